This is an optimization exercise on Yosys and OpenROAD, whose aim is small area, not a production implementation. Where RTL was checked, it was by simulation tests only, not by an equivalence proof against the original. Runs are listed by start time; runs that overlapped did not see each other's results, and the first one shown may already differ from the original design. Not every run is shown, and edits may drop behaviour that the tests do not exercise. For runs 1, 3 to 8, 11, 15 to 17, 21, 29 and 33, only the layout was checked, not whether the RTL still works. Power is estimated from default activity; no workload was simulated.

**flow/road6.hex**
```
0000000000000031
000000000000005F
0000000000000000
0000000000000000
0000000000000000
0000000000000000
0000000000000000
0000000000000000
0000000000000000
0000000000000000
0000000000000000
0000000000000000
0000000000000000
0000000000000000
0000000000000000
0000000000000000
0000000000000000
0000000000000000
0000000000000000
0000000000000000
007C008600B400B4
008E0086005A0000
008E007400B400B4
008E0062005A0000
007C006200B400B4
006A0062005A0000
006A0074005A00B4
007C007401680000
006A0074010E00B4
006A0062005A0000
0058006200B400B4
0046006200B40000
0034006200B400B4
0022006280870000
00150055802D00B4
0027005500B40000
0039005500B400B4
004B005500B40000
005D005500B400B4
006F0055810E0000
006F0043805A00B4
0081004380B40000
00930043805A00B4
00930055805A0000
00810055016800B4
0093005500B40000
00A5005500B400B4
00B70055005A0000
00B7004300B400B4
00B70031005A0000
00A5003100B400B4
00930031005A0000
00930043005A00B4
00A5004300870000
00B20037002D00B4
00A0003700B40000
008E003700B400B4
007C003700B40000
006A003700B400B4
00580037805A0000
00580025805A00B4
006A002580870000
00770031802D00B4
0065003180B40000
0053003180B400B4
0041003180B40000
002F003180B400B4
001D003180B40000
000B0031805A00B4
0003006E80B40000
00030060805A00B4
00120060810E0000
00120051805A00B4
0020005181680000
00120051816800B4
0020005180B40000
002F0051808700B4
0039005B802D0000
002A005B805A00B4
002A004D80B40000
002A003E805A00B4
0039003E80B40000
0047003E80B400B4
0056003E810E0000
00560030805A00B4
0064003080870000
006F003A802D00B4
0060003A80B40000
0052003A816800B4
0060003A80870000
006A0044802D00B4
005C004480B40000
004D0044810E00B4
004D0053005A00B4
005C005300870000
00660049002D00B4
00580049005A0000
00580057005A00B4
0066005700B40000
0075005700B400B4
0083005700870000
008D004D002D00B4
007F004D005A0000
007F005B005A00B4
008D005B010E0000
008D006A005A00B4
009C006A00870000
00A6005F002D00B4
0098005F005A0000
0098006E005A00B4
00A6006E00B40000
00B5006E005A00B4
00B5005F005A0000
00A6005F016800B4
00B5005F00B40000
000B003F00B400B4
001B003F00870000
00270033002D00B4
00170033005A0000
00170044005A00B4
0027004400B40000
0037004400B400B4
0048004400870000
00530038002D00B4
00430038005A0000
00430049005A00B4
0053004900B40000
0064004900B400B4
0074004900B40000
0085004900B400B4
0095004900B40000
00A5004900B400B4
00B6004900870000
00C1003D002D00B4
00B1003D00B40000
00A1003D00B400B4
0090003D00B40000
0080003D005A00B4
0080004D00B40000
0080005E805A0000
006F005E80B400B4
005F005E80B40000
004F005E816800B4
005F005E80B40000
006F005E805A00B4
006F006E805A0000
005F006E80B400B4
004F006E80B40000
003E006E80B400B4
002E006E80B40000
001D006E810E00B4
001D007F805A0000
000C007F000000B4
0000000000000000
0000000000000000
0000000000000000
0000000000000000
0000000000000000
0000000000000000
0000000000000000
0000000000000000
0000000000000000
0000000000000000
0000000000000000
0000000000000000
0000000000000000
0000000000000000
0000000000000000
0000000000000000
0000000000000000
0000000000000000
0000000000000000
0000000000000000
0000000000000000
0000000000000000
0000000000000000
0000000000000000
0000000000000000
0000000000000000
0000000000000000
0000000000000000
0000000000000000
0000000000000000
0000000000000000
0000000000000000
0000000000000000
0000000000000000
0000000000000000
0000000000000000
0000000000000000
0000000000000000
0000000000000000
0000000000000000
0000000000000000
0000000000000000
0000000000000000
0000000000000000
0000000000000000
0000000000000000
0000000000000000
0000000000000000
0000000000000000
0000000000000000
0000000000000000
0000000000000000
0000000000000000
0000000000000000
0000000000000000
0000000000000000
0000000000000000
0000000000000000
0000000000000000
0000000000000000
0000000000000000
0000000000000000
0000000000000000
0000000000000000
0000000000000000
0000000000000000
0000000000000000
0000000000000000
0000000000000000
0000000000000000
0000000000000000
0000000000000000
0000000000000000
0000000000000000
0000000000000000
0000000000000000
0000000000000000
0000000000000000
0000000000000000
0000000000000000
0000000000000000
0000000000000000
0000000000000000
0000000000000000
0000000000000000
0000000000000000
0000000000000000
0000000000000000
0000000000000000
0000000000000000
0000000000000000
0000000000000000
0000000000000000
0000000000000000
0000000000000000
0000000000000000
0000000000000000
0000000000000000
0000000000000000
0000000000000000
0000000000000000
0000000000000000
0000000000000000
0000000000000000
0000000000000000
0000000000000000
0000000000000000
0000000000000000
0000000000000000
0000000000000000
0000000000000000
0000000000000000
0000000000000000
0000000000000000
0000000000000000
0000000000000000
0000000000000000
0000000000000000
0000000000000000
0000000000000000
0000000000000000
0000000000000000
0000000000000000
0000000000000000
0000000000000000
0000000000000000
0000000000000000
0000000000000000
0000000000000000
0000000000000000
0000000000000000
0000000000000000
0000000000000000
0000000000000000
0000000000000000
0000000000000000
0000000000000000
0000000000000000
0000000000000000
0000000000000000
0000000000000000
0000000000000000
0000000000000000
0000000000000000
0000000000000000
0000000000000000
0000000000000000
0000000000000000
0000000000000000
0000000000000000
0000000000000000
0000000000000000
0000000000000000
0000000000000000
0000000000000000
0000000000000000
0000000000000000
0000000000000000
0000000000000000
0000000000000000
0000000000000000
0000000000000000
0000000000000000
0000000000000000
0000000000000000
0000000000000000
0000000000000000
0000000000000000
0000000000000000
0000000000000000
0000000000000000
0000000000000000
0000000000000000
0000000000000000
0000000000000000
0000000000000000
0000000000000000
0000000000000000
0000000000000000
0000000000000000
0000000000000000
0000000000000000
0000000000000000
0000000000000000
0000000000000000
0000000000000000
0000000000000000
0000000000000000
0000000000000000
0000000000000000
0000000000000000
0000000000000000
0000000000000000
0000000000000000
0000000000000000
0000000000000000
0000000000000000
0000000000000000
0000000000000000
0000000000000000
0000000000000000
0000000000000000
0000000000000000
0000000000000000
0000000000000000
0000000000000000
0000000000000000
0000000000000000
0000000000000000
0000000000000000
0000000000000000
0000000000000000
0000000000000000
0000000000000000
0000000000000000
0000000000000000
0000000000000000
0000000000000000
0000000000000000
0000000000000000
0000000000000000
0000000000000000
0000000000000000
0000000000000000
0000000000000000
0000000000000000
0000000000000000
0000000000000000
0000000000000000
0000000000000000
0000000000000000
0000000000000000
0000000000000000
0000000000000000
0000000000000000
0000000000000000
0000000000000000
0000000000000000
0000000000000000
0000000000000000
0000000000000000
0000000000000000
0000000000000000
0000000000000000
0000000000000000
0000000000000000
0000000000000000
0000000000000000
0000000000000000
0000000000000000
0000000000000000
0000000000000000
0000000000000000
0000000000000000
0000000000000000
0000000000000000
0000000000000000
0000000000000000
0000000000000000
0000000000000000
0000000000000000
0000000000000000
0000000000000000
0000000000000000
0000000000000000
0000000000000000
0000000000000000
0000000000000000
0000000000000000
0000000000000000
0000000000000000
0000000000000000
0000000000000000
0000000000000000
0000000000000000
0000000000000000
0000000000000000
0000000000000000
0000000000000000
0000000000000000
0000000000000000
0000000000000000
0000000000000000
0000000000000000
0000000000000000
0000000000000000
0000000000000000
0000000000000000
0000000000000000
0000000000000000
0000000000000000
0000000000000000
0000000000000000
0000000000000000
0000000000000000
0000000000000000
0000000000000000
0000000000000000
0000000000000000
0000000000000000
0000000000000000
0000000000000000
0000000000000000
0000000000000000
0000000000000000
0000000000000000
0000000000000000
0000000000000000
0000000000000000
0000000000000000
0000000000000000
0000000000000000
0000000000000000
0000000000000000
0000000000000000
0000000000000000
0000000000000000
0000000000000000
0000000000000000
0000000000000000
0000000000000000
0000000000000000
0000000000000000
0000000000000000
0000000000000000
0000000000000000
0000000000000000
0000000000000000
0000000000000000
0000000000000000
0000000000000000
0000000000000000
0000000000000000
0000000000000000
0000000000000000
0000000000000000
0000000000000000
0000000000000000
0000000000000000
0000000000000000
0000000000000000
0000000000000000
0000000000000000
0000000000000000
0000000000000000
0000000000000000
0000000000000000
0000000000000000
0000000000000000
0000000000000000
0000000000000000
0000000000000000
0000000000000000
0000000000000000
0000000000000000
0000000000000000
0000000000000000
0000000000000000
0000000000000000
0000000000000000
0000000000000000
0000000000000000
0000000000000000
0000000000000000
0000000000000000
0000000000000000
0000000000000000
0000000000000000
0000000000000000
0000000000000000
0000000000000000
0000000000000000
0000000000000000
0000000000000000
0000000000000000
0000000000000000
0000000000000000
0000000000000000
0000000000000000
0000000000000000
0000000000000000
0000000000000000
0000000000000000
0000000000000000
0000000000000000
0000000000000000
0000000000000000
0000000000000000
0000000000000000
0000000000000000
0000000000000000
0000000000000000
0000000000000000
0000000000000000
0000000000000000
0000000000000000
0000000000000000
0000000000000000
0000000000000000
0000000000000000
0000000000000000
0000000000000000
0000000000000000
0000000000000000
0000000000000000
0000000000000000
0000000000000000
0000000000000000
0000000000000000
0000000000000000
0000000000000000
0000000000000000
0000000000000000
0000000000000000
0000000000000000
0000000000000000
0000000000000000
0000000000000000
0000000000000000
0000000000000000
0000000000000000
0000000000000000
0000000000000000
0000000000000000
0000000000000000
0000000000000000
0000000000000000
0000000000000000
0000000000000000
0000000000000000
0000000000000000
0000000000000000
0000000000000000
0000000000000000
0000000000000000
0000000000000000
0000000000000000
0000000000000000
0000000000000000
0000000000000000
0000000000000000
0000000000000000
0000000000000000
0000000000000000
0000000000000000
0000000000000000
0000000000000000
0000000000000000
0000000000000000
0000000000000000
0000000000000000
0000000000000000
0000000000000000
0000000000000000
0000000000000000
0000000000000000
0000000000000000
0000000000000000
0000000000000000
0000000000000000
0000000000000000
0000000000000000
0000000000000000
0000000000000000
0000000000000000
0000000000000000
0000000000000000
0000000000000000
0000000000000000
0000000000000000
0000000000000000
0000000000000000
0000000000000000
0000000000000000
0000000000000000
0000000000000000
0000000000000000
0000000000000000
0000000000000000
0000000000000000
0000000000000000
0000000000000000
0000000000000000
0000000000000000
0000000000000000
0000000000000000
0000000000000000
0000000000000000
0000000000000000
0000000000000000
0000000000000000
0000000000000000
0000000000000000
0000000000000000
0000000000000000
0000000000000000
0000000000000000
0000000000000000
0000000000000000
0000000000000000
0000000000000000
0000000000000000
0000000000000000
0000000000000000
0000000000000000
0000000000000000
0000000000000000
0000000000000000
0000000000000000
0000000000000000
0000000000000000
0000000000000000
0000000000000000
0000000000000000
0000000000000000
0000000000000000
0000000000000000
0000000000000000
0000000000000000
0000000000000000
0000000000000000
0000000000000000
0000000000000000
0000000000000000
0000000000000000
0000000000000000
0000000000000000
0000000000000000
0000000000000000
0000000000000000
0000000000000000
0000000000000000
0000000000000000
0000000000000000
0000000000000000
0000000000000000
0000000000000000
0000000000000000
0000000000000000
0000000000000000
0000000000000000
0000000000000000
0000000000000000
0000000000000000
0000000000000000
0000000000000000
0000000000000000
0000000000000000
0000000000000000
0000000000000000
0000000000000000
0000000000000000
0000000000000000
0000000000000000
0000000000000000
0000000000000000
0000000000000000
0000000000000000
0000000000000000
0000000000000000
0000000000000000
0000000000000000
0000000000000000
0000000000000000
0000000000000000
0000000000000000
0000000000000000
0000000000000000
0000000000000000
0000000000000000
0000000000000000
0000000000000000
0000000000000000
0000000000000000
0000000000000000
0000000000000000
0000000000000000
0000000000000000
0000000000000000
0000000000000000
0000000000000000
0000000000000000
0000000000000000
0000000000000000
0000000000000000
0000000000000000
0000000000000000
0000000000000000
0000000000000000
0000000000000000
0000000000000000
0000000000000000
0000000000000000
0000000000000000
0000000000000000
0000000000000000
0000000000000000
0000000000000000
0000000000000000
0000000000000000
0000000000000000
0000000000000000
0000000000000000
0000000000000000
0000000000000000
0000000000000000
0000000000000000
0000000000000000
0000000000000000
0000000000000000
0000000000000000
0000000000000000
0000000000000000
0000000000000000
0000000000000000
0000000000000000
0000000000000000
0000000000000000
0000000000000000
0000000000000000
0000000000000000
0000000000000000
0000000000000000
0000000000000000
0000000000000000
0000000000000000
0000000000000000
0000000000000000
0000000000000000
0000000000000000
0000000000000000
0000000000000000
0000000000000000
0000000000000000
0000000000000000
0000000000000000
0000000000000000
0000000000000000
0000000000000000
0000000000000000
0000000000000000
0000000000000000
0000000000000000
0000000000000000
0000000000000000
0000000000000000
0000000000000000
0000000000000000
0000000000000000
0000000000000000
0000000000000000
0000000000000000
0000000000000000
0000000000000000
0000000000000000
0000000000000000
0000000000000000
0000000000000000
0000000000000000
0000000000000000
0000000000000000
0000000000000000
0000000000000000
0000000000000000
0000000000000000
0000000000000000
0000000000000000
0000000000000000
0000000000000000
0000000000000000
0000000000000000
0000000000000000
0000000000000000
0000000000000000
0000000000000000
0000000000000000
0000000000000000
0000000000000000
0000000000000000
0000000000000000
0000000000000000
0000000000000000
0000000000000000
0000000000000000
0000000000000000
0000000000000000
0000000000000000
0000000000000000
0000000000000000
0000000000000000
0000000000000000
0000000000000000
0000000000000000
0000000000000000
0000000000000000
0000000000000000
0000000000000000
0000000000000000
0000000000000000
0000000000000000
0000000000000000
0000000000000000
0000000000000000
0000000000000000
0000000000000000
0000000000000000
0000000000000000
0000000000000000
0000000000000000
0000000000000000
0000000000000000
0000000000000000
0000000000000000
0000000000000000
0000000000000000
0000000000000000
0000000000000000
0000000000000000
0000000000000000
0000000000000000
0000000000000000
0000000000000000
0000000000000000
0000000000000000
0000000000000000
0000000000000000
0000000000000000
0000000000000000
0000000000000000
0000000000000000
0000000000000000
0000000000000000
0000000000000000
0000000000000000
0000000000000000
0000000000000000
0000000000000000
0000000000000000
0000000000000000
0000000000000000
0000000000000000
0000000000000000
0000000000000000
0000000000000000
0000000000000000
0000000000000000
0000000000000000
0000000000000000
0000000000000000
0000000000000000
0000000000000000
0000000000000000
0000000000000000
0000000000000000
0000000000000000
0000000000000000
0000000000000000
0000000000000000
0000000000000000
0000000000000000
0000000000000000
0000000000000000
0000000000000000
0000000000000000
0000000000000000
0000000000000000
0000000000000000
0000000000000000
0000000000000000
0000000000000000
0000000000000000
0000000000000000
0000000000000000
0000000000000000
0000000000000000
0000000000000000
0000000000000000
0000000000000000
0000000000000000
0000000000000000
0000000000000000
0000000000000000
0000000000000000
0000000000000000
0000000000000000
0000000000000000
0000000000000000
0000000000000000
0000000000000000
0000000000000000
0000000000000000
0000000000000000
0000000000000000
0000000000000000
0000000000000000
0000000000000000
0000000000000000
0000000000000000
0000000000000000
0000000000000000
0000000000000000
0000000000000000
0000000000000000
0000000000000000
0000000000000000
0000000000000000
0000000000000000
0000000000000000
0000000000000000
0000000000000000
0000000000000000
0000000000000000
0000000000000000
0000000000000000
0000000000000000
0000000000000000
0000000000000000
0000000000000000
0000000000000000
0000000000000000
0000000000000000
0000000000000000
0000000000000000
0000000000000000
0000000000000000
0000000000000000
0000000000000000
0000000000000000
0000000000000000
0000000000000000
0000000000000000
0000000000000000
0000000000000000
0000000000000000
0000000000000000
0000000000000000
0000000000000000
0000000000000000
0000000000000000
0000000000000000
0000000000000000
0000000000000000
0000000000000000
0000000000000000
0000000000000000
0000000000000000
0000000000000000
0000000000000000
0000000000000000
0000000000000000
0000000000000000
0000000000000000
0000000000000000
0000000000000000
0000000000000000
0000000000000000
0000000000000000
0000000000000000
0000000000000000
0000000000000000
0000000000000000
0000000000000000
0000000000000000
0000000000000000
0000000000000000
0000000000000000
0000000000000000
0000000000000000
0000000000000000
0000000000000000
0000000000000000
```
**flow/constraint.sdc**
```tcl
create_clock -name core_clock -period 10.0 [get_ports {clk}]
set_input_delay 2.0000 -clock core_clock [delete_from_list [all_inputs] [get_ports {clk}]]
set_output_delay 2.0000 -clock core_clock [all_outputs]
set_load 0.01 [all_outputs]
```
**flow/run.sh**
```bash
#!/bin/bash
# synth_recipe.tcl (not shown) runs the flow's synth.tcl, then flattens the netlist and writes it again
# the make line also repeats each setting of config.mk as NAME=value (left out here)
make -C /OpenROAD-flow-scripts/flow DESIGN_CONFIG=/design/flow/config.mk WORK_HOME=/design/flow/orfs CLKGATE_MAP_FILE= SYNTH_SCRIPT=/design/flow/synth_recipe.tcl finish
```
**flow/config.mk**
```make
export PLATFORM = sky130hd
export DESIGN_NAME = Solve
export DESIGN_NICKNAME = Solve
export VERILOG_FILES = /design/flow/design.v
export SDC_FILE = /design/flow/constraint.sdc
export NUM_CORES = 4
export LEC_CHECK = 0
export CAP_MARGIN = 20
export CORE_MARGIN = 2
export CORE_UTILIZATION = 40
export SLEW_MARGIN = 20
export SYNTH_MEMORY_MAX_BITS = 65536
```
**flow/design.v**
```verilog
module Adder8421(
    input clk,start,rst,
    input reset,
    input [31:0] a,b,
    output [31:0] c,
    output ready
);
reg [3:0] state;
reg [31:0] deal;
reg [31:0] modi;
assign c=deal;
localparam IDLE=9;
localparam OK=8;
assign ready=(state==OK);
wire [4:0] pos=(state&3'd7)<<2;
always @(posedge clk)begin
    if(reset)begin
        state<=IDLE;
        modi<=0;
        deal<=0;
    end else if(rst)begin
        state<=IDLE;
    end else if(state==IDLE)begin
        if(start)begin
            state<=0;
            modi<=6;
            deal<=a;
        end
    end else if(state==OK)begin
        state<=IDLE;
    end else begin
        if(b[pos+:4]+deal[pos+:4]>=4'd10)begin
            deal<=deal+(b[pos+:4]<<pos)+modi;
        end else begin
            deal<=deal+(b[pos+:4]<<pos);
        end
        modi<=modi<<4;
        state<=state+1;
    end
end
endmodule
module JK(
    input J,K,clk,
    input reset,
    output out
);
reg e;
assign out=e;
always @(posedge clk)begin
    if(reset)e<=0;
    else if(J)e<=1;
    else if(K)e<=0;
end
endmodule
module STreg(
    input clk,
    input rst,
    input reset,
    input we,
    input [15:0]data,
    output [15:0]out
);
reg [15:0] re;
reg modi;
always @(posedge clk)begin
    if(reset)begin
        re<=0;
        modi<=0;
    end else if(we)begin
        if(rst)re<=0;
        if(modi)begin
            re<=data;
            modi<=0;
        end
    end else begin
        if(rst)re<=0;
        modi<=1;
    end
end
assign out=re;
endmodule
module Judge(
    input clk,
    input start,
    input reset,
    input [15:0] now,
    input [15:0] fac,
    output [2:0] out,
    output signed [15:0] modi,
    output ready
);
reg [1:0] state;
reg [2:0] res;
reg signed [15:0] dec;
reg signed [15:0] rmodi;
assign modi=rmodi;
reg resd;
assign out=res;
assign ready=resd;
always @ (posedge clk) begin
    if(reset)begin
        state<=0;
        resd<=0;
        res<=0;
        dec<=0;
        rmodi<=0;
    end else
    case(state)
        2'd0:begin
            resd<=0;
            if(start)begin
                state<=1;
                dec<=$signed(fac)-$signed(now);
            end
        end
        2'd1:begin
            rmodi<=dec;
            dec<=(dec>16'd360)?dec+16'd360:dec;
            state<=2;
        end
        2'd2:begin
            state<=3;
            if(rmodi<16'd360&&rmodi>=16'd180)begin
                rmodi<=rmodi-16'd360;
            end else if(rmodi>=16'd360&&rmodi<=16'hff4B)begin
                rmodi<=rmodi+16'd360;
            end
            if(dec<16'd180)begin
                if(dec>16'd45)begin
                    if(dec>16'd60)res<=3'b111;
                    else res<=3'b110;
                end else begin
                    if(dec>16'd30)res<=3'b101;
                    else res<=3'b100;
                end 
            end else begin
                if(dec<16'd315)begin
                    if(dec<16'd300)res<=3'b011;
                    else res<=3'b010;
                end else begin
                    if(dec<16'd330)res<=3'b001;
                    else res<=3'b000;
                end 
            end
        end
        2'd3:begin
            state<=0;
            resd<=1;
        end
    endcase
end
endmodule
module Score#(
    parameter AC=32'h100
)(
    input clk,
    input rst,
    input reset,
    input cal,
    input [2:0] result,
    input signed [15:0] dev,
    output [31:0] out
);
wire [31:0] value;
wire ok;
reg [31:0] mid;
reg [31:0] score;
wire signed [15:0] nmodi=-dev;
reg start;
Adder8421 adder(
    .clk(clk),
    .rst(rst),
    .reset(reset),
    .c(value),
    .start(start),
    .ready(ok),
    .a(score),
    .b(mid)
);
reg state;
always @(posedge clk)begin
    if(reset)begin
        state<=0;
        start<=0;
        score<=0;
        mid<=0;
    end else if(rst)score<=0;
    else begin 
        if(state)begin
            start<=0;
            if(ok)begin
                state<=0;
                score<=value;
            end
        end else begin   
            if(cal)begin
                state<=1;
                start<=1;
                if(result[1:0]==0)begin
                    mid<=AC;
                end else if(result[1:0]==3)begin
                    mid<=0;
                end else if(dev>=16'sh0)begin
                    if(result[1])begin
                        mid<=32'h89-{nmodi[5:3],1'd0,nmodi[2:0]};
                    end else begin
                        mid<=32'h99-{nmodi[5:3],1'd0,nmodi[2:0]};
                    end
                end else begin
                    if(result[1])begin
                        mid<=32'h89-{dev[5:3],1'd0,dev[2:0]};
                    end else begin
                        mid<=32'h99-{dev[5:3],1'd0,dev[2:0]};
                    end
                end
            end
        end
    end
end
assign out=score;
endmodule
module memroad(
    input [9:0] a,
    output [63:0] spo
);
reg [63:0] mem [0:1023];
initial $readmemh("road6.hex", mem);
assign spo = mem[a];
endmodule
module Solve#(
    parameter Y=150,
    parameter X=200
)(
    input clk,
    input rst,
    input halt,
    input prepare,
    input start,
    input next,
    input switcher,
    input sw2,
    input auto,
    input keep,
    input [15:0] length,
    input [15:0] now,
    input [4:0] debug,
    output [15:0] dataput, 
    output [31:0] dataput2, 
    output wrong,
    output solved,
    output fakeclick,
    output [31:0] score,
    output signed [15:0] wwmodi, 
    output ready,
    output wfresh,
    output [11:0] wcolorp,
    output [17:0] wBLOn,
    output nnote0,
    output [15:0] wnotex,wnotey,
    output [15:0] wperc,
    output endpass
);
localparam RED12 = 12'hf00;      
localparam BLUE12 = 12'h00f;      
reg [15:0] alldev;
reg [15:0] nnote;
reg [15:0] snote;
reg [15:0] notex,notey,noted,notel;
reg anti;
wire [15:0] per=noted+(anti?now:16'd360-now);
wire [15:0] perc=(per>=16'd360)?(per-16'd360):per;
assign wperc=perc;
reg dealtadd;
reg invalidadd;
reg fclick;
reg [31:0] BLOR0;
localparam BLOR=20;
reg [17:0] BLOn;
reg fresh;
reg [3:0] state;
localparam IDLE=10;
localparam WAITSTART=1;
localparam READNOTE=2;
localparam READINGNOTE=3;
localparam README=4;
localparam READINGSWI=5;
localparam WAIT=6;
localparam WAITJUDGE=7;
localparam CACHEDEV=8;
localparam PASS=14;
localparam WRONG=15;
localparam XY=X*Y;
reg [15:0] cnttt;
reg [31:0] getted;
reg signed [15:0] modi;
reg startcnt;
reg beginscore;
reg preparing;
reg judgestart;
wire addsign;
wire [15:0] outnow,outlength;
JK regjk(
    .clk(clk),
    .reset(rst),
    .J(next),
    .K(dealtadd||(state==IDLE)),
    .out(addsign)
);
STreg regtime(
    .clk(clk),
    .reset(rst),
    .rst(prepare),
    .we(next),
    .data(now),
    .out(outnow)
);
STreg reglength(
    .clk(clk),
    .reset(rst),
    .rst(prepare),
    .we(next),
    .data(length),
    .out(outlength)
);
wire [2:0] jures;
wire AC=~(jures[1]&jures[0]);
wire judgeready;
wire signed [15:0] wmodi;
assign wwmodi=modi;
Judge judger(
    .clk(clk),
    .reset(rst),
    .start(judgestart),
    .ready(judgeready),
    .now(outnow),
    .fac(alldev),
    .modi(wmodi),
    .out(jures)
);
Score #(.AC(16'h100)) scorer(
    .clk(clk),
    .rst(preparing),
    .reset(rst),
    .cal(beginscore),
    .dev(wmodi),
    .result(jures),
    .out(score)
);
reg [9:0] aroad;
reg [15:0] till;
wire [63:0] droad;
memroad memroad(
  .a(aroad),       
  .spo(droad)   
);
reg [63:0] ssav;
reg [11:0] colorp;
wire [15:0] taskp=notel+16'd80+modi;
wire [15:0] taskri=notel+modi;
reg [3:0] waitr;
wire [15:0] tasklow=((notel+modi+16'd90)>16'd180)?(notel+modi-16'd90):0;
assign ready=(state==WAITSTART);
assign wrong=(state==WRONG);
assign wnotex=notex;
assign wnotey=notey;
assign solved=dealtadd&&(!invalidadd);
assign fakeclick=fclick;
assign wBLOn=BLOn;
assign wfresh=fresh;
assign wcolorp=colorp;
assign nnote0=nnote[0];
assign endpass=(state==PASS);
always @(posedge clk) begin
    if(rst)begin
        state<=IDLE;
        fclick<=0;
        BLOR0<=0;
        BLOn<=0;
        fresh<=0;
        nnote<=0;
        snote<=0;
        modi<=0;
        cnttt<=0;
        waitr<=0;
        preparing<=0;
        alldev<=0;
        colorp<=0;
        anti<=0;
        till<=0;
        notel<=0;
        noted<=0;
        notex<=0;
        notey<=0;
        aroad<=0;
        ssav<=0;
        dealtadd<=0;
        invalidadd<=0;
        beginscore<=0;
        judgestart<=0;
    end else
    case(state)
        IDLE:begin
            if(prepare)begin
                fresh<=0;
                nnote<=0;
                modi<=0;
                cnttt<=0;
                waitr<=15;
                preparing<=1;
                snote<=0;
                alldev<=0;
                BLOn<=0;
                BLOR0<=0;
                state<=READNOTE;
            end
        end
        WAITSTART:begin
            preparing<=0;
            if(start)begin
                fresh<=1;
                state<=WAIT;
            end
        end
        READNOTE:begin
            fresh<=0;
            dealtadd<=0;
            beginscore<=0;
            cnttt<=0;
            if(snote==nnote)begin
                aroad<=BLOR0;
                BLOR0<=BLOR0+16'd1;
            end else begin
                aroad<=nnote+BLOR;
            end 
            state<=README;
        end
        READINGSWI:begin 
            fresh<=1;
            snote<=ssav[15:0];
            aroad<=nnote+BLOR;
            state<=README;
            if(nnote!=0)BLOn<=BLOn+XY;
        end
        READINGNOTE:begin
            if(ssav==0)begin
                state<=PASS;
            end else begin
                anti<=ssav[31]; 
                till<={1'b0,ssav[30:16]};
                notel<={1'b0,ssav[30:16]};
                noted<=ssav[15:0];
                notex<=ssav[63:48];
                notey<=ssav[47:32];
                if(ssav[30:16]==0)state<=PASS;
                else state<=CACHEDEV;
            end
        end
        README:begin
            fresh<=0;
            state<=(aroad<BLOR)?READINGSWI:READINGNOTE;
            ssav<=droad;
        end
        CACHEDEV: begin
            fresh<=0;
            dealtadd<=0;
            invalidadd<=0;
            fclick<=0;
            if(till!=0)begin
                till<=0;
                alldev<=alldev+till;
            end else if(alldev>=16'd360)begin
                alldev<=alldev-16'd360;
            end else if(preparing)begin
                state<=WAITSTART;
            end else if(waitr!=4'd15)begin
                waitr<=waitr+4'd1;
            end else state<=WAIT;
        end
        WAIT: begin
            fresh<=0;
            if(debug[4]&&nnote<(debug[3:0]<<3))begin
                nnote<=nnote+1;
                state<=READNOTE;
                fresh<=1;
            end else if(halt)begin
                state<=IDLE;
            end else if(addsign)begin
                if(outlength+16'd150<=notel)begin
                    dealtadd<=1;
                    if(keep||length<=tasklow)begin
                        state<=CACHEDEV;
                        invalidadd<=1;
                    end
                    else begin
                        state<=WAITJUDGE;
                        judgestart<=1;
                        dealtadd<=1;
                    end 
                end else if(length<=tasklow)begin
                    state<=CACHEDEV;
                    dealtadd<=1;
                    invalidadd<=1;
                end else begin
                    state<=WAITJUDGE;
                    judgestart<=1;
                    dealtadd<=1;
                end 
            end else if(length>=taskp)begin
                if(keep)begin
                    state<=CACHEDEV;
                    waitr<=4'd1;
                    fclick<=1;
                end
                else begin
                    modi<=0-16'sd80;
                    colorp<=12'h22f;
                    state<=WRONG;
                end
            end else if(auto)begin
                if(length==taskri)begin
                    state<=CACHEDEV;
                    waitr<=4'd1;
                    fclick<=1;
                end
            end
        end
        WAITJUDGE:begin
            judgestart<=0;
            if(judgeready)begin
                case(jures)
                    3'd4:colorp<=12'h2f0;
                    3'd5:colorp<=12'hff0;
                    3'd6:colorp<=12'hf80;
                    3'd7:colorp<=12'hf00;
                    3'd0:colorp<=12'h0f2;
                    3'd1:colorp<=12'h0ff;
                    3'd2:colorp<=12'h08f;
                    3'd3:colorp<=12'h22f;
                endcase
                if((!AC)&&(!keep))begin
                    modi<=wmodi;
                    state<=WRONG;
                end else begin
                    modi<=wmodi;
                    beginscore<=1;
                    nnote<=nnote+1;
                    state<=READNOTE;
                end
            end
        end
        WRONG:begin
            if(halt)begin
                state<=IDLE;
            end
        end
        PASS:begin 
            if(halt)begin
                state<=IDLE;
            end
        end
        default:;
    endcase
end
assign dataput=switcher?(sw2?perc[15:0]:now[15:0]):{snote[3:0],waitr[3:0],state[3:0],cnttt[3:0]};
wire [31:0] putdata1={colorp,1'd0,jures,score[31:16]};
wire [31:0] putdata2={modi[15:0],wmodi[15:0]};
wire [31:0] dataput22=switcher?putdata1:putdata2;
wire [31:0] putdata3=switcher?{modi,-modi}:{-modi,modi};
assign dataput2=sw2?putdata3:dataput22;
endmodule
```
==> summary.txt, run 1 <==
CTS Buf Count = 44
first-pass GRT wire length = 165700 µm
Area Overhead vs Synth = 13.40%
Avg Cell Area, Syn = 7.249 µm²
sequential element share of the synthesized area = 0.2318
H-Tree Depth = 2
initial core utilization = 0.4042
Sum Neg Setup Slack = 0 ps
Worst Hold Class = flip-flop to flip-flop
Die Y = 278.5 µm
Final Hold Viols = 0
fmax = 0.1134 GHz
Lkg Pwr = 13.20 nW
Setup Fix Bufs, Post-CTS = 0
Rel. slew slack = 0.2804
clk buf depth = 3
CP top delay family = compound AO/OA/AOI/OAI gates
placeable core area = 74570 µm²
Slew @ Worst Pin = 1075 ps
clock sink total = 349
layout net count = 4479
design area = 34180 µm²
Max Clock Skew = 37.89 ps
final worst-path cycle share = 0.8818
drt first-iter violations = 3111
minimum clock period = 8818 ps
Sw Share = 0.4629
YS warnings = 7
# DRC = 0
antenna-violating nets left = 0
DR vias/cell = 5.873
Worst Slack Setup Final = 1182 ps
DIE AREA = 77570 µm²
DRT Pass-1 Iters = 7
Gate power share = 0.542
RSZ-0062 raised after global routing = no
final max-slew violation count = 0
port bufs = 207
Post-synth EDFFs = 0
vias in the first global route = 28.46k
PostCTS Resize Cnt = 0
Critical Path Start = now[0]
clock power share = 0.217
Worst R2R Start = modi[1]$_SDFFE_PP0P_
share of cells above drive strength 1 = 0.05094
status = timing/DRC/antenna clean
R2R setup slack = 3260 ps
critical path endpoint category = primary output
Int Pwr = 0.004039 W
hold buffers post-CTS = 0
CP max stage delay = 610 ps
Critical Path AT = 6820 ps
WP data required = 8000 ps
Worst Path Max Fanout = 13
Cell Rows = 100
Routed Wire Length = 106500 µm
Setup CP Type = primary input to primary output
crit path to = dataput[6]
drt wl/cell = 20.51 µm
Total GRT Usage = 0.2660
initial antenna violation count = 5
Unique masters post-synth = 113
Overflow after GRT = 0
Primary FF master, synth = dfxtp_1
CP cell instances = clkdlybuf4s50_1, inv_1, ha_1, mux2_2, ha_1, a21o_1, a21oi_1, o21ai_0, a21boi_0, or2_2, nor3_1, xnor2_1, and2_4, nand4_4, nor2b_1, xnor2_1, a221o_1, clkdlybuf4s50_1
Top Ports = 228
endpoints failing setup = 0
Chip Width = 278.5 µm
#FFs+latches synth = 349
cell area after synthesis = 30140 µm²
worst-case reg-to-reg path depth = 25
vias = 30.49k
Reg power frac = 0.241
Peak VDD IR = 0.1261 mV
Synth Instances = 4158
DP HPWL = 77770 µm
cell area power density = 220.0 nW/µm²
CTS tree = yes
CTS root buffer = clkbuf_16
worst path bufs/invs = 3
placed cell area = 32680 µm²
sw power = 0.003481 W
Filler cells = 7631
fraction of synthesis flops using an asynchronous set or reset pin = 0
reg-to-reg critical path endpoint = state[2]$_SDFFE_PP0P_
Max-Cap Viols = 0
slowest cell on the critical path = clkdlybuf4s50_1
Setup WS pre-CTS = 1185 ps
Placer Congestion = 0.9762
Clk pin slew, worst setup/hold paths = 50 ps
Skew-Pair Late Insertion Delay = 580 ps
Crit path depth = 18
Startpoint Class = primary input
largest net degree at the start of global routing = 184
==> power by group through the flow <==
stage / Sequential (W) / Combinational (W) / Clock [W]
3_3_place_gp: 0.00184 / 0.00397 / 0
3_5_place_dp: 0.00184 / 0.00397 / 0
4_1_cts: 0.00181 / 0.00399 / 0.00167
6_report: 0.00181 / 0.00407 / 0.00163
2_1_floorplan: 0.00167 / 0.00291 / 0
5_1_grt: 0.00183 / 0.00446 / 0.00173
==> Yosys cell counts (36+ instances only) <==
cell type  number  area [µm²]
nand3_1        98       490.5
nand2_1       555        2083
xnor2_1       145        1270
xor2_1         92       805.8
a21oi_1       440        2202
nor2b_1        44       275.3
nor2_1        452        1697
ha_1          224        2803
inv_1         154       578.1
o21ai_0       230        1151
dfxtp_1       349        6987
mux2i_1        65       650.6
nand2b_1       39       244.0
a211oi_1       76       570.6
and3_1         36       225.2
nor3_1        119       595.6
or3_1          50       312.8
clkbuf_1      243       912.1
a21o_1         64       480.5
a31oi_1        66       412.9
==> metrics by stage <==
stage | util | instances | hold slack, ps | power, W
2_1_floorplan | - | 4199 | 433.5 | 0.004578
3_3_place_gp | 0.4382 | 5114 | 442.0 | 0.005809
3_5_place_dp | 0.4382 | 5114 | 444.1 | 0.005808
4_1_cts | 0.4582 | 5189 | 454.6 | 0.007475
5_1_grt | 0.4583 | 5190 | 469.4 | 0.008019
6_report | 0.4584 | 5192 | 450.2 | 0.007520
==> state kept, by name, indices dropped and copies added, names as in the netlist, 9 cells and up, named ones only <==
| register | cells |
|---|---|
| regtime.re | 16 |
| nnote | 16 |
| ssav | 32 |
| notel | 9 |
| BLOn | 14 |
| reglength.re | 16 |
| alldev | 16 |
| judger.dec | 16 |
| BLOR0 | 10 |
| till | 9 |
| aroad | 10 |
| modi | 16 |
| judger.rmodi | 16 |
| scorer.adder.deal | 32 |
| scorer.score | 32 |
| scorer.mid | 9 |
==> cells in the final DEF (no fill, tap or decap), types with 32 or more instances in the layout <==
cell type        synthesis  final
mux2i_1                 65     65
nor2b_1                 44     44
conb_1                   1     42
inv_1                  154    153
ha_1                   224    224
a211oi_1                76     76
buf_4                   25     42
a21o_1                  64     64
dfxtp_1                349    345
nor2_1                 452    450
and3_1                  36     36
or3_1                   50     50
clkbuf_16                0     44
o211ai_1                32     32
a31oi_1                 66     66
xnor2_1                145    145
clkdlybuf4s50_1          0    204
nand3_1                 98     98
a21oi_1                440    440
a22oi_1                 35     35
xor2_1                  92     92
nand2b_1                39     39
nor3_1                 119    118
nand2_1                555    554
o21ai_0                230    230
==> final cells by class <==
type                    instances  area [µm²]  share of cell area
flip-flops and latches        349        6994              0.2046
clock inverters                 9       145.1            0.004246
well taps                     969        1212             0.03547
repair buffers                249        2396             0.07010
clock buffers                  66        1344             0.03931
inverters                     159       596.8             0.01746
multi-input cells            3389       21490              0.6286
diodes                          2       5.005           0.0001464
==> worst reg2reg max path: stages (launching register included) <==
cell and delay, ps:
dfxtp_1 530, inv_1 150, ha_1 350, inv_1 50
ha_1 210, fa_1 440, maj3_1 380, a21oi_1 230
o21bai_1 90, a21oi_1 220, o21bai_1 110, a21o_1 210
a21oi_1 210, o21bai_1 120, a221o_1 350, a2111oi_0 340
o21ai_0 150, ha_1 340, nand4_1 130, o21ai_0 390
o21ai_0 160, nor3_1 660, nand2_1 220, o31ai_1 150
a31oi_1 180, a311oi_1 310
==> worst min-delay path by stage <==
stage,cells past startpoint,end,from,slack (ps)
after floorplan,2,colorp[10]$_SDFFE_PP0P_,flip-flop,430
after global placement,2,notex[2]$_SDFFE_PP0P_,notex[2]$_SDFFE_PP0P_,440
after detailed placement,2,colorp[10]$_SDFFE_PP0P_,flip-flop,440
after CTS,2,colorp[10]$_SDFFE_PP0P_,flip-flop,450
after global routing,2,colorp[10]$_SDFFE_PP0P_,flip-flop,470
final,2,notey[5]$_SDFFE_PP0P_,notey[5]$_SDFFE_PP0P_,450
==> routing by layer <==
| metal | part of all wire | global-route usage | routed length [µm] | up-vias |
|---|---|---|---|---|
| met5 | 0.00039 | 0 | 41 | - |
| met4 | 0.036 | 0.09691 | 3846 | 6 |
| met3 | 0.075 | 0.04651 | 8034 | 230 |
| met2 | 0.45 | 0.4242 | 47530 | 1169 |
| met1 | 0.44 | 0.3590 | 47020 | 14263 |
| li1 | - | - | - | 14826 |
==> cells by family (layout without fill, tap and decap cells) <==
| logic type | after synthesis | in the layout | synth area share |
|---|---|---|---|
| xor+xnor | 245 | 245 | 0.07380 |
| flops | 349 | 349 | 0.2318 |
| other cells | 1 | 44 | 0.0001244 |
| fa+ha+maj | 241 | 241 | 0.1039 |
| simple gates | 1564 | 1564 | 0.2390 |
| buf+inv | 461 | 483 | 0.06110 |
| compound gates | 1213 | 1213 | 0.2575 |
| mux | 84 | 84 | 0.03279 |
==> run 2: changes to the inputs <==
==> flow/design.v (replaced) <==
module Adder8421(
    input [16:0] a,
    input [8:0] b,
    output [16:0] c
);
wire [3:0] b0=b[3:0], b1=b[7:4], b2={3'd0,b[8]};
wire [4:0] t0={1'b0,a[3:0]};
wire [3:0] n0=t0[3:0];
wire f0=((n0+b0)&4'hf)>=4'd10;
wire [4:0] u0=n0+b0+(f0?4'd6:4'd0);
wire [1:0] c0=t0[4]+u0[4];
wire [4:0] t1=a[7:4]+c0;
wire [3:0] n1=t1[3:0];
wire f1=((n1+b1)&4'hf)>=4'd10;
wire [4:0] u1=n1+b1+(f1?4'd6:4'd0);
wire [1:0] c1=t1[4]+u1[4];
wire [4:0] t2=a[11:8]+c1;
wire [3:0] n2=t2[3:0];
wire f2=((n2+b2)&4'hf)>=4'd10;
wire [4:0] u2=n2+b2+(f2?4'd6:4'd0);
wire [1:0] c2=t2[4]+u2[4];
wire [4:0] t3=a[15:12]+c2;
wire [3:0] n3=t3[3:0];
wire f3=n3>=4'd10;
wire [4:0] u3=n3+(f3?4'd6:4'd0);
wire [1:0] c3=t3[4]+u3[4];
assign c={a[16]^c3[0],u3[3:0],u2[3:0],u1[3:0],u0[3:0]};
endmodule
module JK(
    input J,K,clk,
    input reset,
    output out
);
reg e;
assign out=e;
always @(posedge clk)begin
    if(reset)e<=0;
    else if(J)e<=1;
    else if(K)e<=0;
end
endmodule
module STreg(
    input clk,
    input rst,
    input reset,
    input we,
    input [15:0] data,
    input [15:0] ldata,
    output [15:0] out,
    output [2:0] lcode
);
reg [15:0] re;
reg [2:0] lc;
reg modi;
wire [15:0] w=ldata+16'd150;
wire [2:0] wc=(w==16'd0)?3'd0:(w<=16'd45)?3'd1:(w<=16'd90)?3'd2:(w<=16'd135)?3'd3:
              (w<=16'd180)?3'd4:(w<=16'd270)?3'd5:(w<=16'd360)?3'd6:3'd7;
always @(posedge clk)begin
    if(reset)begin
        re<=0;
        lc<=3'd4;
        modi<=0;
    end else begin
        if(we&&modi)begin
            re<=data;
            lc<=wc;
        end else if(rst)begin
            re<=0;
            lc<=3'd4;
        end
        modi<=!we;
    end
end
assign out=re;
assign lcode=lc;
endmodule
module Judge(
    input clk,
    input start,
    input reset,
    input [15:0] now,
    input [15:0] fac,
    output [2:0] out,
    output signed [15:0] modi,
    output ready
);
reg [1:0] state;
reg [2:0] res;
reg [15:0] dec;
reg [15:0] rmodi;
assign modi=rmodi;
reg resd;
assign out=res;
assign ready=resd;
wire [15:0] d2=(dec>16'd360)?dec+16'd360:dec;
always @ (posedge clk) begin
    if(reset)begin
        state<=0;
        resd<=0;
        res<=0;
        dec<=0;
        rmodi<=0;
    end else
    case(state)
        2'd0:begin
            resd<=0;
            if(start)begin
                state<=1;
                dec<=fac-now;
            end
        end
        2'd1:begin
            rmodi<=dec;
            state<=2;
        end
        2'd2:begin
            state<=3;
            if(rmodi<16'd360&&rmodi>=16'd180)begin
                rmodi<=rmodi-16'd360;
            end else if(rmodi>=16'd360&&rmodi<=16'hff4B)begin
                rmodi<=rmodi+16'd360;
            end
            if(d2<16'd180)begin
                if(d2>16'd45)begin
                    if(d2>16'd60)res<=3'b111;
                    else res<=3'b110;
                end else begin
                    if(d2>16'd30)res<=3'b101;
                    else res<=3'b100;
                end
            end else begin
                if(d2<16'd315)begin
                    if(d2<16'd300)res<=3'b011;
                    else res<=3'b010;
                end else begin
                    if(d2<16'd330)res<=3'b001;
                    else res<=3'b000;
                end
            end
        end
        2'd3:begin
            state<=0;
            resd<=1;
        end
    endcase
end
endmodule
module Score#(
    parameter AC=16'h100
)(
    input clk,
    input rst,
    input reset,
    input cal,
    input [2:0] result,
    input signed [15:0] dev,
    output [31:0] out
);
reg [8:0] mid;
reg [16:0] score;
wire [16:0] value;
wire [15:0] nmodi=-dev;
wire [15:0] m=dev[15]?dev:nmodi;
reg start;
reg state;
reg [3:0] astate;
wire ok=(astate==4'd8);
Adder8421 adder(
    .a(score),
    .b(mid),
    .c(value)
);
always @(posedge clk)begin
    if(reset)astate<=4'd9;
    else if(rst)astate<=4'd9;
    else if(astate==4'd9)begin
        if(start)astate<=4'd0;
    end else if(astate==4'd8)astate<=4'd9;
    else astate<=astate+4'd1;
end
always @(posedge clk)begin
    if(reset)begin
        state<=0;
        start<=0;
        score<=0;
        mid<=0;
    end else if(rst)score<=0;
    else begin
        if(state)begin
            start<=0;
            if(ok)begin
                state<=0;
                score<=value;
            end
        end else begin
            if(cal)begin
                state<=1;
                start<=1;
                if(result[1:0]==0)begin
                    mid<=AC;
                end else if(result[1:0]==3)begin
                    mid<=0;
                end else if(result[1])begin
                    mid<=9'h89-{m[5:3],1'd0,m[2:0]};
                end else begin
                    mid<=9'h99-{m[5:3],1'd0,m[2:0]};
                end
            end
        end
    end
end
assign out={15'd0,score};
endmodule
module memroad(
    input [7:0] a,
    output reg [7:0] x,
    output reg [7:0] y,
    output reg anti,
    output reg [2:0] lc,
    output reg d
);
always @(*) begin
    case(a)
        8'd0: {x,y,anti,lc,d}={8'd124,8'd134,1'b0,3'd4,1'b1};
        8'd1: {x,y,anti,lc,d}={8'd142,8'd134,1'b0,3'd2,1'b0};
        8'd2: {x,y,anti,lc,d}={8'd142,8'd116,1'b0,3'd4,1'b1};
        8'd3: {x,y,anti,lc,d}={8'd142,8'd98,1'b0,3'd2,1'b0};
        8'd4: {x,y,anti,lc,d}={8'd124,8'd98,1'b0,3'd4,1'b1};
        8'd5: {x,y,anti,lc,d}={8'd106,8'd98,1'b0,3'd2,1'b0};
        8'd6: {x,y,anti,lc,d}={8'd106,8'd116,1'b0,3'd2,1'b1};
        8'd7: {x,y,anti,lc,d}={8'd124,8'd116,1'b0,3'd6,1'b0};
        8'd8: {x,y,anti,lc,d}={8'd106,8'd116,1'b0,3'd5,1'b1};
        8'd9: {x,y,anti,lc,d}={8'd106,8'd98,1'b0,3'd2,1'b0};
        8'd10: {x,y,anti,lc,d}={8'd88,8'd98,1'b0,3'd4,1'b1};
        8'd11: {x,y,anti,lc,d}={8'd70,8'd98,1'b0,3'd4,1'b0};
        8'd12: {x,y,anti,lc,d}={8'd52,8'd98,1'b0,3'd4,1'b1};
        8'd13: {x,y,anti,lc,d}={8'd34,8'd98,1'b1,3'd3,1'b0};
        8'd14: {x,y,anti,lc,d}={8'd21,8'd85,1'b1,3'd1,1'b1};
        8'd15: {x,y,anti,lc,d}={8'd39,8'd85,1'b0,3'd4,1'b0};
        8'd16: {x,y,anti,lc,d}={8'd57,8'd85,1'b0,3'd4,1'b1};
        8'd17: {x,y,anti,lc,d}={8'd75,8'd85,1'b0,3'd4,1'b0};
        8'd18: {x,y,anti,lc,d}={8'd93,8'd85,1'b0,3'd4,1'b1};
        8'd19: {x,y,anti,lc,d}={8'd111,8'd85,1'b1,3'd5,1'b0};
        8'd20: {x,y,anti,lc,d}={8'd111,8'd67,1'b1,3'd2,1'b1};
        8'd21: {x,y,anti,lc,d}={8'd129,8'd67,1'b1,3'd4,1'b0};
        8'd22: {x,y,anti,lc,d}={8'd147,8'd67,1'b1,3'd2,1'b1};
        8'd23: {x,y,anti,lc,d}={8'd147,8'd85,1'b1,3'd2,1'b0};
        8'd24: {x,y,anti,lc,d}={8'd129,8'd85,1'b0,3'd6,1'b1};
        8'd25: {x,y,anti,lc,d}={8'd147,8'd85,1'b0,3'd4,1'b0};
        8'd26: {x,y,anti,lc,d}={8'd165,8'd85,1'b0,3'd4,1'b1};
        8'd27: {x,y,anti,lc,d}={8'd183,8'd85,1'b0,3'd2,1'b0};
        8'd28: {x,y,anti,lc,d}={8'd183,8'd67,1'b0,3'd4,1'b1};
        8'd29: {x,y,anti,lc,d}={8'd183,8'd49,1'b0,3'd2,1'b0};
        8'd30: {x,y,anti,lc,d}={8'd165,8'd49,1'b0,3'd4,1'b1};
        8'd31: {x,y,anti,lc,d}={8'd147,8'd49,1'b0,3'd2,1'b0};
        8'd32: {x,y,anti,lc,d}={8'd147,8'd67,1'b0,3'd2,1'b1};
        8'd33: {x,y,anti,lc,d}={8'd165,8'd67,1'b0,3'd3,1'b0};
        8'd34: {x,y,anti,lc,d}={8'd178,8'd55,1'b0,3'd1,1'b1};
        8'd35: {x,y,anti,lc,d}={8'd160,8'd55,1'b0,3'd4,1'b0};
        8'd36: {x,y,anti,lc,d}={8'd142,8'd55,1'b0,3'd4,1'b1};
        8'd37: {x,y,anti,lc,d}={8'd124,8'd55,1'b0,3'd4,1'b0};
        8'd38: {x,y,anti,lc,d}={8'd106,8'd55,1'b0,3'd4,1'b1};
        8'd39: {x,y,anti,lc,d}={8'd88,8'd55,1'b1,3'd2,1'b0};
        8'd40: {x,y,anti,lc,d}={8'd88,8'd37,1'b1,3'd2,1'b1};
        8'd41: {x,y,anti,lc,d}={8'd106,8'd37,1'b1,3'd3,1'b0};
        8'd42: {x,y,anti,lc,d}={8'd119,8'd49,1'b1,3'd1,1'b1};
        8'd43: {x,y,anti,lc,d}={8'd101,8'd49,1'b1,3'd4,1'b0};
        8'd44: {x,y,anti,lc,d}={8'd83,8'd49,1'b1,3'd4,1'b1};
        8'd45: {x,y,anti,lc,d}={8'd65,8'd49,1'b1,3'd4,1'b0};
        8'd46: {x,y,anti,lc,d}={8'd47,8'd49,1'b1,3'd4,1'b1};
        8'd47: {x,y,anti,lc,d}={8'd29,8'd49,1'b1,3'd4,1'b0};
        8'd48: {x,y,anti,lc,d}={8'd11,8'd49,1'b1,3'd2,1'b1};
        8'd49: {x,y,anti,lc,d}={8'd3,8'd110,1'b1,3'd4,1'b0};
        8'd50: {x,y,anti,lc,d}={8'd3,8'd96,1'b1,3'd2,1'b1};
        8'd51: {x,y,anti,lc,d}={8'd18,8'd96,1'b1,3'd5,1'b0};
        8'd52: {x,y,anti,lc,d}={8'd18,8'd81,1'b1,3'd2,1'b1};
        8'd53: {x,y,anti,lc,d}={8'd32,8'd81,1'b1,3'd6,1'b0};
        8'd54: {x,y,anti,lc,d}={8'd18,8'd81,1'b1,3'd6,1'b1};
        8'd55: {x,y,anti,lc,d}={8'd32,8'd81,1'b1,3'd4,1'b0};
        8'd56: {x,y,anti,lc,d}={8'd47,8'd81,1'b1,3'd3,1'b1};
        8'd57: {x,y,anti,lc,d}={8'd57,8'd91,1'b1,3'd1,1'b0};
        8'd58: {x,y,anti,lc,d}={8'd42,8'd91,1'b1,3'd2,1'b1};
        8'd59: {x,y,anti,lc,d}={8'd42,8'd77,1'b1,3'd4,1'b0};
        8'd60: {x,y,anti,lc,d}={8'd42,8'd62,1'b1,3'd2,1'b1};
        8'd61: {x,y,anti,lc,d}={8'd57,8'd62,1'b1,3'd4,1'b0};
        8'd62: {x,y,anti,lc,d}={8'd71,8'd62,1'b1,3'd4,1'b1};
        8'd63: {x,y,anti,lc,d}={8'd86,8'd62,1'b1,3'd5,1'b0};
        8'd64: {x,y,anti,lc,d}={8'd86,8'd48,1'b1,3'd2,1'b1};
        8'd65: {x,y,anti,lc,d}={8'd100,8'd48,1'b1,3'd3,1'b0};
        8'd66: {x,y,anti,lc,d}={8'd111,8'd58,1'b1,3'd1,1'b1};
        8'd67: {x,y,anti,lc,d}={8'd96,8'd58,1'b1,3'd4,1'b0};
        8'd68: {x,y,anti,lc,d}={8'd82,8'd58,1'b1,3'd6,1'b1};
        8'd69: {x,y,anti,lc,d}={8'd96,8'd58,1'b1,3'd3,1'b0};
        8'd70: {x,y,anti,lc,d}={8'd106,8'd68,1'b1,3'd1,1'b1};
        8'd71: {x,y,anti,lc,d}={8'd92,8'd68,1'b1,3'd4,1'b0};
        8'd72: {x,y,anti,lc,d}={8'd77,8'd68,1'b1,3'd5,1'b1};
        8'd73: {x,y,anti,lc,d}={8'd77,8'd83,1'b0,3'd2,1'b1};
        8'd74: {x,y,anti,lc,d}={8'd92,8'd83,1'b0,3'd3,1'b0};
        8'd75: {x,y,anti,lc,d}={8'd102,8'd73,1'b0,3'd1,1'b1};
        8'd76: {x,y,anti,lc,d}={8'd88,8'd73,1'b0,3'd2,1'b0};
        8'd77: {x,y,anti,lc,d}={8'd88,8'd87,1'b0,3'd2,1'b1};
        8'd78: {x,y,anti,lc,d}={8'd102,8'd87,1'b0,3'd4,1'b0};
        8'd79: {x,y,anti,lc,d}={8'd117,8'd87,1'b0,3'd4,1'b1};
        8'd80: {x,y,anti,lc,d}={8'd131,8'd87,1'b0,3'd3,1'b0};
        8'd81: {x,y,anti,lc,d}={8'd141,8'd77,1'b0,3'd1,1'b1};
        8'd82: {x,y,anti,lc,d}={8'd127,8'd77,1'b0,3'd2,1'b0};
        8'd83: {x,y,anti,lc,d}={8'd127,8'd91,1'b0,3'd2,1'b1};
        8'd84: {x,y,anti,lc,d}={8'd141,8'd91,1'b0,3'd5,1'b0};
        8'd85: {x,y,anti,lc,d}={8'd141,8'd106,1'b0,3'd2,1'b1};
        8'd86: {x,y,anti,lc,d}={8'd156,8'd106,1'b0,3'd3,1'b0};
        8'd87: {x,y,anti,lc,d}={8'd166,8'd95,1'b0,3'd1,1'b1};
        8'd88: {x,y,anti,lc,d}={8'd152,8'd95,1'b0,3'd2,1'b0};
        8'd89: {x,y,anti,lc,d}={8'd152,8'd110,1'b0,3'd2,1'b1};
        8'd90: {x,y,anti,lc,d}={8'd166,8'd110,1'b0,3'd4,1'b0};
        8'd91: {x,y,anti,lc,d}={8'd181,8'd110,1'b0,3'd2,1'b1};
        8'd92: {x,y,anti,lc,d}={8'd181,8'd95,1'b0,3'd2,1'b0};
        8'd93: {x,y,anti,lc,d}={8'd166,8'd95,1'b0,3'd6,1'b1};
        8'd94: {x,y,anti,lc,d}={8'd181,8'd95,1'b0,3'd4,1'b0};
        8'd95: {x,y,anti,lc,d}={8'd11,8'd63,1'b0,3'd4,1'b1};
        8'd96: {x,y,anti,lc,d}={8'd27,8'd63,1'b0,3'd3,1'b0};
        8'd97: {x,y,anti,lc,d}={8'd39,8'd51,1'b0,3'd1,1'b1};
        8'd98: {x,y,anti,lc,d}={8'd23,8'd51,1'b0,3'd2,1'b0};
        8'd99: {x,y,anti,lc,d}={8'd23,8'd68,1'b0,3'd2,1'b1};
        8'd100: {x,y,anti,lc,d}={8'd39,8'd68,1'b0,3'd4,1'b0};
        8'd101: {x,y,anti,lc,d}={8'd55,8'd68,1'b0,3'd4,1'b1};
        8'd102: {x,y,anti,lc,d}={8'd72,8'd68,1'b0,3'd3,1'b0};
        8'd103: {x,y,anti,lc,d}={8'd83,8'd56,1'b0,3'd1,1'b1};
        8'd104: {x,y,anti,lc,d}={8'd67,8'd56,1'b0,3'd2,1'b0};
        8'd105: {x,y,anti,lc,d}={8'd67,8'd73,1'b0,3'd2,1'b1};
        8'd106: {x,y,anti,lc,d}={8'd83,8'd73,1'b0,3'd4,1'b0};
        8'd107: {x,y,anti,lc,d}={8'd100,8'd73,1'b0,3'd4,1'b1};
        8'd108: {x,y,anti,lc,d}={8'd116,8'd73,1'b0,3'd4,1'b0};
        8'd109: {x,y,anti,lc,d}={8'd133,8'd73,1'b0,3'd4,1'b1};
        8'd110: {x,y,anti,lc,d}={8'd149,8'd73,1'b0,3'd4,1'b0};
        8'd111: {x,y,anti,lc,d}={8'd165,8'd73,1'b0,3'd4,1'b1};
        8'd112: {x,y,anti,lc,d}={8'd182,8'd73,1'b0,3'd3,1'b0};
        8'd113: {x,y,anti,lc,d}={8'd193,8'd61,1'b0,3'd1,1'b1};
        8'd114: {x,y,anti,lc,d}={8'd177,8'd61,1'b0,3'd4,1'b0};
        8'd115: {x,y,anti,lc,d}={8'd161,8'd61,1'b0,3'd4,1'b1};
        8'd116: {x,y,anti,lc,d}={8'd144,8'd61,1'b0,3'd4,1'b0};
        8'd117: {x,y,anti,lc,d}={8'd128,8'd61,1'b0,3'd2,1'b1};
        8'd118: {x,y,anti,lc,d}={8'd128,8'd77,1'b0,3'd4,1'b0};
        8'd119: {x,y,anti,lc,d}={8'd128,8'd94,1'b1,3'd2,1'b0};
        8'd120: {x,y,anti,lc,d}={8'd111,8'd94,1'b1,3'd4,1'b1};
        8'd121: {x,y,anti,lc,d}={8'd95,8'd94,1'b1,3'd4,1'b0};
        8'd122: {x,y,anti,lc,d}={8'd79,8'd94,1'b1,3'd6,1'b1};
        8'd123: {x,y,anti,lc,d}={8'd95,8'd94,1'b1,3'd4,1'b0};
        8'd124: {x,y,anti,lc,d}={8'd111,8'd94,1'b1,3'd2,1'b1};
        8'd125: {x,y,anti,lc,d}={8'd111,8'd110,1'b1,3'd2,1'b0};
        8'd126: {x,y,anti,lc,d}={8'd95,8'd110,1'b1,3'd4,1'b1};
        8'd127: {x,y,anti,lc,d}={8'd79,8'd110,1'b1,3'd4,1'b0};
        8'd128: {x,y,anti,lc,d}={8'd62,8'd110,1'b1,3'd4,1'b1};
        8'd129: {x,y,anti,lc,d}={8'd46,8'd110,1'b1,3'd4,1'b0};
        8'd130: {x,y,anti,lc,d}={8'd29,8'd110,1'b1,3'd5,1'b1};
        8'd131: {x,y,anti,lc,d}={8'd29,8'd127,1'b1,3'd2,1'b0};
        8'd132: {x,y,anti,lc,d}={8'd12,8'd127,1'b0,3'd0,1'b1};
        default: {x,y,anti,lc,d}=21'd0;
    endcase
end
endmodule
module Solve#(
    parameter Y=150,
    parameter X=200
)(
    input clk,
    input rst,
    input halt,
    input prepare,
    input start,
    input next,
    input switcher,
    input sw2,
    input auto,
    input keep,
    input [15:0] length,
    input [15:0] now,
    input [4:0] debug,
    output [15:0] dataput,
    output [31:0] dataput2,
    output wrong,
    output solved,
    output fakeclick,
    output [31:0] score,
    output signed [15:0] wwmodi,
    output ready,
    output wfresh,
    output [11:0] wcolorp,
    output [17:0] wBLOn,
    output nnote0,
    output [15:0] wnotex,wnotey,
    output [15:0] wperc,
    output endpass
);
localparam IDLE=10;
localparam WAITSTART=1;
localparam READNOTE=2;
localparam READINGNOTE=3;
localparam README=4;
localparam READINGSWI=5;
localparam WAIT=6;
localparam WAITJUDGE=7;
localparam CACHEDEV=8;
localparam PASS=14;
localparam WRONG=15;
localparam XY=X*Y;
localparam LAST=132;         
reg [3:0] state;
reg [7:0] nnote;             
reg [7:0] cur;               
reg [1:0] sn;                
reg tillf;                   
reg [9:0] alldev;
reg signed [15:0] modi;
reg [3:0] waitr;
reg [3:0] cc;                
reg fclick;
reg fresh;
reg dealtadd;
reg invalidadd;
reg preparing;
reg beginscore;
reg judgestart;
wire [7:0] nx,ny;
wire anti,nd;
wire [2:0] lc;
memroad memroad(
    .a(cur),
    .x(nx),
    .y(ny),
    .anti(anti),
    .lc(lc),
    .d(nd)
);
reg [8:0] notel;
always @(*) begin
    case(lc)
        3'd1: notel=9'd45;
        3'd2: notel=9'd90;
        3'd3: notel=9'd135;
        3'd4: notel=9'd180;
        3'd5: notel=9'd270;
        3'd6: notel=9'd360;
        default: notel=9'd0;
    endcase
end
wire [15:0] per=(nd?16'd180:16'd0)+(anti?now:16'd360-now);
wire [15:0] perc=(per>=16'd360)?(per-16'd360):per;
assign wperc=perc;
wire addsign;
wire [15:0] outnow;
wire [2:0] lcode;
JK regjk(
    .clk(clk),
    .reset(rst),
    .J(next),
    .K(dealtadd||(state==IDLE)),
    .out(addsign)
);
STreg regtime(
    .clk(clk),
    .reset(rst),
    .rst(prepare),
    .we(next),
    .data(now),
    .ldata(length),
    .out(outnow),
    .lcode(lcode)
);
wire [2:0] jures;
wire AC=~(jures[1]&jures[0]);
wire judgeready;
wire signed [15:0] wmodi;
assign wwmodi=modi;
Judge judger(
    .clk(clk),
    .reset(rst),
    .start(judgestart),
    .ready(judgeready),
    .now(outnow),
    .fac({6'd0,alldev}),
    .modi(wmodi),
    .out(jures)
);
Score #(.AC(16'h100)) scorer(
    .clk(clk),
    .rst(preparing),
    .reset(rst),
    .cal(beginscore),
    .dev(wmodi),
    .result(jures),
    .out(score)
);
wire [15:0] taskri=notel+modi;
wire [15:0] taskp=taskri+16'd80;
wire [15:0] tasklow=((taskri+16'd90)>16'd180)?(taskri-16'd90):0;
wire early=(lcode<=lc);      
wire seq=(sn==2'd0||sn==2'd3)?(nnote==8'd0):(sn==2'd1)?(nnote==8'd49):(nnote==8'd95);
wire s2=(sn==2'd2);
wire [3:0] snote4={s2,s2,s2,sn[0]^sn[1]};
assign ready=(state==WAITSTART);
assign wrong=(state==WRONG);
assign wnotex={8'd0,nx};
assign wnotey={8'd0,ny};
assign solved=dealtadd&&(!invalidadd);
assign fakeclick=fclick;
assign wBLOn=(sn==2'd2)?XY:(sn==2'd3)?2*XY:18'd0;
assign wfresh=fresh;
reg [11:0] colorp;
always @(*) begin
    case(cc)
        4'd12:colorp=12'h2f0;
        4'd13:colorp=12'hff0;
        4'd14:colorp=12'hf80;
        4'd15:colorp=12'hf00;
        4'd8:colorp=12'h0f2;
        4'd9:colorp=12'h0ff;
        4'd10:colorp=12'h08f;
        4'd11:colorp=12'h22f;
        default:colorp=12'h000;
    endcase
end
assign wcolorp=colorp;
assign nnote0=nnote[0];
assign endpass=(state==PASS);
always @(posedge clk) begin
    if(rst)begin
        state<=IDLE;
        fclick<=0;
        fresh<=0;
        nnote<=0;
        cur<=8'd255;
        sn<=0;
        tillf<=0;
        modi<=0;
        waitr<=0;
        preparing<=0;
        alldev<=0;
        cc<=0;
        dealtadd<=0;
        invalidadd<=0;
        beginscore<=0;
        judgestart<=0;
    end else
    case(state)
        IDLE:begin
            if(prepare)begin
                fresh<=0;
                nnote<=0;
                modi<=0;
                waitr<=15;
                preparing<=1;
                sn<=0;
                alldev<=0;
                state<=READNOTE;
            end
        end
        WAITSTART:begin
            preparing<=0;
            if(start)begin
                fresh<=1;
                state<=WAIT;
            end
        end
        READNOTE:begin
            fresh<=0;
            dealtadd<=0;
            beginscore<=0;
            state<=README;
        end
        READINGSWI:begin
            fresh<=1;
            sn<=sn+2'd1;
            state<=README;
        end
        READINGNOTE:begin
            cur<=nnote;
            tillf<=1;
            if(nnote==LAST)state<=PASS;
            else state<=CACHEDEV;
        end
        README:begin
            fresh<=0;
            state<=seq?READINGSWI:READINGNOTE;
        end
        CACHEDEV: begin
            fresh<=0;
            dealtadd<=0;
            invalidadd<=0;
            fclick<=0;
            if(tillf)begin
                tillf<=0;
                alldev<=alldev+notel;
            end else if(alldev>=10'd360)begin
                alldev<=alldev-10'd360;
            end else if(preparing)begin
                state<=WAITSTART;
            end else if(waitr!=4'd15)begin
                waitr<=waitr+4'd1;
            end else state<=WAIT;
        end
        WAIT: begin
            fresh<=0;
            if(debug[4]&&nnote<{debug[3:0],3'd0})begin
                nnote<=nnote+8'd1;
                state<=READNOTE;
                fresh<=1;
            end else if(halt)begin
                state<=IDLE;
            end else if(addsign)begin
                dealtadd<=1;
                if((early&&keep)||length<=tasklow)begin
                    state<=CACHEDEV;
                    invalidadd<=1;
                end else begin
                    state<=WAITJUDGE;
                    judgestart<=1;
                end
            end else if(length>=taskp)begin
                if(keep)begin
                    state<=CACHEDEV;
                    waitr<=4'd1;
                    fclick<=1;
                end
                else begin
                    modi<=-16'sd80;
                    cc<=4'd11;
                    state<=WRONG;
                end
            end else if(auto)begin
                if(length==taskri)begin
                    state<=CACHEDEV;
                    waitr<=4'd1;
                    fclick<=1;
                end
            end
        end
        WAITJUDGE:begin
            judgestart<=0;
            if(judgeready)begin
                cc<={1'b1,jures};
                modi<=wmodi;
                if((!AC)&&(!keep))begin
                    state<=WRONG;
                end else begin
                    beginscore<=1;
                    nnote<=nnote+8'd1;
                    state<=READNOTE;
                end
            end
        end
        WRONG:begin
            if(halt)begin
                state<=IDLE;
            end
        end
        PASS:begin
            if(halt)begin
                state<=IDLE;
            end
        end
        default:;
    endcase
end
wire [15:0] nmodi=-modi;
assign dataput=switcher?(sw2?perc[15:0]:now[15:0]):{snote4,waitr[3:0],state[3:0],4'd0};
wire [31:0] putdata1={colorp,1'd0,jures,score[31:16]};
wire [31:0] putdata2={modi[15:0],wmodi[15:0]};
wire [31:0] dataput22=switcher?putdata1:putdata2;
wire [31:0] putdata3=switcher?{modi,nmodi}:{nmodi,modi};
assign dataput2=sw2?putdata3:dataput22;
endmodule
removed: flow/road6.hex
==> summary.txt, run 2 <==
Primary FF master, synth = dfxtp_1 (unchanged)
largest net degree at the start of global routing = 69 (was 184)
Biggest register = scorer.score
Worst R2R Start = scorer.score[1]$_SDFFE_PP0P_ (was modi[1]$_SDFFE_PP0P_)
WP data required = 10410 ps (was 8000 ps)
Worst Hold Class = flip-flop to flip-flop (unchanged)
count leader, synth = nand2_1 (unchanged)
Worst Path Max Fanout = 5 (was 13)
R2R setup slack = 430 ps (was 3260 ps)
Rel. slew slack = 0.2417 (was 0.2804)
placed cell area = 21480 µm² (was 32680 µm²)
Unique masters post-synth = 88 (was 113)
most common cell after layout, fill and taps aside = nand2_1 (unchanged)
H-Tree Depth = 4 (was 2)
initial core utilization = 0.4020 (was 0.4042)
Critical Path AT = 9980 ps (was 6820 ps)
Reg power frac = 0.265 (was 0.241)
Cell Rows = 81 (was 100)
# DRC = 0 (unchanged)
Overflow after GRT = 0 (unchanged)
Commonest cells post-synth = 292 x nand2_1, 281 x nor2_1, 229 x a21oi_1 (was 555 x nand2_1, 452 x nor2_1, 440 x a21oi_1)
Worst Slack Setup Final = 429.3 ps (was 1182 ps)
hold wc startpoint = cur[0]$_SDFFE_PP1P_ (was notey[5]$_SDFFE_PP0P_)
DIE AREA = 50680 µm² (was 77570 µm²)
Gate power share = 0.525 (was 0.542)
Lkg Pwr = 8.496 nW (was 13.20 nW)
drt first-iter violations = 1928 (was 3111)
Startpoint Class = flip-flop (was primary input)
hold path depth = 2 (unchanged)
Avg Cell Area, Syn = 7.104 µm² (was 7.249 µm²)
worst-case reg-to-reg path depth = 45 (was 25)
Skew-Pair Late Insertion Delay = 490 ps (was 580 ps)
Post-Layout Cell Count = 3423 (was 5192)
DP HPWL = 50650 µm (was 77770 µm)
cell area power density = 149.1 nW/µm² (was 220.0 nW/µm²)
reg-to-reg critical path endpoint = scorer.score[16]$_SDFFE_PP0P_ (was state[2]$_SDFFE_PP0P_)
final max-slew violation count = 0 (unchanged)
Die Y = 225.1 µm (was 278.5 µm)
Peak VDD IR = 0.1329 mV (was 0.1261 mV)
CP max stage delay = 540 ps (was 610 ps)
Placer Congestion = 0.9575 (was 0.9762)
clock power share = 0.210 (was 0.217)
sw power = 0.001506 W (was 0.003481 W)
Sw Share = 0.4550 (was 0.4629)
CTS tree = yes (unchanged)
Routed Wire Length = 68010 µm (was 106500 µm)
final total power = 0.003309 W (was 0.007520 W)
max reg flops = 17
Synth area leader = dfxtp_1 (unchanged)
Chip Width = 225.1 µm (was 278.5 µm)
post-synth top area share = 0.1873 (was 0.2318)
placeable core area = 48650 µm² (was 74570 µm²)
Max-Cap Viols = 0 (unchanged)
drt wl/cell = 19.87 µm (was 20.51 µm)
commonest cells after routing, fill and taps aside = 292 x nand2_1, 277 x nor2_1, 226 x a21oi_1 (was 554 x nand2_1, 450 x nor2_1, 440 x a21oi_1)
final worst-path cycle share = 0.9571 (was 0.8818)
Setup CP Type = flip-flop to flip-flop (was primary input to primary output)
fraction of synthesis flops using an asynchronous set or reset pin = 0 (unchanged)
Top Ports = 228 (unchanged)
Synth Instances = 2753 (was 4158)
layout net count = 2998 (was 4479)
critical path endpoint category = flip-flop (was primary output)
endpoints failing setup = 0 (unchanged)
CTS root buffer = clkbuf_16 (unchanged)
Post-synth EDFFs = 0 (unchanged)
CTS Buf Count = 17 (was 44)
Setup WS pre-CTS = -5.174 ps (was 1185 ps)
vias = 20.58k (was 30.49k)
clk buf depth = 2 (was 3)
initial antenna violation count = 1 (was 5)
cell count after placement = 3387 (was 5114)
minimum clock period = 9571 ps (was 8818 ps)
Slew @ Worst Pin = 1133 ps (was 1075 ps)
Area Overhead vs Synth = 13.45% (was 13.40%)
Hold Crit Endpoint = cur[0]$_SDFFE_PP1P_ (was notey[5]$_SDFFE_PP0P_)
vias in the first global route = 19.13k (was 28.46k)
synth top area cells = dfxtp_1 19%, ha_1 9.5%, a21oi_1 5.9%, nand2_1 5.6%, nor2_1 5.4% (was dfxtp_1 23%, ha_1 9.3%, a21oi_1 7.3%, nand2_1 6.9%, nor2_1 5.6%)
first-pass GRT wire length = 107600 µm (was 165700 µm)
share of cells above drive strength 1 = 0.04714 (was 0.05094)
Total GRT Usage = 0.2650 (was 0.2660)
#FFs+latches synth = 183 (was 349)
cell area after synthesis = 19560 µm² (was 30140 µm²)
status = timing/DRC/antenna clean (unchanged)
clock sink total = 183 (was 349)
design area = 22190 µm² (was 34180 µm²)
slowest cell on the critical path = fa_1 (was clkdlybuf4s50_1)
port bufs = 189 (was 207)
fmax = 0.1045 GHz (was 0.1134 GHz)
sequential element share of the synthesized area = 0.1873 (was 0.2318)
Max Clock Skew = 16.98 ps (was 37.89 ps)
DRT Pass-1 Iters = 6 (was 7)
Final Hold Viols = 0 (unchanged)
DR vias/cell = 6.013 (was 5.873)
Clk pin slew, worst setup/hold paths = 80 ps (was 50 ps)
Int Pwr = 0.001803 W (was 0.004039 W)
YS warnings = 6 (was 7)
antenna-violating nets left = 0 (unchanged)
[run 2: area by class of cell]
cell class              count  area (µm²)
multi-input cells        2236       14560
flip-flops and latches    183        3666
inverters                 132       495.5
diodes                      1       2.502
fillers                  4948       26460
well taps                 622       778.2
clock buffers              18       429.2
repair buffers            217        2093
clock inverters            14       160.2
[run 2: logic make-up after synthesis]
kind of cell             synth area share
AO/OA/AOI/OAI                      0.2784
XOR/XNOR                          0.06877
adder cells (fa/ha/maj)            0.1107
buffers and inverters             0.08170
flip-flops                         0.1873
multiplexers                      0.03263
other                           0.0001917
AND/OR/NAND/NOR                    0.2403
[run 2: worst max path at each step]
stage                                 startpoint                            end  slack, ps  cells after the start
floorplan           scorer.score[0]$_SDFFE_PP0P_  scorer.score[15]$_SDFFE_PP0P_        860                     43
global placement    scorer.score[0]$_SDFFE_PP0P_  scorer.score[15]$_SDFFE_PP0P_        380                     43
detailed placement  scorer.score[0]$_SDFFE_PP0P_  scorer.score[16]$_SDFFE_PP0P_         -5                     44
CTS                 scorer.score[1]$_SDFFE_PP0P_  scorer.score[16]$_SDFFE_PP0P_         40                     45
global route        scorer.score[1]$_SDFFE_PP0P_  scorer.score[16]$_SDFFE_PP0P_        -60                     45
finish              scorer.score[1]$_SDFFE_PP0P_  scorer.score[16]$_SDFFE_PP0P_        430                     45
[run 2: repair_timing]
| action | CTS | global route |
|---|---|---|
| endpoints found under the setup margin | 2 | 3 |
| setup buffers | 0 | 2 |
| hold buffers | 0 | 0 |
| cloned | 0 | 0 |
| resized for setup | 2 | 18 |
| pin swaps | 0 | 5 |
[run 2: routing by layer]
| metal | track usage | wire length (µm) | part of all wire |
|---|---|---|---|
| met5 | 0 | 0 | 0 |
| met4 | 0.09485 | 1982 | 0.029 |
| met1 | 0.3604 | 30810 | 0.45 |
| met2 | 0.4238 | 31000 | 0.46 |
| met3 | 0.04120 | 4204 | 0.062 |
[run 2: worst max-delay path, delay by kind of cell, from the launching register on]
| family | cells | cell delay (ps) |
|---|---|---|
| simple gates | 7 | 900 |
| compound gates | 14 | 2090 |
| buf+inv | 2 | 140 |
| flops | 1 | 350 |
| fa+ha+maj | 15 | 4860 |
| xor+xnor | 7 | 1120 |
[run 2: metrics by stage]
step / util / hold WS, ps / setup TNS [ps]
finish: 0.4561 / 487.0 / 0
global route: 0.4561 / 512.4 / -116.6
CTS: 0.4538 / 482.4 / 0
detailed placement: 0.4416 / 463.0 / -5.174
global placement: 0.4416 / 455.3 / 0
floorplan: - / 438.3 / 0
[run 2: power by group through the flow]
stage | sequential, W | clock [W] | combinational [W]
detailed placement | 0.000889 | 0 | 0.00170
global placement | 0.000888 | 0 | 0.00169
finish | 0.000876 | 0.000696 | 0.00174
floorplan | 0.000842 | 0 | 0.00122
global route | 0.000883 | 0.000737 | 0.00192
CTS | 0.000872 | 0.000710 | 0.00171
==> run 3: changes to the inputs <==
--- a/flow/design.v
+++ b/flow/design.v
@@ -93,5 +93,17 @@
 assign out=res;
 assign ready=resd;
-wire [15:0] d2=(dec>16'd360)?dec+16'd360:dec;
+wire decb=(dec>=16'd65176);
+function lt(input [15:0] v, input [15:0] t);
+    lt=(v<t);
+endfunction
+wire lt31 =lt(dec,16'd31) |(decb&lt(dec,16'd65207));
+wire lt46 =lt(dec,16'd46) |(decb&lt(dec,16'd65222));
+wire lt61 =lt(dec,16'd61) |(decb&lt(dec,16'd65237));
+wire lt180=lt(dec,16'd180)|(decb&lt(dec,16'd65356));
+wire lt300=lt(dec,16'd300)|(decb&lt(dec,16'd65476));
+wire lt315=lt(dec,16'd315)|(decb&lt(dec,16'd65491));
+wire lt330=lt(dec,16'd330)|(decb&lt(dec,16'd65506));
+wire rsub=(rmodi<16'd360&&rmodi>=16'd180);
+wire radd=(rmodi>=16'd360&&rmodi<=16'hff4B);
 always @ (posedge clk) begin
     if(reset)begin
@@ -116,23 +128,21 @@
         2'd2:begin
             state<=3;
-            if(rmodi<16'd360&&rmodi>=16'd180)begin
-                rmodi<=rmodi-16'd360;
-            end else if(rmodi>=16'd360&&rmodi<=16'hff4B)begin
-                rmodi<=rmodi+16'd360;
+            if(rsub||radd)begin
+                rmodi<={rmodi[15:3]+(rsub?13'h1fd3:13'h002d),rmodi[2:0]};
             end
-            if(d2<16'd180)begin
-                if(d2>16'd45)begin
-                    if(d2>16'd60)res<=3'b111;
+            if(lt180)begin
+                if(!lt46)begin
+                    if(!lt61)res<=3'b111;
                     else res<=3'b110;
                 end else begin
-                    if(d2>16'd30)res<=3'b101;
+                    if(!lt31)res<=3'b101;
                     else res<=3'b100;
                 end
             end else begin
-                if(d2<16'd315)begin
-                    if(d2<16'd300)res<=3'b011;
+                if(lt315)begin
+                    if(lt300)res<=3'b011;
                     else res<=3'b010;
                 end else begin
-                    if(d2<16'd330)res<=3'b001;
+                    if(lt330)res<=3'b001;
                     else res<=3'b000;
                 end
@@ -214,148 +224,54 @@
 module memroad(
     input [7:0] a,
-    output reg [7:0] x,
-    output reg [7:0] y,
-    output reg anti,
-    output reg [2:0] lc,
-    output reg d
+    output [7:0] x,
+    output [7:0] y,
+    output anti,
+    output [2:0] lc,
+    output d
 );
-always @(*) begin
-    case(a)
-        8'd0: {x,y,anti,lc,d}={8'd124,8'd134,1'b0,3'd4,1'b1};
-        8'd1: {x,y,anti,lc,d}={8'd142,8'd134,1'b0,3'd2,1'b0};
-        8'd2: {x,y,anti,lc,d}={8'd142,8'd116,1'b0,3'd4,1'b1};
-        8'd3: {x,y,anti,lc,d}={8'd142,8'd98,1'b0,3'd2,1'b0};
-        8'd4: {x,y,anti,lc,d}={8'd124,8'd98,1'b0,3'd4,1'b1};
-        8'd5: {x,y,anti,lc,d}={8'd106,8'd98,1'b0,3'd2,1'b0};
-        8'd6: {x,y,anti,lc,d}={8'd106,8'd116,1'b0,3'd2,1'b1};
-        8'd7: {x,y,anti,lc,d}={8'd124,8'd116,1'b0,3'd6,1'b0};
-        8'd8: {x,y,anti,lc,d}={8'd106,8'd116,1'b0,3'd5,1'b1};
-        8'd9: {x,y,anti,lc,d}={8'd106,8'd98,1'b0,3'd2,1'b0};
-        8'd10: {x,y,anti,lc,d}={8'd88,8'd98,1'b0,3'd4,1'b1};
-        8'd11: {x,y,anti,lc,d}={8'd70,8'd98,1'b0,3'd4,1'b0};
-        8'd12: {x,y,anti,lc,d}={8'd52,8'd98,1'b0,3'd4,1'b1};
-        8'd13: {x,y,anti,lc,d}={8'd34,8'd98,1'b1,3'd3,1'b0};
-        8'd14: {x,y,anti,lc,d}={8'd21,8'd85,1'b1,3'd1,1'b1};
-        8'd15: {x,y,anti,lc,d}={8'd39,8'd85,1'b0,3'd4,1'b0};
-        8'd16: {x,y,anti,lc,d}={8'd57,8'd85,1'b0,3'd4,1'b1};
-        8'd17: {x,y,anti,lc,d}={8'd75,8'd85,1'b0,3'd4,1'b0};
-        8'd18: {x,y,anti,lc,d}={8'd93,8'd85,1'b0,3'd4,1'b1};
-        8'd19: {x,y,anti,lc,d}={8'd111,8'd85,1'b1,3'd5,1'b0};
-        8'd20: {x,y,anti,lc,d}={8'd111,8'd67,1'b1,3'd2,1'b1};
-        8'd21: {x,y,anti,lc,d}={8'd129,8'd67,1'b1,3'd4,1'b0};
-        8'd22: {x,y,anti,lc,d}={8'd147,8'd67,1'b1,3'd2,1'b1};
-        8'd23: {x,y,anti,lc,d}={8'd147,8'd85,1'b1,3'd2,1'b0};
-        8'd24: {x,y,anti,lc,d}={8'd129,8'd85,1'b0,3'd6,1'b1};
-        8'd25: {x,y,anti,lc,d}={8'd147,8'd85,1'b0,3'd4,1'b0};
-        8'd26: {x,y,anti,lc,d}={8'd165,8'd85,1'b0,3'd4,1'b1};
-        8'd27: {x,y,anti,lc,d}={8'd183,8'd85,1'b0,3'd2,1'b0};
-        8'd28: {x,y,anti,lc,d}={8'd183,8'd67,1'b0,3'd4,1'b1};
-        8'd29: {x,y,anti,lc,d}={8'd183,8'd49,1'b0,3'd2,1'b0};
-        8'd30: {x,y,anti,lc,d}={8'd165,8'd49,1'b0,3'd4,1'b1};
-        8'd31: {x,y,anti,lc,d}={8'd147,8'd49,1'b0,3'd2,1'b0};
-        8'd32: {x,y,anti,lc,d}={8'd147,8'd67,1'b0,3'd2,1'b1};
-        8'd33: {x,y,anti,lc,d}={8'd165,8'd67,1'b0,3'd3,1'b0};
-        8'd34: {x,y,anti,lc,d}={8'd178,8'd55,1'b0,3'd1,1'b1};
-        8'd35: {x,y,anti,lc,d}={8'd160,8'd55,1'b0,3'd4,1'b0};
-        8'd36: {x,y,anti,lc,d}={8'd142,8'd55,1'b0,3'd4,1'b1};
-        8'd37: {x,y,anti,lc,d}={8'd124,8'd55,1'b0,3'd4,1'b0};
-        8'd38: {x,y,anti,lc,d}={8'd106,8'd55,1'b0,3'd4,1'b1};
-        8'd39: {x,y,anti,lc,d}={8'd88,8'd55,1'b1,3'd2,1'b0};
-        8'd40: {x,y,anti,lc,d}={8'd88,8'd37,1'b1,3'd2,1'b1};
-        8'd41: {x,y,anti,lc,d}={8'd106,8'd37,1'b1,3'd3,1'b0};
-        8'd42: {x,y,anti,lc,d}={8'd119,8'd49,1'b1,3'd1,1'b1};
-        8'd43: {x,y,anti,lc,d}={8'd101,8'd49,1'b1,3'd4,1'b0};
-        8'd44: {x,y,anti,lc,d}={8'd83,8'd49,1'b1,3'd4,1'b1};
-        8'd45: {x,y,anti,lc,d}={8'd65,8'd49,1'b1,3'd4,1'b0};
-        8'd46: {x,y,anti,lc,d}={8'd47,8'd49,1'b1,3'd4,1'b1};
-        8'd47: {x,y,anti,lc,d}={8'd29,8'd49,1'b1,3'd4,1'b0};
-        8'd48: {x,y,anti,lc,d}={8'd11,8'd49,1'b1,3'd2,1'b1};
-        8'd49: {x,y,anti,lc,d}={8'd3,8'd110,1'b1,3'd4,1'b0};
-        8'd50: {x,y,anti,lc,d}={8'd3,8'd96,1'b1,3'd2,1'b1};
-        8'd51: {x,y,anti,lc,d}={8'd18,8'd96,1'b1,3'd5,1'b0};
-        8'd52: {x,y,anti,lc,d}={8'd18,8'd81,1'b1,3'd2,1'b1};
-        8'd53: {x,y,anti,lc,d}={8'd32,8'd81,1'b1,3'd6,1'b0};
-        8'd54: {x,y,anti,lc,d}={8'd18,8'd81,1'b1,3'd6,1'b1};
-        8'd55: {x,y,anti,lc,d}={8'd32,8'd81,1'b1,3'd4,1'b0};
-        8'd56: {x,y,anti,lc,d}={8'd47,8'd81,1'b1,3'd3,1'b1};
-        8'd57: {x,y,anti,lc,d}={8'd57,8'd91,1'b1,3'd1,1'b0};
-        8'd58: {x,y,anti,lc,d}={8'd42,8'd91,1'b1,3'd2,1'b1};
-        8'd59: {x,y,anti,lc,d}={8'd42,8'd77,1'b1,3'd4,1'b0};
-        8'd60: {x,y,anti,lc,d}={8'd42,8'd62,1'b1,3'd2,1'b1};
-        8'd61: {x,y,anti,lc,d}={8'd57,8'd62,1'b1,3'd4,1'b0};
-        8'd62: {x,y,anti,lc,d}={8'd71,8'd62,1'b1,3'd4,1'b1};
-        8'd63: {x,y,anti,lc,d}={8'd86,8'd62,1'b1,3'd5,1'b0};
-        8'd64: {x,y,anti,lc,d}={8'd86,8'd48,1'b1,3'd2,1'b1};
-        8'd65: {x,y,anti,lc,d}={8'd100,8'd48,1'b1,3'd3,1'b0};
-        8'd66: {x,y,anti,lc,d}={8'd111,8'd58,1'b1,3'd1,1'b1};
-        8'd67: {x,y,anti,lc,d}={8'd96,8'd58,1'b1,3'd4,1'b0};
-        8'd68: {x,y,anti,lc,d}={8'd82,8'd58,1'b1,3'd6,1'b1};
-        8'd69: {x,y,anti,lc,d}={8'd96,8'd58,1'b1,3'd3,1'b0};
-        8'd70: {x,y,anti,lc,d}={8'd106,8'd68,1'b1,3'd1,1'b1};
-        8'd71: {x,y,anti,lc,d}={8'd92,8'd68,1'b1,3'd4,1'b0};
-        8'd72: {x,y,anti,lc,d}={8'd77,8'd68,1'b1,3'd5,1'b1};
-        8'd73: {x,y,anti,lc,d}={8'd77,8'd83,1'b0,3'd2,1'b1};
-        8'd74: {x,y,anti,lc,d}={8'd92,8'd83,1'b0,3'd3,1'b0};
-        8'd75: {x,y,anti,lc,d}={8'd102,8'd73,1'b0,3'd1,1'b1};
-        8'd76: {x,y,anti,lc,d}={8'd88,8'd73,1'b0,3'd2,1'b0};
-        8'd77: {x,y,anti,lc,d}={8'd88,8'd87,1'b0,3'd2,1'b1};
-        8'd78: {x,y,anti,lc,d}={8'd102,8'd87,1'b0,3'd4,1'b0};
-        8'd79: {x,y,anti,lc,d}={8'd117,8'd87,1'b0,3'd4,1'b1};
-        8'd80: {x,y,anti,lc,d}={8'd131,8'd87,1'b0,3'd3,1'b0};
-        8'd81: {x,y,anti,lc,d}={8'd141,8'd77,1'b0,3'd1,1'b1};
-        8'd82: {x,y,anti,lc,d}={8'd127,8'd77,1'b0,3'd2,1'b0};
-        8'd83: {x,y,anti,lc,d}={8'd127,8'd91,1'b0,3'd2,1'b1};
-        8'd84: {x,y,anti,lc,d}={8'd141,8'd91,1'b0,3'd5,1'b0};
-        8'd85: {x,y,anti,lc,d}={8'd141,8'd106,1'b0,3'd2,1'b1};
-        8'd86: {x,y,anti,lc,d}={8'd156,8'd106,1'b0,3'd3,1'b0};
-        8'd87: {x,y,anti,lc,d}={8'd166,8'd95,1'b0,3'd1,1'b1};
-        8'd88: {x,y,anti,lc,d}={8'd152,8'd95,1'b0,3'd2,1'b0};
-        8'd89: {x,y,anti,lc,d}={8'd152,8'd110,1'b0,3'd2,1'b1};
-        8'd90: {x,y,anti,lc,d}={8'd166,8'd110,1'b0,3'd4,1'b0};
-        8'd91: {x,y,anti,lc,d}={8'd181,8'd110,1'b0,3'd2,1'b1};
-        8'd92: {x,y,anti,lc,d}={8'd181,8'd95,1'b0,3'd2,1'b0};
-        8'd93: {x,y,anti,lc,d}={8'd166,8'd95,1'b0,3'd6,1'b1};
-        8'd94: {x,y,anti,lc,d}={8'd181,8'd95,1'b0,3'd4,1'b0};
-        8'd95: {x,y,anti,lc,d}={8'd11,8'd63,1'b0,3'd4,1'b1};
-        8'd96: {x,y,anti,lc,d}={8'd27,8'd63,1'b0,3'd3,1'b0};
-        8'd97: {x,y,anti,lc,d}={8'd39,8'd51,1'b0,3'd1,1'b1};
-        8'd98: {x,y,anti,lc,d}={8'd23,8'd51,1'b0,3'd2,1'b0};
-        8'd99: {x,y,anti,lc,d}={8'd23,8'd68,1'b0,3'd2,1'b1};
-        8'd100: {x,y,anti,lc,d}={8'd39,8'd68,1'b0,3'd4,1'b0};
-        8'd101: {x,y,anti,lc,d}={8'd55,8'd68,1'b0,3'd4,1'b1};
-        8'd102: {x,y,anti,lc,d}={8'd72,8'd68,1'b0,3'd3,1'b0};
-        8'd103: {x,y,anti,lc,d}={8'd83,8'd56,1'b0,3'd1,1'b1};
-        8'd104: {x,y,anti,lc,d}={8'd67,8'd56,1'b0,3'd2,1'b0};
-        8'd105: {x,y,anti,lc,d}={8'd67,8'd73,1'b0,3'd2,1'b1};
-        8'd106: {x,y,anti,lc,d}={8'd83,8'd73,1'b0,3'd4,1'b0};
-        8'd107: {x,y,anti,lc,d}={8'd100,8'd73,1'b0,3'd4,1'b1};
-        8'd108: {x,y,anti,lc,d}={8'd116,8'd73,1'b0,3'd4,1'b0};
-        8'd109: {x,y,anti,lc,d}={8'd133,8'd73,1'b0,3'd4,1'b1};
-        8'd110: {x,y,anti,lc,d}={8'd149,8'd73,1'b0,3'd4,1'b0};
-        8'd111: {x,y,anti,lc,d}={8'd165,8'd73,1'b0,3'd4,1'b1};
-        8'd112: {x,y,anti,lc,d}={8'd182,8'd73,1'b0,3'd3,1'b0};
-        8'd113: {x,y,anti,lc,d}={8'd193,8'd61,1'b0,3'd1,1'b1};
-        8'd114: {x,y,anti,lc,d}={8'd177,8'd61,1'b0,3'd4,1'b0};
-        8'd115: {x,y,anti,lc,d}={8'd161,8'd61,1'b0,3'd4,1'b1};
-        8'd116: {x,y,anti,lc,d}={8'd144,8'd61,1'b0,3'd4,1'b0};
-        8'd117: {x,y,anti,lc,d}={8'd128,8'd61,1'b0,3'd2,1'b1};
-        8'd118: {x,y,anti,lc,d}={8'd128,8'd77,1'b0,3'd4,1'b0};
-        8'd119: {x,y,anti,lc,d}={8'd128,8'd94,1'b1,3'd2,1'b0};
-        8'd120: {x,y,anti,lc,d}={8'd111,8'd94,1'b1,3'd4,1'b1};
-        8'd121: {x,y,anti,lc,d}={8'd95,8'd94,1'b1,3'd4,1'b0};
-        8'd122: {x,y,anti,lc,d}={8'd79,8'd94,1'b1,3'd6,1'b1};
-        8'd123: {x,y,anti,lc,d}={8'd95,8'd94,1'b1,3'd4,1'b0};
-        8'd124: {x,y,anti,lc,d}={8'd111,8'd94,1'b1,3'd2,1'b1};
-        8'd125: {x,y,anti,lc,d}={8'd111,8'd110,1'b1,3'd2,1'b0};
-        8'd126: {x,y,anti,lc,d}={8'd95,8'd110,1'b1,3'd4,1'b1};
-        8'd127: {x,y,anti,lc,d}={8'd79,8'd110,1'b1,3'd4,1'b0};
-        8'd128: {x,y,anti,lc,d}={8'd62,8'd110,1'b1,3'd4,1'b1};
-        8'd129: {x,y,anti,lc,d}={8'd46,8'd110,1'b1,3'd4,1'b0};
-        8'd130: {x,y,anti,lc,d}={8'd29,8'd110,1'b1,3'd5,1'b1};
-        8'd131: {x,y,anti,lc,d}={8'd29,8'd127,1'b1,3'd2,1'b0};
-        8'd132: {x,y,anti,lc,d}={8'd12,8'd127,1'b0,3'd0,1'b1};
-        default: {x,y,anti,lc,d}=21'd0;
-    endcase
-end
+wire [20:0] w;
+localparam [255:0] C0 = 256'h00000000000000000000000000000015552aaaaaaaaaab555555555555555555;
+assign w[0] = C0[a];
+localparam [255:0] C1 = 256'h00000000000000000000000000000004000300c300d30d668308060600086100;
+assign w[1] = C1[a];
+localparam [255:0] C2 = 256'h0000000000000000000000000000000834a1034d3b6d363315750383a9d022ea;
+assign w[2] = C2[a];
+localparam [255:0] C3 = 256'h00000000000000000000000000000007cf5cfc30e410c198e8eaf878572f9d95;
+assign w[3] = C3[a];
+localparam [255:0] C4 = 256'h0000000000000000000000000000000fff800000000001ffffffff8000f86000;
+assign w[4] = C4[a];
+localparam [255:0] C5 = 256'h00000000000000000000000000000018007ffe07f19ffe000ff1ffffffffc000;
+assign w[5] = C5[a];
+localparam [255:0] C6 = 256'h0000000000000000000000000000001fff800007fff9e63cf60200ff10703e3b;
+assign w[6] = C6[a];
+localparam [255:0] C7 = 256'h0000000000000000000000000000001ffffe0079ff87e1c0f80203fc0f8fc1c7;
+assign w[7] = C7[a];
+localparam [255:0] C8 = 256'h0000000000000000000000000000001fffffff81fffe183cfe02000000000000;
+assign w[8] = C8[a];
+localparam [255:0] C9 = 256'h000000000000000000000000000000181fbe0187f199e63ff7f1fcfcef8fc1c4;
+assign w[9] = C9[a];
+localparam [255:0] C10 = 256'h0000000000000000000000000000001fe03e01878e60003ff00ffffce0003ffc;
+assign w[10] = C10[a];
+localparam [255:0] C11 = 256'h0000000000000000000000000000001fffc1fe787fffffc00ffe00031ffffffc;
+assign w[11] = C11[a];
+localparam [255:0] C12 = 256'h0000000000000000000000000000000000000000000000000000000000000003;
+assign w[12] = C12[a];
+localparam [255:0] C13 = 256'h0000000000000000000000000000000cff0ee7bfd83f83046307fc03ffffc000;
+assign w[13] = C13[a];
+localparam [255:0] C14 = 256'h00000000000000000000000000000003ff0107bfa48d4855dd5f5655badaab6e;
+assign w[14] = C14[a];
+localparam [255:0] C15 = 256'h0000000000000000000000000000001fff01f83e7cfecf87c100cc327c1cd89f;
+assign w[15] = C15[a];
+localparam [255:0] C16 = 256'h0000000000000000000000000000001fff000041837e37c43f01c3f0001f07ff;
+assign w[16] = C16[a];
+localparam [255:0] C17 = 256'h0000000000000000000000000000000d4a1554ad5b4cb491a25895a5bac55491;
+assign w[17] = C17[a];
+localparam [255:0] C18 = 256'h00000000000000000000000000000003310d98327c8cc86e3fa04e6e7c19b3f1;
+assign w[18] = C18[a];
+localparam [255:0] C19 = 256'h00000000000000000000000000000000ff021fc0000cffffc0003fe0001e0ff1;
+assign w[19] = C19[a];
+localparam [255:0] C20 = 256'h0000000000000000000000000000000000ffe0007ff300000000001fffe0000e;
+assign w[20] = C20[a];
+assign {x,y,anti,lc,d} = w;
 endmodule
 module Solve#(
@@ -444,6 +360,7 @@
     endcase
 end
-wire [15:0] per=(nd?16'd180:16'd0)+(anti?now:16'd360-now);
-wire [15:0] perc=(per>=16'd360)?(per-16'd360):per;
+wire [15:0] per=(anti?now:~now)+(anti?(nd?16'd180:16'd0):(nd?16'd541:16'd361));
+wire [16:0] perm={1'b0,per}+17'h0fe98;
+wire [15:0] perc=perm[16]?perm[15:0]:per;
 assign wperc=perc;
 wire addsign;
@@ -492,6 +409,8 @@
 );
 wire [15:0] taskri=notel+modi;
-wire [15:0] taskp=taskri+16'd80;
-wire [15:0] tasklow=((taskri+16'd90)>16'd180)?(taskri-16'd90):0;
+wire [16:0] dl={1'b0,length}-{1'b0,taskri};
+wire len_eq=(dl[15:0]==16'd0);                        
+wire len_ge=(taskri>=16'hffb0)?($signed(dl)>=-17'sd65456):($signed(dl)>=17'sd80);    
+wire len_le=(taskri>16'd90&&taskri<=16'd65445)?($signed(dl)<=-17'sd90):(length==16'd0);  
 wire early=(lcode<=lc);      
 wire seq=(sn==2'd0||sn==2'd3)?(nnote==8'd0):(sn==2'd1)?(nnote==8'd49):(nnote==8'd95);
@@ -609,5 +528,5 @@
             end else if(addsign)begin
                 dealtadd<=1;
-                if((early&&keep)||length<=tasklow)begin
+                if((early&&keep)||len_le)begin
                     state<=CACHEDEV;
                     invalidadd<=1;
@@ -616,5 +535,5 @@
                     judgestart<=1;
                 end
-            end else if(length>=taskp)begin
+            end else if(len_ge)begin
                 if(keep)begin
                     state<=CACHEDEV;
@@ -628,5 +547,5 @@
                 end
             end else if(auto)begin
-                if(length==taskri)begin
+                if(len_eq)begin
                     state<=CACHEDEV;
                     waitr<=4'd1;
==> flow/flow/run.sh (new file) <==
#!/bin/bash
# Standard layout, with the port buffers made of the smallest buffer cell.
cp standard.sh standard_sh.txt
cp config.mk config_mk.txt
export BUFFER_PORTS_ARGS="-buffer_cell sky130_fd_sc_hd__buf_1"
bash standard.sh > standard.log 2>&1
==> flow/standard.sh (new file) <==
#!/bin/bash
# synth_recipe.tcl (not shown) runs the flow's synth.tcl, then flattens the netlist and writes it again
# the make line also repeats each setting of config.mk as NAME=value (left out here)
make -C /OpenROAD-flow-scripts/flow DESIGN_CONFIG=/design/flow/config.mk WORK_HOME=/design/flow/orfs CLKGATE_MAP_FILE= SYNTH_SCRIPT=/design/flow/synth_recipe.tcl "${@:-finish}"
removed: flow/run.sh
==> summary.txt, run 3 <==
Gate power share = 0.390 (was 0.525)
initial core utilization = 0.4032 (was 0.4020)
Core Util, Final = 0.4396 (was 0.4561)
Total GRT Usage = 0.2739 (was 0.2650)
post-synth top area share = 0.1784 (was 0.1873)
layout net count = 2909 (was 2998)
status = timing/DRC/antenna clean (unchanged)
CTS tree = yes (unchanged)
endpoints failing setup = 0 (unchanged)
final max-slew violation count = 0 (unchanged)
count leader, synth = nand2_1 (unchanged)
drt first-iter violations = 2089 (was 1928)
Hold Crit Endpoint = regtime.re[7]$_SDFFE_PP0P_ (was cur[0]$_SDFFE_PP1P_)
CTS root buffer = clkbuf_16 (unchanged)
Skew-Pair Late Insertion Delay = 450 ps (was 490 ps)
Startpoint Class = flip-flop (unchanged)
Worst R2R Start = scorer.score[0]$_SDFFE_PP0P_ (was scorer.score[1]$_SDFFE_PP0P_)
DP HPWL = 50940 µm (was 50650 µm)
diode count = 0 (was 1)
Unique masters post-synth = 87 (was 88)
Sum Neg Setup Slack = 0 ps (unchanged)
first-pass GRT wire length = 103000 µm (was 107600 µm)
hold wc startpoint = regtime.re[7]$_SDFFE_PP0P_ (was cur[0]$_SDFFE_PP1P_)
antenna-violating nets left = 0 (unchanged)
synth top area cells = dfxtp_1 18%, ha_1 11%, a21oi_1 6.7%, nand2_1 6.3%, nor2_1 5.7% (was dfxtp_1 19%, ha_1 9.5%, a21oi_1 5.9%, nand2_1 5.6%, nor2_1 5.4%)
Chip Width = 217.2 µm (was 225.1 µm)
Peak VDD IR = 0.1297 mV (was 0.1329 mV)
most common cell after layout, fill and taps aside = nand2_1 (unchanged)
YS warnings = 5 (was 6)
Synth Instances = 2612 (was 2753)
commonest cells after routing, fill and taps aside = 305 x nand2_1, 273 x nor2_1, 238 x a21oi_1 (was 292 x nand2_1, 277 x nor2_1, 226 x a21oi_1)
cell area power density = 123.7 nW/µm² (was 149.1 nW/µm²)
Final Hold Viols = 0 (unchanged)
H-Tree Depth = 4 (unchanged)
Lkg Pwr = 7.706 nW (was 8.496 nW)
largest net degree at the start of global routing = 90 (was 69)
clock sink total = 162 (was 183)
Top cell by count, worst path = ha_1
CP top delay family = adder cells (unchanged)
Area Overhead vs Synth = 9.045% (was 13.45%)
sequential element share of the synthesized area = 0.1784 (was 0.1873)
Primary FF master, synth = dfxtp_1 (unchanged)
WP data required = 10360 ps (was 10410 ps)
Multi-input gate area = 13560 µm² (was 14560 µm²)
DRT Pass-1 Iters = 6 (unchanged)
# DRC = 0 (unchanged)
Worst Hold Class = flip-flop to flip-flop (unchanged)
#FFs+latches synth = 162 (was 183)
CTS Buf Count = 17 (unchanged)
worst path bufs/invs = 3 (was 2)
reg-to-reg critical path endpoint = scorer.score[15]$_SDFFE_PP0P_ (was scorer.score[16]$_SDFFE_PP0P_)
Synth area leader = dfxtp_1 (unchanged)
Reg power frac = 0.327 (was 0.265)
critical path endpoint category = flip-flop (unchanged)
CP max stage delay = 490 ps (was 540 ps)
DIE AREA = 47170 µm² (was 50680 µm²)
Biggest register = scorer.score (unchanged)
vias = 19.60k (was 20.58k)
drt wl/cell = 20.03 µm (was 19.87 µm)
Cell Rows = 78 (was 81)
cell count after placement = 3267 (was 3387)
Clk pin slew, worst setup/hold paths = 70 ps (was 80 ps)
placeable core area = 45090 µm² (was 48650 µm²)
minimum clock period = 9532 ps (was 9571 ps)
Sw Share = 0.4198 (was 0.4550)
Setup CP Type = flip-flop to flip-flop (unchanged)
final worst-path cycle share = 0.9532 (was 0.9571)
Worst Path Max Fanout = 4 (was 5)
hold path depth = 2 (unchanged)
worst-case reg-to-reg path depth = 43 (was 45)
DR vias/cell = 5.934 (was 6.013)
clk buf depth = 2 (unchanged)
Top Ports = 228 (unchanged)
Die Y = 217.2 µm (was 225.1 µm)
Filler cells = 4692 (was 4948)
Critical Path AT = 9890 ps (was 9980 ps)
Post-synth EDFFs = 0 (unchanged)
R2R setup slack = 470 ps (was 430 ps)
Int Pwr = 0.001423 W (was 0.001803 W)
clock power share = 0.282 (was 0.210)
Post-Layout Cell Count = 3303 (was 3423)
fmax = 0.1049 GHz (was 0.1045 GHz)
Overflow after GRT = 0 (unchanged)
Avg Cell Area, Syn = 6.959 µm² (was 7.104 µm²)
slowest cell on the critical path = fa_1 (unchanged)
initial antenna violation count = 0 (was 1)
Routed Wire Length = 66170 µm (was 68010 µm)
Placer Congestion = 0.9751 (was 0.9575)
cell area after synthesis = 18180 µm² (was 19560 µm²)
FF+latch area = 3248 µm² (was 3666 µm²)
fraction of synthesis flops using an asynchronous set or reset pin = 0 (unchanged)
share of cells above drive strength 1 = 0.05031 (was 0.04714)
vias in the first global route = 18.20k (was 19.13k)
Commonest cells post-synth = 305 x nand2_1, 276 x nor2_1, 244 x a21oi_1 (was 292 x nand2_1, 281 x nor2_1, 229 x a21oi_1)
sw power = 0.001029 W (was 0.001506 W)
Max-Cap Viols = 0 (unchanged)
port bufs = 189 (unchanged)
max reg flops = 17 (unchanged)
Slew @ Worst Pin = 968.3 ps (was 1133 ps)
Max Clock Skew = 20.44 ps (was 16.98 ps)
Rel. slew slack = 0.3545 (was 0.2417)
[run 3: cell count changes after synthesis, moves of 17 or more]
cell / previous run / this run
a21o_1: 48 / 30
nand3_1: 83 / 66
inv_1: 129 / 146
o21ai_0: 170 / 197
mux2i_1: 57 / 40
dfxtp_1: 183 / 162
clkbuf_1: 158 / 133
[run 3: metal layers]
| layer | vias up | global-route usage | wire [µm] |
|---|---|---|---|
| met5 | - | 0 | 0 |
| met4 | 0 | 0.09543 | 2082 |
| met3 | 123 | 0.03760 | 4590 |
| met2 | 791 | 0.4436 | 30080 |
| met1 | 9281 | 0.3720 | 29420 |
| li1 | 9406 | - | - |
[run 3: tightest hold or removal path, delay by kind of cell (launching register included)]
| family | cells | cell delay, ps |
|---|---|---|
| AOI/OAI and AO/OA | 1 | 60 |
| DFF | 1 | 310 |
| and+or+nand+nor | 1 | 60 |
[run 3: kinds of logic after synthesis]
kind of cell / after synthesis / share of synthesized area
buf+inv: 367 / 0.08845
compound gates: 818 / 0.2862
fa+ha+maj: 172 / 0.1254
simple gates: 914 / 0.2296
xor+xnor: 131 / 0.06353
other cells: 1 / 0.0002063
flops: 162 / 0.1784
mux: 47 / 0.02822
[run 3: power groups by stage]
| stage | logic [W] | registers [W] | clock network, W |
|---|---|---|---|
| 2_1_floorplan | 0.000729 | 0.000741 | 0 |
| 3_3_place_gp | 0.000922 | 0.000813 | 0 |
| 3_5_place_dp | 0.000940 | 0.000814 | 0 |
| 4_1_cts | 0.000945 | 0.000800 | 0.000705 |
| 5_1_grt | 0.00106 | 0.000809 | 0.000731 |
| 6_report | 0.000958 | 0.000802 | 0.000693 |
[run 3: area by class of cell]
type	instances	share of cell area
Multi-Input combinational cell	2120	0.6841
Clock buffer	18	0.02216
Sequential cell	162	0.1639
Timing Repair Buffer	237	0.05492
Tap cell	600	0.03787
Clock inverter	14	0.008332
Inverter	152	0.02878
[run 3: stage by stage]
step	worst slack [ps]	hold slack (ps)	total power, W	area [µm²]
2_1_floorplan	624.9	435.6	0.001471	18320
3_3_place_gp	269.4	459.0	0.001735	19100
3_5_place_dp	-236.3	461.8	0.001755	19100
4_1_cts	14.92	472.6	0.002451	19720
5_1_grt	-87.91	503.0	0.002602	19820
6_report	467.9	470.6	0.002452	19820
[run 3: worst max-delay path by stage]
stage | from | end | slack (ps) | cells past startpoint
after floorplan | scorer.score[0]$_SDFFE_PP0P_ | scorer.score[15]$_SDFFE_PP0P_ | 620 | 43
after global placement | scorer.score[0]$_SDFFE_PP0P_ | scorer.score[16]$_SDFFE_PP0P_ | 270 | 44
after detailed placement | scorer.score[0]$_SDFFE_PP0P_ | scorer.score[16]$_SDFFE_PP0P_ | -240 | 44
after CTS | scorer.score[1]$_SDFFE_PP0P_ | scorer.score[16]$_SDFFE_PP0P_ | 10 | 45
after global routing | scorer.score[0]$_SDFFE_PP0P_ | scorer.score[16]$_SDFFE_PP0P_ | -90 | 44
final | scorer.score[0]$_SDFFE_PP0P_ | scorer.score[15]$_SDFFE_PP0P_ | 470 | 43
[run 3: repair_timing]
action	in CTS	in global routing
setup buffers	0	3
setup endpoints to repair	2	3
resized for setup	5	18
pin swaps	0	8
hold buffers	0	0
==> run 4: changes to the inputs <==
==> flow/flow/run.sh (replaced) <==
#!/bin/bash
# Standard layout, with the port buffers made of the smallest buffer cell
# and a clock tree of smaller buffers without dummy loads.
export BUFFER_PORTS_ARGS="-buffer_cell sky130_fd_sc_hd__buf_1"
export CTS_ARGS="-sink_clustering_enable -repair_clock_nets -dont_use_dummy_load -buf_list sky130_fd_sc_hd__clkbuf_8 -sink_clustering_size 20"
bash standard.sh > standard.log 2>&1
==> summary.txt, run 4 <==
compound-cell area share of the yosys netlist = 0.2862 (unchanged)
Sum Neg Setup Slack = 0 ps (unchanged)
CP max stage delay = 490 ps (about the same)
Total GRT Usage = 0.2731 (was 0.2739)
sw power = 0.0009461 W (was 0.001029 W)
Setup CP Type = flip-flop to flip-flop (unchanged)
mux cell area share after synthesis = 0.02822 (unchanged)
final worst-path cycle share = 0.9515 (was 0.9532)
hold buffers post-CTS = 0 (unchanged)
clock sink total = 162 (unchanged)
largest net degree at the start of global routing = 90 (unchanged)
Area Overhead vs Synth = 7.007% (was 9.045%)
final max-slew violation count = 0 (unchanged)
Synth Instances = 2612 (unchanged)
Critical Path Start = scorer.score[0]$_SDFFE_PP0P_ (unchanged)
first-pass GRT wire length = 102800 µm (was 103000 µm)
minimum clock period = 9515 ps (was 9532 ps)
crit path to = scorer.score[15]$_SDFFE_PP0P_ (unchanged)
Critical Path AT = 9890 ps (about the same)
Rel. slew slack = 0.3612 (was 0.3545)
Synth Area in Simple Gates = 0.2296 (unchanged)
post-synth top area share = 0.1784 (unchanged)
Max-Cap Viols = 0 (unchanged)
clock power share = 0.177 (was 0.282)
max reg flops = 17 (unchanged)
port bufs = 189 (unchanged)
Slew @ Worst Pin = 958.2 ps (was 968.3 ps)
DP HPWL = 50940 µm (unchanged)
Post-Layout Cell Count = 3288 (was 3303)
#FFs+latches synth = 162 (unchanged)
CTS root buffer = clkbuf_8 (was clkbuf_16)
count leader, synth = nand2_1 (unchanged)
endpoints failing setup = 0 (unchanged)
reg-to-reg critical path endpoint = scorer.score[15]$_SDFFE_PP0P_ (unchanged)
Reg power frac = 0.376 (was 0.327)
initial antenna violation count = 0 (unchanged)
Post-synth EDFFs = 0 (unchanged)
share of cells above drive strength 1 = 0.04501 (was 0.05031)
antenna-violating nets left = 0 (unchanged)
Lkg Pwr = 7.532 nW (was 7.706 nW)
WP data required = 10370 ps (was 10360 ps)
Placer Congestion = 0.9751 (unchanged)
Int Pwr = 0.001190 W (was 0.001423 W)
cell count after placement = 3267 (unchanged)
Sw Share = 0.4429 (was 0.4198)
Commonest cells post-synth = 305 x nand2_1, 276 x nor2_1, 244 x a21oi_1 (unchanged)
vias = 19.60k (about the same)
fraction of synthesis flops using an asynchronous set or reset pin = 0 (unchanged)
synth top area cells = dfxtp_1 18%, ha_1 11%, a21oi_1 6.7%, nand2_1 6.3%, nor2_1 5.7% (unchanged)
YS warnings = 5 (unchanged)
post-synthesis xor/xnor area fraction = 0.06353 (unchanged)
fmax = 0.1051 GHz (was 0.1049 GHz)
sequential element share of the synthesized area = 0.1784 (unchanged)
Top cell by count, worst path = ha_1 (unchanged)
combinational family with the most area after synthesis = compound AO/OA/AOI/OAI gates (unchanged)
Die Y = 217.2 µm (unchanged)
Clk pin slew, worst setup/hold paths = 90 ps (was 70 ps)
most common cell after layout, fill and taps aside = nand2_1 (unchanged)
critical path endpoint category = flip-flop (unchanged)
Routed Wire Length = 66000 µm (was 66170 µm)
worst-case reg-to-reg path depth = 43 (unchanged)
initial core utilization = 0.4032 (unchanged)
cell area power density = 109.8 nW/µm² (was 123.7 nW/µm²)
R2R setup slack = 480 ps (was 470 ps)
Worst Path Max Fanout = 4 (unchanged)
Core Util, Final = 0.4314 (was 0.4396)
Biggest register = scorer.score (unchanged)
clk buf depth = 2 (unchanged)
Startpoint Class = flip-flop (unchanged)
DR vias/cell = 5.960 (was 5.934)
placeable core area = 45090 µm² (unchanged)
CTS Buf Count = 17 (unchanged)
status = timing/DRC/antenna clean (unchanged)
Worst R2R Start = scorer.score[0]$_SDFFE_PP0P_ (unchanged)
CTS tree = yes (unchanged)
cell area after synthesis = 18180 µm² (unchanged)
Worst Hold Class = flip-flop to flip-flop (unchanged)
Top Ports = 228 (unchanged)
# DRC = 0 (unchanged)
slowest cell on the critical path = fa_1 (unchanged)
layout net count = 2909 (unchanged)
DRT Pass-1 Iters = 6 (unchanged)
drt wl/cell = 20.07 µm (was 20.03 µm)
diode count = 0 (unchanged)
Final Hold Viols = 0 (unchanged)
vias in the first global route = 18.09k (was 18.20k)
Max Clock Skew = 46.75 ps (was 20.44 ps)
Peak VDD IR = 0.08990 mV (was 0.1297 mV)
DIE AREA = 47170 µm² (unchanged)
Cell Rows = 78 (unchanged)
Synth area leader = dfxtp_1 (unchanged)
Primary FF master, synth = dfxtp_1 (unchanged)
Gate power share = 0.448 (was 0.390)
Skew-Pair Late Insertion Delay = 490 ps (was 450 ps)
drt first-iter violations = 2012 (was 2089)
Overflow after GRT = 0 (unchanged)
Avg Cell Area, Syn = 6.959 µm² (unchanged)
Adder-Cell Fraction of Synth Area = 0.1254 (unchanged)
H-Tree Depth = 4 (unchanged)
Unique masters post-synth = 87 (unchanged)
commonest cells after routing, fill and taps aside = 305 x nand2_1, 273 x nor2_1, 238 x a21oi_1 (unchanged)
Chip Width = 217.2 µm (unchanged)
## run 4: cell types whose count changed in the layout (fill, tap and decap cells not counted)
| cell | before | now |
|---|---|---|
| bufinv_16 | 2 | 0 |
| clkbuf_16 | 17 | 0 |
| clkbuf_8 | 1 | 17 |
| clkinv_2 | 1 | 0 |
| clkinv_4 | 2 | 0 |
| clkinvlp_4 | 1 | 0 |
| inv_6 | 6 | 0 |
| inv_8 | 2 | 0 |
## run 4: stage by stage
stage	hold WS [ps]	area [µm²]	worst slack [ps]	total power [W]
finish	473.6	19450	484.5	0.002136
global route	506.9	19450	-73.66	0.002285
CTS	474.5	19350	27.82	0.002133
detailed placement	461.8	19100	-236.3	0.001755
global placement	459.0	19100	269.4	0.001735
floorplan	435.6	18320	624.9	0.001471
## run 4: metal layers
layer  vias up  wire length (µm)  share of wire  global-route usage
li1       9378                 -              -                   -
met1      9276             29130           0.44              0.3730
met2       830             29980           0.45              0.4409
met3       113              4911          0.074             0.03676
met4         0              1982          0.030             0.09361
met5         -                 0              0                   0
## run 4: power by group through the flow
| stage | logic [W] | clock network [W] | registers (W) |
|---|---|---|---|
| global route | 0.00106 | 0.000415 | 0.000809 |
| detailed placement | 0.000940 | 0 | 0.000814 |
| global placement | 0.000922 | 0 | 0.000813 |
| finish | 0.000957 | 0.000377 | 0.000802 |
| CTS | 0.000945 | 0.000387 | 0.000800 |
| floorplan | 0.000729 | 0 | 0.000741 |
## run 4: cells by family (layout without fill, tap and decap cells)
family | count (synthesis) | in the layout
DFF | 162 | 162
and+or+nand+nor | 914 | 914
muxes | 47 | 47
adders and majority gates | 172 | 172
buffers and inverters | 367 | 406
xor gates and xnor gates | 131 | 131
other | 1 | 38
AOI/OAI and AO/OA | 818 | 818
## run 4: area by class of cell
class,count,area (µm²)
Timing Repair Buffer,237,1089
Sequential cell,162,3248
Fill cell,4732,25640
Multi-Input combinational cell,2120,13560
Inverter,152,570.5
Clock buffer,17,234.0
Tap cell,600,750.7
## run 4: worst min path at each step
stage,from,end,slack (ps),cells past startpoint
floorplan,scorer.mid[7]$_SDFFE_PP0P_,scorer.mid[7]$_SDFFE_PP0P_,440,2
global route,regtime.re[0]$_SDFFE_PP0P_,regtime.re[0]$_SDFFE_PP0P_,510,2
finish,regtime.re[7]$_SDFFE_PP0P_,regtime.re[7]$_SDFFE_PP0P_,470,2
global placement,scorer.score[3]$_SDFFE_PP0P_,scorer.score[3]$_SDFFE_PP0P_,460,2
detailed placement,regtime.re[7]$_SDFFE_PP0P_,regtime.re[7]$_SDFFE_PP0P_,460,2
CTS,scorer.mid[7]$_SDFFE_PP0P_,scorer.mid[7]$_SDFFE_PP0P_,470,2
## run 4: worst max-delay path, delay by kind of cell (launching register included)
family | cells | cell delay (ps)
simple gates | 7 | 870
compound gates | 9 | 1500
flops | 1 | 340
fa+ha+maj | 17 | 5430
xor+xnor | 7 | 1090
buf+inv | 3 | 220
## run 4: repair_timing
item / in CTS / in global routing
gates resized for setup: 5 / 18
setup buffers: 0 / 3
pin swaps: 0 / 8
setup endpoints to repair: 2 / 3
==> run 5: changes to the inputs <==
==> flow/flow/run.sh (replaced) <==
#!/bin/bash
# Standard layout, with the port buffers made of the smallest buffer cell
# and a clock tree of smaller buffers without dummy loads.
export BUFFER_PORTS_ARGS="-buffer_cell sky130_fd_sc_hd__buf_1"
export CTS_ARGS="-sink_clustering_enable -repair_clock_nets -dont_use_dummy_load -buf_list sky130_fd_sc_hd__clkbuf_16"
bash standard.sh > standard.log 2>&1
==> summary.txt, run 5 <==
endpoints failing setup = 0 (unchanged)
compound-cell area share of the yosys netlist = 0.2862 (unchanged)
fmax = 0.1049 GHz (was 0.1051 GHz)
most common cell after layout, fill and taps aside = nand2_1 (unchanged)
Synth area leader = dfxtp_1 (unchanged)
final max-slew violation count = 0 (unchanged)
Multi-input gate area = 13560 µm² (unchanged)
DR vias/cell = 5.959 (was 5.960)
Biggest register = scorer.score (unchanged)
Setup CP Type = flip-flop to flip-flop (unchanged)
Top cell by count, worst path = ha_1 (unchanged)
count leader, synth = nand2_1 (unchanged)
initial antenna violation count = 0 (unchanged)
hold path depth = 2 (unchanged)
Worst Slack Setup Final = 462.9 ps (was 484.5 ps)
Placer Congestion = 0.9751 (unchanged)
vias = 19.59k (was 19.60k)
cell area after synthesis = 18180 µm² (unchanged)
placeable core area = 45090 µm² (unchanged)
#FFs+latches synth = 162 (unchanged)
Critical Path AT = 9880 ps (was 9890 ps)
sequential element share of the synthesized area = 0.1784 (unchanged)
combinational family with the most area after synthesis = compound AO/OA/AOI/OAI gates (unchanged)
Adder-Cell Fraction of Synth Area = 0.1254 (unchanged)
Top Ports = 228 (unchanged)
Routed Wire Length = 66100 µm (was 66000 µm)
worst-case reg-to-reg path depth = 43 (unchanged)
Post-Layout Cell Count = 3288 (unchanged)
vias in the first global route = 18.12k (was 18.09k)
fraction of synthesis flops using an asynchronous set or reset pin = 0 (unchanged)
Area Overhead vs Synth = 8.060% (was 7.007%)
Chip Width = 217.2 µm (unchanged)
clock sink total = 162 (unchanged)
CTS tree = yes (unchanged)
Lkg Pwr = 7.619 nW (was 7.532 nW)
Overflow after GRT = 0 (unchanged)
layout net count = 2909 (unchanged)
critical path endpoint category = flip-flop (unchanged)
post-synthesis xor/xnor area fraction = 0.06353 (unchanged)
# DRC = 0 (unchanged)
Rel. slew slack = 0.3525 (was 0.3612)
minimum clock period = 9537 ps (was 9515 ps)
Peak VDD IR = 0.1275 mV (was 0.08990 mV)
commonest cells after routing, fill and taps aside = 305 x nand2_1, 273 x nor2_1, 238 x a21oi_1 (unchanged)
drt wl/cell = 20.10 µm (was 20.07 µm)
Max-Cap Viols = 0 (unchanged)
Post-synth EDFFs = 0 (unchanged)
Max Clock Skew = 29.06 ps (was 46.75 ps)
DIE AREA = 47170 µm² (unchanged)
DP HPWL = 50940 µm (unchanged)
CTS Buf Count = 17 (unchanged)
Synth Instances = 2612 (unchanged)
Core Util, Final = 0.4356 (was 0.4314)
synth top area cells = dfxtp_1 18%, ha_1 11%, a21oi_1 6.7%, nand2_1 6.3%, nor2_1 5.7% (unchanged)
Total GRT Usage = 0.2737 (was 0.2731)
Commonest cells post-synth = 305 x nand2_1, 276 x nor2_1, 244 x a21oi_1 (unchanged)
Unique masters post-synth = 87 (unchanged)
CTS root buffer = clkbuf_16 (was clkbuf_8)
status = timing/DRC/antenna clean (unchanged)
Avg Cell Area, Syn = 6.959 µm² (unchanged)
slowest cell on the critical path = fa_1 (unchanged)
Die Y = 217.2 µm (unchanged)
YS warnings = 5 (unchanged)
DRT Pass-1 Iters = 6 (unchanged)
Slew @ Worst Pin = 971.2 ps (was 958.2 ps)
initial core utilization = 0.4032 (unchanged)
Cell Rows = 78 (unchanged)
Skew-Pair Late Insertion Delay = 450 ps (was 490 ps)
Worst Path Max Fanout = 4 (unchanged)
first-pass GRT wire length = 103000 µm (was 102800 µm)
share of cells above drive strength 1 = 0.04501 (unchanged)
clk buf depth = 2 (unchanged)
max reg flops = 17 (unchanged)
Setup WS pre-CTS = -236.3 ps (unchanged)
antenna-violating nets left = 0 (unchanged)
diode count = 0 (unchanged)
Clk pin slew, worst setup/hold paths = 70 ps (was 90 ps)
Startpoint Class = flip-flop (unchanged)
Filler cells = 4703 (was 4732)
Final Hold Viols = 0 (unchanged)
post-synth top area share = 0.1784 (unchanged)
cell count after placement = 3267 (unchanged)
mux cell area share after synthesis = 0.02822 (unchanged)
H-Tree Depth = 4 (unchanged)
port bufs = 189 (unchanged)
Synth Area in Simple Gates = 0.2296 (unchanged)
CP max stage delay = 490 ps (about the same)
largest net degree at the start of global routing = 90 (unchanged)
WP data required = 10340 ps (was 10370 ps)
Primary FF master, synth = dfxtp_1 (unchanged)
Worst Hold Class = flip-flop to flip-flop (unchanged)
FF+latch area = 3248 µm² (unchanged)
drt first-iter violations = 1968 (was 2012)
final worst-path cycle share = 0.9537 (was 0.9515)
cell area power density = 117.3 nW/µm² (was 109.8 nW/µm²)
## run 5: cell types whose count changed in the layout (fill, tap and decap cells not counted)
| cell | delta |
|---|---|
| clkbuf_16 | +17 |
| clkbuf_8 | -17 |
## run 5: path summary, 6_finish.rpt
path	to	startpoint	slack (ps)
worst max-delay path	scorer.score[15]$_SDFFE_PP0P_	scorer.score[0]$_SDFFE_PP0P_	460
worst min-delay path	regtime.re[7]$_SDFFE_PP0P_	regtime.re[7]$_SDFFE_PP0P_	470
worst min register to register	regtime.re[7]$_SDFFE_PP0P_	regtime.re[7]$_SDFFE_PP0P_	470
worst max register to register	scorer.score[15]$_SDFFE_PP0P_	scorer.score[0]$_SDFFE_PP0P_	460
## run 5: cell families after synthesis
family,count (synthesis)
buffers and inverters,367
muxes,47
AOI/OAI and AO/OA,818
and+or+nand+nor,914
DFF,162
xor gates and xnor gates,131
adders and majority gates,172
other,1
## run 5: final cells by class
cell class	instances	area share
inverter	152	0.02905
clock buffer	17	0.02166
multi-input combinational	2120	0.6903
tap	600	0.03822
sequential	162	0.1654
timing repair buffer	237	0.05542
## run 5: report_power, final
part	total [W]	internal, W	switching (W)
Combinational	0.000958	0.000350	0.000608
Sequential	0.000803	0.000691	0.000112
Clock	0.000543	0.000295	0.000248
Total	0.00230	0.00134	0.000968
## run 5: metrics by stage
stage | hold slack, ps | instance area [µm²] | setup TNS (ps) | total power, W
5_1_grt | 501.8 | 19640 | -129.4 | 0.002452
6_report | 470.3 | 19640 | 0 | 0.002303
3_5_place_dp | 461.8 | 19100 | -401.3 | 0.001755
3_3_place_gp | 459.0 | 19100 | 0 | 0.001735
4_1_cts | 471.2 | 19540 | 0 | 0.002298
2_1_floorplan | 435.6 | 18320 | 0 | 0.001471
## run 5: metal layers
layer	track usage	share of wire	up-vias	wire (µm)
li1	-	-	9396	-
met1	0.3739	0.45	9270	29420
met2	0.4427	0.45	810	30030
met3	0.03718	0.071	116	4666
met4	0.09132	0.030	0	1989
met5	0	0	-	0
## run 5: worst max-delay path: cells and delay by family (launching register included)
family                     cells  cell delay [ps]
AOI/OAI and AO/OA              9             1500
xor gates and xnor gates       7             1100
adders and majority gates     17             5430
buffers and inverters          3              220
DFF                            1              340
and+or+nand+nor                7              870
## run 5: what timing repair did
| item | 4_1_cts | 5_1_grt |
|---|---|---|
| hold endpoints to repair | 0 | 0 |
| buffers inserted | 0 | 3 |
| endpoints found under the setup margin | 2 | 3 |
| hold buffers | 0 | 0 |
| gates resized for setup | 5 | 18 |
| pin swaps | 0 | 8 |
==> run 6: changes to the inputs <==
--- a/flow/design.v
+++ b/flow/design.v
@@ -53,7 +53,8 @@
 reg [2:0] lc;
 reg modi;
-wire [15:0] w=ldata+16'd150;
-wire [2:0] wc=(w==16'd0)?3'd0:(w<=16'd45)?3'd1:(w<=16'd90)?3'd2:(w<=16'd135)?3'd3:
-              (w<=16'd180)?3'd4:(w<=16'd270)?3'd5:(w<=16'd360)?3'd6:3'd7;
+wire hi=(ldata>=16'hff6a);
+wire [7:0] lb=ldata[7:0];
+wire [2:0] wc=hi?((lb==8'h6a)?3'd0:(lb<=8'h97)?3'd1:(lb<=8'hc4)?3'd2:(lb<=8'hf1)?3'd3:3'd4):
+                 ((ldata<=16'd30)?3'd4:(ldata<=16'd120)?3'd5:(ldata<=16'd210)?3'd6:3'd7);
 always @(posedge clk)begin
     if(reset)begin
@@ -326,5 +327,5 @@
 reg [1:0] sn;                
 reg tillf;                   
-reg [9:0] alldev;
+reg [3:0] ak;                
 reg signed [15:0] modi;
 reg [3:0] waitr;
@@ -348,19 +349,34 @@
     .d(nd)
 );
-reg [8:0] notel;
+reg [3:0] lk;                
 always @(*) begin
     case(lc)
-        3'd1: notel=9'd45;
-        3'd2: notel=9'd90;
-        3'd3: notel=9'd135;
-        3'd4: notel=9'd180;
-        3'd5: notel=9'd270;
-        3'd6: notel=9'd360;
-        default: notel=9'd0;
+        3'd1: lk=4'd1;
+        3'd2: lk=4'd2;
+        3'd3: lk=4'd3;
+        3'd4: lk=4'd4;
+        3'd5: lk=4'd6;
+        3'd6: lk=4'd8;
+        default: lk=4'd0;
     endcase
 end
-wire [15:0] per=(anti?now:~now)+(anti?(nd?16'd180:16'd0):(nd?16'd541:16'd361));
-wire [16:0] perm={1'b0,per}+17'h0fe98;
-wire [15:0] perc=perm[16]?perm[15:0]:per;
+wire [8:0] notel=lk*6'd45;
+wire [8:0] alldev=ak[2:0]*6'd45;
+wire pge=anti?(nd?(now>16'd179&&now<16'd65356):(now>16'd359)):
+              (nd?(now<16'd181||now>16'd540):(now<16'd1||now>16'd360));
+reg [15:0] pk;
+always @(*) begin
+    case({anti,nd,pge})
+        3'b100: pk=16'd0;
+        3'b101: pk=16'hfe98;
+        3'b110: pk=16'd180;
+        3'b111: pk=16'hff4c;
+        3'b000: pk=16'd361;
+        3'b001: pk=16'd1;
+        3'b010: pk=16'd541;
+        default: pk=16'd181;
+    endcase
+end
+wire [15:0] perc=(anti?now:~now)+pk;
 assign wperc=perc;
 wire addsign;
@@ -395,5 +411,5 @@
     .ready(judgeready),
     .now(outnow),
-    .fac({6'd0,alldev}),
+    .fac({7'd0,alldev}),
     .modi(wmodi),
     .out(jures)
@@ -454,5 +470,5 @@
         waitr<=0;
         preparing<=0;
-        alldev<=0;
+        ak<=0;
         cc<=0;
         dealtadd<=0;
@@ -470,5 +486,5 @@
                 preparing<=1;
                 sn<=0;
-                alldev<=0;
+                ak<=0;
                 state<=READNOTE;
             end
@@ -509,7 +525,7 @@
             if(tillf)begin
                 tillf<=0;
-                alldev<=alldev+notel;
-            end else if(alldev>=10'd360)begin
-                alldev<=alldev-10'd360;
+                ak<=ak+lk;
+            end else if(ak[3])begin
+                ak[3]<=1'b0;
             end else if(preparing)begin
                 state<=WAITSTART;
==> flow/flow/run.sh (replaced) <==
#!/bin/bash
# The standard layout (standard.sh), with the port buffers made of
# the smallest buffer cell and a clock tree of clkbuf_8 without dummy loads.
export BUFFER_PORTS_ARGS="-buffer_cell sky130_fd_sc_hd__buf_1"
export CTS_ARGS="-sink_clustering_enable -repair_clock_nets -dont_use_dummy_load -buf_list sky130_fd_sc_hd__clkbuf_8 -sink_clustering_size 20"
bash standard.sh > standard.log 2>&1
--- a/flow/config.mk
+++ b/flow/config.mk
@@ -6,7 +6,8 @@
 export NUM_CORES = 4
 export LEC_CHECK = 0
-export CAP_MARGIN = 20
+export CAP_MARGIN = 0
 export CORE_MARGIN = 2
 export CORE_UTILIZATION = 40
-export SLEW_MARGIN = 20
+export GPL_TIMING_DRIVEN = 0
+export SLEW_MARGIN = 0
 export SYNTH_MEMORY_MAX_BITS = 65536
==> summary.txt, run 6 <==
Skew-Pair Late Insertion Delay = 490 ps (was 450 ps)
CP max stage delay = 620 ps (was 490 ps)
vias = 19.40k (was 19.59k)
FF+latch area = 3137 µm² (was 3248 µm²)
CTS Buf Count = 17 (unchanged)
Worst R2R Start = cur[5]$_SDFFE_PP1P_ (was scorer.score[0]$_SDFFE_PP0P_)
synth top area cells = dfxtp_1 18%, ha_1 12%, a21oi_1 6.9%, nor2_1 6.0%, nand2_1 4.9% (was dfxtp_1 18%, ha_1 11%, a21oi_1 6.7%, nand2_1 6.3%, nor2_1 5.7%)
drt wl/cell = 21.48 µm (was 20.10 µm)
cell area after synthesis = 17640 µm² (was 18180 µm²)
Placer Congestion = 0.9973 (was 0.9751)
final max-slew violation count = 0 (unchanged)
Max Clock Skew = 32.86 ps (was 29.06 ps)
Clk pin slew, worst setup/hold paths = 90 ps (was 70 ps)
Multi-input gate area = 13470 µm² (was 13560 µm²)
YS warnings = 5 (unchanged)
Worst Path Max Fanout = 10 (was 4)
Max-Cap Viols = 0 (unchanged)
Avg Cell Area, Syn = 7.192 µm² (was 6.959 µm²)
commonest cells after routing, fill and taps aside = 273 x nor2_1, 235 x a21oi_1, 226 x nand2_1 (was 305 x nand2_1, 273 x nor2_1, 238 x a21oi_1)
initial antenna violation count = 3 (was 0)
DRT Pass-1 Iters = 5 (was 6)
layout net count = 2946 (was 2909)
Cell Rows = 76 (was 78)
sequential element share of the synthesized area = 0.1770 (was 0.1784)
DIE AREA = 45800 µm² (was 47170 µm²)
initial core utilization = 0.4078 (was 0.4032)
Startpoint Class = flip-flop (unchanged)
first-pass GRT wire length = 107700 µm (was 103000 µm)
vias in the first global route = 18.09k (was 18.12k)
port bufs = 180 (was 189)
Synth area leader = dfxtp_1 (unchanged)
share of cells above drive strength 1 = 0.09158 (was 0.04501)
fraction of synthesis flops using an asynchronous set or reset pin = 0 (unchanged)
Total GRT Usage = 0.2987 (was 0.2737)
Area Overhead vs Synth = 13.52% (was 8.060%)
Unique masters post-synth = 92 (was 87)
Chip Width = 214.0 µm (was 217.2 µm)
hold wc startpoint = regtime.re[7]$_SDFFE_PP0P_ (unchanged)
DR vias/cell = 5.891 (was 5.959)
Critical Path AT = 10120 ps (was 9880 ps)
endpoints failing setup = 0 (unchanged)
placed cell area = 19190 µm² (was 19100 µm²)
Core Util, Final = 0.4629 (was 0.4356)
Overflow after GRT = 0 (unchanged)
Top cell by count, worst path = xnor2_1 (was ha_1)
Peak VDD IR = 0.05773 mV (was 0.1275 mV)
slowest cell on the critical path = fa_1 (unchanged)
minimum clock period = 9759 ps (was 9537 ps)
Top Ports = 228 (unchanged)
fmax = 0.1025 GHz (was 0.1049 GHz)
max reg flops = 17 (unchanged)
Setup CP Type = flip-flop to flip-flop (unchanged)
final worst-path cycle share = 0.9759 (was 0.9537)
status = timing/DRC/antenna clean (unchanged)
count leader, synth = nor2_1 (was nand2_1)
Rel. slew slack = 0.2257 (was 0.3525)
diode count = 0 (unchanged)
drt first-iter violations = 1784 (was 1968)
Commonest cells post-synth = 284 x nor2_1, 242 x a21oi_1, 231 x nand2_1 (was 305 x nand2_1, 276 x nor2_1, 244 x a21oi_1)
Hold Crit Endpoint = regtime.re[7]$_SDFFE_PP0P_ (unchanged)
Biggest register = scorer.score (unchanged)
worst-case reg-to-reg path depth = 37 (was 43)
H-Tree Depth = 4 (unchanged)
R2R setup slack = 240 ps (was 460 ps)
CTS root buffer = clkbuf_8 (was clkbuf_16)
#FFs+latches synth = 156 (was 162)
Filler cells = 4554 (was 4703)
WP data required = 10360 ps (was 10340 ps)
clk buf depth = 2 (unchanged)
antenna-violating nets left = 0 (unchanged)
design area = 20030 µm² (was 19640 µm²)
clock sink total = 156 (was 162)
Routed Wire Length = 70740 µm (was 66100 µm)
largest net degree at the start of global routing = 22 (was 90)
Final Hold Viols = 0 (unchanged)
CTS tree = yes (unchanged)
Post-synth EDFFs = 0 (unchanged)
cell area power density = 98.63 nW/µm² (was 117.3 nW/µm²)
worst path bufs/invs = 5 (was 3)
Die Y = 214.0 µm (was 217.2 µm)
critical path endpoint category = flip-flop (unchanged)
reg-to-reg critical path endpoint = wcolorp[5]$_SDFF_PN0_ (was scorer.score[15]$_SDFFE_PP0P_)
post-synth top area share = 0.1770 (was 0.1784)
hold path depth = 2 (unchanged)
Primary FF master, synth = dfxtp_1 (unchanged)
Slew @ Worst Pin = 1153 ps (was 971.2 ps)
Synth Instances = 2453 (was 2612)
placeable core area = 43270 µm² (was 45090 µm²)
# DRC = 0 (unchanged)
most common cell after layout, fill and taps aside = nor2_1 (was nand2_1)
Lkg Pwr = 8.080 nW (was 7.619 nW)
DP HPWL = 55060 µm (was 50940 µm)
Worst Hold Class = flip-flop to flip-flop (unchanged)
CP top delay family = compound AO/OA/AOI/OAI gates (was adder cells)
run 6: worst reg2reg max path, delay by kind of cell, from the launching register on:
kind | cells | cell delay [ps]
DFF | 1 | 360
buffers and inverters | 5 | 1190
AOI/OAI and AO/OA | 13 | 3690
adders and majority gates | 6 | 1930
muxes | 1 | 210
and+or+nand+nor | 9 | 1790
xor gates and xnor gates | 3 | 470
run 6: area by class of cell:
class,count,area share
clock buffers,17,0.01168
flip-flops and latches,156,0.1566
well taps,585,0.03655
repair buffers,204,0.04273
inverters,134,0.02599
plain buffers,204,0.05367
multi-input cells,1993,0.6727
run 6: kinds of logic after synthesis:
kind of cell	synth area share
xor+xnor	0.06603
flops	0.1770
buf+inv	0.08418
other cells	0.0002126
simple gates	0.2259
fa+ha+maj	0.1438
compound gates	0.2622
mux	0.04064
run 6: where the power goes:
group          switching, W  leakage (nW)  internal (W)
registers         0.0000766          1.26      0.000659
clock network      0.000222         0.122      0.000150
logic              0.000551          6.70      0.000317
run 6: stage by stage:
stage	hold slack (ps)	instances	worst slack (ps)	total power [W]	TNS (ps)
finish	468.0	3293	241.0	0.001975	0
global route	491.8	3293	-24.65	0.002087	-46.92
CTS	468.6	3276	1.023	0.001955	0
detailed placement	460.1	3255	-2384	0.001579	-84530
global placement	458.8	3255	-2339	0.001570	-82020
floorplan	436.2	2490	472.6	0.001325	0
run 6: worst max path at each step:
| stage | to | cells after the start | startpoint | slack [ps] |
|---|---|---|---|---|
| after floorplan | wcolorp[5]$_SDFF_PN0_ | 41 | cur[2]$_SDFFE_PP1P_ | 470 |
| after global placement | wcolorp[5]$_SDFF_PN0_ | 41 | cur[2]$_SDFFE_PP1P_ | -2340 |
| after detailed placement | modi[15]$_SDFFE_PP0P_ | 41 | cur[2]$_SDFFE_PP1P_ | -2380 |
| after CTS | wcolorp[5]$_SDFF_PN0_ | 40 | cur[3]$_SDFFE_PP1P_ | 1 |
| after global routing | wcolorp[5]$_SDFF_PN0_ | 41 | cur[1]$_SDFFE_PP1P_ | -20 |
| final | wcolorp[5]$_SDFF_PN0_ | 37 | cur[5]$_SDFFE_PP1P_ | 240 |
run 6: repair_timing:
item,CTS,global route
endpoints found under the setup margin,39,41
gates resized for setup,83,83
pin swaps,4,18
setup buffers,6,18
hold endpoints to repair,0,0
hold buffers,0,0
gates cloned,0,0
run 6: layer usage:
| layer | track usage | wire [µm] | vias to the layer above |
|---|---|---|---|
| met2 | 0.4686 | 31230 | 852 |
| met5 | 0 | 13 | - |
| li1 | - | - | 9157 |
| met4 | 0.1177 | 2585 | 2 |
| met3 | 0.04624 | 5021 | 149 |
| met1 | 0.4100 | 31890 | 9240 |
==> run 7: changes to the inputs <==
--- a/flow/config.mk
+++ b/flow/config.mk
@@ -6,8 +6,8 @@
 export NUM_CORES = 4
 export LEC_CHECK = 0
-export CAP_MARGIN = 0
+export CAP_MARGIN = 20
 export CORE_MARGIN = 2
 export CORE_UTILIZATION = 40
 export GPL_TIMING_DRIVEN = 0
-export SLEW_MARGIN = 0
+export SLEW_MARGIN = 20
 export SYNTH_MEMORY_MAX_BITS = 65536
==> summary.txt, run 7 <==
Primary FF master, synth = dfxtp_1 (unchanged)
layout net count = 2947 (was 2946)
Worst Slack Setup Final = 361.0 ps (was 241.0 ps)
diode count = 0 (unchanged)
commonest cells after routing, fill and taps aside = 274 x nor2_1, 234 x a21oi_1, 225 x nand2_1 (was 273 x nor2_1, 235 x a21oi_1, 226 x nand2_1)
final max-slew violation count = 0 (unchanged)
Commonest cells post-synth = 284 x nor2_1, 242 x a21oi_1, 231 x nand2_1 (unchanged)
most common cell after layout, fill and taps aside = nor2_1 (unchanged)
Peak VDD IR = 0.06278 mV (was 0.05773 mV)
Worst Hold Class = flip-flop to flip-flop (unchanged)
Total GRT Usage = 0.2975 (was 0.2987)
fmax = 0.1037 GHz (was 0.1025 GHz)
Synth area leader = dfxtp_1 (unchanged)
initial core utilization = 0.4078 (unchanged)
Filler cells = 4585 (was 4554)
Max Clock Skew = 31.89 ps (was 32.86 ps)
Cell Rows = 76 (unchanged)
CTS tree = yes (unchanged)
drt wl/cell = 21.48 µm (about the same)
port bufs = 180 (unchanged)
Chip Width = 214.0 µm (unchanged)
Top Ports = 228 (unchanged)
endpoints failing setup = 0 (unchanged)
critical path endpoint category = flip-flop (unchanged)
Max-Cap Viols = 0 (unchanged)
Startpoint Class = flip-flop (unchanged)
Die Y = 214.0 µm (unchanged)
Placer Congestion = 0.9973 (unchanged)
worst path bufs/invs = 6 (was 5)
WP data required = 10370 ps (was 10360 ps)
DP HPWL = 55110 µm (was 55060 µm)
final total power = 0.001991 W (was 0.001975 W)
Area Overhead vs Synth = 13.81% (was 13.52%)
YS warnings = 5 (unchanged)
compound-cell area share of the yosys netlist = 0.2622 (unchanged)
max reg flops = 17 (unchanged)
largest net degree at the start of global routing = 22 (unchanged)
slowest cell on the critical path = fa_1 (unchanged)
antenna-violating nets left = 0 (unchanged)
clk buf depth = 2 (unchanged)
cell area after synthesis = 17640 µm² (unchanged)
Lkg Pwr = 8.104 nW (was 8.080 nW)
Rel. slew slack = 0.2273 (was 0.2257)
DIE AREA = 45800 µm² (unchanged)
minimum clock period = 9639 ps (was 9759 ps)
initial antenna violation count = 0 (was 3)
Clk pin slew, worst setup/hold paths = 80 ps (was 90 ps)
vias = 19.42k (was 19.40k)
Slew @ Worst Pin = 1150 ps (was 1153 ps)
hold buffers post-CTS = 0 (unchanged)
Adder-Cell Fraction of Synth Area = 0.1438 (unchanged)
#FFs+latches synth = 156 (unchanged)
FF+latch area = 3138 µm² (was 3137 µm²)
cell area power density = 99.14 nW/µm² (was 98.63 nW/µm²)
Worst Path Max Fanout = 10 (unchanged)
Final Hold Viols = 0 (unchanged)
Avg Cell Area, Syn = 7.192 µm² (unchanged)
post-synth top area share = 0.1770 (unchanged)
combinational family with the most area after synthesis = compound AO/OA/AOI/OAI gates (unchanged)
Unique masters post-synth = 92 (unchanged)
fraction of synthesis flops using an asynchronous set or reset pin = 0 (unchanged)
Setup WS pre-CTS = -2230 ps (was -2384 ps)
Core Util, Final = 0.4641 (was 0.4629)
Overflow after GRT = 0 (unchanged)
DRT Pass-1 Iters = 6 (was 5)
Synth Instances = 2453 (unchanged)
sequential element share of the synthesized area = 0.1770 (unchanged)
DR vias/cell = 5.895 (was 5.891)
RSZ-0062 raised after global routing = no
Biggest register = scorer.score (unchanged)
CP max stage delay = 600 ps (was 620 ps)
CTS Buf Count = 17 (unchanged)
share of cells above drive strength 1 = 0.09413 (was 0.09158)
CTS root buffer = clkbuf_8 (unchanged)
count leader, synth = nor2_1 (unchanged)
Multi-input gate area = 13490 µm² (was 13470 µm²)
# DRC = 0 (unchanged)
CP top delay family = compound AO/OA/AOI/OAI gates (unchanged)
Top cell by count, worst path = clkbuf_4 (was xnor2_1)
Post-synth EDFFs = 0 (unchanged)
Routed Wire Length = 70760 µm (was 70740 µm)
placeable core area = 43270 µm² (unchanged)
Setup CP Type = flip-flop to flip-flop (unchanged)
mux cell area share after synthesis = 0.04064 (unchanged)
synth top area cells = dfxtp_1 18%, ha_1 12%, a21oi_1 6.9%, nor2_1 6.0%, nand2_1 4.9% (unchanged)
post-synthesis xor/xnor area fraction = 0.06603 (unchanged)
Skew-Pair Late Insertion Delay = 500 ps (was 490 ps)
Synth Area in Simple Gates = 0.2259 (unchanged)
status = timing/DRC/antenna clean (unchanged)
final worst-path cycle share = 0.9639 (was 0.9759)
H-Tree Depth = 4 (unchanged)
clock sink total = 156 (unchanged)
first-pass GRT wire length = 107300 µm (was 107700 µm)
vias in the first global route = 18.11k (was 18.09k)
drt first-iter violations = 1812 (was 1784)
Critical Path AT = 10010 ps (was 10120 ps)
## run 7: cell counts after synthesis
Identical to the previous run, type by type.
## run 7: metrics by stage
step / hold slack, ps / cells / area (µm²) / setup TNS [ps]
finish: 468.4 / 3294 / 20080 / 0
global route: 493.1 / 3294 / 20080 / 0
CTS: 470.0 / 3275 / 19640 / 0
detailed placement: 461.5 / 3255 / 19190 / -78540
global placement: 458.8 / 3255 / 19190 / -82020
floorplan: 436.2 / 2490 / 17780 / 0
## run 7: tightest hold or removal path: cells and delay by family (launching register included)
family	cells	cell delay (ps)
DFF	1	310
and+or+nand+nor	1	60
AOI/OAI and AO/OA	1	60
## run 7: report_power, final
part | internal [W] | switching, W | leakage [nW]
Combinational | 0.000326 | 0.000554 | 6.72
Sequential | 0.000659 | 0.0000763 | 1.26
Clock | 0.000150 | 0.000226 | 0.122
Total | 0.00113 | 0.000856 | 8.10
## run 7: layer usage
metal,global-route usage,part of all wire,vias up
met3,0.04227,0.067,140
met5,0,0,-
met4,0.1100,0.034,0
li1,-,-,9168
met2,0.4709,0.44,827
met1,0.4101,0.45,9283
## run 7: path summary, 6_finish.rpt
check | start | end | slack (ps) | depth (start not counted)
setup / recovery | cur[2]$_SDFFE_PP1P_ | wcolorp[5]$_SDFF_PN0_ | 360 | 42
hold reg to reg | regtime.re[6]$_SDFFE_PP0P_ | regtime.re[6]$_SDFFE_PP0P_ | 470 | 2
hold / removal | regtime.re[6]$_SDFFE_PP0P_ | regtime.re[6]$_SDFFE_PP0P_ | 470 | 2
setup reg to reg | cur[2]$_SDFFE_PP1P_ | wcolorp[5]$_SDFF_PN0_ | 360 | 42
## run 7: cells by family (layout without fill, tap and decap cells)
logic type,Yosys count,after routing
buffers and inverters,341,560
AOI/OAI and AO/OA,713,713
adders and majority gates,189,189
muxes,65,65
other,1,38
xor gates and xnor gates,133,133
and+or+nand+nor,855,855
DFF,156,156
## run 7: cell type report
cell class	instances	area share
tap	585	0.03646
multi-input combinational	1993	0.6718
inverter	134	0.02592
buffer	203	0.05390
sequential	156	0.1563
timing repair buffer	206	0.04400
clock buffer	17	0.01165
## run 7: what timing repair did
action,in CTS,in global routing
gates resized for setup,71,111
setup endpoints to repair,38,41
buffers inserted,4,22
pin swaps,4,20
==> run 8: changes to the inputs <==
==> flow/flow/run.sh (replaced) <==
#!/bin/bash
# Standard layout, with the port buffers made of the smallest buffer cell
# and a clock tree of smaller buffers without dummy loads.
export BUFFER_PORTS_ARGS="-buffer_cell sky130_fd_sc_hd__buf_1"
export CTS_ARGS="-sink_clustering_enable -repair_clock_nets -dont_use_dummy_load -buf_list sky130_fd_sc_hd__clkbuf_8 -sink_clustering_size 20"
bash standard.sh > standard.log 2>&1
--- a/flow/config.mk
+++ b/flow/config.mk
@@ -9,5 +9,4 @@
 export CORE_MARGIN = 2
 export CORE_UTILIZATION = 40
-export GPL_TIMING_DRIVEN = 0
 export SLEW_MARGIN = 20
 export SYNTH_MEMORY_MAX_BITS = 65536
==> summary.txt, run 8 <==
commonest cells after routing, fill and taps aside = 279 x nor2_1, 237 x a21oi_1, 231 x nand2_1 (was 274 x nor2_1, 234 x a21oi_1, 225 x nand2_1)
drt wl/cell = 19.29 µm (was 21.48 µm)
Startpoint Class = flip-flop (unchanged)
crit path to = scorer.score[15]$_SDFFE_PP0P_ (was wcolorp[5]$_SDFF_PN0_)
Worst R2R Start = scorer.score[0]$_SDFFE_PP0P_ (was cur[2]$_SDFFE_PP1P_)
Unique masters post-synth = 92 (unchanged)
Worst Path Max Fanout = 4 (was 10)
Peak VDD IR = 0.09234 mV (was 0.06278 mV)
first-pass GRT wire length = 94300 µm (was 107300 µm)
layout net count = 2781 (was 2947)
largest net degree at the start of global routing = 70 (was 22)
Placer Congestion = 1.019 (was 0.9973)
DRT Pass-1 Iters = 6 (unchanged)
vias in the first global route = 17.09k (was 18.11k)
#FFs+latches synth = 156 (unchanged)
Gate power share = 0.416 (was 0.442)
DR vias/cell = 5.879 (was 5.895)
clk buf depth = 2 (unchanged)
final total power = 0.001911 W (was 0.001991 W)
Slew @ Worst Pin = 1111 ps (was 1150 ps)
port bufs = 189 (was 180)
Rel. slew slack = 0.2535 (was 0.2273)
slowest cell on the critical path = fa_1 (unchanged)
Biggest register = scorer.score (unchanged)
critical path endpoint category = flip-flop (unchanged)
max reg flops = 17 (unchanged)
placeable core area = 43270 µm² (unchanged)
initial antenna violation count = 0 (unchanged)
Int Pwr = 0.001108 W (was 0.001134 W)
Skew-Pair Late Insertion Delay = 510 ps (was 500 ps)
reg-to-reg critical path endpoint = scorer.score[15]$_SDFFE_PP0P_ (was wcolorp[5]$_SDFF_PN0_)
Overflow after GRT = 0 (unchanged)
clock power share = 0.194 (was 0.189)
Worst Slack Setup Final = 541.5 ps (was 361.0 ps)
most common cell after layout, fill and taps aside = nor2_1 (unchanged)
worst-case reg-to-reg path depth = 43 (was 42)
R2R setup slack = 540 ps (was 360 ps)
endpoints failing setup = 0 (unchanged)
Die Y = 214.0 µm (unchanged)
Cell Rows = 76 (unchanged)
CTS Buf Count = 17 (unchanged)
Sum Neg Setup Slack = 0 ps (unchanged)
diode count = 0 (unchanged)
Post-synth EDFFs = 0 (unchanged)
synth top area cells = dfxtp_1 18%, ha_1 12%, a21oi_1 6.9%, nor2_1 6.0%, nand2_1 4.9% (unchanged)
Max-Cap Viols = 0 (unchanged)
antenna-violating nets left = 0 (unchanged)
final worst-path cycle share = 0.9459 (was 0.9639)
final max-slew violation count = 0 (unchanged)
minimum clock period = 9459 ps (was 9639 ps)
Lkg Pwr = 7.649 nW (was 8.104 nW)
Avg Cell Area, Syn = 7.192 µm² (unchanged)
Synth Instances = 2453 (unchanged)
Area Overhead vs Synth = 7.773% (was 13.81%)
fraction of synthesis flops using an asynchronous set or reset pin = 0 (unchanged)
Reg power frac = 0.390 (was 0.369)
cell area power density = 100.5 nW/µm² (was 99.14 nW/µm²)
Synth area leader = dfxtp_1 (unchanged)
Routed Wire Length = 60340 µm (was 70760 µm)
DIE AREA = 45800 µm² (unchanged)
CTS tree = yes (unchanged)
# DRC = 0 (unchanged)
Primary FF master, synth = dfxtp_1 (unchanged)
Filler cells = 4575 (was 4585)
DP HPWL = 45740 µm (was 55110 µm)
status = timing/DRC/antenna clean (unchanged)
CP max stage delay = 560 ps (was 600 ps)
fmax = 0.1057 GHz (was 0.1037 GHz)
CTS root buffer = clkbuf_8 (unchanged)
YS warnings = 5 (unchanged)
post-synth top area share = 0.1770 (unchanged)
Total GRT Usage = 0.2524 (was 0.2975)
share of cells above drive strength 1 = 0.05859 (was 0.09413)
clock sink total = 156 (unchanged)
Core Util, Final = 0.4394 (was 0.4641)
Sw Share = 0.4199 (was 0.4301)
Setup WS pre-CTS = 52.42 ps (was -2230 ps)
Commonest cells post-synth = 284 x nor2_1, 242 x a21oi_1, 231 x nand2_1 (unchanged)
initial core utilization = 0.4078 (unchanged)
vias = 18.39k (was 19.42k)
Critical Path Start = scorer.score[0]$_SDFFE_PP0P_ (was cur[2]$_SDFFE_PP1P_)
drt first-iter violations = 1839 (was 1812)
CP top delay family = adder cells (was compound AO/OA/AOI/OAI gates)
sw power = 0.0008022 W (was 0.0008561 W)
Chip Width = 214.0 µm (unchanged)
Final Hold Viols = 0 (unchanged)
Crit path depth = 43 (was 42)
WP data required = 10420 ps (was 10370 ps)
placed cell area = 18670 µm² (was 19190 µm²)
count leader, synth = nor2_1 (unchanged)
sequential element share of the synthesized area = 0.1770 (unchanged)
Top cell by count, worst path = ha_1 (was clkbuf_4)
design area = 19010 µm² (was 20080 µm²)
Clk pin slew, worst setup/hold paths = 90 ps (was 80 ps)
Top Ports = 228 (unchanged)
H-Tree Depth = 4 (unchanged)
Critical Path AT = 9880 ps (was 10010 ps)
Setup CP Type = flip-flop to flip-flop (unchanged)
Max Clock Skew = 35.53 ps (was 31.89 ps)
Worst Hold Class = flip-flop to flip-flop (unchanged)
worst path bufs/invs = 3 (was 6)
cell area after synthesis = 17640 µm² (unchanged)
hold buffers post-CTS = 0 (unchanged)
-- run 8: cell types whose count changed in the layout (fill, tap and decap cells not counted), sizes merged --
cell	delta
clkbuf	-112
buf	-54
clkinvlp	-4
clkinv	+2
inv	+2
-- run 8: worst min-delay path by stage --
stage                                             to                        from  cells past startpoint  slack, ps
final                     regtime.re[9]$_SDFFE_PP0P_  regtime.re[9]$_SDFFE_PP0P_                      2        470
after global routing      regtime.re[8]$_SDFFE_PP0P_  regtime.re[8]$_SDFFE_PP0P_                      2        490
after CTS                 regtime.re[9]$_SDFFE_PP0P_  regtime.re[9]$_SDFFE_PP0P_                      2        470
after detailed placement  regtime.re[9]$_SDFFE_PP0P_  regtime.re[9]$_SDFFE_PP0P_                      2        460
after global placement    regtime.re[9]$_SDFFE_PP0P_  regtime.re[9]$_SDFFE_PP0P_                      2        460
after floorplan           scorer.mid[7]$_SDFFE_PP0P_  scorer.mid[7]$_SDFFE_PP0P_                      2        440
-- run 8: worst register-to-register path: cells and delay by family, from the launching register on --
kind | cells | cell delay, ps
flip-flops | 1 | 360
adder cells (fa/ha/maj) | 17 | 5420
buffers and inverters | 3 | 210
XOR/XNOR | 7 | 1110
AND/OR/NAND/NOR | 7 | 880
AO/OA/AOI/OAI | 9 | 1410
-- run 8: power by group through the flow --
stage | Clock (W) | Sequential [W] | Combinational [W]
floorplan | 0 | 0.000712 | 0.000612
global placement | 0 | 0.000755 | 0.000768
detailed placement | 0 | 0.000758 | 0.000775
CTS | 0.000378 | 0.000744 | 0.000780
global route | 0.000402 | 0.000752 | 0.000872
finish | 0.000370 | 0.000746 | 0.000795
-- run 8: cell type report --
class / count / area [µm²] / area share
Inverter: 134 / 503.0 / 0.02645
Tap cell: 585 / 732.0 / 0.03850
Sequential cell: 156 / 3128 / 0.1645
Clock buffer: 17 / 234.0 / 0.01231
Multi-Input combinational cell: 1993 / 13280 / 0.6986
Timing Repair Buffer: 243 / 1134 / 0.05962
-- run 8: per-stage QoR --
| stage | hold slack (ps) | instances |
|---|---|---|
| 3_5_place_dp | 461.2 | 3110 |
| 5_1_grt | 487.2 | 3128 |
| 6_report | 466.9 | 3128 |
| 4_1_cts | 469.9 | 3127 |
| 3_3_place_gp | 457.0 | 3110 |
| 2_1_floorplan | 436.2 | 2490 |
-- run 8: metal layers --
metal / wire length (µm) / GRT usage
met5: 0 / 0
met3: 4012 / 0.03447
met2: 26610 / 0.3926
met1: 28110 / 0.3578
met4: 1604 / 0.08438
-- run 8: kinds of logic after synthesis --
group           synth area share
mux                      0.04064
fa+ha+maj                 0.1438
buf+inv                  0.08418
compound gates            0.2622
xor+xnor                 0.06603
simple gates              0.2259
other cells            0.0002126
flops                     0.1770
-- run 8: what timing repair did --
action	CTS	global route
pin swaps	0	6
endpoints found under the setup margin	1	35
gates cloned	0	0
resized for setup	1	26
buffers inserted	0	1
==> run 9: changes to the inputs <==
--- a/flow/design.v
+++ b/flow/design.v
@@ -88,5 +88,5 @@
 reg [1:0] state;
 reg [2:0] res;
-reg [15:0] dec;
+reg [15:0] dec;              
 reg [15:0] rmodi;
 assign modi=rmodi;
@@ -94,17 +94,16 @@
 assign out=res;
 assign ready=resd;
-wire decb=(dec>=16'd65176);
-function lt(input [15:0] v, input [15:0] t);
-    lt=(v<t);
-endfunction
-wire lt31 =lt(dec,16'd31) |(decb&lt(dec,16'd65207));
-wire lt46 =lt(dec,16'd46) |(decb&lt(dec,16'd65222));
-wire lt61 =lt(dec,16'd61) |(decb&lt(dec,16'd65237));
-wire lt180=lt(dec,16'd180)|(decb&lt(dec,16'd65356));
-wire lt300=lt(dec,16'd300)|(decb&lt(dec,16'd65476));
-wire lt315=lt(dec,16'd315)|(decb&lt(dec,16'd65491));
-wire lt330=lt(dec,16'd330)|(decb&lt(dec,16'd65506));
-wire rsub=(rmodi<16'd360&&rmodi>=16'd180);
-wire radd=(rmodi>=16'd360&&rmodi<=16'hff4B);
+wire [15:0] r=rmodi;
+wire rb=(r>=16'd65176);
+wire lt31 =(r<16'd31) |(rb&(r<16'd65207));
+wire lt46 =(r<16'd46) |(rb&(r<16'd65222));
+wire lt61 =(r<16'd61) |(rb&(r<16'd65237));
+wire lt180=(r<16'd180)|(rb&(r<16'd65356));
+wire lt300=(r<16'd300)|(rb&(r<16'd65476));
+wire lt315=(r<16'd315)|(rb&(r<16'd65491));
+wire lt330=(r<16'd330)|(rb&(r<16'd65506));
+wire rsub=(r<16'd360&&r>=16'd180);
+wire radd=(r>=16'd360&&r<=16'hff4B);
+always @(posedge clk) dec<=fac-now;
 always @ (posedge clk) begin
     if(reset)begin
@@ -112,5 +111,4 @@
         resd<=0;
         res<=0;
-        dec<=0;
         rmodi<=0;
     end else
@@ -120,5 +118,4 @@
             if(start)begin
                 state<=1;
-                dec<=fac-now;
             end
         end
@@ -130,5 +127,5 @@
             state<=3;
             if(rsub||radd)begin
-                rmodi<={rmodi[15:3]+(rsub?13'h1fd3:13'h002d),rmodi[2:0]};
+                rmodi<={r[15:3]+(rsub?13'h1fd3:13'h002d),r[2:0]};
             end
             if(lt180)begin
@@ -195,5 +192,4 @@
         start<=0;
         score<=0;
-        mid<=0;
     end else if(rst)score<=0;
     else begin
@@ -466,9 +462,7 @@
         cur<=8'd255;
         sn<=0;
-        tillf<=0;
         modi<=0;
         waitr<=0;
         preparing<=0;
-        ak<=0;
         cc<=0;
         dealtadd<=0;
==> summary.txt, run 9 <==
status = timing/DRC/antenna clean (unchanged)
H-Tree Depth = 4 (unchanged)
CTS Buf Count = 17 (unchanged)
hold wc startpoint = regtime.re[15]$_SDFFE_PP0P_ (was regtime.re[9]$_SDFFE_PP0P_)
synth top area cells = dfxtp_1 16%, ha_1 12%, a21oi_1 6.8%, nor2_1 5.6%, nand2_1 4.8% (was dfxtp_1 18%, ha_1 12%, a21oi_1 6.9%, nor2_1 6.0%, nand2_1 4.9%)
Worst Hold Class = flip-flop to flip-flop (unchanged)
DP HPWL = 46400 µm (was 45740 µm)
Lkg Pwr = 7.651 nW (was 7.649 nW)
worst-case reg-to-reg path depth = 40 (was 43)
Primary FF master, synth = dfxtp_1 (unchanged)
Commonest cells post-synth = 259 x nor2_1, 234 x a21oi_1, 221 x nand2_1 (was 284 x nor2_1, 242 x a21oi_1, 231 x nand2_1)
placeable core area = 42890 µm² (was 43270 µm²)
Setup CP Type = flip-flop to flip-flop (unchanged)
Crit path depth = 40 (was 43)
# DRC = 0 (unchanged)
worst path bufs/invs = 3 (unchanged)
vias = 18.02k (was 18.39k)
fraction of synthesis flops using an asynchronous set or reset pin = 0 (unchanged)
initial core utilization = 0.4039 (was 0.4078)
CTS root buffer = clkbuf_8 (unchanged)
drt first-iter violations = 1820 (was 1839)
cell area power density = 186.4 nW/µm² (was 100.5 nW/µm²)
Cell Rows = 76 (unchanged)
initial antenna violation count = 0 (unchanged)
Unique masters post-synth = 81 (was 92)
Hold Crit Endpoint = judger.dec[15]$_DFF_P_ (was regtime.re[9]$_SDFFE_PP0P_)
commonest cells after routing, fill and taps aside = 256 x nor2_1, 228 x a21oi_1, 221 x nand2_1 (was 279 x nor2_1, 237 x a21oi_1, 231 x nand2_1)
Critical Path AT = 9740 ps (was 9880 ps)
Die Y = 212.1 µm (was 214.0 µm)
Top Ports = 228 (unchanged)
Biggest register = scorer.score (unchanged)
Worst R2R Start = cur[0]$_SDFFE_PP1P_ (was scorer.score[0]$_SDFFE_PP0P_)
Overflow after GRT = 0 (unchanged)
hold buffers post-CTS = 0 (unchanged)
first-pass GRT wire length = 94830 µm (was 94300 µm)
drt wl/cell = 19.81 µm (was 19.29 µm)
slowest cell on the critical path = or4b_4 (was fa_1)
critical path endpoint category = flip-flop (unchanged)
DRT Pass-1 Iters = 5 (was 6)
Skew-Pair Late Insertion Delay = 460 ps (was 510 ps)
port bufs = 189 (unchanged)
max reg flops = 17 (unchanged)
Routed Wire Length = 60800 µm (was 60340 µm)
Synth area leader = dfxtp_1 (unchanged)
Final Hold Viols = 0 (unchanged)
Rel. slew slack = 0.2427 (was 0.2535)
Placer Congestion = 0.9853 (was 1.019)
most common cell after layout, fill and taps aside = nor2_1 (unchanged)
final worst-path cycle share = 0.9441 (was 0.9459)
diode count = 0 (unchanged)
clk buf depth = 2 (unchanged)
fmax = 0.1059 GHz (was 0.1057 GHz)
Max Clock Skew = 39.90 ps (was 35.53 ps)
layout net count = 2725 (was 2781)
Post-synth EDFFs = 14 (was 0)
DR vias/cell = 5.873 (was 5.879)
reg-to-reg critical path endpoint = waitr[3]$_SDFFE_PP0P_ (was scorer.score[15]$_SDFFE_PP0P_)
final max-slew violation count = 0 (unchanged)
hold path depth = 1 (was 2)
Total GRT Usage = 0.2656 (was 0.2524)
CP top delay family = compound AO/OA/AOI/OAI gates (was adder cells)
clock sink total = 156 (unchanged)
Chip Width = 212.1 µm (was 214.0 µm)
Peak VDD IR = 0.1093 mV (was 0.09234 mV)
antenna-violating nets left = 0 (unchanged)
Synth Instances = 2373 (was 2453)
vias in the first global route = 16.81k (was 17.09k)
sequential element share of the synthesized area = 0.1884 (was 0.1770)
Avg Cell Area, Syn = 7.299 µm² (was 7.192 µm²)
count leader, synth = nor2_1 (unchanged)
final total power = 0.003513 W (was 0.001911 W)
R2R setup slack = 560 ps (was 540 ps)
Area Overhead vs Synth = 8.784% (was 7.773%)
CP max stage delay = 600 ps (was 560 ps)
endpoints failing setup = 0 (unchanged)
YS warnings = 5 (unchanged)
Top cell by count, worst path = ha_1 (unchanged)
#FFs+latches synth = 156 (unchanged)
CTS tree = yes (unchanged)
Core Util, Final = 0.4393 (was 0.4394)
Max-Cap Viols = 0 (unchanged)
WP data required = 10300 ps (was 10420 ps)
post-synth top area share = 0.1641 (was 0.1770)
Startpoint Class = flip-flop (unchanged)
Slew @ Worst Pin = 1136 ps (was 1111 ps)
minimum clock period = 9441 ps (was 9459 ps)
Filler cells = 4417 (was 4575)
share of cells above drive strength 1 = 0.06039 (was 0.05859)
Clk pin slew, worst setup/hold paths = 80 ps (was 90 ps)
DIE AREA = 44980 µm² (was 45800 µm²)
Worst Path Max Fanout = 9 (was 4)
largest net degree at the start of global routing = 72 (was 70)
cell area after synthesis = 17320 µm² (was 17640 µm²)
run 9: changes by cell type in the layout (fill, tap and decap cells not counted), moves of 9 or more:
cell	change
nor2_1	-23
edfxtp_1	+14
nand3_1	-14
o21ai_0	+14
or3_1	+14
dfxtp_1	-13
nand2b_1	-11
xor2_1	+11
nand2_1	-10
a21oi_1	-9
a22oi_1	-9
o22ai_1	-9
run 9: final cells by class:
class,count,area [µm²],area share
timing repair buffer,252,1226,0.06508
sequential,156,3267,0.1734
clock buffer,17,234.0,0.01242
multi-input combinational,1925,12880,0.6836
tap,585,732.0,0.03885
inverter,134,503.0,0.02670
run 9: cells by family after synthesis:
family | after synthesis | share of synthesized area
flops | 156 | 0.1884
mux | 69 | 0.04327
xor+xnor | 136 | 0.06877
simple gates | 810 | 0.2194
fa+ha+maj | 192 | 0.1487
other cells | 1 | 0.0002165
compound gates | 680 | 0.2486
buf+inv | 329 | 0.08271
run 9: power by group:
group          leakage, nW  internal [W]  switching, W
clock network        0.122      0.000150      0.000215
registers             1.29      0.000729      0.000178
logic                 6.24      0.000882       0.00136
run 9: worst max-delay path by stage:
stage	from	endpoint	slack (ps)
final	cur[0]$_SDFFE_PP1P_	waitr[3]$_SDFFE_PP0P_	560
after global routing	cur[0]$_SDFFE_PP1P_	waitr[3]$_SDFFE_PP0P_	-2
after CTS	scorer.mid[0]$_SDFFCE_PP0P_	scorer.score[16]$_SDFFE_PP0P_	70
after detailed placement	cur[0]$_SDFFE_PP1P_	wcolorp[9]$_SDFF_PN0_	120
after global placement	scorer.mid[0]$_SDFFCE_PP0P_	scorer.score[16]$_SDFFE_PP0P_	240
after floorplan	cur[2]$_SDFFE_PP1P_	waitr[3]$_SDFFE_PP0P_	120
run 9: per-layer routing:
layer	global-route usage	wire [µm]	vias to the layer above
li1	-	-	8602
met1	0.3692	27180	8489
met2	0.4102	26480	825
met3	0.04919	5119	107
met4	0.09228	2023	0
met5	0	0	-
run 9: timing repair:
| item | in CTS | in global routing |
|---|---|---|
| setup buffers | 0 | 4 |
| setup endpoints to repair | 0 | 39 |
| gates resized for setup | 0 | 34 |
| endpoints found under the hold margin | 0 | 0 |
run 9: through the flow:
| stage | cell area (µm²) | cells | hold WS (ps) | worst slack, ps | TNS, ps |
|---|---|---|---|---|---|
| finish | 18840 | 3069 | 472.4 | 558.9 | 0 |
| global route | 18840 | 3069 | 502.5 | -1.774 | -1.774 |
| CTS | 18710 | 3065 | 470.2 | 74.88 | 0 |
| detailed placement | 18480 | 3048 | 453.8 | 119.1 | 0 |
| global placement | 18480 | 3048 | 450.5 | 244.0 | 0 |
| floorplan | 17460 | 2410 | 435.5 | 117.5 | 0 |
==> run 10: changes to the inputs <==
--- a/flow/design.v
+++ b/flow/design.v
@@ -4,26 +4,29 @@
     output [16:0] c
 );
-wire [3:0] b0=b[3:0], b1=b[7:4], b2={3'd0,b[8]};
-wire [4:0] t0={1'b0,a[3:0]};
-wire [3:0] n0=t0[3:0];
-wire f0=((n0+b0)&4'hf)>=4'd10;
-wire [4:0] u0=n0+b0+(f0?4'd6:4'd0);
-wire [1:0] c0=t0[4]+u0[4];
-wire [4:0] t1=a[7:4]+c0;
-wire [3:0] n1=t1[3:0];
-wire f1=((n1+b1)&4'hf)>=4'd10;
-wire [4:0] u1=n1+b1+(f1?4'd6:4'd0);
-wire [1:0] c1=t1[4]+u1[4];
-wire [4:0] t2=a[11:8]+c1;
-wire [3:0] n2=t2[3:0];
-wire f2=((n2+b2)&4'hf)>=4'd10;
-wire [4:0] u2=n2+b2+(f2?4'd6:4'd0);
-wire [1:0] c2=t2[4]+u2[4];
-wire [4:0] t3=a[15:12]+c2;
-wire [3:0] n3=t3[3:0];
-wire f3=n3>=4'd10;
-wire [4:0] u3=n3+(f3?4'd6:4'd0);
-wire [1:0] c3=t3[4]+u3[4];
-assign c={a[16]^c3[0],u3[3:0],u2[3:0],u1[3:0],u0[3:0]};
+function automatic [4:0] add4(input [3:0] x, input [3:0] y, input ci);
+    integer i;
+    reg cc;
+    reg [3:0] s;
+    begin
+        cc=ci;
+        for(i=0;i<4;i=i+1)begin
+            s[i]=x[i]^y[i]^cc;
+            cc=(x[i]&y[i])|(cc&(x[i]^y[i]));
+        end
+        add4={cc,s};
+    end
+endfunction
+function automatic [4:0] digit(input [4:0] s);      
+    reg corr;
+    begin
+        corr=!s[4]&s[3]&(s[2]|s[1]);
+        digit={s[4]|corr,corr?{1'b0,s[2]&s[1],s[2]&!s[1],s[0]}:s[3:0]};
+    end
+endfunction
+wire [4:0] d0=digit(add4(a[3:0],b[3:0],1'b0));
+wire [4:0] d1=digit(add4(a[7:4],b[7:4],d0[4]));
+wire [4:0] d2=digit(add4(a[11:8],{3'd0,b[8]},d1[4]));
+wire [4:0] d3=digit(add4(a[15:12],4'd0,d2[4]));
+assign c={a[16]^d3[4],d3[3:0],d2[3:0],d1[3:0],d0[3:0]};
 endmodule
 module JK(
@@ -105,5 +108,20 @@
 wire rsub=(r<16'd360&&r>=16'd180);
 wire radd=(r>=16'd360&&r<=16'hff4B);
-always @(posedge clk) dec<=fac-now;
+function automatic [16:0] add16(input [15:0] x, input [15:0] y, input ci);
+    integer i;
+    reg cc;
+    reg [15:0] s;
+    begin
+        cc=ci;
+        for(i=0;i<16;i=i+1)begin
+            s[i]=x[i]^y[i]^cc;
+            cc=(x[i]&y[i])|(cc&(x[i]^y[i]));
+        end
+        add16={cc,s};
+    end
+endfunction
+wire [16:0] facnow=add16(fac,~now,1'b1);
+wire [16:0] radj=add16(r,rsub?16'hfe98:16'h0168,1'b0);
+always @(posedge clk) dec<=facnow[15:0];
 always @ (posedge clk) begin
     if(reset)begin
@@ -127,5 +145,5 @@
             state<=3;
             if(rsub||radd)begin
-                rmodi<={r[15:3]+(rsub?13'h1fd3:13'h002d),r[2:0]};
+                rmodi<=radj[15:0];
             end
             if(lt180)begin
@@ -168,6 +186,8 @@
 reg [16:0] score;
 wire [16:0] value;
-wire [15:0] nmodi=-dev;
-wire [15:0] m=dev[15]?dev:nmodi;
+wire [5:0] m=dev[15]?dev[5:0]:(~dev[5:0])+6'd1;
+wire [3:0] mlo=4'd9-{1'b0,m[2:0]};
+wire [3:0] mhi8=4'd8-{1'b0,m[5:3]};
+wire [3:0] mhi9=4'd9-{1'b0,m[5:3]};
 reg start;
 reg state;
@@ -185,5 +205,5 @@
         if(start)astate<=4'd0;
     end else if(astate==4'd8)astate<=4'd9;
-    else astate<=astate+4'd1;
+    else astate<=astate+4'd1;    
 end
 always @(posedge clk)begin
@@ -209,7 +229,7 @@
                     mid<=0;
                 end else if(result[1])begin
-                    mid<=9'h89-{m[5:3],1'd0,m[2:0]};
+                    mid<={1'b0,mhi8,mlo};
                 end else begin
-                    mid<=9'h99-{m[5:3],1'd0,m[2:0]};
+                    mid<={1'b0,mhi9,mlo};
                 end
             end
@@ -318,7 +338,32 @@
 localparam XY=X*Y;
 localparam LAST=132;         
+function automatic [16:0] add16(input [15:0] x, input [15:0] y, input ci);
+    integer i;
+    reg cc;
+    reg [15:0] s;
+    begin
+        cc=ci;
+        for(i=0;i<16;i=i+1)begin
+            s[i]=x[i]^y[i]^cc;
+            cc=(x[i]&y[i])|(cc&(x[i]^y[i]));
+        end
+        add16={cc,s};
+    end
+endfunction
+function automatic lt8(input [7:0] x, input [7:0] y);
+    integer i;
+    reg r;
+    begin
+        r=1'b0;
+        for(i=0;i<8;i=i+1)
+            r=(~x[i]&y[i])|(r&(~x[i]|y[i]));
+        lt8=r;
+    end
+endfunction
 reg [3:0] state;
 reg [7:0] nnote;             
 reg [7:0] cur;               
+wire [16:0] nnote1w=add16({8'd0,nnote},16'd0,1'b1);
+wire [7:0] nnote1=nnote1w[7:0];
 reg [1:0] sn;                
 reg tillf;                   
@@ -420,9 +465,14 @@
     .out(score)
 );
-wire [15:0] taskri=notel+modi;
-wire [16:0] dl={1'b0,length}-{1'b0,taskri};
-wire len_eq=(dl[15:0]==16'd0);                        
-wire len_ge=(taskri>=16'hffb0)?($signed(dl)>=-17'sd65456):($signed(dl)>=17'sd80);    
-wire len_le=(taskri>16'd90&&taskri<=16'd65445)?($signed(dl)<=-17'sd90):(length==16'd0);  
+wire [16:0] taskri_d=add16({7'd0,notel},modi,1'b0);
+reg [15:0] taskri;
+always @(posedge clk) taskri<=taskri_d[15:0];
+wire [16:0] dl=add16(length,~taskri,1'b1);           
+wire nb=dl[16];
+wire [15:0] d=dl[15:0];
+wire len_eq=(d==16'd0);                               
+wire ge80=(d>=16'd80);
+wire len_ge=(taskri>=16'hffb0)?(nb|ge80):(nb&ge80);   
+wire len_le=(taskri>16'd90&&taskri<=16'd65445)?(!nb&&d<=16'd65446):(length==16'd0);  
 wire early=(lcode<=lc);      
 wire seq=(sn==2'd0||sn==2'd3)?(nnote==8'd0):(sn==2'd1)?(nnote==8'd49):(nnote==8'd95);
@@ -530,6 +580,6 @@
         WAIT: begin
             fresh<=0;
-            if(debug[4]&&nnote<{debug[3:0],3'd0})begin
-                nnote<=nnote+8'd1;
+            if(debug[4]&&lt8(nnote,{debug[3:0],3'd0}))begin
+                nnote<=nnote1;
                 state<=READNOTE;
                 fresh<=1;
@@ -573,5 +623,5 @@
                 end else begin
                     beginscore<=1;
-                    nnote<=nnote+8'd1;
+                    nnote<=nnote1;
                     state<=READNOTE;
                 end
@@ -591,5 +641,6 @@
     endcase
 end
-wire [15:0] nmodi=-modi;
+wire [16:0] nmodi17=add16(~modi,16'd0,1'b1);
+wire [15:0] nmodi=nmodi17[15:0];
 assign dataput=switcher?(sw2?perc[15:0]:now[15:0]):{snote4,waitr[3:0],state[3:0],4'd0};
 wire [31:0] putdata1={colorp,1'd0,jures,score[31:16]};
==> summary.txt, run 10 <==
Top cell by count, worst path = fa_1 (was ha_1)
Max-Cap Viols = 0 (unchanged)
clk buf depth = 2 (unchanged)
Area Overhead vs Synth = 7.395% (was 8.784%)
Avg Cell Area, Syn = 7.681 µm² (was 7.299 µm²)
Total GRT Usage = 0.2549 (was 0.2656)
#FFs+latches synth = 172 (was 156)
Routed Wire Length = 53860 µm (was 60800 µm)
# DRC = 0 (unchanged)
first-pass GRT wire length = 84060 µm (was 94830 µm)
Biggest register = scorer.score (unchanged)
final total power = 0.003145 W (was 0.003513 W)
Worst Hold Class = flip-flop to flip-flop (unchanged)
critical path endpoint category = flip-flop (unchanged)
Worst Slack Setup Final = 406.6 ps (was 558.9 ps)
Gate power share = 0.574 (was 0.638)
Placer Congestion = 0.9969 (was 0.9853)
Worst Path Max Fanout = 4 (was 9)
CTS tree = yes (unchanged)
sequential element share of the synthesized area = 0.2248 (was 0.1884)
Core Util, Final = 0.4328 (was 0.4393)
fmax = 0.1042 GHz (was 0.1059 GHz)
drt first-iter violations = 1845 (was 1820)
placeable core area = 39550 µm² (was 42890 µm²)
most crowded layer after global routing = met2 (unchanged)
Synth Instances = 2075 (was 2373)
hold buffers post-CTS = 0 (unchanged)
sw power = 0.001506 W (was 0.001752 W)
Post-synth EDFFs = 14 (unchanged)
vias in the first global route = 14.72k (was 16.81k)
Setup WS pre-CTS = -178.5 ps (was 119.1 ps)
DP HPWL = 40710 µm (was 46400 µm)
post-synth top area share = 0.1984 (was 0.1641)
DR vias/cell = 5.871 (was 5.873)
Cell Rows = 73 (was 76)
YS warnings = 6 (was 5)
Critical Path AT = 9960 ps (was 9740 ps)
Unique masters post-synth = 83 (was 81)
initial core utilization = 0.4030 (was 0.4039)
Overflow after GRT = 0 (unchanged)
GRT met1 Usage = 0.3538 (was 0.3692)
clock sink total = 172 (was 156)
Primary FF master, synth = dfxtp_1 (unchanged)
CTS root buffer = clkbuf_8 (unchanged)
port bufs = 189 (unchanged)
commonest cells after routing, fill and taps aside = 186 x buf_1, 185 x nor2_1, 158 x a21oi_1 (was 256 x nor2_1, 228 x a21oi_1, 221 x nand2_1)
Final Hold Viols = 0 (unchanged)
Skew-Pair Late Insertion Delay = 490 ps (was 460 ps)
initial antenna violation count = 0 (unchanged)
Setup CP Type = primary input to flip-flop (was flip-flop to flip-flop)
largest net degree at the start of global routing = 67 (was 72)
met3 Resource Use GR = 0.03180 (was 0.04919)
Startpoint Class = primary input (was flip-flop)
CP max stage delay = 420 ps (was 600 ps)
final worst-path cycle share = 0.9593 (was 0.9441)
Max Clock Skew = 48.42 ps (was 39.90 ps)
Lkg Pwr = 6.679 nW (was 7.651 nW)
clock power share = 0.122 (was 0.104)
Peak VDD IR = 0.08794 mV (was 0.1093 mV)
endpoints failing setup = 0 (unchanged)
WP data required = 10370 ps (was 10300 ps)
antenna-violating nets left = 0 (unchanged)
slowest cell on the critical path = fa_1 (was or4b_4)
Slew @ Worst Pin = 984.2 ps (was 1136 ps)
Synth area leader = dfxtp_1 (unchanged)
Sw Share = 0.4788 (was 0.4988)
Chip Width = 203.6 µm (was 212.1 µm)
Commonest cells post-synth = 185 x nor2_1, 158 x a21oi_1, 158 x dfxtp_1 (was 259 x nor2_1, 234 x a21oi_1, 221 x nand2_1)
most common cell after layout, fill and taps aside = buf_1 (was nor2_1)
Filler cells = 4091 (was 4417)
RSZ-0062 raised after global routing = no
vias = 15.78k (was 18.02k)
synth top area cells = dfxtp_1 20%, ha_1 10%, fa_1 6.8%, a21oi_1 5.0%, nor2_1 4.4% (was dfxtp_1 16%, ha_1 12%, a21oi_1 6.8%, nor2_1 5.6%, nand2_1 4.8%)
Rel. slew slack = 0.3415 (was 0.2427)
DRT Pass-1 Iters = 6 (was 5)
Die Y = 203.6 µm (was 212.1 µm)
cell area power density = 183.8 nW/µm² (was 186.4 nW/µm²)
H-Tree Depth = 4 (unchanged)
Reg power frac = 0.304 (was 0.258)
DIE AREA = 41460 µm² (was 44980 µm²)
Int Pwr = 0.001639 W (was 0.001761 W)
GR Layer Usage met2 = 0.4130 (was 0.4102)
share of cells above drive strength 1 = 0.04718 (was 0.06039)
status = timing/DRC/antenna clean (unchanged)
layout net count = 2397 (was 2725)
minimum clock period = 9593 ps (was 9441 ps)
drt wl/cell = 20.05 µm (was 19.81 µm)
final max-slew violation count = 0 (unchanged)
Top Ports = 228 (unchanged)
CTS Buf Count = 17 (unchanged)
fraction of synthesis flops using an asynchronous set or reset pin = 0 (unchanged)
cell area after synthesis = 15940 µm² (was 17320 µm²)
diode count = 0 (unchanged)
max reg flops = 17 (unchanged)
count leader, synth = nor2_1 (unchanged)
Clk pin slew, worst setup/hold paths = 120 ps (was 80 ps)
==> run 10: cell types whose count changed in the layout (fill, tap and decap cells not counted), moves of 17 or more <==
| cell | delta |
|---|---|
| a21oi_1 | -70 |
| buf_4 | -17 |
| dfxtp_1 | +17 |
| fa_1 | +32 |
| ha_1 | -30 |
| inv_1 | +28 |
| nand2_1 | -69 |
| nand2b_1 | +19 |
| nor2_1 | -71 |
| xnor2_1 | -38 |
| xor2_1 | -35 |
==> run 10: cell families after synthesis <==
| logic type | share of synthesized area |
|---|---|
| flops | 0.2248 |
| compound gates | 0.2346 |
| fa+ha+maj | 0.1728 |
| other cells | 0.0002353 |
| simple gates | 0.1925 |
| buf+inv | 0.09891 |
| xor+xnor | 0.03352 |
| mux | 0.04270 |
==> run 10: final timing paths <==
path                               start                      to  slack (ps)  depth (start not counted)
max                            length[0]   waitr[0]$_SDFFE_PP0P_         410                         30
min          regtime.re[15]$_SDFFE_PP0P_  judger.dec[15]$_DFF_P_         470                          1
max reg2reg          cur[4]$_SDFFE_PP1P_      taskri[15]$_DFF_P_        1720                         28
min reg2reg  regtime.re[15]$_SDFFE_PP0P_  judger.dec[15]$_DFF_P_         470                          1
==> run 10: power by group through the flow <==
stage          registers (W)  logic [W]  clock network (W)
2_1_floorplan       0.000890    0.00130                  0
3_3_place_gp        0.000968    0.00174                  0
3_5_place_dp        0.000969    0.00177                  0
4_1_cts             0.000953    0.00178           0.000387
5_1_grt             0.000971    0.00200           0.000415
6_report            0.000956    0.00181           0.000383
==> run 10: area by class of cell <==
cell class                      instances  area (µm²)  share of cell area
Timing Repair Buffer                  234        1076             0.06286
Multi-Input combinational cell       1577       10960              0.6401
Sequential cell                       172        3586              0.2095
Inverter                              162       608.1             0.03552
Clock buffer                           17       234.0             0.01367
Tap cell                              525       656.9             0.03837
==> run 10: layer usage <==
metal / part of all wire / wire (µm) / up-vias
met4: 0.026 / 1377 / 0
met5: 0 / 0 / -
met3: 0.080 / 4302 / 95
met2: 0.46 / 24610 / 804
met1: 0.44 / 23580 / 7437
li1: - / - / 7440
==> run 10: critical path, delay by kind of cell <==
kind                     cells  cell delay [ps]
AO/OA/AOI/OAI                3              630
adder cells (fa/ha/maj)     17             6070
buffers and inverters        6              400
AND/OR/NAND/NOR              4              850
==> run 10: through the flow <==
step                cell area (µm²)  TNS [ps]  hold slack, ps  std cells
floorplan                     16080         0           431.9       2112
global placement              16860         0           454.0       2670
detailed placement            16860     -1207           454.6       2670
CTS                           17100         0           471.7       2687
global route                  17120         0           502.6       2687
finish                        17120         0           472.5       2687
==> run 10: timing repair <==
action	4_1_cts	5_1_grt
endpoints found under the setup margin	0	14
hold endpoints to repair	0	0
setup buffers	0	0
resized for setup	0	6
==> run 11: changes to the inputs <==
--- a/flow/design.v
+++ b/flow/design.v
@@ -61,18 +61,13 @@
                  ((ldata<=16'd30)?3'd4:(ldata<=16'd120)?3'd5:(ldata<=16'd210)?3'd6:3'd7);
 always @(posedge clk)begin
-    if(reset)begin
+    if(we&&modi)begin
+        re<=data;
+        lc<=wc;
+    end else if(rst)begin
         re<=0;
         lc<=3'd4;
-        modi<=0;
-    end else begin
-        if(we&&modi)begin
-            re<=data;
-            lc<=wc;
-        end else if(rst)begin
-            re<=0;
-            lc<=3'd4;
-        end
-        modi<=!we;
     end
+    if(reset)modi<=0;
+    else modi<=!we;
 end
 assign out=re;
@@ -362,8 +357,9 @@
 endfunction
 reg [3:0] state;
-reg [7:0] nnote;             
-reg [7:0] cur;               
-wire [16:0] nnote1w=add16({8'd0,nnote},16'd0,1'b1);
-wire [7:0] nnote1=nnote1w[7:0];
+reg [7:0] cur;
+reg pz;
+wire rd=(state==READNOTE)||(state==README)||(state==READINGSWI)||(state==READINGNOTE);
+wire [16:0] cur1w=add16({8'd0,cur},16'd0,1'b1);
+wire [7:0] cur1=cur1w[7:0];
 reg [1:0] sn;                
 reg tillf;                   
@@ -466,6 +462,5 @@
 );
 wire [16:0] taskri_d=add16({7'd0,notel},modi,1'b0);
-reg [15:0] taskri;
-always @(posedge clk) taskri<=taskri_d[15:0];
+wire [15:0] taskri=taskri_d[15:0];
 wire [16:0] dl=add16(length,~taskri,1'b1);           
 wire nb=dl[16];
@@ -476,5 +471,5 @@
 wire len_le=(taskri>16'd90&&taskri<=16'd65445)?(!nb&&d<=16'd65446):(length==16'd0);  
 wire early=(lcode<=lc);      
-wire seq=(sn==2'd0||sn==2'd3)?(nnote==8'd0):(sn==2'd1)?(nnote==8'd49):(nnote==8'd95);
+wire seq=pz?(sn==2'd0||sn==2'd3):((sn==2'd1&&cur==8'd48)||(sn==2'd2&&cur==8'd94));
 wire s2=(sn==2'd2);
 wire [3:0] snote4={s2,s2,s2,sn[0]^sn[1]};
@@ -502,5 +497,5 @@
 end
 assign wcolorp=colorp;
-assign nnote0=nnote[0];
+assign nnote0=!pz&&(rd?!cur[0]:cur[0]);
 assign endpass=(state==PASS);
 always @(posedge clk) begin
@@ -509,5 +504,5 @@
         fclick<=0;
         fresh<=0;
-        nnote<=0;
+        pz<=1;
         cur<=8'd255;
         sn<=0;
@@ -525,5 +520,5 @@
             if(prepare)begin
                 fresh<=0;
-                nnote<=0;
+                pz<=1;
                 modi<=0;
                 waitr<=15;
@@ -553,7 +548,8 @@
         end
         READINGNOTE:begin
-            cur<=nnote;
+            cur<=pz?8'd0:cur1;
+            pz<=0;
             tillf<=1;
-            if(nnote==LAST)state<=PASS;
+            if(!pz&&cur==LAST-1)state<=PASS;
             else state<=CACHEDEV;
         end
@@ -580,6 +576,5 @@
         WAIT: begin
             fresh<=0;
-            if(debug[4]&&lt8(nnote,{debug[3:0],3'd0}))begin
-                nnote<=nnote1;
+            if(debug[4]&&lt8(cur,{debug[3:0],3'd0}))begin
                 state<=READNOTE;
                 fresh<=1;
@@ -623,5 +618,4 @@
                 end else begin
                     beginscore<=1;
-                    nnote<=nnote1;
                     state<=READNOTE;
                 end
==> flow/flow/run.sh (replaced) <==
#!/bin/bash
# Standard layout, with the port buffers made of the smallest buffer cell
# and a clock tree of smaller buffers without dummy loads.
export BUFFER_PORTS_ARGS="-buffer_cell sky130_fd_sc_hd__buf_1"
export CTS_ARGS="-sink_clustering_enable -repair_clock_nets -dont_use_dummy_load -buf_list sky130_fd_sc_hd__clkbuf_8 -sink_clustering_size 16"
bash standard.sh > standard.log 2>&1
==> summary.txt, run 11 <==
status = complete, but fails checks (was timing/DRC/antenna clean)
Blocking Checks = setup timing
post-synth top area share = 0.1526 (was 0.1984)
Post-synth EDFFs = 33 (was 14)
vias in the first global route = 14.20k (was 14.72k)
mux cell area share after synthesis = 0.04071 (was 0.04270)
RSZ-0062 raised after global routing = yes (was no)
CTS root buffer = clkbuf_8 (unchanged)
DP HPWL = 39910 µm (was 40710 µm)
WP data required = 10290 ps (was 10370 ps)
fmax = 0.09938 GHz (was 0.1042 GHz)
layout net count = 2383 (was 2397)
placeable core area = 37580 µm² (was 39550 µm²)
cell area after synthesis = 15210 µm² (was 15940 µm²)
Total GRT Usage = 0.2613 (was 0.2549)
CP max stage delay = 460 ps (was 420 ps)
Die Y = 199.0 µm (was 203.6 µm)
Chip Width = 199.0 µm (was 203.6 µm)
Clk pin slew, worst setup/hold paths = 90 ps (was 120 ps)
first-pass GRT wire length = 80830 µm (was 84060 µm)
Top cell by count, worst path = fa_2 (was fa_1)
combinational family with the most area after synthesis = compound AO/OA/AOI/OAI gates (unchanged)
slowest cell on the critical path = fa_2 (was fa_1)
Synth Instances = 1960 (was 2075)
cell count after placement = 2629 (was 2670)
max reg flops = 17 (unchanged)
Worst Hold Class = flip-flop to flip-flop (unchanged)
Worst Slack Setup Final = -62.87 ps (was 406.6 ps)
most common cell after layout, fill and taps aside = nor2_1 (was buf_1)
cell area power density = 163.7 nW/µm² (was 183.8 nW/µm²)
Unique masters post-synth = 89 (was 83)
Primary FF master, synth = dfxtp_1 (unchanged)
CTS tree = yes (unchanged)
Sum Neg Setup Slack = -249.2 ps (was 0 ps)
H-Tree Depth = 4 (unchanged)
# DRC = 0 (unchanged)
fraction of synthesis flops using an asynchronous set or reset pin = 0 (unchanged)
Top Ports = 228 (unchanged)
Worst Path Max Fanout = 4 (unchanged)
vias = 15.25k (was 15.78k)
Slew @ Worst Pin = 1133 ps (was 984.2 ps)
Rel. slew slack = 0.2445 (was 0.3415)
drt first-iter violations = 1378 (was 1845)
Core Util, Final = 0.4664 (was 0.4328)
Critical Path AT = 10360 ps (was 9960 ps)
sequential element share of the synthesized area = 0.2178 (was 0.2248)
clk buf depth = 2 (unchanged)
Adder-Cell Fraction of Synth Area = 0.1793 (was 0.1728)
Cell Rows = 71 (was 73)
Final Hold Viols = 0 (unchanged)
diode count = 0 (unchanged)
clock sink total = 149 (was 172)
minimum clock period = 10060 ps (was 9593 ps)
CTS Buf Count = 17 (unchanged)
Startpoint Class = flip-flop (was primary input)
YS warnings = 6 (unchanged)
Placer Congestion = 0.9759 (was 0.9969)
Setup CP Type = flip-flop to flip-flop (was primary input to flip-flop)
antenna-violating nets left = 0 (unchanged)
Avg Cell Area, Syn = 7.762 µm² (was 7.681 µm²)
Post-Layout Cell Count = 2661 (was 2687)
largest net degree at the start of global routing = 70 (was 67)
Max-Cap Viols = 0 (unchanged)
Peak VDD IR = 0.07485 mV (was 0.08794 mV)
Synth area leader = dfxtp_1 (unchanged)
Overflow after GRT = 0 (unchanged)
final max-slew violation count = 0 (unchanged)
Lkg Pwr = 6.993 nW (was 6.679 nW)
count leader, synth = nor2_1 (unchanged)
Routed Wire Length = 52220 µm (was 53860 µm)
commonest cells after routing, fill and taps aside = 187 x nor2_1, 186 x buf_1, 154 x a21oi_1 (was 186 x buf_1, 185 x nor2_1, 158 x a21oi_1)
Max Clock Skew = 42.46 ps (was 48.42 ps)
endpoints failing setup = 7 (was 0)
share of cells above drive strength 1 = 0.1260 (was 0.04718)
initial core utilization = 0.4049 (was 0.4030)
critical path endpoint category = flip-flop (unchanged)
synth top area cells = dfxtp_1 15%, ha_1 11%, fa_1 7.1%, edfxtp_1 6.5%, a21oi_1 5.4% (was dfxtp_1 20%, ha_1 10%, fa_1 6.8%, a21oi_1 5.0%, nor2_1 4.4%)
DR vias/cell = 5.731 (was 5.871)
port bufs = 189 (unchanged)
Area Overhead vs Synth = 15.19% (was 7.395%)
DIE AREA = 39610 µm² (was 41460 µm²)
final worst-path cycle share = 1.006 (was 0.9593)
Synth Area in Simple Gates = 0.1947 (was 0.1925)
post-synthesis xor/xnor area fraction = 0.03331 (was 0.03352)
compound-cell area share of the yosys netlist = 0.2344 (was 0.2346)
initial antenna violation count = 1 (was 0)
DRT Pass-1 Iters = 5 (was 6)
Biggest register = scorer.score (unchanged)
drt wl/cell = 19.62 µm (was 20.05 µm)
Skew-Pair Late Insertion Delay = 470 ps (was 490 ps)
Commonest cells post-synth = 191 x nor2_1, 165 x a21oi_1, 145 x inv_1 (was 185 x nor2_1, 158 x a21oi_1, 158 x dfxtp_1)
#FFs+latches synth = 149 (was 172)
run 11: cell types whose count changed in the layout (fill, tap and decap cells not counted), moves of 12 or more:
cell and delta:
nor2b_1 +21, fa_1 -18, dfxtp_1 -45, nand2_1 -12, buf_4 +80, nand2b_1 -14, edfxtp_1 +19, and3_1 +15
nand3_1 -15, inv_2 +13, inv_1 -25, fa_2 +18, o21ai_0 -35, or3_1 -16
run 11: worst paths after layout:
| kind | startpoint | endpoint | slack (ps) | cells past startpoint |
|---|---|---|---|---|
| hold reg to reg | judger.dec[1]$_DFF_P_ | judger.rmodi[1]$_SDFFE_PP0P_ | 460 | 2 |
| setup reg to reg | cur[1]$_SDFFE_PP1P_ | waitr[3]$_SDFFE_PP0P_ | -60 | 47 |
| hold / removal | judger.dec[1]$_DFF_P_ | judger.rmodi[1]$_SDFFE_PP0P_ | 460 | 2 |
| setup / recovery | cur[1]$_SDFFE_PP1P_ | waitr[3]$_SDFFE_PP0P_ | -60 | 47 |
run 11: repair_timing:
action	4_1_cts	5_1_grt
gates resized for setup	38	51
pin swaps	29	29
gates cloned	2	0
endpoints found under the setup margin	32	36
hold buffers	0	0
setup buffers	8	7
run 11: power by group:
group,internal [W],switching [W]
Sequential,0.000712,0.000151
Combinational,0.000671,0.000976
Clock,0.000150,0.000209
Total,0.00153,0.00134
run 11: kinds of logic after synthesis:
logic type	after synthesis
flip-flops	149
multiplexers	59
other	1
XOR/XNOR	57
AO/OA/AOI/OAI	550
adder cells (fa/ha/maj)	186
AND/OR/NAND/NOR	617
buffers and inverters	341
run 11: final cells by class:
cell class | count | area (µm²)
Clock buffer | 17 | 234.0
Fill cell | 3770 | 20050
Inverter | 152 | 578.1
Multi-Input combinational cell | 1509 | 10940
Sequential cell | 149 | 3327
Tap cell | 511 | 639.4
Timing Repair Buffer | 323 | 1804
run 11: metrics by stage:
stage	area (µm²)	hold WS [ps]	total power (W)	worst slack (ps)
final	17520	460.3	0.002869	-62.87
after global routing	17520	497.5	0.003101	-518.4
after CTS	17290	456.6	0.002819	-111.3
after detailed placement	16830	448.2	0.002400	-385.3
after global placement	16830	452.1	0.002374	-126.7
after floorplan	15510	422.7	0.001936	-73.95
run 11: worst max-delay path, delay by kind of cell (launching register included):
family,cells,cell delay [ps]
AO/OA/AOI/OAI,9,1480
adder cells (fa/ha/maj),19,5970
buffers and inverters,13,1100
flip-flops,1,370
multiplexers,2,430
AND/OR/NAND/NOR,4,520
run 11: per-layer routing:
metal | GRT usage | vias to the layer above | wire [µm]
met2 | 0.4090 | 668 | 23430
li1 | - | 7252 | -
met1 | 0.3679 | 7214 | 23540
met4 | 0.08320 | 2 | 1520
met5 | 0 | - | 12
met3 | 0.03967 | 113 | 3712
==> run 12: changes to the inputs <==
--- a/flow/design.v
+++ b/flow/design.v
@@ -462,5 +462,6 @@
 );
 wire [16:0] taskri_d=add16({7'd0,notel},modi,1'b0);
-wire [15:0] taskri=taskri_d[15:0];
+reg [15:0] taskri;
+always @(posedge clk) taskri<=taskri_d[15:0];
 wire [16:0] dl=add16(length,~taskri,1'b1);           
 wire nb=dl[16];
==> summary.txt, run 12 <==
status = timing/DRC/antenna clean (was complete, but fails checks)
CP max stage delay = 440 ps (was 460 ps)
sw power = 0.001465 W (was 0.001336 W)
drt wl/cell = 19.21 µm (was 19.62 µm)
Unique masters post-synth = 87 (was 89)
clock power share = 0.122 (was 0.125)
largest net degree at the start of global routing = 96 (was 70)
DIE AREA = 40410 µm² (was 39610 µm²)
post-synth top area share = 0.1702 (was 0.1526)
YS warnings = 6 (unchanged)
DR vias/cell = 5.753 (was 5.731)
Int Pwr = 0.001578 W (was 0.001533 W)
Cell Rows = 72 (was 71)
design area = 16630 µm² (was 17520 µm²)
clk buf depth = 2 (unchanged)
Slew @ Worst Pin = 1024 ps (was 1133 ps)
Sw Share = 0.4814 (was 0.4656)
fraction of synthesis flops using an asynchronous set or reset pin = 0 (unchanged)
final worst-path cycle share = 0.9677 (was 1.006)
cell area power density = 183.1 nW/µm² (was 163.7 nW/µm²)
Sum Neg Setup Slack = 0 ps (was -249.2 ps)
endpoints failing setup = 0 (was 7)
Filler cells = 4029 (was 3770)
Avg Cell Area, Syn = 7.843 µm² (was 7.762 µm²)
H-Tree Depth = 4 (unchanged)
placeable core area = 38470 µm² (was 37580 µm²)
worst hold slack = 457.1 ps (was 460.3 ps)
count leader, synth = nor2_1 (unchanged)
Area Overhead vs Synth = 7.066% (was 15.19%)
antenna-violating nets left = 0 (unchanged)
cell area after synthesis = 15530 µm² (was 15210 µm²)
Post-synth EDFFs = 33 (unchanged)
Top cell by count, worst path = fa_1 (was fa_2)
Worst R2R Start = cur[1]$_SDFFE_PP1P_ (unchanged)
WP data required = 10270 ps (was 10290 ps)
Critical Path AT = 9950 ps (was 10360 ps)
Setup CP Type = primary input to flip-flop (was flip-flop to flip-flop)
DP HPWL = 37630 µm (was 39910 µm)
initial antenna violation count = 1 (unchanged)
Max-Cap Viols = 0 (unchanged)
diode count = 0 (unchanged)
vias = 14.87k (was 15.25k)
hold buffers post-CTS = 0 (unchanged)
FF+latch area = 3640 µm² (was 3327 µm²)
Synth area leader = dfxtp_1 (unchanged)
R2R setup slack = 1530 ps (was -60 ps)
minimum clock period = 9677 ps (was 10060 ps)
clock sink total = 165 (was 149)
CTS tree = yes (unchanged)
Worst Slack Setup Final = 323.4 ps (was -62.87 ps)
initial core utilization = 0.4037 (was 0.4049)
slowest cell on the critical path = or3_4 (was fa_2)
Worst Hold Class = flip-flop to flip-flop (unchanged)
Commonest cells post-synth = 187 x nor2_1, 150 x inv_1, 144 x a21oi_1 (was 191 x nor2_1, 165 x a21oi_1, 145 x inv_1)
worst-case reg-to-reg path depth = 29 (was 47)
vias in the first global route = 14.02k (was 14.20k)
layout net count = 2301 (was 2383)
cell count after placement = 2565 (was 2629)
Lkg Pwr = 6.661 nW (was 6.993 nW)
CTS Buf Count = 17 (unchanged)
Skew-Pair Late Insertion Delay = 460 ps (was 470 ps)
Max Clock Skew = 35.33 ps (was 42.46 ps)
Setup WS pre-CTS = -322.6 ps (was -385.3 ps)
share of cells above drive strength 1 = 0.04356 (was 0.1260)
Hold Crit Endpoint = judger.dec[15]$_DFF_P_ (was judger.rmodi[1]$_SDFFE_PP0P_)
hold path depth = 1 (was 2)
max reg flops = 17 (unchanged)
Rel. slew slack = 0.3173 (was 0.2445)
CTS root buffer = clkbuf_8 (unchanged)
Peak VDD IR = 0.09455 mV (was 0.07485 mV)
Placer Congestion = 0.9531 (was 0.9759)
Clk pin slew, worst setup/hold paths = 80 ps (was 90 ps)
Die Y = 201.0 µm (was 199.0 µm)
Primary FF master, synth = dfxtp_1 (unchanged)
hold wc startpoint = regtime.re[15]$_SDFFCE_PN0P_ (was judger.dec[1]$_DFF_P_)
Routed Wire Length = 49630 µm (was 52220 µm)
Reg power frac = 0.314 (was 0.301)
reg-to-reg critical path endpoint = taskri[15]$_DFF_P_ (was waitr[3]$_SDFFE_PP0P_)
port bufs = 189 (unchanged)
Startpoint Class = primary input (was flip-flop)
first-pass GRT wire length = 78340 µm (was 80830 µm)
sequential element share of the synthesized area = 0.2340 (was 0.2178)
# DRC = 0 (unchanged)
final max-slew violation count = 0 (unchanged)
Post-Layout Cell Count = 2584 (was 2661)
DRT Pass-1 Iters = 6 (was 5)
Gate power share = 0.565 (was 0.574)
placed cell area = 16330 µm² (was 16830 µm²)
Multi-input gate area = 10560 µm² (was 10940 µm²)
synth top area cells = dfxtp_1 17%, ha_1 11%, fa_1 7.0%, edfxtp_1 6.4%, a21oi_1 4.6% (was dfxtp_1 15%, ha_1 11%, fa_1 7.1%, edfxtp_1 6.5%, a21oi_1 5.4%)
Synth Instances = 1980 (was 1960)
Top Ports = 228 (unchanged)
fmax = 0.1033 GHz (was 0.09938 GHz)
Biggest register = scorer.score (unchanged)
drt first-iter violations = 1583 (was 1378)
#FFs+latches synth = 165 (was 149)
Chip Width = 201.0 µm (was 199.0 µm)
commonest cells after routing, fill and taps aside = 187 x nor2_1, 186 x buf_1, 150 x inv_1 (was 187 x nor2_1, 186 x buf_1, 154 x a21oi_1)
Total GRT Usage = 0.2409 (was 0.2613)
Worst Path Max Fanout = 6 (was 4)
Overflow after GRT = 0 (unchanged)
most common cell after layout, fill and taps aside = nor2_1 (unchanged)
critical path endpoint category = flip-flop (unchanged)
Final Hold Viols = 0 (unchanged)
## run 12: cell types whose count changed in the layout (fill, tap and decap cells not counted), sizes merged, moves of 8 or more
cell	delta
dfxtp	+16
o21ai	+22
nor2b	-18
a21oi	-21
buf	-101
nand2	-8
o311ai	-13
a21o	+10
## run 12: worst max path at each step
stage	start	endpoint	cells after the start	slack, ps
6_report	length[0]	waitr[3]$_SDFFE_PP0P_	30	320
5_1_grt	length[0]	wcolorp[7]$_SDFF_PN0_	32	-7
4_1_cts	length[0]	waitr[3]$_SDFFE_PP0P_	30	140
3_5_place_dp	length[0]	wcolorp[10]$_SDFF_PN0_	31	-320
3_3_place_gp	length[0]	waitr[3]$_SDFFE_PP0P_	30	-220
2_1_floorplan	length[0]	cc[1]$_SDFFE_PP0N_	30	20
## run 12: stage by stage
step	total power, W	utilization
after detailed placement	0.002652	0.4245
after global routing	0.003319	0.4322
final	0.003043	0.4322
after global placement	0.002626	0.4245
after CTS	0.003031	0.4306
after floorplan	0.002188	-
## run 12: routing by layer
layer | global-route usage | wire, µm | vias to the layer above
met5 | 0 | 13 | -
met4 | 0.06323 | 1077 | 2
met3 | 0.03929 | 3512 | 72
met2 | 0.3931 | 23020 | 631
met1 | 0.3305 | 22010 | 7032
li1 | - | - | 7129
## run 12: layout make-up
cell class,instances,share of cell area
Sequential cell,165,0.2189
Multi-Input combinational cell,1509,0.6354
Timing Repair Buffer,222,0.05810
Inverter,153,0.03454
Clock buffer,17,0.01407
Tap cell,518,0.03898
## run 12: kinds of logic after synthesis
group,after synthesis,synth area share
and+or+nand+nor,625,0.1964
muxes,58,0.03827
adders and majority gates,189,0.1779
AOI/OAI and AO/OA,546,0.2259
buffers and inverters,343,0.09733
xor gates and xnor gates,53,0.02989
DFF,165,0.2340
other,1,0.0002415
## run 12: repair_timing
item	4_1_cts	5_1_grt
resized for setup	0	14
setup buffers	0	1
endpoints found under the setup margin	0	24
## run 12: power groups by stage
| stage | registers, W | clock network [W] | logic [W] |
|---|---|---|---|
| finish | 0.000954 | 0.000370 | 0.00172 |
| global route | 0.000969 | 0.000410 | 0.00194 |
| CTS | 0.000950 | 0.000379 | 0.00170 |
| detailed placement | 0.000965 | 0 | 0.00169 |
| global placement | 0.000964 | 0 | 0.00166 |
| floorplan | 0.000869 | 0 | 0.00132 |
## run 12: critical path, delay by kind of cell
| kind | cells | cell delay (ps) |
|---|---|---|
| adder cells (fa/ha/maj) | 17 | 6060 |
| multiplexers | 1 | 140 |
| buffers and inverters | 6 | 370 |
| AND/OR/NAND/NOR | 3 | 820 |
| AO/OA/AOI/OAI | 3 | 540 |
==> run 13: changes to the inputs <==
==> flow/flow/run.sh (replaced) <==
#!/bin/bash
# Standard layout, with the port buffers made of the smallest buffer cell
# and a clock tree of smaller buffers without dummy loads.
export BUFFER_PORTS_ARGS="-buffer_cell sky130_fd_sc_hd__buf_1"
export CTS_ARGS="-sink_clustering_enable -repair_clock_nets -dont_use_dummy_load -buf_list sky130_fd_sc_hd__clkbuf_16 -sink_clustering_size 30 -sink_clustering_max_diameter 60"
bash standard.sh > standard.log 2>&1
==> summary.txt, run 13 <==
status = timing/DRC/antenna clean (unchanged)
Cell Rows = 72 (unchanged)
mux cell area share after synthesis = 0.03827 (unchanged)
clk buf depth = 2 (unchanged)
YS warnings = 6 (unchanged)
cell area power density = 190.6 nW/µm² (was 183.1 nW/µm²)
hold wc startpoint = regtime.re[15]$_SDFFCE_PN0P_ (unchanged)
# DRC = 0 (unchanged)
Max-Cap Viols = 0 (unchanged)
Slew @ Worst Pin = 1029 ps (was 1024 ps)
Overflow after GRT = 0 (unchanged)
cell area after synthesis = 15530 µm² (unchanged)
post-synthesis xor/xnor area fraction = 0.02989 (unchanged)
Sum Neg Setup Slack = 0 ps (unchanged)
DIE AREA = 40410 µm² (unchanged)
DRT Pass-1 Iters = 5 (was 6)
vias in the first global route = 14.07k (was 14.02k)
post-synth top area share = 0.1702 (unchanged)
Die Y = 201.0 µm (unchanged)
layout net count = 2301 (unchanged)
drt first-iter violations = 1498 (was 1583)
met2 wire len = 22980 µm (was 23020 µm)
fraction of synthesis flops using an asynchronous set or reset pin = 0 (unchanged)
final worst-path cycle share = 0.9643 (was 0.9677)
CTS tree = yes (unchanged)
Synth area leader = dfxtp_1 (unchanged)
combinational family with the most area after synthesis = compound AO/OA/AOI/OAI gates (unchanged)
final total power = 0.003204 W (was 0.003043 W)
metal3 WL = 3471 µm (was 3512 µm)
Adder-Cell Fraction of Synth Area = 0.1779 (unchanged)
Rel. slew slack = 0.3140 (was 0.3173)
Critical Path AT = 9950 ps (about the same)
compound-cell area share of the yosys netlist = 0.2259 (unchanged)
Unique masters post-synth = 87 (unchanged)
Max Clock Skew = 21.87 ps (was 35.33 ps)
commonest cells after routing, fill and taps aside = 187 x nor2_1, 186 x buf_1, 150 x inv_1 (unchanged)
Worst Hold Class = flip-flop to flip-flop (unchanged)
Total GRT Usage = 0.2410 (was 0.2409)
Critical Path Start = length[0] (unchanged)
sequential element share of the synthesized area = 0.2340 (unchanged)
hold buffers post-CTS = 0 (unchanged)
Biggest register = scorer.score (unchanged)
port bufs = 189 (unchanged)
DR vias/cell = 5.783 (was 5.753)
Worst Slack Setup Final = 357.0 ps (was 323.4 ps)
Avg Cell Area, Syn = 7.843 µm² (unchanged)
endpoints failing setup = 0 (unchanged)
met1 WL = 22110 µm (was 22010 µm)
Commonest cells post-synth = 187 x nor2_1, 150 x inv_1, 144 x a21oi_1 (unchanged)
Synth Instances = 1980 (unchanged)
CTS Buf Count = 17 (unchanged)
Lkg Pwr = 6.748 nW (was 6.661 nW)
Primary FF master, synth = dfxtp_1 (unchanged)
Post-synth EDFFs = 33 (unchanged)
slowest cell on the critical path = fa_1 (was or3_4)
Peak VDD IR = 0.1155 mV (was 0.09455 mV)
largest net degree at the start of global routing = 96 (unchanged)
Chip Width = 201.0 µm (unchanged)
Routed Wire Length = 49730 µm (was 49630 µm)
Top Ports = 228 (unchanged)
Setup CP Type = primary input to flip-flop (unchanged)
first-pass GRT wire length = 78470 µm (was 78340 µm)
Setup WS pre-CTS = -322.6 ps (unchanged)
Worst Path Max Fanout = 6 (unchanged)
fmax = 0.1037 GHz (was 0.1033 GHz)
initial antenna violation count = 1 (unchanged)
Top cell by count, worst path = fa_1 (unchanged)
#FFs+latches synth = 165 (unchanged)
Skew-Pair Late Insertion Delay = 430 ps (was 460 ps)
DP HPWL = 37630 µm (unchanged)
Synth Area in Simple Gates = 0.1964 (unchanged)
Placer Congestion = 0.9531 (unchanged)
minimum clock period = 9643 ps (was 9677 ps)
max reg flops = 17 (unchanged)
clock sink total = 165 (unchanged)
CTS root buffer = clkbuf_16 (was clkbuf_8)
share of cells above drive strength 1 = 0.04405 (was 0.04356)
H-Tree Depth = 4 (unchanged)
Clk pin slew, worst setup/hold paths = 60 ps (was 80 ps)
diode count = 0 (unchanged)
placeable core area = 38470 µm² (unchanged)
most common cell after layout, fill and taps aside = nor2_1 (unchanged)
initial core utilization = 0.4037 (unchanged)
final max-slew violation count = 0 (unchanged)
RSZ-0062 raised after global routing = no
CP max stage delay = 420 ps (was 440 ps)
critical path endpoint category = flip-flop (unchanged)
vias = 14.94k (was 14.87k)
Worst R2R Start = cur[1]$_SDFFE_PP1P_ (unchanged)
drt wl/cell = 19.25 µm (was 19.21 µm)
Startpoint Class = primary input (unchanged)
Top Metal Used = met5 (unchanged)
Area Overhead vs Synth = 8.291% (was 7.066%)
count leader, synth = nor2_1 (unchanged)
WP data required = 10310 ps (was 10270 ps)
Final Hold Viols = 0 (unchanged)
antenna-violating nets left = 0 (unchanged)
synth top area cells = dfxtp_1 17%, ha_1 11%, fa_1 7.0%, edfxtp_1 6.4%, a21oi_1 4.6% (unchanged)
-- run 13: stage by stage --
step	cell area, µm²	instances	utilization	hold slack [ps]
finish	16820	2584	0.4372	454.6
global route	16820	2584	0.4372	482.4
CTS	16760	2582	0.4356	462.6
detailed placement	16330	2565	0.4245	454.2
global placement	16330	2565	0.4245	443.1
floorplan	15670	2017	-	430.9
-- run 13: worst max-delay path, delay by kind of cell --
family | cells | cell delay, ps
AOI/OAI and AO/OA | 2 | 390
adders and majority gates | 17 | 6000
buffers and inverters | 7 | 530
muxes | 1 | 340
and+or+nand+nor | 5 | 670
-- run 13: path summary, 6_finish.rpt --
check,to,slack [ps],cells after the start
worst max register to register,taskri[15]$_DFF_P_,1500,29
worst min register to register,judger.dec[15]$_DFF_P_,450,1
worst max-delay path,wcolorp[7]$_SDFF_PN0_,360,32
worst min-delay path,judger.dec[15]$_DFF_P_,450,1
-- run 13: layout make-up --
class / instances / area (µm²)
fill: 3997 / 21650
clock buffer: 17 / 425.4
timing repair buffer: 222 / 962.2
sequential: 165 / 3640
tap: 518 / 648.1
multi-input combinational: 1509 / 10570
inverter: 153 / 574.3
-- run 13: logic make-up (layout without fill, tap and decap cells) --
| kind of cell | Yosys count | in the layout |
|---|---|---|
| other cells | 1 | 38 |
| compound gates | 546 | 546 |
| simple gates | 625 | 625 |
| flops | 165 | 165 |
| fa+ha+maj | 189 | 189 |
| xor+xnor | 53 | 53 |
| mux | 58 | 58 |
| buf+inv | 343 | 392 |
-- run 13: report_power, final --
part	total [W]	switching, W	internal (W)
sequential	0.000955	0.000167	0.000788
clock	0.000534	0.000239	0.000295
combinational	0.00172	0.00107	0.000641
total	0.00320	0.00148	0.00172
-- run 13: routing by layer --
| layer | up-vias | track usage |
|---|---|---|
| li1 | 7144 | - |
| met3 | 91 | 0.04042 |
| met2 | 640 | 0.3925 |
| met4 | 2 | 0.06243 |
| met1 | 7065 | 0.3308 |
| met5 | - | 0 |
-- run 13: repair_timing --
action	4_1_cts	5_1_grt
resized for setup	0	14
hold endpoints to repair	0	0
setup buffers	0	1
endpoints found under the setup margin	0	28
==> run 14: changes to the inputs <==
==> flow/flow/run.sh (replaced) <==
#!/bin/bash
# Standard layout, with the port buffers made of the smallest buffer cell
# and a clock tree of smaller buffers without dummy loads.
export BUFFER_PORTS_ARGS="-buffer_cell sky130_fd_sc_hd__buf_1"
export CTS_ARGS="-sink_clustering_enable -repair_clock_nets -dont_use_dummy_load -buf_list sky130_fd_sc_hd__clkbuf_8 -sink_clustering_size 16"
bash standard.sh > standard.log 2>&1
--- a/flow/config.mk
+++ b/flow/config.mk
@@ -8,5 +8,5 @@
 export CAP_MARGIN = 20
 export CORE_MARGIN = 2
-export CORE_UTILIZATION = 40
+export CORE_UTILIZATION = 65
 export SLEW_MARGIN = 20
 export SYNTH_MEMORY_MAX_BITS = 65536
==> summary.txt, run 14 <==
Core Util, Final = 0.6960 (was 0.4372)
endpoints failing setup = 0 (unchanged)
Post-synth EDFFs = 33 (unchanged)
reg-to-reg critical path endpoint = taskri[15]$_DFF_P_ (unchanged)
fraction of synthesis flops using an asynchronous set or reset pin = 0 (unchanged)
final worst-path cycle share = 0.9667 (was 0.9643)
initial core utilization = 0.6616 (was 0.4037)
clock sink total = 165 (unchanged)
H-Tree Depth = 4 (unchanged)
Unique masters post-synth = 87 (unchanged)
R2R setup slack = 1350 ps (was 1500 ps)
# DRC = 0 (unchanged)
initial antenna violation count = 0 (was 1)
Total GRT Usage = 0.3652 (was 0.2410)
count leader, synth = nor2_1 (unchanged)
Startpoint Class = primary input (unchanged)
port bufs = 189 (unchanged)
drt wl/cell = 19.42 µm (was 19.25 µm)
diode count = 0 (unchanged)
minimum clock period = 9667 ps (was 9643 ps)
final max-slew violation count = 0 (unchanged)
status = timing/DRC/antenna clean (unchanged)
#FFs+latches synth = 165 (unchanged)
Cell Rows = 56 (was 72)
Max-Cap Viols = 0 (unchanged)
Hold Crit Endpoint = judger.rmodi[2]$_SDFFE_PP0P_ (was judger.dec[15]$_DFF_P_)
DIE AREA = 25140 µm² (was 40410 µm²)
Worst Path Max Fanout = 6 (unchanged)
Synth area leader = dfxtp_1 (unchanged)
placeable core area = 23470 µm² (was 38470 µm²)
vias = 15.21k (was 14.94k)
critical path endpoint category = flip-flop (unchanged)
Slew @ Worst Pin = 1091 ps (was 1029 ps)
placed cell area = 16070 µm² (was 16330 µm²)
Overflow after GRT = 0 (unchanged)
Critical Path AT = 10010 ps (was 9950 ps)
layout net count = 2298 (was 2301)
Worst Hold Class = flip-flop to flip-flop (unchanged)
DP HPWL = 34090 µm (was 37630 µm)
design area = 16340 µm² (was 16820 µm²)
cell count after placement = 2365 (was 2565)
hold wc startpoint = judger.dec[2]$_DFF_P_ (was regtime.re[15]$_SDFFCE_PN0P_)
WP data required = 10340 ps (was 10310 ps)
Setup Fix Bufs, Post-CTS = 0 (unchanged)
max reg flops = 17 (unchanged)
Post-Layout Cell Count = 2382 (was 2584)
Routed Wire Length = 46250 µm (was 49730 µm)
Area Overhead vs Synth = 5.205% (was 8.291%)
fmax = 0.1034 GHz (was 0.1037 GHz)
Peak VDD IR = 0.1324 mV (was 0.1155 mV)
YS warnings = 6 (unchanged)
Avg Cell Area, Syn = 7.843 µm² (unchanged)
slowest cell on the critical path = fa_1 (unchanged)
cell area power density = 186.6 nW/µm² (was 190.6 nW/µm²)
Top cell by count, worst path = fa_1 (unchanged)
Die Y = 158.6 µm (was 201.0 µm)
hold path depth = 2 (was 1)
DRT Pass-1 Iters = 7 (was 5)
DR vias/cell = 6.385 (was 5.783)
Placer Congestion = 0.9965 (was 0.9531)
cell area after synthesis = 15530 µm² (unchanged)
Commonest cells post-synth = 187 x nor2_1, 150 x inv_1, 144 x a21oi_1 (unchanged)
synth top area cells = dfxtp_1 17%, ha_1 11%, fa_1 7.0%, edfxtp_1 6.4%, a21oi_1 4.6% (unchanged)
sequential element share of the synthesized area = 0.2340 (unchanged)
CTS tree = yes (unchanged)
worst-case reg-to-reg path depth = 29 (unchanged)
antenna-violating nets left = 0 (unchanged)
post-synth top area share = 0.1702 (unchanged)
RSZ-0062 raised after global routing = no (unchanged)
clk buf depth = 2 (unchanged)
CP max stage delay = 440 ps (was 420 ps)
Setup CP Type = primary input to flip-flop (unchanged)
Rel. slew slack = 0.2679 (was 0.3140)
Clk pin slew, worst setup/hold paths = 90 ps (was 60 ps)
Chip Width = 158.6 µm (was 201.0 µm)
CTS Buf Count = 17 (unchanged)
share of cells above drive strength 1 = 0.04023 (was 0.04405)
Biggest register = scorer.score (unchanged)
first-pass GRT wire length = 72080 µm (was 78470 µm)
CTS root buffer = clkbuf_8 (was clkbuf_16)
most common cell after layout, fill and taps aside = nor2_1 (unchanged)
hold buffers post-CTS = 0 (unchanged)
Worst R2R Start = cur[0]$_SDFFE_PP1P_ (was cur[1]$_SDFFE_PP1P_)
Max Clock Skew = 43.84 ps (was 21.87 ps)
Synth Instances = 1980 (unchanged)
vias in the first global route = 13.71k (was 14.07k)
Lkg Pwr = 6.646 nW (was 6.748 nW)
Final Hold Viols = 0 (unchanged)
drt first-iter violations = 1820 (was 1498)
Top Ports = 228 (unchanged)
commonest cells after routing, fill and taps aside = 187 x nor2_1, 186 x buf_1, 150 x inv_1 (unchanged)
Filler cells = 2024 (was 3997)
Primary FF master, synth = dfxtp_1 (unchanged)
Skew-Pair Late Insertion Delay = 470 ps (was 430 ps)
largest net degree at the start of global routing = 97 (was 96)
==> run 14: cell types whose count changed in the layout (fill, tap and decap cells not counted), moves of 3 or more <==
cell,change
clkbuf_8,+17
clkbuf_16,-17
fa_2,-3
fa_1,+3
==> run 14: logic make-up (layout without fill, tap and decap cells) <==
kind of cell / count (synthesis) / in the layout / synth area share
multiplexers: 58 / 58 / 0.03827
flip-flops: 165 / 165 / 0.2340
adder cells (fa/ha/maj): 189 / 189 / 0.1779
AND/OR/NAND/NOR: 625 / 625 / 0.1964
XOR/XNOR: 53 / 53 / 0.02989
buffers and inverters: 343 / 389 / 0.09733
other: 1 / 38 / 0.0002415
AO/OA/AOI/OAI: 546 / 546 / 0.2259
==> run 14: how the worst max path moves through the flow <==
| stage | start | endpoint | slack (ps) | cells after the start |
|---|---|---|---|---|
| detailed placement | length[0] | wcolorp[3]$_SDFF_PP0_ | -280 | 31 |
| floorplan | length[0] | cc[1]$_SDFFE_PP0N_ | 20 | 30 |
| global placement | length[0] | waitr[3]$_SDFFE_PP0P_ | -70 | 30 |
| global route | length[0] | cc[1]$_SDFFE_PP0N_ | 30 | 32 |
| CTS | length[0] | wcolorp[3]$_SDFF_PP0_ | 220 | 31 |
| finish | length[0] | waitr[2]$_SDFFE_PP0P_ | 330 | 30 |
==> run 14: final cells by class <==
type | count | area, µm² | share of cell area
clock buffers | 17 | 234.0 | 0.01432
inverters | 153 | 574.3 | 0.03515
multi-input cells | 1509 | 10550 | 0.6459
flip-flops and latches | 165 | 3640 | 0.2228
well taps | 319 | 399.1 | 0.02443
repair buffers | 219 | 938.4 | 0.05744
==> run 14: critical path, delay by kind of cell <==
kind	cells	cell delay, ps
buffers and inverters	6	380
and+or+nand+nor	3	830
adders and majority gates	17	6100
AOI/OAI and AO/OA	3	570
muxes	1	140
==> run 14: power breakdown <==
group	internal [W]	switching [W]	total, W
logic	0.000640	0.00108	0.00172
registers	0.000786	0.000174	0.000960
clock network	0.000150	0.000215	0.000366
total	0.00158	0.00147	0.00305
==> run 14: timing repair <==
action | 4_1_cts | 5_1_grt
setup endpoints to repair | 0 | 27
resized for setup | 0 | 7
hold endpoints to repair | 0 | 0
==> run 14: routing by layer <==
metal,global-route usage,up-vias,part of all wire
met3,0.06805,160,0.097
met5,0,-,0
met2,0.5898,918,0.45
li1,-,7111,-
met1,0.4855,7019,0.41
met4,0.1420,0,0.038
==> run 14: stage by stage <==
| stage | TNS [ps] | worst slack, ps | power (W) | hold WS [ps] |
|---|---|---|---|---|
| 2_1_floorplan | 0 | 19.63 | 0.002188 | 430.9 |
| 4_1_cts | 0 | 218.4 | 0.003003 | 455.2 |
| 5_1_grt | 0 | 26.17 | 0.003300 | 462.2 |
| 6_report | 0 | 333.3 | 0.003048 | 450.5 |
| 3_5_place_dp | -4441 | -280.6 | 0.002632 | 448.9 |
| 3_3_place_gp | -180.8 | -69.14 | 0.002590 | 445.7 |
==> run 15: changes to the inputs <==
--- a/flow/design.v
+++ b/flow/design.v
@@ -234,56 +234,838 @@
 assign out={15'd0,score};
 endmodule
-module memroad(
-    input [7:0] a,
-    output [7:0] x,
-    output [7:0] y,
-    output anti,
-    output [2:0] lc,
-    output d
-);
-wire [20:0] w;
-localparam [255:0] C0 = 256'h00000000000000000000000000000015552aaaaaaaaaab555555555555555555;
-assign w[0] = C0[a];
-localparam [255:0] C1 = 256'h00000000000000000000000000000004000300c300d30d668308060600086100;
-assign w[1] = C1[a];
-localparam [255:0] C2 = 256'h0000000000000000000000000000000834a1034d3b6d363315750383a9d022ea;
-assign w[2] = C2[a];
-localparam [255:0] C3 = 256'h00000000000000000000000000000007cf5cfc30e410c198e8eaf878572f9d95;
-assign w[3] = C3[a];
-localparam [255:0] C4 = 256'h0000000000000000000000000000000fff800000000001ffffffff8000f86000;
-assign w[4] = C4[a];
-localparam [255:0] C5 = 256'h00000000000000000000000000000018007ffe07f19ffe000ff1ffffffffc000;
-assign w[5] = C5[a];
-localparam [255:0] C6 = 256'h0000000000000000000000000000001fff800007fff9e63cf60200ff10703e3b;
-assign w[6] = C6[a];
-localparam [255:0] C7 = 256'h0000000000000000000000000000001ffffe0079ff87e1c0f80203fc0f8fc1c7;
-assign w[7] = C7[a];
-localparam [255:0] C8 = 256'h0000000000000000000000000000001fffffff81fffe183cfe02000000000000;
-assign w[8] = C8[a];
-localparam [255:0] C9 = 256'h000000000000000000000000000000181fbe0187f199e63ff7f1fcfcef8fc1c4;
-assign w[9] = C9[a];
-localparam [255:0] C10 = 256'h0000000000000000000000000000001fe03e01878e60003ff00ffffce0003ffc;
-assign w[10] = C10[a];
-localparam [255:0] C11 = 256'h0000000000000000000000000000001fffc1fe787fffffc00ffe00031ffffffc;
-assign w[11] = C11[a];
-localparam [255:0] C12 = 256'h0000000000000000000000000000000000000000000000000000000000000003;
-assign w[12] = C12[a];
-localparam [255:0] C13 = 256'h0000000000000000000000000000000cff0ee7bfd83f83046307fc03ffffc000;
-assign w[13] = C13[a];
-localparam [255:0] C14 = 256'h00000000000000000000000000000003ff0107bfa48d4855dd5f5655badaab6e;
-assign w[14] = C14[a];
-localparam [255:0] C15 = 256'h0000000000000000000000000000001fff01f83e7cfecf87c100cc327c1cd89f;
-assign w[15] = C15[a];
-localparam [255:0] C16 = 256'h0000000000000000000000000000001fff000041837e37c43f01c3f0001f07ff;
-assign w[16] = C16[a];
-localparam [255:0] C17 = 256'h0000000000000000000000000000000d4a1554ad5b4cb491a25895a5bac55491;
-assign w[17] = C17[a];
-localparam [255:0] C18 = 256'h00000000000000000000000000000003310d98327c8cc86e3fa04e6e7c19b3f1;
-assign w[18] = C18[a];
-localparam [255:0] C19 = 256'h00000000000000000000000000000000ff021fc0000cffffc0003fe0001e0ff1;
-assign w[19] = C19[a];
-localparam [255:0] C20 = 256'h0000000000000000000000000000000000ffe0007ff300000000001fffe0000e;
-assign w[20] = C20[a];
-assign {x,y,anti,lc,d} = w;
+module memroad(a, x, y, anti, lc, d);
+  input [7:0] a;
+  wire [7:0] a;
+  output [7:0] x;
+  wire [7:0] x;
+  output [7:0] y;
+  wire [7:0] y;
+  output anti;
+  wire anti;
+  output [2:0] lc;
+  wire [2:0] lc;
+  output d;
+  wire d;
+  wire _000_;
+  wire _001_;
+  wire _002_;
+  wire _003_;
+  wire _004_;
+  wire _005_;
+  wire _006_;
+  wire _007_;
+  wire _008_;
+  wire _009_;
+  wire _010_;
+  wire _011_;
+  wire _012_;
+  wire _013_;
+  wire _014_;
+  wire _015_;
+  wire _016_;
+  wire _017_;
+  wire _018_;
+  wire _019_;
+  wire _020_;
+  wire _021_;
+  wire _022_;
+  wire _023_;
+  wire _024_;
+  wire _025_;
+  wire _026_;
+  wire _027_;
+  wire _028_;
+  wire _029_;
+  wire _030_;
+  wire _031_;
+  wire _032_;
+  wire _033_;
+  wire _034_;
+  wire _035_;
+  wire _036_;
+  wire _037_;
+  wire _038_;
+  wire _039_;
+  wire _040_;
+  wire _041_;
+  wire _042_;
+  wire _043_;
+  wire _044_;
+  wire _045_;
+  wire _046_;
+  wire _047_;
+  wire _048_;
+  wire _049_;
+  wire _050_;
+  wire _051_;
+  wire _052_;
+  wire _053_;
+  wire _054_;
+  wire _055_;
+  wire _056_;
+  wire _057_;
+  wire _058_;
+  wire _059_;
+  wire _060_;
+  wire _061_;
+  wire _062_;
+  wire _063_;
+  wire _064_;
+  wire _065_;
+  wire _066_;
+  wire _067_;
+  wire _068_;
+  wire _069_;
+  wire _070_;
+  wire _071_;
+  wire _072_;
+  wire _073_;
+  wire _074_;
+  wire _075_;
+  wire _076_;
+  wire _077_;
+  wire _078_;
+  wire _079_;
+  wire _080_;
+  wire _081_;
+  wire _082_;
+  wire _083_;
+  wire _084_;
+  wire _085_;
+  wire _086_;
+  wire _087_;
+  wire _088_;
+  wire _089_;
+  wire _090_;
+  wire _091_;
+  wire _092_;
+  wire _093_;
+  wire _094_;
+  wire _095_;
+  wire _096_;
+  wire _097_;
+  wire _098_;
+  wire _099_;
+  wire _100_;
+  wire _101_;
+  wire _102_;
+  wire _103_;
+  wire _104_;
+  wire _105_;
+  wire _106_;
+  wire _107_;
+  wire _108_;
+  wire _109_;
+  wire _110_;
+  wire _111_;
+  wire _112_;
+  wire _113_;
+  wire _114_;
+  wire _115_;
+  wire _116_;
+  wire _117_;
+  wire _118_;
+  wire _119_;
+  wire _120_;
+  wire _121_;
+  wire _122_;
+  wire _123_;
+  wire _124_;
+  wire _125_;
+  wire _126_;
+  wire _127_;
+  wire _128_;
+  wire _129_;
+  wire _130_;
+  wire _131_;
+  wire _132_;
+  wire _133_;
+  wire _134_;
+  wire _135_;
+  wire _136_;
+  wire _137_;
+  wire _138_;
+  wire _139_;
+  wire _140_;
+  wire _141_;
+  wire _142_;
+  wire _143_;
+  wire _144_;
+  wire _145_;
+  wire _146_;
+  wire _147_;
+  wire _148_;
+  wire _149_;
+  wire _150_;
+  wire _151_;
+  wire _152_;
+  wire _153_;
+  wire _154_;
+  wire _155_;
+  wire _156_;
+  wire _157_;
+  wire _158_;
+  wire _159_;
+  wire _160_;
+  wire _161_;
+  wire _162_;
+  wire _163_;
+  wire _164_;
+  wire _165_;
+  wire _166_;
+  wire _167_;
+  wire _168_;
+  wire _169_;
+  wire _170_;
+  wire _171_;
+  wire _172_;
+  wire _173_;
+  wire _174_;
+  wire _175_;
+  wire _176_;
+  wire _177_;
+  wire _178_;
+  wire _179_;
+  wire _180_;
+  wire _181_;
+  wire _182_;
+  wire _183_;
+  wire _184_;
+  wire _185_;
+  wire _186_;
+  wire _187_;
+  wire _188_;
+  wire _189_;
+  wire _190_;
+  wire _191_;
+  wire _192_;
+  wire _193_;
+  wire _194_;
+  wire _195_;
+  wire _196_;
+  wire _197_;
+  wire _198_;
+  wire _199_;
+  wire _200_;
+  wire _201_;
+  wire _202_;
+  wire _203_;
+  wire _204_;
+  wire _205_;
+  wire _206_;
+  wire _207_;
+  wire _208_;
+  wire _209_;
+  wire _210_;
+  wire _211_;
+  wire _212_;
+  wire _213_;
+  wire _214_;
+  wire _215_;
+  wire _216_;
+  wire _217_;
+  wire _218_;
+  wire _219_;
+  wire _220_;
+  wire _221_;
+  wire _222_;
+  wire _223_;
+  wire _224_;
+  wire _225_;
+  wire _226_;
+  wire _227_;
+  wire _228_;
+  wire _229_;
+  wire _230_;
+  wire _231_;
+  wire _232_;
+  wire _233_;
+  wire _234_;
+  wire _235_;
+  wire _236_;
+  wire _237_;
+  wire _238_;
+  wire _239_;
+  wire _240_;
+  wire _241_;
+  wire _242_;
+  wire _243_;
+  wire _244_;
+  wire _245_;
+  wire _246_;
+  wire _247_;
+  wire _248_;
+  wire _249_;
+  wire _250_;
+  wire _251_;
+  wire _252_;
+  wire _253_;
+  wire _254_;
+  wire _255_;
+  wire _256_;
+  wire _257_;
+  wire _258_;
+  wire _259_;
+  wire _260_;
+  wire _261_;
+  wire _262_;
+  wire _263_;
+  wire _264_;
+  wire _265_;
+  wire _266_;
+  wire _267_;
+  wire _268_;
+  wire _269_;
+  wire _270_;
+  wire _271_;
+  wire _272_;
+  wire _273_;
+  wire _274_;
+  wire _275_;
+  wire _276_;
+  wire _277_;
+  wire _278_;
+  wire _279_;
+  wire _280_;
+  wire _281_;
+  wire _282_;
+  wire _283_;
+  wire _284_;
+  wire _285_;
+  wire _286_;
+  wire _287_;
+  wire _288_;
+  wire _289_;
+  wire _290_;
+  wire _291_;
+  wire _292_;
+  wire _293_;
+  wire _294_;
+  wire _295_;
+  wire _296_;
+  wire _297_;
+  wire _298_;
+  wire _299_;
+  wire _300_;
+  wire _301_;
+  wire _302_;
+  wire _303_;
+  wire _304_;
+  wire _305_;
+  wire _306_;
+  wire _307_;
+  wire _308_;
+  wire _309_;
+  wire _310_;
+  wire _311_;
+  wire _312_;
+  wire _313_;
+  wire _314_;
+  wire _315_;
+  wire _316_;
+  wire _317_;
+  wire _318_;
+  wire _319_;
+  wire _320_;
+  wire _321_;
+  wire _322_;
+  wire _323_;
+  wire _324_;
+  wire _325_;
+  wire _326_;
+  wire _327_;
+  wire _328_;
+  wire _329_;
+  wire _330_;
+  wire _331_;
+  wire _332_;
+  wire _333_;
+  wire _334_;
+  wire _335_;
+  wire _336_;
+  wire _337_;
+  wire _338_;
+  wire _339_;
+  wire _340_;
+  wire _341_;
+  wire _342_;
+  wire _343_;
+  wire _344_;
+  wire _345_;
+  wire _346_;
+  wire _347_;
+  wire _348_;
+  wire _349_;
+  wire _350_;
+  wire _351_;
+  wire _352_;
+  wire _353_;
+  wire _354_;
+  wire _355_;
+  wire _356_;
+  wire _357_;
+  wire _358_;
+  wire _359_;
+  wire _360_;
+  wire _361_;
+  wire _362_;
+  wire _363_;
+  wire _364_;
+  wire _365_;
+  wire _366_;
+  wire _367_;
+  wire _368_;
+  wire _369_;
+  wire _370_;
+  wire _371_;
+  wire _372_;
+  wire _373_;
+  wire _374_;
+  wire _375_;
+  wire _376_;
+  wire _377_;
+  wire _378_;
+  wire _379_;
+  wire _380_;
+  wire _381_;
+  wire _382_;
+  wire _383_;
+  wire _384_;
+  wire _385_;
+  wire _386_;
+  wire _387_;
+  wire _388_;
+  wire _389_;
+  wire _390_;
+  wire _391_;
+  wire _392_;
+  wire _393_;
+  wire _394_;
+  wire _395_;
+  wire _396_;
+  wire _397_;
+  wire _398_;
+  wire [20:0] _399_;
+  assign _192_ = ~a[6];
+  assign _202_ = a[2] & a[1];
+  assign _212_ = _202_ | a[3];
+  assign _223_ = ~a[4];
+  assign _232_ = ~(a[3] | a[0]);
+  assign _243_ = _232_ | _223_;
+  assign _253_ = _243_ | ~(_212_);
+  assign _264_ = _253_ ^ a[0];
+  assign _274_ = ~(a[2] | a[1]);
+  assign _285_ = a[3] & ~(_274_);
+  assign _296_ = ~_285_;
+  assign _306_ = ~(a[4] | a[0]);
+  assign _316_ = ~(a[3] | a[4]);
+  assign _326_ = ~_316_;
+  assign _336_ = ~((_326_ & a[0]) | (_306_ & _296_));
+  assign _346_ = a[5] ? _264_ : _336_;
+  assign _347_ = _192_ ? a[0] : _346_;
+  assign _348_ = a[6] | a[5];
+  assign _349_ = ~(_316_ & a[7]);
+  assign _350_ = _349_ | _348_;
+  assign _351_ = _202_ | a[0];
+  assign d = ~((_351_ | _350_) & (_347_ | a[7]));
+  assign _352_ = ~a[2];
+  assign _353_ = ~(a[1] | a[0]);
+  assign _354_ = _353_ | _352_;
+  assign _355_ = _350_ | ~(_354_);
+  assign _356_ = ~(a[2] | a[0]);
+  assign _357_ = a[1] ? a[2] : _356_;
+  assign _358_ = a[4] & ~(a[3]);
+  assign _359_ = ~_358_;
+  assign _360_ = ~a[3];
+  assign _361_ = ~a[0];
+  assign _362_ = a[2] & ~(a[1]);
+  assign _363_ = a[1] & ~(a[2]);
+  assign _364_ = ~(_363_ | _362_);
+  assign _365_ = _361_ ? _352_ : _364_;
+  assign _366_ = _360_ & ~(_365_);
+  assign _367_ = a[3] & a[1];
+  assign _368_ = _367_ | a[4];
+  assign _369_ = _356_ | _360_;
+  assign _370_ = _368_ | ~(_369_);
+  assign _371_ = ~(_370_ | _366_);
+  assign _372_ = a[5] & ~(_371_);
+  assign _373_ = ~((_359_ | _357_) & _372_);
+  assign _374_ = a[3] & a[4];
+  assign _375_ = ~_374_;
+  assign _376_ = ~a[1];
+  assign _377_ = a[2] & a[0];
+  assign _378_ = _377_ & ~(_376_);
+  assign _379_ = ~_378_;
+  assign _380_ = ~((_326_ | _202_) & (_379_ | _375_));
+  assign _381_ = ~((_380_ | a[5]) & a[6]);
+  assign _382_ = _373_ & ~(_381_);
+  assign _383_ = ~a[7];
+  assign _384_ = ~a[5];
+  assign _385_ = _316_ & _274_;
+  assign _386_ = a[3] & a[2];
+  assign _387_ = ~_386_;
+  assign _388_ = ~(a[3] | a[2]);
+  assign _389_ = ~((_353_ & _388_) | _223_);
+  assign _390_ = ~((_389_ & _387_) | _385_);
+  assign _391_ = _386_ & ~(_353_);
+  assign _392_ = _391_ & ~(_223_);
+  assign _393_ = _392_ | a[5];
+  assign _394_ = ~((_393_ | _385_) & (_390_ | _384_));
+  assign _395_ = ~((_394_ | a[6]) & _383_);
+  assign y[6] = ~((_395_ | _382_) & _355_);
+  assign _396_ = ~_202_;
+  assign _397_ = ~_356_;
+  assign _398_ = a[1] & ~(a[3]);
+  assign _000_ = a[3] & ~(a[1]);
+  assign _001_ = ~(_000_ | _398_);
+  assign _002_ = ~((_001_ | _397_) & _396_);
+  assign _003_ = ~(a[5] | a[4]);
+  assign _004_ = a[1] & a[0];
+  assign _005_ = _004_ | _352_;
+  assign _006_ = _353_ | _360_;
+  assign _007_ = _005_ | ~(_006_);
+  assign _008_ = a[4] & ~(a[5]);
+  assign _009_ = ~((_008_ & _007_) | (_003_ & _002_));
+  assign _010_ = ~(a[4] & a[0]);
+  assign _011_ = a[4] & ~(_367_);
+  assign _012_ = ~_011_;
+  assign _013_ = a[0] & ~(a[1]);
+  assign _014_ = a[2] ? a[3] : _013_;
+  assign _015_ = ~((_012_ & _010_) | _014_);
+  assign _016_ = ~((_360_ | a[4]) & _192_);
+  assign _017_ = ~((_016_ | _015_) & _348_);
+  assign _018_ = ~_388_;
+  assign _019_ = _004_ | a[4];
+  assign _020_ = ~((_019_ | _018_) & _253_);
+  assign _021_ = _353_ | _004_;
+  assign _022_ = _352_ & ~(_021_);
+  assign _023_ = a[3] & ~(a[0]);
+  assign _024_ = _023_ | _388_;
+  assign _025_ = _386_ | _376_;
+  assign _026_ = ~_025_;
+  assign _027_ = _024_ ? _376_ : _026_;
+  assign _028_ = ~((_027_ & _223_) | (_022_ & _358_));
+  assign _029_ = a[5] ? _020_ : _028_;
+  assign _030_ = ~((_029_ & a[6]) | (_017_ & _009_));
+  assign y[1] = ~((_030_ | a[7]) & _355_);
+  assign _031_ = _004_ | a[2];
+  assign _032_ = ~_031_;
+  assign _033_ = ~(_032_ | _355_);
+  assign _034_ = ~_033_;
+  assign _035_ = ~_232_;
+  assign _036_ = _364_ & ~(_035_);
+  assign _037_ = _391_ | _223_;
+  assign _038_ = _037_ | _036_;
+  assign _039_ = _353_ | a[2];
+  assign _040_ = ~((_021_ | _359_) & (_039_ | _375_));
+  assign _041_ = a[0] & ~(a[2]);
+  assign _042_ = _376_ ? _361_ : _041_;
+  assign _043_ = _360_ ? _202_ : _042_;
+  assign _044_ = _043_ & ~(a[4]);
+  assign _045_ = _044_ | _040_;
+  assign _046_ = ~((_045_ & _384_) | (_038_ & _372_));
+  assign _047_ = _046_ & ~(_192_);
+  assign _048_ = a[0] & ~(a[3]);
+  assign _049_ = _376_ & ~(_048_);
+  assign _050_ = _352_ & ~(_023_);
+  assign _051_ = _050_ & ~(_049_);
+  assign _052_ = _223_ ? _274_ : _051_;
+  assign _053_ = _052_ | _384_;
+  assign _054_ = ~((_053_ & _009_) | a[6]);
+  assign _055_ = ~((_054_ | _047_) & _383_);
+  assign y[4] = ~(_055_ & _034_);
+  assign _056_ = _031_ & ~(_360_);
+  assign _057_ = _223_ & ~(_056_);
+  assign _058_ = ~(_354_ & _360_);
+  assign _059_ = _058_ & ~(_057_);
+  assign _060_ = _353_ & ~(a[2]);
+  assign _061_ = _060_ | a[3];
+  assign _062_ = _379_ & ~(_061_);
+  assign _063_ = ~_062_;
+  assign _064_ = a[2] & ~(a[0]);
+  assign _065_ = _064_ | _360_;
+  assign _066_ = _364_ & ~(_065_);
+  assign _067_ = a[4] & ~(_066_);
+  assign _068_ = _025_ | _041_;
+  assign _069_ = _223_ & ~(_000_);
+  assign _070_ = ~((_069_ & _068_) | (_067_ & _063_));
+  assign _071_ = a[4] ? a[3] : _036_;
+  assign _072_ = _384_ ? _070_ : _071_;
+  assign _073_ = _202_ & ~(_360_);
+  assign _074_ = _061_ & ~(_223_);
+  assign _075_ = _074_ & ~(_073_);
+  assign _076_ = _000_ & ~(a[2]);
+  assign _077_ = _000_ | _352_;
+  assign _078_ = _077_ & ~(_076_);
+  assign _079_ = ~((_078_ | a[4]) & _192_);
+  assign _080_ = ~((_079_ | _075_) & (_072_ | _192_));
+  assign _081_ = _348_ ? _080_ : _059_;
+  assign x[3] = ~((_081_ | a[7]) & _355_);
+  assign _082_ = _398_ | _274_;
+  assign _083_ = a[3] | ~(a[2]);
+  assign _084_ = ~(_386_ | _388_);
+  assign _085_ = _084_ | a[1];
+  assign _086_ = ~((_083_ | _361_) & _085_);
+  assign _087_ = _223_ ? _082_ : _086_;
+  assign _088_ = _357_ & ~(_360_);
+  assign _089_ = _274_ | a[3];
+  assign _090_ = _021_ & ~(_089_);
+  assign _091_ = ~(_090_ | _088_);
+  assign _092_ = ~(_023_ | _048_);
+  assign _093_ = a[1] & ~(a[0]);
+  assign _094_ = a[2] & ~(_093_);
+  assign _095_ = ~((_094_ & _092_) | (_023_ & a[1]));
+  assign _096_ = _223_ ? _091_ : _095_;
+  assign _097_ = a[5] ? _087_ : _096_;
+  assign _098_ = _351_ & ~(_076_);
+  assign _099_ = a[5] & a[4];
+  assign _100_ = ~_099_;
+  assign _101_ = _351_ & ~(a[4]);
+  assign _102_ = _388_ | ~(_004_);
+  assign _103_ = _048_ & ~(a[1]);
+  assign _104_ = a[4] & ~(_388_);
+  assign _105_ = _104_ & ~(_103_);
+  assign _106_ = ~(_023_ | _274_);
+  assign _107_ = ~((_106_ & _105_) | (_102_ & _101_));
+  assign _108_ = _366_ | ~(_057_);
+  assign _109_ = _384_ ? _107_ : _108_;
+  assign _110_ = ~((_100_ | _098_) & _109_);
+  assign _111_ = a[6] ? _097_ : _110_;
+  assign _112_ = _350_ | a[2];
+  assign lc[2] = ~((_112_ | _004_) & (_111_ | a[7]));
+  assign _113_ = _094_ | _103_;
+  assign _114_ = _113_ | _368_;
+  assign _115_ = _367_ | _352_;
+  assign _116_ = ~_115_;
+  assign _117_ = ~((_116_ & _035_) | (_001_ & _356_));
+  assign _118_ = ~((_117_ | _100_) & (_114_ | _384_));
+  assign _119_ = ~_367_;
+  assign _120_ = _023_ & ~(a[2]);
+  assign _121_ = ~((_120_ | a[1]) & (_397_ | _119_));
+  assign _122_ = _232_ | _376_;
+  assign _123_ = _122_ | _041_;
+  assign _124_ = ~(a[3] | a[1]);
+  assign _125_ = _356_ | ~(_124_);
+  assign _126_ = ~(_125_ | _377_);
+  assign _127_ = _123_ & ~(_126_);
+  assign _128_ = _223_ ? _121_ : _127_;
+  assign _129_ = ~((_128_ & _384_) | _118_);
+  assign _130_ = ~_105_;
+  assign _131_ = ~_064_;
+  assign _132_ = ~_022_;
+  assign _133_ = ~((_132_ & _131_) | _360_);
+  assign _134_ = ~((_101_ & _119_) | a[5]);
+  assign _135_ = ~((_133_ | _130_) & _134_);
+  assign _136_ = _004_ & ~(_083_);
+  assign _137_ = _136_ | _274_;
+  assign _138_ = ~_362_;
+  assign _139_ = ~((_138_ & a[0]) | _391_);
+  assign _140_ = _223_ ? _137_ : _139_;
+  assign _141_ = _140_ | _384_;
+  assign _142_ = _141_ & _135_;
+  assign _143_ = ~((_142_ | a[6]) & (_033_ | _383_));
+  assign lc[1] = ~((_129_ & a[6]) | _143_);
+  assign _144_ = _001_ | _361_;
+  assign _145_ = a[3] ? a[2] : _353_;
+  assign _146_ = _145_ | a[4];
+  assign _147_ = _144_ & ~(_146_);
+  assign _148_ = ~((_364_ | _353_) & _358_);
+  assign _149_ = _148_ & ~(_147_);
+  assign _150_ = ~((_202_ & _223_) | _274_);
+  assign _151_ = _150_ | a[3];
+  assign _152_ = _384_ ? _149_ : _151_;
+  assign _153_ = ~(_363_ & _048_);
+  assign _154_ = ~((_153_ & _067_) | (_132_ & _223_));
+  assign _155_ = _354_ & ~(_060_);
+  assign _156_ = ~((_155_ | _019_) & _153_);
+  assign _157_ = _384_ & ~(_316_);
+  assign _158_ = ~((_157_ & _156_) | (_154_ & a[5]));
+  assign _159_ = a[6] ? _152_ : _158_;
+  assign _160_ = _112_ | _376_;
+  assign lc[0] = ~((_160_ | a[0]) & (_159_ | a[7]));
+  assign _161_ = ~((_138_ & _361_) | a[4]);
+  assign _162_ = ~_013_;
+  assign _163_ = a[2] ? a[3] : _162_;
+  assign _164_ = ~((_163_ & _011_) | (_161_ & _144_));
+  assign _165_ = ~_136_;
+  assign _166_ = _092_ & ~(_352_);
+  assign _167_ = ~((_166_ | _376_) & (_138_ | _360_));
+  assign _168_ = _223_ & ~(_120_);
+  assign _169_ = _168_ & ~(_049_);
+  assign _170_ = ~((_169_ & _165_) | (_167_ & a[4]));
+  assign _171_ = a[5] ? _164_ : _170_;
+  assign _172_ = _360_ ? _377_ : _396_;
+  assign _173_ = _103_ | _041_;
+  assign _174_ = _173_ | _093_;
+  assign _175_ = a[4] ? _172_ : _174_;
+  assign _176_ = ~_069_;
+  assign _177_ = a[3] & ~(a[2]);
+  assign _178_ = _049_ & ~(_177_);
+  assign _179_ = ~((_122_ | _377_) & a[4]);
+  assign _180_ = _039_ & ~(_023_);
+  assign _181_ = ~((_180_ | _176_) & (_179_ | _178_));
+  assign _182_ = _384_ & ~(_181_);
+  assign _183_ = ~((_175_ & a[5]) | _182_);
+  assign _184_ = a[6] ? _171_ : _183_;
+  assign x[5] = ~((_184_ | a[7]) & (_112_ | a[1]));
+  assign _185_ = _348_ | a[7];
+  assign y[7] = _385_ & ~(_185_);
+  assign _186_ = a[5] ? _253_ : _370_;
+  assign _187_ = _186_ & ~(_192_);
+  assign _188_ = _326_ | _378_;
+  assign _189_ = ~_391_;
+  assign _190_ = ~((_032_ | _359_) & (_019_ | _189_));
+  assign _191_ = a[5] ? _188_ : _190_;
+  assign _193_ = ~((_191_ | a[6]) & _383_);
+  assign anti = ~((_193_ | _187_) & _112_);
+  assign _194_ = _392_ | _373_;
+  assign _195_ = ~_004_;
+  assign _196_ = ~((_021_ | _386_) & (_195_ | _360_));
+  assign _197_ = ~(_196_ & _104_);
+  assign _198_ = ~((_316_ & _396_) | a[5]);
+  assign _199_ = ~((_198_ & _197_) | _192_);
+  assign _200_ = _124_ & ~(a[2]);
+  assign _201_ = _223_ ? _200_ : _084_;
+  assign _203_ = _223_ & ~(_202_);
+  assign _204_ = _326_ & ~(_203_);
+  assign _205_ = _204_ | _200_;
+  assign _206_ = _205_ & ~(_393_);
+  assign _207_ = ~((_201_ & a[5]) | _206_);
+  assign _208_ = ~((_207_ & _192_) | (_199_ & _194_));
+  assign y[5] = ~((_208_ | a[7]) & _355_);
+  assign _209_ = _223_ & ~(_391_);
+  assign _210_ = _089_ & ~(_243_);
+  assign _211_ = _210_ | _384_;
+  assign _213_ = ~((_209_ & _212_) | _211_);
+  assign _214_ = _363_ & ~(a[3]);
+  assign _215_ = _008_ & ~(_214_);
+  assign _216_ = _215_ | _213_;
+  assign _217_ = a[2] ? _223_ : _326_;
+  assign _218_ = ~((_217_ | _353_) & _387_);
+  assign _219_ = _218_ | _074_;
+  assign _220_ = ~_204_;
+  assign _221_ = ~((_220_ & _058_) | (_202_ & _374_));
+  assign _222_ = _384_ ? _219_ : _221_;
+  assign _224_ = a[6] ? _216_ : _222_;
+  assign x[6] = _383_ & ~(_224_);
+  assign _225_ = _374_ | _384_;
+  assign _226_ = _209_ | _225_;
+  assign _227_ = _215_ ? _380_ : _226_;
+  assign _228_ = ~((_353_ & _384_) | a[4]);
+  assign _229_ = _058_ ? _008_ : _228_;
+  assign _230_ = ~((_229_ | a[6]) & _383_);
+  assign x[7] = ~((_227_ & a[6]) | _230_);
+  assign _231_ = ~_389_;
+  assign _233_ = _119_ & ~(_365_);
+  assign _234_ = ~((_233_ | a[4]) & (_066_ | _231_));
+  assign _235_ = _357_ | _326_;
+  assign _236_ = _074_ | ~(_235_);
+  assign _237_ = _236_ | _056_;
+  assign _238_ = _384_ ? _234_ : _237_;
+  assign _239_ = a[6] & ~(_238_);
+  assign _240_ = ~_088_;
+  assign _241_ = _125_ & ~(_368_);
+  assign _242_ = ~((_241_ & a[5]) | (_240_ & _099_));
+  assign _244_ = ~((_064_ | _362_) & (_353_ | a[3]));
+  assign _245_ = a[4] & ~(_363_);
+  assign _246_ = _018_ & ~(_019_);
+  assign _247_ = _398_ | ~(_064_);
+  assign _248_ = ~((_247_ & _246_) | (_245_ & _244_));
+  assign _249_ = _248_ | a[5];
+  assign _250_ = ~((_249_ & _242_) | a[6]);
+  assign _251_ = _250_ | a[7];
+  assign x[2] = ~((_251_ | _239_) & _355_);
+  assign _252_ = a[5] & ~(_389_);
+  assign _254_ = ~((_188_ | _022_) & _252_);
+  assign _255_ = _155_ | _124_;
+  assign _256_ = ~((_255_ & _003_) | (_008_ & _366_));
+  assign _257_ = ~((_256_ & _254_) | _192_);
+  assign _258_ = ~((_200_ | _285_) & _223_);
+  assign _259_ = ~(_258_ & a[5]);
+  assign _260_ = ~(_048_ & _274_);
+  assign _261_ = a[4] & ~(_056_);
+  assign _262_ = ~((_261_ & _260_) | _259_);
+  assign _263_ = _031_ | ~(_006_);
+  assign _265_ = ~((_048_ & a[1]) | _352_);
+  assign _266_ = ~((_265_ & a[4]) | (_263_ & _203_));
+  assign _267_ = _266_ & ~(a[5]);
+  assign _268_ = _267_ | a[6];
+  assign _269_ = ~((_268_ | _262_) & _383_);
+  assign y[2] = ~((_269_ | _257_) & _355_);
+  assign _270_ = _021_ & ~(_115_);
+  assign _271_ = ~((_270_ & _223_) | (_001_ & _306_));
+  assign _272_ = ~((_023_ & _138_) | _223_);
+  assign _273_ = ~((_356_ | _212_) & _272_);
+  assign _275_ = _273_ & _271_;
+  assign _276_ = _275_ | _348_;
+  assign _277_ = _124_ | _377_;
+  assign _278_ = ~((_356_ & _367_) | _277_);
+  assign _279_ = _177_ ? _376_ : _093_;
+  assign _280_ = ~(_279_ | _173_);
+  assign _281_ = a[4] ? _278_ : _280_;
+  assign _282_ = ~((_092_ | _274_) & (_018_ | a[0]));
+  assign _283_ = ~_001_;
+  assign _284_ = ~_092_;
+  assign _286_ = ~((_284_ | a[2]) & (_283_ | _131_));
+  assign _287_ = _223_ ? _282_ : _286_;
+  assign _288_ = _384_ ? _281_ : _287_;
+  assign _289_ = _083_ & ~(_144_);
+  assign _290_ = _289_ | _166_;
+  assign _291_ = _361_ & ~(_000_);
+  assign _292_ = ~((_291_ & a[2]) | (_077_ & a[0]));
+  assign _293_ = a[4] ? _290_ : _292_;
+  assign _294_ = _293_ & ~(_384_);
+  assign _295_ = a[6] ? _288_ : _294_;
+  assign _297_ = _276_ & ~(_295_);
+  assign x[4] = ~((_297_ | a[7]) & (_112_ | _013_));
+  assign _298_ = ~((_220_ & _384_) | a[6]);
+  assign _299_ = ~((_006_ & a[2]) | _223_);
+  assign _300_ = _131_ & ~(_122_);
+  assign _301_ = _299_ & ~(_300_);
+  assign _302_ = _301_ | _259_;
+  assign _303_ = ~((_363_ & _232_) | a[4]);
+  assign _304_ = _303_ & ~(_066_);
+  assign _305_ = ~((_013_ | _369_) & a[4]);
+  assign _307_ = _212_ & ~(_305_);
+  assign _308_ = ~((_307_ | _304_) & _384_);
+  assign _309_ = ~_039_;
+  assign _310_ = ~((_283_ & _064_) | (_177_ & _004_));
+  assign _311_ = ~((_310_ | a[4]) & (_359_ | _309_));
+  assign _312_ = ~((_311_ & a[5]) | _192_);
+  assign _313_ = ~((_312_ & _308_) | (_302_ & _298_));
+  assign x[0] = ~((_313_ | a[7]) & _160_);
+  assign _314_ = _040_ & ~(a[5]);
+  assign _315_ = a[3] ? _060_ : _031_;
+  assign _317_ = ~((_315_ & _223_) | (_314_ & _018_));
+  assign _318_ = a[4] & ~(_084_);
+  assign _319_ = a[5] & ~(_060_);
+  assign _320_ = ~(_319_ & _318_);
+  assign _321_ = ~((_320_ & _298_) | (_317_ & _187_));
+  assign y[0] = ~((_321_ | a[7]) & _034_);
+  assign _322_ = _389_ | a[5];
+  assign _323_ = _064_ | ~(_083_);
+  assign _324_ = _376_ ? _323_ : _050_;
+  assign _325_ = ~((_324_ & _223_) | _322_);
+  assign _327_ = ~((_062_ & a[5]) | _192_);
+  assign _328_ = ~((_319_ & _089_) | a[6]);
+  assign _329_ = _383_ & ~(_328_);
+  assign _330_ = ~((_327_ | a[4]) & _329_);
+  assign y[3] = ~((_330_ | _325_) & _355_);
+  assign _331_ = ~(_064_ & a[1]);
+  assign _332_ = ~((_331_ & _057_) | _074_);
+  assign _333_ = _361_ ? a[2] : _177_;
+  assign _334_ = _333_ & ~(_376_);
+  assign _335_ = _232_ | a[4];
+  assign _337_ = ~((_284_ & _376_) | _333_);
+  assign _338_ = ~((_337_ | _223_) & (_335_ | _334_));
+  assign _339_ = a[5] ? _332_ : _338_;
+  assign _340_ = _010_ | _388_;
+  assign _341_ = ~((_340_ | _367_) & (_335_ | _133_));
+  assign _342_ = ~((_115_ & _361_) | (_124_ & _377_));
+  assign _343_ = ~((_342_ | _223_) & _271_);
+  assign _344_ = a[5] ? _341_ : _343_;
+  assign _345_ = a[6] ? _339_ : _344_;
+  assign x[1] = ~((_345_ | a[7]) & (_112_ | a[1]));
+  assign _399_ = { x, y, anti, lc, d };
 endmodule
 module Solve#(
--- a/flow/config.mk
+++ b/flow/config.mk
@@ -8,5 +8,5 @@
 export CAP_MARGIN = 20
 export CORE_MARGIN = 2
-export CORE_UTILIZATION = 65
+export CORE_UTILIZATION = 40
 export SLEW_MARGIN = 20
 export SYNTH_MEMORY_MAX_BITS = 65536
==> summary.txt, run 15 <==
Max-Cap Viols = 0 (unchanged)
CTS root buffer = clkbuf_8 (unchanged)
most crowded layer after global routing = met2 (unchanged)
Area Overhead vs Synth = 7.138% (was 5.205%)
Avg Cell Area, Syn = 7.930 µm² (was 7.843 µm²)
Final Hold Viols = 0 (unchanged)
Synth Instances = 1912 (was 1980)
Worst R2R Start = cur[1]$_SDFFE_PP1P_ (was cur[0]$_SDFFE_PP1P_)
Synth area leader = dfxtp_1 (unchanged)
Synth Area in Simple Gates = 0.1957 (was 0.1964)
Chip Width = 198.7 µm (was 158.6 µm)
#FFs+latches synth = 165 (unchanged)
endpoints failing setup = 0 (unchanged)
Critical Path AT = 9840 ps (was 10010 ps)
minimum clock period = 9494 ps (was 9667 ps)
DR vias/cell = 5.822 (was 6.385)
count leader, synth = nor2_1 (unchanged)
fraction of synthesis flops using an asynchronous set or reset pin = 0 (unchanged)
Setup Fix Bufs, Post-CTS = 0 (unchanged)
hold wc startpoint = regtime.re[15]$_SDFFCE_PN0P_ (was judger.dec[2]$_DFF_P_)
Worst Path Max Fanout = 7 (was 6)
Worst Hold Class = flip-flop to flip-flop (unchanged)
post-synthesis xor/xnor area fraction = 0.03235 (was 0.02989)
H-Tree Depth = 4 (unchanged)
placed cell area = 16000 µm² (was 16070 µm²)
Sum Neg Setup Slack = 0 ps (unchanged)
synth top area cells = dfxtp_1 17%, ha_1 11%, fa_1 7.1%, edfxtp_1 6.5%, a21oi_1 4.5% (was dfxtp_1 17%, ha_1 11%, fa_1 7.0%, edfxtp_1 6.4%, a21oi_1 4.6%)
largest net degree at the start of global routing = 54 (was 97)
port bufs = 189 (unchanged)
Total GRT Usage = 0.2636 (was 0.3652)
drt first-iter violations = 1428 (was 1820)
final worst-path cycle share = 0.9494 (was 0.9667)
DIE AREA = 39480 µm² (was 25140 µm²)
Peak VDD IR = 0.07387 mV (was 0.1324 mV)
DRT Pass-1 Iters = 6 (was 7)
met3 Resource Use GR = 0.05053 (was 0.06805)
WP data required = 10340 ps (about the same)
post-synth top area share = 0.1743 (was 0.1702)
commonest cells after routing, fill and taps aside = 186 x buf_1, 176 x nor2_1, 145 x inv_1 (was 187 x nor2_1, 186 x buf_1, 150 x inv_1)
final max-slew violation count = 0 (unchanged)
mux cell area share after synthesis = 0.03474 (was 0.03827)
fmax = 0.1053 GHz (was 0.1034 GHz)
YS warnings = 6 (unchanged)
cell area after synthesis = 15160 µm² (was 15530 µm²)
hold buffers post-CTS = 0 (unchanged)
CTS tree = yes (unchanged)
RSZ-0062 raised after global routing = no (unchanged)
Startpoint Class = primary input (unchanged)
GR Layer Usage met2 = 0.4306 (was 0.5898)
Lkg Pwr = 6.565 nW (was 6.646 nW)
share of cells above drive strength 1 = 0.04378 (was 0.04023)
vias in the first global route = 13.93k (was 13.71k)
worst hold slack = 442.3 ps (was 450.5 ps)
Clk pin slew, worst setup/hold paths = 100 ps (was 90 ps)
Unique masters post-synth = 97 (was 87)
initial core utilization = 0.4044 (was 0.6616)
compound-cell area share of the yosys netlist = 0.2238 (was 0.2259)
antenna-violating nets left = 0 (unchanged)
Overflow after GRT = 0 (unchanged)
first-pass GRT wire length = 80840 µm (was 72080 µm)
design area = 16240 µm² (was 16340 µm²)
cell area power density = 193.7 nW/µm² (was 186.6 nW/µm²)
Biggest register = scorer.score (unchanged)
PostCTS Resize Cnt = 0 (unchanged)
placeable core area = 37490 µm² (was 23470 µm²)
sequential element share of the synthesized area = 0.2396 (was 0.2340)
Worst Slack Setup Final = 506.0 ps (was 333.3 ps)
Routed Wire Length = 51960 µm (was 46250 µm)
Max Clock Skew = 34.32 ps (was 43.84 ps)
combinational family with the most area after synthesis = compound AO/OA/AOI/OAI gates (unchanged)
drt wl/cell = 20.61 µm (was 19.42 µm)
Adder-Cell Fraction of Synth Area = 0.1785 (was 0.1779)
clk buf depth = 2 (unchanged)
Die Y = 198.7 µm (was 158.6 µm)
status = timing/DRC/antenna clean (unchanged)
CTS Buf Count = 17 (unchanged)
Post-synth EDFFs = 33 (unchanged)
Cell Rows = 71 (was 56)
max reg flops = 17 (unchanged)
critical path endpoint category = flip-flop (unchanged)
Skew-Pair Late Insertion Delay = 470 ps (about the same)
Setup WS pre-CTS = 91.96 ps (was -280.6 ps)
# DRC = 0 (unchanged)
Rel. slew slack = 0.3262 (was 0.2679)
Primary FF master, synth = dfxtp_1 (unchanged)
DP HPWL = 39550 µm (was 34090 µm)
Placer Congestion = 0.9782 (was 0.9965)
Critical Path Start = length[0] (unchanged)
most common cell after layout, fill and taps aside = buf_1 (was nor2_1)
Top Ports = 228 (unchanged)
Setup CP Type = primary input to flip-flop (unchanged)
vias = 14.68k (was 15.21k)
diode count = 0 (unchanged)
Slew @ Worst Pin = 1011 ps (was 1091 ps)
clock sink total = 165 (unchanged)
layout net count = 2241 (was 2298)
initial antenna violation count = 0 (unchanged)
Commonest cells post-synth = 176 x nor2_1, 145 x inv_1, 137 x a21oi_1 (was 187 x nor2_1, 150 x inv_1, 144 x a21oi_1)
GRT met1 Usage = 0.3499 (was 0.4855)
[run 15: changes by cell type after synthesis, moves of 7 or more]
cell / before / now
clkbuf_1: 108 / 93
xor2_1: 14 / 28
o211ai_1: 23 / 11
nor2_1: 187 / 176
o31ai_1: 15 / 4
xnor2_1: 39 / 28
nor3b_1: 14 / 5
a211o_1: 13 / 6
a21oi_1: 144 / 137
and2_1: 18 / 11
[run 15: final cells by class]
| type | instances | area [µm²] |
|---|---|---|
| multi-input combinational | 1460 | 10230 |
| clock buffer | 17 | 234.0 |
| fill | 3850 | 21240 |
| timing repair buffer | 218 | 943.4 |
| sequential | 165 | 3635 |
| tap | 511 | 639.4 |
| inverter | 150 | 563.0 |
[run 15: final timing paths]
kind	to	slack (ps)	depth (start not counted)
worst max-delay path	waitr[1]$_SDFFE_PP0P_	510	28
worst min-delay path	judger.dec[15]$_DFF_P_	440	1
worst max register to register	taskri[15]$_DFF_P_	1740	29
worst min register to register	judger.dec[15]$_DFF_P_	440	1
[run 15: report_power, final]
part / switching [W] / leakage (nW) / total [W] / internal, W
Clock: 0.000225 / 0.122 / 0.000376 / 0.000150
Sequential: 0.000219 / 1.41 / 0.00103 / 0.000815
Combinational: 0.00106 / 5.03 / 0.00174 / 0.000674
Total: 0.00151 / 6.57 / 0.00315 / 0.00164
[run 15: cells by family after synthesis]
logic type               after synthesis
adder cells (fa/ha/maj)              184
flip-flops                           165
AO/OA/AOI/OAI                        528
multiplexers                          52
buffers and inverters                324
other                                  2
AND/OR/NAND/NOR                      601
XOR/XNOR                              56
[run 15: metal layers]
metal	routed length (µm)	share of wire	vias to the layer above
li1	-	-	6898
met1	22420	0.43	6994
met2	24030	0.46	668
met3	3971	0.076	118
met4	1535	0.030	0
met5	0	0	-
[run 15: worst max-delay path, stage by stage]
cell	delay (ps)
buf_1	110
inv_1	70
ha_1	150
inv_1	50
fa_1	370
fa_1	390
fa_1	390
fa_1	400
fa_1	390
fa_1	410
fa_1	420
fa_1	400
fa_1	390
fa_1	390
fa_1	390
fa_1	360
inv_1	70
fa_1	150
inv_1	50
fa_1	450
or4_4	550
nor4b_4	270
maj3_4	270
mux2_4	310
nand3b_2	110
a21o_1	250
nor3_1	80
a31o_1	190
[run 15: through the flow]
| stage | std cells | util | power, W |
|---|---|---|---|
| 2_1_floorplan | 1949 | - | 0.002217 |
| 5_1_grt | 2521 | 0.4333 | 0.003421 |
| 6_report | 2521 | 0.4333 | 0.003146 |
| 3_3_place_gp | 2503 | 0.4269 | 0.002732 |
| 4_1_cts | 2520 | 0.4331 | 0.003142 |
| 3_5_place_dp | 2503 | 0.4269 | 0.002762 |
==> run 16: changes to the inputs <==
--- a/flow/design.v
+++ b/flow/design.v
@@ -82,9 +82,10 @@
     output [2:0] out,
     output signed [15:0] modi,
-    output ready
+    output ready,
+    output idle
 );
 reg [1:0] state;
 reg [2:0] res;
-reg [15:0] dec;              
+reg [15:0] decn;             
 reg [15:0] rmodi;
 assign modi=rmodi;
@@ -92,4 +93,5 @@
 assign out=res;
 assign ready=resd;
+assign idle=(state==2'd0)&&!resd;
 wire [15:0] r=rmodi;
 wire rb=(r>=16'd65176);
@@ -116,7 +118,7 @@
     end
 endfunction
-wire [16:0] facnow=add16(fac,~now,1'b1);
+wire [16:0] facnow=add16(~fac,now,1'b0);       
 wire [16:0] radj=add16(r,rsub?16'hfe98:16'h0168,1'b0);
-always @(posedge clk) dec<=facnow[15:0];
+always @(posedge clk) decn<=facnow[15:0];
 always @ (posedge clk) begin
     if(reset)begin
@@ -134,5 +136,5 @@
         end
         2'd1:begin
-            rmodi<=dec;
+            rmodi<=~decn;
             state<=2;
         end
@@ -1147,5 +1149,6 @@
 reg tillf;                   
 reg [3:0] ak;                
-reg signed [15:0] modi;
+reg [15:0] mn;               
+wire signed [15:0] modi=~mn;
 reg [3:0] waitr;
 reg [3:0] cc;                
@@ -1155,6 +1158,7 @@
 reg invalidadd;
 reg preparing;
-reg beginscore;
-reg judgestart;
+wire jidle;
+wire beginscore=(state==READNOTE)&&!fresh&&!pz;
+wire judgestart=(state==WAITJUDGE)&&jidle;
 wire [7:0] nx,ny;
 wire anti,nd;
@@ -1229,4 +1233,5 @@
     .start(judgestart),
     .ready(judgeready),
+    .idle(jidle),
     .now(outnow),
     .fac({7'd0,alldev}),
@@ -1243,8 +1248,9 @@
     .out(score)
 );
-wire [16:0] taskri_d=add16({7'd0,notel},modi,1'b0);
-reg [15:0] taskri;
-always @(posedge clk) taskri<=taskri_d[15:0];
-wire [16:0] dl=add16(length,~taskri,1'b1);           
+wire [16:0] tn_d=add16(mn,~{7'd0,notel},1'b1);
+reg [15:0] tn;
+always @(posedge clk) tn<=tn_d[15:0];
+wire [15:0] taskri=~tn;
+wire [16:0] dl=add16(length,tn,1'b1);                
 wire nb=dl[16];
 wire [15:0] d=dl[15:0];
@@ -1290,5 +1296,5 @@
         cur<=8'd255;
         sn<=0;
-        modi<=0;
+        mn<=16'hffff;
         waitr<=0;
         preparing<=0;
@@ -1296,6 +1302,4 @@
         dealtadd<=0;
         invalidadd<=0;
-        beginscore<=0;
-        judgestart<=0;
     end else
     case(state)
@@ -1304,5 +1308,5 @@
                 fresh<=0;
                 pz<=1;
-                modi<=0;
+                mn<=16'hffff;
                 waitr<=15;
                 preparing<=1;
@@ -1322,5 +1326,4 @@
             fresh<=0;
             dealtadd<=0;
-            beginscore<=0;
             state<=README;
         end
@@ -1371,5 +1374,4 @@
                 end else begin
                     state<=WAITJUDGE;
-                    judgestart<=1;
                 end
             end else if(len_ge)begin
@@ -1380,5 +1382,5 @@
                 end
                 else begin
-                    modi<=-16'sd80;
+                    mn<=16'h004f;
                     cc<=4'd11;
                     state<=WRONG;
@@ -1393,12 +1395,10 @@
         end
         WAITJUDGE:begin
-            judgestart<=0;
             if(judgeready)begin
                 cc<={1'b1,jures};
-                modi<=wmodi;
+                mn<=~wmodi;
                 if((!AC)&&(!keep))begin
                     state<=WRONG;
                 end else begin
-                    beginscore<=1;
                     state<=READNOTE;
                 end
@@ -1418,5 +1418,5 @@
     endcase
 end
-wire [16:0] nmodi17=add16(~modi,16'd0,1'b1);
+wire [16:0] nmodi17=add16(mn,16'd0,1'b1);
 wire [15:0] nmodi=nmodi17[15:0];
 assign dataput=switcher?(sw2?perc[15:0]:now[15:0]):{snote4,waitr[3:0],state[3:0],4'd0};
==> summary.txt, run 16 <==
Sw Share = 0.4696 (was 0.4787)
Unique masters post-synth = 84 (was 97)
hold buffers post-CTS = 0 (unchanged)
H-Tree Depth = 4 (unchanged)
Clk pin slew, worst setup/hold paths = 60 ps (was 100 ps)
Top Metal Used = met4 (unchanged)
drt first-iter violations = 1248 (was 1428)
Critical Path AT = 10100 ps (was 9840 ps)
diode count = 0 (unchanged)
Chip Width = 197.6 µm (was 198.7 µm)
Startpoint Class = primary input (unchanged)
final max-slew violation count = 0 (unchanged)
YS warnings = 6 (unchanged)
Max Clock Skew = 47.61 ps (was 34.32 ps)
Avg Cell Area, Syn = 7.756 µm² (was 7.930 µm²)
share of cells above drive strength 1 = 0.04459 (was 0.04378)
vias in the first global route = 13.51k (was 13.93k)
Skew-Pair Late Insertion Delay = 470 ps (about the same)
FF+latch area = 3595 µm² (was 3635 µm²)
clock sink total = 163 (was 165)
Max-Cap Viols = 0 (unchanged)
Post-synth EDFFs = 33 (unchanged)
largest net degree at the start of global routing = 74 (was 54)
Int Pwr = 0.001572 W (was 0.001640 W)
commonest cells after routing, fill and taps aside = 189 x nor2_1, 186 x buf_1, 168 x inv_1 (was 186 x buf_1, 176 x nor2_1, 145 x inv_1)
synth top area cells = dfxtp_1 17%, ha_1 11%, fa_1 7.2%, edfxtp_1 6.6%, a21oi_1 5.3% (was dfxtp_1 17%, ha_1 11%, fa_1 7.1%, edfxtp_1 6.5%, a21oi_1 4.5%)
Final Hold Viols = 0 (unchanged)
Reg power frac = 0.333 (was 0.329)
initial core utilization = 0.4073 (was 0.4044)
met2 wire len = 21460 µm (was 24030 µm)
design area = 16150 µm² (was 16240 µm²)
Synth Instances = 1932 (was 1912)
final worst-path cycle share = 0.9783 (was 0.9494)
Setup CP Type = primary input to flip-flop (unchanged)
fraction of synthesis flops using an asynchronous set or reset pin = 0 (unchanged)
DP HPWL = 36980 µm (was 39550 µm)
endpoints failing setup = 0 (unchanged)
Biggest register = scorer.score (unchanged)
minimum clock period = 9783 ps (was 9494 ps)
Multi-input gate area = 10060 µm² (was 10230 µm²)
vias = 14.58k (was 14.68k)
CP top delay family = adder cells (unchanged)
CTS tree = yes (unchanged)
clock power share = 0.125 (was 0.119)
combinational family with the most area after synthesis = compound AO/OA/AOI/OAI gates (unchanged)
Peak VDD IR = 0.08633 mV (was 0.07387 mV)
mux cell area share after synthesis = 0.02012 (was 0.03474)
Top Ports = 228 (unchanged)
DIE AREA = 39030 µm² (was 39480 µm²)
Overflow after GRT = 0 (unchanged)
CTS root buffer = clkbuf_8 (unchanged)
Top cell by count, worst path = fa_1 (unchanged)
cell area power density = 183.6 nW/µm² (was 193.7 nW/µm²)
first-pass GRT wire length = 76040 µm (was 80840 µm)
Synth area leader = dfxtp_1 (unchanged)
status = timing/DRC/antenna clean (unchanged)
Routed Wire Length = 49480 µm (was 51960 µm)
met1 WL = 23260 µm (was 22420 µm)
placeable core area = 36790 µm² (was 37490 µm²)
WP data required = 10320 ps (was 10340 ps)
clk buf depth = 2 (unchanged)
drt wl/cell = 19.72 µm (was 20.61 µm)
worst path bufs/invs = 6 (was 5)
layout net count = 2272 (was 2241)
CP max stage delay = 510 ps (was 550 ps)
Area Overhead vs Synth = 7.766% (was 7.138%)
Worst Hold Class = flip-flop to flip-flop (unchanged)
post-synthesis xor/xnor area fraction = 0.03156 (was 0.03235)
compound-cell area share of the yosys netlist = 0.2265 (was 0.2238)
critical path endpoint category = flip-flop (unchanged)
cell area after synthesis = 14980 µm² (was 15160 µm²)
slowest cell on the critical path = fa_1 (was or4_4)
antenna-violating nets left = 0 (unchanged)
DR vias/cell = 5.810 (was 5.822)
cell count after placement = 2489 (was 2503)
Cell Rows = 70 (was 71)
count leader, synth = nor2_1 (unchanged)
initial antenna violation count = 0 (unchanged)
DRT Pass-1 Iters = 6 (unchanged)
Synth Area in Simple Gates = 0.2002 (was 0.1957)
Commonest cells post-synth = 189 x nor2_1, 168 x inv_1, 162 x nand2_1 (was 176 x nor2_1, 145 x inv_1, 137 x a21oi_1)
most common cell after layout, fill and taps aside = nor2_1 (was buf_1)
Rel. slew slack = 0.2727 (was 0.3262)
post-synth top area share = 0.1737 (was 0.1743)
sequential element share of the synthesized area = 0.2398 (was 0.2396)
Lkg Pwr = 6.919 nW (was 6.565 nW)
Gate power share = 0.542 (was 0.552)
Slew @ Worst Pin = 1091 ps (was 1011 ps)
Filler cells = 3801 (was 3850)
Primary FF master, synth = dfxtp_1 (unchanged)
max reg flops = 17 (unchanged)
# DRC = 0 (unchanged)
Adder-Cell Fraction of Synth Area = 0.1819 (was 0.1785)
Post-Layout Cell Count = 2509 (was 2521)
placed cell area = 15850 µm² (was 16000 µm²)
fmax = 0.1022 GHz (was 0.1053 GHz)
metal3 WL = 3494 µm (was 3971 µm)
#FFs+latches synth = 163 (was 165)
Total GRT Usage = 0.2475 (was 0.2636)
port bufs = 189 (unchanged)
sw power = 0.001392 W (was 0.001506 W)
CTS Buf Count = 17 (unchanged)
Worst Path Max Fanout = 14 (was 7)
Placer Congestion = 0.9516 (was 0.9782)
Die Y = 197.6 µm (was 198.7 µm)
[run 16: final timing paths]
check / start / slack [ps] / end / depth (start not counted)
worst max-delay path: length[0] / 220 / mn[4]$_SDFFE_PP1P_ / 30
worst min-delay path: dealtadd$_SDFFE_PP0P_ / 460 / dealtadd$_SDFFE_PP0P_ / 2
worst max register to register: tn[0]$_DFF_P_ / 1540 / mn[4]$_SDFFE_PP1P_ / 29
worst min register to register: dealtadd$_SDFFE_PP0P_ / 460 / dealtadd$_SDFFE_PP0P_ / 2
[run 16: power groups by stage]
stage | clock (W) | sequential, W | combinational (W)
after CTS | 0.000385 | 0.000980 | 0.00157
after detailed placement | 0 | 0.000994 | 0.00156
after global placement | 0 | 0.000994 | 0.00154
after global routing | 0.000409 | 0.00100 | 0.00179
after floorplan | 0 | 0.000886 | 0.00118
final | 0.000370 | 0.000986 | 0.00161
[run 16: what timing repair did]
action                     CTS  global route
setup endpoints to repair    0            29
setup buffers                0             2
resized for setup            0             4
[run 16: per-stage QoR]
stage	hold slack [ps]	total power, W	worst slack, ps	TNS (ps)	utilization
after floorplan	423.8	0.002066	189.6	0	-
after global placement	446.5	0.002531	-149.7	-2137	0.4310
after detailed placement	457.5	0.002553	-306.8	-6884	0.4310
after CTS	465.9	0.002934	166.5	0	0.4373
after global routing	489.7	0.003207	-18.07	-78.39	0.4390
final	464.7	0.002965	217.4	0	0.4390
[run 16: cell type report]
cell class | instances | area share
clock buffers | 17 | 0.01449
inverters | 171 | 0.03975
multi-input cells | 1463 | 0.6232
flip-flops and latches | 163 | 0.2226
well taps | 468 | 0.03626
repair buffers | 227 | 0.06369
[run 16: per-layer routing]
metal,global-route usage,vias to the layer above
met3,0.03107,81
met5,0,-
li1,-,6955
met4,0.07797,0
met1,0.3598,6891
met2,0.3796,650
[run 16: logic make-up (layout without fill, tap and decap cells)]
kind of cell | count (synthesis) | count (layout)
AOI/OAI and AO/OA | 528 | 528
xor gates and xnor gates | 54 | 54
DFF | 163 | 163
and+or+nand+nor | 626 | 626
muxes | 30 | 30
other | 2 | 39
buffers and inverters | 343 | 415
adders and majority gates | 186 | 186
[run 16: worst register-to-register path, delay by kind of cell, from the launching register on]
kind	cells	cell delay [ps]
AO/OA/AOI/OAI	2	430
flip-flops	1	350
AND/OR/NAND/NOR	5	780
adder cells (fa/ha/maj)	17	6280
buffers and inverters	5	460
==> run 17: too many edits to list; what changed since run 16 <==
flow/design.v: 1428 -> 3849 lines; modules unchanged: 0
  Solve: edited, 356 -> 3849 lines, shown in part
  removed: Adder8421, JK, STreg, Judge, Score, memroad
==> module Solve as of run 17, first 94 of 3849 lines <==
module Solve(clk, rst, halt, prepare, start, next, switcher, sw2, auto, keep, length, now, debug, dataput, dataput2, wrong, solved, fakeclick, score, wwmodi, ready
, wfresh, wcolorp, wBLOn, nnote0, wnotex, wnotey, wperc, endpass);
  input clk;
  wire clk;
  input rst;
  wire rst;
  input halt;
  wire halt;
  input prepare;
  wire prepare;
  input start;
  wire start;
  input next;
  wire next;
  input switcher;
  wire switcher;
  input sw2;
  wire sw2;
  input auto;
  wire auto;
  input keep;
  wire keep;
  input [15:0] length;
  wire [15:0] length;
  input [15:0] now;
  wire [15:0] now;
  input [4:0] debug;
  wire [4:0] debug;
  output [15:0] dataput;
  wire [15:0] dataput;
  output [31:0] dataput2;
  wire [31:0] dataput2;
  output wrong;
  wire wrong;
  output solved;
  wire solved;
  output fakeclick;
  reg fakeclick;
  output [31:0] score;
  wire [31:0] score;
  output [15:0] wwmodi;
  wire [15:0] wwmodi;
  output ready;
  wire ready;
  output wfresh;
  reg wfresh;
  output [11:0] wcolorp;
  wire [11:0] wcolorp;
  output [17:0] wBLOn;
  wire [17:0] wBLOn;
  output nnote0;
  wire nnote0;
  output [15:0] wnotex;
  wire [15:0] wnotex;
  output [15:0] wnotey;
  wire [15:0] wnotey;
  output [15:0] wperc;
  wire [15:0] wperc;
  output endpass;
  wire endpass;
  wire _0000_;
  wire _0001_;
  wire _0002_;
  wire _0003_;
  wire _0004_;
  wire _0005_;
  wire _0006_;
  wire _0007_;
  wire _0008_;
  wire _0009_;
  wire _0010_;
  wire _0011_;
  wire _0012_;
  wire _0013_;
  wire _0014_;
  wire _0015_;
  wire _0016_;
  wire _0017_;
  wire _0018_;
  wire _0019_;
  wire _0020_;
  wire _0021_;
  wire _0022_;
  wire _0023_;
  wire _0024_;
  wire _0025_;
  wire _0026_;
  wire _0027_;
  wire _0028_;
  wire _0029_;
  wire _0030_;
  wire _0031_;
  wire _0032_;
  wire _0033_;
==> summary.txt, run 17 <==
Total GRT Usage = 0.2638 (was 0.2475)
CTS root buffer = clkbuf_8 (unchanged)
Startpoint Class = primary input (unchanged)
cell area power density = 148.8 nW/µm² (was 183.6 nW/µm²)
post-synth top area share = 0.1772 (was 0.1737)
Worst Path Max Fanout = 4 (was 14)
worst hold slack = 408.4 ps (was 464.7 ps)
Worst R2R Start = tn[1]$_DFF_P_ (was tn[0]$_DFF_P_)
layout net count = 2136 (was 2272)
H-Tree Depth = 4 (unchanged)
fraction of synthesis flops using an asynchronous set or reset pin = 0 (unchanged)
design area = 15360 µm² (was 16150 µm²)
RSZ-0062 raised after global routing = yes
diode count = 0 (unchanged)
Synth area leader = dfxtp_1 (unchanged)
Slew @ Worst Pin = 1033 ps (was 1091 ps)
vias = 14.05k (was 14.58k)
YS warnings = 1 (was 6)
Post-synth EDFFs = 33 (unchanged)
vias in the first global route = 13.30k (was 13.51k)
Top Ports = 228 (unchanged)
Worst Hold Class = flip-flop to flip-flop (unchanged)
Setup CP Type = primary input to primary output (was primary input to flip-flop)
Blocking Checks = setup timing
Die Y = 191.9 µm (was 197.6 µm)
# DRC = 0 (unchanged)
synth top area cells = dfxtp_1 18%, ha_1 8.9%, fa_1 7.4%, edfxtp_1 7.0%, nor2_1 5.8% (was dfxtp_1 17%, ha_1 11%, fa_1 7.2%, edfxtp_1 6.6%, a21oi_1 5.3%)
first-pass GRT wire length = 75960 µm (was 76040 µm)
clock sink total = 158 (was 163)
status = complete, but fails checks (was timing/DRC/antenna clean)
CTS tree = yes (unchanged)
antenna-violating nets left = 0 (unchanged)
Max Clock Skew = 24.12 ps (was 47.61 ps)
Primary FF master, synth = dfxtp_1 (unchanged)
placed cell area = 15050 µm² (was 15850 µm²)
port bufs = 189 (unchanged)
slowest cell on the critical path = or4_4 (was fa_1)
Lkg Pwr = 6.244 nW (was 6.919 nW)
Routed Wire Length = 49350 µm (was 49480 µm)
R2R setup slack = 1730 ps (was 1540 ps)
final max-slew violation count = 0 (unchanged)
Critical Path Start = now[11] (was length[0])
final total power = 0.002287 W (was 0.002965 W)
Commonest cells post-synth = 217 x nor2_1, 144 x inv_1, 129 x nand2_1 (was 189 x nor2_1, 168 x inv_1, 162 x nand2_1)
Critical Path AT = 8250 ps (was 10100 ps)
Worst Slack Setup Final = -254.3 ps (was 217.4 ps)
Area Overhead vs Synth = 8.826% (was 7.766%)
drt first-iter violations = 1284 (was 1248)
cell count after placement = 2369 (was 2489)
WP data required = 8000 ps (was 10320 ps)
Top cell by count, worst path = fa_2 (was fa_1)
Chip Width = 191.9 µm (was 197.6 µm)
hold buffers post-CTS = 0 (unchanged)
DP HPWL = 37780 µm (was 36980 µm)
CTS Buf Count = 17 (unchanged)
cell area after synthesis = 14120 µm² (was 14980 µm²)
Rel. slew slack = 0.3103 (was 0.2727)
fmax = 0.09752 GHz (was 0.1022 GHz)
DRT Pass-1 Iters = 6 (unchanged)
largest net degree at the start of global routing = 54 (was 74)
Avg Cell Area, Syn = 7.762 µm² (was 7.756 µm²)
worst-case reg-to-reg path depth = 30 (was 29)
critical path endpoint category = primary output (was flip-flop)
initial core utilization = 0.4077 (was 0.4073)
Final Hold Viols = 0 (unchanged)
endpoints failing setup = 2 (was 0)
sequential element share of the synthesized area = 0.2474 (was 0.2398)
Max-Cap Viols = 0 (unchanged)
Synth Instances = 1819 (was 1932)
Peak VDD IR = 0.08153 mV (was 0.08633 mV)
share of cells above drive strength 1 = 0.07494 (was 0.04459)
Clk pin slew, worst setup/hold paths = 70 ps (was 60 ps)
minimum clock period = 10250 ps (was 9783 ps)
most common cell after layout, fill and taps aside = nor2_1 (unchanged)
count leader, synth = nor2_1 (unchanged)
commonest cells after routing, fill and taps aside = 216 x nor2_1, 183 x buf_1, 143 x inv_1 (was 189 x nor2_1, 186 x buf_1, 168 x inv_1)
Skew-Pair Late Insertion Delay = 460 ps (was 470 ps)
Core Util, Final = 0.4437 (was 0.4390)
Post-Layout Cell Count = 2390 (was 2509)
placeable core area = 34630 µm² (was 36790 µm²)
initial antenna violation count = 1 (was 0)
crit path to = dataput[15] (was mn[4]$_SDFFE_PP1P_)
CP max stage delay = 530 ps (was 510 ps)
Placer Congestion = 0.9980 (was 0.9516)
final worst-path cycle share = 1.025 (was 0.9783)
DR vias/cell = 5.877 (was 5.810)
drt wl/cell = 20.65 µm (was 19.72 µm)
DIE AREA = 36820 µm² (was 39030 µm²)
Cell Rows = 68 (was 70)
Unique masters post-synth = 88 (was 84)
reg-to-reg critical path endpoint = waitr[0]$_SDFFE_PP0P_ (was mn[4]$_SDFFE_PP1P_)
clk buf depth = 2 (unchanged)
Overflow after GRT = 0 (unchanged)
#FFs+latches synth = 158 (was 163)
==> run 17: cell count changes after synthesis, moves of 23 or more <==
cell / before / now
nor2_1: 189 / 217
inv_1: 168 / 144
xor2_1: 28 / 5
nand2_1: 162 / 129
buf_4: 52 / 76
ha_1: 128 / 100
a21oi_1: 158 / 106
==> run 17: kinds of logic after synthesis <==
group / Yosys count / synth area share
adders and majority gates: 153 / 0.1631
other: 1 / 0.0002656
AOI/OAI and AO/OA: 492 / 0.2360
DFF: 158 / 0.2474
and+or+nand+nor: 630 / 0.2139
buffers and inverters: 345 / 0.1129
xor gates and xnor gates: 24 / 0.01489
muxes: 16 / 0.01152
==> run 17: repair_timing <==
| item | CTS | global route |
|---|---|---|
| resized for setup | 8 | 8 |
| gates cloned | 0 | 0 |
| setup buffers | 3 | 1 |
| pin swaps | 3 | 4 |
| endpoints found under the setup margin | 3 | 4 |
==> run 17: layout make-up <==
class | instances | area, µm²
Clock buffer | 17 | 234.0
Sequential cell | 158 | 3495
Tap cell | 455 | 569.3
Fill cell | 3588 | 19260
Inverter | 151 | 566.8
Timing Repair Buffer | 256 | 1232
Multi-Input combinational cell | 1353 | 9268
==> run 17: worst min path at each step <==
| stage | start | end | slack [ps] | cells past startpoint |
|---|---|---|---|---|
| 6_report | judger_decn[1]$_DFF_P_ | flip-flop | 410 | 1 |
| 5_1_grt | judger_decn[1]$_DFF_P_ | flip-flop | 420 | 1 |
| 4_1_cts | judger_decn[1]$_DFF_P_ | flip-flop | 410 | 1 |
| 3_5_place_dp | judger_decn[1]$_DFF_P_ | flip-flop | 400 | 1 |
| 3_3_place_gp | judger_decn[1]$_DFF_P_ | flip-flop | 390 | 1 |
| 2_1_floorplan | judger_decn[0]$_DFF_P_ | flip-flop | 390 | 1 |
==> run 17: stage by stage <==
step,setup slack [ps],setup TNS [ps]
floorplan,-141.2,-141.2
global placement,-261.4,-443.6
detailed placement,-392.2,-729.1
CTS,-301.4,-431.9
global route,-502.7,-897.4
finish,-254.3,-372.5
==> run 17: critical path: cells and delay by family <==
kind / cells / cell delay (ps)
and+or+nand+nor: 5 / 1410
AOI/OAI and AO/OA: 12 / 1740
adders and majority gates: 10 / 2820
buffers and inverters: 3 / 280
==> run 17: layer usage <==
layer / global-route usage / up-vias / share of wire
met5: 0 / - / 0.00026
met4: 0.08935 / 2 / 0.031
met3: 0.04257 / 122 / 0.076
met2: 0.4218 / 690 / 0.46
met1: 0.3607 / 6666 / 0.44
li1: - / 6566 / -
==> run 17: where the power goes <==
part           total (W)  leakage, nW  internal (W)  switching (W)
clock           0.000365        0.122      0.000150       0.000215
combinational    0.00113         4.77      0.000396       0.000731
sequential      0.000794         1.35      0.000718      0.0000769
==> run 18: too many edits to list; what changed since run 17 <==
flow/design.v: 3849 -> 3894 lines; modules unchanged: 0
  Solve: edited, 3849 -> 3894 lines, shown in part
==> module Solve as of run 18, first 97 of 3894 lines <==
module Solve(clk, rst, halt, prepare, start, next, switcher, sw2, auto, keep, length, now, debug, dataput, dataput2, wrong, solved, fakeclick, score, wwmodi, ready
, wfresh, wcolorp, wBLOn, nnote0, wnotex, wnotey, wperc, endpass);
  input clk;
  wire clk;
  input rst;
  wire rst;
  input halt;
  wire halt;
  input prepare;
  wire prepare;
  input start;
  wire start;
  input next;
  wire next;
  input switcher;
  wire switcher;
  input sw2;
  wire sw2;
  input auto;
  wire auto;
  input keep;
  wire keep;
  input [15:0] length;
  wire [15:0] length;
  input [15:0] now;
  wire [15:0] now;
  input [4:0] debug;
  wire [4:0] debug;
  output [15:0] dataput;
  wire [15:0] dataput;
  output [31:0] dataput2;
  wire [31:0] dataput2;
  output wrong;
  wire wrong;
  output solved;
  wire solved;
  output fakeclick;
  reg fakeclick;
  output [31:0] score;
  wire [31:0] score;
  output [15:0] wwmodi;
  wire [15:0] wwmodi;
  output ready;
  wire ready;
  output wfresh;
  reg wfresh;
  output [11:0] wcolorp;
  wire [11:0] wcolorp;
  output [17:0] wBLOn;
  wire [17:0] wBLOn;
  output nnote0;
  wire nnote0;
  output [15:0] wnotex;
  wire [15:0] wnotex;
  output [15:0] wnotey;
  wire [15:0] wnotey;
  output [15:0] wperc;
  wire [15:0] wperc;
  output endpass;
  wire endpass;
  wire w0000;
  wire w0001;
  wire w0002;
  wire w0003;
  wire w0004;
  wire w0005;
  wire w0006;
  wire w0007;
  wire w0008;
  wire w0009;
  wire w0010;
  wire w0011;
  wire w0012;
  wire w0013;
  wire w0014;
  wire w0015;
  wire w0016;
  wire w0017;
  wire w0018;
  wire w0019;
  wire w0020;
  wire w0021;
  wire w0022;
  wire w0023;
  wire w0024;
  wire w0025;
  wire w0026;
  wire w0027;
  wire w0028;
  wire w0029;
  wire w0030;
  wire w0031;
  wire w0032;
  wire w0033;
  wire w0034;
  wire w0035;
  wire w0036;
==> summary.txt, run 18 <==
port bufs = 189 (unchanged)
most common cell after layout, fill and taps aside = nor2_1 (unchanged)
cell area power density = 157.4 nW/µm² (was 148.8 nW/µm²)
final worst-path cycle share = 0.9678 (was 1.025)
DRT Pass-1 Iters = 5 (was 6)
Core Util, Final = 0.4371 (was 0.4437)
Post-synth EDFFs = 33 (unchanged)
YS warnings = 1 (unchanged)
Synth Instances = 1864 (was 1819)
drt first-iter violations = 1360 (was 1284)
Skew-Pair Late Insertion Delay = 480 ps (was 460 ps)
Rel. slew slack = 0.2606 (was 0.3103)
Die Y = 194.9 µm (was 191.9 µm)
status = timing/DRC/antenna clean (was complete, but fails checks)
Avg Cell Area, Syn = 7.824 µm² (was 7.762 µm²)
fraction of synthesis flops using an asynchronous set or reset pin = 0 (unchanged)
vias = 14.35k (was 14.05k)
placeable core area = 35740 µm² (was 34630 µm²)
commonest cells after routing, fill and taps aside = 189 x nor2_1, 187 x buf_1, 155 x inv_1 (was 216 x nor2_1, 183 x buf_1, 143 x inv_1)
Setup CP Type = primary input to flip-flop (was primary input to primary output)
Total GRT Usage = 0.2654 (was 0.2638)
Routed Wire Length = 51410 µm (was 49350 µm)
vias in the first global route = 13.70k (was 13.30k)
Primary FF master, synth = dfxtp_1 (unchanged)
synth top area cells = dfxtp_1 17%, ha_1 9.1%, edfxtp_1 6.8%, fa_1 6.2%, nor2_1 4.9% (was dfxtp_1 18%, ha_1 8.9%, fa_1 7.4%, edfxtp_1 7.0%, nor2_1 5.8%)
Top Ports = 228 (unchanged)
Peak VDD IR = 0.08346 mV (was 0.08153 mV)
post-synth top area share = 0.1688 (was 0.1772)
DP HPWL = 39560 µm (was 37780 µm)
final max-slew violation count = 0 (unchanged)
#FFs+latches synth = 156 (was 158)
Slew @ Worst Pin = 1107 ps (was 1033 ps)
Cell Rows = 69 (was 68)
Startpoint Class = primary input (unchanged)
sequential element share of the synthesized area = 0.2368 (was 0.2474)
most crowded layer after global routing = met2 (unchanged)
largest net degree at the start of global routing = 63 (was 54)
initial antenna violation count = 1 (unchanged)
Unique masters post-synth = 94 (was 88)
H-Tree Depth = 4 (unchanged)
Chip Width = 194.9 µm (was 191.9 µm)
Worst Slack Setup Final = 321.9 ps (was -254.3 ps)
CTS root buffer = clkbuf_8 (unchanged)
GR Layer Usage met2 = 0.4328 (was 0.4218)
Max-Cap Viols = 0 (unchanged)
first-pass GRT wire length = 79640 µm (was 75960 µm)
initial core utilization = 0.4080 (was 0.4077)
GRT met1 Usage = 0.3532 (was 0.3607)
endpoints failing setup = 0 (was 2)
clock sink total = 156 (was 158)
# DRC = 0 (unchanged)
share of cells above drive strength 1 = 0.06748 (was 0.07494)
Placer Congestion = 0.9714 (was 0.9980)
Area Overhead vs Synth = 7.121% (was 8.826%)
count leader, synth = nor2_1 (unchanged)
met3 Resource Use GR = 0.04980 (was 0.04257)
Synth area leader = dfxtp_1 (unchanged)
Commonest cells post-synth = 189 x nor2_1, 155 x inv_1, 134 x nand2_1 (was 217 x nor2_1, 144 x inv_1, 129 x nand2_1)
fmax = 0.1033 GHz (was 0.09752 GHz)
minimum clock period = 9678 ps (was 10250 ps)
Setup WS pre-CTS = -262.9 ps (was -392.2 ps)
Worst Hold Class = flip-flop to flip-flop (unchanged)
Final Hold Viols = 0 (unchanged)
Overflow after GRT = 0 (unchanged)
antenna-violating nets left = 0 (unchanged)
Max Clock Skew = 45.96 ps (was 24.12 ps)
CTS tree = yes (unchanged)
RSZ-0062 raised after global routing = no (was yes)
Critical Path AT = 10030 ps (was 8250 ps)
Worst Path Max Fanout = 3 (was 4)
Clk pin slew, worst setup/hold paths = 80 ps (was 70 ps)
Filler cells = 3693 (was 3588)
DIE AREA = 38000 µm² (was 36820 µm²)
diode count = 0 (unchanged)
WP data required = 10350 ps (was 8000 ps)
Multi-input gate area = 9589 µm² (was 9268 µm²)
final total power = 0.002459 W (was 0.002287 W)
FF+latch area = 3455 µm² (was 3495 µm²)
layout net count = 2171 (was 2136)
drt wl/cell = 21.14 µm (was 20.65 µm)
critical path endpoint category = flip-flop (was primary output)
clk buf depth = 2 (unchanged)
Lkg Pwr = 6.366 nW (was 6.244 nW)
DR vias/cell = 5.902 (was 5.877)
CTS Buf Count = 17 (unchanged)
worst hold slack = 448.6 ps (was 408.4 ps)
cell area after synthesis = 14580 µm² (was 14120 µm²)
==> run 18: changes by cell type after synthesis, sizes merged, moves of 7 or more <==
cell	delta
fa	-7
nor2	-28
inv	+11
xnor2	+15
a31oi	+9
a21oi	+16
clkbuf	-11
or3	+8
buf	+11
a211oi	+8
==> run 18: kinds of logic (layout without fill, tap and decap cells) <==
group	count (synthesis)	after routing	share of synthesized area
simple gates	617	617	0.2098
compound gates	508	508	0.2333
buf+inv	356	426	0.1173
flops	156	156	0.2368
fa+ha+maj	155	155	0.1555
xor+xnor	45	45	0.02702
mux	26	26	0.02016
other cells	1	38	0.0002571
==> run 18: final timing paths <==
kind	start	endpoint	slack (ps)	cells after the start
worst max-delay path	length[1]	state[3]$_SDFFE_PP1N_	320	28
worst min-delay path	judger_now[15]$_SDFFCE_PN0P_	judger_decn[15]$_DFF_P_	450	1
worst max register to register	tn[1]$_DFF_P_	state[3]$_SDFFE_PP1N_	1610	27
worst min register to register	judger_now[15]$_SDFFCE_PN0P_	judger_decn[15]$_DFF_P_	450	1
==> run 18: routing by layer <==
metal | wire length [µm] | part of all wire | up-vias
met5 | 13 | 0.00025 | -
met2 | 23790 | 0.46 | 626
met1 | 22440 | 0.44 | 6893
met4 | 1532 | 0.030 | 2
li1 | - | - | 6729
met3 | 3634 | 0.071 | 103
==> run 18: per-stage QoR <==
| stage | setup TNS [ps] | std cells | area, µm² |
|---|---|---|---|
| after floorplan | 0 | 1901 | 14720 |
| after global placement | -15.89 | 2414 | 15360 |
| after detailed placement | -744.8 | 2414 | 15360 |
| after CTS | 0 | 2431 | 15590 |
| after global routing | 0 | 2432 | 15620 |
| final | 0 | 2432 | 15620 |
==> run 18: cell type report <==
cell class / instances / area share
Clock buffer: 17 / 0.01498
Inverter: 162 / 0.03892
Multi-Input combinational cell: 1389 / 0.6138
Sequential cell: 156 / 0.2211
Tap cell: 461 / 0.03692
Timing Repair Buffer: 247 / 0.07424
==> run 18: worst max-delay path: stages <==
cell and delay (ps):
buf_1 100, ha_1 190, o21bai_1 170, fa_1 390, fa_1 390, fa_1 390, fa_1 400, fa_1 360
inv_1 80, fa_1 180, inv_1 60, fa_1 390, fa_2 350, fa_1 390, fa_1 390, fa_2 350
fa_1 390, fa_1 380, inv_1 70, fa_1 410, nand4b_1 180, or4b_2 620, o31a_1 300, mux2i_2 200
o311ai_1 140, a31oi_1 260, nand4b_1 130, a311o_1 340
==> run 18: power by group <==
part           switching (W)  leakage [nW]  total, W  internal, W
Sequential          0.000146          1.33  0.000873     0.000727
Combinational       0.000762          4.91   0.00122     0.000455
Clock               0.000217         0.122  0.000368     0.000150
==> run 18: repair_timing <==
item | in CTS | in global routing
gates resized for setup | 0 | 5
setup endpoints to repair | 0 | 6
hold buffers | 0 | 0
buffers inserted | 0 | 1
--- run 19: outline of the changes from run 18 ---
flow/design.v: 3894 -> 1423 lines; modules unchanged: 0
  Adder8421: new, 31 lines, not shown
  JK: new, 13 lines
  STreg: new, 31 lines
  Judge: new, 95 lines, not shown
  Score: new, 67 lines, not shown
  memroad: new, 835 lines, shown in part
  Solve: edited, 3894 -> 351 lines, not shown
==> module JK as of run 19 <==
module JK(
    input J,K,clk,
    input reset,
    output out
);
reg e;
assign out=e;
always @(posedge clk)begin
    if(reset)e<=0;
    else if(J)e<=1;
    else if(K)e<=0;
end
endmodule
==> module STreg as of run 19 <==
module STreg(
    input clk,
    input rst,
    input reset,
    input we,
    input [15:0] data,
    input [15:0] ldata,
    output [15:0] out,
    output [2:0] lcode
);
reg [15:0] re;
reg [2:0] lc;
reg modi;
wire hi=(ldata>=16'hff6a);
wire [7:0] lb=ldata[7:0];
wire [2:0] wc=hi?((lb==8'h6a)?3'd0:(lb<=8'h97)?3'd1:(lb<=8'hc4)?3'd2:(lb<=8'hf1)?3'd3:3'd4):
                 ((ldata<=16'd30)?3'd4:(ldata<=16'd120)?3'd5:(ldata<=16'd210)?3'd6:3'd7);
always @(posedge clk)begin
    if(we&&modi)begin
        re<=data;
        lc<=wc;
    end else if(rst)begin
        re<=0;
        lc<=3'd4;
    end
    if(reset)modi<=0;
    else modi<=!we;
end
assign out=re;
assign lcode=lc;
endmodule
==> module memroad as of run 19, first 125 of 835 lines <==
module memroad(a, x, y, anti, lc, d);
  input [7:0] a;
  wire [7:0] a;
  output [7:0] x;
  wire [7:0] x;
  output [7:0] y;
  wire [7:0] y;
  output anti;
  wire anti;
  output [2:0] lc;
  wire [2:0] lc;
  output d;
  wire d;
  wire _000_;
  wire _001_;
  wire _002_;
  wire _003_;
  wire _004_;
  wire _005_;
  wire _006_;
  wire _007_;
  wire _008_;
  wire _009_;
  wire _010_;
  wire _011_;
  wire _012_;
  wire _013_;
  wire _014_;
  wire _015_;
  wire _016_;
  wire _017_;
  wire _018_;
  wire _019_;
  wire _020_;
  wire _021_;
  wire _022_;
  wire _023_;
  wire _024_;
  wire _025_;
  wire _026_;
  wire _027_;
  wire _028_;
  wire _029_;
  wire _030_;
  wire _031_;
  wire _032_;
  wire _033_;
  wire _034_;
  wire _035_;
  wire _036_;
  wire _037_;
  wire _038_;
  wire _039_;
  wire _040_;
  wire _041_;
  wire _042_;
  wire _043_;
  wire _044_;
  wire _045_;
  wire _046_;
  wire _047_;
  wire _048_;
  wire _049_;
  wire _050_;
  wire _051_;
  wire _052_;
  wire _053_;
  wire _054_;
  wire _055_;
  wire _056_;
  wire _057_;
  wire _058_;
  wire _059_;
  wire _060_;
  wire _061_;
  wire _062_;
  wire _063_;
  wire _064_;
  wire _065_;
  wire _066_;
  wire _067_;
  wire _068_;
  wire _069_;
  wire _070_;
  wire _071_;
  wire _072_;
  wire _073_;
  wire _074_;
  wire _075_;
  wire _076_;
  wire _077_;
  wire _078_;
  wire _079_;
  wire _080_;
  wire _081_;
  wire _082_;
  wire _083_;
  wire _084_;
  wire _085_;
  wire _086_;
  wire _087_;
  wire _088_;
  wire _089_;
  wire _090_;
  wire _091_;
  wire _092_;
  wire _093_;
  wire _094_;
  wire _095_;
  wire _096_;
  wire _097_;
  wire _098_;
  wire _099_;
  wire _100_;
  wire _101_;
  wire _102_;
  wire _103_;
  wire _104_;
  wire _105_;
  wire _106_;
  wire _107_;
  wire _108_;
  wire _109_;
  wire _110_;
  wire _111_;
==> summary.txt, run 19 <==
Slew @ Worst Pin = 889.3 ps (was 1107 ps)
Clk pin slew, worst setup/hold paths = 90 ps (was 80 ps)
WP data required = 10290 ps (was 10350 ps)
slowest cell on the critical path = fa_1 (was or4b_2)
clk buf depth = 2 (unchanged)
drt first-iter violations = 1500 (was 1360)
port bufs = 189 (unchanged)
Final Hold Viols = 0 (unchanged)
Top cell by count, worst path = fa_1 (unchanged)
Biggest register = scorer.score
DP HPWL = 38140 µm (was 39560 µm)
initial core utilization = 0.4049 (was 0.4080)
Int Pwr = 0.001446 W (was 0.001333 W)
Avg Cell Area, Syn = 7.826 µm² (was 7.824 µm²)
max reg flops = 17
post-synth top area share = 0.1669 (was 0.1688)
met2 wire len = 22200 µm (was 23790 µm)
CTS root buffer = clkbuf_8 (unchanged)
clock sink total = 156 (unchanged)
Top Ports = 228 (unchanged)
Sum Neg Setup Slack = 0 ps (unchanged)
Die Y = 196.0 µm (was 194.9 µm)
Total GRT Usage = 0.2586 (was 0.2654)
Worst Hold Class = flip-flop to flip-flop (unchanged)
Placer Congestion = 0.9868 (was 0.9714)
Top Metal Used = met5 (unchanged)
Sw Share = 0.4719 (was 0.4579)
fraction of synthesis flops using an asynchronous set or reset pin = 0 (unchanged)
placeable core area = 36430 µm² (was 35740 µm²)
Post-Layout Cell Count = 2456 (was 2432)
vias in the first global route = 13.74k (was 13.70k)
final max-slew violation count = 0 (unchanged)
initial antenna violation count = 2 (was 1)
Routed Wire Length = 49880 µm (was 51410 µm)
DR vias/cell = 5.857 (was 5.902)
cell count after placement = 2435 (was 2414)
YS warnings = 6 (was 1)
final worst-path cycle share = 0.9685 (was 0.9678)
Primary FF master, synth = dfxtp_1 (unchanged)
DIE AREA = 38430 µm² (was 38000 µm²)
Cell Rows = 70 (was 69)
Worst Path Max Fanout = 6 (was 3)
Reg power frac = 0.324 (was 0.355)
Max Clock Skew = 34.18 ps (was 45.96 ps)
metal3 WL = 4149 µm (was 3634 µm)
Max-Cap Viols = 0 (unchanged)
cell area power density = 172.4 nW/µm² (was 157.4 nW/µm²)
CP top delay family = adder cells (unchanged)
sequential element share of the synthesized area = 0.2341 (was 0.2368)
Critical Path AT = 9970 ps (was 10030 ps)
status = timing/DRC/antenna clean (unchanged)
CP max stage delay = 480 ps (was 620 ps)
CTS Buf Count = 17 (unchanged)
Rel. slew slack = 0.4050 (was 0.2606)
Lkg Pwr = 6.683 nW (was 6.366 nW)
clock power share = 0.133 (was 0.150)
hold buffers post-CTS = 0 (unchanged)
H-Tree Depth = 4 (unchanged)
# DRC = 0 (unchanged)
drt wl/cell = 20.31 µm (was 21.14 µm)
worst path bufs/invs = 5 (was 4)
endpoints failing setup = 0 (unchanged)
Synth Instances = 1885 (was 1864)
Unique masters post-synth = 81 (was 94)
met1 WL = 22310 µm (was 22440 µm)
cell area after synthesis = 14750 µm² (was 14580 µm²)
largest net degree at the start of global routing = 69 (was 63)
worst hold slack = 481.5 ps (was 448.6 ps)
most common cell after layout, fill and taps aside = buf_1 (was nor2_1)
commonest cells after routing, fill and taps aside = 186 x buf_1, 164 x nor2_1, 155 x inv_1 (was 189 x nor2_1, 187 x buf_1, 155 x inv_1)
Peak VDD IR = 0.1170 mV (was 0.08346 mV)
antenna-violating nets left = 0 (unchanged)
Startpoint Class = primary input (unchanged)
fmax = 0.1033 GHz (about the same)
vias = 14.38k (was 14.35k)
Setup CP Type = primary input to flip-flop (unchanged)
synth top area cells = dfxtp_1 17%, ha_1 11%, fa_1 7.3%, edfxtp_1 6.7%, a21oi_1 4.7% (was dfxtp_1 17%, ha_1 9.1%, edfxtp_1 6.8%, fa_1 6.2%, nor2_1 4.9%)
Chip Width = 196.0 µm (was 194.9 µm)
Commonest cells post-synth = 165 x nor2_1, 155 x inv_1, 149 x nand2_1 (was 189 x nor2_1, 155 x inv_1, 134 x nand2_1)
Overflow after GRT = 0 (unchanged)
CTS tree = yes (unchanged)
final total power = 0.002738 W (was 0.002459 W)
count leader, synth = nor2_1 (unchanged)
sw power = 0.001292 W (was 0.001126 W)
layout net count = 2218 (was 2171)
share of cells above drive strength 1 = 0.04026 (was 0.06748)
Area Overhead vs Synth = 7.684% (was 7.121%)
#FFs+latches synth = 156 (unchanged)
Gate power share = 0.543 (was 0.495)
Synth area leader = dfxtp_1 (unchanged)
Post-synth EDFFs = 33 (unchanged)
minimum clock period = 9685 ps (was 9678 ps)
critical path endpoint category = flip-flop (unchanged)
DRT Pass-1 Iters = 7 (was 5)
Skew-Pair Late Insertion Delay = 460 ps (was 480 ps)
design area = 15890 µm² (was 15620 µm²)
first-pass GRT wire length = 78250 µm (was 79640 µm)
placed cell area = 15550 µm² (was 15360 µm²)
run 19: cell types whose count changed after synthesis, moves of 12 or more:
| cell | previous run | this run |
|---|---|---|
| mux2i_1 | 17 | 35 |
| ha_1 | 106 | 128 |
| a22oi_1 | 17 | 5 |
| nand2b_1 | 27 | 39 |
| nor2_1 | 189 | 165 |
| a21oi_1 | 120 | 138 |
| nand2_1 | 134 | 149 |
| buf_4 | 77 | 55 |
run 19: power groups by stage:
| stage | logic [W] | clock network, W | registers, W |
|---|---|---|---|
| 3_5_place_dp | 0.00142 | 0 | 0.000896 |
| 5_1_grt | 0.00165 | 0.000396 | 0.000901 |
| 3_3_place_gp | 0.00141 | 0 | 0.000895 |
| 6_report | 0.00149 | 0.000365 | 0.000887 |
| 2_1_floorplan | 0.00108 | 0 | 0.000803 |
| 4_1_cts | 0.00144 | 0.000370 | 0.000882 |
run 19: cell families (layout without fill, tap and decap cells):
kind of cell             after synthesis  after routing  share of synthesized area
AO/OA/AOI/OAI                        503            503                     0.2201
XOR/XNOR                              56             56                    0.03325
adder cells (fa/ha/maj)              186            186                     0.1846
buffers and inverters                333            398                     0.1005
flip-flops                           156            156                     0.2341
multiplexers                          40             40                    0.02850
other                                  2             40                  0.0005091
AND/OR/NAND/NOR                      609            609                     0.1985
run 19: layer usage:
| metal | up-vias | global-route usage |
|---|---|---|
| met5 | - | 0 |
| met4 | 2 | 0.08081 |
| met3 | 86 | 0.05003 |
| met2 | 652 | 0.3999 |
| met1 | 6833 | 0.3636 |
| li1 | 6811 | - |
run 19: tightest hold or removal path, cell delays in order, from the launching register on:
cell and delay (ps):
dfxtp_1 330, nand2_1 60, a21oi_1 50
run 19: worst paths after layout:
check | start | end | slack, ps | cells after the start
setup / recovery | length[0] | state[1]$_SDFFE_PP1P_ | 310 | 28
hold / removal | scorer.score[11]$_SDFFE_PP0P_ | scorer.score[11]$_SDFFE_PP0P_ | 480 | 2
setup reg to reg | tn[0]$_DFF_P_ | state[1]$_SDFFE_PP1P_ | 1650 | 27
hold reg to reg | scorer.score[11]$_SDFFE_PP0P_ | scorer.score[11]$_SDFFE_PP0P_ | 480 | 2
run 19: layout make-up:
type / count / area (µm²)
repair buffers: 219 / 989.7
well taps: 468 / 585.6
fillers: 3806 / 20550
clock buffers: 17 / 234.0
inverters: 162 / 608.1
diodes: 1 / 2.502
multi-input cells: 1433 / 10010
flip-flops and latches: 156 / 3455
run 19: repair_timing:
action	in CTS	in global routing
resized for setup	0	8
setup buffers	0	1
hold endpoints to repair	0	0
endpoints found under the setup margin	0	20
run 19: per-stage QoR:
step	utilization	setup WS [ps]
after floorplan	-	335.3
after global placement	0.4268	-38.13
after detailed placement	0.4268	-123.1
after CTS	0.4332	362.3
after global routing	0.4360	-24.98
final	0.4360	314.8
==> run 20: too many edits to list; what changed since run 19 <==
flow/design.v: 1423 -> 4011 lines; modules unchanged: 0
  Solve: edited, 351 -> 4011 lines, shown in part
  removed: Adder8421, JK, STreg, Judge, Score, memroad
==> module Solve as of run 20, first 96 of 4011 lines <==
module Solve(clk, rst, halt, prepare, start, next, switcher, sw2, auto, keep, length, now, debug, dataput, dataput2, wrong, solved, fakeclick, score, wwmodi, ready
, wfresh, wcolorp, wBLOn, nnote0, wnotex, wnotey, wperc, endpass);
  input clk;
  wire clk;
  input rst;
  wire rst;
  input halt;
  wire halt;
  input prepare;
  wire prepare;
  input start;
  wire start;
  input next;
  wire next;
  input switcher;
  wire switcher;
  input sw2;
  wire sw2;
  input auto;
  wire auto;
  input keep;
  wire keep;
  input [15:0] length;
  wire [15:0] length;
  input [15:0] now;
  wire [15:0] now;
  input [4:0] debug;
  wire [4:0] debug;
  output [15:0] dataput;
  wire [15:0] dataput;
  output [31:0] dataput2;
  wire [31:0] dataput2;
  output wrong;
  wire wrong;
  output solved;
  wire solved;
  output fakeclick;
  reg fakeclick;
  output [31:0] score;
  wire [31:0] score;
  output [15:0] wwmodi;
  wire [15:0] wwmodi;
  output ready;
  wire ready;
  output wfresh;
  reg wfresh;
  output [11:0] wcolorp;
  wire [11:0] wcolorp;
  output [17:0] wBLOn;
  wire [17:0] wBLOn;
  output nnote0;
  wire nnote0;
  output [15:0] wnotex;
  wire [15:0] wnotex;
  output [15:0] wnotey;
  wire [15:0] wnotey;
  output [15:0] wperc;
  wire [15:0] wperc;
  output endpass;
  wire endpass;
  wire [15:0] w0000;
  wire w0001;
  wire w0002;
  wire w0003;
  wire w0004;
  wire w0005;
  wire w0006;
  wire w0007;
  wire w0008;
  wire w0009;
  wire w0010;
  wire w0011;
  wire w0012;
  wire w0013;
  wire w0014;
  wire w0015;
  wire w0016;
  wire w0017;
  wire w0018;
  wire w0019;
  wire w0020;
  wire w0021;
  wire w0022;
  wire w0023;
  wire w0024;
  wire w0025;
  wire w0026;
  wire w0027;
  wire w0028;
  wire w0029;
  wire w0030;
  wire w0031;
  wire w0032;
  wire w0033;
  wire w0034;
  wire w0035;
==> summary.txt, run 20 <==
Post-synth EDFFs = 49 (was 33)
Avg Cell Area, Syn = 7.853 µm² (was 7.826 µm²)
worst hold slack = 483.5 ps (was 481.5 ps)
Area Overhead vs Synth = 8.894% (was 7.684%)
DR vias/cell = 5.846 (was 5.857)
layout net count = 2167 (was 2218)
CTS Buf Count = 17 (unchanged)
CP max stage delay = 540 ps (was 480 ps)
Peak VDD IR = 0.06515 mV (was 0.1170 mV)
diode count = 0 (was 1)
H-Tree Depth = 4 (unchanged)
DIE AREA = 37620 µm² (was 38430 µm²)
Unique masters post-synth = 87 (was 81)
post-synth top area share = 0.1290 (was 0.1669)
Routed Wire Length = 51530 µm (was 49880 µm)
fraction of synthesis flops using an asynchronous set or reset pin = 0 (unchanged)
drt wl/cell = 21.21 µm (was 20.31 µm)
final worst-path cycle share = 0.9747 (was 0.9685)
Filler cells = 3688 (was 3806)
cell area power density = 132.4 nW/µm² (was 172.4 nW/µm²)
Startpoint Class = primary input (unchanged)
clk buf depth = 2 (unchanged)
minimum clock period = 9747 ps (was 9685 ps)
Skew-Pair Late Insertion Delay = 450 ps (was 460 ps)
slowest cell on the critical path = or4_4 (was fa_1)
share of cells above drive strength 1 = 0.08329 (was 0.04026)
cell area after synthesis = 14430 µm² (was 14750 µm²)
Largest regs = judger_now (16), judger_rm (16), tn (16)
#FFs+latches synth = 142 (was 156)
port bufs = 189 (unchanged)
Die Y = 194.0 µm (was 196.0 µm)
Rel. slew slack = 0.2749 (was 0.4050)
Overflow after GRT = 0 (unchanged)
vias in the first global route = 13.71k (was 13.74k)
RSZ-0062 raised after global routing = yes
Max Clock Skew = 37.15 ps (was 34.18 ps)
final max-slew violation count = 0 (unchanged)
Synth area leader = dfxtp_1 (unchanged)
Top Ports = 228 (unchanged)
Lkg Pwr = 6.292 nW (was 6.683 nW)
DP HPWL = 40360 µm (was 38140 µm)
endpoints failing setup = 0 (unchanged)
Post-Layout Cell Count = 2430 (was 2456)
status = timing/DRC/antenna clean (unchanged)
Synth Instances = 1838 (was 1885)
count leader, synth = nor2_1 (unchanged)
cell count after placement = 2411 (was 2435)
initial core utilization = 0.4058 (was 0.4049)
fmax = 0.1026 GHz (was 0.1033 GHz)
synth top area cells = dfxtp_1 13%, edfxtp_1 10%, ha_1 9.0%, fa_1 6.2%, nor2_1 5.2% (was dfxtp_1 17%, ha_1 11%, fa_1 7.3%, edfxtp_1 6.7%, a21oi_1 4.7%)
Placer Congestion = 0.9865 (was 0.9868)
Worst Hold Class = flip-flop to flip-flop (unchanged)
Critical Path AT = 7750 ps (was 9970 ps)
CTS tree = yes (unchanged)
Sum Neg Setup Slack = 0 ps (unchanged)
Final Hold Viols = 0 (unchanged)
sequential element share of the synthesized area = 0.2309 (was 0.2341)
Commonest cells post-synth = 201 x nor2_1, 150 x inv_1, 134 x a21oi_1 (was 165 x nor2_1, 155 x inv_1, 149 x nand2_1)
CTS root buffer = clkbuf_8 (unchanged)
Setup CP Type = primary input to primary output (was primary input to flip-flop)
largest net degree at the start of global routing = 51 (was 69)
Cell Rows = 69 (was 70)
critical path endpoint category = primary output (was flip-flop)
clock sink total = 142 (was 156)
drt first-iter violations = 1311 (was 1500)
# DRC = 0 (unchanged)
most common cell after layout, fill and taps aside = nor2_1 (was buf_1)
Total GRT Usage = 0.2691 (was 0.2586)
Primary FF master, synth = dfxtp_1 (unchanged)
Clk pin slew, worst setup/hold paths = 80 ps (was 90 ps)
Worst Path Max Fanout = 4 (was 6)
commonest cells after routing, fill and taps aside = 199 x nor2_1, 186 x buf_1, 150 x inv_1 (was 186 x buf_1, 164 x nor2_1, 155 x inv_1)
hold buffers post-CTS = 0 (unchanged)
Slew @ Worst Pin = 1088 ps (was 889.3 ps)
YS warnings = 1 (was 6)
Max-Cap Viols = 0 (unchanged)
WP data required = 8000 ps (was 10290 ps)
final total power = 0.002082 W (was 0.002738 W)
Chip Width = 194.0 µm (was 196.0 µm)
first-pass GRT wire length = 80170 µm (was 78250 µm)
vias = 14.21k (was 14.38k)
antenna-violating nets left = 0 (unchanged)
placeable core area = 35570 µm² (was 36430 µm²)
initial antenna violation count = 3 (was 2)
DRT Pass-1 Iters = 6 (was 7)
## run 20: changes by cell type after synthesis, moves of 20 or more
| cell | before | now |
|---|---|---|
| ha_1 | 128 | 104 |
| nand2_1 | 149 | 121 |
| buf_4 | 55 | 75 |
| nor2_1 | 165 | 201 |
| o21ai_0 | 111 | 85 |
| dfxtp_1 | 123 | 93 |
## run 20: final cells by class
cell class,instances,area [µm²],share of cell area
repair buffers,262,1261,0.08024
well taps,461,576.8,0.03670
flip-flops and latches,142,3333,0.2121
multi-input cells,1392,9727,0.6188
clock buffers,17,234.0,0.01489
inverters,156,585.6,0.03726
## run 20: timing repair
item | 4_1_cts | 5_1_grt
setup buffers | 2 | 0
setup endpoints to repair | 4 | 15
pin swaps | 2 | 4
endpoints found under the hold margin | 0 | 0
gates resized for setup | 5 | 12
## run 20: final timing paths
kind | from | cells past startpoint | to | slack [ps]
hold / removal | score_reg_12$_SDFFE_PP0P_ | 2 | score_reg_12$_SDFFE_PP0P_ | 480
hold reg to reg | score_reg_12$_SDFFE_PP0P_ | 2 | score_reg_12$_SDFFE_PP0P_ | 480
setup / recovery | now[10] | 28 | dataput[15] | 250
setup reg to reg | tn[1]$_DFF_P_ | 30 | state[0]$_SDFFE_PP0N_ | 1980
## run 20: kinds of logic (layout without fill, tap and decap cells)
family          after synthesis  count (layout)  synth area share
simple gates                607             607            0.2053
compound gates              476             476            0.2179
buf+inv                     341             435            0.1105
fa+ha+maj                   152             152            0.1546
flops                       142             142            0.2309
mux                          66              66           0.04828
xor+xnor                     53              53           0.03216
other cells                   1              38         0.0002598
## run 20: report_power, final
part	internal, W	switching, W
combinational	0.000369	0.000612
sequential	0.000654	0.000101
clock	0.000150	0.000197
## run 20: routing by layer
metal,vias up,share of wire,GRT usage
li1,6669,-,-
met1,6714,0.44,0.3724
met2,718,0.44,0.4222
met3,98,0.083,0.04731
met4,6,0.029,0.09315
met5,-,0.00072,0
## run 20: critical path, delay by kind of cell
family,cells,cell delay [ps]
xor+xnor,1,110
compound gates,7,1360
buf+inv,7,580
fa+ha+maj,8,2350
simple gates,5,1330
## run 20: per-stage QoR
| step | utilization | setup slack (ps) | instance area, µm² |
|---|---|---|---|
| 2_1_floorplan | - | 109.4 | 14570 |
| 3_3_place_gp | 0.4326 | 3.608 | 15390 |
| 3_5_place_dp | 0.4326 | -112.1 | 15390 |
| 4_1_cts | 0.4401 | 38.67 | 15650 |
| 5_1_grt | 0.4419 | -15.66 | 15720 |
| 6_report | 0.4419 | 253.4 | 15720 |
==> run 21: too many edits to list; what changed since run 20 <==
flow/design.v: 4011 -> 3973 lines; modules unchanged: 0
  Solve: edited, 4011 -> 3973 lines, shown in part
==> module Solve, changes in run 21, first 69 of 4220 lines <==
@@ -59,5 +59,5 @@
   output endpass;
   wire endpass;
-  wire [15:0] w0000;
+  wire w0000;
   wire w0001;
   wire w0002;
@@ -1673,13 +1673,18 @@
   wire w1612;
   wire w1613;
-  wire [3:0] w1614;
-  wire [3:0] w1615;
-  wire [2:0] w1616;
-  wire [1:0] w1617;
-  wire [1:0] w1618;
-  wire [0:0] w1619;
+  wire w1614;
+  wire w1615;
+  wire w1616;
+  wire w1617;
+  wire w1618;
+  wire [3:0] w1619;
   wire [3:0] w1620;
-  wire [1:0] w1621;
-  wire [3:0] w1622;
+  wire [2:0] w1621;
+  wire [1:0] w1622;
+  wire [1:0] w1623;
+  wire [0:0] w1624;
+  wire [3:0] w1625;
+  wire [1:0] w1626;
+  wire [3:0] w1627;
   reg addsign;
   reg [3:0] ak;
@@ -1720,1941 +1725,1930 @@
   reg [3:0] state;
   reg tillf;
-  reg [15:0] tn;
   reg [3:0] waitr;
-  assign w1059 = ~(cur[3] | cur[2]);
-  assign w1060 = w1059 & ~(cur[4]);
-  assign w1061 = ~(cur[5] | cur[6]);
-  assign w1062 = ~(w1061 & cur[7]);
-  assign w1063 = w1060 & ~(w1062);
-  assign w1064 = ~w1063;
-  assign w1065 = ~cur[6];
-  assign w1066 = ~cur[5];
-  assign w1067 = ~(cur[3] | cur[4]);
-  assign w1068 = ~cur[1];
-  assign w1069 = cur[0] & cur[2];
-  assign w1070 = w1069 & ~(w1068);
-  assign w1071 = w1067 & ~(w1070);
-  assign w1072 = ~((w1071 | w1066) & w1065);
-  assign w1073 = cur[0] & cur[1];
-  assign w1074 = w1073 | cur[2];
-  assign w1075 = cur[4] & ~(cur[3]);
-  assign w1076 = ~cur[4];
-  assign w1077 = w1076 & ~(w1073);
-  assign w1078 = cur[3] & cur[2];
-  assign w1079 = ~(cur[0] | cur[1]);
-  assign w1080 = w1078 & ~(w1079);
-  assign w1081 = ~((w1080 & w1077) | (w1075 & w1074));
-  assign w1082 = w1066 & ~(w1081);
-  assign w1083 = ~(w1082 | w1072);
-  assign w1084 = ~cur[7];
-  assign w1085 = cur[1] & cur[3];
-  assign w1086 = w1076 & ~(w1085);
-  assign w1087 = ~cur[3];
-  assign w1088 = ~(cur[0] | cur[2]);
==> summary.txt, run 21 <==
status = complete, but fails checks (was timing/DRC/antenna clean)
Blocking Checks = setup timing
Skew-Pair Late Insertion Delay = 460 ps (was 450 ps)
Worst Path Max Fanout = 7 (was 4)
post-synthesis xor/xnor area fraction = 0.03330 (was 0.03216)
Placer Congestion = 1.022 (was 0.9865)
hold wc startpoint = score_reg_0$_SDFFE_PP0P_ (was score_reg_12$_SDFFE_PP0P_)
FF+latch area = 3025 µm² (was 3333 µm²)
diode count = 0 (unchanged)
final worst-path cycle share = 1.005 (was 0.9747)
Critical Path Start = cur[5]$_SDFFE_PP1P_ (was now[10])
Post-synth EDFFs = 49 (unchanged)
Reg power frac = 0.291 (was 0.363)
clock sink total = 126 (was 142)
reg-to-reg critical path endpoint = state[1]$_SDFFE_PP1N_ (was state[0]$_SDFFE_PP0N_)
clk buf depth = 2 (unchanged)
Filler cells = 3556 (was 3688)
sequential element share of the synthesized area = 0.2121 (was 0.2309)
synth top area cells = dfxtp_1 11%, edfxtp_1 10%, ha_1 9.9%, fa_1 6.2%, nor2_1 4.8% (was dfxtp_1 13%, edfxtp_1 10%, ha_1 9.0%, fa_1 6.2%, nor2_1 5.2%)
largest net degree at the start of global routing = 48 (was 51)
hold path depth = 2 (unchanged)
Final Hold Viols = 0 (unchanged)
cell area after synthesis = 14200 µm² (was 14430 µm²)
CTS tree = yes (unchanged)
clock power share = 0.149 (was 0.167)
Synth area leader = dfxtp_1 (unchanged)
worst-case reg-to-reg path depth = 37 (was 30)
Synth Area in Simple Gates = 0.2087 (was 0.2053)
cell area power density = 139.5 nW/µm² (was 132.4 nW/µm²)
YS warnings = 1 (unchanged)
Synth Instances = 1826 (was 1838)
Gate power share = 0.560 (was 0.471)
commonest cells after routing, fill and taps aside = 182 x buf_1, 178 x nor2_1, 165 x buf_4 (was 199 x nor2_1, 186 x buf_1, 150 x inv_1)
#FFs+latches synth = 126 (was 142)
Setup WS pre-CTS = -254.2 ps (was -112.1 ps)
slowest cell on the critical path = nor2_1 (was or4_4)
Worst Slack Setup Final = -51.06 ps (was 253.4 ps)
Lkg Pwr = 6.884 nW (was 6.292 nW)
Worst R2R Start = cur[5]$_SDFFE_PP1P_ (was tn[1]$_DFF_P_)
drt first-iter violations = 1284 (was 1311)
hold buffers post-CTS = 0 (unchanged)
mux cell area share after synthesis = 0.04819 (was 0.04828)
combinational family with the most area after synthesis = compound AO/OA/AOI/OAI gates (unchanged)
DIE AREA = 37030 µm² (was 37620 µm²)
Primary FF master, synth = dfxtp_1 (unchanged)
Die Y = 192.4 µm (was 194.0 µm)
most common cell after layout, fill and taps aside = buf_1 (was nor2_1)
CTS root buffer = clkbuf_8 (unchanged)
CP max stage delay = 690 ps (was 540 ps)
worst hold slack = 485.7 ps (was 483.5 ps)
Chip Width = 192.4 µm (was 194.0 µm)
CTS Buf Count = 17 (unchanged)
H-Tree Depth = 4 (unchanged)
DRT Pass-1 Iters = 6 (unchanged)
Critical Path AT = 10420 ps (was 7750 ps)
final max-slew violation count = 0 (unchanged)
placeable core area = 35220 µm² (was 35570 µm²)
Worst Hold Class = flip-flop to flip-flop (unchanged)
share of cells above drive strength 1 = 0.1546 (was 0.08329)
Sw Share = 0.4589 (was 0.4367)
Avg Cell Area, Syn = 7.778 µm² (was 7.853 µm²)
drt wl/cell = 22.01 µm (was 21.21 µm)
Setup CP Type = flip-flop to flip-flop (was primary input to primary output)
Startpoint Class = flip-flop (was primary input)
compound-cell area share of the yosys netlist = 0.2240 (was 0.2179)
post-synth top area share = 0.1085 (was 0.1290)
initial antenna violation count = 0 (was 3)
fmax = 0.09949 GHz (was 0.1026 GHz)
Adder-Cell Fraction of Synth Area = 0.1621 (was 0.1546)
Max Clock Skew = 32.51 ps (was 37.15 ps)
antenna-violating nets left = 0 (unchanged)
Commonest cells post-synth = 183 x nor2_1, 145 x inv_1, 134 x nand2_1 (was 201 x nor2_1, 150 x inv_1, 134 x a21oi_1)
critical path endpoint category = flip-flop (was primary output)
placed cell area = 15870 µm² (was 15390 µm²)
Slew @ Worst Pin = 1080 ps (was 1088 ps)
Top Ports = 228 (unchanged)
Max-Cap Viols = 0 (unchanged)
vias in the first global route = 13.83k (was 13.71k)
endpoints failing setup = 2 (was 0)
Largest regs = judger_now (16), judger_rm (16), scorer_adder_b (9) (was judger_now (16), judger_rm (16), tn (16))
fraction of synthesis flops using an asynchronous set or reset pin = 0 (unchanged)
RSZ-0062 raised after global routing = yes (unchanged)
Top cell by count, worst path = fa_2
port bufs = 189 (unchanged)
Rel. slew slack = 0.2797 (was 0.2749)
design area = 16530 µm² (was 15720 µm²)
Unique masters post-synth = 93 (was 87)
WP data required = 10370 ps (was 8000 ps)
Cell Rows = 69 (unchanged)
count leader, synth = nor2_1 (unchanged)
Total GRT Usage = 0.2952 (was 0.2691)
first-pass GRT wire length = 83370 µm (was 80170 µm)
Int Pwr = 0.001247 W (was 0.001173 W)
initial core utilization = 0.4032 (was 0.4058)
R2R setup slack = -50 ps (was 1980 ps)
DP HPWL = 43870 µm (was 40360 µm)
Area Overhead vs Synth = 16.37% (was 8.894%)
Clk pin slew, worst setup/hold paths = 80 ps (about the same)
Routed Wire Length = 55410 µm (was 51530 µm)
Multi-input gate area = 10050 µm² (was 9727 µm²)
vias = 14.73k (was 14.21k)
layout net count = 2262 (was 2167)
DR vias/cell = 5.851 (was 5.846)
Hold Crit Endpoint = score_reg_0$_SDFFE_PP0P_ (was score_reg_12$_SDFFE_PP0P_)
minimum clock period = 10050 ps (was 9747 ps)
# DRC = 0 (unchanged)
Overflow after GRT = 0 (unchanged)
Peak VDD IR = 0.09342 mV (was 0.06515 mV)
sw power = 0.001058 W (was 0.0009089 W)
[run 21: logic make-up (layout without fill, tap and decap cells)]
family,count (synthesis),count (layout)
xor gates and xnor gates,54,54
AOI/OAI and AO/OA,479,479
DFF,126,126
and+or+nand+nor,609,609
buffers and inverters,333,527
muxes,66,66
adders and majority gates,158,158
other,1,38
[run 21: critical path: cells and delay by family (launching register included)]
family | cells | cell delay, ps
adders and majority gates | 15 | 5030
muxes | 1 | 310
and+or+nand+nor | 6 | 2000
buffers and inverters | 8 | 570
AOI/OAI and AO/OA | 7 | 1680
DFF | 1 | 350
[run 21: repair_timing]
action                     in CTS  in global routing
cloned                          0                  0
setup buffers                   3                 13
gates resized for setup        10                 71
pin swaps                       8                 34
setup endpoints to repair      12                 21
[run 21: final cells by class]
| cell class | instances | area share |
|---|---|---|
| clock buffers | 17 | 0.01416 |
| multi-input cells | 1404 | 0.6081 |
| well taps | 461 | 0.03490 |
| repair buffers | 360 | 0.1246 |
| flip-flops and latches | 126 | 0.1831 |
| inverters | 150 | 0.03513 |
[run 21: per-stage QoR]
stage,TNS (ps),instances,total power (W),util
after floorplan,0,1863,0.001441,-
after global placement,-399.2,2485,0.001901,0.4506
after detailed placement,-1386,2485,0.001901,0.4506
after CTS,0,2505,0.002249,0.4590
after global routing,-2518,2518,0.002447,0.4692
final,-62.59,2518,0.002305,0.4692
[run 21: per-layer routing]
metal,global-route usage,wire [µm]
met4,0.08925,1652
met3,0.04328,4228
met1,0.4070,24270
met5,0,0
met2,0.4761,25260
[run 21: worst max-delay path by stage]
stage	to	slack, ps	cells past startpoint
after CTS	cc[2]$_SDFFE_PP0P_	0.6	44
after detailed placement	state[1]$_SDFFE_PP1N_	-250	38
after global placement	state[1]$_SDFFE_PP1N_	-140	39
after floorplan	state[1]$_SDFFE_PP1N_	3	42
final	state[1]$_SDFFE_PP1N_	-50	37
after global routing	state[1]$_SDFFE_PP1N_	-290	42
[run 21: power by group through the flow]
stage                     combinational, W  sequential (W)  clock [W]
after global placement             0.00123        0.000676          0
final                              0.00129        0.000670   0.000343
after floorplan                   0.000805        0.000636          0
after global routing               0.00140        0.000678   0.000367
after CTS                          0.00124        0.000667   0.000346
after detailed placement           0.00122        0.000677          0
==> run 22: changes to the inputs <==
==> flow/design.v: back to that of run 18 <==
--- a/flow/flow/run.sh
+++ b/flow/flow/run.sh
@@ -3,4 +3,5 @@
 # and a clock tree of smaller buffers without dummy loads.
 export BUFFER_PORTS_ARGS="-buffer_cell sky130_fd_sc_hd__buf_1"
+export GPL_KEEP_OVERFLOW=0
 export CTS_ARGS="-sink_clustering_enable -repair_clock_nets -dont_use_dummy_load -buf_list sky130_fd_sc_hd__clkbuf_8 -sink_clustering_size 16"
 bash standard.sh > standard.log 2>&1
==> summary.txt, run 22 <==
initial antenna violation count = 2 (was 0)
# DRC = 0 (unchanged)
Critical Path AT = 10040 ps (was 10420 ps)
sequential element share of the synthesized area = 0.2368 (was 0.2121)
RSZ-0062 raised after global routing = no (was yes)
DRT Pass-1 Iters = 6 (unchanged)
minimum clock period = 9701 ps (was 10050 ps)
layout net count = 2133 (was 2262)
Area Overhead vs Synth = 6.306% (was 16.37%)
Final Hold Viols = 0 (unchanged)
DR vias/cell = 5.970 (was 5.851)
cell area power density = 156.8 nW/µm² (was 139.5 nW/µm²)
largest net degree at the start of global routing = 79 (was 48)
Commonest cells post-synth = 189 x nor2_1, 155 x inv_1, 134 x nand2_1 (was 183 x nor2_1, 145 x inv_1, 134 x nand2_1)
Worst Hold Class = flip-flop to flip-flop (unchanged)
Setup CP Type = primary input to flip-flop (was flip-flop to flip-flop)
Reg power frac = 0.371 (was 0.291)
Synth Instances = 1864 (was 1826)
commonest cells after routing, fill and taps aside = 188 x nor2_1, 181 x buf_1, 152 x inv_1 (was 182 x buf_1, 178 x nor2_1, 165 x buf_4)
Gate power share = 0.481 (was 0.560)
Clk pin slew, worst setup/hold paths = 100 ps (was 80 ps)
critical path endpoint category = flip-flop (unchanged)
cell area after synthesis = 14580 µm² (was 14200 µm²)
Worst Path Max Fanout = 8 (was 7)
CTS root buffer = clkbuf_8 (unchanged)
Routed Wire Length = 50370 µm (was 55410 µm)
Rel. slew slack = 0.2731 (was 0.2797)
Skew-Pair Late Insertion Delay = 470 ps (was 460 ps)
Setup WS pre-CTS = -978.7 ps (was -254.2 ps)
final worst-path cycle share = 0.9701 (was 1.005)
status = timing/DRC/antenna clean (was complete, but fails checks)
WP data required = 10340 ps (was 10370 ps)
Sw Share = 0.4580 (was 0.4589)
endpoints failing setup = 0 (was 2)
DP HPWL = 37990 µm (was 43870 µm)
post-synth top area share = 0.1688 (was 0.1085)
Chip Width = 194.9 µm (was 192.4 µm)
Primary FF master, synth = dfxtp_1 (unchanged)
Int Pwr = 0.001317 W (was 0.001247 W)
CTS Buf Count = 17 (unchanged)
vias = 14.30k (was 14.73k)
count leader, synth = nor2_1 (unchanged)
Total GRT Usage = 0.2570 (was 0.2952)
Placer Congestion = 0.9221 (was 1.022)
initial core utilization = 0.4080 (was 0.4032)
placed cell area = 15020 µm² (was 15870 µm²)
placeable core area = 35740 µm² (was 35220 µm²)
Worst Slack Setup Final = 299.2 ps (was -51.06 ps)
final max-slew violation count = 0 (unchanged)
clock power share = 0.149 (about the same)
Synth area leader = dfxtp_1 (unchanged)
Post-synth EDFFs = 33 (was 49)
sw power = 0.001113 W (was 0.001058 W)
DIE AREA = 38000 µm² (was 37030 µm²)
antenna-violating nets left = 0 (unchanged)
Peak VDD IR = 0.07491 mV (was 0.09342 mV)
most common cell after layout, fill and taps aside = nor2_1 (was buf_1)
worst-case reg-to-reg path depth = 27 (was 37)
Die Y = 194.9 µm (was 192.4 µm)
Slew @ Worst Pin = 1090 ps (was 1080 ps)
Max Clock Skew = 42.69 ps (was 32.51 ps)
Startpoint Class = primary input (was flip-flop)
design area = 15500 µm² (was 16530 µm²)
share of cells above drive strength 1 = 0.06363 (was 0.1546)
H-Tree Depth = 4 (unchanged)
YS warnings = 1 (unchanged)
Lkg Pwr = 6.193 nW (was 6.884 nW)
clk buf depth = 2 (unchanged)
Avg Cell Area, Syn = 7.824 µm² (was 7.778 µm²)
fraction of synthesis flops using an asynchronous set or reset pin = 0 (unchanged)
Max-Cap Viols = 0 (unchanged)
fmax = 0.1031 GHz (was 0.09949 GHz)
Top Ports = 228 (unchanged)
hold path depth = 1 (was 2)
synth top area cells = dfxtp_1 17%, ha_1 9.1%, edfxtp_1 6.8%, fa_1 6.2%, nor2_1 4.9% (was dfxtp_1 11%, edfxtp_1 10%, ha_1 9.9%, fa_1 6.2%, nor2_1 4.8%)
Cell Rows = 69 (unchanged)
#FFs+latches synth = 156 (was 126)
Unique masters post-synth = 94 (was 93)
port bufs = 189 (unchanged)
CTS tree = yes (unchanged)
first-pass GRT wire length = 76960 µm (was 83370 µm)
Overflow after GRT = 0 (unchanged)
vias in the first global route = 13.30k (was 13.83k)
clock sink total = 156 (was 126)
drt first-iter violations = 1476 (was 1284)
drt wl/cell = 21.03 µm (was 22.01 µm)
run 22: cell types whose count changed after synthesis, sizes merged, moves of 8 or more:
cell | previous run | this run
edfxtp | 49 | 33
nor3 | 56 | 65
a211oi | 22 | 34
a22oi | 6 | 17
and3 | 32 | 24
a31oi | 27 | 44
nand4 | 23 | 14
buf | 97 | 115
mux2i | 50 | 17
dfxtp | 77 | 123
inv | 145 | 156
mux2 | 16 | 7
run 22: power groups by stage:
stage	Clock (W)	Combinational, W	Sequential (W)
4_1_cts	0.000369	0.00113	0.000895
5_1_grt	0.000396	0.00129	0.000913
3_3_place_gp	0	0.00109	0.000921
2_1_floorplan	0	0.000907	0.000788
3_5_place_dp	0	0.00111	0.000908
6_report	0.000361	0.00117	0.000901
run 22: path summary, 6_finish.rpt:
kind	from	endpoint	slack (ps)
max reg2reg	tn[1]$_DFF_P_	state[3]$_SDFFE_PP1N_	1660
min	judger_now[15]$_SDFFCE_PN0P_	judger_decn[15]$_DFF_P_	420
max	length[1]	state[3]$_SDFFE_PP1N_	300
min reg2reg	judger_now[15]$_SDFFCE_PN0P_	judger_decn[15]$_DFF_P_	420
run 22: per-stage QoR:
stage	util	total power [W]	std cells	hold WS [ps]	setup TNS, ps
finish	0.4338	0.002430	2395	419.3	0
global route	0.4338	0.002603	2395	428.2	0
CTS	0.4282	0.002393	2380	416.1	0
detailed placement	0.4202	0.002022	2361	441.0	-9489
global placement	0.4171	0.002008	2357	440.6	-19990
floorplan	-	0.001695	1901	423.8	0
run 22: final cells by class:
cell class | count | area [µm²]
antenna | 1 | 2.502
sequential | 156 | 3473
clock buffer | 17 | 234.0
timing repair buffer | 209 | 929.6
inverter | 162 | 621.8
multi-input combinational | 1389 | 9666
tap | 461 | 576.8
fill | 3737 | 20240
run 22: metal layers:
metal | up-vias | routed length [µm] | GRT usage
li1 | 6647 | - | -
met1 | 6773 | 21470 | 0.3455
met2 | 743 | 23130 | 0.4111
met3 | 134 | 4056 | 0.04442
met4 | 2 | 1696 | 0.09895
met5 | - | 17 | 0
run 22: critical path: stages:
cell	delay, ps
clkbuf_2	140
ha_1	200
o21bai_1	160
fa_1	380
fa_2	350
fa_1	390
fa_1	400
fa_1	380
inv_1	80
fa_1	160
inv_1	50
fa_1	380
fa_2	360
fa_2	350
fa_1	380
fa_1	400
fa_2	360
fa_1	380
inv_1	80
fa_1	420
nand4b_1	180
or4b_2	610
o31a_1	310
mux2i_2	210
o311ai_1	140
a31oi_1	310
nand4b_1	140
a311o_1	340
run 22: cells by family (layout without fill, tap and decap cells):
family                   after synthesis  in the layout  share of synthesized area
other                                  1             39                  0.0002571
flip-flops                           156            156                     0.2368
adder cells (fa/ha/maj)              155            155                     0.1555
multiplexers                          26             26                    0.02016
AND/OR/NAND/NOR                      617            617                     0.2098
AO/OA/AOI/OAI                        508            508                     0.2333
buffers and inverters                356            388                     0.1173
XOR/XNOR                              45             45                    0.02702
run 22: timing repair:
action	in CTS	in global routing
hold buffers	0	0
resized for setup	14	25
setup buffers	2	14
setup endpoints to repair	17	16
pin swaps	0	4
cloned	0	0
==> run 23: changes to the inputs <==
==> flow/design.v: back to that of run 20 <==
==> summary.txt, run 23 <==
vias = 14.05k (was 14.30k)
Int Pwr = 0.001154 W (was 0.001317 W)
Filler cells = 3711 (was 3737)
share of cells above drive strength 1 = 0.06440 (was 0.06363)
Top Ports = 228 (unchanged)
Lkg Pwr = 6.062 nW (was 6.193 nW)
Critical Path AT = 7760 ps (was 10040 ps)
Post-synth EDFFs = 49 (was 33)
Skew-Pair Late Insertion Delay = 460 ps (was 470 ps)
drt wl/cell = 20.97 µm (was 21.03 µm)
largest net degree at the start of global routing = 43 (was 79)
Final Hold Viols = 0 (unchanged)
CP top delay family = adder cells (unchanged)
Largest regs = judger_now (16), judger_rm (16), tn (16)
Startpoint Class = primary input (unchanged)
clock power share = 0.171 (was 0.149)
cell area after synthesis = 14430 µm² (was 14580 µm²)
hold path depth = 2 (was 1)
post-synth top area share = 0.1290 (was 0.1688)
# DRC = 0 (unchanged)
Top cell by count, worst path = fa_1 (unchanged)
fmax = 0.1025 GHz (was 0.1031 GHz)
Multi-input gate area = 9769 µm² (was 9666 µm²)
drt first-iter violations = 1237 (was 1476)
diode count = 0 (was 1)
WP data required = 8000 ps (was 10340 ps)
YS warnings = 1 (unchanged)
worst path bufs/invs = 7 (was 4)
placeable core area = 35570 µm² (was 35740 µm²)
Synth Instances = 1838 (was 1864)
Setup CP Type = primary input to primary output (was primary input to flip-flop)
Critical Path Start = now[10] (was length[1])
Area Overhead vs Synth = 6.978% (was 6.306%)
synth top area cells = dfxtp_1 13%, edfxtp_1 10%, ha_1 9.0%, fa_1 6.2%, nor2_1 5.2% (was dfxtp_1 17%, ha_1 9.1%, edfxtp_1 6.8%, fa_1 6.2%, nor2_1 4.9%)
Cell Rows = 69 (unchanged)
fraction of synthesis flops using an asynchronous set or reset pin = 0 (unchanged)
Peak VDD IR = 0.07201 mV (was 0.07491 mV)
initial antenna violation count = 0 (was 2)
sw power = 0.0008963 W (was 0.001113 W)
antenna-violating nets left = 0 (unchanged)
#FFs+latches synth = 142 (was 156)
final max-slew violation count = 0 (unchanged)
Clk pin slew, worst setup/hold paths = 80 ps (was 100 ps)
cell area power density = 132.8 nW/µm² (was 156.8 nW/µm²)
first-pass GRT wire length = 77290 µm (was 76960 µm)
worst-case reg-to-reg path depth = 30 (was 27)
Crit path depth = 28 (unchanged)
Chip Width = 194.0 µm (was 194.9 µm)
H-Tree Depth = 4 (unchanged)
port bufs = 189 (unchanged)
Sum Neg Setup Slack = 0 ps (unchanged)
Worst Hold Class = flip-flop to flip-flop (unchanged)
DP HPWL = 38080 µm (was 37990 µm)
Unique masters post-synth = 87 (was 94)
commonest cells after routing, fill and taps aside = 199 x nor2_1, 184 x buf_1, 148 x inv_1 (was 188 x nor2_1, 181 x buf_1, 152 x inv_1)
slowest cell on the critical path = or4_4 (was or4b_2)
minimum clock period = 9761 ps (was 9701 ps)
final worst-path cycle share = 0.9761 (was 0.9701)
FF+latch area = 3344 µm² (was 3473 µm²)
sequential element share of the synthesized area = 0.2309 (was 0.2368)
Routed Wire Length = 49710 µm (was 50370 µm)
Worst Path Max Fanout = 9 (was 8)
DIE AREA = 37620 µm² (was 38000 µm²)
Max Clock Skew = 39.48 ps (was 42.69 ps)
DR vias/cell = 5.927 (was 5.970)
layout net count = 2108 (was 2133)
Avg Cell Area, Syn = 7.853 µm² (was 7.824 µm²)
count leader, synth = nor2_1 (unchanged)
Primary FF master, synth = dfxtp_1 (unchanged)
most common cell after layout, fill and taps aside = nor2_1 (unchanged)
Worst R2R Start = tn[1]$_DFF_P_ (unchanged)
Die Y = 194.0 µm (was 194.9 µm)
initial core utilization = 0.4058 (was 0.4080)
Gate power share = 0.452 (was 0.481)
vias in the first global route = 13.28k (was 13.30k)
Synth area leader = dfxtp_1 (unchanged)
Commonest cells post-synth = 201 x nor2_1, 150 x inv_1, 134 x a21oi_1 (was 189 x nor2_1, 155 x inv_1, 134 x nand2_1)
DRT Pass-1 Iters = 5 (was 6)
Overflow after GRT = 0 (unchanged)
Reg power frac = 0.377 (was 0.371)
Sw Share = 0.4372 (was 0.4580)
final total power = 0.002050 W (was 0.002430 W)
hold buffers post-CTS = 0 (unchanged)
status = timing/DRC/antenna clean (unchanged)
hold wc startpoint = invalidadd$_SDFFE_PP0N_ (was judger_now[15]$_SDFFCE_PN0P_)
CTS tree = yes (unchanged)
clk buf depth = 2 (unchanged)
Slew @ Worst Pin = 1034 ps (was 1090 ps)
Max-Cap Viols = 0 (unchanged)
Rel. slew slack = 0.3096 (was 0.2731)
CTS Buf Count = 17 (unchanged)
Total GRT Usage = 0.2570 (about the same)
clock sink total = 142 (was 156)
CP max stage delay = 560 ps (was 610 ps)
Placer Congestion = 0.9552 (was 0.9221)
critical path endpoint category = primary output (was flip-flop)
endpoints failing setup = 0 (unchanged)
CTS root buffer = clkbuf_8 (unchanged)
[run 23: cell count changes after synthesis, moves of 7 or more]
cell | before | now
dfxtp_1 | 123 | 93
mux2i_1 | 17 | 46
o21ai_0 | 108 | 85
a31oi_1 | 44 | 26
edfxtp_1 | 33 | 49
a21oi_1 | 120 | 134
nand2_1 | 134 | 121
mux2_2 | 7 | 19
nor2_1 | 189 | 201
a22oi_1 | 17 | 6
nand3_1 | 41 | 33
buf_6 | 9 | 2
[run 23: path summary, 6_finish.rpt]
path | endpoint | slack [ps]
max | dataput[15] | 240
min | invalidadd$_SDFFE_PP0N_ | 460
max reg2reg | state[3]$_SDFFE_PP1N_ | 1930
min reg2reg | invalidadd$_SDFFE_PP0N_ | 460
[run 23: area by class of cell]
class                   instances  share of cell area
clock buffers                  17             0.01515
well taps                     461             0.03736
inverters                     156             0.03800
repair buffers                203             0.06021
flip-flops and latches        142              0.2166
multi-input cells            1392              0.6327
[run 23: timing repair]
item / CTS / global route
resized for setup: 17 / 19
setup endpoints to repair: 12 / 12
cloned: 0 / 0
buffers inserted: 4 / 3
pin swaps: 3 / 7
[run 23: per-layer routing]
metal | wire (µm) | part of all wire | global-route usage
met1 | 22330 | 0.45 | 0.3618
met2 | 22150 | 0.45 | 0.3988
met3 | 4067 | 0.082 | 0.05184
met4 | 1171 | 0.024 | 0.07211
met5 | 0 | 0 | 0
[run 23: cell families after synthesis]
family          after synthesis  share of synthesized area
xor+xnor                     53                    0.03216
flops                       142                     0.2309
compound gates              476                     0.2179
other cells                   1                  0.0002598
fa+ha+maj                   152                     0.1546
simple gates                607                     0.2053
buf+inv                     341                     0.1105
mux                          66                    0.04828
[run 23: power groups by stage]
| stage | Combinational, W | Clock (W) | Sequential (W) |
|---|---|---|---|
| final | 0.000927 | 0.000351 | 0.000772 |
| after global routing | 0.00102 | 0.000381 | 0.000781 |
| after CTS | 0.000903 | 0.000359 | 0.000767 |
| after detailed placement | 0.000892 | 0 | 0.000779 |
| after global placement | 0.000867 | 0 | 0.000791 |
| after floorplan | 0.000692 | 0 | 0.000697 |
[run 23: stage by stage]
stage,utilization,worst slack (ps),instances,hold slack [ps],instance area [µm²]
2_1_floorplan,-,109.4,1875,434.3,14570
3_3_place_gp,0.4175,-1103,2340,446.2,14850
3_5_place_dp,0.4224,-760.7,2347,457.0,15030
4_1_cts,0.4311,13.04,2368,468.2,15330
5_1_grt,0.4341,-26.83,2371,492.2,15440
6_report,0.4341,239.5,2371,462.9,15440
[run 23: tightest hold or removal path, cell delays in order (launching register included)]
cell and delay (ps):
dfxtp_1 320, inv_1 50, a211oi_1 50
==> run 24: changes to the inputs <==
==> flow/flow/run.sh (replaced) <==
#!/bin/bash
# Standard layout, with the port buffers made of the smallest buffer cell
# and a clock tree of smaller buffers without dummy loads.
export BUFFER_PORTS_ARGS="-buffer_cell sky130_fd_sc_hd__buf_1"
export GPL_KEEP_OVERFLOW=0
export CTS_ARGS="-sink_clustering_enable -repair_clock_nets -dont_use_dummy_load -buf_list sky130_fd_sc_hd__clkbuf_8 -sink_clustering_size 24 -sink_clustering_max_diameter 50"
bash standard.sh > standard.log 2>&1
==> summary.txt, run 24 <==
Gate power share = 0.452 (about the same)
Overflow after GRT = 0 (unchanged)
sequential element share of the synthesized area = 0.2309 (unchanged)
H-Tree Depth = 4 (unchanged)
# DRC = 0 (unchanged)
Synth area leader = dfxtp_1 (unchanged)
Core Util, Final = 0.4341 (unchanged)
Area Overhead vs Synth = 6.978% (unchanged)
YS warnings = 1 (unchanged)
clock sink total = 142 (unchanged)
DR vias/cell = 5.927 (unchanged)
Startpoint Class = primary input (unchanged)
post-synth top area share = 0.1290 (unchanged)
vias = 14.05k (unchanged)
placeable core area = 35570 µm² (unchanged)
most common cell after layout, fill and taps aside = nor2_1 (unchanged)
Primary FF master, synth = dfxtp_1 (unchanged)
DIE AREA = 37620 µm² (unchanged)
Synth Instances = 1838 (unchanged)
Top Ports = 228 (unchanged)
fraction of synthesis flops using an asynchronous set or reset pin = 0 (unchanged)
Chip Width = 194.0 µm (unchanged)
Final Hold Viols = 0 (unchanged)
first-pass GRT wire length = 77290 µm (unchanged)
Reg power frac = 0.377 (about the same)
largest net degree at the start of global routing = 43 (unchanged)
Cell Rows = 69 (unchanged)
Lkg Pwr = 6.062 nW (unchanged)
Peak VDD IR = 0.07201 mV (unchanged)
drt first-iter violations = 1237 (unchanged)
status = timing/DRC/antenna clean (unchanged)
Max Clock Skew = 39.48 ps (unchanged)
CTS root buffer = clkbuf_8 (unchanged)
Worst Path Max Fanout = 9 (unchanged)
design area = 15440 µm² (unchanged)
Setup CP Type = primary input to primary output (unchanged)
Int Pwr = 0.001154 W (unchanged)
synth top area cells = dfxtp_1 13%, edfxtp_1 10%, ha_1 9.0%, fa_1 6.2%, nor2_1 5.2% (unchanged)
initial core utilization = 0.4058 (unchanged)
CTS tree = yes (unchanged)
DP HPWL = 38080 µm (unchanged)
endpoints failing setup = 0 (unchanged)
FF+latch area = 3344 µm² (unchanged)
final worst-path cycle share = 0.9761 (unchanged)
drt wl/cell = 20.97 µm (unchanged)
Worst Hold Class = flip-flop to flip-flop (unchanged)
critical path endpoint category = primary output (unchanged)
Critical Path Start = now[10] (unchanged)
Worst Slack Setup Final = 239.5 ps (unchanged)
share of cells above drive strength 1 = 0.06440 (unchanged)
cell area after synthesis = 14430 µm² (unchanged)
Multi-input gate area = 9769 µm² (unchanged)
Critical Path AT = 7760 ps (about the same)
Sw Share = 0.4372 (unchanged)
#FFs+latches synth = 142 (unchanged)
sw power = 0.0008963 W (unchanged)
Unique masters post-synth = 87 (unchanged)
Setup WS pre-CTS = -760.7 ps (unchanged)
layout net count = 2108 (unchanged)
Max-Cap Viols = 0 (unchanged)
cell count after placement = 2347 (unchanged)
vias in the first global route = 13.28k (unchanged)
final max-slew violation count = 0 (unchanged)
Worst R2R Start = tn[1]$_DFF_P_ (unchanged)
fmax = 0.1025 GHz (unchanged)
Avg Cell Area, Syn = 7.853 µm² (unchanged)
Post-Layout Cell Count = 2371 (unchanged)
Largest regs = judger_now (16), judger_rm (16), tn (16) (unchanged)
DRT Pass-1 Iters = 5 (unchanged)
Skew-Pair Late Insertion Delay = 460 ps (about the same)
WP data required = 8000 ps (about the same)
port bufs = 189 (unchanged)
clock power share = 0.171 (about the same)
commonest cells after routing, fill and taps aside = 199 x nor2_1, 184 x buf_1, 148 x inv_1 (unchanged)
Filler cells = 3711 (unchanged)
hold wc startpoint = invalidadd$_SDFFE_PP0N_ (unchanged)
antenna-violating nets left = 0 (unchanged)
clk buf depth = 2 (unchanged)
Die Y = 194.0 µm (unchanged)
Placer Congestion = 0.9552 (unchanged)
minimum clock period = 9761 ps (unchanged)
CTS Buf Count = 17 (unchanged)
Sum Neg Setup Slack = 0 ps (unchanged)
Clk pin slew, worst setup/hold paths = 80 ps (about the same)
diode count = 0 (unchanged)
cell area power density = 132.8 nW/µm² (unchanged)
Post-synth EDFFs = 49 (unchanged)
placed cell area = 15030 µm² (unchanged)
Total GRT Usage = 0.2570 (unchanged)
Slew @ Worst Pin = 1034 ps (unchanged)
Routed Wire Length = 49710 µm (unchanged)
Commonest cells post-synth = 201 x nor2_1, 150 x inv_1, 134 x a21oi_1 (unchanged)
Rel. slew slack = 0.3096 (unchanged)
count leader, synth = nor2_1 (unchanged)
initial antenna violation count = 0 (unchanged)
run 24: kinds of logic (layout without fill, tap and decap cells):
logic type | count (synthesis) | after routing | synth area share
adders and majority gates | 152 | 152 | 0.1546
other | 1 | 38 | 0.0002598
muxes | 66 | 66 | 0.04828
DFF | 142 | 142 | 0.2309
AOI/OAI and AO/OA | 476 | 476 | 0.2179
buffers and inverters | 341 | 376 | 0.1105
and+or+nand+nor | 607 | 607 | 0.2053
xor gates and xnor gates | 53 | 53 | 0.03216
run 24: power by group through the flow:
stage / sequential, W / combinational [W] / clock (W)
5_1_grt: 0.000781 / 0.00102 / 0.000381
4_1_cts: 0.000767 / 0.000903 / 0.000359
3_3_place_gp: 0.000791 / 0.000867 / 0
2_1_floorplan: 0.000697 / 0.000692 / 0
6_report: 0.000772 / 0.000927 / 0.000351
3_5_place_dp: 0.000779 / 0.000892 / 0
run 24: area by class of cell:
| cell class | instances | share of cell area |
|---|---|---|
| well taps | 461 | 0.03736 |
| inverters | 156 | 0.03800 |
| multi-input cells | 1392 | 0.6327 |
| flip-flops and latches | 142 | 0.2166 |
| clock buffers | 17 | 0.01515 |
| repair buffers | 203 | 0.06021 |
run 24: worst paths after layout:
| check | endpoint | slack, ps | cells after the start |
|---|---|---|---|
| max | dataput[15] | 240 | 28 |
| min | invalidadd$_SDFFE_PP0N_ | 460 | 2 |
| max reg2reg | state[3]$_SDFFE_PP1N_ | 1930 | 30 |
| min reg2reg | invalidadd$_SDFFE_PP0N_ | 460 | 2 |
run 24: per-stage QoR:
| stage | total power (W) | hold slack [ps] |
|---|---|---|
| 5_1_grt | 0.002182 | 492.2 |
| 4_1_cts | 0.002029 | 468.2 |
| 3_3_place_gp | 0.001658 | 446.2 |
| 6_report | 0.002050 | 462.9 |
| 2_1_floorplan | 0.001389 | 434.3 |
| 3_5_place_dp | 0.001671 | 457.0 |
run 24: layer usage:
metal  share of wire  global-route usage  up-vias  wire [µm]
met3           0.082             0.05184       73       4067
li1                -                   -     6537          -
met1            0.45              0.3618     6774      22330
met4           0.024             0.07211        0       1171
met5               0                   0        -          0
met2            0.45              0.3988      670      22150
run 24: worst max-delay path: stages:
cell	delay, ps
buf_2	150
or4_4	560
or3_4	420
a221oi_4	210
o21ai_2	110
nor4_4	270
nor3_2	80
fa_1	410
inv_2	70
fa_1	160
inv_1	50
fa_1	370
inv_1	80
fa_1	150
inv_1	50
fa_2	340
fa_2	370
fa_2	360
inv_2	80
ha_4	140
nand2_1	70
o32a_1	290
o31a_1	120
o21bai_1	170
o221ai_2	200
xnor2_2	90
o31a_1	240
buf_1	120
run 24: what timing repair did:
action,CTS,global route
pin swaps,3,7
hold buffers,0,0
endpoints found under the hold margin,0,0
gates resized for setup,17,19
setup buffers,4,3
setup endpoints to repair,12,12
==> run 25: changes to the inputs <==
==> flow/flow/run.sh (replaced) <==
#!/bin/bash
# Standard layout, with the port buffers made of the smallest buffer cell
# and a clock tree of smaller buffers without dummy loads.
export BUFFER_PORTS_ARGS="-buffer_cell sky130_fd_sc_hd__buf_1"
export GPL_KEEP_OVERFLOW=0
export CTS_ARGS='-sink_clustering_enable -repair_clock_nets -dont_use_dummy_load -buf_list {sky130_fd_sc_hd__clkbuf_4 sky130_fd_sc_hd__clkbuf_8} -sink_clustering_size 12 -sink_clustering_max_diameter 40'
bash standard.sh > standard.log 2>&1
==> summary.txt, run 25 <==
Synth Instances = 1838 (unchanged)
Area Overhead vs Synth = 6.978% (unchanged)
largest net degree at the start of global routing = 43 (unchanged)
drt first-iter violations = 1237 (unchanged)
Die Y = 194.0 µm (unchanged)
Synth area leader = dfxtp_1 (unchanged)
Rel. slew slack = 0.3096 (unchanged)
Routed Wire Length = 49710 µm (unchanged)
Largest regs = judger_now (16), judger_rm (16), tn (16) (unchanged)
Peak VDD IR = 0.07201 mV (unchanged)
DRT Pass-1 Iters = 5 (unchanged)
synth top area cells = dfxtp_1 13%, edfxtp_1 10%, ha_1 9.0%, fa_1 6.2%, nor2_1 5.2% (unchanged)
Primary FF master, synth = dfxtp_1 (unchanged)
minimum clock period = 9761 ps (unchanged)
WP data required = 8000 ps (about the same)
DP HPWL = 38080 µm (unchanged)
antenna-violating nets left = 0 (unchanged)
fmax = 0.1025 GHz (unchanged)
clk buf depth = 2 (unchanged)
DIE AREA = 37620 µm² (unchanged)
Cell Rows = 69 (unchanged)
CTS Buf Count = 17 (unchanged)
critical path endpoint category = primary output (unchanged)
Slew @ Worst Pin = 1034 ps (unchanged)
layout net count = 2108 (unchanged)
final worst-path cycle share = 0.9761 (unchanged)
CTS tree = yes (unchanged)
Reg power frac = 0.377 (about the same)
Worst Path Max Fanout = 9 (unchanged)
most common cell after layout, fill and taps aside = nor2_1 (unchanged)
hold buffers post-CTS = 0 (unchanged)
DR vias/cell = 5.927 (unchanged)
cell area after synthesis = 14430 µm² (unchanged)
Setup WS pre-CTS = -760.7 ps (unchanged)
sw power = 0.0008963 W (unchanged)
worst-case reg-to-reg path depth = 30 (unchanged)
Startpoint Class = primary input (unchanged)
clock power share = 0.171 (about the same)
commonest cells after routing, fill and taps aside = 199 x nor2_1, 184 x buf_1, 148 x inv_1 (unchanged)
Critical Path AT = 7760 ps (about the same)
vias in the first global route = 13.28k (unchanged)
share of cells above drive strength 1 = 0.06440 (unchanged)
CTS root buffer = clkbuf_8 (unchanged)
Commonest cells post-synth = 201 x nor2_1, 150 x inv_1, 134 x a21oi_1 (unchanged)
Int Pwr = 0.001154 W (unchanged)
Skew-Pair Late Insertion Delay = 460 ps (about the same)
diode count = 0 (unchanged)
# DRC = 0 (unchanged)
endpoints failing setup = 0 (unchanged)
status = timing/DRC/antenna clean (unchanged)
Unique masters post-synth = 87 (unchanged)
Final Hold Viols = 0 (unchanged)
Placer Congestion = 0.9552 (unchanged)
hold path depth = 2 (unchanged)
Sw Share = 0.4372 (unchanged)
Avg Cell Area, Syn = 7.853 µm² (unchanged)
Worst Hold Class = flip-flop to flip-flop (unchanged)
Overflow after GRT = 0 (unchanged)
YS warnings = 1 (unchanged)
count leader, synth = nor2_1 (unchanged)
clock sink total = 142 (unchanged)
fraction of synthesis flops using an asynchronous set or reset pin = 0 (unchanged)
vias = 14.05k (unchanged)
Gate power share = 0.452 (about the same)
Max-Cap Viols = 0 (unchanged)
Total GRT Usage = 0.2570 (unchanged)
Clk pin slew, worst setup/hold paths = 80 ps (about the same)
post-synth top area share = 0.1290 (unchanged)
final max-slew violation count = 0 (unchanged)
Max Clock Skew = 39.48 ps (unchanged)
first-pass GRT wire length = 77290 µm (unchanged)
Post-synth EDFFs = 49 (unchanged)
Worst Slack Setup Final = 239.5 ps (unchanged)
placeable core area = 35570 µm² (unchanged)
cell area power density = 132.8 nW/µm² (unchanged)
initial core utilization = 0.4058 (unchanged)
Lkg Pwr = 6.062 nW (unchanged)
H-Tree Depth = 4 (unchanged)
Chip Width = 194.0 µm (unchanged)
initial antenna violation count = 0 (unchanged)
worst hold slack = 462.9 ps (unchanged)
Setup CP Type = primary input to primary output (unchanged)
port bufs = 189 (unchanged)
drt wl/cell = 20.97 µm (unchanged)
Top Ports = 228 (unchanged)
#FFs+latches synth = 142 (unchanged)
final total power = 0.002050 W (unchanged)
sequential element share of the synthesized area = 0.2309 (unchanged)
## run 25: metrics by stage
step                instances  utilization  setup TNS, ps  cell area, µm²
floorplan                1875            -              0           14570
global placement         2340       0.4175          -8882           14850
detailed placement       2347       0.4224          -5314           15030
CTS                      2368       0.4311              0           15330
global route             2371       0.4341         -26.83           15440
finish                   2371       0.4341              0           15440
## run 25: layer usage
metal | routed length (µm) | track usage | share of wire | vias up
li1 | - | - | - | 6537
met1 | 22330 | 0.3618 | 0.45 | 6774
met2 | 22150 | 0.3988 | 0.45 | 670
met3 | 4067 | 0.05184 | 0.082 | 73
met4 | 1171 | 0.07211 | 0.024 | 0
met5 | 0 | 0 | 0 | -
## run 25: worst paths after layout
kind	startpoint	endpoint	slack (ps)
setup reg to reg	tn[1]$_DFF_P_	state[3]$_SDFFE_PP1N_	1930
hold reg to reg	invalidadd$_SDFFE_PP0N_	invalidadd$_SDFFE_PP0N_	460
hold / removal	invalidadd$_SDFFE_PP0N_	invalidadd$_SDFFE_PP0N_	460
setup / recovery	now[10]	dataput[15]	240
## run 25: power groups by stage
| stage | clock network [W] | registers [W] | logic [W] |
|---|---|---|---|
| final | 0.000351 | 0.000772 | 0.000927 |
| after detailed placement | 0 | 0.000779 | 0.000892 |
| after global routing | 0.000381 | 0.000781 | 0.00102 |
| after global placement | 0 | 0.000791 | 0.000867 |
| after CTS | 0.000359 | 0.000767 | 0.000903 |
| after floorplan | 0 | 0.000697 | 0.000692 |
## run 25: worst max-delay path: stages
cell and delay [ps]:
buf_2 150, or4_4 560, or3_4 420, a221oi_4 210, o21ai_2 110, nor4_4 270, nor3_2 80, fa_1 410
inv_2 70, fa_1 160, inv_1 50, fa_1 370, inv_1 80, fa_1 150, inv_1 50, fa_2 340
fa_2 370, fa_2 360, inv_2 80, ha_4 140, nand2_1 70, o32a_1 290, o31a_1 120, o21bai_1 170
o221ai_2 200, xnor2_2 90, o31a_1 240, buf_1 120
## run 25: cell type report
class,count,area [µm²]
repair buffers,203,929.6
well taps,461,576.8
fillers,3711,20130
clock buffers,17,234.0
inverters,156,586.8
multi-input cells,1392,9769
flip-flops and latches,142,3344
## run 25: cell families after synthesis
kind of cell / after synthesis / synth area share
buf+inv: 341 / 0.1105
simple gates: 607 / 0.2053
mux: 66 / 0.04828
xor+xnor: 53 / 0.03216
compound gates: 476 / 0.2179
fa+ha+maj: 152 / 0.1546
other cells: 1 / 0.0002598
flops: 142 / 0.2309
## run 25: repair_timing
action	in CTS	in global routing
pin swaps	3	7
setup endpoints to repair	12	12
resized for setup	17	19
gates cloned	0	0
buffers inserted	4	3
==> run 26: changes to the inputs <==
==> flow/flow/run.sh (replaced) <==
#!/bin/bash
# Standard layout, with the port buffers made of the smallest buffer cell
# and a clock tree of smaller buffers without dummy loads.
export BUFFER_PORTS_ARGS="-buffer_cell sky130_fd_sc_hd__buf_1"
export GPL_KEEP_OVERFLOW=0
export CTS_ARGS="-sink_clustering_enable -repair_clock_nets -dont_use_dummy_load -buf_list sky130_fd_sc_hd__clkbuf_8 -sink_clustering_size 30 -sink_clustering_max_diameter 120"
bash standard.sh > standard.log 2>&1
==> summary.txt, run 26 <==
endpoints failing setup = 0 (unchanged)
cell area power density = 132.8 nW/µm² (unchanged)
Setup CP Type = primary input to primary output (unchanged)
final total power = 0.002050 W (unchanged)
Unique masters post-synth = 87 (unchanged)
compound-cell area share of the yosys netlist = 0.2179 (unchanged)
DR vias/cell = 5.927 (unchanged)
Int Pwr = 0.001154 W (unchanged)
Sum Neg Setup Slack = 0 ps (unchanged)
Synth area leader = dfxtp_1 (unchanged)
Worst Path Max Fanout = 9 (unchanged)
sw power = 0.0008963 W (unchanged)
Adder-Cell Fraction of Synth Area = 0.1546 (unchanged)
Cell Rows = 69 (unchanged)
Avg Cell Area, Syn = 7.853 µm² (unchanged)
Peak VDD IR = 0.07201 mV (unchanged)
antenna-violating nets left = 0 (unchanged)
minimum clock period = 9761 ps (unchanged)
Commonest cells post-synth = 201 x nor2_1, 150 x inv_1, 134 x a21oi_1 (unchanged)
Max Clock Skew = 39.48 ps (unchanged)
Startpoint Class = primary input (unchanged)
mux cell area share after synthesis = 0.04828 (unchanged)
fmax = 0.1025 GHz (unchanged)
Synth Area in Simple Gates = 0.2053 (unchanged)
Filler cells = 3711 (unchanged)
Sw Share = 0.4372 (unchanged)
Slew @ Worst Pin = 1034 ps (unchanged)
initial antenna violation count = 0 (unchanged)
Routed Wire Length = 49710 µm (unchanged)
fraction of synthesis flops using an asynchronous set or reset pin = 0 (unchanged)
final max-slew violation count = 0 (unchanged)
clock sink total = 142 (unchanged)
vias = 14.05k (unchanged)
Synth Instances = 1838 (unchanged)
Chip Width = 194.0 µm (unchanged)
Max-Cap Viols = 0 (unchanged)
Post-synth EDFFs = 49 (unchanged)
Total GRT Usage = 0.2570 (unchanged)
H-Tree Depth = 4 (unchanged)
clock power share = 0.171 (about the same)
first-pass GRT wire length = 77290 µm (unchanged)
drt wl/cell = 20.97 µm (unchanged)
final worst-path cycle share = 0.9761 (unchanged)
initial core utilization = 0.4058 (unchanged)
vias in the first global route = 13.28k (unchanged)
cell count after placement = 2347 (unchanged)
Worst Hold Class = flip-flop to flip-flop (unchanged)
Die Y = 194.0 µm (unchanged)
Area Overhead vs Synth = 6.978% (unchanged)
drt first-iter violations = 1237 (unchanged)
largest net degree at the start of global routing = 43 (unchanged)
Core Util, Final = 0.4341 (unchanged)
Skew-Pair Late Insertion Delay = 460 ps (about the same)
post-synthesis xor/xnor area fraction = 0.03216 (unchanged)
critical path endpoint category = primary output (unchanged)
cell area after synthesis = 14430 µm² (unchanged)
Gate power share = 0.452 (about the same)
share of cells above drive strength 1 = 0.06440 (unchanged)
CTS root buffer = clkbuf_8 (unchanged)
combinational family with the most area after synthesis = compound AO/OA/AOI/OAI gates (unchanged)
Clk pin slew, worst setup/hold paths = 80 ps (about the same)
Rel. slew slack = 0.3096 (unchanged)
status = timing/DRC/antenna clean (unchanged)
Overflow after GRT = 0 (unchanged)
port bufs = 189 (unchanged)
commonest cells after routing, fill and taps aside = 199 x nor2_1, 184 x buf_1, 148 x inv_1 (unchanged)
hold buffers post-CTS = 0 (unchanged)
post-synth top area share = 0.1290 (unchanged)
WP data required = 8000 ps (about the same)
diode count = 0 (unchanged)
Top Ports = 228 (unchanged)
Placer Congestion = 0.9552 (unchanged)
layout net count = 2108 (unchanged)
DIE AREA = 37620 µm² (unchanged)
synth top area cells = dfxtp_1 13%, edfxtp_1 10%, ha_1 9.0%, fa_1 6.2%, nor2_1 5.2% (unchanged)
clk buf depth = 2 (unchanged)
most common cell after layout, fill and taps aside = nor2_1 (unchanged)
CTS tree = yes (unchanged)
Lkg Pwr = 6.062 nW (unchanged)
CTS Buf Count = 17 (unchanged)
Worst Slack Setup Final = 239.5 ps (unchanged)
# DRC = 0 (unchanged)
count leader, synth = nor2_1 (unchanged)
sequential element share of the synthesized area = 0.2309 (unchanged)
#FFs+latches synth = 142 (unchanged)
Largest regs = judger_now (16), judger_rm (16), tn (16) (unchanged)
YS warnings = 1 (unchanged)
Final Hold Viols = 0 (unchanged)
DRT Pass-1 Iters = 5 (unchanged)
placeable core area = 35570 µm² (unchanged)
Setup WS pre-CTS = -760.7 ps (unchanged)
DP HPWL = 38080 µm (unchanged)
Post-Layout Cell Count = 2371 (unchanged)
Reg power frac = 0.377 (about the same)
Critical Path AT = 7760 ps (about the same)
Primary FF master, synth = dfxtp_1 (unchanged)
==> run 26: cell counts after synthesis <==
Identical to the previous run, type by type.
==> run 26: cell type report <==
class | instances | area [µm²] | area share
sequential | 142 | 3344 | 0.2166
inverter | 156 | 586.8 | 0.03800
clock buffer | 17 | 234.0 | 0.01515
timing repair buffer | 203 | 929.6 | 0.06021
tap | 461 | 576.8 | 0.03736
multi-input combinational | 1392 | 9769 | 0.6327
==> run 26: power by group through the flow <==
stage | sequential [W] | clock (W) | combinational [W]
after floorplan | 0.000697 | 0 | 0.000692
after global placement | 0.000791 | 0 | 0.000867
after detailed placement | 0.000779 | 0 | 0.000892
after CTS | 0.000767 | 0.000359 | 0.000903
after global routing | 0.000781 | 0.000381 | 0.00102
final | 0.000772 | 0.000351 | 0.000927
==> run 26: kinds of logic after synthesis <==
kind of cell             after synthesis
buffers and inverters                341
adder cells (fa/ha/maj)              152
AND/OR/NAND/NOR                      607
flip-flops                           142
AO/OA/AOI/OAI                        476
multiplexers                          66
other                                  1
XOR/XNOR                              53
==> run 26: critical path: stages <==
cell	delay (ps)
buf_2	150
or4_4	560
or3_4	420
a221oi_4	210
o21ai_2	110
nor4_4	270
nor3_2	80
fa_1	410
inv_2	70
fa_1	160
inv_1	50
fa_1	370
inv_1	80
fa_1	150
inv_1	50
fa_2	340
fa_2	370
fa_2	360
inv_2	80
ha_4	140
nand2_1	70
o32a_1	290
o31a_1	120
o21bai_1	170
o221ai_2	200
xnor2_2	90
o31a_1	240
buf_1	120
==> run 26: through the flow <==
step / hold WS (ps) / area [µm²]
4_1_cts: 468.2 / 15330
3_5_place_dp: 457.0 / 15030
2_1_floorplan: 434.3 / 14570
3_3_place_gp: 446.2 / 14850
5_1_grt: 492.2 / 15440
6_report: 462.9 / 15440
==> run 26: repair_timing <==
action,CTS,global route
hold endpoints to repair,0,0
setup buffers,4,3
resized for setup,17,19
endpoints found under the setup margin,12,12
pin swaps,3,7
==> run 26: path summary, 6_finish.rpt <==
kind                            cells after the start                 endpoint  slack, ps                    start
worst max-delay path                               28              dataput[15]        240                  now[10]
worst min-delay path                                2  invalidadd$_SDFFE_PP0N_        460  invalidadd$_SDFFE_PP0N_
worst max register to register                     30    state[3]$_SDFFE_PP1N_       1930            tn[1]$_DFF_P_
worst min register to register                      2  invalidadd$_SDFFE_PP0N_        460  invalidadd$_SDFFE_PP0N_
==> run 26: layer usage <==
metal | share of wire | track usage | vias up
li1 | - | - | 6537
met1 | 0.45 | 0.3618 | 6774
met2 | 0.45 | 0.3988 | 670
met3 | 0.082 | 0.05184 | 73
met4 | 0.024 | 0.07211 | 0
met5 | 0 | 0 | -
==> run 27: changes to the inputs <==
==> flow/flow/run.sh (replaced) <==
#!/bin/bash
# Standard layout, with the port buffers made of the smallest buffer cell
# and a clock tree of smaller buffers without dummy loads.
export BUFFER_PORTS_ARGS="-buffer_cell sky130_fd_sc_hd__buf_1"
export GPL_KEEP_OVERFLOW=0
export CTS_ARGS="-sink_clustering_enable -repair_clock_nets -dont_use_dummy_load -buf_list sky130_fd_sc_hd__clkbuf_8 -sink_clustering_size 16"
bash standard.sh > standard.log 2>&1
--- a/flow/config.mk
+++ b/flow/config.mk
@@ -6,4 +6,5 @@
 export NUM_CORES = 4
 export LEC_CHECK = 0
+export ABC_AREA = 1
 export CAP_MARGIN = 20
 export CORE_MARGIN = 2
==> summary.txt, run 27 <==
status = timing/DRC/antenna clean (unchanged)
Synth area leader = dfxtp_1 (unchanged)
Primary FF master, synth = dfxtp_1 (unchanged)
Setup WS pre-CTS = 561.7 ps (was -760.7 ps)
Adder-Cell Fraction of Synth Area = 0.1552 (was 0.1546)
Int Pwr = 0.001404 W (was 0.001154 W)
Filler cells = 3693 (was 3711)
final worst-path cycle share = 0.9587 (was 0.9761)
Synth Area in Simple Gates = 0.2297 (was 0.2053)
Post-synth EDFFs = 49 (unchanged)
Multi-input gate area = 8838 µm² (was 9769 µm²)
R2R setup slack = 2340 ps (was 1930 ps)
CP max stage delay = 910 ps (was 560 ps)
Peak VDD IR = 0.08930 mV (was 0.07201 mV)
Skew-Pair Late Insertion Delay = 470 ps (was 460 ps)
clock sink total = 142 (unchanged)
Gate power share = 0.570 (was 0.452)
Slew @ Worst Pin = 998.6 ps (was 1034 ps)
Largest regs = judger_now (16), judger_rm (16), tn (16) (unchanged)
CTS Buf Count = 17 (unchanged)
Area Overhead vs Synth = 6.260% (was 6.978%)
Worst Slack Setup Final = 413.4 ps (was 239.5 ps)
DRT Pass-1 Iters = 6 (was 5)
reg-to-reg critical path endpoint = tn[15]$_DFF_P_ (was state[3]$_SDFFE_PP1N_)
Commonest cells post-synth = 354 x nand2_1, 316 x inv_1, 195 x nor2_1 (was 201 x nor2_1, 150 x inv_1, 134 x a21oi_1)
met2 wire len = 23410 µm (was 22150 µm)
fmax = 0.1043 GHz (was 0.1025 GHz)
synth top area cells = dfxtp_1 13%, edfxtp_1 10%, nand2_1 9.4%, ha_1 9.2%, inv_1 8.4% (was dfxtp_1 13%, edfxtp_1 10%, ha_1 9.0%, fa_1 6.2%, nor2_1 5.2%)
Avg Cell Area, Syn = 6.902 µm² (was 7.853 µm²)
H-Tree Depth = 4 (unchanged)
DR vias/cell = 5.556 (was 5.927)
post-synthesis xor/xnor area fraction = 0.02398 (was 0.03216)
vias in the first global route = 13.72k (was 13.28k)
vias = 14.56k (was 14.05k)
final max-slew violation count = 0 (unchanged)
sw power = 0.001494 W (was 0.0008963 W)
hold wc startpoint = scorer_astate[0]$_SDFFE_PP1P_ (was invalidadd$_SDFFE_PP0N_)
# DRC = 0 (unchanged)
WP data required = 8000 ps (about the same)
Post-Layout Cell Count = 2621 (was 2371)
cell area power density = 192.2 nW/µm² (was 132.8 nW/µm²)
worst-case reg-to-reg path depth = 29 (was 30)
port bufs = 189 (unchanged)
Hold Crit Endpoint = scorer_astate[0]$_SDFFE_PP1P_ (was invalidadd$_SDFFE_PP0N_)
hold path depth = 1 (was 2)
most common cell after layout, fill and taps aside = nand2_1 (was nor2_1)
CTS root buffer = clkbuf_8 (unchanged)
initial antenna violation count = 0 (unchanged)
critical path endpoint category = primary output (unchanged)
clk buf depth = 2 (unchanged)
#FFs+latches synth = 142 (unchanged)
Max Clock Skew = 63.31 ps (was 39.48 ps)
count leader, synth = nand2_1 (was nor2_1)
fraction of synthesis flops using an asynchronous set or reset pin = 0 (unchanged)
Reg power frac = 0.311 (was 0.377)
largest net degree at the start of global routing = 44 (was 43)
initial core utilization = 0.4088 (was 0.4058)
first-pass GRT wire length = 79600 µm (was 77290 µm)
Unique masters post-synth = 62 (was 87)
Die Y = 192.4 µm (was 194.0 µm)
Worst Path Max Fanout = 19 (was 9)
post-synth top area share = 0.1312 (was 0.1290)
cell area after synthesis = 14190 µm² (was 14430 µm²)
Lkg Pwr = 6.807 nW (was 6.062 nW)
slowest cell on the critical path = dfxtp_1 (was or4_4)
CTS tree = yes (unchanged)
Top Metal Used = met4 (unchanged)
Sw Share = 0.5155 (was 0.4372)
drt first-iter violations = 1325 (was 1237)
DIE AREA = 37000 µm² (was 37620 µm²)
Clk pin slew, worst setup/hold paths = 80 ps (about the same)
clock power share = 0.120 (was 0.171)
Worst R2R Start = cur[3]$_SDFFE_PP1P_ (was tn[1]$_DFF_P_)
compound-cell area share of the yosys netlist = 0.2024 (was 0.2179)
share of cells above drive strength 1 = 0.05217 (was 0.06440)
Setup Fix Bufs, Post-CTS = 0 (was 4)
worst hold slack = 448.0 ps (was 462.9 ps)
FF+latch area = 3338 µm² (was 3344 µm²)
cell count after placement = 2604 (was 2347)
Placer Congestion = 0.9825 (was 0.9552)
combinational family with the most area after synthesis = simple AND/OR/NAND/NOR gates (was compound AO/OA/AOI/OAI gates)
Worst Hold Class = flip-flop to flip-flop (unchanged)
drt wl/cell = 20.00 µm (was 20.97 µm)
endpoints failing setup = 0 (unchanged)
layout net count = 2364 (was 2108)
Overflow after GRT = 0 (unchanged)
Max-Cap Viols = 0 (unchanged)
Top Ports = 228 (unchanged)
RSZ-0062 raised after global routing = no
Setup CP Type = flip-flop to primary output (was primary input to primary output)
Critical Path AT = 7590 ps (was 7760 ps)
met1 WL = 23010 µm (was 22330 µm)
mux cell area share after synthesis = 0.0007053 (was 0.04828)
YS warnings = 1 (unchanged)
Total GRT Usage = 0.2808 (was 0.2570)
Startpoint Class = flip-flop (was primary input)
Synth Instances = 2056 (was 1838)
antenna-violating nets left = 0 (unchanged)
Routed Wire Length = 52430 µm (was 49710 µm)
minimum clock period = 9587 ps (was 9761 ps)
DP HPWL = 41950 µm (was 38080 µm)
sequential element share of the synthesized area = 0.2349 (was 0.2309)
commonest cells after routing, fill and taps aside = 354 x nand2_1, 313 x inv_1, 195 x nor2_1 (was 199 x nor2_1, 184 x buf_1, 148 x inv_1)
diode count = 0 (unchanged)
Cell Rows = 68 (was 69)
Sum Neg Setup Slack = 0 ps (unchanged)
hold buffers post-CTS = 0 (unchanged)
Chip Width = 192.4 µm (was 194.0 µm)
Final Hold Viols = 0 (unchanged)
placeable core area = 34710 µm² (was 35570 µm²)
metal3 WL = 4157 µm (was 4067 µm)
Rel. slew slack = 0.3318 (was 0.3096)
==> run 27: area by class of cell <==
type	instances	area share
multi-input cells	1470	0.5861
flip-flops and latches	142	0.2214
inverters	342	0.08538
repair buffers	195	0.05385
well taps	455	0.03775
clock buffers	17	0.01552
==> run 27: worst max-delay path by stage <==
stage	cells after the start	slack, ps	start	endpoint
finish	36	410	cur[3]$_SDFFE_PP1P_	dataput[15]
global route	37	30	cur[3]$_SDFFE_PP1P_	dataput[15]
CTS	37	220	cur[1]$_SDFFE_PP1P_	dataput[15]
detailed placement	31	560	length[1]	waitr[0]$_SDFFE_PP0P_
global placement	29	490	cur[4]$_SDFFE_PP1P_	dataput[12]
floorplan	30	1520	now[3]	dataput[12]
==> run 27: per-layer routing <==
metal | vias up | global-route usage
met2 | 719 | 0.4454
li1 | 6910 | -
met1 | 6830 | 0.3819
met4 | 0 | 0.1001
met5 | - | 0
met3 | 104 | 0.05110
==> run 27: logic make-up (layout without fill, tap and decap cells) <==
logic type | after synthesis | in the layout
AND/OR/NAND/NOR | 750 | 750
adder cells (fa/ha/maj) | 149 | 149
buffers and inverters | 481 | 554
multiplexers | 1 | 1
flip-flops | 142 | 142
other | 1 | 38
AO/OA/AOI/OAI | 494 | 494
XOR/XNOR | 38 | 38
==> run 27: worst max-delay path: cells and delay by family (launching register included) <==
family | cells | cell delay, ps
compound gates | 1 | 160
flops | 1 | 910
fa+ha+maj | 9 | 2830
buf+inv | 11 | 1490
simple gates | 15 | 1710
==> run 27: repair_timing <==
item,CTS,global route
resized for setup,0,2
setup endpoints to repair,0,9
hold endpoints to repair,0,0
==> run 27: power by group through the flow <==
| stage | registers [W] | logic [W] | clock network, W |
|---|---|---|---|
| global placement | 0.000914 | 0.00160 | 0 |
| finish | 0.000901 | 0.00165 | 0.000347 |
| detailed placement | 0.000905 | 0.00162 | 0 |
| global route | 0.000913 | 0.00185 | 0.000380 |
| floorplan | 0.000814 | 0.00119 | 0 |
| CTS | 0.000893 | 0.00163 | 0.000356 |
==> run 27: per-stage QoR <==
step / area [µm²] / total power, W / utilization
after CTS: 15070 / 0.002880 / 0.4342
after detailed placement: 14840 / 0.002525 / 0.4274
after floorplan: 14330 / 0.002006 / -
after global routing: 15080 / 0.003140 / 0.4344
after global placement: 14720 / 0.002514 / 0.4241
final: 15080 / 0.002899 / 0.4344
==> run 28: changes to the inputs <==
--- a/flow/config.mk
+++ b/flow/config.mk
@@ -9,5 +9,5 @@
 export CAP_MARGIN = 20
 export CORE_MARGIN = 2
-export CORE_UTILIZATION = 40
+export CORE_UTILIZATION = 60
 export SLEW_MARGIN = 20
 export SYNTH_MEMORY_MAX_BITS = 65536
==> summary.txt, run 28 <==
status = timing/DRC/antenna clean (unchanged)
Adder-Cell Fraction of Synth Area = 0.1552 (unchanged)
worst-case reg-to-reg path depth = 30 (was 29)
Max Clock Skew = 34.05 ps (was 63.31 ps)
Placer Congestion = 1.006 (was 0.9825)
clock power share = 0.119 (was 0.120)
initial antenna violation count = 1 (was 0)
sequential element share of the synthesized area = 0.2349 (unchanged)
count leader, synth = nand2_1 (unchanged)
DIE AREA = 24900 µm² (was 37000 µm²)
synth top area cells = dfxtp_1 13%, edfxtp_1 10%, nand2_1 9.4%, ha_1 9.2%, inv_1 8.4% (unchanged)
met3 Resource Use GR = 0.07829 (was 0.05110)
Skew-Pair Late Insertion Delay = 450 ps (was 470 ps)
Max-Cap Viols = 0 (unchanged)
Top Ports = 228 (unchanged)
Primary FF master, synth = dfxtp_1 (unchanged)
Lkg Pwr = 6.788 nW (was 6.807 nW)
WP data required = 8000 ps (about the same)
Startpoint Class = flip-flop (unchanged)
Int Pwr = 0.001406 W (was 0.001404 W)
hold buffers post-CTS = 0 (unchanged)
YS warnings = 1 (unchanged)
Filler cells = 2087 (was 3693)
Worst R2R Start = tn[1]$_DFF_P_ (was cur[3]$_SDFFE_PP1P_)
Gate power share = 0.568 (was 0.570)
drt wl/cell = 20.01 µm (was 20.00 µm)
Synth area leader = dfxtp_1 (unchanged)
GR Layer Usage met2 = 0.6213 (was 0.4454)
cell area power density = 195.4 nW/µm² (was 192.2 nW/µm²)
Cell Rows = 56 (was 68)
final worst-path cycle share = 0.9594 (was 0.9587)
cell area after synthesis = 14190 µm² (unchanged)
Clk pin slew, worst setup/hold paths = 70 ps (was 80 ps)
combinational family with the most area after synthesis = simple AND/OR/NAND/NOR gates (unchanged)
Reg power frac = 0.313 (was 0.311)
Area Overhead vs Synth = 4.761% (was 6.260%)
cell count after placement = 2466 (was 2604)
Die Y = 157.8 µm (was 192.4 µm)
Synth Instances = 2056 (unchanged)
R2R setup slack = 2120 ps (was 2340 ps)
CTS root buffer = clkbuf_8 (unchanged)
Top cell by count, worst path = nand2_1
crit path to = dataput[15] (unchanged)
CP max stage delay = 820 ps (was 910 ps)
Total GRT Usage = 0.3930 (was 0.2808)
sw power = 0.001499 W (was 0.001494 W)
CTS tree = yes (unchanged)
# DRC = 0 (unchanged)
Post-Layout Cell Count = 2483 (was 2621)
RSZ-0062 raised after global routing = no (unchanged)
Multi-input gate area = 8833 µm² (was 8838 µm²)
final max-slew violation count = 0 (unchanged)
Final Hold Viols = 0 (unchanged)
post-synth top area share = 0.1312 (unchanged)
design area = 14870 µm² (was 15080 µm²)
Avg Cell Area, Syn = 6.902 µm² (unchanged)
slowest cell on the critical path = dfxtp_1 (unchanged)
Commonest cells post-synth = 354 x nand2_1, 316 x inv_1, 195 x nor2_1 (unchanged)
commonest cells after routing, fill and taps aside = 354 x nand2_1, 313 x inv_1, 195 x nor2_1 (unchanged)
FF+latch area = 3339 µm² (was 3338 µm²)
mux cell area share after synthesis = 0.0007053 (unchanged)
Peak VDD IR = 0.1274 mV (was 0.08930 mV)
share of cells above drive strength 1 = 0.05129 (was 0.05217)
Synth Area in Simple Gates = 0.2297 (unchanged)
fraction of synthesis flops using an asynchronous set or reset pin = 0 (unchanged)
Chip Width = 157.8 µm (was 192.4 µm)
Setup CP Type = flip-flop to primary output (unchanged)
placeable core area = 23330 µm² (was 34710 µm²)
vias in the first global route = 13.79k (was 13.72k)
#FFs+latches synth = 142 (unchanged)
H-Tree Depth = 4 (unchanged)
endpoints failing setup = 0 (unchanged)
Critical Path Start = cur[2]$_SDFFE_PP1P_ (was cur[3]$_SDFFE_PP1P_)
DR vias/cell = 6.072 (was 5.556)
critical path endpoint category = primary output (unchanged)
fmax = 0.1042 GHz (was 0.1043 GHz)
clk buf depth = 2 (unchanged)
clock sink total = 142 (unchanged)
most crowded layer after global routing = met2 (unchanged)
layout net count = 2362 (was 2364)
Worst Hold Class = flip-flop to flip-flop (unchanged)
Sw Share = 0.5159 (was 0.5155)
compound-cell area share of the yosys netlist = 0.2024 (unchanged)
DP HPWL = 38270 µm (was 41950 µm)
final total power = 0.002905 W (was 0.002899 W)
reg-to-reg critical path endpoint = waitr[1]$_SDFFE_PP0P_ (was tn[15]$_DFF_P_)
largest net degree at the start of global routing = 44 (unchanged)
diode count = 0 (unchanged)
Worst Path Max Fanout = 19 (unchanged)
antenna-violating nets left = 0 (unchanged)
GRT met1 Usage = 0.5109 (was 0.3819)
Critical Path AT = 7590 ps (about the same)
drt first-iter violations = 2089 (was 1325)
vias = 15.08k (was 14.56k)
minimum clock period = 9594 ps (was 9587 ps)
Slew @ Worst Pin = 1193 ps (was 998.6 ps)
placed cell area = 14620 µm² (was 14840 µm²)
first-pass GRT wire length = 75380 µm (was 79600 µm)
initial core utilization = 0.6082 (was 0.4088)
post-synthesis xor/xnor area fraction = 0.02398 (unchanged)
DRT Pass-1 Iters = 6 (unchanged)
Largest regs = judger_now (16), judger_rm (16), tn (16) (unchanged)
Sum Neg Setup Slack = 0 ps (unchanged)
CTS Buf Count = 17 (unchanged)
Unique masters post-synth = 62 (unchanged)
Overflow after GRT = 0 (unchanged)
Routed Wire Length = 49680 µm (was 52430 µm)
most common cell after layout, fill and taps aside = nand2_1 (unchanged)
Post-synth EDFFs = 49 (unchanged)
port bufs = 189 (unchanged)
Rel. slew slack = 0.2014 (was 0.3318)
-- run 28: stage by stage --
stage	worst slack, ps	utilization	hold WS (ps)
after detailed placement	463.0	0.6267	434.8
after global placement	563.7	0.6237	424.6
final	405.8	0.6372	449.3
after CTS	285.4	0.6367	451.9
after floorplan	1518	-	407.2
after global routing	66.06	0.6372	483.6
-- run 28: worst max-delay path: cells and delay by family, from the launching register on --
family	cells	cell delay [ps]
flops	1	820
simple gates	16	1800
buf+inv	11	1450
fa+ha+maj	9	2890
compound gates	1	160
-- run 28: worst min path at each step --
stage                     slack, ps                     startpoint                            end  cells after the start
after floorplan                 410  scorer_astate[0]$_SDFFE_PP1P_  scorer_astate[0]$_SDFFE_PP1P_                      1
after global placement          420  scorer_astate[0]$_SDFFE_PP1P_  scorer_astate[0]$_SDFFE_PP1P_                      1
after detailed placement        430  scorer_astate[0]$_SDFFE_PP1P_  scorer_astate[0]$_SDFFE_PP1P_                      1
after CTS                       450  scorer_astate[0]$_SDFFE_PP1P_  scorer_astate[0]$_SDFFE_PP1P_                      1
after global routing            480  scorer_astate[0]$_SDFFE_PP1P_  scorer_astate[0]$_SDFFE_PP1P_                      1
final                           450  scorer_astate[0]$_SDFFE_PP1P_  scorer_astate[0]$_SDFFE_PP1P_                      1
-- run 28: power by group through the flow --
| stage | registers, W | logic (W) | clock network, W |
|---|---|---|---|
| global placement | 0.000912 | 0.00153 | 0 |
| finish | 0.000910 | 0.00165 | 0.000346 |
| floorplan | 0.000814 | 0.00119 | 0 |
| detailed placement | 0.000908 | 0.00158 | 0 |
| global route | 0.000917 | 0.00181 | 0.000368 |
| CTS | 0.000897 | 0.00160 | 0.000348 |
-- run 28: routing by layer --
layer  wire (µm)  up-vias  share of wire
met2       22130     1111           0.45
li1            -     6905              -
met1       19270     6868           0.39
met5          18        -        0.00036
met4        2627        2          0.053
met3        5630      192           0.11
-- run 28: timing repair --
item	CTS	global route
setup buffers	0	0
gates resized for setup	0	3
setup endpoints to repair	0	8
endpoints found under the hold margin	0	0
-- run 28: area by class of cell --
type | instances | share of cell area
Multi-Input combinational cell | 1470 | 0.5942
Sequential cell | 142 | 0.2246
Inverter | 342 | 0.08660
Timing Repair Buffer | 193 | 0.05201
Tap cell | 319 | 0.02685
Clock buffer | 17 | 0.01574
-- run 28: cells by family after synthesis --
logic type | Yosys count
xor gates and xnor gates | 38
buffers and inverters | 481
muxes | 1
AOI/OAI and AO/OA | 494
and+or+nand+nor | 750
adders and majority gates | 149
other | 1
DFF | 142
==> run 29: too many edits to list; what changed since run 28 <==
flow/design.v: 4011 -> 1428 lines; modules unchanged: 0
  Adder8421: new, 31 lines, not shown
  JK: new, 13 lines
  STreg: new, 31 lines
  Judge: new, 98 lines, not shown
  Score: new, 67 lines, not shown
  memroad: new, 835 lines, shown in part
  Solve: edited, 4011 -> 353 lines, not shown
==> module JK as of run 29 <==
module JK(
    input J,K,clk,
    input reset,
    output out
);
reg e;
assign out=e;
always @(posedge clk)begin
    if(reset)e<=0;
    else if(J)e<=1;
    else if(K)e<=0;
end
endmodule
==> module STreg as of run 29 <==
module STreg(
    input clk,
    input rst,
    input reset,
    input we,
    input [15:0] data,
    input [15:0] ldata,
    output [15:0] out,
    output [2:0] lcode
);
reg [15:0] re;
reg [2:0] lc;
reg modi;
wire hi=(ldata>=16'hff6a);
wire [7:0] lb=ldata[7:0];
wire [2:0] wc=hi?((lb==8'h6a)?3'd0:(lb<=8'h97)?3'd1:(lb<=8'hc4)?3'd2:(lb<=8'hf1)?3'd3:3'd4):
                 ((ldata<=16'd30)?3'd4:(ldata<=16'd120)?3'd5:(ldata<=16'd210)?3'd6:3'd7);
always @(posedge clk)begin
    if(we&&modi)begin
        re<=data;
        lc<=wc;
    end else if(rst)begin
        re<=0;
        lc<=3'd4;
    end
    if(reset)modi<=0;
    else modi<=!we;
end
assign out=re;
assign lcode=lc;
endmodule
==> module memroad as of run 29, first 125 of 835 lines <==
module memroad(a, x, y, anti, lc, d);
  input [7:0] a;
  wire [7:0] a;
  output [7:0] x;
  wire [7:0] x;
  output [7:0] y;
  wire [7:0] y;
  output anti;
  wire anti;
  output [2:0] lc;
  wire [2:0] lc;
  output d;
  wire d;
  wire _000_;
  wire _001_;
  wire _002_;
  wire _003_;
  wire _004_;
  wire _005_;
  wire _006_;
  wire _007_;
  wire _008_;
  wire _009_;
  wire _010_;
  wire _011_;
  wire _012_;
  wire _013_;
  wire _014_;
  wire _015_;
  wire _016_;
  wire _017_;
  wire _018_;
  wire _019_;
  wire _020_;
  wire _021_;
  wire _022_;
  wire _023_;
  wire _024_;
  wire _025_;
  wire _026_;
  wire _027_;
  wire _028_;
  wire _029_;
  wire _030_;
  wire _031_;
  wire _032_;
  wire _033_;
  wire _034_;
  wire _035_;
  wire _036_;
  wire _037_;
  wire _038_;
  wire _039_;
  wire _040_;
  wire _041_;
  wire _042_;
  wire _043_;
  wire _044_;
  wire _045_;
  wire _046_;
  wire _047_;
  wire _048_;
  wire _049_;
  wire _050_;
  wire _051_;
  wire _052_;
  wire _053_;
  wire _054_;
  wire _055_;
  wire _056_;
  wire _057_;
  wire _058_;
  wire _059_;
  wire _060_;
  wire _061_;
  wire _062_;
  wire _063_;
  wire _064_;
  wire _065_;
  wire _066_;
  wire _067_;
  wire _068_;
  wire _069_;
  wire _070_;
  wire _071_;
  wire _072_;
  wire _073_;
  wire _074_;
  wire _075_;
  wire _076_;
  wire _077_;
  wire _078_;
  wire _079_;
  wire _080_;
  wire _081_;
  wire _082_;
  wire _083_;
  wire _084_;
  wire _085_;
  wire _086_;
  wire _087_;
  wire _088_;
  wire _089_;
  wire _090_;
  wire _091_;
  wire _092_;
  wire _093_;
  wire _094_;
  wire _095_;
  wire _096_;
  wire _097_;
  wire _098_;
  wire _099_;
  wire _100_;
  wire _101_;
  wire _102_;
  wire _103_;
  wire _104_;
  wire _105_;
  wire _106_;
  wire _107_;
  wire _108_;
  wire _109_;
  wire _110_;
  wire _111_;
==> summary.txt, run 29 <==
critical path endpoint category = flip-flop (was primary output)
diode count = 0 (unchanged)
hold path depth = 2 (was 1)
Routed Wire Length = 50710 µm (was 49680 µm)
share of cells above drive strength 1 = 0.04348 (was 0.05129)
Clk pin slew, worst setup/hold paths = 90 ps (was 70 ps)
Rel. slew slack = 0.3539 (was 0.2014)
largest net degree at the start of global routing = 43 (was 44)
DRT Pass-1 Iters = 6 (unchanged)
max reg flops = 17
hold wc startpoint = scorer.score[13]$_SDFFE_PP0P_ (was scorer_astate[0]$_SDFFE_PP1P_)
# DRC = 0 (unchanged)
Hold Crit Endpoint = scorer.score[13]$_SDFFE_PP0P_ (was scorer_astate[0]$_SDFFE_PP1P_)
Worst Hold Class = flip-flop to flip-flop (unchanged)
layout net count = 2506 (was 2362)
DIE AREA = 26110 µm² (was 24900 µm²)
RSZ-0062 raised after global routing = no (unchanged)
worst path bufs/invs = 4 (was 11)
Setup CP Type = primary input to flip-flop (was flip-flop to primary output)
drt first-iter violations = 2206 (was 2089)
worst-case reg-to-reg path depth = 29 (was 30)
DP HPWL = 39900 µm (was 38270 µm)
Skew-Pair Late Insertion Delay = 460 ps (was 450 ps)
clock sink total = 142 (unchanged)
Overflow after GRT = 0 (unchanged)
status = timing/DRC/antenna clean (unchanged)
initial antenna violation count = 0 (was 1)
CTS root buffer = clkbuf_8 (unchanged)
H-Tree Depth = 4 (unchanged)
Biggest register = scorer.score
Reg power frac = 0.348 (was 0.313)
Cell Rows = 57 (was 56)
#FFs+latches synth = 142 (unchanged)
Max-Cap Viols = 0 (unchanged)
sw power = 0.0009760 W (was 0.001499 W)
CTS Buf Count = 17 (unchanged)
Sw Share = 0.4506 (was 0.5159)
Max Clock Skew = 41.73 ps (was 34.05 ps)
Avg Cell Area, Syn = 6.929 µm² (was 6.902 µm²)
Post-synth EDFFs = 49 (unchanged)
fraction of synthesis flops using an asynchronous set or reset pin = 0 (unchanged)
Final Hold Viols = 0 (unchanged)
Gate power share = 0.493 (was 0.568)
Setup WS pre-CTS = 388.1 ps (was 463.0 ps)
Commonest cells post-synth = 378 x nand2_1, 335 x inv_1, 231 x nor2_1 (was 354 x nand2_1, 316 x inv_1, 195 x nor2_1)
Setup Fix Bufs, Post-CTS = 0 (unchanged)
PostCTS Resize Cnt = 0 (unchanged)
Synth area leader = dfxtp_1 (unchanged)
minimum clock period = 9238 ps (was 9594 ps)
cell area power density = 138.1 nW/µm² (was 195.4 nW/µm²)
DR vias/cell = 6.145 (was 6.072)
Die Y = 161.6 µm (was 157.8 µm)
count leader, synth = nand2_1 (unchanged)
vias in the first global route = 14.99k (was 13.79k)
Int Pwr = 0.001190 W (was 0.001406 W)
CP top delay family = adder cells (unchanged)
Primary FF master, synth = dfxtp_1 (unchanged)
R2R setup slack = 1240 ps (was 2120 ps)
vias = 15.98k (was 15.08k)
fmax = 0.1082 GHz (was 0.1042 GHz)
final worst-path cycle share = 0.9238 (was 0.9594)
placeable core area = 24320 µm² (was 23330 µm²)
Sum Neg Setup Slack = 0 ps (unchanged)
Chip Width = 161.6 µm (was 157.8 µm)
hold buffers post-CTS = 0 (unchanged)
port bufs = 189 (unchanged)
final total power = 0.002166 W (was 0.002905 W)
Lkg Pwr = 7.487 nW (was 6.788 nW)
antenna-violating nets left = 0 (unchanged)
YS warnings = 6 (was 1)
most common cell after layout, fill and taps aside = nand2_1 (unchanged)
CP max stage delay = 520 ps (was 820 ps)
Peak VDD IR = 0.1549 mV (was 0.1274 mV)
slowest cell on the critical path = fa_1 (was dfxtp_1)
Worst Path Max Fanout = 6 (was 19)
worst hold slack = 486.9 ps (was 449.3 ps)
Area Overhead vs Synth = 5.308% (was 4.761%)
Unique masters post-synth = 66 (was 62)
commonest cells after routing, fill and taps aside = 378 x nand2_1, 334 x inv_1, 229 x nor2_1 (was 354 x nand2_1, 313 x inv_1, 195 x nor2_1)
CTS tree = yes (unchanged)
final max-slew violation count = 0 (unchanged)
Total GRT Usage = 0.3847 (was 0.3930)
WP data required = 10320 ps (was 8000 ps)
reg-to-reg critical path endpoint = tn[15]$_DFF_P_ (was waitr[1]$_SDFFE_PP0P_)
Placer Congestion = 1.050 (was 1.006)
synth top area cells = dfxtp_1 12%, ha_1 11%, edfxtp_1 9.9%, nand2_1 9.5%, inv_1 8.4% (was dfxtp_1 13%, edfxtp_1 10%, nand2_1 9.4%, ha_1 9.2%, inv_1 8.4%)
Startpoint Class = primary input (was flip-flop)
post-synth top area share = 0.1250 (was 0.1312)
Slew @ Worst Pin = 967.8 ps (was 1193 ps)
initial core utilization = 0.6126 (was 0.6082)
Synth Instances = 2150 (was 2056)
first-pass GRT wire length = 79630 µm (was 75380 µm)
endpoints failing setup = 0 (unchanged)
sequential element share of the synthesized area = 0.2237 (was 0.2349)
clk buf depth = 2 (unchanged)
Worst R2R Start = cur[1]$_SDFFE_PP1P_ (was tn[1]$_DFF_P_)
Top cell by count, worst path = fa_1 (was nand2_1)
Critical Path AT = 9560 ps (was 7590 ps)
drt wl/cell = 19.50 µm (was 20.01 µm)
Core Util, Final = 0.6451 (was 0.6372)
clock power share = 0.159 (was 0.119)
Top Ports = 228 (unchanged)
cell area after synthesis = 14900 µm² (was 14190 µm²)
Worst Slack Setup Final = 761.6 ps (was 405.8 ps)
## run 29: power by group through the flow
stage                     logic [W]  clock network, W  registers [W]
after floorplan            0.000770                 0       0.000721
after global placement      0.00100                 0       0.000758
after detailed placement    0.00104                 0       0.000759
after CTS                   0.00105          0.000346       0.000748
after global routing        0.00118          0.000364       0.000758
final                       0.00107          0.000345       0.000754
## run 29: cell families after synthesis
family	count (synthesis)	share of synthesized area
simple gates	840	0.2454
buf+inv	476	0.1388
compound gates	468	0.1876
fa+ha+maj	180	0.1784
flops	142	0.2237
xor+xnor	43	0.02578
other cells	1	0.0002517
## run 29: final cells by class
type,count,area (µm²)
fillers,2257,8631
inverters,359,1350
multi-input cells,1570,9649
flip-flops and latches,142,3339
well taps,324,405.4
clock buffers,17,234.0
repair buffers,189,710.7
## run 29: per-layer routing
| layer | share of wire | up-vias | global-route usage | wire, µm |
|---|---|---|---|---|
| li1 | - | 7303 | - | - |
| met1 | 0.39 | 7304 | 0.5005 | 19860 |
| met2 | 0.44 | 1168 | 0.6111 | 22400 |
| met3 | 0.12 | 208 | 0.09399 | 6165 |
| met4 | 0.045 | 0 | 0.1648 | 2287 |
| met5 | 0 | - | 0 | 0 |
## run 29: worst max path at each step
stage	from	end	slack, ps	cells past startpoint
after floorplan	length[0]	waitr[2]$_SDFFE_PP0P_	1060	28
final	length[0]	waitr[2]$_SDFFE_PP0P_	760	29
after detailed placement	length[0]	waitr[2]$_SDFFE_PP0P_	390	29
after CTS	length[0]	waitr[2]$_SDFFE_PP0P_	860	29
after global routing	length[0]	waitr[2]$_SDFFE_PP0P_	460	29
after global placement	length[0]	waitr[1]$_SDFFE_PP0P_	710	29
## run 29: worst reg2reg max path: cells and delay by family, from the launching register on
| kind | cells | cell delay [ps] |
|---|---|---|
| buffers and inverters | 5 | 1430 |
| AOI/OAI and AO/OA | 1 | 130 |
| xor gates and xnor gates | 1 | 160 |
| DFF | 1 | 950 |
| and+or+nand+nor | 6 | 1060 |
| adders and majority gates | 16 | 4900 |
## run 29: stage by stage
stage / instances / cell area, µm²
global route: 2601 / 15690
CTS: 2601 / 15680
global placement: 2584 / 15440
floorplan: 2188 / 15040
finish: 2601 / 15690
detailed placement: 2584 / 15440
## Run 30: large edit since run 29, in outline
flow/design.v: 1428 -> 3909 lines; modules unchanged: 0
  Solve: edited, 353 -> 3909 lines, shown in part
  removed: Adder8421, JK, STreg, Judge, Score, memroad
==> module Solve as of run 30, first 96 of 3909 lines <==
module Solve(clk, rst, halt, prepare, start, next, switcher, sw2, auto, keep, length, now, debug, dataput, dataput2, wrong, solved, fakeclick, score, wwmodi, ready
, wfresh, wcolorp, wBLOn, nnote0, wnotex, wnotey, wperc, endpass);
  input clk;
  wire clk;
  input rst;
  wire rst;
  input halt;
  wire halt;
  input prepare;
  wire prepare;
  input start;
  wire start;
  input next;
  wire next;
  input switcher;
  wire switcher;
  input sw2;
  wire sw2;
  input auto;
  wire auto;
  input keep;
  wire keep;
  input [15:0] length;
  wire [15:0] length;
  input [15:0] now;
  wire [15:0] now;
  input [4:0] debug;
  wire [4:0] debug;
  output [15:0] dataput;
  wire [15:0] dataput;
  output [31:0] dataput2;
  wire [31:0] dataput2;
  output wrong;
  wire wrong;
  output solved;
  wire solved;
  output fakeclick;
  reg fakeclick;
  output [31:0] score;
  wire [31:0] score;
  output [15:0] wwmodi;
  wire [15:0] wwmodi;
  output ready;
  wire ready;
  output wfresh;
  reg wfresh;
  output [11:0] wcolorp;
  wire [11:0] wcolorp;
  output [17:0] wBLOn;
  wire [17:0] wBLOn;
  output nnote0;
  wire nnote0;
  output [15:0] wnotex;
  wire [15:0] wnotex;
  output [15:0] wnotey;
  wire [15:0] wnotey;
  output [15:0] wperc;
  wire [15:0] wperc;
  output endpass;
  wire endpass;
  wire [15:0] w0000;
  wire w0001;
  wire w0002;
  wire w0003;
  wire w0004;
  wire w0005;
  wire w0006;
  wire w0007;
  wire w0008;
  wire w0009;
  wire w0010;
  wire w0011;
  wire w0012;
  wire w0013;
  wire w0014;
  wire w0015;
  wire w0016;
  wire w0017;
  wire w0018;
  wire w0019;
  wire w0020;
  wire w0021;
  wire w0022;
  wire w0023;
  wire w0024;
  wire w0025;
  wire w0026;
  wire w0027;
  wire w0028;
  wire w0029;
  wire w0030;
  wire w0031;
  wire w0032;
  wire w0033;
  wire w0034;
  wire w0035;
==> summary.txt, run 30 <==
status = timing/DRC/antenna clean (unchanged)
slowest cell on the critical path = dfxtp_1 (was fa_1)
Worst Hold Class = flip-flop to flip-flop (unchanged)
initial core utilization = 0.6132 (was 0.6126)
final worst-path cycle share = 0.9610 (was 0.9238)
Synth area leader = dfxtp_1 (unchanged)
Unique masters post-synth = 65 (was 66)
#FFs+latches synth = 142 (unchanged)
Synth Instances = 2014 (was 2150)
H-Tree Depth = 4 (unchanged)
Placer Congestion = 1.028 (was 1.050)
antenna-violating nets left = 0 (unchanged)
Slew @ Worst Pin = 1192 ps (was 967.8 ps)
layout net count = 2334 (was 2506)
Setup CP Type = flip-flop to primary output (was primary input to flip-flop)
Top Metal Used = met4 (unchanged)
cell area power density = 212.6 nW/µm² (was 138.1 nW/µm²)
Hold Crit Endpoint = scorer_astate[0]$_SDFFE_PP1P_ (was scorer.score[13]$_SDFFE_PP0P_)
DR vias/cell = 6.211 (was 6.145)
R2R setup slack = 2480 ps (was 1240 ps)
CP max stage delay = 1100 ps (was 520 ps)
post-synth top area share = 0.1337 (was 0.1250)
placeable core area = 22710 µm² (was 24320 µm²)
sequential element share of the synthesized area = 0.2394 (was 0.2237)
drt wl/cell = 20.11 µm (was 19.50 µm)
DP HPWL = 37360 µm (was 39900 µm)
most common cell after layout, fill and taps aside = nand2_1 (unchanged)
final total power = 0.003115 W (was 0.002166 W)
# DRC = 0 (unchanged)
Max Clock Skew = 38.18 ps (was 41.73 ps)
minimum clock period = 9610 ps (was 9238 ps)
count leader, synth = nand2_1 (unchanged)
metal3 WL = 6493 µm (was 6165 µm)
fraction of synthesis flops using an asynchronous set or reset pin = 0 (unchanged)
Largest regs = judger_now (16), judger_rm (16), tn (16)
first-pass GRT wire length = 74330 µm (was 79630 µm)
Area Overhead vs Synth = 5.239% (was 5.308%)
Total GRT Usage = 0.3912 (was 0.3847)
Filler cells = 2017 (was 2257)
Sum Neg Setup Slack = 0 ps (unchanged)
Post-synth EDFFs = 49 (unchanged)
placed cell area = 14290 µm² (was 15440 µm²)
Critical Path AT = 7610 ps (was 9560 ps)
Commonest cells post-synth = 364 x nand2_1, 314 x inv_1, 202 x nor2_1 (was 378 x nand2_1, 335 x inv_1, 231 x nor2_1)
clk buf depth = 2 (unchanged)
fmax = 0.1041 GHz (was 0.1082 GHz)
Avg Cell Area, Syn = 6.914 µm² (was 6.929 µm²)
share of cells above drive strength 1 = 0.04541 (was 0.04348)
largest net degree at the start of global routing = 41 (was 43)
Primary FF master, synth = dfxtp_1 (unchanged)
Lkg Pwr = 6.793 nW (was 7.487 nW)
vias = 15.04k (was 15.98k)
drt first-iter violations = 2162 (was 2206)
critical path endpoint category = primary output (was flip-flop)
Startpoint Class = flip-flop (was primary input)
Overflow after GRT = 0 (unchanged)
endpoints failing setup = 0 (unchanged)
DIE AREA = 24440 µm² (was 26110 µm²)
commonest cells after routing, fill and taps aside = 364 x nand2_1, 311 x inv_1, 201 x nor2_1 (was 378 x nand2_1, 334 x inv_1, 229 x nor2_1)
hold path depth = 1 (was 2)
diode count = 0 (unchanged)
YS warnings = 1 (was 6)
Skew-Pair Late Insertion Delay = 460 ps (about the same)
synth top area cells = dfxtp_1 13%, edfxtp_1 11%, nand2_1 9.8%, ha_1 9.1%, inv_1 8.5% (was dfxtp_1 12%, ha_1 11%, edfxtp_1 9.9%, nand2_1 9.5%, inv_1 8.4%)
Top Ports = 228 (unchanged)
clock sink total = 142 (unchanged)
Die Y = 156.3 µm (was 161.6 µm)
CTS Buf Count = 17 (unchanged)
reg-to-reg critical path endpoint = waitr[3]$_SDFFE_PP0P_ (was tn[15]$_DFF_P_)
met2 wire len = 21290 µm (was 22400 µm)
vias in the first global route = 14.00k (was 14.99k)
Top cell by count, worst path = inv_1 (was fa_1)
cell area after synthesis = 13920 µm² (was 14900 µm²)
Routed Wire Length = 48680 µm (was 50710 µm)
initial antenna violation count = 0 (unchanged)
DRT Pass-1 Iters = 9 (was 6)
CTS tree = yes (unchanged)
worst-case reg-to-reg path depth = 34 (was 29)
Peak VDD IR = 0.1216 mV (was 0.1549 mV)
Cell Rows = 55 (was 57)
Max-Cap Viols = 0 (unchanged)
hold buffers post-CTS = 0 (unchanged)
Worst R2R Start = tn[1]$_DFF_P_ (was cur[1]$_SDFFE_PP1P_)
RSZ-0062 raised after global routing = no (unchanged)
Chip Width = 156.3 µm (was 161.6 µm)
Clk pin slew, worst setup/hold paths = 90 ps (about the same)
Final Hold Viols = 0 (unchanged)
met1 WL = 18430 µm (was 19860 µm)
port bufs = 189 (unchanged)
final max-slew violation count = 0 (unchanged)
WP data required = 8000 ps (was 10320 ps)
hold wc startpoint = scorer_astate[0]$_SDFFE_PP1P_ (was scorer.score[13]$_SDFFE_PP0P_)
CTS root buffer = clkbuf_8 (unchanged)
design area = 14650 µm² (was 15690 µm²)
Worst Path Max Fanout = 25 (was 6)
Rel. slew slack = 0.2053 (was 0.3539)
## run 30: cell types whose count changed after synthesis, moves of 14 or more
cell | previous run | this run
inv_1 | 335 | 314
ha_1 | 126 | 101
nor2_1 | 231 | 202
buf_4 | 60 | 77
o211ai_1 | 41 | 20
nand2_1 | 378 | 364
## run 30: cells by family (layout without fill, tap and decap cells)
| group | after synthesis | count (layout) | synth area share |
|---|---|---|---|
| XOR/XNOR | 22 | 22 | 0.01384 |
| AND/OR/NAND/NOR | 777 | 777 | 0.2411 |
| buffers and inverters | 466 | 551 | 0.1507 |
| flip-flops | 142 | 142 | 0.2394 |
| other | 1 | 38 | 0.0002693 |
| multiplexers | 3 | 3 | 0.002157 |
| AO/OA/AOI/OAI | 454 | 454 | 0.1928 |
| adder cells (fa/ha/maj) | 149 | 149 | 0.1598 |
## run 30: worst max-delay path, delay by kind of cell, from the launching register on
kind / cells / cell delay (ps)
xor gates and xnor gates: 1 / 230
and+or+nand+nor: 6 / 940
buffers and inverters: 11 / 1350
adders and majority gates: 11 / 3050
AOI/OAI and AO/OA: 4 / 480
DFF: 1 / 1100
## run 30: how the worst max path moves through the flow
stage / startpoint / endpoint / cells past startpoint
floorplan: now[6] / dataput[14] / 32
global placement: cur[4]$_SDFFE_PP1P_ / dataput[15] / 35
detailed placement: cur[2]$_SDFFE_PP1P_ / dataput[15] / 36
CTS: cur[3]$_SDFFE_PP1P_ / dataput[15] / 35
global route: now[12] / dataput[15] / 36
finish: cur[5]$_SDFFE_PP1P_ / dataput[15] / 33
## run 30: final cells by class
cell class | count | area [µm²] | area share
Multi-Input combinational cell | 1443 | 8651 | 0.5903
Inverter | 331 | 1250 | 0.08530
Sequential cell | 142 | 3339 | 0.2279
Clock buffer | 17 | 234.0 | 0.01597
Tap cell | 285 | 356.6 | 0.02433
Timing Repair Buffer | 203 | 823.3 | 0.05618
## run 30: power by group
part           switching [W]  internal, W  total [W]
Sequential          0.000156     0.000740   0.000895
Combinational        0.00126     0.000596    0.00186
Clock               0.000213     0.000150   0.000363
Total                0.00163      0.00149    0.00311
## run 30: layer usage
layer	up-vias	GRT usage
li1	6804	-
met1	6808	0.5059
met2	1198	0.6107
met3	226	0.09859
met4	0	0.1927
met5	-	0
## run 30: per-stage QoR
| stage | util | cells | hold WS, ps | setup WS, ps |
|---|---|---|---|---|
| global placement | 0.6285 | 2390 | 425.6 | 429.6 |
| floorplan | - | 2051 | 410.4 | 1145 |
| finish | 0.6453 | 2421 | 453.0 | 389.7 |
| detailed placement | 0.6294 | 2391 | 433.8 | 430.1 |
| global route | 0.6453 | 2421 | 471.3 | 7.129 |
| CTS | 0.6397 | 2408 | 450.1 | 7.368 |
## run 30: what timing repair did
| item | CTS | global route |
|---|---|---|
| setup buffers | 0 | 12 |
| setup endpoints to repair | 1 | 7 |
| resized for setup | 1 | 6 |
| pin swaps | 0 | 0 |
==> run 31: too many edits to list; what changed since run 30 <==
flow/design.v: 3909 -> 3803 lines; modules unchanged: 0
  Solve: edited, 3909 -> 3803 lines, shown in part
==> module Solve, changes in run 31, first 91 of 3636 lines <==
@@ -1569,66 +1569,13 @@
   wire w1508;
   wire w1509;
-  wire w1510;
-  wire w1511;
-  wire w1512;
-  wire w1513;
-  wire w1514;
-  wire w1515;
-  wire w1516;
-  wire w1517;
-  wire w1518;
-  wire w1519;
-  wire w1520;
-  wire w1521;
-  wire w1522;
-  wire w1523;
-  wire w1524;
-  wire w1525;
-  wire w1526;
-  wire w1527;
-  wire w1528;
-  wire w1529;
-  wire w1530;
-  wire w1531;
-  wire w1532;
-  wire w1533;
-  wire w1534;
-  wire w1535;
-  wire w1536;
-  wire w1537;
-  wire w1538;
-  wire w1539;
-  wire w1540;
-  wire w1541;
-  wire w1542;
-  wire w1543;
-  wire w1544;
-  wire w1545;
-  wire w1546;
-  wire w1547;
-  wire w1548;
-  wire w1549;
-  wire w1550;
-  wire w1551;
-  wire w1552;
-  wire w1553;
-  wire w1554;
-  wire w1555;
-  wire w1556;
-  wire w1557;
-  wire w1558;
-  wire w1559;
-  wire w1560;
-  wire w1561;
-  wire w1562;
-  wire [3:0] w1563;
-  wire [3:0] w1564;
-  wire [2:0] w1565;
-  wire [1:0] w1566;
-  wire [1:0] w1567;
-  wire [0:0] w1568;
-  wire [3:0] w1569;
-  wire [1:0] w1570;
-  wire [3:0] w1571;
+  wire [3:0] w1510;
+  wire [3:0] w1511;
+  wire [2:0] w1512;
+  wire [1:0] w1513;
+  wire [1:0] w1514;
+  wire [0:0] w1515;
+  wire [3:0] w1516;
+  wire [1:0] w1517;
+  wire [3:0] w1518;
   reg addsign;
   reg [3:0] ak;
@@ -1671,1732 +1618,1679 @@
   reg [15:0] tn;
   reg [3:0] waitr;
-  assign w1008 = ~(now[14] | now[15]);
-  assign w1009 = ~(now[12] | now[13]);
-  assign w1010 = ~(w1008 & w1009);
-  assign w1011 = now[11] | now[10];
-  assign w1012 = w1010 | w1011;
-  assign w1013 = now[8] | now[9];
-  assign w1014 = ~((now[6] & now[7]) | w1013);
-  assign w1015 = w1012 | ~(w1014);
-  assign w1016 = now[2] | now[3];
-  assign w1017 = now[6] | ~(now[4]);
-  assign w1018 = ~(now[7] & now[5]);
-  assign w1019 = w1017 | w1018;
==> summary.txt, run 31 <==
Area Overhead vs Synth = 5.035% (was 5.239%)
minimum clock period = 9576 ps (was 9610 ps)
CTS tree = yes (unchanged)
Largest regs = judger_now (16), judger_rm (16), tn (16) (unchanged)
Max Clock Skew = 51.67 ps (was 38.18 ps)
DRT Pass-1 Iters = 6 (was 9)
count leader, synth = nand2_1 (unchanged)
# DRC = 0 (unchanged)
Sum Neg Setup Slack = 0 ps (unchanged)
worst hold slack = 465.8 ps (was 453.0 ps)
initial core utilization = 0.6059 (was 0.6132)
DIE AREA = 23870 µm² (was 24440 µm²)
Total GRT Usage = 0.3939 (was 0.3912)
placeable core area = 22430 µm² (was 22710 µm²)
WP data required = 8000 ps (about the same)
slowest cell on the critical path = dfxtp_1 (unchanged)
DR vias/cell = 6.112 (was 6.211)
DP HPWL = 37200 µm (was 37360 µm)
Die Y = 154.5 µm (was 156.3 µm)
clk buf depth = 2 (unchanged)
Routed Wire Length = 47900 µm (was 48680 µm)
Top cell by count, worst path = fa_1 (was inv_1)
post-synth top area share = 0.1370 (was 0.1337)
Max-Cap Viols = 0 (unchanged)
Worst Path Max Fanout = 24 (was 25)
antenna-violating nets left = 0 (unchanged)
drt first-iter violations = 1873 (was 2162)
Peak VDD IR = 0.09246 mV (was 0.1216 mV)
Slew @ Worst Pin = 1148 ps (was 1192 ps)
Lkg Pwr = 6.628 nW (was 6.793 nW)
Startpoint Class = flip-flop (unchanged)
fmax = 0.1044 GHz (was 0.1041 GHz)
final max-slew violation count = 0 (unchanged)
Worst Hold Class = flip-flop to flip-flop (unchanged)
Primary FF master, synth = dfxtp_1 (unchanged)
vias = 14.46k (was 15.04k)
H-Tree Depth = 4 (unchanged)
share of cells above drive strength 1 = 0.04519 (was 0.04541)
Synth Instances = 1961 (was 2014)
Post-synth EDFFs = 49 (unchanged)
Final Hold Viols = 0 (unchanged)
YS warnings = 1 (unchanged)
drt wl/cell = 20.24 µm (was 20.11 µm)
cell area power density = 178.8 nW/µm² (was 212.6 nW/µm²)
Clk pin slew, worst setup/hold paths = 70 ps (was 90 ps)
CTS Buf Count = 17 (unchanged)
first-pass GRT wire length = 73430 µm (was 74330 µm)
final worst-path cycle share = 0.9576 (was 0.9610)
Synth area leader = dfxtp_1 (unchanged)
RSZ-0062 raised after global routing = no (unchanged)
Placer Congestion = 1.023 (was 1.028)
Critical Path AT = 7580 ps (was 7610 ps)
Top Ports = 228 (unchanged)
layout net count = 2269 (was 2334)
vias in the first global route = 13.28k (was 14.00k)
Rel. slew slack = 0.2263 (was 0.2053)
Setup CP Type = flip-flop to primary output (unchanged)
Chip Width = 154.5 µm (was 156.3 µm)
cell area after synthesis = 13590 µm² (was 13920 µm²)
#FFs+latches synth = 142 (unchanged)
Filler cells = 2060 (was 2017)
hold buffers post-CTS = 0 (unchanged)
fraction of synthesis flops using an asynchronous set or reset pin = 0 (unchanged)
Overflow after GRT = 0 (unchanged)
synth top area cells = dfxtp_1 14%, edfxtp_1 11%, nand2_1 9.4%, inv_1 8.9%, ha_1 8.4% (was dfxtp_1 13%, edfxtp_1 11%, nand2_1 9.8%, ha_1 9.1%, inv_1 8.5%)
sequential element share of the synthesized area = 0.2452 (was 0.2394)
CP max stage delay = 660 ps (was 1100 ps)
status = timing/DRC/antenna clean (unchanged)
port bufs = 189 (unchanged)
Skew-Pair Late Insertion Delay = 490 ps (was 460 ps)
Unique masters post-synth = 68 (was 65)
largest net degree at the start of global routing = 38 (was 41)
initial antenna violation count = 0 (unchanged)
Cell Rows = 55 (unchanged)
endpoints failing setup = 0 (unchanged)
most common cell after layout, fill and taps aside = nand2_1 (unchanged)
clock sink total = 142 (unchanged)
Avg Cell Area, Syn = 6.932 µm² (was 6.914 µm²)
CTS root buffer = clkbuf_8 (unchanged)
commonest cells after routing, fill and taps aside = 340 x nand2_1, 322 x inv_1, 204 x nor2_1 (was 364 x nand2_1, 311 x inv_1, 201 x nor2_1)
critical path endpoint category = primary output (unchanged)
Commonest cells post-synth = 340 x nand2_1, 323 x inv_1, 205 x nor2_1 (was 364 x nand2_1, 314 x inv_1, 202 x nor2_1)
-- run 31: cell count changes in the layout (fill, tap and decap cells not counted), sizes merged, moves of 5 or more --
cell,before,now
o22ai,18,13
a22oi,2,7
o21a,7,2
nand2,381,357
nand3,94,89
a221oi,7,1
o211ai,20,28
ha,101,91
a21oi,152,145
inv,324,342
buf,203,192
nand4,25,19
-- run 31: final timing paths --
kind / start / endpoint / slack (ps) / depth (start not counted)
worst max-delay path: cur[5]$_SDFFE_PP1P_ / dataput[15] / 420 / 31
worst min-delay path: scorer_astate[0]$_SDFFE_PP1P_ / scorer_astate[0]$_SDFFE_PP1P_ / 470 / 1
worst max register to register: tn[1]$_DFF_P_ / waitr[3]$_SDFFE_PP0P_ / 2340 / 34
worst min register to register: scorer_astate[0]$_SDFFE_PP1P_ / scorer_astate[0]$_SDFFE_PP1P_ / 470 / 1
-- run 31: stage by stage --
step	area [µm²]	power (W)	cells	utilization	setup slack, ps
after CTS	14240	0.002496	2362	0.6346	15.35
after floorplan	13730	0.001741	1998	-	1317
final	14280	0.002553	2366	0.6364	424.1
after global placement	13990	0.002114	2345	0.6236	478.9
after detailed placement	14000	0.002147	2345	0.6241	532.1
after global routing	14270	0.002718	2365	0.6363	128.3
-- run 31: worst max-delay path, delay by kind of cell (launching register included) --
kind	cells	cell delay (ps)
AOI/OAI and AO/OA	3	650
xor gates and xnor gates	1	170
adders and majority gates	11	3480
DFF	1	660
buffers and inverters	10	1420
and+or+nand+nor	6	700
-- run 31: kinds of logic (layout without fill, tap and decap cells) --
family,Yosys count,in the layout,synth area share
xor+xnor,25,25,0.01611
buf+inv,473,555,0.1557
simple gates,738,738,0.2359
fa+ha+maj,140,140,0.1559
other cells,1,39,0.0002759
compound gates,442,442,0.1908
flops,142,142,0.2452
-- run 31: final cells by class --
type                       count  area (µm²)  share of cell area
inverter                     346        1313             0.09193
timing repair buffer         192       733.2             0.05135
antenna                        1       2.502           0.0001753
sequential                   142        3339              0.2339
tap                          285       356.6             0.02498
multi-input combinational   1383        8299              0.5813
clock buffer                  17       234.0             0.01639
-- run 31: routing by layer --
layer / global-route usage / share of wire
met1: 0.5168 / 0.38
met3: 0.07845 / 0.12
met4: 0.1944 / 0.058
met2: 0.6237 / 0.44
met5: 0 / 0
-- run 31: repair_timing --
item                                    in CTS  in global routing
endpoints found under the setup margin       0                  7
buffers inserted                             0                  3
resized for setup                            0                  5
endpoints found under the hold margin        0                  0
-- run 31: power breakdown --
group          switching [W]  internal [W]
Sequential          0.000131      0.000705
Combinational       0.000921      0.000447
Clock               0.000199      0.000149
==> run 32: changes to the inputs <==
--- a/flow/config.mk
+++ b/flow/config.mk
@@ -9,5 +9,5 @@
 export CAP_MARGIN = 20
 export CORE_MARGIN = 2
-export CORE_UTILIZATION = 60
+export CORE_UTILIZATION = 75
 export SLEW_MARGIN = 20
 export SYNTH_MEMORY_MAX_BITS = 65536
==> summary.txt, run 32 <==
initial antenna violation count = 0 (unchanged)
Avg Cell Area, Syn = 6.932 µm² (unchanged)
Worst Hold Class = flip-flop to flip-flop (unchanged)
# DRC = 0 (unchanged)
Routed Wire Length = 45680 µm (was 47900 µm)
first-pass GRT wire length = 71890 µm (was 73430 µm)
cell count after placement = 2290 (was 2345)
clock sink total = 142 (unchanged)
endpoints failing setup = 0 (unchanged)
port bufs = 189 (unchanged)
vias in the first global route = 14.01k (was 13.28k)
Rel. slew slack = 0.2371 (was 0.2263)
CTS tree = yes (unchanged)
Top cell by count, worst path = fa_1 (unchanged)
FF+latch area = 3342 µm² (was 3339 µm²)
Commonest cells post-synth = 340 x nand2_1, 323 x inv_1, 205 x nor2_1 (unchanged)
Sum Neg Setup Slack = 0 ps (unchanged)
Clk pin slew, worst setup/hold paths = 70 ps (about the same)
RSZ-0062 raised after global routing = no (unchanged)
Synth area leader = dfxtp_1 (unchanged)
DRT Pass-1 Iters = 6 (unchanged)
final worst-path cycle share = 0.9642 (was 0.9576)
Post-Layout Cell Count = 2311 (was 2366)
drt wl/cell = 19.76 µm (was 20.24 µm)
Skew-Pair Late Insertion Delay = 460 ps (was 490 ps)
met1 WL = 16250 µm (was 18440 µm)
Final Hold Viols = 0 (unchanged)
drt first-iter violations = 2284 (was 1873)
Top Ports = 228 (unchanged)
fmax = 0.1037 GHz (was 0.1044 GHz)
antenna-violating nets left = 0 (unchanged)
met2 wire len = 20160 µm (was 21100 µm)
sequential element share of the synthesized area = 0.2452 (unchanged)
CTS root buffer = clkbuf_8 (unchanged)
cell area power density = 181.0 nW/µm² (was 178.8 nW/µm²)
final max-slew violation count = 0 (unchanged)
count leader, synth = nand2_1 (unchanged)
Multi-input gate area = 8292 µm² (was 8299 µm²)
Post-synth EDFFs = 49 (unchanged)
Placer Congestion = 1.182 (was 1.023)
commonest cells after routing, fill and taps aside = 340 x nand2_1, 322 x inv_1, 204 x nor2_1 (unchanged)
share of cells above drive strength 1 = 0.04563 (was 0.04519)
H-Tree Depth = 4 (unchanged)
Slew @ Worst Pin = 1132 ps (was 1148 ps)
Filler cells = 1318 (was 2060)
Unique masters post-synth = 68 (unchanged)
Startpoint Class = flip-flop (unchanged)
initial core utilization = 0.7593 (was 0.6059)
Setup CP Type = flip-flop to primary output (unchanged)
vias = 14.98k (was 14.46k)
critical path endpoint category = primary output (unchanged)
Worst Path Max Fanout = 24 (unchanged)
fraction of synthesis flops using an asynchronous set or reset pin = 0 (unchanged)
post-synth top area share = 0.1370 (unchanged)
Area Overhead vs Synth = 4.620% (was 5.035%)
Primary FF master, synth = dfxtp_1 (unchanged)
#FFs+latches synth = 142 (unchanged)
Die Y = 138.6 µm (was 154.5 µm)
Overflow after GRT = 0 (unchanged)
clk buf depth = 2 (unchanged)
Total GRT Usage = 0.4643 (was 0.3939)
cell area after synthesis = 13590 µm² (unchanged)
placed cell area = 13940 µm² (was 14000 µm²)
Max Clock Skew = 29.98 ps (was 51.67 ps)
metal3 WL = 6320 µm (was 5568 µm)
Lkg Pwr = 6.637 nW (was 6.628 nW)
Peak VDD IR = 0.1412 mV (was 0.09246 mV)
layout net count = 2271 (was 2269)
diode count = 0 (was 1)
Max-Cap Viols = 0 (unchanged)
placeable core area = 17900 µm² (was 22430 µm²)
Cell Rows = 49 (was 55)
DIE AREA = 19220 µm² (was 23870 µm²)
YS warnings = 1 (unchanged)
synth top area cells = dfxtp_1 14%, edfxtp_1 11%, nand2_1 9.4%, inv_1 8.9%, ha_1 8.4% (unchanged)
Synth Instances = 1961 (unchanged)
CTS Buf Count = 17 (unchanged)
design area = 14220 µm² (was 14280 µm²)
hold buffers post-CTS = 0 (unchanged)
slowest cell on the critical path = o21ai_2 (was dfxtp_1)
WP data required = 8000 ps (about the same)
DR vias/cell = 6.482 (was 6.112)
status = timing/DRC/antenna clean (unchanged)
Top Metal Used = met4 (unchanged)
CP max stage delay = 720 ps (was 660 ps)
DP HPWL = 35120 µm (was 37200 µm)
minimum clock period = 9642 ps (was 9576 ps)
Critical Path AT = 7640 ps (was 7580 ps)
Chip Width = 138.6 µm (was 154.5 µm)
most common cell after layout, fill and taps aside = nand2_1 (unchanged)
largest net degree at the start of global routing = 38 (unchanged)
Largest regs = judger_now (16), judger_rm (16), tn (16) (unchanged)
==> run 32: worst max-delay path, delay by kind of cell, from the launching register on <==
kind            cells  cell delay (ps)
buf+inv            10             1420
flops               1              630
compound gates      3              860
simple gates        6              640
fa+ha+maj          11             3450
xor+xnor            1              190
==> run 32: area by class of cell <==
cell class,instances,area share
flip-flops and latches,142,0.2350
inverters,346,0.09229
repair buffers,194,0.05305
multi-input cells,1383,0.5831
clock buffers,17,0.01645
well taps,229,0.02015
==> run 32: power by group <==
| group | total, W | internal (W) | switching, W | leakage, nW |
|---|---|---|---|---|
| Sequential | 0.000834 | 0.000705 | 0.000129 | 1.23 |
| Clock | 0.000349 | 0.000150 | 0.000199 | 0.122 |
| Combinational | 0.00139 | 0.000452 | 0.000940 | 5.28 |
| Total | 0.00257 | 0.00131 | 0.00127 | 6.64 |
==> run 32: worst paths after layout <==
path	startpoint	to	slack, ps	depth (start not counted)
max reg2reg	tn[1]$_DFF_P_	waitr[3]$_SDFFE_PP0P_	2170	34
min	scorer_astate[0]$_SDFFE_PP1P_	scorer_astate[0]$_SDFFE_PP1P_	460	1
max	cur[5]$_SDFFE_PP1P_	dataput[15]	360	31
min reg2reg	scorer_astate[0]$_SDFFE_PP1P_	scorer_astate[0]$_SDFFE_PP1P_	460	1
==> run 32: kinds of logic after synthesis <==
kind of cell | synth area share
simple gates | 0.2359
buf+inv | 0.1557
compound gates | 0.1908
flops | 0.2452
fa+ha+maj | 0.1559
xor+xnor | 0.01611
other cells | 0.0002759
==> run 32: repair_timing <==
action	4_1_cts	5_1_grt
setup endpoints to repair	0	7
gates resized for setup	0	6
setup buffers	0	4
==> run 32: metal layers <==
metal	global-route usage	vias up
li1	-	6597
met1	0.6016	6657
met2	0.7306	1417
met3	0.09565	310
met4	0.2610	0
met5	0	-
==> run 32: through the flow <==
stage / total power, W / setup slack (ps) / hold WS, ps / util
3_3_place_gp: 0.002074 / 711.2 / 426.4 / 0.7775
3_5_place_dp: 0.002141 / 493.6 / 441.2 / 0.7789
6_report: 0.002574 / 358.0 / 456.5 / 0.7944
2_1_floorplan: 0.001741 / 1317 / 410.4 / -
5_1_grt: 0.002719 / 60.89 / 481.5 / 0.7944
4_1_cts: 0.002489 / 78.86 / 457.1 / 0.7919
## Run 33: large edit since run 32, in outline
flow/design.v: 3803 -> 3755 lines; modules unchanged: 0
  Solve: edited, 3803 -> 3755 lines, shown in part
==> module Solve as of run 33, first 97 of 3755 lines <==
module Solve(clk, rst, halt, prepare, start, next, switcher, sw2, auto, keep, length, now, debug, dataput, dataput2, wrong, solved, fakeclick, score, wwmodi, ready
, wfresh, wcolorp, wBLOn, nnote0, wnotex, wnotey, wperc, endpass);
  input clk;
  wire clk;
  input rst;
  wire rst;
  input halt;
  wire halt;
  input prepare;
  wire prepare;
  input start;
  wire start;
  input next;
  wire next;
  input switcher;
  wire switcher;
  input sw2;
  wire sw2;
  input auto;
  wire auto;
  input keep;
  wire keep;
  input [15:0] length;
  wire [15:0] length;
  input [15:0] now;
  wire [15:0] now;
  input [4:0] debug;
  wire [4:0] debug;
  output [15:0] dataput;
  wire [15:0] dataput;
  output [31:0] dataput2;
  wire [31:0] dataput2;
  output wrong;
  wire wrong;
  output solved;
  wire solved;
  output fakeclick;
  reg fakeclick;
  output [31:0] score;
  wire [31:0] score;
  output [15:0] wwmodi;
  wire [15:0] wwmodi;
  output ready;
  wire ready;
  output wfresh;
  reg wfresh;
  output [11:0] wcolorp;
  wire [11:0] wcolorp;
  output [17:0] wBLOn;
  wire [17:0] wBLOn;
  output nnote0;
  wire nnote0;
  output [15:0] wnotex;
  wire [15:0] wnotex;
  output [15:0] wnotey;
  wire [15:0] wnotey;
  output [15:0] wperc;
  wire [15:0] wperc;
  output endpass;
  wire endpass;
  wire w0000;
  wire w0001;
  wire w0002;
  wire w0003;
  wire w0004;
  wire w0005;
  wire w0006;
  wire w0007;
  wire w0008;
  wire w0009;
  wire w0010;
  wire w0011;
  wire w0012;
  wire w0013;
  wire w0014;
  wire w0015;
  wire w0016;
  wire w0017;
  wire w0018;
  wire w0019;
  wire w0020;
  wire w0021;
  wire w0022;
  wire w0023;
  wire w0024;
  wire w0025;
  wire w0026;
  wire w0027;
  wire w0028;
  wire w0029;
  wire w0030;
  wire w0031;
  wire w0032;
  wire w0033;
  wire w0034;
  wire w0035;
  wire w0036;
--- a/flow/config.mk
+++ b/flow/config.mk
@@ -9,5 +9,5 @@
 export CAP_MARGIN = 20
 export CORE_MARGIN = 2
-export CORE_UTILIZATION = 75
+export CORE_UTILIZATION = 60
 export SLEW_MARGIN = 20
 export SYNTH_MEMORY_MAX_BITS = 65536
==> summary.txt, run 33 <==
status = timing/DRC/antenna clean (unchanged)
diode count = 0 (unchanged)
clock power share = 0.088 (was 0.135)
Clk pin slew, worst setup/hold paths = 90 ps (was 70 ps)
count leader, synth = inv_1 (was nand2_1)
Routed Wire Length = 49980 µm (was 45680 µm)
Lkg Pwr = 6.696 nW (was 6.637 nW)
DR vias/cell = 6.208 (was 6.482)
drt first-iter violations = 2030 (was 2284)
met1 WL = 19100 µm (was 16250 µm)
WP data required = 10380 ps (was 8000 ps)
Top cell by count, worst path = fa_2 (was fa_1)
endpoints failing setup = 0 (unchanged)
DRT Pass-1 Iters = 8 (was 6)
Final Hold Viols = 0 (unchanged)
Critical Path AT = 10110 ps (was 7640 ps)
post-synth top area share = 0.1144 (was 0.1370)
critical path endpoint category = flip-flop (was primary output)
most common cell after layout, fill and taps aside = inv_1 (was nand2_1)
Setup CP Type = flip-flop to flip-flop (was flip-flop to primary output)
CP max stage delay = 590 ps (was 720 ps)
met2 wire len = 22110 µm (was 20160 µm)
cell area after synthesis = 13470 µm² (was 13590 µm²)
final max-slew violation count = 0 (unchanged)
design area = 14810 µm² (was 14220 µm²)
Startpoint Class = flip-flop (unchanged)
share of cells above drive strength 1 = 0.09504 (was 0.04563)
sw power = 0.002154 W (was 0.001268 W)
largest net degree at the start of global routing = 41 (was 38)
Gate power share = 0.692 (was 0.541)
antenna-violating nets left = 0 (unchanged)
Skew-Pair Late Insertion Delay = 470 ps (was 460 ps)
minimum clock period = 9729 ps (was 9642 ps)
Max-Cap Viols = 0 (unchanged)
CTS Buf Count = 17 (unchanged)
Peak VDD IR = 0.1787 mV (was 0.1412 mV)
H-Tree Depth = 4 (unchanged)
port bufs = 189 (unchanged)
Rel. slew slack = 0.2992 (was 0.2371)
initial core utilization = 0.6135 (was 0.7593)
Worst Hold Class = flip-flop to flip-flop (unchanged)
clk buf depth = 2 (unchanged)
Worst Path Max Fanout = 11 (was 24)
#FFs+latches synth = 126 (was 142)
layout net count = 2332 (was 2271)
Primary FF master, synth = dfxtp_1 (unchanged)
placed cell area = 13900 µm² (was 13940 µm²)
Top Metal Used = met4 (unchanged)
sequential element share of the synthesized area = 0.2236 (was 0.2452)
vias in the first global route = 13.88k (was 14.01k)
slowest cell on the critical path = dfxtp_1 (was o21ai_2)
fmax = 0.1028 GHz (was 0.1037 GHz)
Sum Neg Setup Slack = 0 ps (unchanged)
Int Pwr = 0.001701 W (was 0.001306 W)
Synth Instances = 1979 (was 1961)
Worst Slack Setup Final = 271.3 ps (was 358.0 ps)
Synth area leader = dfxtp_1 (unchanged)
initial antenna violation count = 0 (unchanged)
commonest cells after routing, fill and taps aside = 324 x inv_1, 310 x nand2_1, 210 x nor2_1 (was 340 x nand2_1, 322 x inv_1, 204 x nor2_1)
Cell Rows = 54 (was 49)
synth top area cells = dfxtp_1 11%, edfxtp_1 11%, inv_1 9.4%, ha_1 9.4%, nand2_1 9.0% (was dfxtp_1 14%, edfxtp_1 11%, nand2_1 9.4%, inv_1 8.9%, ha_1 8.4%)
first-pass GRT wire length = 75440 µm (was 71890 µm)
hold buffers post-CTS = 0 (unchanged)
clock sink total = 126 (was 142)
Core Util, Final = 0.6745 (was 0.7944)
CTS tree = yes (unchanged)
# DRC = 0 (unchanged)
Overflow after GRT = 0 (unchanged)
fraction of synthesis flops using an asynchronous set or reset pin = 0 (unchanged)
Unique masters post-synth = 66 (was 68)
placeable core area = 21960 µm² (was 17900 µm²)
Commonest cells post-synth = 339 x inv_1, 322 x nand2_1, 225 x nor2_1 (was 340 x nand2_1, 323 x inv_1, 205 x nor2_1)
final worst-path cycle share = 0.9729 (was 0.9642)
vias = 15.00k (was 14.98k)
DP HPWL = 37730 µm (was 35120 µm)
cell area power density = 260.3 nW/µm² (was 181.0 nW/µm²)
Top Ports = 228 (unchanged)
metal3 WL = 6218 µm (was 6320 µm)
Post-synth EDFFs = 49 (unchanged)
Largest regs = judger_now (16), judger_rm (16), scorer_adder_b (9) (was judger_now (16), judger_rm (16), tn (16))
Max Clock Skew = 41.38 ps (was 29.98 ps)
YS warnings = 1 (unchanged)
drt wl/cell = 20.69 µm (was 19.76 µm)
Die Y = 153.8 µm (was 138.6 µm)
Setup WS pre-CTS = -1153 ps (was 493.6 ps)
Placer Congestion = 1.028 (was 1.182)
Sw Share = 0.5587 (was 0.4926)
Slew @ Worst Pin = 1050 ps (was 1132 ps)
CTS root buffer = clkbuf_8 (unchanged)
DIE AREA = 23670 µm² (was 19220 µm²)
Area Overhead vs Synth = 9.938% (was 4.620%)
Filler cells = 1970 (was 1318)
Avg Cell Area, Syn = 6.807 µm² (was 6.932 µm²)
Reg power frac = 0.220 (was 0.324)
Total GRT Usage = 0.4099 (was 0.4643)
Chip Width = 153.8 µm (was 138.6 µm)
## run 33: cell count changes after synthesis, moves of 5 or more
cell,previous run,this run
nand3_1,83,97
xor2_1,21,13
o2111ai_1,3,9
nand2_2,14,8
inv_2,17,11
nor2_1,205,225
inv_1,323,339
nand4_1,19,25
nand2_1,340,322
ha_1,91,101
o221ai_1,18,24
a21oi_1,142,127
dfxtp_1,93,77
xnor2_1,4,9
## run 33: per-stage QoR
stage               hold slack [ps]  instances  total power [W]
finish                        449.4       2416         0.003855
global route                  478.1       2416         0.004117
CTS                           449.9       2398         0.003620
detailed placement            435.0       2358         0.003184
global placement              428.1       2355         0.003165
floorplan                     410.4       2016         0.002450
## run 33: worst max-delay path, delay by kind of cell, from the launching register on
kind,cells,cell delay [ps]
adders and majority gates,17,5060
AOI/OAI and AO/OA,3,520
DFF,1,590
xor gates and xnor gates,1,160
buffers and inverters,10,960
and+or+nand+nor,17,2320
## run 33: power groups by stage
stage          Sequential, W  Combinational [W]  Clock, W
2_1_floorplan       0.000758            0.00169         0
3_3_place_gp        0.000876            0.00229         0
3_5_place_dp        0.000878            0.00231         0
4_1_cts             0.000846            0.00244  0.000333
5_1_grt             0.000857            0.00290  0.000355
6_report            0.000849            0.00267  0.000338
## run 33: cell families (layout without fill, tap and decap cells)
family          Yosys count  in the layout  synth area share
xor+xnor                 22             22           0.01430
fa+ha+maj               147            147            0.1622
flops                   126            126            0.2236
other cells               1             38         0.0002784
compound gates          440            440            0.1957
buf+inv                 486            606            0.1600
simple gates            756            756            0.2432
mux                       1              1         0.0007430
## run 33: path summary, 6_finish.rpt
check                                 from                            end  slack (ps)  cells past startpoint
min          scorer_astate[0]$_SDFFE_PP1P_  scorer_astate[0]$_SDFFE_PP1P_         450                      1
max                    cur[6]$_SDFFE_PP1P_          state[0]$_SDFFE_PP0N_         270                     48
min reg2reg  scorer_astate[0]$_SDFFE_PP1P_  scorer_astate[0]$_SDFFE_PP1P_         450                      1
max reg2reg            cur[6]$_SDFFE_PP1P_          state[0]$_SDFFE_PP0N_         270                     48
## run 33: layout make-up
cell class                 instances  area (µm²)  area share
clock buffer                      17       234.0     0.01580
inverter                         356        1361     0.09192
multi-input combinational       1404        8758      0.5914
sequential                       126        3037      0.2050
tap                              280       350.3     0.02365
timing repair buffer             233        1070     0.07223
## run 33: layer usage
layer,track usage,up-vias
met3,0.1068,217
li1,-,6741
met2,0.6542,1150
met5,0,-
met4,0.1967,0
met1,0.5197,6891
## run 33: repair_timing
action                     CTS  global route
setup buffers               23            18
setup endpoints to repair   16            16
pin swaps                    4            21
gates resized for setup     39            75
==> run 34: changes to the inputs <==
==> flow/design.v: back to that of run 31 <==
==> flow/flow/run.sh (replaced) <==
#!/bin/bash
# The standard layout (standard.sh: the standard synthesis and ORFS),
# with three changes to how the layout is made:
# - the port buffers are sky130_fd_sc_hd__buf_1, the smallest buffer cell;
# - global placement stays timing-driven but does not keep the resizer's
#   changes (GPL_KEEP_OVERFLOW=0); the later repair steps fix what is left;
# - the clock tree uses clkbuf_8 buffers and no dummy loads.
# ORFS writes each tool's log under orfs/logs/; make's own output goes to
# standard.log here.
export BUFFER_PORTS_ARGS="-buffer_cell sky130_fd_sc_hd__buf_1"
export GPL_KEEP_OVERFLOW=0
export CTS_ARGS="-sink_clustering_enable -repair_clock_nets -dont_use_dummy_load -buf_list sky130_fd_sc_hd__clkbuf_8 -sink_clustering_size 16"
bash standard.sh > standard.log 2>&1
==> summary.txt, run 34 <==
sequential element share of the synthesized area = 0.2452 (was 0.2236)
Unique masters post-synth = 68 (was 66)
CTS Buf Count = 17 (unchanged)
drt first-iter violations = 1873 (was 2030)
final total power = 0.002553 W (was 0.003855 W)
Worst Hold Class = flip-flop to flip-flop (unchanged)
vias = 14.46k (was 15.00k)
DRT Pass-1 Iters = 6 (was 8)
Top Ports = 228 (unchanged)
cell area power density = 178.8 nW/µm² (was 260.3 nW/µm²)
slowest cell on the critical path = dfxtp_1 (unchanged)
Cell Rows = 55 (was 54)
Final Hold Viols = 0 (unchanged)
fraction of synthesis flops using an asynchronous set or reset pin = 0 (unchanged)
clk buf depth = 2 (unchanged)
Filler cells = 2060 (was 1970)
Routed Wire Length = 47900 µm (was 49980 µm)
Post-synth EDFFs = 49 (unchanged)
Rel. slew slack = 0.2263 (was 0.2992)
cell count after placement = 2345 (was 2358)
most common cell after layout, fill and taps aside = nand2_1 (was inv_1)
placeable core area = 22430 µm² (was 21960 µm²)
commonest cells after routing, fill and taps aside = 340 x nand2_1, 322 x inv_1, 204 x nor2_1 (was 324 x inv_1, 310 x nand2_1, 210 x nor2_1)
Total GRT Usage = 0.3939 (was 0.4099)
count leader, synth = nand2_1 (was inv_1)
Area Overhead vs Synth = 5.035% (was 9.938%)
Primary FF master, synth = dfxtp_1 (unchanged)
Slew @ Worst Pin = 1148 ps (was 1050 ps)
Clk pin slew, worst setup/hold paths = 70 ps (was 90 ps)
drt wl/cell = 20.24 µm (was 20.69 µm)
synth top area cells = dfxtp_1 14%, edfxtp_1 11%, nand2_1 9.4%, inv_1 8.9%, ha_1 8.4% (was dfxtp_1 11%, edfxtp_1 11%, inv_1 9.4%, ha_1 9.4%, nand2_1 9.0%)
FF+latch area = 3339 µm² (was 3037 µm²)
minimum clock period = 9576 ps (was 9729 ps)
Top cell by count, worst path = fa_1 (was fa_2)
Peak VDD IR = 0.09246 mV (was 0.1787 mV)
Die Y = 154.5 µm (was 153.8 µm)
H-Tree Depth = 4 (unchanged)
Synth Instances = 1961 (was 1979)
Worst Path Max Fanout = 24 (was 11)
share of cells above drive strength 1 = 0.04519 (was 0.09504)
DIE AREA = 23870 µm² (was 23670 µm²)
Startpoint Class = flip-flop (unchanged)
Max-Cap Viols = 0 (unchanged)
Synth area leader = dfxtp_1 (unchanged)
Core Util, Final = 0.6364 (was 0.6745)
first-pass GRT wire length = 73430 µm (was 75440 µm)
post-synth top area share = 0.1370 (was 0.1144)
final worst-path cycle share = 0.9576 (was 0.9729)
#FFs+latches synth = 142 (was 126)
Commonest cells post-synth = 340 x nand2_1, 323 x inv_1, 205 x nor2_1 (was 339 x inv_1, 322 x nand2_1, 225 x nor2_1)
worst hold slack = 465.8 ps (was 449.4 ps)
RSZ-0062 raised after global routing = no
YS warnings = 1 (unchanged)
Sum Neg Setup Slack = 0 ps (unchanged)
Avg Cell Area, Syn = 6.932 µm² (was 6.807 µm²)
largest net degree at the start of global routing = 38 (was 41)
DP HPWL = 37200 µm (was 37730 µm)
Lkg Pwr = 6.628 nW (was 6.696 nW)
CTS root buffer = clkbuf_8 (unchanged)
# DRC = 0 (unchanged)
initial antenna violation count = 0 (unchanged)
clock sink total = 142 (was 126)
Max Clock Skew = 51.67 ps (was 41.38 ps)
layout net count = 2269 (was 2332)
endpoints failing setup = 0 (unchanged)
CP max stage delay = 660 ps (was 590 ps)
Setup CP Type = flip-flop to primary output (was flip-flop to flip-flop)
cell area after synthesis = 13590 µm² (was 13470 µm²)
Chip Width = 154.5 µm (was 153.8 µm)
critical path endpoint category = primary output (was flip-flop)
WP data required = 8000 ps (was 10380 ps)
Post-Layout Cell Count = 2366 (was 2416)
port bufs = 189 (unchanged)
hold buffers post-CTS = 0 (unchanged)
DR vias/cell = 6.112 (was 6.208)
antenna-violating nets left = 0 (unchanged)
initial core utilization = 0.6059 (was 0.6135)
Overflow after GRT = 0 (unchanged)
Multi-input gate area = 8299 µm² (was 8758 µm²)
CTS tree = yes (unchanged)
Critical Path AT = 7580 ps (was 10110 ps)
status = timing/DRC/antenna clean (unchanged)
Placer Congestion = 1.023 (was 1.028)
fmax = 0.1044 GHz (was 0.1028 GHz)
Skew-Pair Late Insertion Delay = 490 ps (was 470 ps)
Largest regs = judger_now (16), judger_rm (16), tn (16) (was judger_now (16), judger_rm (16), scorer_adder_b (9))
final max-slew violation count = 0 (unchanged)
vias in the first global route = 13.28k (was 13.88k)
run 34: cell count changes after synthesis, moves of 8 or more:
cell / previous run / this run
a21oi_1: 127 / 142
dfxtp_1: 77 / 93
ha_1: 101 / 91
inv_1: 339 / 323
nand2_1: 322 / 340
nand3_1: 97 / 83
nor2_1: 225 / 205
xor2_1: 13 / 21
run 34: final timing paths:
kind                            startpoint                            end  slack (ps)  cells past startpoint
max reg2reg                  tn[1]$_DFF_P_          waitr[3]$_SDFFE_PP0P_        2340                     34
min reg2reg  scorer_astate[0]$_SDFFE_PP1P_  scorer_astate[0]$_SDFFE_PP1P_         470                      1
min          scorer_astate[0]$_SDFFE_PP1P_  scorer_astate[0]$_SDFFE_PP1P_         470                      1
max                    cur[5]$_SDFFE_PP1P_                    dataput[15]         420                     31
run 34: timing repair:
action                                  in CTS  in global routing
endpoints found under the setup margin       0                  7
buffers inserted                             0                  3
hold endpoints to repair                     0                  0
gates resized for setup                      0                  5
run 34: critical path, delay by kind of cell, from the launching register on:
family                   cells  cell delay (ps)
AO/OA/AOI/OAI                3              650
adder cells (fa/ha/maj)     11             3480
buffers and inverters       10             1420
AND/OR/NAND/NOR              6              700
XOR/XNOR                     1              170
flip-flops                   1              660
run 34: power breakdown:
group          total, W  leakage (nW)  switching (W)  internal (W)
Combinational   0.00137          5.27       0.000921      0.000447
Sequential     0.000836          1.23       0.000131      0.000705
Clock          0.000348         0.122       0.000199      0.000149
run 34: cell type report:
cell class                      instances  area share
Antenna cell                            1   0.0001753
Clock buffer                           17     0.01639
Inverter                              346     0.09193
Multi-Input combinational cell       1383      0.5813
Sequential cell                       142      0.2339
Tap cell                              285     0.02498
Timing Repair Buffer                  192     0.05135
run 34: cells by family (layout without fill, tap and decap cells):
kind of cell	count (synthesis)	in the layout	synth area share
fa+ha+maj	140	140	0.1559
buf+inv	473	555	0.1557
simple gates	738	738	0.2359
xor+xnor	25	25	0.01611
other cells	1	39	0.0002759
compound gates	442	442	0.1908
flops	142	142	0.2452
run 34: stage by stage:
stage | instance area, µm² | worst slack [ps]
6_report | 14280 | 424.1
5_1_grt | 14270 | 128.3
4_1_cts | 14240 | 15.35
3_5_place_dp | 14000 | 532.1
3_3_place_gp | 13990 | 478.9
2_1_floorplan | 13730 | 1317
run 34: routing by layer:
metal | vias to the layer above | GRT usage | wire length, µm
met2 | 1062 | 0.6237 | 21100
met3 | 213 | 0.07845 | 5568
met5 | - | 0 | 0
met4 | 0 | 0.1944 | 2791
met1 | 6617 | 0.5168 | 18440
li1 | 6570 | - | -
## Run 35: large edit since run 34, in outline
flow/design.v: 3803 -> 3650 lines; modules unchanged: 0
  Solve: edited, 3803 -> 3650 lines, shown in part
==> module Solve, changes in run 35, first 101 of 4127 lines <==
@@ -1501,81 +1501,13 @@
   wire w1440;
   wire w1441;
-  wire w1442;
-  wire w1443;
-  wire w1444;
-  wire w1445;
-  wire w1446;
-  wire w1447;
-  wire w1448;
-  wire w1449;
-  wire w1450;
-  wire w1451;
-  wire w1452;
-  wire w1453;
-  wire w1454;
-  wire w1455;
-  wire w1456;
-  wire w1457;
-  wire w1458;
-  wire w1459;
-  wire w1460;
-  wire w1461;
-  wire w1462;
-  wire w1463;
-  wire w1464;
-  wire w1465;
-  wire w1466;
-  wire w1467;
-  wire w1468;
-  wire w1469;
-  wire w1470;
-  wire w1471;
-  wire w1472;
-  wire w1473;
-  wire w1474;
-  wire w1475;
-  wire w1476;
-  wire w1477;
-  wire w1478;
-  wire w1479;
-  wire w1480;
-  wire w1481;
-  wire w1482;
-  wire w1483;
-  wire w1484;
-  wire w1485;
-  wire w1486;
-  wire w1487;
-  wire w1488;
-  wire w1489;
-  wire w1490;
-  wire w1491;
-  wire w1492;
-  wire w1493;
-  wire w1494;
-  wire w1495;
-  wire w1496;
-  wire w1497;
-  wire w1498;
-  wire w1499;
-  wire w1500;
-  wire w1501;
-  wire w1502;
-  wire w1503;
-  wire w1504;
-  wire w1505;
-  wire w1506;
-  wire w1507;
-  wire w1508;
-  wire w1509;
-  wire [3:0] w1510;
-  wire [3:0] w1511;
-  wire [2:0] w1512;
-  wire [1:0] w1513;
-  wire [1:0] w1514;
-  wire [0:0] w1515;
-  wire [3:0] w1516;
-  wire [1:0] w1517;
-  wire [3:0] w1518;
+  wire [3:0] w1442;
+  wire [3:0] w1443;
+  wire [2:0] w1444;
+  wire [1:0] w1445;
+  wire [1:0] w1446;
+  wire [0:0] w1447;
+  wire [3:0] w1448;
+  wire [1:0] w1449;
+  wire [3:0] w1450;
   reg addsign;
   reg [3:0] ak;
@@ -1586,6 +1518,6 @@
   wire gf;
   reg invalidadd;
-  wire [16:0] judger_add16_func_src_Judge_v_58_227_result ;
-  wire [15:0] judger_dec ;
+  wire [16:0] judger_add16_func_src_Judge_v_59_226_result ;
+  reg [15:0] judger_dec ;
   wire judger_lt180 ;
   reg [15:0] judger_now ;
@@ -1618,2142 +1550,2058 @@
==> summary.txt, run 35 <==
clock sink total = 142 (unchanged)
placeable core area = 21760 µm² (was 22430 µm²)
post-synth top area share = 0.1401 (was 0.1370)
Worst Path Max Fanout = 13 (was 24)
count leader, synth = nand2_1 (unchanged)
Overflow after GRT = 0 (unchanged)
YS warnings = 1 (unchanged)
layout net count = 2238 (was 2269)
WP data required = 8000 ps (about the same)
Avg Cell Area, Syn = 6.844 µm² (was 6.932 µm²)
first-pass GRT wire length = 73910 µm (was 73430 µm)
drt wl/cell = 20.25 µm (was 20.24 µm)
Peak VDD IR = 0.1261 mV (was 0.09246 mV)
Sum Neg Setup Slack = 0 ps (unchanged)
DRT Pass-1 Iters = 7 (was 6)
drt first-iter violations = 2093 (was 1873)
DP HPWL = 36640 µm (was 37200 µm)
slowest cell on the critical path = dfxtp_1 (unchanged)
minimum clock period = 9566 ps (was 9576 ps)
Total GRT Usage = 0.3962 (was 0.3939)
endpoints failing setup = 0 (unchanged)
DIE AREA = 23360 µm² (was 23870 µm²)
Max Clock Skew = 55.23 ps (was 51.67 ps)
Synth area leader = dfxtp_1 (unchanged)
commonest cells after routing, fill and taps aside = 329 x nand2_1, 321 x inv_1, 205 x nor2_1 (was 340 x nand2_1, 322 x inv_1, 204 x nor2_1)
cell area power density = 223.2 nW/µm² (was 178.8 nW/µm²)
Rel. slew slack = 0.2615 (was 0.2263)
vias = 14.44k (was 14.46k)
final total power = 0.003123 W (was 0.002553 W)
final worst-path cycle share = 0.9566 (was 0.9576)
CTS Buf Count = 17 (unchanged)
# DRC = 0 (unchanged)
Reg power frac = 0.305 (was 0.328)
CP max stage delay = 740 ps (was 660 ps)
Die Y = 152.8 µm (was 154.5 µm)
final max-slew violation count = 0 (unchanged)
diode count = 0 (was 1)
Max-Cap Viols = 0 (unchanged)
initial antenna violation count = 0 (unchanged)
#FFs+latches synth = 142 (unchanged)
Final Hold Viols = 0 (unchanged)
Slew @ Worst Pin = 1096 ps (was 1148 ps)
Area Overhead vs Synth = 5.282% (was 5.035%)
Clk pin slew, worst setup/hold paths = 70 ps (about the same)
fmax = 0.1045 GHz (was 0.1044 GHz)
Skew-Pair Late Insertion Delay = 450 ps (was 490 ps)
DR vias/cell = 6.178 (was 6.112)
synth top area cells = dfxtp_1 14%, edfxtp_1 11%, nand2_1 9.3%, inv_1 9.1%, ha_1 8.5% (was dfxtp_1 14%, edfxtp_1 11%, nand2_1 9.4%, inv_1 8.9%, ha_1 8.4%)
Synth Instances = 1942 (was 1961)
Commonest cells post-synth = 329 x nand2_1, 322 x inv_1, 206 x nor2_1 (was 340 x nand2_1, 323 x inv_1, 205 x nor2_1)
Int Pwr = 0.001517 W (was 0.001301 W)
port bufs = 189 (unchanged)
RSZ-0062 raised after global routing = no (unchanged)
Primary FF master, synth = dfxtp_1 (unchanged)
Top cell by count, worst path = inv_1 (was fa_1)
fraction of synthesis flops using an asynchronous set or reset pin = 0 (unchanged)
Routed Wire Length = 47310 µm (was 47900 µm)
largest net degree at the start of global routing = 37 (was 38)
critical path endpoint category = primary output (unchanged)
CTS tree = yes (unchanged)
Worst Hold Class = flip-flop to flip-flop (unchanged)
Sw Share = 0.5143 (was 0.4902)
Cell Rows = 54 (was 55)
CTS root buffer = clkbuf_8 (unchanged)
Critical Path AT = 7570 ps (was 7580 ps)
share of cells above drive strength 1 = 0.03403 (was 0.04519)
worst hold slack = 487.5 ps (was 465.8 ps)
initial core utilization = 0.6109 (was 0.6059)
Placer Congestion = 1.019 (was 1.023)
vias in the first global route = 13.69k (was 13.28k)
Setup CP Type = flip-flop to primary output (unchanged)
status = timing/DRC/antenna clean (unchanged)
Gate power share = 0.586 (was 0.536)
H-Tree Depth = 4 (unchanged)
clock power share = 0.109 (was 0.136)
Top Ports = 228 (unchanged)
hold buffers post-CTS = 0 (unchanged)
Unique masters post-synth = 62 (was 68)
Startpoint Class = flip-flop (unchanged)
Chip Width = 152.8 µm (was 154.5 µm)
sequential element share of the synthesized area = 0.2508 (was 0.2452)
Lkg Pwr = 6.472 nW (was 6.628 nW)
most common cell after layout, fill and taps aside = nand2_1 (unchanged)
antenna-violating nets left = 0 (unchanged)
clk buf depth = 2 (unchanged)
Post-synth EDFFs = 49 (unchanged)
cell area after synthesis = 13290 µm² (was 13590 µm²)
sw power = 0.001606 W (was 0.001251 W)
==> run 35: area by class of cell <==
type,instances,area (µm²)
Fill cell,1973,7764
Sequential cell,142,3343
Tap cell,280,350.3
Inverter,338,1275
Clock buffer,17,234.0
Multi-Input combinational cell,1367,8049
Timing Repair Buffer,193,740.7
==> run 35: path summary, 6_finish.rpt <==
kind	startpoint	end	slack, ps	depth (start not counted)
max	cur[1]$_SDFFE_PP1P_	dataput[14]	430	36
min	dealtadd$_SDFFE_PP0N_	dealtadd$_SDFFE_PP0N_	490	2
max reg2reg	cur[5]$_SDFFE_PP1P_	tn[15]$_DFF_P_	2360	30
min reg2reg	dealtadd$_SDFFE_PP0N_	dealtadd$_SDFFE_PP0N_	490	2
==> run 35: worst max-delay path: cells and delay by family, from the launching register on <==
family / cells / cell delay [ps]
AO/OA/AOI/OAI: 9 / 1650
adder cells (fa/ha/maj): 11 / 3170
buffers and inverters: 11 / 900
flip-flops: 1 / 740
AND/OR/NAND/NOR: 5 / 690
==> run 35: repair_timing <==
item | CTS | global route
setup endpoints to repair | 2 | 7
gates resized for setup | 1 | 6
buffers inserted | 0 | 4
==> run 35: power by group through the flow <==
stage	registers (W)	logic [W]	clock network [W]
floorplan	0.000857	0.00128	0
global placement	0.000946	0.00168	0
detailed placement	0.000949	0.00175	0
CTS	0.000939	0.00178	0.000337
global route	0.000963	0.00203	0.000359
finish	0.000952	0.00183	0.000340
==> run 35: routing by layer <==
layer	wire length (µm)	track usage	share of wire
met4	2396	0.1918	0.051
met5	0	0	0
met3	5302	0.07599	0.11
met2	21150	0.6329	0.45
met1	18470	0.5185	0.39
==> run 35: cells by family (layout without fill, tap and decap cells) <==
group                      after synthesis  after routing  synth area share
DFF                                    142            142            0.2508
and+or+nand+nor                        729            729            0.2350
buffers and inverters                  470            548            0.1553
AOI/OAI and AO/OA                      446            446            0.1961
adders and majority gates              132            132            0.1480
other                                    1             38         0.0002822
xor gates and xnor gates                22             22           0.01450
==> run 35: metrics by stage <==
step / util / cell area (µm²) / setup slack, ps / std cells
floorplan: - / 13430 / 1648 / 1979
global placement: 0.6295 / 13700 / 362.2 / 2316
detailed placement: 0.6296 / 13700 / 428.0 / 2316
CTS: 0.6404 / 13930 / 141.9 / 2333
global route: 0.6431 / 13990 / 10.00 / 2337
finish: 0.6431 / 13990 / 433.9 / 2337
--- run 36: outline of the changes from run 35 ---
flow/design.v: 3650 -> 3670 lines; modules unchanged: 0
  Solve: edited, 3650 -> 3670 lines, shown in part
==> module Solve, changes in run 36, first 69 of 3826 lines <==
@@ -1501,13 +1501,23 @@
   wire w1440;
   wire w1441;
-  wire [3:0] w1442;
-  wire [3:0] w1443;
-  wire [2:0] w1444;
-  wire [1:0] w1445;
-  wire [1:0] w1446;
-  wire [0:0] w1447;
-  wire [3:0] w1448;
-  wire [1:0] w1449;
-  wire [3:0] w1450;
+  wire w1442;
+  wire w1443;
+  wire w1444;
+  wire w1445;
+  wire w1446;
+  wire w1447;
+  wire w1448;
+  wire w1449;
+  wire w1450;
+  wire w1451;
+  wire [3:0] w1452;
+  wire [3:0] w1453;
+  wire [2:0] w1454;
+  wire [1:0] w1455;
+  wire [1:0] w1456;
+  wire [0:0] w1457;
+  wire [3:0] w1458;
+  wire [1:0] w1459;
+  wire [3:0] w1460;
   reg addsign;
   reg [3:0] ak;
@@ -1521,4 +1531,5 @@
   reg [15:0] judger_dec ;
   wire judger_lt180 ;
+  wire [15:0] judger_modi ;
   reg [15:0] judger_now ;
   reg [2:0] judger_out ;
@@ -1538,9 +1549,9 @@
   wire [4:0] scorer_adder_add4_func_src_Adder8421_v_37_6_result ;
   wire [4:0] scorer_adder_add4_func_src_Adder8421_v_38_8_result ;
-  reg [8:0] scorer_adder_b ;
   wire [16:0] scorer_adder_c ;
   reg [3:0] scorer_astate ;
   wire [5:0] scorer_m ;
   wire [3:0] scorer_mlo ;
+  wire [7:0] scorer_mr ;
   reg scorer_start ;
   reg scorer_state ;
@@ -1550,789 +1561,800 @@
   reg [15:0] tn;
   reg [3:0] waitr;
-  assign w0895 = ~state[2];
-  assign w0896 = state[1] | state[3];
-  assign w0897 = ~state[0];
-  assign w0898 = w0896 | w0897;
-  assign ready = w0895 & ~(w0898);
-  assign w0899 = cur[5] & ~(cur[6]);
-  assign w0900 = ~(cur[3] | cur[4]);
-  assign w0901 = cur[0] & cur[2];
-  assign w0902 = ~cur[1];
-  assign w0903 = w0901 & ~(w0902);
-  assign w0904 = w0900 & ~(w0903);
-  assign w0905 = cur[3] & cur[2];
-  assign w0906 = ~(cur[0] | cur[1]);
+  assign w1454[0] = judger_state [1] & judger_state [0];
+  assign w0902 = waitr[0] & waitr[1];
+  assign w0903 = ~waitr[2];
==> summary.txt, run 36 <==
sequential element share of the synthesized area = 0.2501 (was 0.2508)
Post-Layout Cell Count = 2324 (was 2337)
YS warnings = 1 (unchanged)
CP top delay family = adder cells (unchanged)
critical path endpoint category = primary output (unchanged)
Filler cells = 2073 (was 1973)
drt first-iter violations = 1693 (was 2093)
largest net degree at the start of global routing = 35 (was 37)
Routed Wire Length = 44970 µm (was 47310 µm)
Commonest cells post-synth = 374 x nand2_1, 297 x inv_1, 199 x nor2_1 (was 329 x nand2_1, 322 x inv_1, 206 x nor2_1)
final max-slew violation count = 0 (unchanged)
clock sink total = 141 (was 142)
Lkg Pwr = 6.452 nW (was 6.472 nW)
Top cell by count, worst path = fa_1 (was inv_1)
placed cell area = 13650 µm² (was 13700 µm²)
initial antenna violation count = 0 (unchanged)
Overflow after GRT = 0 (unchanged)
Hold Crit Endpoint = judger_rm[3]$_SDFFE_PP0P_ (was dealtadd$_SDFFE_PP0N_)
worst path bufs/invs = 9 (was 11)
share of cells above drive strength 1 = 0.03963 (was 0.03403)
Unique masters post-synth = 63 (was 62)
Cell Rows = 54 (unchanged)
Worst R2R Start = cur[5]$_SDFFE_PP1P_ (unchanged)
CTS root buffer = clkbuf_8 (unchanged)
Chip Width = 152.4 µm (was 152.8 µm)
design area = 13890 µm² (was 13990 µm²)
minimum clock period = 9605 ps (was 9566 ps)
antenna-violating nets left = 0 (unchanged)
Total GRT Usage = 0.3779 (was 0.3962)
layout net count = 2222 (was 2238)
vias = 14.12k (was 14.44k)
count leader, synth = nand2_1 (unchanged)
final worst-path cycle share = 0.9605 (was 0.9566)
# DRC = 0 (unchanged)
cell area power density = 203.4 nW/µm² (was 223.2 nW/µm²)
commonest cells after routing, fill and taps aside = 374 x nand2_1, 297 x inv_1, 199 x nor2_1 (was 329 x nand2_1, 321 x inv_1, 205 x nor2_1)
port bufs = 189 (unchanged)
placeable core area = 21690 µm² (was 21760 µm²)
WP data required = 8000 ps (about the same)
CTS Buf Count = 17 (unchanged)
Post-synth EDFFs = 48 (was 49)
Startpoint Class = flip-flop (unchanged)
Synth Instances = 1925 (was 1942)
clk buf depth = 2 (unchanged)
Max-Cap Viols = 0 (unchanged)
Die Y = 152.4 µm (was 152.8 µm)
Skew-Pair Late Insertion Delay = 460 ps (was 450 ps)
Clk pin slew, worst setup/hold paths = 70 ps (about the same)
diode count = 0 (unchanged)
DRT Pass-1 Iters = 6 (was 7)
Avg Cell Area, Syn = 6.860 µm² (was 6.844 µm²)
worst-case reg-to-reg path depth = 30 (unchanged)
Max Clock Skew = 27.72 ps (was 55.23 ps)
RSZ-0062 raised after global routing = no (unchanged)
vias in the first global route = 13.26k (was 13.69k)
Synth area leader = dfxtp_1 (unchanged)
Critical Path AT = 7600 ps (was 7570 ps)
most common cell after layout, fill and taps aside = nand2_1 (unchanged)
CTS tree = yes (unchanged)
Peak VDD IR = 0.08710 mV (was 0.1261 mV)
synth top area cells = dfxtp_1 14%, edfxtp_1 11%, nand2_1 11%, inv_1 8.4%, ha_1 8.0% (was dfxtp_1 14%, edfxtp_1 11%, nand2_1 9.3%, inv_1 9.1%, ha_1 8.5%)
FF+latch area = 3309 µm² (was 3343 µm²)
Core Util, Final = 0.6404 (was 0.6431)
Crit path depth = 33 (was 36)
Setup CP Type = flip-flop to primary output (unchanged)
post-synth top area share = 0.1410 (was 0.1401)
drt wl/cell = 19.35 µm (was 20.25 µm)
fraction of synthesis flops using an asynchronous set or reset pin = 0 (unchanged)
Sum Neg Setup Slack = 0 ps (unchanged)
DR vias/cell = 6.074 (was 6.178)
Worst Path Max Fanout = 15 (was 13)
Setup Fix Bufs, Post-CTS = 0 (unchanged)
Worst Hold Class = flip-flop to flip-flop (unchanged)
DP HPWL = 35720 µm (was 36640 µm)
fmax = 0.1041 GHz (was 0.1045 GHz)
reg-to-reg critical path endpoint = tn[15]$_DFF_P_ (unchanged)
hold wc startpoint = judger_rm[3]$_SDFFE_PP0P_ (was dealtadd$_SDFFE_PP0N_)
Placer Congestion = 1.058 (was 1.019)
Rel. slew slack = 0.2255 (was 0.2615)
DIE AREA = 23210 µm² (was 23360 µm²)
H-Tree Depth = 4 (unchanged)
CP max stage delay = 710 ps (was 740 ps)
#FFs+latches synth = 141 (was 142)
initial core utilization = 0.6089 (was 0.6109)
Top Ports = 228 (unchanged)
Multi-input gate area = 8069 µm² (was 8049 µm²)
Primary FF master, synth = dfxtp_1 (unchanged)
R2R setup slack = 2520 ps (was 2360 ps)
cell count after placement = 2306 (was 2316)
endpoints failing setup = 0 (unchanged)
hold path depth = 2 (unchanged)
slowest cell on the critical path = dfxtp_1 (unchanged)
status = timing/DRC/antenna clean (unchanged)
Final Hold Viols = 0 (unchanged)
Slew @ Worst Pin = 1160 ps (was 1096 ps)
Area Overhead vs Synth = 5.173% (was 5.282%)
cell area after synthesis = 13210 µm² (was 13290 µm²)
first-pass GRT wire length = 69900 µm (was 73910 µm)
[run 36: report_power, final]
group	internal [W]	switching, W	leakage [nW]
Clock	0.000149	0.000190	0.122
Combinational	0.000500	0.00105	5.10
Sequential	0.000772	0.000166	1.23
[run 36: what timing repair did]
item,4_1_cts,5_1_grt
gates resized for setup,0,3
endpoints found under the setup margin,0,3
hold buffers,0,0
[run 36: final cells by class]
cell class / instances / share of cell area
sequential: 141 / 0.2383
tap: 280 / 0.02522
timing repair buffer: 191 / 0.05351
inverter: 314 / 0.08522
multi-input combinational: 1381 / 0.5809
clock buffer: 17 / 0.01685
[run 36: worst max path at each step]
stage / end / slack (ps) / startpoint
finish: dataput[14] / 400 / cur[1]$_SDFFE_PP1P_
global route: dataput[14] / 9 / now[7]
CTS: dataput[14] / 390 / cur[3]$_SDFFE_PP1P_
detailed placement: dataput[14] / 530 / now[2]
global placement: dataput[14] / 720 / now[2]
floorplan: dataput[14] / 1440 / now[6]
[run 36: worst register-to-register path: cells and delay by family (launching register included)]
family,cells,cell delay (ps)
flip-flops,1,1090
buffers and inverters,7,880
adder cells (fa/ha/maj),15,4080
XOR/XNOR,1,70
AND/OR/NAND/NOR,7,1250
[run 36: cells by family after synthesis]
group,share of synthesized area
AO/OA/AOI/OAI,0.1888
XOR/XNOR,0.01127
adder cells (fa/ha/maj),0.1478
buffers and inverters,0.1494
flip-flops,0.2501
other,0.0002840
AND/OR/NAND/NOR,0.2523
[run 36: stage by stage]
step                      setup slack (ps)  power [W]  hold WS [ps]
after floorplan                       1436   0.001977         430.8
after global placement               720.6   0.002398         466.5
after detailed placement             534.1   0.002448         469.9
after CTS                            390.0   0.002789         480.1
after global routing                 9.326   0.003049         511.8
final                                395.4   0.002824         480.0
[run 36: layer usage]
layer | part of all wire | GRT usage | vias to the layer above
met5 | 0 | 0 | -
met4 | 0.046 | 0.1687 | 0
met3 | 0.13 | 0.08248 | 180
met2 | 0.44 | 0.5974 | 1037
met1 | 0.39 | 0.4992 | 6390
li1 | - | - | 6509
==> run 37: changes to the inputs <==
--- a/flow/flow/run.sh
+++ b/flow/flow/run.sh
@@ -10,4 +10,4 @@
 export BUFFER_PORTS_ARGS="-buffer_cell sky130_fd_sc_hd__buf_1"
 export GPL_KEEP_OVERFLOW=0
-export CTS_ARGS="-sink_clustering_enable -repair_clock_nets -dont_use_dummy_load -buf_list sky130_fd_sc_hd__clkbuf_8 -sink_clustering_size 16"
+export CTS_ARGS="-sink_clustering_enable -repair_clock_nets -dont_use_dummy_load -buf_list sky130_fd_sc_hd__clkbuf_16 -sink_clustering_size 40 -sink_clustering_max_diameter 200 -sink_clustering_levels 1"
 bash standard.sh > standard.log 2>&1
==> summary.txt, run 37 <==
status = timing/DRC/antenna clean (unchanged)
sequential element share of the synthesized area = 0.2501 (unchanged)
Synth area leader = dfxtp_1 (unchanged)
vias = 14.12k (about the same)
DR vias/cell = 6.075 (was 6.074)
Routed Wire Length = 45140 µm (was 44970 µm)
Max-Cap Viols = 0 (unchanged)
slowest cell on the critical path = dfxtp_1 (unchanged)
Worst Hold Class = flip-flop to flip-flop (unchanged)
CTS tree = yes (unchanged)
Unique masters post-synth = 63 (unchanged)
Area Overhead vs Synth = 6.603% (was 5.173%)
Synth Instances = 1925 (unchanged)
diode count = 0 (unchanged)
minimum clock period = 9631 ps (was 9605 ps)
post-synth top area share = 0.1410 (unchanged)
first-pass GRT wire length = 70500 µm (was 69900 µm)
vias in the first global route = 13.31k (was 13.26k)
# DRC = 0 (unchanged)
YS warnings = 1 (unchanged)
Commonest cells post-synth = 374 x nand2_1, 297 x inv_1, 199 x nor2_1 (unchanged)
Peak VDD IR = 0.09268 mV (was 0.08710 mV)
Rel. slew slack = 0.2216 (was 0.2255)
CP max stage delay = 710 ps (about the same)
DRT Pass-1 Iters = 6 (unchanged)
Top Ports = 228 (unchanged)
cell area after synthesis = 13210 µm² (unchanged)
most common cell after layout, fill and taps aside = nand2_1 (unchanged)
placeable core area = 21690 µm² (unchanged)
Overflow after GRT = 0 (unchanged)
final max-slew violation count = 0 (unchanged)
Top cell by count, worst path = fa_1 (unchanged)
Setup CP Type = flip-flop to primary output (unchanged)
critical path endpoint category = primary output (unchanged)
Total GRT Usage = 0.3812 (was 0.3779)
R2R setup slack = 2480 ps (was 2520 ps)
Post-synth EDFFs = 48 (unchanged)
Skew-Pair Late Insertion Delay = 430 ps (was 460 ps)
worst hold slack = 477.5 ps (was 480.0 ps)
DP HPWL = 35720 µm (unchanged)
final worst-path cycle share = 0.9631 (was 0.9605)
Placer Congestion = 1.058 (unchanged)
Cell Rows = 54 (unchanged)
Primary FF master, synth = dfxtp_1 (unchanged)
Avg Cell Area, Syn = 6.860 µm² (unchanged)
share of cells above drive strength 1 = 0.03865 (was 0.03963)
clk buf depth = 2 (unchanged)
count leader, synth = nand2_1 (unchanged)
CTS Buf Count = 17 (unchanged)
Max Clock Skew = 19.54 ps (was 27.72 ps)
Worst Path Max Fanout = 15 (unchanged)
fraction of synthesis flops using an asynchronous set or reset pin = 0 (unchanged)
CTS root buffer = clkbuf_16 (was clkbuf_8)
Sum Neg Setup Slack = 0 ps (unchanged)
Die Y = 152.4 µm (unchanged)
Lkg Pwr = 6.540 nW (was 6.452 nW)
synth top area cells = dfxtp_1 14%, edfxtp_1 11%, nand2_1 11%, inv_1 8.4%, ha_1 8.0% (unchanged)
cell area power density = 212.5 nW/µm² (was 203.4 nW/µm²)
drt wl/cell = 19.42 µm (was 19.35 µm)
H-Tree Depth = 4 (unchanged)
RSZ-0062 raised after global routing = no (unchanged)
commonest cells after routing, fill and taps aside = 374 x nand2_1, 297 x inv_1, 199 x nor2_1 (unchanged)
Setup Fix Bufs, Post-CTS = 0 (unchanged)
WP data required = 8000 ps (about the same)
initial antenna violation count = 0 (unchanged)
clock sink total = 141 (unchanged)
endpoints failing setup = 0 (unchanged)
fmax = 0.1038 GHz (was 0.1041 GHz)
initial core utilization = 0.6089 (unchanged)
Startpoint Class = flip-flop (unchanged)
largest net degree at the start of global routing = 35 (unchanged)
layout net count = 2222 (unchanged)
drt first-iter violations = 1640 (was 1693)
Final Hold Viols = 0 (unchanged)
Chip Width = 152.4 µm (unchanged)
antenna-violating nets left = 0 (unchanged)
port bufs = 189 (unchanged)
Slew @ Worst Pin = 1166 ps (was 1160 ps)
Critical Path AT = 7630 ps (was 7600 ps)
hold buffers post-CTS = 0 (unchanged)
DIE AREA = 23210 µm² (unchanged)
Clk pin slew, worst setup/hold paths = 50 ps (was 70 ps)
#FFs+latches synth = 141 (unchanged)
[run 37: final timing paths]
| check | start | to | cells past startpoint |
|---|---|---|---|
| worst min-delay path | judger_rm[3]$_SDFFE_PP0P_ | judger_rm[3]$_SDFFE_PP0P_ | 2 |
| worst max register to register | cur[5]$_SDFFE_PP1P_ | tn[15]$_DFF_P_ | 30 |
| worst min register to register | judger_rm[3]$_SDFFE_PP0P_ | judger_rm[3]$_SDFFE_PP0P_ | 2 |
| worst max-delay path | cur[1]$_SDFFE_PP1P_ | dataput[14] | 33 |
[run 37: layout make-up]
class	instances	area (µm²)
Multi-Input combinational cell	1381	8069
Fill cell	2037	7610
Sequential cell	141	3307
Inverter	314	1184
Timing Repair Buffer	191	743.2
Clock buffer	17	425.4
Tap cell	280	350.3
[run 37: cells by family after synthesis]
logic type / count (synthesis) / synth area share
xor gates and xnor gates: 17 / 0.01127
DFF: 141 / 0.2501
and+or+nand+nor: 777 / 0.2523
AOI/OAI and AO/OA: 420 / 0.1888
other: 1 / 0.0002840
buffers and inverters: 440 / 0.1494
adders and majority gates: 129 / 0.1478
[run 37: per-layer routing]
| metal | GRT usage | up-vias | share of wire |
|---|---|---|---|
| met3 | 0.08532 | 186 | 0.12 |
| met5 | 0 | - | 0 |
| li1 | - | 6521 | - |
| met1 | 0.5012 | 6385 | 0.39 |
| met2 | 0.6017 | 1026 | 0.44 |
| met4 | 0.1749 | 0 | 0.047 |
[run 37: repair_timing]
item	4_1_cts	5_1_grt
setup endpoints to repair	0	3
gates resized for setup	0	2
endpoints found under the hold margin	0	0
[run 37: worst max-delay path: cells and delay by family (launching register included)]
| kind | cells | cell delay [ps] |
|---|---|---|
| AOI/OAI and AO/OA | 5 | 710 |
| adders and majority gates | 12 | 3680 |
| buffers and inverters | 9 | 1210 |
| DFF | 1 | 710 |
| and+or+nand+nor | 7 | 850 |
[run 37: metrics by stage]
step	worst slack [ps]	total power [W]	instances	utilization	area (µm²)
6_report	369.2	0.002992	2324	0.6491	14080
5_1_grt	7.677	0.003218	2324	0.6491	14080
4_1_cts	418.9	0.002957	2323	0.6488	14070
3_5_place_dp	534.1	0.002448	2306	0.6292	13650
3_3_place_gp	720.6	0.002398	2305	0.6278	13620
2_1_floorplan	1436	0.001977	1962	-	13350
[run 37: where the power goes]
group          switching (W)  internal (W)  leakage, nW  total (W)
clock               0.000213      0.000294        0.209   0.000506
combinational        0.00105      0.000500         5.10    0.00155
sequential          0.000167      0.000773         1.23   0.000940

## static timing again, ports no longer ideal
How much do the figures lean on ideal ports? The routed layouts below were timed once more, with nothing changed but the port constraints.
Step 1, drivers: a clkbuf_16 drives clk and a buf_2 each remaining input, both assumed.
Step 2 adds t to the input delays and takes it off the output delays; t is the mean of the earliest and latest rising clock arrival at the registers after step 1. Input paths then give back, and output paths get back, about the clock's delay inside the block.
Three values: ideal, step 1, step 2; two values: the first two.
run	t (ns)	setup WS [ns]	clock arrival spread, ns	pins driven straight from the clock port
run 1	0.623	1.182 / 1.160 / 1.160	0.039 / 0.039	1
run 2	0.540	0.429 / 0.429 / 0.429	0.018 / 0.018	1
run 3	0.489	0.468 / 0.468 / 0.468	0.020 / 0.020	1
run 4	0.512	0.485 / 0.485 / 0.485	0.046 / 0.047	1
run 5	0.480	0.463 / 0.463 / 0.463	0.029 / 0.029	1
run 6	0.532	0.241 / 0.241 / 0.241	0.034 / 0.033	1
run 7	0.545	0.361 / 0.361 / 0.361	0.034 / 0.034	1
run 8	0.540	0.541 / 0.541 / 0.541	0.036 / 0.035	1
run 9	0.481	0.559 / 0.559 / 0.559	0.040 / 0.040	1
run 10	0.510	0.407 / 0.435 / -0.076	0.050 / 0.051	1
run 11	0.496	-0.063 / -0.063 / -0.063	0.042 / 0.043	1
run 12	0.494	0.323 / 0.353 / -0.142	0.039 / 0.039	1
run 13	0.477	0.357 / 0.391 / -0.086	0.025 / 0.024	1
run 14	0.499	0.333 / 0.360 / -0.139	0.046 / 0.046	1
run 15	0.504	0.506 / 0.532 / 0.029	0.035 / 0.035	1
run 16	0.494	0.217 / 0.243 / -0.251	0.051 / 0.052	1
run 17	0.478	-0.254 / -0.303 / -0.303	0.032 / 0.033	1
run 18	0.506	0.322 / 0.352 / -0.154	0.049 / 0.048	1
run 19	0.496	0.315 / 0.339 / -0.157	0.034 / 0.034	1
run 20	0.475	0.253 / 0.233 / 0.143	0.037 / 0.037	1
run 21	0.484	-0.051 / -0.051 / -0.051	0.033 / 0.032	1
run 22	0.502	0.299 / 0.328 / -0.174	0.042 / 0.043	1
run 23	0.490	0.239 / 0.218 / 0.108	0.041 / 0.041	1
run 24	0.490	0.239 / 0.218 / 0.108	0.041 / 0.041	1
run 25	0.490	0.239 / 0.218 / 0.108	0.041 / 0.041	1
run 26	0.490	0.239 / 0.218 / 0.108	0.041 / 0.041	1
run 27	0.487	0.413 / 0.371 / 0.522	0.066 / 0.066	1
run 28	0.482	0.406 / 0.356 / 0.231	0.034 / 0.035	1
run 29	0.493	0.762 / 0.790 / 0.296	0.042 / 0.043	1
run 30	0.487	0.390 / 0.343 / 0.417	0.041 / 0.040	1
run 31	0.510	0.424 / 0.375 / 0.464	0.053 / 0.053	1
run 32	0.493	0.358 / 0.312 / 0.350	0.030 / 0.030	1
run 33	0.504	0.271 / 0.271 / 0.271	0.046 / 0.045	1
run 34	0.510	0.424 / 0.375 / 0.464	0.053 / 0.053	1
run 35	0.478	0.434 / 0.383 / 0.769	0.056 / 0.056	1
run 36	0.497	0.395 / 0.348 / 0.427	0.028 / 0.028	1
run 37	0.468	0.369 / 0.319 / 0.421	0.021 / 0.022	1
Met with ideal ports but missed after step 2: setup timing in 8 of these runs. The setup slack of run 10, which loses most, moves by +0.028 ns with the drivers and by -0.483 ns with both steps.
